Background: an optimization exercise with open tools, aiming at small area and a short achievable clock period. Do not read the settings as production practice. Where RTL was checked, it was by simulation tests only, not by an equivalence proof against the original. The runs stand in the order in which they began. Some may have run side by side, so a run need not build on the results above it, and the first need not be the original design. The series may have gaps, and a smaller design here may also do less where the tests do not look. Function not checked in runs 2 to 15, 19, 21, 26, 29, 30, 32 and 33: the RTL went through the layout flow alone. Power is estimated from default activity; no workload was simulated.

[flow/config.mk]
export PLATFORM = sky130hd
export DESIGN_NAME = solution
export DESIGN_NICKNAME = solution
export VERILOG_FILES = /design/flow/design.v
export SDC_FILE = /design/flow/constraint.sdc
export NUM_CORES = 4
export LEC_CHECK = 0
export CAP_MARGIN = 20
export CORE_MARGIN = 2
export CORE_UTILIZATION = 40
export SLEW_MARGIN = 20
[flow/constraint.sdc]
create_clock -name core_clock -period 100.0 [get_ports {clk}]
set_input_delay 20.0000 -clock core_clock [delete_from_list [all_inputs] [get_ports {clk}]]
set_output_delay 20.0000 -clock core_clock [all_outputs]
set_load 0.01 [all_outputs]
[flow/design.v]
`timescale 1ns/1ps
module solution (
    input clk,
    input rst,
    input row_valid,
    input [281:0] row_data,
    output reg [63:0] splitters_hit,
    output reg done
);
    localparam WIDTH = 141;
    localparam HEIGHT = 142;
    localparam ROW_BITS = 282;
    reg [31:0] y;
    reg [WIDTH-1:0] active_mask;
    reg [ROW_BITS-1:0] current_row_data;
    wire [WIDTH-1:0] next_active;
    wire [15:0]      row_hit_count;  
    genvar i;
    wire [WIDTH-1:0] effective_active;
    wire [WIDTH-1:0] is_split;
    wire [WIDTH-1:0] beam_throwing_left;  
    wire [WIDTH-1:0] beam_throwing_right;  
    wire [WIDTH-1:0] beam_passing_down;    
    generate
        for (i=0; i<WIDTH; i=i+1) begin : cells
            wire [1:0] code = current_row_data[2*i+1 : 2*i];
            assign is_split[i] = (code == 2'd1);
            wire is_source = (code == 2'd2);
            assign effective_active[i] = active_mask[i] | is_source;
            assign beam_throwing_left[i]  = effective_active[i] & is_split[i];
            assign beam_throwing_right[i] = effective_active[i] & is_split[i];
            assign beam_passing_down[i]   = effective_active[i] & (~is_split[i]);
        end
    endgenerate
    generate
        for (i=0; i<WIDTH; i=i+1) begin : routing
            wire from_left;
            wire from_right;
            wire from_up;
            if (i == 0) assign from_left = 0;
            else assign from_left = beam_throwing_right[i-1];  
            if (i == WIDTH-1) assign from_right = 0;
            else assign from_right = beam_throwing_left[i+1];  
            assign from_up = beam_passing_down[i];
            assign next_active[i] = from_left | from_right | from_up;
        end
    endgenerate
    reg [15:0] pop_count;
    integer k;
    always @(*) begin
        pop_count = 0;
        for (k=0; k<WIDTH; k=k+1) begin
            if (effective_active[k] && is_split[k]) begin
                pop_count = pop_count + 1;
            end
        end
    end
    always @(posedge clk) begin
        if (rst) begin
            y <= 0;
            active_mask <= 0;
            splitters_hit <= 0;
            done <= 0;
        end else begin
            if (!done && row_valid) begin
                splitters_hit <= splitters_hit + pop_count;
                active_mask <= next_active;
                if (y == HEIGHT - 1) begin
                    done <= 1;
                end else begin
                    y <= y + 1;
                end
            end
        end
    end
    always @(*) begin
        current_row_data = row_data;
    end
endmodule
[flow/run.sh]
#!/bin/bash
# synth_recipe.tcl (not shown) runs the flow's synth.tcl, then flattens the netlist and writes it again
# the make line also repeats each setting of config.mk as NAME=value (left out here)
make -C /OpenROAD-flow-scripts/flow DESIGN_CONFIG=/design/flow/config.mk WORK_HOME=/design/flow/orfs CLKGATE_MAP_FILE= SYNTH_SCRIPT=/design/flow/synth_recipe.tcl finish
==> results of run 1 <==
-- synth_stat cells (all sizes together), types with 23 or more instances --
library cell  count
nand3           269
and3b            49
xor2            452
xnor3           164
and2             94
buf              71
clkbuf          158
a21oi           331
or2             142
mux2             33
mux2i           112
xor3             23
a21o             46
o21ai           327
nor3            229
a211oi           50
o31ai            30
inv             297
nor2            964
nand2b          171
o21bai           29
nand2           851
dfxtp           238
xnor2           973
nand3b          153
ha              160
and4             31
a311oi          138
or3              94
o22ai           143
a31oi           103
nand4b           44
a22oi            30
and3            104
nor2b           223
a21boi           31
nand4            86
nor3b            67
nor4             52
o21a             38
o211ai           43
-- timing repair --
item                                    4_1_cts  5_1_grt
gates resized for setup                      37      204
pin swaps                                     8      136
setup buffers                                 6       52
endpoints found under the setup margin       53       63
-- kinds of logic after synthesis --
logic type               synth area share
adder cells (fa/ha/maj)            0.0367
multiplexers                       0.0261
flip-flops                         0.0821
AND/OR/NAND/NOR                     0.327
buffers and inverters              0.0363
AO/OA/AOI/OAI                       0.184
XOR/XNOR                            0.307
-- path summary, 6_finish.rpt --
kind                                          end  slack, ps
worst max register to register  splitters_hit[63]      23890
worst max-delay path            splitters_hit[63]       4360
worst min-delay path            splitters_hit[13]        480
worst min register to register  splitters_hit[13]        480
-- report_power, final --
group	total [mW]	leakage [nW]	switching, mW	internal [mW]
Combinational	0.706	22.6	0.376	0.330
Sequential	0.102	1.93	0.00308	0.0985
Clock	0.133	0.579	0.0583	0.0746
Total	0.940	25.1	0.437	0.503
-- area by class of cell --
class / count / area, um^2 / area share
multi-input combinational: 7203 / 52300 / 0.763
tap: 1903 / 2380 / 0.0347
inverter: 299 / 1130 / 0.0164
sequential: 238 / 4760 / 0.0695
clock buffer: 48 / 1010 / 0.0147
clock inverter: 16 / 195 / 0.00285
timing repair buffer: 782 / 6760 / 0.0986
antenna: 11 / 27.5 / 0.000402
-- registers in the layout (all words and copies together), names as in the netlist --
name           flops
y                 32
active_mask      141
splitters_hit     64
done               1
-- worst reg2reg max path, delay by kind of cell, from the launching register on --
kind | cells | cell delay, ps
xor gates and xnor gates | 5 | 870
and+or+nand+nor | 166 | 16490
DFF | 1 | 350
muxes | 8 | 1670
AOI/OAI and AO/OA | 129 | 16190
adders and majority gates | 133 | 37700
buffers and inverters | 30 | 2700
-- through the flow --
step | area, um^2 | TNS, ps | setup slack (ps)
after floorplan | 58100 | 0 | 55.2
after global placement | 65800 | -79.8 | -53.5
after detailed placement | 65800 | -84670 | -1930
after CTS | 67100 | 0 | 9.53
after global routing | 68500 | -17370 | -573
final | 68500 | 0 | 4360
-- placed cells by master, fill, tap and decap left out, types with 138 or more instances in the layout --
master and count:
buf_4 431, a21oi_1 294, nor2b_1 220, nand2_1 823
nor3_1 211, nand3b_1 152, inv_1 286, xor2_1 419
nand3_1 265, o21ai_0 267, nor2_1 923, o22ai_1 138
xnor2_1 891, clkdlybuf4s50_1 348, dfxtp_1 238, nand2b_1 170
-- layer usage --
layer  routed length (um)  share of wire  global-route usage  vias up
met3                 5600          0.032              0.0165      168
met5                    0              0                   0        -
met1                85000           0.48               0.311    27400
met4                 4050          0.023              0.0564        0
li1                     -              -                   -    29500
met2                81600           0.46               0.383      931
==> flow_summary_export.csv, run 1 <==
group,metric,value,unit
worst_setup_path,slowest_delay,550,ps
synthesis,synth_cells,7969,
global_routing,track_usage,0.227,
synthesis,synth.distinct_cells,151,
global_routing,grt.overflow.total,0,
worst_setup_path,crit_fanout,5,
run,cap_violations,0,
cells_and_area,final_cell_count_no_fill,10500,
sta,drv_slew,0,
worst_setup_path,r2r_cells,471,
power_and_ir_drop,ir_worst_vdd,0.0166,mV
worst_setup_path,cpMostUsedCell,"ha_1",
sta,finalClockSkew,42.4,ps
synthesis,ys_ff_latch,238,
cells_and_area,postLayoutCoreUtil,0.477,
global_routing,grt_pass1_wl,283,mm
worst_setup_path,cp.depth,472,
worst_setup_path,crit_start,"row_data[0]",
synthesis,synth_flop_cell,"dfxtp_1",
global_routing,grt_pass1_vias,54700,
min_path,min_path_cells,2,
floorplan,placementRows,139,
cts,cts_buffers,36,
synthesis,syn_avg_cell_area,7.28,um^2
power_and_ir_drop,finalPower,0.940,mW
synthesis,synth_top_cell_area_share,0.135,
outcome,run_status,"complete, no violations",
global_routing,antenna_found_initial,10,
worst_setup_path,rr_startpoint,"active_mask[0]",
synthesis,synth_edf_count,0,
placed_design,dp_hpwl,142,mm
route,dr.pass1.iters,5,
sta,worst_pin_slew,1060,ps
cells_and_area,fillers,14400,
min_path,hold_class,"flip-flop to flip-flop",
floorplan,start_util,0.404,
sta,hold_viol,0,
sta,min_period_over_period,0.956,
route,wl_per_cell,16.8,um
cts,cts_tree,"yes",
floorplan,die_h,385,um
route,wl,176,mm
power_and_ir_drop,leakagePower,25.1,nW
min_path,hold_start,"splitters_hit[13]",
cts,h-tree-depth,2,
placed_design,gp_congestion,0.901,
worst_setup_path,arrival,96120,ps
sta,fmax,10.5,MHz
floorplan,io_pins,350,
synthesis,yosysWarnings,1,
cells_and_area,drive_gt1_frac,0.130,
cts,clock_latency,630,ps
synthesis,yosys.area.top_type,"xnor2_1",
worst_setup_path,cp.buffers_inverters,31,
power_and_ir_drop,power.density,13.7,nW/um^2
sta,whs,479,ps
cts,numClockSinks,238,
route,routed_via_density,5.52,
synthesis,synthArstFlopShare,0,
worst_setup_path,critPathTopFamily,"adder cells",
global_routing,grt_max_degree,107,
sta,finalWorstPathRequiredPeriod,95640,ps
cts,cts-root-buf,"clkbuf_16",
synthesis,synth.area.top_cells,"xnor2_1 13%, dfxtp_1 8.2%, xor2_1 6.4%, nor2_1 6.2%, nand2_1 5.5%",
synthesis,yosysSeqAreaShare,0.0821,
synthesis,syn-cell-area,58000,um^2
floorplan,dieArea,148000,um^2
cts,clk_pin_slew,60,ps
cells_and_area,nets,9006,
worst_setup_path,start_kind,"input pin",
floorplan,core_area,144000,um^2
worst_setup_path,end_kind,"flip-flop",
cts,cts_buffer_depth,3,
route,via_count,58000,
worst_setup_path,critical_path_class,"input pin to flip-flop",
placed_design,port_buffers,349,
cts,ctsHoldBuffers,0,
placed_design,post-place-cells,10400,
worst_setup_path,crit_required,100480,ps
sta,finalSetupViolCount,0,
route,drc,0,
cells_and_area,syn2layout_area_growth,18.1,%
route,first_iter_violations,3269,
floorplan,die-width,385,um
worst_setup_path,crit_path_top_delay_cell,"or4bb_1",
sta,max_slew_margin,0.294,
route,antenna_left,0,
==> inputs of run 2 (changes only) <==
==> flow/design.v (replaced) <==
`timescale 1ns/1ps
module solution (
    input clk,
    input rst,
    input row_valid,
    input [281:0] row_data,
    output [63:0] splitters_hit,
    output reg done
);
    localparam WIDTH = 141;
    localparam HEIGHT = 142;
    reg [7:0] y;                  
    reg [WIDTH-1:0] active;       
    wire take = row_valid & ~done & ~rst;
    wire [WIDTH-1:0] spl, src, hit;
    genvar i;
    generate
        for (i = 0; i < WIDTH; i = i + 1) begin : cells
            assign spl[i] = take & (row_data[2*i+1:2*i] == 2'd1);
            assign src[i] = take & (row_data[2*i+1:2*i] == 2'd2);
            assign hit[i] = active[i] & spl[i];
        end
    endgenerate
    wire [WIDTH-1:0] next_active = (active & ~spl) | src | (hit << 1) | (hit >> 1);
    always @(posedge clk) begin
        if (rst) begin
            active <= {WIDTH{1'b0}};
            y <= 8'd0;
            done <= 1'b0;
        end else begin
            active <= next_active;
            if (row_valid & ~done) begin
                y <= y + 8'd1;
                if (y == HEIGHT - 1) done <= 1'b1;
            end
        end
    end
    reg [7:0] pend0;
    wire s1 = hit[0] ^ hit[100] ^ hit[101];
    wire c2 = (hit[0] & hit[100]) | (hit[0] & hit[101]) | (hit[100] & hit[101]);
    wire s3 = hit[102] ^ hit[103] ^ hit[104];
    wire c4 = (hit[102] & hit[103]) | (hit[102] & hit[104]) | (hit[103] & hit[104]);
    wire s5 = hit[105] ^ hit[106] ^ hit[107];
    wire c6 = (hit[105] & hit[106]) | (hit[105] & hit[107]) | (hit[106] & hit[107]);
    wire s7 = hit[108] ^ hit[109] ^ hit[10];
    wire c8 = (hit[108] & hit[109]) | (hit[108] & hit[10]) | (hit[109] & hit[10]);
    wire s9 = hit[110] ^ hit[111] ^ hit[112];
    wire c10 = (hit[110] & hit[111]) | (hit[110] & hit[112]) | (hit[111] & hit[112]);
    wire s11 = hit[113] ^ hit[114] ^ hit[115];
    wire c12 = (hit[113] & hit[114]) | (hit[113] & hit[115]) | (hit[114] & hit[115]);
    wire s13 = hit[116] ^ hit[117] ^ hit[118];
    wire c14 = (hit[116] & hit[117]) | (hit[116] & hit[118]) | (hit[117] & hit[118]);
    wire s15 = hit[119] ^ hit[11] ^ hit[120];
    wire c16 = (hit[119] & hit[11]) | (hit[119] & hit[120]) | (hit[11] & hit[120]);
    wire s17 = hit[121] ^ hit[122] ^ hit[123];
    wire c18 = (hit[121] & hit[122]) | (hit[121] & hit[123]) | (hit[122] & hit[123]);
    wire s19 = hit[124] ^ hit[125] ^ hit[126];
    wire c20 = (hit[124] & hit[125]) | (hit[124] & hit[126]) | (hit[125] & hit[126]);
    wire s21 = hit[127] ^ hit[128] ^ hit[129];
    wire c22 = (hit[127] & hit[128]) | (hit[127] & hit[129]) | (hit[128] & hit[129]);
    wire s23 = hit[12] ^ hit[130] ^ hit[131];
    wire c24 = (hit[12] & hit[130]) | (hit[12] & hit[131]) | (hit[130] & hit[131]);
    wire s25 = hit[132] ^ hit[133] ^ hit[134];
    wire c26 = (hit[132] & hit[133]) | (hit[132] & hit[134]) | (hit[133] & hit[134]);
    wire s27 = hit[135] ^ hit[136] ^ hit[137];
    wire c28 = (hit[135] & hit[136]) | (hit[135] & hit[137]) | (hit[136] & hit[137]);
    wire s29 = hit[138] ^ hit[139] ^ hit[13];
    wire c30 = (hit[138] & hit[139]) | (hit[138] & hit[13]) | (hit[139] & hit[13]);
    wire s31 = hit[140] ^ hit[14] ^ hit[15];
    wire c32 = (hit[140] & hit[14]) | (hit[140] & hit[15]) | (hit[14] & hit[15]);
    wire s33 = hit[16] ^ hit[17] ^ hit[18];
    wire c34 = (hit[16] & hit[17]) | (hit[16] & hit[18]) | (hit[17] & hit[18]);
    wire s35 = hit[19] ^ hit[1] ^ hit[20];
    wire c36 = (hit[19] & hit[1]) | (hit[19] & hit[20]) | (hit[1] & hit[20]);
    wire s37 = hit[21] ^ hit[22] ^ hit[23];
    wire c38 = (hit[21] & hit[22]) | (hit[21] & hit[23]) | (hit[22] & hit[23]);
    wire s39 = hit[24] ^ hit[25] ^ hit[26];
    wire c40 = (hit[24] & hit[25]) | (hit[24] & hit[26]) | (hit[25] & hit[26]);
    wire s41 = hit[27] ^ hit[28] ^ hit[29];
    wire c42 = (hit[27] & hit[28]) | (hit[27] & hit[29]) | (hit[28] & hit[29]);
    wire s43 = hit[2] ^ hit[30] ^ hit[31];
    wire c44 = (hit[2] & hit[30]) | (hit[2] & hit[31]) | (hit[30] & hit[31]);
    wire s45 = hit[32] ^ hit[33] ^ hit[34];
    wire c46 = (hit[32] & hit[33]) | (hit[32] & hit[34]) | (hit[33] & hit[34]);
    wire s47 = hit[35] ^ hit[36] ^ hit[37];
    wire c48 = (hit[35] & hit[36]) | (hit[35] & hit[37]) | (hit[36] & hit[37]);
    wire s49 = hit[38] ^ hit[39] ^ hit[3];
    wire c50 = (hit[38] & hit[39]) | (hit[38] & hit[3]) | (hit[39] & hit[3]);
    wire s51 = hit[40] ^ hit[41] ^ hit[42];
    wire c52 = (hit[40] & hit[41]) | (hit[40] & hit[42]) | (hit[41] & hit[42]);
    wire s53 = hit[43] ^ hit[44] ^ hit[45];
    wire c54 = (hit[43] & hit[44]) | (hit[43] & hit[45]) | (hit[44] & hit[45]);
    wire s55 = hit[46] ^ hit[47] ^ hit[48];
    wire c56 = (hit[46] & hit[47]) | (hit[46] & hit[48]) | (hit[47] & hit[48]);
    wire s57 = hit[49] ^ hit[4] ^ hit[50];
    wire c58 = (hit[49] & hit[4]) | (hit[49] & hit[50]) | (hit[4] & hit[50]);
    wire s59 = hit[51] ^ hit[52] ^ hit[53];
    wire c60 = (hit[51] & hit[52]) | (hit[51] & hit[53]) | (hit[52] & hit[53]);
    wire s61 = hit[54] ^ hit[55] ^ hit[56];
    wire c62 = (hit[54] & hit[55]) | (hit[54] & hit[56]) | (hit[55] & hit[56]);
    wire s63 = hit[57] ^ hit[58] ^ hit[59];
    wire c64 = (hit[57] & hit[58]) | (hit[57] & hit[59]) | (hit[58] & hit[59]);
    wire s65 = hit[5] ^ hit[60] ^ hit[61];
    wire c66 = (hit[5] & hit[60]) | (hit[5] & hit[61]) | (hit[60] & hit[61]);
    wire s67 = hit[62] ^ hit[63] ^ hit[64];
    wire c68 = (hit[62] & hit[63]) | (hit[62] & hit[64]) | (hit[63] & hit[64]);
    wire s69 = hit[65] ^ hit[66] ^ hit[67];
    wire c70 = (hit[65] & hit[66]) | (hit[65] & hit[67]) | (hit[66] & hit[67]);
    wire s71 = hit[68] ^ hit[69] ^ hit[6];
    wire c72 = (hit[68] & hit[69]) | (hit[68] & hit[6]) | (hit[69] & hit[6]);
    wire s73 = hit[70] ^ hit[71] ^ hit[72];
    wire c74 = (hit[70] & hit[71]) | (hit[70] & hit[72]) | (hit[71] & hit[72]);
    wire s75 = hit[73] ^ hit[74] ^ hit[75];
    wire c76 = (hit[73] & hit[74]) | (hit[73] & hit[75]) | (hit[74] & hit[75]);
    wire s77 = hit[76] ^ hit[77] ^ hit[78];
    wire c78 = (hit[76] & hit[77]) | (hit[76] & hit[78]) | (hit[77] & hit[78]);
    wire s79 = hit[79] ^ hit[7] ^ hit[80];
    wire c80 = (hit[79] & hit[7]) | (hit[79] & hit[80]) | (hit[7] & hit[80]);
    wire s81 = hit[81] ^ hit[82] ^ hit[83];
    wire c82 = (hit[81] & hit[82]) | (hit[81] & hit[83]) | (hit[82] & hit[83]);
    wire s83 = hit[84] ^ hit[85] ^ hit[86];
    wire c84 = (hit[84] & hit[85]) | (hit[84] & hit[86]) | (hit[85] & hit[86]);
    wire s85 = hit[87] ^ hit[88] ^ hit[89];
    wire c86 = (hit[87] & hit[88]) | (hit[87] & hit[89]) | (hit[88] & hit[89]);
    wire s87 = hit[8] ^ hit[90] ^ hit[91];
    wire c88 = (hit[8] & hit[90]) | (hit[8] & hit[91]) | (hit[90] & hit[91]);
    wire s89 = hit[92] ^ hit[93] ^ hit[94];
    wire c90 = (hit[92] & hit[93]) | (hit[92] & hit[94]) | (hit[93] & hit[94]);
    wire s91 = hit[95] ^ hit[96] ^ hit[97];
    wire c92 = (hit[95] & hit[96]) | (hit[95] & hit[97]) | (hit[96] & hit[97]);
    wire s93 = hit[98] ^ hit[99] ^ hit[9];
    wire c94 = (hit[98] & hit[99]) | (hit[98] & hit[9]) | (hit[99] & hit[9]);
    wire s95 = s1 ^ s11 ^ s13;
    wire c96 = (s1 & s11) | (s1 & s13) | (s11 & s13);
    wire s97 = s15 ^ s17 ^ s19;
    wire c98 = (s15 & s17) | (s15 & s19) | (s17 & s19);
    wire s99 = s21 ^ s23 ^ s25;
    wire c100 = (s21 & s23) | (s21 & s25) | (s23 & s25);
    wire s101 = s27 ^ s29 ^ s3;
    wire c102 = (s27 & s29) | (s27 & s3) | (s29 & s3);
    wire s103 = s31 ^ s33 ^ s35;
    wire c104 = (s31 & s33) | (s31 & s35) | (s33 & s35);
    wire s105 = s37 ^ s39 ^ s41;
    wire c106 = (s37 & s39) | (s37 & s41) | (s39 & s41);
    wire s107 = s43 ^ s45 ^ s47;
    wire c108 = (s43 & s45) | (s43 & s47) | (s45 & s47);
    wire s109 = s49 ^ s5 ^ s51;
    wire c110 = (s49 & s5) | (s49 & s51) | (s5 & s51);
    wire s111 = s53 ^ s55 ^ s57;
    wire c112 = (s53 & s55) | (s53 & s57) | (s55 & s57);
    wire s113 = s59 ^ s61 ^ s63;
    wire c114 = (s59 & s61) | (s59 & s63) | (s61 & s63);
    wire s115 = s65 ^ s67 ^ s69;
    wire c116 = (s65 & s67) | (s65 & s69) | (s67 & s69);
    wire s117 = s7 ^ s71 ^ s73;
    wire c118 = (s7 & s71) | (s7 & s73) | (s71 & s73);
    wire s119 = s75 ^ s77 ^ s79;
    wire c120 = (s75 & s77) | (s75 & s79) | (s77 & s79);
    wire s121 = s81 ^ s83 ^ s85;
    wire c122 = (s81 & s83) | (s81 & s85) | (s83 & s85);
    wire s123 = s87 ^ s89 ^ s9;
    wire c124 = (s87 & s89) | (s87 & s9) | (s89 & s9);
    wire s125 = s91 ^ s93 ^ s101;
    wire c126 = (s91 & s93) | (s91 & s101) | (s93 & s101);
    wire s127 = s103 ^ s105 ^ s107;
    wire c128 = (s103 & s105) | (s103 & s107) | (s105 & s107);
    wire s129 = s109 ^ s111 ^ s113;
    wire c130 = (s109 & s111) | (s109 & s113) | (s111 & s113);
    wire s131 = s115 ^ s117 ^ s119;
    wire c132 = (s115 & s117) | (s115 & s119) | (s117 & s119);
    wire s133 = s121 ^ s123 ^ s95;
    wire c134 = (s121 & s123) | (s121 & s95) | (s123 & s95);
    wire s135 = s97 ^ s99 ^ s125;
    wire c136 = (s97 & s99) | (s97 & s125) | (s99 & s125);
    wire s137 = s127 ^ s129 ^ s131;
    wire c138 = (s127 & s129) | (s127 & s131) | (s129 & s131);
    wire s139 = s133 ^ s135 ^ s137;
    wire c140 = (s133 & s135) | (s133 & s137) | (s135 & s137);
    wire s141 = c10 ^ c12 ^ c14;
    wire c142 = (c10 & c12) | (c10 & c14) | (c12 & c14);
    wire s143 = c16 ^ c18 ^ c2;
    wire c144 = (c16 & c18) | (c16 & c2) | (c18 & c2);
    wire s145 = c20 ^ c22 ^ c24;
    wire c146 = (c20 & c22) | (c20 & c24) | (c22 & c24);
    wire s147 = c26 ^ c28 ^ c30;
    wire c148 = (c26 & c28) | (c26 & c30) | (c28 & c30);
    wire s149 = c32 ^ c34 ^ c36;
    wire c150 = (c32 & c34) | (c32 & c36) | (c34 & c36);
    wire s151 = c38 ^ c4 ^ c40;
    wire c152 = (c38 & c4) | (c38 & c40) | (c4 & c40);
    wire s153 = c42 ^ c44 ^ c46;
    wire c154 = (c42 & c44) | (c42 & c46) | (c44 & c46);
    wire s155 = c48 ^ c50 ^ c52;
    wire c156 = (c48 & c50) | (c48 & c52) | (c50 & c52);
    wire s157 = c54 ^ c56 ^ c58;
    wire c158 = (c54 & c56) | (c54 & c58) | (c56 & c58);
    wire s159 = c6 ^ c60 ^ c62;
    wire c160 = (c6 & c60) | (c6 & c62) | (c60 & c62);
    wire s161 = c64 ^ c66 ^ c68;
    wire c162 = (c64 & c66) | (c64 & c68) | (c66 & c68);
    wire s163 = c70 ^ c72 ^ c74;
    wire c164 = (c70 & c72) | (c70 & c74) | (c72 & c74);
    wire s165 = c76 ^ c78 ^ c8;
    wire c166 = (c76 & c78) | (c76 & c8) | (c78 & c8);
    wire s167 = c80 ^ c82 ^ c84;
    wire c168 = (c80 & c82) | (c80 & c84) | (c82 & c84);
    wire s169 = c86 ^ c88 ^ c90;
    wire c170 = (c86 & c88) | (c86 & c90) | (c88 & c90);
    wire s171 = c92 ^ c94 ^ c100;
    wire c172 = (c92 & c94) | (c92 & c100) | (c94 & c100);
    wire s173 = c102 ^ c104 ^ c106;
    wire c174 = (c102 & c104) | (c102 & c106) | (c104 & c106);
    wire s175 = c108 ^ c110 ^ c112;
    wire c176 = (c108 & c110) | (c108 & c112) | (c110 & c112);
    wire s177 = c114 ^ c116 ^ c118;
    wire c178 = (c114 & c116) | (c114 & c118) | (c116 & c118);
    wire s179 = c120 ^ c122 ^ c124;
    wire c180 = (c120 & c122) | (c120 & c124) | (c122 & c124);
    wire s181 = c96 ^ c98 ^ s141;
    wire c182 = (c96 & c98) | (c96 & s141) | (c98 & s141);
    wire s183 = s143 ^ s145 ^ s147;
    wire c184 = (s143 & s145) | (s143 & s147) | (s145 & s147);
    wire s185 = s149 ^ s151 ^ s153;
    wire c186 = (s149 & s151) | (s149 & s153) | (s151 & s153);
    wire s187 = s155 ^ s157 ^ s159;
    wire c188 = (s155 & s157) | (s155 & s159) | (s157 & s159);
    wire s189 = s161 ^ s163 ^ s165;
    wire c190 = (s161 & s163) | (s161 & s165) | (s163 & s165);
    wire s191 = s167 ^ s169 ^ c126;
    wire c192 = (s167 & s169) | (s167 & c126) | (s169 & c126);
    wire s193 = c128 ^ c130 ^ c132;
    wire c194 = (c128 & c130) | (c128 & c132) | (c130 & c132);
    wire s195 = c134 ^ s171 ^ s173;
    wire c196 = (c134 & s171) | (c134 & s173) | (s171 & s173);
    wire s197 = s175 ^ s177 ^ s179;
    wire c198 = (s175 & s177) | (s175 & s179) | (s177 & s179);
    wire s199 = s181 ^ s183 ^ s185;
    wire c200 = (s181 & s183) | (s181 & s185) | (s183 & s185);
    wire s201 = s187 ^ s189 ^ c136;
    wire c202 = (s187 & s189) | (s187 & c136) | (s189 & c136);
    wire s203 = c138 ^ s191 ^ s193;
    wire c204 = (c138 & s191) | (c138 & s193) | (s191 & s193);
    wire s205 = s195 ^ s197 ^ s199;
    wire c206 = (s195 & s197) | (s195 & s199) | (s197 & s199);
    wire s207 = c140 ^ s201 ^ s203;
    wire c208 = (c140 & s201) | (c140 & s203) | (s201 & s203);
    wire s209 = c142 ^ c144 ^ c146;
    wire c210 = (c142 & c144) | (c142 & c146) | (c144 & c146);
    wire s211 = c148 ^ c150 ^ c152;
    wire c212 = (c148 & c150) | (c148 & c152) | (c150 & c152);
    wire s213 = c154 ^ c156 ^ c158;
    wire c214 = (c154 & c156) | (c154 & c158) | (c156 & c158);
    wire s215 = c160 ^ c162 ^ c164;
    wire c216 = (c160 & c162) | (c160 & c164) | (c162 & c164);
    wire s217 = c166 ^ c168 ^ c170;
    wire c218 = (c166 & c168) | (c166 & c170) | (c168 & c170);
    wire s219 = c172 ^ c174 ^ c176;
    wire c220 = (c172 & c174) | (c172 & c176) | (c174 & c176);
    wire s221 = c178 ^ c180 ^ c182;
    wire c222 = (c178 & c180) | (c178 & c182) | (c180 & c182);
    wire s223 = c184 ^ c186 ^ c188;
    wire c224 = (c184 & c186) | (c184 & c188) | (c186 & c188);
    wire s225 = c190 ^ s209 ^ s211;
    wire c226 = (c190 & s209) | (c190 & s211) | (s209 & s211);
    wire s227 = s213 ^ s215 ^ s217;
    wire c228 = (s213 & s215) | (s213 & s217) | (s215 & s217);
    wire s229 = c192 ^ c194 ^ c196;
    wire c230 = (c192 & c194) | (c192 & c196) | (c194 & c196);
    wire s231 = c198 ^ c200 ^ s219;
    wire c232 = (c198 & c200) | (c198 & s219) | (c200 & s219);
    wire s233 = s221 ^ s223 ^ s225;
    wire c234 = (s221 & s223) | (s221 & s225) | (s223 & s225);
    wire s235 = s227 ^ c202 ^ c204;
    wire c236 = (s227 & c202) | (s227 & c204) | (c202 & c204);
    wire s237 = c206 ^ s229 ^ s231;
    wire c238 = (c206 & s229) | (c206 & s231) | (s229 & s231);
    wire s239 = s233 ^ c208 ^ s235;
    wire c240 = (s233 & c208) | (s233 & s235) | (c208 & s235);
    wire s241 = c210 ^ c212 ^ c214;
    wire c242 = (c210 & c212) | (c210 & c214) | (c212 & c214);
    wire s243 = c216 ^ c218 ^ c220;
    wire c244 = (c216 & c218) | (c216 & c220) | (c218 & c220);
    wire s245 = c222 ^ c224 ^ c226;
    wire c246 = (c222 & c224) | (c222 & c226) | (c224 & c226);
    wire s247 = c228 ^ s241 ^ c230;
    wire c248 = (c228 & s241) | (c228 & c230) | (s241 & c230);
    wire s249 = c232 ^ c234 ^ s243;
    wire c250 = (c232 & c234) | (c232 & s243) | (c234 & s243);
    wire s251 = s245 ^ c236 ^ c238;
    wire c252 = (s245 & c236) | (s245 & c238) | (c236 & c238);
    wire s253 = s247 ^ s249 ^ c240;
    wire c254 = (s247 & s249) | (s247 & c240) | (s249 & c240);
    wire s255 = c242 ^ c244 ^ c246;
    wire c256 = (c242 & c244) | (c242 & c246) | (c244 & c246);
    wire s257 = c248 ^ c250 ^ s255;
    wire c258 = (c248 & c250) | (c248 & s255) | (c250 & s255);
    wire s259 = c252 ^ s257 ^ c254;
    wire c260 = (c252 & s257) | (c252 & c254) | (s257 & c254);
    wire s261 = c256 ^ c258 ^ c260;
    wire c262 = (c256 & c258) | (c256 & c260) | (c258 & c260);
    wire s263 = s205 ^ s207;
    wire c264 = s205 & s207;
    wire s265 = s237 ^ s239 ^ c264;
    wire c266 = (s237 & s239) | (s237 & c264) | (s239 & c264);
    wire s267 = s251 ^ s253 ^ c266;
    wire c268 = (s251 & s253) | (s251 & c266) | (s253 & c266);
    wire s269 = s259 ^ c268;
    wire c270 = s259 & c268;
    wire s271 = s261 ^ c270;
    wire c272 = s261 & c270;
    wire s273 = c262 ^ c272;
    wire c274 = c262 & c272;
    wire [7:0] pend0_next = {c274, s273, s271, s269, s267, s265, s263, s139};
    reg [14:0] acc;
    wire s275 = acc[0] ^ pend0[0];
    wire c276 = acc[0] & pend0[0];
    wire s277 = acc[1] ^ pend0[1] ^ c276;
    wire c278 = (acc[1] & pend0[1]) | (acc[1] & c276) | (pend0[1] & c276);
    wire s279 = acc[2] ^ pend0[2] ^ c278;
    wire c280 = (acc[2] & pend0[2]) | (acc[2] & c278) | (pend0[2] & c278);
    wire s281 = acc[3] ^ pend0[3] ^ c280;
    wire c282 = (acc[3] & pend0[3]) | (acc[3] & c280) | (pend0[3] & c280);
    wire s283 = acc[4] ^ pend0[4] ^ c282;
    wire c284 = (acc[4] & pend0[4]) | (acc[4] & c282) | (pend0[4] & c282);
    wire s285 = acc[5] ^ pend0[5] ^ c284;
    wire c286 = (acc[5] & pend0[5]) | (acc[5] & c284) | (pend0[5] & c284);
    wire s287 = acc[6] ^ pend0[6] ^ c286;
    wire c288 = (acc[6] & pend0[6]) | (acc[6] & c286) | (pend0[6] & c286);
    wire s289 = acc[7] ^ pend0[7] ^ c288;
    wire c290 = (acc[7] & pend0[7]) | (acc[7] & c288) | (pend0[7] & c288);
    wire s291 = acc[8] ^ c290;
    wire c292 = acc[8] & c290;
    wire s293 = acc[9] ^ c292;
    wire c294 = acc[9] & c292;
    wire s295 = acc[10] ^ c294;
    wire c296 = acc[10] & c294;
    wire s297 = acc[11] ^ c296;
    wire c298 = acc[11] & c296;
    wire s299 = acc[12] ^ c298;
    wire c300 = acc[12] & c298;
    wire s301 = acc[13] ^ c300;
    wire c302 = acc[13] & c300;
    wire s303 = acc[14] ^ c302;
    wire c304 = acc[14] & c302;
    wire [14:0] total = {s303, s301, s299, s297, s295, s293, s291, s289, s287, s285, s283, s281, s279, s277, s275};
    always @(posedge clk) begin
        if (rst) acc <= 15'd0;
        else acc <= total;
        pend0 <= pend0_next;    
    end
    assign splitters_hit = {49'd0, total};
endmodule
==> flow_summary_export.csv, run 2 <==
group,metric,value,unit
power_and_ir_drop,ir_worst_vdd,0.0118,mV
synthesis,synthArstFlopShare,0,
global_routing,antenna_found_initial,4,
cells_and_area,final_cell_count_no_fill,2258,
sta,rsz0062_at_grt,"no",
cts,post_cts_resized,0,
worst_setup_path,timing.reg2reg.setup_slack,91570,ps
power_and_ir_drop,power.density,11.2,nW/um^2
route,drc,0,
synthesis,synth_flop_cell,"dfxtp_1",
floorplan,die-width,189,um
global_routing,grt.overflow.total,0,
synthesis,synth_cells,1551,
cts,numClockSinks,173,
sta,finalClockSkew,12.3,ps
cts,ctsHoldBuffers,0,
route,via_count,12200,
worst_setup_path,r2r-end,"pend0[6]",
placed_design,gp_congestion,0.844,
min_path,hold_path_end,"y[7]",
cts,clk_pin_slew,60,ps
worst_setup_path,arrival,28590,ps
min_path,hold_start,"y[7]",
synthesis,ys_ff_latch,173,
cts,cts_tree,"yes",
worst_setup_path,crit_required,100330,ps
cells_and_area,drive_gt1_frac,0.0221,
power_and_ir_drop,power.switching,0.0533,mW
power_and_ir_drop,clkPwrFrac,0.372,
sta,finalSetupViolCount,0,
power_and_ir_drop,p_seq_frac,0.402,
global_routing,grt_pass1_vias,12000,
cells_and_area,largest_reg_flops,141,
power_and_ir_drop,swShare,0.272,
global_routing,grt_max_degree,92,
route,antenna_left,0,
synthesis,yosysWarnings,1,
power_and_ir_drop,leakagePower,7.30,nW
placed_design,postPlaceCellArea,16800,um^2
synthesis,yosysMostFrequentCell,"inv_1",
synthesis,syn_avg_cell_area,8.86,um^2
cells_and_area,nets,2234,
cts,cts_setup_buffers,0,
run,cap_violations,0,
placed_design,dp_hpwl,32.6,mm
sta,hold_viol,0,
outcome,run_status,"complete, no violations",
sta,finalWorstPathRequiredPeriod,28260,ps
synthesis,synth.distinct_cells,37,
worst_setup_path,r2r_cells,23,
cts,cts_buffers,17,
cts,cts_buffer_depth,2,
sta,whs,491,ps
global_routing,grt_pass1_wl,66.3,mm
sta,worst_pin_slew,1080,ps
sta,fin_tns_setup,0,ps
route,routed_via_density,5.42,
global_routing,track_usage,0.236,
placed_design,post-place-cells,2225,
floorplan,placementRows,67,
cts,h-tree-depth,4,
cells_and_area,final_area,17400,um^2
cells_and_area,reg.largest.list,"active (141), acc (15)",
route,wl_per_cell,18.8,um
power_and_ir_drop,p_int,0.142,mW
route,dr.pass1.iters,5,
cells_and_area,mostFrequentLayoutCell,"inv_1",
cells_and_area,top_register,"active",
floorplan,die_h,189,um
sta,drv_slew,0,
power_and_ir_drop,finalPower,0.195,mW
worst_setup_path,critical_path_class,"input pin to flip-flop",
cells_and_area,fillers,3139,
worst_setup_path,crit_fanout,91,
min_path,min_path_cells,2,
min_path,hold_class,"flip-flop to flip-flop",
worst_setup_path,start_kind,"input pin",
sta,fmax,35.4,MHz
sta,max_slew_margin,0.280,
synthesis,synth_top_cell_area_share,0.252,
floorplan,start_util,0.408,
cts,clock_latency,450,ps
floorplan,io_pins,350,
cells_and_area,syn2layout_area_growth,26.7,%
synthesis,yosys.area.top_type,"dfxtp_1",
cts,cts-root-buf,"clkbuf_16",
sta,min_period_over_period,0.283,
worst_setup_path,end_kind,"flip-flop",
placed_design,port_buffers,300,
floorplan,dieArea,35800,um^2
route,wl,42.4,mm
synthesis,syn-cell-area,13700,um^2
cells_and_area,mostFrequentLayoutCells,"338 x inv_1, 299 x clkdlybuf4s50_1, 173 x dfxtp_1",
floorplan,core_area,33700,um^2
power_and_ir_drop,combPwrFrac,0.226,
route,first_iter_violations,823,
synthesis,yosysSeqAreaShare,0.252,
synthesis,synth_edf_count,0,
synthesis,synth.area.top_cells,"dfxtp_1 25%, fa_1 20%, inv_1 9.2%, nand4b_1 9.0%, a41oi_1 8.9%",
worst_setup_path,rr_startpoint,"done",
synthesis,synth.top_cells.by_count,"338 x inv_1, 173 x dfxtp_1, 142 x o21ai_0, 141 x nand4b_1",
-- run 2: cell types whose count changed after synthesis, sizes merged, moves of 143 or more --
cell | previous run | this run
a21oi | 331 | 7
ha | 160 | 13
nand2 | 851 | 2
nand2b | 171 | 1
nand3 | 269 | 1
nand3b | 153 | 1
nor2 | 964 | 5
nor3 | 229 | 0
o21ai | 327 | 143
o22ai | 143 | 0
xnor2 | 973 | 2
xnor3 | 164 | 0
xor2 | 452 | 1
-- run 2: logic make-up after synthesis --
kind of cell | count (synthesis) | synth area share
buf+inv | 467 | 0.148
compound gates | 433 | 0.209
simple gates | 321 | 0.172
flops | 173 | 0.252
fa+ha+maj | 153 | 0.216
xor+xnor | 3 | 0.00191
other cells | 1 | 0.000273
-- run 2: metrics by stage --
step / util / setup WS [ps]
after floorplan: - / 74210
after global placement: 0.498 / 71240
after detailed placement: 0.498 / 71270
after CTS: 0.517 / 71750
after global routing: 0.517 / 71310
final: 0.517 / 71740
-- run 2: worst max-delay path by stage --
stage,start,endpoint,cells after the start
finish,row_valid,pend0[6],24
CTS,row_valid,pend0[6],24
global route,row_valid,pend0[6],24
global placement,row_valid,pend0[6],24
floorplan,rst,pend0[6],23
detailed placement,row_valid,pend0[6],24
-- run 2: cell type report --
cell class | instances | area, um^2 | area share
Antenna cell | 2 | 5.00 | 0.000287
Clock buffer | 24 | 482 | 0.0277
Clock inverter | 7 | 135 | 0.00776
Inverter | 338 | 1270 | 0.0729
Multi-Input combinational cell | 959 | 8440 | 0.485
Sequential cell | 173 | 3460 | 0.199
Tap cell | 448 | 561 | 0.0322
Timing Repair Buffer | 307 | 3060 | 0.176
-- run 2: power groups by stage --
| stage | clock (mW) | sequential, mW | combinational (mW) |
|---|---|---|---|
| final | 0.0727 | 0.0785 | 0.0442 |
| after global routing | 0.0771 | 0.0793 | 0.0485 |
| after CTS | 0.0745 | 0.0784 | 0.0445 |
| after detailed placement | 0 | 0.0800 | 0.0442 |
| after global placement | 0 | 0.0796 | 0.0437 |
| after floorplan | 0 | 0.0791 | 0.0251 |
-- run 2: critical path, cell delays in order --
cell and delay, ps:
clkdlybuf4s50_1 720, nor3b_4 920, buf_4 470, buf_4 860, nand4b_1 360, fa_1 680, inv_1 70, fa_1 490
inv_1 50, fa_1 480, inv_1 50, fa_1 370, inv_1 70, fa_1 160, inv_1 50, fa_1 530
inv_1 50, fa_1 520, inv_1 50, fa_1 410, fa_1 450, ha_1 220, ha_1 200, ha_1 280
-- run 2: routing by layer --
| layer | up-vias | share of wire | global-route usage | routed length [um] |
|---|---|---|---|---|
| met5 | - | 0.00064 | 0 | 27 |
| met4 | 4 | 0.019 | 0.0698 | 825 |
| met3 | 44 | 0.056 | 0.0397 | 2370 |
| met2 | 374 | 0.46 | 0.368 | 19300 |
| met1 | 5982 | 0.47 | 0.337 | 19800 |
| li1 | 5840 | - | - | - |
==> inputs of run 3 (changes only) <==
--- a/flow/design.v
+++ b/flow/design.v
@@ -35,7 +35,7 @@
             end
         end
     end
-    reg [7:0] pend0;
+    reg [7:0] pend0, pend1;
     wire s1 = hit[0] ^ hit[100] ^ hit[101];
     wire c2 = (hit[0] & hit[100]) | (hit[0] & hit[101]) | (hit[100] & hit[101]);
     wire s3 = hit[102] ^ hit[103] ^ hit[104];
@@ -298,55 +298,59 @@
     wire c260 = (c252 & s257) | (c252 & c254) | (s257 & c254);
     wire s261 = c256 ^ c258 ^ c260;
     wire c262 = (c256 & c258) | (c256 & c260) | (c258 & c260);
-    wire s263 = s205 ^ s207;
-    wire c264 = s205 & s207;
-    wire s265 = s237 ^ s239 ^ c264;
-    wire c266 = (s237 & s239) | (s237 & c264) | (s239 & c264);
-    wire s267 = s251 ^ s253 ^ c266;
-    wire c268 = (s251 & s253) | (s251 & c266) | (s253 & c266);
-    wire s269 = s259 ^ c268;
-    wire c270 = s259 & c268;
-    wire s271 = s261 ^ c270;
-    wire c272 = s261 & c270;
-    wire s273 = c262 ^ c272;
-    wire c274 = c262 & c272;
-    wire [7:0] pend0_next = {c274, s273, s271, s269, s267, s265, s263, s139};
+    wire [7:0] pend0_next = {1'b0, c262, s261, s259, s251, s237, s205, s139};
+    wire [7:0] pend1_next = {1'b0, 1'b0, 1'b0, 1'b0, s253, s239, s207, 1'b0};
     reg [14:0] acc;
-    wire s275 = acc[0] ^ pend0[0];
-    wire c276 = acc[0] & pend0[0];
-    wire s277 = acc[1] ^ pend0[1] ^ c276;
-    wire c278 = (acc[1] & pend0[1]) | (acc[1] & c276) | (pend0[1] & c276);
-    wire s279 = acc[2] ^ pend0[2] ^ c278;
-    wire c280 = (acc[2] & pend0[2]) | (acc[2] & c278) | (pend0[2] & c278);
-    wire s281 = acc[3] ^ pend0[3] ^ c280;
-    wire c282 = (acc[3] & pend0[3]) | (acc[3] & c280) | (pend0[3] & c280);
-    wire s283 = acc[4] ^ pend0[4] ^ c282;
-    wire c284 = (acc[4] & pend0[4]) | (acc[4] & c282) | (pend0[4] & c282);
-    wire s285 = acc[5] ^ pend0[5] ^ c284;
-    wire c286 = (acc[5] & pend0[5]) | (acc[5] & c284) | (pend0[5] & c284);
-    wire s287 = acc[6] ^ pend0[6] ^ c286;
-    wire c288 = (acc[6] & pend0[6]) | (acc[6] & c286) | (pend0[6] & c286);
-    wire s289 = acc[7] ^ pend0[7] ^ c288;
-    wire c290 = (acc[7] & pend0[7]) | (acc[7] & c288) | (pend0[7] & c288);
-    wire s291 = acc[8] ^ c290;
-    wire c292 = acc[8] & c290;
-    wire s293 = acc[9] ^ c292;
-    wire c294 = acc[9] & c292;
-    wire s295 = acc[10] ^ c294;
-    wire c296 = acc[10] & c294;
-    wire s297 = acc[11] ^ c296;
-    wire c298 = acc[11] & c296;
-    wire s299 = acc[12] ^ c298;
-    wire c300 = acc[12] & c298;
-    wire s301 = acc[13] ^ c300;
-    wire c302 = acc[13] & c300;
-    wire s303 = acc[14] ^ c302;
-    wire c304 = acc[14] & c302;
-    wire [14:0] total = {s303, s301, s299, s297, s295, s293, s291, s289, s287, s285, s283, s281, s279, s277, s275};
+    wire s263 = acc[0] ^ pend0[0] ^ pend1[0];
+    wire c264 = (acc[0] & pend0[0]) | (acc[0] & pend1[0]) | (pend0[0] & pend1[0]);
+    wire s265 = acc[1] ^ pend0[1] ^ pend1[1];
+    wire c266 = (acc[1] & pend0[1]) | (acc[1] & pend1[1]) | (pend0[1] & pend1[1]);
+    wire s267 = acc[2] ^ pend0[2] ^ pend1[2];
+    wire c268 = (acc[2] & pend0[2]) | (acc[2] & pend1[2]) | (pend0[2] & pend1[2]);
+    wire s269 = acc[3] ^ pend0[3] ^ pend1[3];
+    wire c270 = (acc[3] & pend0[3]) | (acc[3] & pend1[3]) | (pend0[3] & pend1[3]);
+    wire s271 = acc[4] ^ pend0[4] ^ pend1[4];
+    wire c272 = (acc[4] & pend0[4]) | (acc[4] & pend1[4]) | (pend0[4] & pend1[4]);
+    wire s273 = acc[5] ^ pend0[5] ^ pend1[5];
+    wire c274 = (acc[5] & pend0[5]) | (acc[5] & pend1[5]) | (pend0[5] & pend1[5]);
+    wire s275 = acc[6] ^ pend0[6] ^ pend1[6];
+    wire c276 = (acc[6] & pend0[6]) | (acc[6] & pend1[6]) | (pend0[6] & pend1[6]);
+    wire s277 = acc[7] ^ pend0[7] ^ pend1[7];
+    wire c278 = (acc[7] & pend0[7]) | (acc[7] & pend1[7]) | (pend0[7] & pend1[7]);
+    wire s279 = c264 ^ s265;
+    wire c280 = c264 & s265;
+    wire s281 = c266 ^ s267 ^ c280;
+    wire c282 = (c266 & s267) | (c266 & c280) | (s267 & c280);
+    wire s283 = c268 ^ s269 ^ c282;
+    wire c284 = (c268 & s269) | (c268 & c282) | (s269 & c282);
+    wire s285 = c270 ^ s271 ^ c284;
+    wire c286 = (c270 & s271) | (c270 & c284) | (s271 & c284);
+    wire s287 = c272 ^ s273 ^ c286;
+    wire c288 = (c272 & s273) | (c272 & c286) | (s273 & c286);
+    wire s289 = c274 ^ s275 ^ c288;
+    wire c290 = (c274 & s275) | (c274 & c288) | (s275 & c288);
+    wire s291 = c276 ^ s277 ^ c290;
+    wire c292 = (c276 & s277) | (c276 & c290) | (s277 & c290);
+    wire s293 = acc[8] ^ c278 ^ c292;
+    wire c294 = (acc[8] & c278) | (acc[8] & c292) | (c278 & c292);
+    wire s295 = acc[9] ^ c294;
+    wire c296 = acc[9] & c294;
+    wire s297 = acc[10] ^ c296;
+    wire c298 = acc[10] & c296;
+    wire s299 = acc[11] ^ c298;
+    wire c300 = acc[11] & c298;
+    wire s301 = acc[12] ^ c300;
+    wire c302 = acc[12] & c300;
+    wire s303 = acc[13] ^ c302;
+    wire c304 = acc[13] & c302;
+    wire s305 = acc[14] ^ c304;
+    wire c306 = acc[14] & c304;
+    wire [14:0] total = {s305, s303, s301, s299, s297, s295, s293, s291, s289, s287, s285, s283, s281, s279, s263};
     always @(posedge clk) begin
         if (rst) acc <= 15'd0;
         else acc <= total;
         pend0 <= pend0_next;    
+        pend1 <= pend1_next;    
     end
     assign splitters_hit = {49'd0, total};
 endmodule
==> flow_summary_export.csv, run 3 <==
group,metric,value,unit
route,wl_per_cell,19.0,um
floorplan,start_util,0.404,
global_routing,grt.overflow.total,0,
worst_setup_path,end_kind,"flip-flop",
cells_and_area,mostFrequentLayoutCell,"inv_1",
power_and_ir_drop,ir_worst_vdd,0.0109,mV
cells_and_area,largest_reg_flops,141,
placed_design,pre_cts_slack,71690,ps
global_routing,grt_max_degree,102,
worst_setup_path,slowest_delay,840,ps
synthesis,synthSimpleGateAreaFrac,0.171,
route,wl,43.3,mm
synthesis,syn-cell-area,13800,um^2
power_and_ir_drop,leakagePower,7.33,nW
power_and_ir_drop,finalPower,0.198,mW
cts,clock_latency,440,ps
route,routed_via_density,5.42,
synthesis,synth_compound_area_frac,0.208,
route,via_count,12400,
route,antenna_left,0,
cts,numClockSinks,175,
worst_setup_path,cp.buffers_inverters,6,
cells_and_area,mostFrequentLayoutCells,"352 x inv_1, 299 x clkdlybuf4s50_1, 175 x dfxtp_1",
min_path,hold_class,"flip-flop to flip-flop",
cells_and_area,top_register,"active",
cts,post_cts_resized,0,
power_and_ir_drop,power.density,11.3,nW/um^2
route,dr.pass1.iters,4,
cts,cts_buffer_depth,2,
placed_design,gp_congestion,0.856,
synthesis,synth_fa_ha_area_frac,0.214,
sta,min_period_over_period,0.277,
synthesis,synth_edf_count,0,
synthesis,synth-xor-area-share,0.00127,
synthesis,yosysWarnings,1,
placed_design,port_buffers,300,
floorplan,core_area,34300,um^2
synthesis,synth_cells,1569,
cts,ctsHoldBuffers,0,
run,cap_violations,0,
worst_setup_path,start_kind,"input pin",
route,first_iter_violations,692,
cts,cts-root-buf,"clkbuf_16",
cts,cts_buffers,17,
cts,h-tree-depth,4,
synthesis,ys_ff_latch,175,
synthesis,synth.top_cells.by_count,"352 x inv_1, 175 x dfxtp_1, 142 x nand4b_1, 141 x o21ai_0, 140 x fa_1",
cells_and_area,final_cell_count_no_fill,2283,
synthesis,synth_top_family_by_area,"adder cells",
floorplan,die_h,190,um
placed_design,post-place-cells,2248,
placed_design,postPlaceCellArea,16900,um^2
sta,fmax,36.1,MHz
outcome,run_status,"complete, no violations",
sta,drv_slew,0,
cells_and_area,reg.largest.list,"active (141), acc (15), y (8)",
route,drc,0,
synthesis,synth.area.top_cells,"dfxtp_1 25%, fa_1 20%, inv_1 9.5%, nand4b_1 9.0%, a41oi_1 8.8%",
cells_and_area,syn2layout_area_growth,26.6,%
cts,clk_pin_slew,70,ps
synthesis,synthArstFlopShare,0,
synthesis,synth.distinct_cells,37,
cells_and_area,drive_gt1_frac,0.0236,
cts,cts_tree,"yes",
sta,worst_pin_slew,1030,ps
cells_and_area,nets,2250,
sta,finalClockSkew,16.5,ps
synthesis,yosysMostFrequentCell,"inv_1",
global_routing,grt_pass1_wl,67.4,mm
global_routing,antenna_found_initial,5,
synthesis,yosysSeqAreaShare,0.253,
synthesis,synth_top_cell_area_share,0.253,
worst_setup_path,critical_path_class,"input pin to flip-flop",
global_routing,track_usage,0.239,
worst_setup_path,arrival,28040,ps
worst_setup_path,crit_required,100310,ps
sta,hold_viol,0,
global_routing,grt_pass1_vias,12300,
sta,fin_tns_setup,0,ps
placed_design,dp_hpwl,33.5,mm
worst_setup_path,critPathTopFamily,"adder cells",
synthesis,syn_avg_cell_area,8.82,um^2
floorplan,dieArea,36100,um^2
worst_setup_path,cpMostUsedCell,"fa_1",
synthesis,yosys.area.top_type,"dfxtp_1",
synthesis,synth_flop_cell,"dfxtp_1",
floorplan,die-width,190,um
worst_setup_path,crit_fanout,83,
worst_setup_path,path_cells,"clkdlybuf4s50_1 -> nor3b_4 -> buf_4 -> buf_4 -> nand4b_1 -> fa_1 -> inv_1 -> fa_1 -> inv_1 -> fa_1 -> fa_1 -> fa_1 -> inv_1 -> fa_1 -> fa_1 -> fa_1 -> fa_1 -> fa_1",
floorplan,io_pins,350,
cells_and_area,final_area,17500,um^2
sta,rsz0062_at_grt,"no",
synthesis,synth_mux_area_frac,0.000814,
sta,finalSetupViolCount,0,
sta,max_slew_margin,0.317,
floorplan,placementRows,68,
sta,finalWorstPathRequiredPeriod,27730,ps
sta,setup_ws,72270,ps
worst_setup_path,crit_path_top_delay_cell,"buf_4",
cts,cts_setup_buffers,0,
==> run 3: cell types whose count changed after synthesis, sizes merged, moves of 2 or more <==
| cell | previous run | this run |
|---|---|---|
| nor2 | 5 | 7 |
| o21ai | 143 | 141 |
| or4 | 1 | 3 |
| o31ai | 1 | 3 |
| nand2 | 2 | 4 |
| or3 | 4 | 1 |
| dfxtp | 173 | 175 |
| inv | 338 | 352 |
| clkbuf | 37 | 39 |
==> run 3: kinds of logic (layout without fill, tap and decap cells) <==
logic type      after synthesis  in the layout
xor+xnor                      2              2
compound gates              433            433
simple gates                322            322
other cells                   1             53
buf+inv                     482            689
flops                       175            175
mux                           1              1
fa+ha+maj                   153            153
==> run 3: tightest hold or removal path: cells and delay by family (launching register included) <==
kind            cells  cell delay [ps]
flops               1              330
compound gates      2              110
==> run 3: stage by stage <==
stage               hold slack (ps)   util
floorplan                       452      -
finish                          489  0.511
CTS                             491  0.510
detailed placement              480  0.492
global placement                473  0.492
global route                    514  0.511
==> run 3: layout make-up <==
type	count	area (um^2)
Clock buffer	23	488
Sequential cell	175	3500
Tap cell	455	569
Antenna cell	4	10.0
Timing Repair Buffer	306	3050
Clock inverter	8	129
Multi-Input combinational cell	960	8440
Inverter	352	1320
Fill cell	3202	16800
==> run 3: final timing paths <==
path / startpoint / to / slack, ps / depth (start not counted)
worst max-delay path: row_valid / pend0[5] / 72270 / 18
worst min-delay path: y[7] / y[7] / 490 / 2
worst max register to register: done / pend0[5] / 92050 / 17
worst min register to register: y[7] / y[7] / 490 / 2
==> run 3: routing by layer <==
| layer | part of all wire | track usage | wire, um |
|---|---|---|---|
| met1 | 0.44 | 0.312 | 19000 |
| met5 | 0.00060 | 0 | 26 |
| met2 | 0.48 | 0.402 | 20900 |
| met4 | 0.021 | 0.0689 | 928 |
| met3 | 0.055 | 0.0489 | 2380 |
==> run 3: power breakdown <==
group | switching (mW) | internal (mW) | total (mW)
logic | 0.0214 | 0.0240 | 0.0454
clock network | 0.0310 | 0.0421 | 0.0731
registers | 0.00348 | 0.0758 | 0.0793
total | 0.0559 | 0.142 | 0.198
==> inputs of run 4 (changes only) <==
==> flow/design.v (replaced) <==
`timescale 1ns/1ps
module solution (
    input clk,
    input rst,
    input row_valid,
    input [281:0] row_data,
    output [63:0] splitters_hit,
    output reg done
);
    localparam WIDTH = 141;
    localparam HEIGHT = 142;
    reg [7:0] y;                   
    reg [WIDTH-1:0] active;        
    reg [9:0] pn;               
    reg [14:0] acc;              
    wire take = row_valid & ~done & ~rst;
    wire ntake = ~take;
    wire [WIDTH-1:0] nhit, d;
    genvar i;
    generate
        for (i = 0; i < WIDTH; i = i + 1) begin : cols
            wire nhl = (i == 0) ? 1'b1 : nhit[(i == 0) ? 0 : i - 1];
            wire nhr = (i == WIDTH - 1) ? 1'b1 : nhit[(i == WIDTH - 1) ? 0 : i + 1];
            bs_col u_col (
                .a(active[i]), .c0(row_data[2*i]), .c1(row_data[2*i+1]),
                .take(take), .ntake(ntake), .rst(rst), .nhl(nhl), .nhr(nhr),
                .nhit(nhit[i]), .d(d[i])
            );
        end
    endgenerate
    always @(posedge clk) begin
        active <= d;
        if (rst) begin
            y <= 8'd0;
            done <= 1'b0;
        end else if (take) begin
            y <= y + 8'd1;
            if (y == HEIGHT - 1) done <= 1'b1;
        end
    end
    wire s1, c2;
    bs_fa u_s1 (.a(nhit[0]), .b(nhit[100]), .c(nhit[101]), .s(s1), .co(c2));
    wire s3, c4;
    bs_fa u_s3 (.a(nhit[102]), .b(nhit[103]), .c(nhit[104]), .s(s3), .co(c4));
    wire s5, c6;
    bs_fa u_s5 (.a(nhit[105]), .b(nhit[106]), .c(nhit[107]), .s(s5), .co(c6));
    wire s7, c8;
    bs_fa u_s7 (.a(nhit[108]), .b(nhit[109]), .c(nhit[10]), .s(s7), .co(c8));
    wire s9, c10;
    bs_fa u_s9 (.a(nhit[110]), .b(nhit[111]), .c(nhit[112]), .s(s9), .co(c10));
    wire s11, c12;
    bs_fa u_s11 (.a(nhit[113]), .b(nhit[114]), .c(nhit[115]), .s(s11), .co(c12));
    wire s13, c14;
    bs_fa u_s13 (.a(nhit[116]), .b(nhit[117]), .c(nhit[118]), .s(s13), .co(c14));
    wire s15, c16;
    bs_fa u_s15 (.a(nhit[119]), .b(nhit[11]), .c(nhit[120]), .s(s15), .co(c16));
    wire s17, c18;
    bs_fa u_s17 (.a(nhit[121]), .b(nhit[122]), .c(nhit[123]), .s(s17), .co(c18));
    wire s19, c20;
    bs_fa u_s19 (.a(nhit[124]), .b(nhit[125]), .c(nhit[126]), .s(s19), .co(c20));
    wire s21, c22;
    bs_fa u_s21 (.a(nhit[127]), .b(nhit[128]), .c(nhit[129]), .s(s21), .co(c22));
    wire s23, c24;
    bs_fa u_s23 (.a(nhit[12]), .b(nhit[130]), .c(nhit[131]), .s(s23), .co(c24));
    wire s25, c26;
    bs_fa u_s25 (.a(nhit[132]), .b(nhit[133]), .c(nhit[134]), .s(s25), .co(c26));
    wire s27, c28;
    bs_fa u_s27 (.a(nhit[135]), .b(nhit[136]), .c(nhit[137]), .s(s27), .co(c28));
    wire s29, c30;
    bs_fa u_s29 (.a(nhit[138]), .b(nhit[139]), .c(nhit[13]), .s(s29), .co(c30));
    wire s31, c32;
    bs_fa u_s31 (.a(nhit[140]), .b(nhit[14]), .c(nhit[15]), .s(s31), .co(c32));
    wire s33, c34;
    bs_fa u_s33 (.a(nhit[16]), .b(nhit[17]), .c(nhit[18]), .s(s33), .co(c34));
    wire s35, c36;
    bs_fa u_s35 (.a(nhit[19]), .b(nhit[1]), .c(nhit[20]), .s(s35), .co(c36));
    wire s37, c38;
    bs_fa u_s37 (.a(nhit[21]), .b(nhit[22]), .c(nhit[23]), .s(s37), .co(c38));
    wire s39, c40;
    bs_fa u_s39 (.a(nhit[24]), .b(nhit[25]), .c(nhit[26]), .s(s39), .co(c40));
    wire s41, c42;
    bs_fa u_s41 (.a(nhit[27]), .b(nhit[28]), .c(nhit[29]), .s(s41), .co(c42));
    wire s43, c44;
    bs_fa u_s43 (.a(nhit[2]), .b(nhit[30]), .c(nhit[31]), .s(s43), .co(c44));
    wire s45, c46;
    bs_fa u_s45 (.a(nhit[32]), .b(nhit[33]), .c(nhit[34]), .s(s45), .co(c46));
    wire s47, c48;
    bs_fa u_s47 (.a(nhit[35]), .b(nhit[36]), .c(nhit[37]), .s(s47), .co(c48));
    wire s49, c50;
    bs_fa u_s49 (.a(nhit[38]), .b(nhit[39]), .c(nhit[3]), .s(s49), .co(c50));
    wire s51, c52;
    bs_fa u_s51 (.a(nhit[40]), .b(nhit[41]), .c(nhit[42]), .s(s51), .co(c52));
    wire s53, c54;
    bs_fa u_s53 (.a(nhit[43]), .b(nhit[44]), .c(nhit[45]), .s(s53), .co(c54));
    wire s55, c56;
    bs_fa u_s55 (.a(nhit[46]), .b(nhit[47]), .c(nhit[48]), .s(s55), .co(c56));
    wire s57, c58;
    bs_fa u_s57 (.a(nhit[49]), .b(nhit[4]), .c(nhit[50]), .s(s57), .co(c58));
    wire s59, c60;
    bs_fa u_s59 (.a(nhit[51]), .b(nhit[52]), .c(nhit[53]), .s(s59), .co(c60));
    wire s61, c62;
    bs_fa u_s61 (.a(nhit[54]), .b(nhit[55]), .c(nhit[56]), .s(s61), .co(c62));
    wire s63, c64;
    bs_fa u_s63 (.a(nhit[57]), .b(nhit[58]), .c(nhit[59]), .s(s63), .co(c64));
    wire s65, c66;
    bs_fa u_s65 (.a(nhit[5]), .b(nhit[60]), .c(nhit[61]), .s(s65), .co(c66));
    wire s67, c68;
    bs_fa u_s67 (.a(nhit[62]), .b(nhit[63]), .c(nhit[64]), .s(s67), .co(c68));
    wire s69, c70;
    bs_fa u_s69 (.a(nhit[65]), .b(nhit[66]), .c(nhit[67]), .s(s69), .co(c70));
    wire s71, c72;
    bs_fa u_s71 (.a(nhit[68]), .b(nhit[69]), .c(nhit[6]), .s(s71), .co(c72));
    wire s73, c74;
    bs_fa u_s73 (.a(nhit[70]), .b(nhit[71]), .c(nhit[72]), .s(s73), .co(c74));
    wire s75, c76;
    bs_fa u_s75 (.a(nhit[73]), .b(nhit[74]), .c(nhit[75]), .s(s75), .co(c76));
    wire s77, c78;
    bs_fa u_s77 (.a(nhit[76]), .b(nhit[77]), .c(nhit[78]), .s(s77), .co(c78));
    wire s79, c80;
    bs_fa u_s79 (.a(nhit[79]), .b(nhit[7]), .c(nhit[80]), .s(s79), .co(c80));
    wire s81, c82;
    bs_fa u_s81 (.a(nhit[81]), .b(nhit[82]), .c(nhit[83]), .s(s81), .co(c82));
    wire s83, c84;
    bs_fa u_s83 (.a(nhit[84]), .b(nhit[85]), .c(nhit[86]), .s(s83), .co(c84));
    wire s85, c86;
    bs_fa u_s85 (.a(nhit[87]), .b(nhit[88]), .c(nhit[89]), .s(s85), .co(c86));
    wire s87, c88;
    bs_fa u_s87 (.a(nhit[8]), .b(nhit[90]), .c(nhit[91]), .s(s87), .co(c88));
    wire s89, c90;
    bs_fa u_s89 (.a(nhit[92]), .b(nhit[93]), .c(nhit[94]), .s(s89), .co(c90));
    wire s91, c92;
    bs_fa u_s91 (.a(nhit[95]), .b(nhit[96]), .c(nhit[97]), .s(s91), .co(c92));
    wire s93, c94;
    bs_fa u_s93 (.a(nhit[98]), .b(nhit[99]), .c(nhit[9]), .s(s93), .co(c94));
    wire s95, c96;
    bs_fa u_s95 (.a(s1), .b(s11), .c(s13), .s(s95), .co(c96));
    wire s97, c98;
    bs_fa u_s97 (.a(s15), .b(s17), .c(s19), .s(s97), .co(c98));
    wire s99, c100;
    bs_fa u_s99 (.a(s21), .b(s23), .c(s25), .s(s99), .co(c100));
    wire s101, c102;
    bs_fa u_s101 (.a(s27), .b(s29), .c(s3), .s(s101), .co(c102));
    wire s103, c104;
    bs_fa u_s103 (.a(s31), .b(s33), .c(s35), .s(s103), .co(c104));
    wire s105, c106;
    bs_fa u_s105 (.a(s37), .b(s39), .c(s41), .s(s105), .co(c106));
    wire s107, c108;
    bs_fa u_s107 (.a(s43), .b(s45), .c(s47), .s(s107), .co(c108));
    wire s109, c110;
    bs_fa u_s109 (.a(s49), .b(s5), .c(s51), .s(s109), .co(c110));
    wire s111, c112;
    bs_fa u_s111 (.a(s53), .b(s55), .c(s57), .s(s111), .co(c112));
    wire s113, c114;
    bs_fa u_s113 (.a(s59), .b(s61), .c(s63), .s(s113), .co(c114));
    wire s115, c116;
    bs_fa u_s115 (.a(s65), .b(s67), .c(s69), .s(s115), .co(c116));
    wire s117, c118;
    bs_fa u_s117 (.a(s7), .b(s71), .c(s73), .s(s117), .co(c118));
    wire s119, c120;
    bs_fa u_s119 (.a(s75), .b(s77), .c(s79), .s(s119), .co(c120));
    wire s121, c122;
    bs_fa u_s121 (.a(s81), .b(s83), .c(s85), .s(s121), .co(c122));
    wire s123, c124;
    bs_fa u_s123 (.a(s87), .b(s89), .c(s9), .s(s123), .co(c124));
    wire s125, c126;
    bs_fa u_s125 (.a(s91), .b(s93), .c(s101), .s(s125), .co(c126));
    wire s127, c128;
    bs_fa u_s127 (.a(s103), .b(s105), .c(s107), .s(s127), .co(c128));
    wire s129, c130;
    bs_fa u_s129 (.a(s109), .b(s111), .c(s113), .s(s129), .co(c130));
    wire s131, c132;
    bs_fa u_s131 (.a(s115), .b(s117), .c(s119), .s(s131), .co(c132));
    wire s133, c134;
    bs_fa u_s133 (.a(s121), .b(s123), .c(s95), .s(s133), .co(c134));
    wire s135, c136;
    bs_fa u_s135 (.a(s97), .b(s99), .c(s125), .s(s135), .co(c136));
    wire s137, c138;
    bs_fa u_s137 (.a(s127), .b(s129), .c(s131), .s(s137), .co(c138));
    wire s139, c140;
    bs_fa u_s139 (.a(s133), .b(s135), .c(s137), .s(s139), .co(c140));
    wire s141, c142;
    bs_fa u_s141 (.a(c10), .b(c12), .c(c14), .s(s141), .co(c142));
    wire s143, c144;
    bs_fa u_s143 (.a(c16), .b(c18), .c(c2), .s(s143), .co(c144));
    wire s145, c146;
    bs_fa u_s145 (.a(c20), .b(c22), .c(c24), .s(s145), .co(c146));
    wire s147, c148;
    bs_fa u_s147 (.a(c26), .b(c28), .c(c30), .s(s147), .co(c148));
    wire s149, c150;
    bs_fa u_s149 (.a(c32), .b(c34), .c(c36), .s(s149), .co(c150));
    wire s151, c152;
    bs_fa u_s151 (.a(c38), .b(c4), .c(c40), .s(s151), .co(c152));
    wire s153, c154;
    bs_fa u_s153 (.a(c42), .b(c44), .c(c46), .s(s153), .co(c154));
    wire s155, c156;
    bs_fa u_s155 (.a(c48), .b(c50), .c(c52), .s(s155), .co(c156));
    wire s157, c158;
    bs_fa u_s157 (.a(c54), .b(c56), .c(c58), .s(s157), .co(c158));
    wire s159, c160;
    bs_fa u_s159 (.a(c6), .b(c60), .c(c62), .s(s159), .co(c160));
    wire s161, c162;
    bs_fa u_s161 (.a(c64), .b(c66), .c(c68), .s(s161), .co(c162));
    wire s163, c164;
    bs_fa u_s163 (.a(c70), .b(c72), .c(c74), .s(s163), .co(c164));
    wire s165, c166;
    bs_fa u_s165 (.a(c76), .b(c78), .c(c8), .s(s165), .co(c166));
    wire s167, c168;
    bs_fa u_s167 (.a(c80), .b(c82), .c(c84), .s(s167), .co(c168));
    wire s169, c170;
    bs_fa u_s169 (.a(c86), .b(c88), .c(c90), .s(s169), .co(c170));
    wire s171, c172;
    bs_fa u_s171 (.a(c92), .b(c94), .c(c100), .s(s171), .co(c172));
    wire s173, c174;
    bs_fa u_s173 (.a(c102), .b(c104), .c(c106), .s(s173), .co(c174));
    wire s175, c176;
    bs_fa u_s175 (.a(c108), .b(c110), .c(c112), .s(s175), .co(c176));
    wire s177, c178;
    bs_fa u_s177 (.a(c114), .b(c116), .c(c118), .s(s177), .co(c178));
    wire s179, c180;
    bs_fa u_s179 (.a(c120), .b(c122), .c(c124), .s(s179), .co(c180));
    wire s181, c182;
    bs_fa u_s181 (.a(c96), .b(c98), .c(s141), .s(s181), .co(c182));
    wire s183, c184;
    bs_fa u_s183 (.a(s143), .b(s145), .c(s147), .s(s183), .co(c184));
    wire s185, c186;
    bs_fa u_s185 (.a(s149), .b(s151), .c(s153), .s(s185), .co(c186));
    wire s187, c188;
    bs_fa u_s187 (.a(s155), .b(s157), .c(s159), .s(s187), .co(c188));
    wire s189, c190;
    bs_fa u_s189 (.a(s161), .b(s163), .c(s165), .s(s189), .co(c190));
    wire s191, c192;
    bs_fa u_s191 (.a(s167), .b(s169), .c(c126), .s(s191), .co(c192));
    wire s193, c194;
    bs_fa u_s193 (.a(c128), .b(c130), .c(c132), .s(s193), .co(c194));
    wire s195, c196;
    bs_fa u_s195 (.a(c134), .b(s171), .c(s173), .s(s195), .co(c196));
    wire s197, c198;
    bs_fa u_s197 (.a(s175), .b(s177), .c(s179), .s(s197), .co(c198));
    wire s199, c200;
    bs_fa u_s199 (.a(s181), .b(s183), .c(s185), .s(s199), .co(c200));
    wire s201, c202;
    bs_fa u_s201 (.a(s187), .b(s189), .c(c136), .s(s201), .co(c202));
    wire s203, c204;
    bs_fa u_s203 (.a(c138), .b(s191), .c(s193), .s(s203), .co(c204));
    wire s205, c206;
    bs_fa u_s205 (.a(s195), .b(s197), .c(s199), .s(s205), .co(c206));
    wire s207, c208;
    bs_fa u_s207 (.a(c140), .b(s201), .c(s203), .s(s207), .co(c208));
    wire s209, c210;
    bs_fa u_s209 (.a(c142), .b(c144), .c(c146), .s(s209), .co(c210));
    wire s211, c212;
    bs_fa u_s211 (.a(c148), .b(c150), .c(c152), .s(s211), .co(c212));
    wire s213, c214;
    bs_fa u_s213 (.a(c154), .b(c156), .c(c158), .s(s213), .co(c214));
    wire s215, c216;
    bs_fa u_s215 (.a(c160), .b(c162), .c(c164), .s(s215), .co(c216));
    wire s217, c218;
    bs_fa u_s217 (.a(c166), .b(c168), .c(c170), .s(s217), .co(c218));
    wire s219, c220;
    bs_fa u_s219 (.a(c172), .b(c174), .c(c176), .s(s219), .co(c220));
    wire s221, c222;
    bs_fa u_s221 (.a(c178), .b(c180), .c(c182), .s(s221), .co(c222));
    wire s223, c224;
    bs_fa u_s223 (.a(c184), .b(c186), .c(c188), .s(s223), .co(c224));
    wire s225, c226;
    bs_fa u_s225 (.a(c190), .b(s209), .c(s211), .s(s225), .co(c226));
    wire s227, c228;
    bs_fa u_s227 (.a(s213), .b(s215), .c(s217), .s(s227), .co(c228));
    wire s229, c230;
    bs_fa u_s229 (.a(c192), .b(c194), .c(c196), .s(s229), .co(c230));
    wire s231, c232;
    bs_fa u_s231 (.a(c198), .b(c200), .c(s219), .s(s231), .co(c232));
    wire s233, c234;
    bs_fa u_s233 (.a(s221), .b(s223), .c(s225), .s(s233), .co(c234));
    wire s235, c236;
    bs_fa u_s235 (.a(s227), .b(c202), .c(c204), .s(s235), .co(c236));
    wire s237, c238;
    bs_fa u_s237 (.a(c206), .b(s229), .c(s231), .s(s237), .co(c238));
    wire s239, c240;
    bs_fa u_s239 (.a(s233), .b(c208), .c(s235), .s(s239), .co(c240));
    wire s241, c242;
    bs_fa u_s241 (.a(c210), .b(c212), .c(c214), .s(s241), .co(c242));
    wire s243, c244;
    bs_fa u_s243 (.a(c216), .b(c218), .c(c220), .s(s243), .co(c244));
    wire s245, c246;
    bs_fa u_s245 (.a(c222), .b(c224), .c(c226), .s(s245), .co(c246));
    wire s247, c248;
    bs_fa u_s247 (.a(c228), .b(s241), .c(c230), .s(s247), .co(c248));
    wire s249, c250;
    bs_fa u_s249 (.a(c232), .b(c234), .c(s243), .s(s249), .co(c250));
    wire s251, c252;
    bs_fa u_s251 (.a(s245), .b(c236), .c(c238), .s(s251), .co(c252));
    wire s253, c254;
    bs_fa u_s253 (.a(s247), .b(s249), .c(c240), .s(s253), .co(c254));
    wire s255, c256;
    bs_fa u_s255 (.a(c242), .b(c244), .c(c246), .s(s255), .co(c256));
    wire s257, c258;
    bs_fa u_s257 (.a(c248), .b(c250), .c(s255), .s(s257), .co(c258));
    wire s259, c260;
    bs_fa u_s259 (.a(c252), .b(s257), .c(c254), .s(s259), .co(c260));
    wire s261, c262;
    bs_fa u_s261 (.a(c256), .b(c258), .c(c260), .s(s261), .co(c262));
    wire [9:0] pn_next = {c262, s261, s259, s253, s251, s239, s237, s207, s205, s139};
    wire [9:0] pt = ~pn;
    wire s263, c264;
    bs_fa u_s263 (.a(acc[1]), .b(pt[1]), .c(pt[2]), .s(s263), .co(c264));
    wire s265, c266;
    bs_fa u_s265 (.a(acc[2]), .b(pt[3]), .c(pt[4]), .s(s265), .co(c266));
    wire s267, c268;
    bs_fa u_s267 (.a(acc[3]), .b(pt[5]), .c(pt[6]), .s(s267), .co(c268));
    wire s269, c270;
    bs_fa u_s269 (.a(acc[4]), .b(pt[7]), .c(c268), .s(s269), .co(c270));
    wire s271, c272;
    bs_fa u_s271 (.a(acc[5]), .b(pt[8]), .c(c270), .s(s271), .co(c272));
    wire s273, c274;
    bs_fa u_s273 (.a(acc[6]), .b(pt[9]), .c(c272), .s(s273), .co(c274));
    wire s275, c276;
    bs_ha u_s275 (.a(acc[0]), .b(pt[0]), .s(s275), .co(c276));
    wire s277, c278;
    bs_ha u_s277 (.a(s263), .b(c276), .s(s277), .co(c278));
    wire s279, c280;
    bs_fa u_s279 (.a(c264), .b(s265), .c(c278), .s(s279), .co(c280));
    wire s281, c282;
    bs_fa u_s281 (.a(c266), .b(s267), .c(c280), .s(s281), .co(c282));
    wire s283, c284;
    bs_ha u_s283 (.a(s269), .b(c282), .s(s283), .co(c284));
    wire s285, c286;
    bs_ha u_s285 (.a(s271), .b(c284), .s(s285), .co(c286));
    wire s287, c288;
    bs_ha u_s287 (.a(s273), .b(c286), .s(s287), .co(c288));
    wire s289, c290;
    bs_fa u_s289 (.a(acc[7]), .b(c274), .c(c288), .s(s289), .co(c290));
    wire s291, c292;
    bs_ha u_s291 (.a(acc[8]), .b(c290), .s(s291), .co(c292));
    wire s293, c294;
    bs_ha u_s293 (.a(acc[9]), .b(c292), .s(s293), .co(c294));
    wire s295, c296;
    bs_ha u_s295 (.a(acc[10]), .b(c294), .s(s295), .co(c296));
    wire s297, c298;
    bs_ha u_s297 (.a(acc[11]), .b(c296), .s(s297), .co(c298));
    wire s299, c300;
    bs_ha u_s299 (.a(acc[12]), .b(c298), .s(s299), .co(c300));
    wire s301, c302;
    bs_ha u_s301 (.a(acc[13]), .b(c300), .s(s301), .co(c302));
    wire s303, c304;
    bs_ha u_s303 (.a(acc[14]), .b(c302), .s(s303), .co(c304));
    wire [14:0] total = {s303, s301, s299, s297, s295, s293, s291, s289, s287, s285, s283, s281, s279, s277, s275};
    always @(posedge clk) begin
        pn <= pn_next;                  
        if (rst) acc <= 15'd0;
        else acc <= total;
    end
    assign splitters_hit = {49'd0, total};
endmodule
module bs_col (
    input a, input c0, input c1, input take, input ntake, input rst,
    input nhl, input nhr,
    output nhit, output d
);
    assign nhit = ~(a & c0 & ~c1 & take);
    wire src = ~ntake & c1 & ~c0;
    wire nkeep = ~((a & nhit) | src);
    assign d = ~((nkeep & nhl & nhr) | rst);
endmodule
module bs_fa (input a, input b, input c, output s, output co);
    assign s = a ^ b ^ c;
    assign co = (a & b) | (a & c) | (b & c);
endmodule
module bs_ha (input a, input b, output s, output co);
    assign s = a ^ b;
    assign co = a & b;
endmodule
module bs_hac (input a, input b, output s, output co);
    assign s = ~(a ^ b);
    assign co = a | b;
endmodule
==> flow/flow/run.sh (new file) <==
#!/bin/bash
# Own layout flow: the standard flow, with
#  - the column cell bs_col mapped by hand (flow/bs_col_cells.v) before flattening,
#  - flow/extra.mk appended to config.mk (port buffer cell).
set -euo pipefail
cd "$(dirname "$0")/.."
W=$PWD
cat flow/extra.mk >> config.mk
# synthesis: the standard flow's script, with the hand-mapped bs_col read over the synthesized one
awk -v f="$W/flow/bs_col_cells.v" '{print} /source .*synth.tcl/ {print "read_verilog -overwrite " f}' \
  synth_recipe.tcl > my_synth.tcl
grep -q "read_verilog -overwrite" my_synth.tcl
sed "s#SYNTH_SCRIPT=[^ ]*#SYNTH_SCRIPT=$W/my_synth.tcl#" standard.sh > my_standard.sh
grep -q "my_synth.tcl" my_standard.sh
bash my_standard.sh ${FLOW_TARGET:-finish} > make_finish.log 2>&1
==> flow/flow/bs_col_cells.v (new file) <==
// bs_col (see rtl/solution.v) mapped by hand to sky130_fd_sc_hd cells.
// nhit = ~(a & c0 & ~c1 & take)
// src  = ~c0 & ~ntake & c1
// nk   = ~((a & nhit) | src)
// d    = ~((nk & nhl & nhr) | rst)
module bs_col (
    input a, input c0, input c1, input take, input ntake, input rst,
    input nhl, input nhr,
    output nhit, output d
);
    wire src, nk;
    sky130_fd_sc_hd__nand4b_1 g_hit (.A_N(c1), .B(c0), .C(a), .D(take), .Y(nhit));
    sky130_fd_sc_hd__nor3b_1 g_src (.A(c0), .B(ntake), .C_N(c1), .Y(src));
    sky130_fd_sc_hd__a21oi_1 g_keep (.A1(a), .A2(nhit), .B1(src), .Y(nk));
    sky130_fd_sc_hd__a31oi_1 g_d (.A1(nk), .A2(nhl), .A3(nhr), .B1(rst), .Y(d));
endmodule
==> flow/flow/extra.mk (new file) <==
# port buffers: the smallest buffer
export BUFFER_PORTS_ARGS = -buffer_cell sky130_fd_sc_hd__buf_1
==> flow/standard.sh (new file) <==
#!/bin/bash
# synth_recipe.tcl (not shown) runs the flow's synth.tcl, then flattens the netlist and writes it again
# the make line also repeats each setting of config.mk as NAME=value (left out here)
make -C /OpenROAD-flow-scripts/flow DESIGN_CONFIG=/design/flow/config.mk WORK_HOME=/design/flow/orfs CLKGATE_MAP_FILE= SYNTH_SCRIPT=/design/flow/synth_recipe.tcl "${@:-finish}"
--- a/flow/config.mk
+++ b/flow/config.mk
@@ -9,3 +9,7 @@
 export CORE_MARGIN = 2
 export CORE_UTILIZATION = 40
 export SLEW_MARGIN = 20
+export SYNTH_HIERARCHICAL = 1
+export SYNTH_MINIMUM_KEEP_SIZE = 0
+# port buffers: the smallest buffer
+export BUFFER_PORTS_ARGS = -buffer_cell sky130_fd_sc_hd__buf_1
removed: flow/run.sh
==> flow_summary_export.csv, run 4 <==
group,metric,value,unit
outcome,run_status,"complete, no violations",
global_routing,grt_max_degree,74,
power_and_ir_drop,swShare,0.268,
global_routing,grt_pass1_vias,9251,
route,drc,0,
route,wl_per_cell,19.2,um
cts,cts_tree,"yes",
power_and_ir_drop,leakagePower,3.56,nW
floorplan,die_h,171,um
power_and_ir_drop,combPwrFrac,0.126,
placed_design,gp_congestion,0.846,
cts,post_cts_resized,0,
power_and_ir_drop,p_seq_frac,0.437,
global_routing,grt.overflow.total,0,
min_path,hold_class,"flip-flop to flip-flop",
sta,hold_viol,0,
sta,min_period_over_period,0.268,
placed_design,port_buffers,300,
global_routing,antenna_found_initial,8,
sta,worst_pin_slew,847,ps
worst_setup_path,crit_path_top_delay_cell,"buf_4",
cells_and_area,largest_reg_flops,141,
cts,clk_pin_slew,70,ps
cts,cts-root-buf,"clkbuf_16",
power_and_ir_drop,power.switching,0.0457,mW
sta,fmax,37.3,MHz
worst_setup_path,end_kind,"flip-flop",
sta,finalWorstPathRequiredPeriod,26820,ps
floorplan,io_pins,350,
route,via_count,9534,
worst_setup_path,cpMostUsedCell,"fa_1",
synthesis,yosysWarnings,7,
route,first_iter_violations,611,
worst_setup_path,crit_required,100300,ps
worst_setup_path,arrival,27120,ps
route,wl,33.1,mm
floorplan,core_area,27700,um^2
cells_and_area,nets,1768,
global_routing,top_usage_layer,"met2",
power_and_ir_drop,clkPwrFrac,0.437,
synthesis,synth_cells,1023,
cts,ctsHoldBuffers,0,
worst_setup_path,cp.buffers_inverters,3,
global_routing,track_usage,0.223,
cells_and_area,top_register,"active",
sta,finalClockSkew,12.8,ps
worst_setup_path,slowest_delay,700,ps
cts,cts_buffer_depth,2,
cells_and_area,fillers,2706,
cts,cts_setup_buffers,0,
power_and_ir_drop,p_int,0.125,mW
cts,cts_buffers,17,
global_routing,grt_util_met2,0.361,
cells_and_area,drive_gt1_frac,0.0306,
global_routing,grt_use_met1,0.301,
placed_design,dp_hpwl,25.9,mm
cells_and_area,reg.largest.list,"active (141), acc (15), pn (10)",
cts,clock_latency,430,ps
cells_and_area,mostFrequentLayoutCell,"buf_1",
cells_and_area,mostFrequentLayoutCells,"299 x buf_1, 175 x dfxtp_1, 146 x a21oi_1",
synthesis,syn-cell-area,11200,um^2
synthesis,syn_avg_cell_area,11.0,um^2
worst_setup_path,critical_path_class,"input pin to flip-flop",
sta,rsz0062_at_grt,"no",
cells_and_area,syn2layout_area_growth,17.8,%
floorplan,placementRows,61,
worst_setup_path,critPathTopFamily,"adder cells",
worst_setup_path,path_cells,"clkbuf_4 -> nor3b_2 -> buf_4 -> buf_4 -> nand4b_1 -> fa_1 -> fa_1 -> fa_1 -> fa_1 -> fa_1 -> fa_1 -> fa_1 -> fa_1 -> fa_1 -> fa_1",
power_and_ir_drop,finalPower,0.171,mW
cts,h-tree-depth,4,
sta,drv_slew,0,
sta,max_slew_margin,0.435,
route,dr.pass1.iters,5,
power_and_ir_drop,power.density,12.9,nW/um^2
global_routing,grt_use_met3,0.0584,
floorplan,die-width,171,um
sta,fin_tns_setup,0,ps
global_routing,grt_pass1_wl,50.3,mm
route,routed_via_density,5.53,
floorplan,start_util,0.405,
cts,numClockSinks,175,
floorplan,dieArea,29400,um^2
worst_setup_path,crit_fanout,63,
route,antenna_left,0,
sta,finalSetupViolCount,0,
run,cap_violations,0,
power_and_ir_drop,ir_worst_vdd,0.0106,mV
worst_setup_path,start_kind,"input pin",
[run 4: path summary, 6_finish.rpt]
path	startpoint	end	slack, ps	depth (start not counted)
worst min register to register	y[7]	y[7]	500	2
worst max register to register	done	pn[8]	92850	14
worst min-delay path	y[7]	y[7]	500	2
worst max-delay path	rst	pn[8]	73180	15
[run 4: layout make-up]
cell class / instances / area (um^2) / share of cell area
clock buffers: 18 / 439 / 0.0332
well taps: 378 / 473 / 0.0358
clock inverters: 14 / 205 / 0.0155
repair buffers: 306 / 1170 / 0.0889
flip-flops and latches: 175 / 3500 / 0.265
multi-input cells: 817 / 7350 / 0.557
diodes: 5 / 12.5 / 0.000947
inverters: 12 / 47.5 / 0.00360
[run 4: worst register-to-register path, cell delays in order, from the launching register on]
cell and delay, ps:
dfxtp_1 360, nor3b_2 220, buf_4 560, buf_4 750
nand4b_1 480, fa_1 610, fa_1 550, fa_1 580
fa_1 440, fa_1 410, fa_1 460, fa_1 410
fa_1 380, fa_1 380, fa_1 440
[run 4: metal layers]
layer | vias up | part of all wire
met1 | 4680 | 0.44
li1 | 4488 | -
met2 | 332 | 0.47
met4 | 6 | 0.013
met3 | 28 | 0.072
met5 | - | 0.0012
[run 4: stage by stage]
step           hold slack, ps  instance area, um^2  instances  utilization  worst slack, ps
2_1_floorplan             456                11400       1072            -            65060
3_3_place_gp              475                12600       1688        0.453            72880
3_5_place_dp              488                12600       1688        0.453            72760
4_1_cts                   499                13200       1720        0.476            73200
5_1_grt                   529                13200       1722        0.477            72940
6_report                  502                13200       1725        0.477            73180
[run 4: power groups by stage]
| stage | clock network, mW | registers [mW] | logic, mW |
|---|---|---|---|
| after CTS | 0.0761 | 0.0746 | 0.0215 |
| after global routing | 0.0786 | 0.0750 | 0.0240 |
| final | 0.0746 | 0.0746 | 0.0215 |
| after floorplan | 0 | 0.0758 | 0.0137 |
| after global placement | 0 | 0.0761 | 0.0213 |
| after detailed placement | 0 | 0.0761 | 0.0214 |
==> inputs of run 5 (changes only) <==
--- a/flow/design.v
+++ b/flow/design.v
@@ -13,8 +13,16 @@
     reg [WIDTH-1:0] active;        
     reg [9:0] pn;               
     reg [14:0] acc;              
-    wire take = row_valid & ~done & ~rst;
-    wire ntake = ~take;
+    localparam NTAKE = 8;
+    wire [NTAKE-1:0] take_g, ntake_g;
+    genvar k;
+    generate
+        for (k = 0; k < NTAKE; k = k + 1) begin : tk
+            bs_take u_take (.row_valid(row_valid), .done(done), .rst(rst),
+                            .take(take_g[k]), .ntake(ntake_g[k]));
+        end
+    endgenerate
+    wire take = take_g[0];
     wire [WIDTH-1:0] nhit, d;
     genvar i;
     generate
@@ -23,7 +31,8 @@
             wire nhr = (i == WIDTH - 1) ? 1'b1 : nhit[(i == WIDTH - 1) ? 0 : i + 1];
             bs_col u_col (
                 .a(active[i]), .c0(row_data[2*i]), .c1(row_data[2*i+1]),
-                .take(take), .ntake(ntake), .rst(rst), .nhl(nhl), .nhr(nhr),
+                .take(take_g[i * NTAKE / WIDTH]), .ntake(ntake_g[i * NTAKE / WIDTH]),
+                .rst(rst), .nhl(nhl), .nhr(nhr),
                 .nhit(nhit[i]), .d(d[i])
             );
         end
@@ -362,6 +371,10 @@
     wire nkeep = ~((a & nhit) | src);
     assign d = ~((nkeep & nhl & nhr) | rst);
 endmodule
+module bs_take (input row_valid, input done, input rst, output take, output ntake);
+    assign take = row_valid & ~done & ~rst;
+    assign ntake = ~take;
+endmodule
 module bs_fa (input a, input b, input c, output s, output co);
     assign s = a ^ b ^ c;
     assign co = (a & b) | (a & c) | (b & c);
==> flow/flow/extra.mk (replaced) <==
# port buffers: the smallest buffer
export BUFFER_PORTS_ARGS = -buffer_cell sky130_fd_sc_hd__buf_1
# one tie cell per constant
export SKIP_REPAIR_TIE_FANOUT = 1
--- a/flow/config.mk
+++ b/flow/config.mk
@@ -13,3 +13,5 @@
 export SYNTH_MINIMUM_KEEP_SIZE = 0
 # port buffers: the smallest buffer
 export BUFFER_PORTS_ARGS = -buffer_cell sky130_fd_sc_hd__buf_1
+# one tie cell per constant
+export SKIP_REPAIR_TIE_FANOUT = 1
==> flow_summary_export.csv, run 5 <==
group,metric,value,unit
outcome,run_status,"complete, no violations",
worst_setup_path,arrival,26590,ps
worst_setup_path,rr_startpoint,"done",
worst_setup_path,critical_path_class,"input pin to flip-flop",
sta,fin_tns_setup,0,ps
min_path,min_path_cells,2,
cts,clock_latency,420,ps
power_and_ir_drop,p_seq_frac,0.456,
global_routing,grt_pass1_wl,50.9,mm
power_and_ir_drop,p_int,0.121,mW
route,drc,0,
floorplan,dieArea,29600,um^2
worst_setup_path,crit_path_top_delay_cell,"nor3b_2",
cells_and_area,reg.largest.list,"active (141), acc (15), pn (10)",
route,via_count,9501,
route,wl_per_cell,19.9,um
min_path,hold_path_end,"y[7]",
global_routing,track_usage,0.226,
floorplan,placementRows,61,
cts,post_cts_resized,0,
route,antenna_left,0,
cts,h-tree-depth,4,
worst_setup_path,timing.reg2reg.setup_slack,93350,ps
worst_setup_path,r2r-end,"pn[8]",
placed_design,port_buffers,300,
cells_and_area,mostFrequentLayoutCells,"299 x buf_1, 175 x dfxtp_1, 144 x a21oi_1",
power_and_ir_drop,power.density,12.5,nW/um^2
worst_setup_path,start_kind,"input pin",
worst_setup_path,slowest_delay,1010,ps
power_and_ir_drop,finalPower,0.163,mW
cts,cts_tree,"yes",
floorplan,core_area,27800,um^2
cts,cts_setup_buffers,0,
power_and_ir_drop,leakagePower,3.44,nW
worst_setup_path,crit_fanout,181,
route,wl,33.4,mm
power_and_ir_drop,swShare,0.260,
cts,cts-root-buf,"clkbuf_16",
worst_setup_path,critPathTopFamily,"adder cells",
cells_and_area,drive_gt1_frac,0.0346,
power_and_ir_drop,combPwrFrac,0.132,
global_routing,grt_max_degree,182,
cells_and_area,nets,1729,
sta,hold_viol,0,
global_routing,grt_pass1_vias,9554,
cts,numClockSinks,175,
min_path,hold_class,"flip-flop to flip-flop",
floorplan,io_pins,350,
cells_and_area,final_cell_count_no_fill,1681,
sta,worst_pin_slew,1090,ps
cts,cts_buffers,17,
synthesis,yosysWarnings,7,
placed_design,gp_congestion,0.835,
power_and_ir_drop,power.switching,0.0425,mW
global_routing,antenna_found_initial,2,
global_routing,grt.overflow.total,0,
cts,cts_buffer_depth,2,
worst_setup_path,end_kind,"flip-flop",
floorplan,start_util,0.407,
cells_and_area,syn2layout_area_growth,16.1,%
route,routed_via_density,5.65,
worst_setup_path,cpMostUsedCell,"fa_1",
placed_design,post-place-cells,1649,
placed_design,dp_hpwl,26.2,mm
cts,ctsHoldBuffers,0,
sta,drv_slew,0,
cells_and_area,postLayoutCoreUtil,0.472,
sta,finalWorstPathRequiredPeriod,26290,ps
cells_and_area,largest_reg_flops,141,
sta,fmax,38.0,MHz
synthesis,syn-cell-area,11300,um^2
sta,max_slew_margin,0.269,
placed_design,pre_cts_slack,73310,ps
sta,finalSetupViolCount,0,
sta,rsz0062_at_grt,"no",
worst_setup_path,cp.buffers_inverters,2,
floorplan,die-width,172,um
sta,min_period_over_period,0.263,
worst_setup_path,path_cells,"clkbuf_4 -> buf_12 -> nor3b_2 -> nand4b_1 -> fa_1 -> fa_1 -> fa_1 -> fa_1 -> fa_1 -> fa_1 -> fa_1 -> fa_1 -> fa_1 -> fa_1",
route,dr.pass1.iters,5,
cts,clk_pin_slew,60,ps
cells_and_area,mostFrequentLayoutCell,"buf_1",
route,first_iter_violations,580,
synthesis,synth_cells,1032,
sta,setup_ws,73710,ps
power_and_ir_drop,ir_worst_vdd,0.00978,mV
synthesis,syn_avg_cell_area,10.9,um^2
floorplan,die_h,172,um
cells_and_area,top_register,"active",
min_path,hold_start,"y[7]",
run,cap_violations,0,
worst_setup_path,r2r_cells,13,
sta,finalClockSkew,11.6,ps
power_and_ir_drop,clkPwrFrac,0.411,
worst_setup_path,crit_required,100300,ps
run 5: per-stage QoR:
stage	hold WS, ps	instance area [um^2]
2_1_floorplan	458	11300
3_3_place_gp	470	12500
3_5_place_dp	486	12500
4_1_cts	495	13100
5_1_grt	527	13100
6_report	495	13100
run 5: cell type report:
cell class	count	area (um^2)
diodes	2	5.00
clock buffers	21	470
clock inverters	9	110
fillers	2713	14700
inverters	11	41.3
multi-input cells	780	7330
flip-flops and latches	175	3500
well taps	378	473
repair buffers	305	1180
run 5: worst register-to-register path, stage by stage (launching register included):
cell	delay, ps
dfxtp_1	300
buf_4	240
nor3b_2	930
nand4b_1	390
fa_1	590
fa_1	550
fa_1	610
fa_1	440
fa_1	400
fa_1	450
fa_1	420
fa_1	390
fa_1	390
fa_1	420
run 5: power by group through the flow:
stage / clock network [mW] / logic, mW / registers [mW]
global route: 0.0717 / 0.0241 / 0.0749
global placement: 0 / 0.0213 / 0.0761
finish: 0.0672 / 0.0216 / 0.0746
detailed placement: 0 / 0.0214 / 0.0761
CTS: 0.0689 / 0.0215 / 0.0745
floorplan: 0 / 0.0138 / 0.0758
run 5: metal layers:
| metal | track usage | vias to the layer above | wire (um) |
|---|---|---|---|
| met3 | 0.0513 | 39 | 2250 |
| met2 | 0.376 | 306 | 16100 |
| met1 | 0.292 | 4667 | 14400 |
| met5 | 0 | - | 19 |
| met4 | 0.0720 | 4 | 660 |
| li1 | - | 4485 | - |
run 5: how the worst max path moves through the flow:
stage	cells past startpoint	startpoint	end	slack, ps
after floorplan	12	rst	pn[8]	73510
after global placement	14	rst	pn[8]	73190
after detailed placement	14	rst	pn[8]	73310
after CTS	14	rst	pn[8]	73760
after global routing	14	rst	pn[8]	73510
final	14	rst	pn[8]	73710
==> inputs of run 6 (changes only) <==
--- a/flow/config.mk
+++ b/flow/config.mk
@@ -7,7 +7,8 @@
 export LEC_CHECK = 0
 export CAP_MARGIN = 20
 export CORE_MARGIN = 2
-export CORE_UTILIZATION = 40
+export CORE_UTILIZATION = 65
+export CTS_BUF_LIST = sky130_fd_sc_hd__clkbuf_4 sky130_fd_sc_hd__clkbuf_8
 export SLEW_MARGIN = 20
 export SYNTH_HIERARCHICAL = 1
 export SYNTH_MINIMUM_KEEP_SIZE = 0
==> flow_summary_export.csv, run 6 <==
group,metric,value,unit
cts,clock_latency,470,ps
cts,h-tree-depth,4,
floorplan,placementRows,48,
cells_and_area,mostFrequentLayoutCell,"buf_1",
cells_and_area,largest_reg_flops,141,
route,dr.pass1.iters,5,
floorplan,die_h,136,um
cts,numClockSinks,175,
cts,clk_pin_slew,90,ps
sta,rsz0062_at_grt,"no",
sta,min_period_over_period,0.270,
worst_setup_path,crit_fanout,91,
synthesis,syn-cell-area,11300,um^2
cells_and_area,top_register,"active",
global_routing,grt.overflow.total,0,
worst_setup_path,arrival,27350,ps
worst_setup_path,cpMostUsedCell,"fa_1",
worst_setup_path,cp.buffers_inverters,4,
worst_setup_path,critical_path_class,"input pin to flip-flop",
floorplan,core_area,17100,um^2
synthesis,synth_cells,1032,
route,via_count,9670,
route,wl,30.3,mm
worst_setup_path,start_kind,"input pin",
cts,post_cts_resized,0,
synthesis,syn_avg_cell_area,10.9,um^2
route,drc,0,
sta,worst_pin_slew,1150,ps
cells_and_area,drive_gt1_frac,0.0368,
cells_and_area,nets,1729,
route,wl_per_cell,19.8,um
cells_and_area,n_antenna_cell,0,
floorplan,dieArea,18400,um^2
cells_and_area,fillers,1307,
cells_and_area,syn2layout_area_growth,12.2,%
placed_design,port_buffers,300,
sta,drv_slew,0,
outcome,run_status,"complete, no violations",
run,cap_violations,0,
min_path,hold_class,"flip-flop to flip-flop",
route,antenna_left,0,
cts,ctsHoldBuffers,0,
global_routing,grt_pass1_wl,48.3,mm
worst_setup_path,end_kind,"flip-flop",
cells_and_area,mostFrequentLayoutCells,"299 x buf_1, 175 x dfxtp_1, 144 x a21oi_1",
global_routing,grt_max_degree,92,
cts,cts_tree,"yes",
global_routing,antenna_found_initial,0,
sta,fin_tns_setup,0,ps
sta,hold_viol,0,
cts,cts_buffer_depth,2,
power_and_ir_drop,ir_worst_vdd,0.00859,mV
global_routing,grt_use_met3,0.0515,
global_routing,grt_use_met1,0.461,
global_routing,grt_util_met2,0.554,
route,first_iter_violations,685,
floorplan,io_pins,350,
sta,finalClockSkew,12.6,ps
worst_setup_path,critPathTopFamily,"adder cells",
placed_design,gp_congestion,0.913,
sta,finalSetupViolCount,0,
worst_setup_path,crit_required,100350,ps
worst_setup_path,path_cells,"clkbuf_4 -> buf_4 -> buf_4 -> nor3b_2 -> buf_4 -> nand4b_1 -> fa_1 -> fa_1 -> fa_1 -> fa_1 -> fa_1 -> fa_1 -> fa_1 -> fa_1 -> fa_1 -> fa_1",
power_and_ir_drop,power.density,11.3,nW/um^2
floorplan,start_util,0.660,
worst_setup_path,slowest_delay,870,ps
global_routing,top_usage_layer,"met2",
worst_setup_path,crit_path_top_delay_cell,"buf_4",
global_routing,track_usage,0.338,
sta,fmax,37.0,MHz
cells_and_area,reg.largest.list,"active (141), acc (15), pn (10)",
cts,cts_setup_buffers,0,
placed_design,dp_hpwl,23.7,mm
cells_and_area,postLayoutCoreUtil,0.741,
sta,max_slew_margin,0.233,
global_routing,grt_pass1_vias,9706,
cts,cts-root-buf,"clkbuf_8",
route,routed_via_density,6.33,
cts,cts_buffers,17,
power_and_ir_drop,leakagePower,3.33,nW
sta,finalWorstPathRequiredPeriod,27000,ps
synthesis,yosysWarnings,7,
floorplan,die-width,136,um
[run 6: report_power, final]
part / internal, mW / total, mW / switching, mW
sequential: 0.0730 / 0.0746 / 0.00164
clock: 0.0180 / 0.0469 / 0.0289
combinational: 0.00927 / 0.0216 / 0.0124
[run 6: final cells by class]
class | count | area [um^2] | share of cell area
Multi-Input combinational cell | 780 | 7320 | 0.578
Sequential cell | 175 | 3500 | 0.276
Timing Repair Buffer | 305 | 1170 | 0.0921
Tap cell | 225 | 282 | 0.0222
Clock buffer | 17 | 234 | 0.0185
Clock inverter | 15 | 128 | 0.0101
Inverter | 11 | 41.3 | 0.00326
[run 6: worst paths after layout]
path / slack [ps] / end / from / cells after the start
setup reg to reg: 93000 / pn[8] / done / 12
hold reg to reg: 510 / y[7] / y[7] / 2
hold / removal: 510 / y[7] / y[7] / 2
setup / recovery: 73000 / pn[8] / rst / 16
[run 6: worst min-delay path, cell delays in order, from the launching register on]
cell and delay (ps):
dfxtp_1 330, o21ai_0 70, a21oi_1 60
[run 6: layer usage]
layer | vias up | part of all wire
li1 | 4469 | -
met2 | 398 | 0.48
met5 | - | 0
met4 | 0 | 0.032
met3 | 57 | 0.070
met1 | 4746 | 0.42
[run 6: stage by stage]
step | hold slack [ps] | total power [mW] | std cells | setup WS (ps) | instance area, um^2
2_1_floorplan | 458 | 0.0895 | 1032 | 73510 | 11300
3_3_place_gp | 469 | 0.0968 | 1495 | 72730 | 12300
3_5_place_dp | 483 | 0.0973 | 1495 | 72520 | 12300
4_1_cts | 496 | 0.143 | 1527 | 73010 | 12600
5_1_grt | 536 | 0.150 | 1528 | 72750 | 12700
6_report | 505 | 0.143 | 1528 | 73000 | 12700
==> inputs of run 7 (changes only) <==
--- a/flow/design.v
+++ b/flow/design.v
@@ -14,12 +14,12 @@
     reg [9:0] pn;               
     reg [14:0] acc;              
     localparam NTAKE = 8;
-    wire [NTAKE-1:0] take_g, ntake_g;
+    wire [NTAKE-1:0] take_g, ntake_g, rst_g;
     genvar k;
     generate
         for (k = 0; k < NTAKE; k = k + 1) begin : tk
             bs_take u_take (.row_valid(row_valid), .done(done), .rst(rst),
-                            .take(take_g[k]), .ntake(ntake_g[k]));
+                            .take(take_g[k]), .ntake(ntake_g[k]), .rst_l(rst_g[k]));
         end
     endgenerate
     wire take = take_g[0];
@@ -32,7 +32,7 @@
             bs_col u_col (
                 .a(active[i]), .c0(row_data[2*i]), .c1(row_data[2*i+1]),
                 .take(take_g[i * NTAKE / WIDTH]), .ntake(ntake_g[i * NTAKE / WIDTH]),
-                .rst(rst), .nhl(nhl), .nhr(nhr),
+                .rst(rst_g[i * NTAKE / WIDTH]), .nhl(nhl), .nhr(nhr),
                 .nhit(nhit[i]), .d(d[i])
             );
         end
@@ -371,9 +371,11 @@
     wire nkeep = ~((a & nhit) | src);
     assign d = ~((nkeep & nhl & nhr) | rst);
 endmodule
-module bs_take (input row_valid, input done, input rst, output take, output ntake);
+module bs_take (input row_valid, input done, input rst, output take, output ntake,
+                output rst_l);
     assign take = row_valid & ~done & ~rst;
     assign ntake = ~take;
+    assign rst_l = rst;
 endmodule
 module bs_fa (input a, input b, input c, output s, output co);
     assign s = a ^ b ^ c;
--- a/flow/flow/bs_col_cells.v
+++ b/flow/flow/bs_col_cells.v
@@ -1,4 +1,6 @@
-// bs_col (see rtl/solution.v) mapped by hand to sky130_fd_sc_hd cells.
+// bs_col and bs_take (see rtl/solution.v) mapped by hand to sky130_fd_sc_hd cells.
+//
+// bs_col:
 // nhit = ~(a & c0 & ~c1 & take)
 // src  = ~c0 & ~ntake & c1
 // nk   = ~((a & nhit) | src)
@@ -14,3 +16,12 @@
     sky130_fd_sc_hd__a21oi_1 g_keep (.A1(a), .A2(nhit), .B1(src), .Y(nk));
     sky130_fd_sc_hd__a31oi_1 g_d (.A1(nk), .A2(nhl), .A3(nhr), .B1(rst), .Y(d));
 endmodule
+
+// bs_take:
+// ntake = done | rst | ~row_valid, take = ~ntake, rst_l = rst (buffered)
+module bs_take (input row_valid, input done, input rst, output take, output ntake,
+                output rst_l);
+    sky130_fd_sc_hd__or3b_2 g_ntake (.A(done), .B(rst), .C_N(row_valid), .X(ntake));
+    sky130_fd_sc_hd__inv_4 g_take (.A(ntake), .Y(take));
+    sky130_fd_sc_hd__buf_2 g_rst (.A(rst), .X(rst_l));
+endmodule
==> flow_summary_export.csv, run 7 <==
group,metric,value,unit
route,routed_via_density,6.23,
cts,clk_pin_slew,90,ps
route,antenna_left,0,
worst_setup_path,start_kind,"input pin",
power_and_ir_drop,finalPower,0.142,mW
global_routing,grt_pass1_wl,46.9,mm
route,drc,0,
cts,cts_setup_buffers,0,
global_routing,grt_pass1_vias,9392,
cts,h-tree-depth,4,
cts,clock_latency,470,ps
route,via_count,9500,
cells_and_area,fillers,1336,
placed_design,dp_hpwl,23.2,mm
sta,fmax,37.1,MHz
floorplan,start_util,0.659,
synthesis,yosysWarnings,7,
cts,cts_buffer_depth,2,
cts,numClockSinks,175,
power_and_ir_drop,ir_worst_vdd,0.00791,mV
synthesis,synth_cells,1040,
global_routing,antenna_found_initial,0,
worst_setup_path,critical_path_class,"input pin to flip-flop",
sta,hold_viol,0,
cells_and_area,regArea,3500,um^2
placed_design,port_buffers,300,
cells_and_area,mostFrequentLayoutCell,"buf_1",
floorplan,core_area,17200,um^2
worst_setup_path,timing.reg2reg.setup_slack,93300,ps
route,first_iter_violations,558,
sta,fin_tns_setup,0,ps
cts,ctsHoldBuffers,0,
sta,min_period_over_period,0.269,
worst_setup_path,crit_fanout,92,
worst_setup_path,end_kind,"flip-flop",
sta,drv_slew,0,
placed_design,gp_congestion,0.867,
cts,cts_tree,"yes",
worst_setup_path,cp-endpoint,"pn[8]",
synthesis,syn-cell-area,11300,um^2
floorplan,die-width,136,um
global_routing,track_usage,0.327,
worst_setup_path,crit_start,"rst",
cts,cts-root-buf,"clkbuf_8",
worst_setup_path,arrival,27290,ps
cells_and_area,final_cell_count_no_fill,1525,
run,cap_violations,0,
floorplan,io_pins,350,
cells_and_area,multi_input_area,7200,um^2
sta,finalWorstPathRequiredPeriod,26950,ps
cells_and_area,largest_reg_flops,141,
power_and_ir_drop,leakagePower,3.33,nW
floorplan,die_h,136,um
route,wl_per_cell,19.5,um
cts,cts_buffers,17,
synthesis,syn_avg_cell_area,10.9,um^2
route,dr.pass1.iters,5,
global_routing,grt.overflow.total,0,
worst_setup_path,crit_required,100350,ps
sta,rsz0062_at_grt,"no",
cells_and_area,syn2layout_area_growth,11.1,%
cells_and_area,top_register,"active",
cells_and_area,drive_gt1_frac,0.0400,
cells_and_area,reg.largest.list,"active (141), acc (15), pn (10)",
cells_and_area,nets,1725,
placed_design,post-place-cells,1492,
power_and_ir_drop,power.density,11.3,nW/um^2
worst_setup_path,r2r_cells,13,
route,wl,29.7,mm
cells_and_area,postLayoutCoreUtil,0.732,
floorplan,dieArea,18500,um^2
cts,post_cts_resized,0,
cells_and_area,mostFrequentLayoutCells,"299 x buf_1, 175 x dfxtp_1, 144 x a21oi_1",
sta,max_slew_margin,0.361,
worst_setup_path,r2r-end,"pn[8]",
floorplan,placementRows,48,
global_routing,grt_max_degree,93,
sta,finalSetupViolCount,0,
sta,worst_pin_slew,958,ps
outcome,run_status,"complete, no violations",
sta,finalClockSkew,19.2,ps
worst_setup_path,rr_startpoint,"done",
min_path,hold_class,"flip-flop to flip-flop",
run 7: changes by cell type in the layout (fill, tap and decap cells not counted), moves of 3 or more:
cell,previous run,this run
or3b_1,8,0
nor3b_2,5,0
buf_4,5,1
clkinvlp_4,4,1
or3b_2,0,8
clkinv_4,2,6
inv_4,0,8
nor3b_4,3,0
run 7: power by group:
group	total, mW	internal [mW]	switching (mW)
registers	0.0745	0.0730	0.00159
logic	0.0212	0.00907	0.0121
clock network	0.0460	0.0186	0.0274
total	0.142	0.101	0.0412
run 7: how the worst min path moves through the flow:
stage,start,end,depth (start not counted)
floorplan,y[7],y[7],2
global placement,y[7],y[7],2
detailed placement,y[7],y[7],2
CTS,y[7],y[7],2
global route,y[7],y[7],2
finish,y[7],y[7],2
run 7: per-stage QoR:
step / instance area [um^2] / hold WS (ps) / worst slack (ps)
2_1_floorplan: 11300 / 458 / 74360
3_3_place_gp: 12200 / 475 / 72660
3_5_place_dp: 12200 / 485 / 72570
4_1_cts: 12600 / 498 / 73060
5_1_grt: 12600 / 524 / 72720
6_report: 12600 / 500 / 73050
run 7: final cells by class:
class                   count  share of cell area
repair buffers            301              0.0904
clock inverters            13             0.00836
multi-input cells         772               0.573
well taps                 225              0.0224
clock buffers              19              0.0203
inverters                  19             0.00726
diodes                      1            0.000199
flip-flops and latches    175               0.279
run 7: metal layers:
layer  track usage  routed length, um
met5             0                  0
met4        0.0891                478
met3        0.0742               2150
met2         0.541              14500
met1         0.438              12500
run 7: worst max-delay path, cell delays in order:
cell and delay, ps:
clkbuf_4 710, buf_4 880, or3b_2 540, inv_4 210
nand4b_1 270, fa_1 480, fa_1 530, fa_1 570
fa_1 530, fa_1 410, fa_1 450, fa_1 420
fa_1 390, fa_1 400, fa_1 440
==> inputs of run 8 (changes only) <==
--- a/flow/design.v
+++ b/flow/design.v
@@ -11,7 +11,7 @@
     localparam HEIGHT = 142;
     reg [7:0] y;                   
     reg [WIDTH-1:0] active;        
-    reg [9:0] pn;               
+    reg [15:0] pn;               
     reg [14:0] acc;              
     localparam NTAKE = 8;
     wire [NTAKE-1:0] take_g, ntake_g, rst_g;
@@ -186,153 +186,153 @@
     wire s137, c138;
     bs_fa u_s137 (.a(s127), .b(s129), .c(s131), .s(s137), .co(c138));
     wire s139, c140;
-    bs_fa u_s139 (.a(s133), .b(s135), .c(s137), .s(s139), .co(c140));
+    bs_fa u_s139 (.a(c10), .b(c12), .c(c14), .s(s139), .co(c140));
     wire s141, c142;
-    bs_fa u_s141 (.a(c10), .b(c12), .c(c14), .s(s141), .co(c142));
+    bs_fa u_s141 (.a(c16), .b(c18), .c(c2), .s(s141), .co(c142));
     wire s143, c144;
-    bs_fa u_s143 (.a(c16), .b(c18), .c(c2), .s(s143), .co(c144));
+    bs_fa u_s143 (.a(c20), .b(c22), .c(c24), .s(s143), .co(c144));
     wire s145, c146;
-    bs_fa u_s145 (.a(c20), .b(c22), .c(c24), .s(s145), .co(c146));
+    bs_fa u_s145 (.a(c26), .b(c28), .c(c30), .s(s145), .co(c146));
     wire s147, c148;
-    bs_fa u_s147 (.a(c26), .b(c28), .c(c30), .s(s147), .co(c148));
+    bs_fa u_s147 (.a(c32), .b(c34), .c(c36), .s(s147), .co(c148));
     wire s149, c150;
-    bs_fa u_s149 (.a(c32), .b(c34), .c(c36), .s(s149), .co(c150));
+    bs_fa u_s149 (.a(c38), .b(c4), .c(c40), .s(s149), .co(c150));
     wire s151, c152;
-    bs_fa u_s151 (.a(c38), .b(c4), .c(c40), .s(s151), .co(c152));
+    bs_fa u_s151 (.a(c42), .b(c44), .c(c46), .s(s151), .co(c152));
     wire s153, c154;
-    bs_fa u_s153 (.a(c42), .b(c44), .c(c46), .s(s153), .co(c154));
+    bs_fa u_s153 (.a(c48), .b(c50), .c(c52), .s(s153), .co(c154));
     wire s155, c156;
-    bs_fa u_s155 (.a(c48), .b(c50), .c(c52), .s(s155), .co(c156));
+    bs_fa u_s155 (.a(c54), .b(c56), .c(c58), .s(s155), .co(c156));
     wire s157, c158;
-    bs_fa u_s157 (.a(c54), .b(c56), .c(c58), .s(s157), .co(c158));
+    bs_fa u_s157 (.a(c6), .b(c60), .c(c62), .s(s157), .co(c158));
     wire s159, c160;
-    bs_fa u_s159 (.a(c6), .b(c60), .c(c62), .s(s159), .co(c160));
+    bs_fa u_s159 (.a(c64), .b(c66), .c(c68), .s(s159), .co(c160));
     wire s161, c162;
-    bs_fa u_s161 (.a(c64), .b(c66), .c(c68), .s(s161), .co(c162));
+    bs_fa u_s161 (.a(c70), .b(c72), .c(c74), .s(s161), .co(c162));
     wire s163, c164;
-    bs_fa u_s163 (.a(c70), .b(c72), .c(c74), .s(s163), .co(c164));
+    bs_fa u_s163 (.a(c76), .b(c78), .c(c8), .s(s163), .co(c164));
     wire s165, c166;
-    bs_fa u_s165 (.a(c76), .b(c78), .c(c8), .s(s165), .co(c166));
+    bs_fa u_s165 (.a(c80), .b(c82), .c(c84), .s(s165), .co(c166));
     wire s167, c168;
-    bs_fa u_s167 (.a(c80), .b(c82), .c(c84), .s(s167), .co(c168));
+    bs_fa u_s167 (.a(c86), .b(c88), .c(c90), .s(s167), .co(c168));
     wire s169, c170;
-    bs_fa u_s169 (.a(c86), .b(c88), .c(c90), .s(s169), .co(c170));
+    bs_fa u_s169 (.a(c92), .b(c94), .c(c100), .s(s169), .co(c170));
     wire s171, c172;
-    bs_fa u_s171 (.a(c92), .b(c94), .c(c100), .s(s171), .co(c172));
+    bs_fa u_s171 (.a(c102), .b(c104), .c(c106), .s(s171), .co(c172));
     wire s173, c174;
-    bs_fa u_s173 (.a(c102), .b(c104), .c(c106), .s(s173), .co(c174));
+    bs_fa u_s173 (.a(c108), .b(c110), .c(c112), .s(s173), .co(c174));
     wire s175, c176;
-    bs_fa u_s175 (.a(c108), .b(c110), .c(c112), .s(s175), .co(c176));
+    bs_fa u_s175 (.a(c114), .b(c116), .c(c118), .s(s175), .co(c176));
     wire s177, c178;
-    bs_fa u_s177 (.a(c114), .b(c116), .c(c118), .s(s177), .co(c178));
+    bs_fa u_s177 (.a(c120), .b(c122), .c(c124), .s(s177), .co(c178));
     wire s179, c180;
-    bs_fa u_s179 (.a(c120), .b(c122), .c(c124), .s(s179), .co(c180));
+    bs_fa u_s179 (.a(c96), .b(c98), .c(s139), .s(s179), .co(c180));
     wire s181, c182;
-    bs_fa u_s181 (.a(c96), .b(c98), .c(s141), .s(s181), .co(c182));
+    bs_fa u_s181 (.a(s141), .b(s143), .c(s145), .s(s181), .co(c182));
     wire s183, c184;
-    bs_fa u_s183 (.a(s143), .b(s145), .c(s147), .s(s183), .co(c184));
+    bs_fa u_s183 (.a(s147), .b(s149), .c(s151), .s(s183), .co(c184));
     wire s185, c186;
-    bs_fa u_s185 (.a(s149), .b(s151), .c(s153), .s(s185), .co(c186));
+    bs_fa u_s185 (.a(s153), .b(s155), .c(s157), .s(s185), .co(c186));
     wire s187, c188;
-    bs_fa u_s187 (.a(s155), .b(s157), .c(s159), .s(s187), .co(c188));
+    bs_fa u_s187 (.a(s159), .b(s161), .c(s163), .s(s187), .co(c188));
     wire s189, c190;
-    bs_fa u_s189 (.a(s161), .b(s163), .c(s165), .s(s189), .co(c190));
+    bs_fa u_s189 (.a(s165), .b(s167), .c(c126), .s(s189), .co(c190));
     wire s191, c192;
-    bs_fa u_s191 (.a(s167), .b(s169), .c(c126), .s(s191), .co(c192));
+    bs_fa u_s191 (.a(c128), .b(c130), .c(c132), .s(s191), .co(c192));
     wire s193, c194;
-    bs_fa u_s193 (.a(c128), .b(c130), .c(c132), .s(s193), .co(c194));
+    bs_fa u_s193 (.a(c134), .b(s169), .c(s171), .s(s193), .co(c194));
     wire s195, c196;
-    bs_fa u_s195 (.a(c134), .b(s171), .c(s173), .s(s195), .co(c196));
+    bs_fa u_s195 (.a(s173), .b(s175), .c(s177), .s(s195), .co(c196));
     wire s197, c198;
-    bs_fa u_s197 (.a(s175), .b(s177), .c(s179), .s(s197), .co(c198));
+    bs_fa u_s197 (.a(s179), .b(s181), .c(s183), .s(s197), .co(c198));
     wire s199, c200;
-    bs_fa u_s199 (.a(s181), .b(s183), .c(s185), .s(s199), .co(c200));
+    bs_fa u_s199 (.a(s185), .b(s187), .c(c136), .s(s199), .co(c200));
     wire s201, c202;
-    bs_fa u_s201 (.a(s187), .b(s189), .c(c136), .s(s201), .co(c202));
+    bs_fa u_s201 (.a(c138), .b(s189), .c(s191), .s(s201), .co(c202));
     wire s203, c204;
-    bs_fa u_s203 (.a(c138), .b(s191), .c(s193), .s(s203), .co(c204));
+    bs_fa u_s203 (.a(s193), .b(s195), .c(s197), .s(s203), .co(c204));
     wire s205, c206;
-    bs_fa u_s205 (.a(s195), .b(s197), .c(s199), .s(s205), .co(c206));
+    bs_fa u_s205 (.a(c140), .b(c142), .c(c144), .s(s205), .co(c206));
     wire s207, c208;
-    bs_fa u_s207 (.a(c140), .b(s201), .c(s203), .s(s207), .co(c208));
+    bs_fa u_s207 (.a(c146), .b(c148), .c(c150), .s(s207), .co(c208));
     wire s209, c210;
-    bs_fa u_s209 (.a(c142), .b(c144), .c(c146), .s(s209), .co(c210));
+    bs_fa u_s209 (.a(c152), .b(c154), .c(c156), .s(s209), .co(c210));
     wire s211, c212;
-    bs_fa u_s211 (.a(c148), .b(c150), .c(c152), .s(s211), .co(c212));
+    bs_fa u_s211 (.a(c158), .b(c160), .c(c162), .s(s211), .co(c212));
     wire s213, c214;
-    bs_fa u_s213 (.a(c154), .b(c156), .c(c158), .s(s213), .co(c214));
+    bs_fa u_s213 (.a(c164), .b(c166), .c(c168), .s(s213), .co(c214));
     wire s215, c216;
-    bs_fa u_s215 (.a(c160), .b(c162), .c(c164), .s(s215), .co(c216));
+    bs_fa u_s215 (.a(c170), .b(c172), .c(c174), .s(s215), .co(c216));
     wire s217, c218;
-    bs_fa u_s217 (.a(c166), .b(c168), .c(c170), .s(s217), .co(c218));
+    bs_fa u_s217 (.a(c176), .b(c178), .c(c180), .s(s217), .co(c218));
     wire s219, c220;
-    bs_fa u_s219 (.a(c172), .b(c174), .c(c176), .s(s219), .co(c220));
+    bs_fa u_s219 (.a(c182), .b(c184), .c(c186), .s(s219), .co(c220));
     wire s221, c222;
-    bs_fa u_s221 (.a(c178), .b(c180), .c(c182), .s(s221), .co(c222));
+    bs_fa u_s221 (.a(c188), .b(s205), .c(s207), .s(s221), .co(c222));
     wire s223, c224;
-    bs_fa u_s223 (.a(c184), .b(c186), .c(c188), .s(s223), .co(c224));
+    bs_fa u_s223 (.a(s209), .b(s211), .c(s213), .s(s223), .co(c224));
     wire s225, c226;
-    bs_fa u_s225 (.a(c190), .b(s209), .c(s211), .s(s225), .co(c226));
+    bs_fa u_s225 (.a(c190), .b(c192), .c(c194), .s(s225), .co(c226));
     wire s227, c228;
-    bs_fa u_s227 (.a(s213), .b(s215), .c(s217), .s(s227), .co(c228));
+    bs_fa u_s227 (.a(c196), .b(c198), .c(s215), .s(s227), .co(c228));
     wire s229, c230;
-    bs_fa u_s229 (.a(c192), .b(c194), .c(c196), .s(s229), .co(c230));
+    bs_fa u_s229 (.a(s217), .b(s219), .c(s221), .s(s229), .co(c230));
     wire s231, c232;
-    bs_fa u_s231 (.a(c198), .b(c200), .c(s219), .s(s231), .co(c232));
+    bs_fa u_s231 (.a(s223), .b(c200), .c(c202), .s(s231), .co(c232));
     wire s233, c234;
-    bs_fa u_s233 (.a(s221), .b(s223), .c(s225), .s(s233), .co(c234));
+    bs_fa u_s233 (.a(c204), .b(s225), .c(s227), .s(s233), .co(c234));
     wire s235, c236;
-    bs_fa u_s235 (.a(s227), .b(c202), .c(c204), .s(s235), .co(c236));
+    bs_fa u_s235 (.a(c206), .b(c208), .c(c210), .s(s235), .co(c236));
     wire s237, c238;
-    bs_fa u_s237 (.a(c206), .b(s229), .c(s231), .s(s237), .co(c238));
+    bs_fa u_s237 (.a(c212), .b(c214), .c(c216), .s(s237), .co(c238));
     wire s239, c240;
-    bs_fa u_s239 (.a(s233), .b(c208), .c(s235), .s(s239), .co(c240));
+    bs_fa u_s239 (.a(c218), .b(c220), .c(c222), .s(s239), .co(c240));
     wire s241, c242;
-    bs_fa u_s241 (.a(c210), .b(c212), .c(c214), .s(s241), .co(c242));
+    bs_fa u_s241 (.a(c224), .b(s235), .c(c226), .s(s241), .co(c242));
     wire s243, c244;
-    bs_fa u_s243 (.a(c216), .b(c218), .c(c220), .s(s243), .co(c244));
+    bs_fa u_s243 (.a(c228), .b(c230), .c(s237), .s(s243), .co(c244));
     wire s245, c246;
-    bs_fa u_s245 (.a(c222), .b(c224), .c(c226), .s(s245), .co(c246));
+    bs_fa u_s245 (.a(s239), .b(c232), .c(c234), .s(s245), .co(c246));
     wire s247, c248;
-    bs_fa u_s247 (.a(c228), .b(s241), .c(c230), .s(s247), .co(c248));
+    bs_fa u_s247 (.a(c236), .b(c238), .c(c240), .s(s247), .co(c248));
     wire s249, c250;
-    bs_fa u_s249 (.a(c232), .b(c234), .c(s243), .s(s249), .co(c250));
+    bs_fa u_s249 (.a(c242), .b(c244), .c(s247), .s(s249), .co(c250));
+    wire [15:0] pn_next = {c250, c248, s249, c246, s245, s243, s241, s233, s231, s229, s203, s201, s199, s137, s135, s133};
+    wire [15:0] pt = ~pn;
     wire s251, c252;
-    bs_fa u_s251 (.a(s245), .b(c236), .c(c238), .s(s251), .co(c252));
+    bs_fa u_s251 (.a(acc[0]), .b(pt[0]), .c(pt[1]), .s(s251), .co(c252));
     wire s253, c254;
-    bs_fa u_s253 (.a(s247), .b(s249), .c(c240), .s(s253), .co(c254));
+    bs_fa u_s253 (.a(acc[1]), .b(pt[3]), .c(pt[4]), .s(s253), .co(c254));
     wire s255, c256;
-    bs_fa u_s255 (.a(c242), .b(c244), .c(c246), .s(s255), .co(c256));
+    bs_fa u_s255 (.a(pt[5]), .b(c252), .c(s253), .s(s255), .co(c256));
     wire s257, c258;
-    bs_fa u_s257 (.a(c248), .b(c250), .c(s255), .s(s257), .co(c258));
+    bs_fa u_s257 (.a(acc[2]), .b(pt[6]), .c(pt[7]), .s(s257), .co(c258));
     wire s259, c260;
-    bs_fa u_s259 (.a(c252), .b(s257), .c(c254), .s(s259), .co(c260));
+    bs_fa u_s259 (.a(pt[8]), .b(c254), .c(s257), .s(s259), .co(c260));
     wire s261, c262;
-    bs_fa u_s261 (.a(c256), .b(c258), .c(c260), .s(s261), .co(c262));
-    wire [9:0] pn_next = {c262, s261, s259, s253, s251, s239, s237, s207, s205, s139};
-    wire [9:0] pt = ~pn;
+    bs_fa u_s261 (.a(acc[3]), .b(pt[10]), .c(pt[11]), .s(s261), .co(c262));
     wire s263, c264;
-    bs_fa u_s263 (.a(acc[1]), .b(pt[1]), .c(pt[2]), .s(s263), .co(c264));
+    bs_fa u_s263 (.a(pt[9]), .b(c258), .c(s261), .s(s263), .co(c264));
     wire s265, c266;
-    bs_fa u_s265 (.a(acc[2]), .b(pt[3]), .c(pt[4]), .s(s265), .co(c266));
+    bs_fa u_s265 (.a(acc[4]), .b(pt[12]), .c(pt[13]), .s(s265), .co(c266));
     wire s267, c268;
-    bs_fa u_s267 (.a(acc[3]), .b(pt[5]), .c(pt[6]), .s(s267), .co(c268));
+    bs_fa u_s267 (.a(c262), .b(s265), .c(c264), .s(s267), .co(c268));
     wire s269, c270;
-    bs_fa u_s269 (.a(acc[4]), .b(pt[7]), .c(c268), .s(s269), .co(c270));
+    bs_fa u_s269 (.a(acc[5]), .b(pt[14]), .c(pt[15]), .s(s269), .co(c270));
     wire s271, c272;
-    bs_fa u_s271 (.a(acc[5]), .b(pt[8]), .c(c270), .s(s271), .co(c272));
+    bs_fa u_s271 (.a(c266), .b(s269), .c(c268), .s(s271), .co(c272));
     wire s273, c274;
-    bs_fa u_s273 (.a(acc[6]), .b(pt[9]), .c(c272), .s(s273), .co(c274));
+    bs_fa u_s273 (.a(acc[6]), .b(c270), .c(c272), .s(s273), .co(c274));
     wire s275, c276;
-    bs_ha u_s275 (.a(acc[0]), .b(pt[0]), .s(s275), .co(c276));
+    bs_ha u_s275 (.a(pt[2]), .b(s251), .s(s275), .co(c276));
     wire s277, c278;
-    bs_ha u_s277 (.a(s263), .b(c276), .s(s277), .co(c278));
+    bs_ha u_s277 (.a(s255), .b(c276), .s(s277), .co(c278));
     wire s279, c280;
-    bs_fa u_s279 (.a(c264), .b(s265), .c(c278), .s(s279), .co(c280));
+    bs_fa u_s279 (.a(c256), .b(s259), .c(c278), .s(s279), .co(c280));
     wire s281, c282;
-    bs_fa u_s281 (.a(c266), .b(s267), .c(c280), .s(s281), .co(c282));
+    bs_fa u_s281 (.a(c260), .b(s263), .c(c280), .s(s281), .co(c282));
     wire s283, c284;
-    bs_ha u_s283 (.a(s269), .b(c282), .s(s283), .co(c284));
+    bs_ha u_s283 (.a(s267), .b(c282), .s(s283), .co(c284));
     wire s285, c286;
     bs_ha u_s285 (.a(s271), .b(c284), .s(s285), .co(c286));
     wire s287, c288;
==> flow_summary_export.csv, run 8 <==
group,metric,value,unit
route,routed_via_density,6.25,
sta,finalSetupViolCount,0,
cts,ctsHoldBuffers,0,
route,via_count,9617,
route,first_iter_violations,678,
cells_and_area,drive_gt1_frac,0.0404,
cts,numClockSinks,181,
sta,fmax,39.4,MHz
sta,finalClockSkew,17.7,ps
floorplan,core_area,17300,um^2
global_routing,grt_max_degree,84,
power_and_ir_drop,leakagePower,3.51,nW
cts,h-tree-depth,4,
cts,post_cts_resized,0,
synthesis,yosysWarnings,7,
cells_and_area,fillers,1345,
route,drc,0,
placed_design,dp_hpwl,23.9,mm
worst_setup_path,critPathTopFamily,"adder cells",
floorplan,start_util,0.663,
global_routing,grt_use_met3,0.0752,
cts,cts_buffer_depth,2,
sta,worst_pin_slew,860,ps
global_routing,grt_pass1_vias,9385,
worst_setup_path,cp.buffers_inverters,1,
cells_and_area,reg.largest.list,"active (141), pn (16), acc (15)",
floorplan,die_h,137,um
worst_setup_path,end_kind,"output pin",
power_and_ir_drop,clkPwrFrac,0.339,
cts,clk_pin_slew,100,ps
worst_setup_path,crit_fanout,2,
floorplan,dieArea,18700,um^2
power_and_ir_drop,swShare,0.289,
global_routing,grt.overflow.total,0,
route,antenna_left,0,
floorplan,io_pins,350,
sta,drv_slew,0,
worst_setup_path,critical_path_class,"flip-flop to output pin",
cts,cts_buffers,17,
cts,clock_latency,470,ps
global_routing,grt_use_met1,0.432,
cts,cts-root-buf,"clkbuf_8",
floorplan,placementRows,48,
global_routing,track_usage,0.328,
sta,whs,509,ps
power_and_ir_drop,p_int,0.105,mW
synthesis,syn_avg_cell_area,10.9,um^2
min_path,hold_start,"y[7]",
worst_setup_path,crit_start,"acc[1]",
sta,hold_viol,0,
sta,min_period_over_period,0.254,
global_routing,grt_pass1_wl,46.9,mm
global_routing,top_usage_layer,"met2",
placed_design,gp_congestion,0.870,
cells_and_area,multi_input_area,7200,um^2
synthesis,synth_cells,1052,
cells_and_area,regArea,3620,um^2
power_and_ir_drop,power.switching,0.0428,mW
sta,max_slew_margin,0.427,
worst_setup_path,crit_path_top_delay_cell,"fa_1",
sta,finalWorstPathRequiredPeriod,25370,ps
power_and_ir_drop,finalPower,0.148,mW
cts,cts_setup_buffers,0,
synthesis,syn-cell-area,11500,um^2
cells_and_area,largest_reg_flops,141,
cells_and_area,nets,1738,
global_routing,antenna_found_initial,2,
min_path,hold_class,"flip-flop to flip-flop",
worst_setup_path,path_cells,"fa_1 -> fa_1 -> ha_1 -> fa_1 -> fa_1 -> ha_1 -> ha_1 -> ha_1 -> fa_1 -> ha_1 -> ha_1 -> ha_1 -> ha_1 -> ha_1 -> ha_1 -> ha_1 -> buf_1",
power_and_ir_drop,combPwrFrac,0.142,
worst_setup_path,crit_required,80000,ps
route,wl_per_cell,19.7,um
sta,rsz0062_at_grt,"no",
outcome,run_status,"complete, no violations",
worst_setup_path,cpMostUsedCell,"ha_1",
power_and_ir_drop,power.density,11.6,nW/um^2
worst_setup_path,slowest_delay,550,ps
floorplan,die-width,137,um
cells_and_area,syn2layout_area_growth,11.3,%
cells_and_area,mostFrequentLayoutCell,"buf_1",
sta,fin_tns_setup,0,ps
run,cap_violations,0,
placed_design,port_buffers,300,
power_and_ir_drop,p_seq_frac,0.519,
route,dr.pass1.iters,5,
worst_setup_path,rr_startpoint,"done",
route,wl,30.2,mm
worst_setup_path,start_kind,"flip-flop",
global_routing,grt_util_met2,0.543,
worst_setup_path,arrival,5370,ps
cells_and_area,mostFrequentLayoutCells,"299 x buf_1, 181 x dfxtp_1, 144 x a21oi_1",
cts,cts_tree,"yes",
power_and_ir_drop,ir_worst_vdd,0.0102,mV
cells_and_area,postLayoutCoreUtil,0.738,
cells_and_area,top_register,"active",
==> run 8: worst reg2reg max path, stage by stage (launching register included) <==
cell,delay [ps]
dfxtp_1,530
or3b_2,790
inv_4,340
nand4b_1,350
fa_1,630
fa_1,560
fa_1,460
fa_1,530
fa_1,470
fa_1,450
fa_1,430
==> run 8: power by group through the flow <==
stage	Sequential, mW	Clock, mW	Combinational, mW
3_3_place_gp	0.0785	0	0.0203
2_1_floorplan	0.0782	0	0.0146
6_report	0.0769	0.0503	0.0210
5_1_grt	0.0773	0.0538	0.0234
4_1_cts	0.0769	0.0509	0.0208
3_5_place_dp	0.0785	0	0.0207
==> run 8: routing by layer <==
layer | share of wire | wire (um) | vias to the layer above
met5 | 0 | 0 | -
met4 | 0.027 | 816 | 0
met3 | 0.077 | 2330 | 54
met2 | 0.49 | 14700 | 370
met1 | 0.41 | 12400 | 4708
li1 | - | - | 4485
==> run 8: worst paths after layout <==
| kind | to | slack [ps] | depth (start not counted) |
|---|---|---|---|
| hold / removal | y[7] | 510 | 2 |
| setup reg to reg | pn[11] | 94330 | 10 |
| setup / recovery | splitters_hit[14] | 74630 | 17 |
| hold reg to reg | y[7] | 510 | 2 |
==> run 8: layout make-up <==
cell class | count | area share
Antenna cell | 1 | 0.000196
Clock buffer | 18 | 0.0194
Clock inverter | 14 | 0.0112
Inverter | 25 | 0.00892
Multi-Input combinational cell | 772 | 0.564
Sequential cell | 181 | 0.284
Tap cell | 225 | 0.0221
Timing Repair Buffer | 302 | 0.0897
==> run 8: metrics by stage <==
| step | cells | area (um^2) | setup WS [ps] |
|---|---|---|---|
| after floorplan | 1052 | 11500 | 75470 |
| after global placement | 1505 | 12400 | 74360 |
| after detailed placement | 1505 | 12400 | 74310 |
| after CTS | 1537 | 12800 | 74600 |
| after global routing | 1538 | 12800 | 74440 |
| final | 1538 | 12800 | 74630 |
==> inputs of run 9 (changes only) <==
--- a/flow/design.v
+++ b/flow/design.v
@@ -5,11 +5,12 @@
     input row_valid,
     input [281:0] row_data,
     output [63:0] splitters_hit,
-    output reg done
+    output done
 );
     localparam WIDTH = 141;
     localparam HEIGHT = 142;
     reg [7:0] y;                   
+    reg running;                   
     reg [WIDTH-1:0] active;        
     reg [15:0] pn;               
     reg [14:0] acc;              
@@ -18,7 +19,7 @@
     genvar k;
     generate
         for (k = 0; k < NTAKE; k = k + 1) begin : tk
-            bs_take u_take (.row_valid(row_valid), .done(done), .rst(rst),
+            bs_take u_take (.row_valid(row_valid), .running(running), .rst(rst),
                             .take(take_g[k]), .ntake(ntake_g[k]), .rst_l(rst_g[k]));
         end
     endgenerate
@@ -37,16 +38,18 @@
             );
         end
     endgenerate
+    wire rst0 = rst_g[0];
     always @(posedge clk) begin
         active <= d;
-        if (rst) begin
+        if (rst0) begin
             y <= 8'd0;
-            done <= 1'b0;
+            running <= 1'b1;
         end else if (take) begin
             y <= y + 8'd1;
-            if (y == HEIGHT - 1) done <= 1'b1;
+            if (y == HEIGHT - 1) running <= 1'b0;
         end
     end
+    assign done = ~running;
     wire s1, c2;
     bs_fa u_s1 (.a(nhit[0]), .b(nhit[100]), .c(nhit[101]), .s(s1), .co(c2));
     wire s3, c4;
@@ -323,40 +326,13 @@
     bs_fa u_s271 (.a(c266), .b(s269), .c(c268), .s(s271), .co(c272));
     wire s273, c274;
     bs_fa u_s273 (.a(acc[6]), .b(c270), .c(c272), .s(s273), .co(c274));
-    wire s275, c276;
-    bs_ha u_s275 (.a(pt[2]), .b(s251), .s(s275), .co(c276));
-    wire s277, c278;
-    bs_ha u_s277 (.a(s255), .b(c276), .s(s277), .co(c278));
-    wire s279, c280;
-    bs_fa u_s279 (.a(c256), .b(s259), .c(c278), .s(s279), .co(c280));
-    wire s281, c282;
-    bs_fa u_s281 (.a(c260), .b(s263), .c(c280), .s(s281), .co(c282));
-    wire s283, c284;
-    bs_ha u_s283 (.a(s267), .b(c282), .s(s283), .co(c284));
-    wire s285, c286;
-    bs_ha u_s285 (.a(s271), .b(c284), .s(s285), .co(c286));
-    wire s287, c288;
-    bs_ha u_s287 (.a(s273), .b(c286), .s(s287), .co(c288));
-    wire s289, c290;
-    bs_fa u_s289 (.a(acc[7]), .b(c274), .c(c288), .s(s289), .co(c290));
-    wire s291, c292;
-    bs_ha u_s291 (.a(acc[8]), .b(c290), .s(s291), .co(c292));
-    wire s293, c294;
-    bs_ha u_s293 (.a(acc[9]), .b(c292), .s(s293), .co(c294));
-    wire s295, c296;
-    bs_ha u_s295 (.a(acc[10]), .b(c294), .s(s295), .co(c296));
-    wire s297, c298;
-    bs_ha u_s297 (.a(acc[11]), .b(c296), .s(s297), .co(c298));
-    wire s299, c300;
-    bs_ha u_s299 (.a(acc[12]), .b(c298), .s(s299), .co(c300));
-    wire s301, c302;
-    bs_ha u_s301 (.a(acc[13]), .b(c300), .s(s301), .co(c302));
-    wire s303, c304;
-    bs_ha u_s303 (.a(acc[14]), .b(c302), .s(s303), .co(c304));
-    wire [14:0] total = {s303, s301, s299, s297, s295, s293, s291, s289, s287, s285, s283, s281, s279, s277, s275};
+    wire [14:0] fr0 = {acc[14], acc[13], acc[12], acc[11], acc[10], acc[9], acc[8], acc[7], s273, s271, s267, c260, c256, s255, pt[2]};
+    wire [14:0] fr1 = {1'b0, 1'b0, 1'b0, 1'b0, 1'b0, 1'b0, 1'b0, c274, 1'b0, 1'b0, 1'b0, s263, s259, 1'b0, s251};
+    wire [14:0] fsum = fr0 + fr1;
+    wire [14:0] total = {fsum[14], fsum[13], fsum[12], fsum[11], fsum[10], fsum[9], fsum[8], fsum[7], fsum[6], fsum[5], fsum[4], fsum[3], fsum[2], fsum[1], fsum[0]};
     always @(posedge clk) begin
         pn <= pn_next;                  
-        if (rst) acc <= 15'd0;
+        if (rst0) acc <= 15'd0;
         else acc <= total;
     end
     assign splitters_hit = {49'd0, total};
@@ -371,9 +347,9 @@
     wire nkeep = ~((a & nhit) | src);
     assign d = ~((nkeep & nhl & nhr) | rst);
 endmodule
-module bs_take (input row_valid, input done, input rst, output take, output ntake,
+module bs_take (input row_valid, input running, input rst, output take, output ntake,
                 output rst_l);
-    assign take = row_valid & ~done & ~rst;
+    assign take = row_valid & running & ~rst;
     assign ntake = ~take;
     assign rst_l = rst;
 endmodule
--- a/flow/flow/bs_col_cells.v
+++ b/flow/flow/bs_col_cells.v
@@ -18,10 +18,10 @@
 endmodule
 
 // bs_take:
-// ntake = done | rst | ~row_valid, take = ~ntake, rst_l = rst (buffered)
-module bs_take (input row_valid, input done, input rst, output take, output ntake,
+// take = row_valid & running & ~rst, ntake = ~take, rst_l = rst (buffered)
+module bs_take (input row_valid, input running, input rst, output take, output ntake,
                 output rst_l);
-    sky130_fd_sc_hd__or3b_2 g_ntake (.A(done), .B(rst), .C_N(row_valid), .X(ntake));
-    sky130_fd_sc_hd__inv_4 g_take (.A(ntake), .Y(take));
+    sky130_fd_sc_hd__and3b_2 g_take (.A_N(rst), .B(running), .C(row_valid), .X(take));
+    sky130_fd_sc_hd__nand3b_1 g_ntake (.A_N(rst), .B(running), .C(row_valid), .Y(ntake));
     sky130_fd_sc_hd__buf_2 g_rst (.A(rst), .X(rst_l));
 endmodule
==> flow_summary_export.csv, run 9 <==
group,metric,value,unit
outcome,run_status,"complete, no violations",
sta,finalSetupViolCount,0,
cts,cts_tree,"yes",
route,dr.pass1.iters,6,
worst_setup_path,critPathTopFamily,"adder cells",
cts,h-tree-depth,4,
min_path,hold_start,"y[7]",
sta,max_slew_margin,0.336,
floorplan,die-width,138,um
route,wl,31.6,mm
route,first_iter_violations,788,
floorplan,start_util,0.668,
cts,clock_latency,470,ps
sta,whs,515,ps
cts,ctsHoldBuffers,0,
worst_setup_path,timing.reg2reg.setup_slack,94660,ps
cells_and_area,reg.largest.list,"active (141), pn (16), acc (15)",
worst_setup_path,crit_required,100340,ps
worst_setup_path,path_cells,"clkbuf_4 -> buf_12 -> and3b_2 -> nand4b_1 -> fa_1 -> fa_1 -> fa_1 -> fa_1 -> fa_1 -> fa_1 -> fa_1",
floorplan,dieArea,18900,um^2
min_path,min_path_cells,2,
floorplan,die_h,138,um
cells_and_area,syn2layout_area_growth,12.6,%
worst_setup_path,rr_startpoint,"running",
worst_setup_path,slowest_delay,660,ps
sta,setup_ws,75370,ps
placed_design,pre_cts_slack,75010,ps
cts,cts-root-buf,"clkbuf_8",
route,antenna_left,0,
min_path,hold_path_end,"y[7]",
worst_setup_path,r2r-end,"pn[13]",
sta,fin_tns_setup,0,ps
cts,post_cts_resized,0,
global_routing,grt_pass1_vias,9718,
cells_and_area,top_register,"active",
sta,fmax,40.6,MHz
sta,drv_slew,0,
cells_and_area,mostFrequentLayoutCells,"299 x buf_1, 181 x dfxtp_1, 148 x a21oi_1",
cells_and_area,drive_gt1_frac,0.0391,
power_and_ir_drop,power.density,11.8,nW/um^2
sta,worst_pin_slew,992,ps
placed_design,gp_congestion,0.855,
worst_setup_path,critical_path_class,"input pin to flip-flop",
sta,min_period_over_period,0.246,
route,routed_via_density,6.39,
run,cap_violations,0,
worst_setup_path,cp.buffers_inverters,2,
power_and_ir_drop,leakagePower,3.58,nW
synthesis,syn_avg_cell_area,10.7,um^2
global_routing,grt_pass1_wl,48.5,mm
worst_setup_path,arrival,24970,ps
worst_setup_path,cpMostUsedCell,"fa_1",
placed_design,port_buffers,300,
cells_and_area,largest_reg_flops,141,
worst_setup_path,crit_fanout,185,
cells_and_area,mostFrequentLayoutCell,"buf_1",
sta,finalClockSkew,26.9,ps
cells_and_area,nets,1772,
worst_setup_path,r2r_cells,10,
global_routing,track_usage,0.335,
cts,numClockSinks,181,
sta,hold_viol,0,
cts,cts_setup_buffers,0,
global_routing,antenna_found_initial,2,
synthesis,yosysWarnings,7,
power_and_ir_drop,ir_worst_vdd,0.00859,mV
cts,cts_buffer_depth,2,
cts,clk_pin_slew,90,ps
global_routing,grt.overflow.total,0,
sta,rsz0062_at_grt,"no",
floorplan,placementRows,48,
worst_setup_path,start_kind,"input pin",
power_and_ir_drop,finalPower,0.155,mW
synthesis,syn-cell-area,11600,um^2
cells_and_area,postLayoutCoreUtil,0.753,
route,drc,0,
cts,cts_buffers,17,
worst_setup_path,crit_path_top_delay_cell,"fa_1",
worst_setup_path,end_kind,"flip-flop",
floorplan,io_pins,350,
min_path,hold_class,"flip-flop to flip-flop",
synthesis,synth_cells,1082,
sta,finalWorstPathRequiredPeriod,24630,ps
route,via_count,10100,
floorplan,core_area,17400,um^2
route,wl_per_cell,20.0,um
global_routing,grt_max_degree,186,
placed_design,dp_hpwl,24.4,mm
run 9: power breakdown:
part | internal, mW | total, mW | switching (mW)
clock network | 0.0268 | 0.0549 | 0.0281
logic | 0.00946 | 0.0225 | 0.0131
registers | 0.0753 | 0.0770 | 0.00171
run 9: tightest hold or removal path, stage by stage (launching register included):
cell	delay, ps
dfxtp_1	330
o21ai_0	80
a21oi_1	60
run 9: worst max-delay path by stage:
stage | start | to | slack [ps] | cells after the start
after floorplan | rst | pn[11] | 75960 | 9
after global placement | rst | pn[11] | 75080 | 11
after detailed placement | row_valid | pn[13] | 75010 | 11
after CTS | rst | pn[13] | 75520 | 11
after global routing | rst | pn[13] | 75310 | 11
final | rst | pn[13] | 75370 | 11
run 9: stage by stage:
stage | cells | area (um^2)
4_1_cts | 1581 | 13100
3_5_place_dp | 1549 | 12600
5_1_grt | 1582 | 13100
6_report | 1583 | 13100
2_1_floorplan | 1082 | 11600
3_3_place_gp | 1549 | 12600
run 9: area by class of cell:
cell class,instances,area [um^2]
antenna,2,5.00
clock buffer,20,269
clock inverter,12,168
fill,1329,4290
inverter,18,67.6
multi-input combinational,822,7480
sequential,181,3620
tap,225,282
timing repair buffer,303,1160
run 9: routing by layer:
layer	global-route usage	vias up	wire, um
li1	-	4654	-
met1	0.447	4940	13000
met2	0.553	475	15300
met3	0.0684	52	2630
met4	0.102	0	697
met5	0	-	0
==> inputs of run 10 (changes only) <==
--- a/flow/design.v
+++ b/flow/design.v
@@ -326,10 +326,43 @@
     bs_fa u_s271 (.a(c266), .b(s269), .c(c268), .s(s271), .co(c272));
     wire s273, c274;
     bs_fa u_s273 (.a(acc[6]), .b(c270), .c(c272), .s(s273), .co(c274));
-    wire [14:0] fr0 = {acc[14], acc[13], acc[12], acc[11], acc[10], acc[9], acc[8], acc[7], s273, s271, s267, c260, c256, s255, pt[2]};
-    wire [14:0] fr1 = {1'b0, 1'b0, 1'b0, 1'b0, 1'b0, 1'b0, 1'b0, c274, 1'b0, 1'b0, 1'b0, s263, s259, 1'b0, s251};
-    wire [14:0] fsum = fr0 + fr1;
-    wire [14:0] total = {fsum[14], fsum[13], fsum[12], fsum[11], fsum[10], fsum[9], fsum[8], fsum[7], fsum[6], fsum[5], fsum[4], fsum[3], fsum[2], fsum[1], fsum[0]};
+    wire s275, c276;
+    bs_ha u_s275 (.a(pt[2]), .b(s251), .s(s275), .co(c276));
+    wire s277, c278;
+    bs_ha u_s277 (.a(s255), .b(c276), .s(s277), .co(c278));
+    wire s279, c280;
+    bs_fa u_s279 (.a(c256), .b(s259), .c(c278), .s(s279), .co(c280));
+    wire s281, c282;
+    bs_fa u_s281 (.a(c260), .b(s263), .c(c280), .s(s281), .co(c282));
+    wire s283, c284;
+    bs_ha u_s283 (.a(s267), .b(c282), .s(s283), .co(c284));
+    wire s285, c286;
+    bs_ha u_s285 (.a(s271), .b(c284), .s(s285), .co(c286));
+    wire s287, c288;
+    bs_ha u_s287 (.a(s273), .b(c286), .s(s287), .co(c288));
+    wire s289, c290;
+    bs_fa u_s289 (.a(acc[7]), .b(c274), .c(c288), .s(s289), .co(c290));
+    wire inc8 = c290;
+    wire tot8 = acc[8] ^ inc8;
+    wire pre9 = acc[8];
+    wire inc9 = c290 & pre9;
+    wire tot9 = acc[9] ^ inc9;
+    wire pre10 = pre9 & acc[9];
+    wire inc10 = c290 & pre10;
+    wire tot10 = acc[10] ^ inc10;
+    wire pre11 = pre10 & acc[10];
+    wire inc11 = c290 & pre11;
+    wire tot11 = acc[11] ^ inc11;
+    wire pre12 = pre11 & acc[11];
+    wire inc12 = c290 & pre12;
+    wire tot12 = acc[12] ^ inc12;
+    wire pre13 = pre12 & acc[12];
+    wire inc13 = c290 & pre13;
+    wire tot13 = acc[13] ^ inc13;
+    wire pre14 = pre13 & acc[13];
+    wire inc14 = c290 & pre14;
+    wire tot14 = acc[14] ^ inc14;
+    wire [14:0] total = {tot14, tot13, tot12, tot11, tot10, tot9, tot8, s289, s287, s285, s283, s281, s279, s277, s275};
     always @(posedge clk) begin
         pn <= pn_next;                  
         if (rst0) acc <= 15'd0;
==> flow_summary_export.csv, run 10 <==
group,metric,value,unit
outcome,run_status,"complete, no violations",
cells_and_area,mostFrequentLayoutCell,"buf_1",
power_and_ir_drop,power.switching,0.0426,mW
floorplan,die-width,137,um
sta,setup_ws,74370,ps
power_and_ir_drop,swShare,0.290,
synthesis,yosysWarnings,7,
worst_setup_path,crit_fanout,78,
sta,worst_pin_slew,1000,ps
synthesis,syn_avg_cell_area,10.8,um^2
worst_setup_path,critical_path_class,"input pin to flip-flop",
floorplan,start_util,0.666,
sta,max_slew_margin,0.333,
sta,finalWorstPathRequiredPeriod,25630,ps
cells_and_area,n_antenna_cell,0,
worst_setup_path,critPathTopFamily,"adder cells",
worst_setup_path,timing.reg2reg.setup_slack,94240,ps
cells_and_area,top_register,"active",
worst_setup_path,cp.depth,12,
global_routing,grt_pass1_wl,47.0,mm
route,wl,30.1,mm
global_routing,grt_max_degree,79,
worst_setup_path,end_kind,"flip-flop",
cts,post_cts_resized,0,
global_routing,antenna_found_initial,0,
route,via_count,9828,
cts,cts_buffer_depth,2,
power_and_ir_drop,clkPwrFrac,0.328,
floorplan,die_h,137,um
power_and_ir_drop,leakagePower,3.49,nW
cts,cts_tree,"yes",
power_and_ir_drop,ir_worst_vdd,0.00869,mV
synthesis,syn-cell-area,11500,um^2
cells_and_area,mostFrequentLayoutCells,"299 x buf_1, 181 x dfxtp_1, 146 x a21oi_1",
sta,fin_tns_setup,0,ps
synthesis,synth_cells,1065,
placed_design,gp_congestion,0.843,
sta,hold_viol,0,
power_and_ir_drop,combPwrFrac,0.148,
worst_setup_path,crit_start,"rst",
worst_setup_path,r2r_cells,9,
cts,ctsHoldBuffers,0,
sta,min_period_over_period,0.256,
sta,rsz0062_at_grt,"no",
floorplan,io_pins,350,
power_and_ir_drop,p_int,0.104,mW
cts,cts_buffers,17,
worst_setup_path,rr_startpoint,"running",
worst_setup_path,arrival,25980,ps
min_path,hold_class,"flip-flop to flip-flop",
worst_setup_path,crit_required,100350,ps
route,antenna_left,0,
global_routing,grt_pass1_vias,9594,
power_and_ir_drop,p_seq_frac,0.524,
route,first_iter_violations,638,
cts,cts_setup_buffers,0,
floorplan,dieArea,18800,um^2
route,wl_per_cell,19.4,um
cts,numClockSinks,181,
route,routed_via_density,6.34,
route,drc,0,
worst_setup_path,path_cells,"clkbuf_4 -> buf_4 -> buf_4 -> and3b_2 -> nand4b_1 -> fa_1 -> fa_1 -> fa_1 -> fa_1 -> fa_1 -> fa_1 -> fa_1",
cells_and_area,reg.largest.list,"active (141), pn (16), acc (15)",
worst_setup_path,crit_path_top_delay_cell,"buf_4",
worst_setup_path,start_kind,"input pin",
run,cap_violations,0,
cts,clk_pin_slew,100,ps
cells_and_area,final_area,12800,um^2
floorplan,placementRows,48,
cells_and_area,largest_reg_flops,141,
sta,whs,505,ps
sta,fmax,39.0,MHz
global_routing,grt.overflow.total,0,
sta,finalSetupViolCount,0,
worst_setup_path,slowest_delay,710,ps
cells_and_area,syn2layout_area_growth,10.9,%
global_routing,track_usage,0.326,
placed_design,port_buffers,300,
cells_and_area,drive_gt1_frac,0.0340,
route,dr.pass1.iters,6,
cts,h-tree-depth,4,
floorplan,core_area,17300,um^2
cells_and_area,postLayoutCoreUtil,0.739,
cts,cts-root-buf,"clkbuf_8",
worst_setup_path,cpMostUsedCell,"fa_1",
power_and_ir_drop,power.density,11.5,nW/um^2
placed_design,pre_cts_slack,73940,ps
placed_design,dp_hpwl,23.5,mm
sta,drv_slew,0,
worst_setup_path,cp.buffers_inverters,3,
placed_design,postPlaceCellArea,12400,um^2
worst_setup_path,r2r-end,"pn[13]",
cells_and_area,nets,1745,
worst_setup_path,cp-endpoint,"pn[13]",
cts,clock_latency,480,ps
sta,finalClockSkew,10.6,ps
-- run 10: cell types whose count changed in the layout (fill, tap and decap cells not counted), sizes merged, moves of 3 or more --
cell,before,now
or3,2,5
a21oi,149,146
mux2,5,1
xnor2,7,3
nor2,12,7
xor2,9,5
clkbuf,21,18
inv,21,24
fa,137,140
-- run 10: tightest hold or removal path: stages, from the launching register on --
cell and delay, ps:
dfxtp_1 330, o21ai_0 70, a21oi_1 60
-- run 10: cell type report --
| cell class | count | area [um^2] |
|---|---|---|
| multi-input cells | 791 | 7300 |
| fillers | 1338 | 4510 |
| flip-flops and latches | 181 | 3620 |
| repair buffers | 302 | 1140 |
| well taps | 225 | 282 |
| clock buffers | 17 | 234 |
| clock inverters | 14 | 128 |
| inverters | 19 | 71.3 |
-- run 10: how the worst min path moves through the flow --
stage          start    to  slack (ps)  cells after the start
5_1_grt         y[7]  y[7]         530                      2
6_report        y[7]  y[7]         500                      2
2_1_floorplan   y[7]  y[7]         460                      2
3_3_place_gp    y[7]  y[7]         470                      2
4_1_cts         y[7]  y[7]         500                      2
3_5_place_dp    y[7]  y[7]         480                      2
-- run 10: per-layer routing --
metal	vias to the layer above	track usage	share of wire
met3	40	0.0711	0.080
met2	420	0.543	0.49
li1	4536	-	-
met1	4832	0.432	0.41
met5	-	0	0
met4	0	0.0928	0.018
-- run 10: power by group through the flow --
| stage | registers (mW) | logic [mW] | clock network [mW] |
|---|---|---|---|
| floorplan | 0.0782 | 0.0148 | 0 |
| finish | 0.0770 | 0.0217 | 0.0482 |
| global placement | 0.0786 | 0.0212 | 0 |
| global route | 0.0775 | 0.0240 | 0.0516 |
| detailed placement | 0.0787 | 0.0214 | 0 |
| CTS | 0.0770 | 0.0215 | 0.0491 |
-- run 10: stage by stage --
| step | total power, mW | std cells |
|---|---|---|
| 2_1_floorplan | 0.0931 | 1065 |
| 3_3_place_gp | 0.0998 | 1518 |
| 3_5_place_dp | 0.100 | 1518 |
| 4_1_cts | 0.148 | 1549 |
| 5_1_grt | 0.153 | 1549 |
| 6_report | 0.147 | 1549 |
==> inputs of run 11 (changes only) <==
--- a/flow/design.v
+++ b/flow/design.v
@@ -189,180 +189,151 @@
     wire s137, c138;
     bs_fa u_s137 (.a(s127), .b(s129), .c(s131), .s(s137), .co(c138));
     wire s139, c140;
-    bs_fa u_s139 (.a(c10), .b(c12), .c(c14), .s(s139), .co(c140));
+    bs_fa u_s139 (.a(s133), .b(s135), .c(s137), .s(s139), .co(c140));
     wire s141, c142;
-    bs_fa u_s141 (.a(c16), .b(c18), .c(c2), .s(s141), .co(c142));
+    bs_fa u_s141 (.a(c10), .b(c12), .c(c14), .s(s141), .co(c142));
     wire s143, c144;
-    bs_fa u_s143 (.a(c20), .b(c22), .c(c24), .s(s143), .co(c144));
+    bs_fa u_s143 (.a(c16), .b(c18), .c(c2), .s(s143), .co(c144));
     wire s145, c146;
-    bs_fa u_s145 (.a(c26), .b(c28), .c(c30), .s(s145), .co(c146));
+    bs_fa u_s145 (.a(c20), .b(c22), .c(c24), .s(s145), .co(c146));
     wire s147, c148;
-    bs_fa u_s147 (.a(c32), .b(c34), .c(c36), .s(s147), .co(c148));
+    bs_fa u_s147 (.a(c26), .b(c28), .c(c30), .s(s147), .co(c148));
     wire s149, c150;
-    bs_fa u_s149 (.a(c38), .b(c4), .c(c40), .s(s149), .co(c150));
+    bs_fa u_s149 (.a(c32), .b(c34), .c(c36), .s(s149), .co(c150));
     wire s151, c152;
-    bs_fa u_s151 (.a(c42), .b(c44), .c(c46), .s(s151), .co(c152));
+    bs_fa u_s151 (.a(c38), .b(c4), .c(c40), .s(s151), .co(c152));
     wire s153, c154;
-    bs_fa u_s153 (.a(c48), .b(c50), .c(c52), .s(s153), .co(c154));
+    bs_fa u_s153 (.a(c42), .b(c44), .c(c46), .s(s153), .co(c154));
     wire s155, c156;
-    bs_fa u_s155 (.a(c54), .b(c56), .c(c58), .s(s155), .co(c156));
+    bs_fa u_s155 (.a(c48), .b(c50), .c(c52), .s(s155), .co(c156));
     wire s157, c158;
-    bs_fa u_s157 (.a(c6), .b(c60), .c(c62), .s(s157), .co(c158));
+    bs_fa u_s157 (.a(c54), .b(c56), .c(c58), .s(s157), .co(c158));
     wire s159, c160;
-    bs_fa u_s159 (.a(c64), .b(c66), .c(c68), .s(s159), .co(c160));
+    bs_fa u_s159 (.a(c6), .b(c60), .c(c62), .s(s159), .co(c160));
     wire s161, c162;
-    bs_fa u_s161 (.a(c70), .b(c72), .c(c74), .s(s161), .co(c162));
+    bs_fa u_s161 (.a(c64), .b(c66), .c(c68), .s(s161), .co(c162));
     wire s163, c164;
-    bs_fa u_s163 (.a(c76), .b(c78), .c(c8), .s(s163), .co(c164));
+    bs_fa u_s163 (.a(c70), .b(c72), .c(c74), .s(s163), .co(c164));
     wire s165, c166;
-    bs_fa u_s165 (.a(c80), .b(c82), .c(c84), .s(s165), .co(c166));
+    bs_fa u_s165 (.a(c76), .b(c78), .c(c8), .s(s165), .co(c166));
     wire s167, c168;
-    bs_fa u_s167 (.a(c86), .b(c88), .c(c90), .s(s167), .co(c168));
+    bs_fa u_s167 (.a(c80), .b(c82), .c(c84), .s(s167), .co(c168));
     wire s169, c170;
-    bs_fa u_s169 (.a(c92), .b(c94), .c(c100), .s(s169), .co(c170));
+    bs_fa u_s169 (.a(c86), .b(c88), .c(c90), .s(s169), .co(c170));
     wire s171, c172;
-    bs_fa u_s171 (.a(c102), .b(c104), .c(c106), .s(s171), .co(c172));
+    bs_fa u_s171 (.a(c92), .b(c94), .c(c100), .s(s171), .co(c172));
     wire s173, c174;
-    bs_fa u_s173 (.a(c108), .b(c110), .c(c112), .s(s173), .co(c174));
+    bs_fa u_s173 (.a(c102), .b(c104), .c(c106), .s(s173), .co(c174));
     wire s175, c176;
-    bs_fa u_s175 (.a(c114), .b(c116), .c(c118), .s(s175), .co(c176));
+    bs_fa u_s175 (.a(c108), .b(c110), .c(c112), .s(s175), .co(c176));
     wire s177, c178;
-    bs_fa u_s177 (.a(c120), .b(c122), .c(c124), .s(s177), .co(c178));
+    bs_fa u_s177 (.a(c114), .b(c116), .c(c118), .s(s177), .co(c178));
     wire s179, c180;
-    bs_fa u_s179 (.a(c96), .b(c98), .c(s139), .s(s179), .co(c180));
+    bs_fa u_s179 (.a(c120), .b(c122), .c(c124), .s(s179), .co(c180));
     wire s181, c182;
-    bs_fa u_s181 (.a(s141), .b(s143), .c(s145), .s(s181), .co(c182));
+    bs_fa u_s181 (.a(c96), .b(c98), .c(s141), .s(s181), .co(c182));
     wire s183, c184;
-    bs_fa u_s183 (.a(s147), .b(s149), .c(s151), .s(s183), .co(c184));
+    bs_fa u_s183 (.a(s143), .b(s145), .c(s147), .s(s183), .co(c184));
     wire s185, c186;
-    bs_fa u_s185 (.a(s153), .b(s155), .c(s157), .s(s185), .co(c186));
+    bs_fa u_s185 (.a(s149), .b(s151), .c(s153), .s(s185), .co(c186));
     wire s187, c188;
-    bs_fa u_s187 (.a(s159), .b(s161), .c(s163), .s(s187), .co(c188));
+    bs_fa u_s187 (.a(s155), .b(s157), .c(s159), .s(s187), .co(c188));
     wire s189, c190;
-    bs_fa u_s189 (.a(s165), .b(s167), .c(c126), .s(s189), .co(c190));
+    bs_fa u_s189 (.a(s161), .b(s163), .c(s165), .s(s189), .co(c190));
     wire s191, c192;
-    bs_fa u_s191 (.a(c128), .b(c130), .c(c132), .s(s191), .co(c192));
+    bs_fa u_s191 (.a(s167), .b(s169), .c(c126), .s(s191), .co(c192));
     wire s193, c194;
-    bs_fa u_s193 (.a(c134), .b(s169), .c(s171), .s(s193), .co(c194));
+    bs_fa u_s193 (.a(c128), .b(c130), .c(c132), .s(s193), .co(c194));
     wire s195, c196;
-    bs_fa u_s195 (.a(s173), .b(s175), .c(s177), .s(s195), .co(c196));
+    bs_fa u_s195 (.a(c134), .b(s171), .c(s173), .s(s195), .co(c196));
     wire s197, c198;
-    bs_fa u_s197 (.a(s179), .b(s181), .c(s183), .s(s197), .co(c198));
+    bs_fa u_s197 (.a(s175), .b(s177), .c(s179), .s(s197), .co(c198));
     wire s199, c200;
-    bs_fa u_s199 (.a(s185), .b(s187), .c(c136), .s(s199), .co(c200));
+    bs_fa u_s199 (.a(s181), .b(s183), .c(s185), .s(s199), .co(c200));
     wire s201, c202;
-    bs_fa u_s201 (.a(c138), .b(s189), .c(s191), .s(s201), .co(c202));
+    bs_fa u_s201 (.a(s187), .b(s189), .c(c136), .s(s201), .co(c202));
     wire s203, c204;
-    bs_fa u_s203 (.a(s193), .b(s195), .c(s197), .s(s203), .co(c204));
+    bs_fa u_s203 (.a(c138), .b(s191), .c(s193), .s(s203), .co(c204));
     wire s205, c206;
-    bs_fa u_s205 (.a(c140), .b(c142), .c(c144), .s(s205), .co(c206));
+    bs_fa u_s205 (.a(s195), .b(s197), .c(s199), .s(s205), .co(c206));
     wire s207, c208;
-    bs_fa u_s207 (.a(c146), .b(c148), .c(c150), .s(s207), .co(c208));
+    bs_fa u_s207 (.a(c140), .b(s201), .c(s203), .s(s207), .co(c208));
     wire s209, c210;
-    bs_fa u_s209 (.a(c152), .b(c154), .c(c156), .s(s209), .co(c210));
+    bs_fa u_s209 (.a(c142), .b(c144), .c(c146), .s(s209), .co(c210));
     wire s211, c212;
-    bs_fa u_s211 (.a(c158), .b(c160), .c(c162), .s(s211), .co(c212));
+    bs_fa u_s211 (.a(c148), .b(c150), .c(c152), .s(s211), .co(c212));
     wire s213, c214;
-    bs_fa u_s213 (.a(c164), .b(c166), .c(c168), .s(s213), .co(c214));
+    bs_fa u_s213 (.a(c154), .b(c156), .c(c158), .s(s213), .co(c214));
     wire s215, c216;
-    bs_fa u_s215 (.a(c170), .b(c172), .c(c174), .s(s215), .co(c216));
+    bs_fa u_s215 (.a(c160), .b(c162), .c(c164), .s(s215), .co(c216));
     wire s217, c218;
-    bs_fa u_s217 (.a(c176), .b(c178), .c(c180), .s(s217), .co(c218));
+    bs_fa u_s217 (.a(c166), .b(c168), .c(c170), .s(s217), .co(c218));
     wire s219, c220;
-    bs_fa u_s219 (.a(c182), .b(c184), .c(c186), .s(s219), .co(c220));
+    bs_fa u_s219 (.a(c172), .b(c174), .c(c176), .s(s219), .co(c220));
     wire s221, c222;
-    bs_fa u_s221 (.a(c188), .b(s205), .c(s207), .s(s221), .co(c222));
+    bs_fa u_s221 (.a(c178), .b(c180), .c(c182), .s(s221), .co(c222));
     wire s223, c224;
-    bs_fa u_s223 (.a(s209), .b(s211), .c(s213), .s(s223), .co(c224));
+    bs_fa u_s223 (.a(c184), .b(c186), .c(c188), .s(s223), .co(c224));
     wire s225, c226;
-    bs_fa u_s225 (.a(c190), .b(c192), .c(c194), .s(s225), .co(c226));
+    bs_fa u_s225 (.a(c190), .b(s209), .c(s211), .s(s225), .co(c226));
     wire s227, c228;
-    bs_fa u_s227 (.a(c196), .b(c198), .c(s215), .s(s227), .co(c228));
+    bs_fa u_s227 (.a(s213), .b(s215), .c(s217), .s(s227), .co(c228));
     wire s229, c230;
-    bs_fa u_s229 (.a(s217), .b(s219), .c(s221), .s(s229), .co(c230));
+    bs_fa u_s229 (.a(c192), .b(c194), .c(c196), .s(s229), .co(c230));
     wire s231, c232;
-    bs_fa u_s231 (.a(s223), .b(c200), .c(c202), .s(s231), .co(c232));
+    bs_fa u_s231 (.a(c198), .b(c200), .c(s219), .s(s231), .co(c232));
     wire s233, c234;
-    bs_fa u_s233 (.a(c204), .b(s225), .c(s227), .s(s233), .co(c234));
+    bs_fa u_s233 (.a(s221), .b(s223), .c(s225), .s(s233), .co(c234));
     wire s235, c236;
-    bs_fa u_s235 (.a(c206), .b(c208), .c(c210), .s(s235), .co(c236));
+    bs_fa u_s235 (.a(s227), .b(c202), .c(c204), .s(s235), .co(c236));
     wire s237, c238;
-    bs_fa u_s237 (.a(c212), .b(c214), .c(c216), .s(s237), .co(c238));
+    bs_fa u_s237 (.a(c206), .b(s229), .c(s231), .s(s237), .co(c238));
     wire s239, c240;
-    bs_fa u_s239 (.a(c218), .b(c220), .c(c222), .s(s239), .co(c240));
+    bs_fa u_s239 (.a(c210), .b(c212), .c(c214), .s(s239), .co(c240));
     wire s241, c242;
-    bs_fa u_s241 (.a(c224), .b(s235), .c(c226), .s(s241), .co(c242));
+    bs_fa u_s241 (.a(c216), .b(c218), .c(c220), .s(s241), .co(c242));
     wire s243, c244;
-    bs_fa u_s243 (.a(c228), .b(c230), .c(s237), .s(s243), .co(c244));
+    bs_fa u_s243 (.a(c222), .b(c224), .c(c226), .s(s243), .co(c244));
     wire s245, c246;
-    bs_fa u_s245 (.a(s239), .b(c232), .c(c234), .s(s245), .co(c246));
+    bs_fa u_s245 (.a(c228), .b(s239), .c(c230), .s(s245), .co(c246));
     wire s247, c248;
-    bs_fa u_s247 (.a(c236), .b(c238), .c(c240), .s(s247), .co(c248));
+    bs_fa u_s247 (.a(c232), .b(c234), .c(s241), .s(s247), .co(c248));
     wire s249, c250;
-    bs_fa u_s249 (.a(c242), .b(c244), .c(s247), .s(s249), .co(c250));
-    wire [15:0] pn_next = {c250, c248, s249, c246, s245, s243, s241, s233, s231, s229, s203, s201, s199, s137, s135, s133};
+    bs_fa u_s249 (.a(c240), .b(c242), .c(c244), .s(s249), .co(c250));
+    wire [15:0] pn_next = {c250, s249, c248, c246, s247, s245, c238, c236, s243, s237, s235, c208, s233, s207, s205, s139};
     wire [15:0] pt = ~pn;
     wire s251, c252;
-    bs_fa u_s251 (.a(acc[0]), .b(pt[0]), .c(pt[1]), .s(s251), .co(c252));
+    bs_ha u_s251 (.a(acc[2]), .b(pt[3]), .s(s251), .co(c252));
     wire s253, c254;
-    bs_fa u_s253 (.a(acc[1]), .b(pt[3]), .c(pt[4]), .s(s253), .co(c254));
+    bs_fa u_s253 (.a(acc[3]), .b(pt[10]), .c(pt[11]), .s(s253), .co(c254));
     wire s255, c256;
-    bs_fa u_s255 (.a(pt[5]), .b(c252), .c(s253), .s(s255), .co(c256));
+    bs_ha u_s255 (.a(pt[7]), .b(pt[8]), .s(s255), .co(c256));
     wire s257, c258;
-    bs_fa u_s257 (.a(acc[2]), .b(pt[6]), .c(pt[7]), .s(s257), .co(c258));
+    bs_fa u_s257 (.a(acc[4]), .b(pt[12]), .c(pt[13]), .s(s257), .co(c258));
     wire s259, c260;
-    bs_fa u_s259 (.a(pt[8]), .b(c254), .c(s257), .s(s259), .co(c260));
+    bs_ha u_s259 (.a(pt[4]), .b(pt[5]), .s(s259), .co(c260));
     wire s261, c262;
-    bs_fa u_s261 (.a(acc[3]), .b(pt[10]), .c(pt[11]), .s(s261), .co(c262));
+    bs_fa u_s261 (.a(pt[9]), .b(c252), .c(s255), .s(s261), .co(c262));
     wire s263, c264;
-    bs_fa u_s263 (.a(pt[9]), .b(c258), .c(s261), .s(s263), .co(c264));
+    bs_fa u_s263 (.a(pt[14]), .b(c256), .c(c254), .s(s263), .co(c264));
     wire s265, c266;
-    bs_fa u_s265 (.a(acc[4]), .b(pt[12]), .c(pt[13]), .s(s265), .co(c266));
+    bs_ha u_s265 (.a(acc[5]), .b(pt[15]), .s(s265), .co(c266));
     wire s267, c268;
-    bs_fa u_s267 (.a(c262), .b(s265), .c(c264), .s(s267), .co(c268));
+    bs_ha u_s267 (.a(acc[1]), .b(pt[1]), .s(s267), .co(c268));
     wire s269, c270;
-    bs_fa u_s269 (.a(acc[5]), .b(pt[14]), .c(pt[15]), .s(s269), .co(c270));
+    bs_fa u_s269 (.a(pt[6]), .b(s251), .c(s259), .s(s269), .co(c270));
     wire s271, c272;
-    bs_fa u_s271 (.a(c266), .b(s269), .c(c268), .s(s271), .co(c272));
+    bs_fa u_s271 (.a(c260), .b(s253), .c(s261), .s(s271), .co(c272));
     wire s273, c274;
-    bs_fa u_s273 (.a(acc[6]), .b(c270), .c(c272), .s(s273), .co(c274));
+    bs_fa u_s273 (.a(s257), .b(c262), .c(s263), .s(s273), .co(c274));
     wire s275, c276;
-    bs_ha u_s275 (.a(pt[2]), .b(s251), .s(s275), .co(c276));
+    bs_fa u_s275 (.a(s265), .b(c258), .c(c264), .s(s275), .co(c276));
     wire s277, c278;
-    bs_ha u_s277 (.a(s255), .b(c276), .s(s277), .co(c278));
-    wire s279, c280;
-    bs_fa u_s279 (.a(c256), .b(s259), .c(c278), .s(s279), .co(c280));
-    wire s281, c282;
-    bs_fa u_s281 (.a(c260), .b(s263), .c(c280), .s(s281), .co(c282));
-    wire s283, c284;
-    bs_ha u_s283 (.a(s267), .b(c282), .s(s283), .co(c284));
-    wire s285, c286;
-    bs_ha u_s285 (.a(s271), .b(c284), .s(s285), .co(c286));
-    wire s287, c288;
-    bs_ha u_s287 (.a(s273), .b(c286), .s(s287), .co(c288));
-    wire s289, c290;
-    bs_fa u_s289 (.a(acc[7]), .b(c274), .c(c288), .s(s289), .co(c290));
-    wire inc8 = c290;
-    wire tot8 = acc[8] ^ inc8;
-    wire pre9 = acc[8];
-    wire inc9 = c290 & pre9;
-    wire tot9 = acc[9] ^ inc9;
-    wire pre10 = pre9 & acc[9];
-    wire inc10 = c290 & pre10;
-    wire tot10 = acc[10] ^ inc10;
-    wire pre11 = pre10 & acc[10];
-    wire inc11 = c290 & pre11;
-    wire tot11 = acc[11] ^ inc11;
-    wire pre12 = pre11 & acc[11];
-    wire inc12 = c290 & pre12;
-    wire tot12 = acc[12] ^ inc12;
-    wire pre13 = pre12 & acc[12];
-    wire inc13 = c290 & pre13;
-    wire tot13 = acc[13] ^ inc13;
-    wire pre14 = pre13 & acc[13];
-    wire inc14 = c290 & pre14;
-    wire tot14 = acc[14] ^ inc14;
-    wire [14:0] total = {tot14, tot13, tot12, tot11, tot10, tot9, tot8, s289, s287, s285, s283, s281, s279, s277, s275};
+    bs_ha u_s277 (.a(acc[6]), .b(c266), .s(s277), .co(c278));
+    wire [14:0] fr0 = {acc[14], acc[13], acc[12], acc[11], acc[10], acc[9], acc[8], c278, c276, c274, c272, c270, c268, s267, acc[0]};
+    wire [14:0] fr1 = {1'b0, 1'b0, 1'b0, 1'b0, 1'b0, 1'b0, 1'b0, acc[7], s277, s275, s273, s271, s269, pt[2], pt[0]};
+    wire [14:0] fsum = fr0 + fr1;
+    wire [14:0] total = {fsum[14], fsum[13], fsum[12], fsum[11], fsum[10], fsum[9], fsum[8], fsum[7], fsum[6], fsum[5], fsum[4], fsum[3], fsum[2], fsum[1], fsum[0]};
     always @(posedge clk) begin
         pn <= pn_next;                  
         if (rst0) acc <= 15'd0;
==> flow_summary_export.csv, run 11 <==
group,metric,value,unit
sta,finalWorstPathRequiredPeriod,24720,ps
route,drc,0,
global_routing,grt.overflow.total,0,
worst_setup_path,path_cells,"clkbuf_4 -> buf_4 -> and3b_2 -> nand4b_1 -> fa_1 -> fa_1 -> fa_1 -> fa_1 -> fa_1 -> fa_1",
placed_design,gp_congestion,0.890,
cts,h-tree-depth,4,
worst_setup_path,r2r-end,"pn[6]",
route,dr.pass1.iters,6,
cts,cts-root-buf,"clkbuf_8",
worst_setup_path,critPathTopFamily,"adder cells",
cells_and_area,mostFrequentLayoutCells,"299 x buf_1, 181 x dfxtp_1, 146 x a21oi_1",
sta,fin_tns_setup,0,ps
floorplan,dieArea,19300,um^2
worst_setup_path,cpMostUsedCell,"fa_1",
placed_design,port_buffers,300,
min_path,min_path_cells,2,
cts,numClockSinks,181,
cells_and_area,final_area,13200,um^2
cells_and_area,reg.largest.list,"active (141), pn (16), acc (15)",
power_and_ir_drop,leakagePower,3.68,nW
placed_design,postPlaceCellArea,12800,um^2
sta,worst_pin_slew,931,ps
worst_setup_path,crit_path_top_delay_cell,"buf_4",
synthesis,yosysWarnings,7,
sta,min_period_over_period,0.247,
floorplan,die_h,139,um
cts,clk_pin_slew,90,ps
sta,fmax,40.5,MHz
sta,drv_slew,0,
cells_and_area,multi_input_area,7690,um^2
sta,hold_viol,0,
worst_setup_path,start_kind,"input pin",
run,cap_violations,0,
min_path,hold_class,"flip-flop to flip-flop",
route,first_iter_violations,612,
sta,rsz0062_at_grt,"no",
placed_design,dp_hpwl,24.8,mm
power_and_ir_drop,finalPower,0.152,mW
cells_and_area,n_antenna_cell,0,
placed_design,post-place-cells,1572,
cells_and_area,drive_gt1_frac,0.0444,
power_and_ir_drop,power.switching,0.0408,mW
route,via_count,10200,
global_routing,grt_use_met1,0.440,
route,wl,31.7,mm
worst_setup_path,slowest_delay,740,ps
floorplan,die-width,139,um
route,routed_via_density,6.34,
cts,cts_tree,"yes",
global_routing,track_usage,0.324,
cells_and_area,top_register,"active",
route,wl_per_cell,19.8,um
power_and_ir_drop,combPwrFrac,0.141,
cts,cts_buffer_depth,2,
synthesis,syn-cell-area,11800,um^2
cells_and_area,regArea,3620,um^2
global_routing,grt_max_degree,82,
cts,clock_latency,480,ps
global_routing,antenna_found_initial,0,
power_and_ir_drop,power.density,11.5,nW/um^2
cts,cts_buffers,17,
synthesis,syn_avg_cell_area,10.7,um^2
cells_and_area,nets,1797,
worst_setup_path,arrival,25070,ps
cells_and_area,largest_reg_flops,141,
worst_setup_path,critical_path_class,"input pin to flip-flop",
sta,max_slew_margin,0.379,
floorplan,core_area,17900,um^2
worst_setup_path,crit_start,"rst",
power_and_ir_drop,p_seq_frac,0.508,
sta,whs,516,ps
sta,finalSetupViolCount,0,
worst_setup_path,cp.buffers_inverters,2,
cts,cts_setup_buffers,0,
worst_setup_path,crit_required,100350,ps
synthesis,synth_cells,1102,
worst_setup_path,end_kind,"flip-flop",
power_and_ir_drop,swShare,0.269,
sta,finalClockSkew,14.6,ps
worst_setup_path,timing.reg2reg.setup_slack,94830,ps
global_routing,grt_pass1_wl,50.1,mm
global_routing,grt_pass1_vias,10100,
power_and_ir_drop,p_int,0.111,mW
power_and_ir_drop,ir_worst_vdd,0.00871,mV
outcome,run_status,"complete, no violations",
worst_setup_path,crit_fanout,81,
global_routing,grt_util_met2,0.517,
min_path,hold_start,"y[7]",
cells_and_area,fillers,1355,
cts,post_cts_resized,0,
cells_and_area,final_cell_count_no_fill,1603,
floorplan,placementRows,49,
power_and_ir_drop,clkPwrFrac,0.351,
cells_and_area,syn2layout_area_growth,12.0,%
worst_setup_path,r2r_cells,8,
min_path,hold_path_end,"y[7]",
floorplan,io_pins,350,
worst_setup_path,rr_startpoint,"running",
floorplan,start_util,0.661,
global_routing,grt_use_met3,0.0732,
route,antenna_left,0,
cts,ctsHoldBuffers,0,
cells_and_area,mostFrequentLayoutCell,"buf_1",
global_routing,top_usage_layer,"met2",
run 11: cell types whose count changed in the layout (fill, tap and decap cells not counted), sizes merged, moves of 3 or more:
| cell | delta |
|---|---|
| mux2 | +6 |
| or3 | -3 |
| a21oi | +4 |
| clkbuf | +5 |
| fa | -6 |
| xnor2 | +5 |
| xor2 | +4 |
| clkinv | -3 |
| ha | +8 |
| nor2 | +13 |
run 11: power by group through the flow:
stage                     logic (mW)  clock network (mW)  registers, mW
after floorplan               0.0140                   0         0.0782
after global placement        0.0207                   0         0.0786
after detailed placement      0.0211                   0         0.0786
after CTS                     0.0212              0.0540         0.0770
after global routing          0.0238              0.0565         0.0774
final                         0.0215              0.0532         0.0770
run 11: worst max-delay path by stage:
stage | slack (ps) | depth (start not counted) | to
after floorplan | 76320 | 8 | pn[2]
after global placement | 74900 | 10 | pn[6]
after detailed placement | 74820 | 10 | pn[2]
after CTS | 75350 | 10 | pn[2]
after global routing | 75140 | 10 | pn[2]
final | 75280 | 10 | pn[2]
run 11: worst register-to-register path, cell delays in order (launching register included):
cell and delay, ps:
dfxtp_1 890, and3b_2 690, nand4b_1 410, fa_1 610
fa_1 530, fa_1 450, fa_1 530, fa_1 460
fa_1 480
run 11: stage by stage:
stage / util / worst slack, ps
after global routing: 0.740 / 75140
after global placement: 0.717 / 74900
final: 0.740 / 75280
after floorplan: - / 76320
after CTS: 0.740 / 75350
after detailed placement: 0.717 / 74820
run 11: layout make-up:
class                   count  area share
well taps                 229      0.0216
clock inverters             9     0.00973
repair buffers            302      0.0865
flip-flops and latches    181       0.274
multi-input cells         837       0.581
clock buffers              22      0.0210
inverters                  23     0.00652
run 11: routing by layer:
layer / vias to the layer above / share of wire
met5: - / 0
met1: 4941 / 0.42
met2: 436 / 0.47
met4: 0 / 0.035
met3: 70 / 0.077
li1: 4720 / -
==> inputs of run 12 (changes only) <==
--- a/flow/design.v
+++ b/flow/design.v
@@ -330,10 +330,30 @@
     bs_fa u_s275 (.a(s265), .b(c258), .c(c264), .s(s275), .co(c276));
     wire s277, c278;
     bs_ha u_s277 (.a(acc[6]), .b(c266), .s(s277), .co(c278));
-    wire [14:0] fr0 = {acc[14], acc[13], acc[12], acc[11], acc[10], acc[9], acc[8], c278, c276, c274, c272, c270, c268, s267, acc[0]};
-    wire [14:0] fr1 = {1'b0, 1'b0, 1'b0, 1'b0, 1'b0, 1'b0, 1'b0, acc[7], s277, s275, s273, s271, s269, pt[2], pt[0]};
-    wire [14:0] fsum = fr0 + fr1;
-    wire [14:0] total = {fsum[14], fsum[13], fsum[12], fsum[11], fsum[10], fsum[9], fsum[8], fsum[7], fsum[6], fsum[5], fsum[4], fsum[3], fsum[2], fsum[1], fsum[0]};
+    wire [7:0] fr0 = {c278, c276, c274, c272, c270, c268, s267, acc[0]};
+    wire [7:0] fr1 = {acc[7], s277, s275, s273, s271, s269, pt[2], pt[0]};
+    wire [8:0] fsum = fr0 + fr1;
+    wire inc8 = fsum[8];
+    wire tot8 = acc[8] ^ inc8;
+    wire pre9 = acc[8];
+    wire inc9 = fsum[8] & pre9;
+    wire tot9 = acc[9] ^ inc9;
+    wire pre10 = pre9 & acc[9];
+    wire inc10 = fsum[8] & pre10;
+    wire tot10 = acc[10] ^ inc10;
+    wire pre11 = pre10 & acc[10];
+    wire inc11 = fsum[8] & pre11;
+    wire tot11 = acc[11] ^ inc11;
+    wire pre12 = pre11 & acc[11];
+    wire inc12 = fsum[8] & pre12;
+    wire tot12 = acc[12] ^ inc12;
+    wire pre13 = pre12 & acc[12];
+    wire inc13 = fsum[8] & pre13;
+    wire tot13 = acc[13] ^ inc13;
+    wire pre14 = pre13 & acc[13];
+    wire inc14 = fsum[8] & pre14;
+    wire tot14 = acc[14] ^ inc14;
+    wire [14:0] total = {tot14, tot13, tot12, tot11, tot10, tot9, tot8, fsum[7], fsum[6], fsum[5], fsum[4], fsum[3], fsum[2], fsum[1], fsum[0]};
     always @(posedge clk) begin
         pn <= pn_next;                  
         if (rst0) acc <= 15'd0;
==> flow_summary_export.csv, run 12 <==
group,metric,value,unit
outcome,run_status,"complete, no violations",
cells_and_area,drive_gt1_frac,0.0358,
cts,clk_pin_slew,90,ps
sta,finalSetupViolCount,0,
global_routing,grt_pass1_wl,50.9,mm
route,drc,0,
cts,cts_buffer_depth,2,
floorplan,core_area,17800,um^2
sta,min_period_over_period,0.246,
sta,max_slew_margin,0.338,
cts,numClockSinks,181,
cts,cts-root-buf,"clkbuf_8",
sta,drv_slew,0,
route,routed_via_density,6.37,
cells_and_area,syn2layout_area_growth,12.1,%
worst_setup_path,crit_fanout,68,
power_and_ir_drop,ir_worst_vdd,0.0130,mV
global_routing,track_usage,0.332,
placed_design,port_buffers,300,
placed_design,dp_hpwl,24.8,mm
sta,whs,519,ps
worst_setup_path,critical_path_class,"input pin to flip-flop",
cells_and_area,fillers,1362,
cts,h-tree-depth,4,
worst_setup_path,start_kind,"input pin",
worst_setup_path,cpMostUsedCell,"fa_1",
worst_setup_path,rr_startpoint,"running",
floorplan,die-width,138,um
sta,finalWorstPathRequiredPeriod,24590,ps
placed_design,post-place-cells,1565,
cells_and_area,multi_input_area,7530,um^2
worst_setup_path,crit_path_top_delay_cell,"buf_4",
cts,ctsHoldBuffers,0,
min_path,hold_path_end,"y[7]",
worst_setup_path,cp.buffers_inverters,2,
sta,worst_pin_slew,993,ps
worst_setup_path,slowest_delay,650,ps
sta,fmax,40.7,MHz
route,first_iter_violations,781,
cts,cts_tree,"yes",
min_path,min_path_cells,2,
floorplan,io_pins,350,
cts,clock_latency,470,ps
worst_setup_path,crit_required,100340,ps
route,wl,31.9,mm
min_path,hold_class,"flip-flop to flip-flop",
placed_design,pre_cts_slack,74960,ps
cells_and_area,reg.largest.list,"active (141), pn (16), acc (15)",
cells_and_area,largest_reg_flops,141,
floorplan,dieArea,19100,um^2
worst_setup_path,r2r-end,"pn[2]",
run,cap_violations,0,
sta,finalClockSkew,16.0,ps
sta,setup_ws,75410,ps
global_routing,grt_pass1_vias,9979,
cts,cts_buffers,17,
worst_setup_path,arrival,24930,ps
cts,cts_setup_buffers,0,
synthesis,yosysWarnings,7,
route,antenna_left,0,
sta,hold_viol,0,
worst_setup_path,timing.reg2reg.setup_slack,94880,ps
power_and_ir_drop,leakagePower,3.65,nW
cts,post_cts_resized,0,
worst_setup_path,r2r_cells,8,
worst_setup_path,cp.depth,10,
floorplan,placementRows,49,
global_routing,antenna_found_initial,1,
worst_setup_path,path_cells,"clkbuf_4 -> buf_4 -> and3b_2 -> nand4b_1 -> fa_1 -> fa_1 -> fa_1 -> fa_1 -> fa_1 -> fa_1",
synthesis,synth_cells,1101,
cells_and_area,regArea,3620,um^2
synthesis,syn-cell-area,11700,um^2
cells_and_area,mostFrequentLayoutCell,"buf_1",
sta,fin_tns_setup,0,ps
route,via_count,10200,
power_and_ir_drop,power.density,11.9,nW/um^2
synthesis,syn_avg_cell_area,10.6,um^2
floorplan,die_h,138,um
worst_setup_path,critPathTopFamily,"adder cells",
sta,rsz0062_at_grt,"no",
global_routing,grt_max_degree,71,
floorplan,start_util,0.657,
worst_setup_path,end_kind,"flip-flop",
cells_and_area,final_cell_count_no_fill,1597,
cells_and_area,mostFrequentLayoutCells,"299 x buf_1, 181 x dfxtp_1, 149 x a21oi_1",
cells_and_area,top_register,"active",
placed_design,gp_congestion,0.898,
route,wl_per_cell,20.0,um
min_path,hold_start,"y[7]",
route,dr.pass1.iters,6,
global_routing,grt.overflow.total,0,
cells_and_area,nets,1791,
-- run 12: cell type report --
type | instances | share of cell area
multi-input combinational | 828 | 0.573
sequential | 181 | 0.276
timing repair buffer | 302 | 0.0871
tap | 229 | 0.0218
clock buffer | 20 | 0.0200
clock inverter | 11 | 0.0150
inverter | 25 | 0.00714
antenna | 1 | 0.000190
-- run 12: metal layers --
metal / share of wire / routed length, um / vias to the layer above / GRT usage
li1: - / - / 4674 / -
met1: 0.43 / 13700 / 5022 / 0.470
met2: 0.48 / 15300 / 418 / 0.537
met3: 0.073 / 2330 / 51 / 0.0547
met4: 0.020 / 647 / 0 / 0.0870
met5: 0 / 0 / - / 0
-- run 12: how the worst max path moves through the flow --
stage	start	endpoint	slack, ps
6_report	rst	pn[2]	75410
5_1_grt	rst	pn[2]	75210
4_1_cts	rst	pn[2]	75440
3_5_place_dp	rst	pn[2]	74960
3_3_place_gp	rst	pn[2]	74970
2_1_floorplan	rst	pn[2]	76320
-- run 12: power by group --
group          internal (mW)  switching (mW)  leakage (nW)
clock network         0.0310          0.0273         0.219
registers             0.0753         0.00169          1.47
logic                0.00915          0.0125          1.96
-- run 12: tightest hold or removal path, delay by kind of cell, from the launching register on --
| kind | cells | cell delay (ps) |
|---|---|---|
| DFF | 1 | 340 |
| AOI/OAI and AO/OA | 2 | 140 |
-- run 12: per-stage QoR --
| stage | utilization | area (um^2) | total power, mW |
|---|---|---|---|
| final | 0.737 | 13100 | 0.157 |
| after global routing | 0.737 | 13100 | 0.163 |
| after CTS | 0.737 | 13100 | 0.157 |
| after detailed placement | 0.711 | 12700 | 0.100 |
| after global placement | 0.711 | 12700 | 0.0996 |
| after floorplan | - | 11700 | 0.0921 |
==> inputs of run 13 (changes only) <==
--- a/flow/design.v
+++ b/flow/design.v
@@ -16,10 +16,12 @@
     reg [14:0] acc;              
     localparam NTAKE = 8;
     wire [NTAKE-1:0] take_g, ntake_g, rst_g;
+    wire rst_c;
+    bs_buf u_rst (.i(rst), .o(rst_c));
     genvar k;
     generate
         for (k = 0; k < NTAKE; k = k + 1) begin : tk
-            bs_take u_take (.row_valid(row_valid), .running(running), .rst(rst),
+            bs_take u_take (.row_valid(row_valid), .running(running), .rst(rst), .rst_c(rst_c),
                             .take(take_g[k]), .ntake(ntake_g[k]), .rst_l(rst_g[k]));
         end
     endgenerate
@@ -371,11 +373,14 @@
     wire nkeep = ~((a & nhit) | src);
     assign d = ~((nkeep & nhl & nhr) | rst);
 endmodule
-module bs_take (input row_valid, input running, input rst, output take, output ntake,
-                output rst_l);
+module bs_take (input row_valid, input running, input rst, input rst_c,
+                output take, output ntake, output rst_l);
     assign take = row_valid & running & ~rst;
     assign ntake = ~take;
-    assign rst_l = rst;
+    assign rst_l = rst_c;
+endmodule
+module bs_buf (input i, output o);
+    assign o = i;
 endmodule
 module bs_fa (input a, input b, input c, output s, output co);
     assign s = a ^ b ^ c;
--- a/flow/flow/bs_col_cells.v
+++ b/flow/flow/bs_col_cells.v
@@ -18,10 +18,15 @@
 endmodule
 
 // bs_take:
-// take = row_valid & running & ~rst, ntake = ~take, rst_l = rst (buffered)
-module bs_take (input row_valid, input running, input rst, output take, output ntake,
-                output rst_l);
+// take = row_valid & running & ~rst, ntake = ~take, rst_l = rst_c (buffered)
+module bs_take (input row_valid, input running, input rst, input rst_c,
+                output take, output ntake, output rst_l);
     sky130_fd_sc_hd__and3b_2 g_take (.A_N(rst), .B(running), .C(row_valid), .X(take));
-    sky130_fd_sc_hd__nand3b_1 g_ntake (.A_N(rst), .B(running), .C(row_valid), .Y(ntake));
-    sky130_fd_sc_hd__buf_2 g_rst (.A(rst), .X(rst_l));
+    sky130_fd_sc_hd__inv_1 g_ntake (.A(take), .Y(ntake));
+    sky130_fd_sc_hd__buf_2 g_rst (.A(rst_c), .X(rst_l));
 endmodule
+
+// bs_buf: a buffer
+module bs_buf (input i, output o);
+    sky130_fd_sc_hd__buf_2 g_buf (.A(i), .X(o));
+endmodule
==> flow_summary_export.csv, run 13 <==
group,metric,value,unit
cts,cts-root-buf,"clkbuf_8",
min_path,hold_path_end,"y[7]",
sta,fin_tns_setup,0,ps
cells_and_area,nets,1790,
synthesis,syn-cell-area,11700,um^2
cells_and_area,syn2layout_area_growth,11.5,%
power_and_ir_drop,leakagePower,3.63,nW
route,antenna_left,0,
worst_setup_path,crit_path_top_delay_cell,"buf_4",
global_routing,grt_pass1_vias,9875,
cells_and_area,mostFrequentLayoutCells,"299 x buf_1, 181 x dfxtp_1, 149 x a21oi_1",
worst_setup_path,crit_fanout,97,
min_path,hold_class,"flip-flop to flip-flop",
global_routing,track_usage,0.327,
sta,worst_pin_slew,1100,ps
placed_design,port_buffers,300,
worst_setup_path,r2r-end,"pn[2]",
synthesis,yosysWarnings,7,
cells_and_area,top_register,"active",
route,routed_via_density,6.33,
worst_setup_path,rr_startpoint,"running",
sta,fmax,39.9,MHz
route,dr.pass1.iters,7,
sta,finalSetupViolCount,0,
cts,cts_buffers,17,
global_routing,grt_pass1_wl,50.0,mm
power_and_ir_drop,ir_worst_vdd,0.00940,mV
min_path,min_path_cells,2,
sta,drv_slew,0,
cells_and_area,postLayoutCoreUtil,0.734,
sta,finalClockSkew,16.8,ps
min_path,hold_start,"y[7]",
placed_design,gp_congestion,0.902,
worst_setup_path,arrival,25410,ps
power_and_ir_drop,power.switching,0.0430,mW
floorplan,dieArea,19100,um^2
placed_design,dp_hpwl,24.6,mm
placed_design,postPlaceCellArea,12600,um^2
cells_and_area,mostFrequentLayoutCell,"buf_1",
route,drc,0,
cts,cts_setup_buffers,0,
cts,h-tree-depth,4,
sta,min_period_over_period,0.251,
power_and_ir_drop,power.density,11.6,nW/um^2
synthesis,synth_cells,1102,
worst_setup_path,cpMostUsedCell,"fa_1",
worst_setup_path,timing.reg2reg.setup_slack,94940,ps
cts,cts_buffer_depth,2,
power_and_ir_drop,swShare,0.285,
floorplan,die-width,138,um
power_and_ir_drop,combPwrFrac,0.145,
floorplan,core_area,17800,um^2
cts,cts_tree,"yes",
worst_setup_path,start_kind,"input pin",
worst_setup_path,cp.buffers_inverters,2,
global_routing,antenna_found_initial,2,
route,first_iter_violations,650,
worst_setup_path,critPathTopFamily,"adder cells",
cts,post_cts_resized,0,
sta,finalWorstPathRequiredPeriod,25070,ps
worst_setup_path,slowest_delay,800,ps
cells_and_area,drive_gt1_frac,0.0351,
global_routing,grt.overflow.total,0,
worst_setup_path,end_kind,"flip-flop",
floorplan,placementRows,49,
cells_and_area,reg.largest.list,"active (141), pn (16), acc (15)",
cells_and_area,final_area,13000,um^2
power_and_ir_drop,p_seq_frac,0.510,
power_and_ir_drop,clkPwrFrac,0.345,
worst_setup_path,crit_required,100350,ps
route,wl,31.7,mm
sta,rsz0062_at_grt,"no",
sta,hold_viol,0,
cells_and_area,largest_reg_flops,141,
global_routing,grt_max_degree,98,
power_and_ir_drop,p_int,0.108,mW
worst_setup_path,r2r_cells,8,
cts,numClockSinks,181,
floorplan,die_h,138,um
route,via_count,10100,
worst_setup_path,path_cells,"clkbuf_4 -> buf_4 -> and3b_2 -> nand4b_1 -> fa_1 -> fa_1 -> fa_1 -> fa_1 -> fa_1 -> fa_1",
sta,max_slew_margin,0.268,
worst_setup_path,critical_path_class,"input pin to flip-flop",
outcome,run_status,"complete, no violations",
run,cap_violations,0,
floorplan,start_util,0.658,
cells_and_area,n_antenna_cell,0,
floorplan,io_pins,350,
cts,ctsHoldBuffers,0,
synthesis,syn_avg_cell_area,10.6,um^2
route,wl_per_cell,19.8,um
cts,clk_pin_slew,90,ps
cts,clock_latency,480,ps
-- run 13: per-layer routing --
| metal | share of wire | vias to the layer above | GRT usage |
|---|---|---|---|
| met5 | 0.0010 | - | 0 |
| met4 | 0.022 | 4 | 0.104 |
| met3 | 0.068 | 58 | 0.0578 |
| met2 | 0.48 | 395 | 0.532 |
| met1 | 0.43 | 4974 | 0.452 |
| li1 | - | 4670 | - |
-- run 13: how the worst max path moves through the flow --
stage                     start     to  depth (start not counted)  slack, ps
after floorplan             rst  pn[2]                          8      76310
after global placement      rst  pn[2]                         10      74610
after detailed placement    rst  pn[2]                         10      74550
after CTS                   rst  pn[2]                         10      75060
after global routing        rst  pn[2]                         10      74770
final                       rst  pn[2]                         10      74930
-- run 13: area by class of cell --
| cell class | instances | area [um^2] |
|---|---|---|
| Clock buffer | 19 | 255 |
| Clock inverter | 12 | 146 |
| Fill cell | 1385 | 4730 |
| Inverter | 33 | 124 |
| Multi-Input combinational cell | 820 | 7470 |
| Sequential cell | 181 | 3620 |
| Tap cell | 229 | 287 |
| Timing Repair Buffer | 301 | 1140 |
-- run 13: metrics by stage --
stage               total power, mW  std cells  hold WS [ps]  worst slack [ps]
CTS                           0.151       1595           492             75060
global route                  0.157       1595           522             74770
finish                        0.151       1595           492             74930
floorplan                    0.0921       1102           458             76310
detailed placement            0.100       1564           479             74550
global placement             0.0994       1564           469             74610
-- run 13: worst min-delay path, cell delays in order, from the launching register on --
cell     delay (ps)
dfxtp_1         330
o21ai_0          70
a21oi_1          60
-- run 13: power by group through the flow --
stage	Combinational, mW	Sequential [mW]	Clock, mW
3_5_place_dp	0.0215	0.0786	0
6_report	0.0219	0.0770	0.0521
4_1_cts	0.0216	0.0770	0.0524
5_1_grt	0.0242	0.0774	0.0551
3_3_place_gp	0.0209	0.0785	0
2_1_floorplan	0.0139	0.0782	0
==> inputs of run 14 (changes only) <==
--- a/flow/design.v
+++ b/flow/design.v
@@ -16,12 +16,10 @@
     reg [14:0] acc;              
     localparam NTAKE = 8;
     wire [NTAKE-1:0] take_g, ntake_g, rst_g;
-    wire rst_c;
-    bs_buf u_rst (.i(rst), .o(rst_c));
     genvar k;
     generate
         for (k = 0; k < NTAKE; k = k + 1) begin : tk
-            bs_take u_take (.row_valid(row_valid), .running(running), .rst(rst), .rst_c(rst_c),
+            bs_take u_take (.row_valid(row_valid), .running(running), .rst(rst),
                             .take(take_g[k]), .ntake(ntake_g[k]), .rst_l(rst_g[k]));
         end
     endgenerate
@@ -373,14 +371,11 @@
     wire nkeep = ~((a & nhit) | src);
     assign d = ~((nkeep & nhl & nhr) | rst);
 endmodule
-module bs_take (input row_valid, input running, input rst, input rst_c,
-                output take, output ntake, output rst_l);
+module bs_take (input row_valid, input running, input rst, output take, output ntake,
+                output rst_l);
     assign take = row_valid & running & ~rst;
     assign ntake = ~take;
-    assign rst_l = rst_c;
-endmodule
-module bs_buf (input i, output o);
-    assign o = i;
+    assign rst_l = rst;
 endmodule
 module bs_fa (input a, input b, input c, output s, output co);
     assign s = a ^ b ^ c;
--- a/flow/flow/bs_col_cells.v
+++ b/flow/flow/bs_col_cells.v
@@ -18,15 +18,10 @@
 endmodule
 
 // bs_take:
-// take = row_valid & running & ~rst, ntake = ~take, rst_l = rst_c (buffered)
-module bs_take (input row_valid, input running, input rst, input rst_c,
-                output take, output ntake, output rst_l);
+// take = row_valid & running & ~rst, ntake = ~take, rst_l = rst (buffered)
+module bs_take (input row_valid, input running, input rst, output take, output ntake,
+                output rst_l);
     sky130_fd_sc_hd__and3b_2 g_take (.A_N(rst), .B(running), .C(row_valid), .X(take));
-    sky130_fd_sc_hd__inv_1 g_ntake (.A(take), .Y(ntake));
-    sky130_fd_sc_hd__buf_2 g_rst (.A(rst_c), .X(rst_l));
+    sky130_fd_sc_hd__nand3b_1 g_ntake (.A_N(rst), .B(running), .C(row_valid), .Y(ntake));
+    sky130_fd_sc_hd__buf_2 g_rst (.A(rst), .X(rst_l));
 endmodule
-
-// bs_buf: a buffer
-module bs_buf (input i, output o);
-    sky130_fd_sc_hd__buf_2 g_buf (.A(i), .X(o));
-endmodule
--- a/flow/config.mk
+++ b/flow/config.mk
@@ -9,6 +9,8 @@
 export CORE_MARGIN = 2
 export CORE_UTILIZATION = 65
 export CTS_BUF_LIST = sky130_fd_sc_hd__clkbuf_4 sky130_fd_sc_hd__clkbuf_8
+export CTS_CLUSTER_DIAMETER = 150
+export CTS_CLUSTER_SIZE = 50
 export SLEW_MARGIN = 20
 export SYNTH_HIERARCHICAL = 1
 export SYNTH_MINIMUM_KEEP_SIZE = 0
==> flow_summary_export.csv, run 14 <==
group,metric,value,unit
route,wl,31.9,mm
worst_setup_path,end_kind,"flip-flop",
cts,numClockSinks,181,
sta,rsz0062_at_grt,"no",
sta,drv_slew,0,
sta,finalWorstPathRequiredPeriod,24590,ps
run,cap_violations,0,
worst_setup_path,start_kind,"input pin",
floorplan,io_pins,350,
placed_design,post-place-cells,1565,
global_routing,grt_pass1_vias,9979,
global_routing,grt.overflow.total,0,
synthesis,yosysWarnings,7,
route,routed_via_density,6.37,
min_path,hold_class,"flip-flop to flip-flop",
global_routing,antenna_found_initial,1,
cts,ctsHoldBuffers,0,
cells_and_area,mostFrequentLayoutCells,"299 x buf_1, 181 x dfxtp_1, 149 x a21oi_1",
worst_setup_path,crit_fanout,68,
placed_design,port_buffers,300,
floorplan,die-width,138,um
sta,fin_tns_setup,0,ps
cts,cts_buffers,17,
route,dr.pass1.iters,6,
worst_setup_path,rr_startpoint,"running",
worst_setup_path,critical_path_class,"input pin to flip-flop",
cells_and_area,reg.largest.list,"active (141), pn (16), acc (15)",
outcome,run_status,"complete, no violations",
cts,cts_buffer_depth,2,
sta,finalSetupViolCount,0,
synthesis,syn-cell-area,11700,um^2
cts,clock_latency,470,ps
floorplan,placementRows,49,
cells_and_area,drive_gt1_frac,0.0358,
cts,post_cts_resized,0,
sta,worst_pin_slew,993,ps
placed_design,dp_hpwl,24.8,mm
cts,cts_setup_buffers,0,
route,drc,0,
floorplan,start_util,0.657,
cells_and_area,final_cell_count_no_fill,1597,
placed_design,pre_cts_slack,74960,ps
floorplan,core_area,17800,um^2
power_and_ir_drop,ir_worst_vdd,0.0130,mV
sta,min_period_over_period,0.246,
power_and_ir_drop,power.density,11.9,nW/um^2
sta,setup_ws,75410,ps
min_path,hold_start,"y[7]",
cts,cts_tree,"yes",
cells_and_area,mostFrequentLayoutCell,"buf_1",
synthesis,synth_cells,1101,
cells_and_area,largest_reg_flops,141,
sta,finalClockSkew,16.0,ps
synthesis,syn_avg_cell_area,10.6,um^2
global_routing,track_usage,0.332,
placed_design,gp_congestion,0.898,
cells_and_area,syn2layout_area_growth,12.1,%
worst_setup_path,crit_start,"rst",
floorplan,die_h,138,um
cts,h-tree-depth,4,
floorplan,dieArea,19100,um^2
sta,hold_viol,0,
route,via_count,10200,
cells_and_area,nets,1791,
cells_and_area,postLayoutCoreUtil,0.737,
cts,cts-root-buf,"clkbuf_8",
worst_setup_path,arrival,24930,ps
worst_setup_path,crit_required,100340,ps
sta,whs,519,ps
global_routing,grt_max_degree,71,
cts,clk_pin_slew,90,ps
cells_and_area,fillers,1362,
sta,fmax,40.7,MHz
route,antenna_left,0,
route,wl_per_cell,20.0,um
cells_and_area,top_register,"active",
global_routing,grt_pass1_wl,50.9,mm
route,first_iter_violations,781,
sta,max_slew_margin,0.338,
power_and_ir_drop,leakagePower,3.65,nW
## run 14: through the flow
stage	total power, mW	instance area [um^2]
floorplan	0.0921	11700
global placement	0.0996	12700
detailed placement	0.100	12700
CTS	0.157	13100
global route	0.163	13100
finish	0.157	13100
## run 14: power breakdown
group	switching [mW]	leakage, nW	total [mW]	internal (mW)
Combinational	0.0125	1.96	0.0217	0.00915
Sequential	0.00169	1.47	0.0770	0.0753
Clock	0.0273	0.219	0.0583	0.0310
Total	0.0415	3.65	0.157	0.115
## run 14: layer usage
| layer | up-vias | global-route usage | share of wire |
|---|---|---|---|
| met5 | - | 0 | 0 |
| met4 | 0 | 0.0870 | 0.020 |
| met3 | 51 | 0.0547 | 0.073 |
| met2 | 418 | 0.537 | 0.48 |
| met1 | 5022 | 0.470 | 0.43 |
| li1 | 4674 | - | - |
## run 14: final timing paths
kind	endpoint	cells after the start	slack, ps
hold reg to reg	y[7]	2	520
hold / removal	y[7]	2	520
setup / recovery	pn[2]	10	75410
setup reg to reg	pn[2]	8	94880
## run 14: worst max-delay path, stage by stage
cell and delay, ps:
clkbuf_4 450, buf_4 650, and3b_2 480, nand4b_1 280, fa_1 490, fa_1 530
fa_1 550, fa_1 470, fa_1 560, fa_1 400
## run 14: layout make-up
class	instances	area, um^2	area share
multi-input cells	828	7530	0.573
flip-flops and latches	181	3620	0.276
repair buffers	302	1140	0.0871
well taps	229	287	0.0218
clock buffers	20	263	0.0200
clock inverters	11	198	0.0150
inverters	25	93.8	0.00714
diodes	1	2.50	0.000190
==> inputs of run 15 (changes only) <==
--- a/flow/design.v
+++ b/flow/design.v
@@ -16,10 +16,12 @@
     reg [14:0] acc;              
     localparam NTAKE = 8;
     wire [NTAKE-1:0] take_g, ntake_g, rst_g;
+    wire rst_c;
+    bs_buf u_rst (.i(rst), .o(rst_c));
     genvar k;
     generate
         for (k = 0; k < NTAKE; k = k + 1) begin : tk
-            bs_take u_take (.row_valid(row_valid), .running(running), .rst(rst),
+            bs_take u_take (.row_valid(row_valid), .running(running), .rst(rst), .rst_c(rst_c),
                             .take(take_g[k]), .ntake(ntake_g[k]), .rst_l(rst_g[k]));
         end
     endgenerate
@@ -371,11 +373,14 @@
     wire nkeep = ~((a & nhit) | src);
     assign d = ~((nkeep & nhl & nhr) | rst);
 endmodule
-module bs_take (input row_valid, input running, input rst, output take, output ntake,
-                output rst_l);
+module bs_take (input row_valid, input running, input rst, input rst_c,
+                output take, output ntake, output rst_l);
     assign take = row_valid & running & ~rst;
     assign ntake = ~take;
-    assign rst_l = rst;
+    assign rst_l = rst_c;
+endmodule
+module bs_buf (input i, output o);
+    assign o = i;
 endmodule
 module bs_fa (input a, input b, input c, output s, output co);
     assign s = a ^ b ^ c;
--- a/flow/flow/bs_col_cells.v
+++ b/flow/flow/bs_col_cells.v
@@ -18,10 +18,15 @@
 endmodule
 
 // bs_take:
-// take = row_valid & running & ~rst, ntake = ~take, rst_l = rst (buffered)
-module bs_take (input row_valid, input running, input rst, output take, output ntake,
-                output rst_l);
+// take = row_valid & running & ~rst, ntake = ~take, rst_l = rst_c (buffered)
+module bs_take (input row_valid, input running, input rst, input rst_c,
+                output take, output ntake, output rst_l);
     sky130_fd_sc_hd__and3b_2 g_take (.A_N(rst), .B(running), .C(row_valid), .X(take));
-    sky130_fd_sc_hd__nand3b_1 g_ntake (.A_N(rst), .B(running), .C(row_valid), .Y(ntake));
-    sky130_fd_sc_hd__buf_2 g_rst (.A(rst), .X(rst_l));
+    sky130_fd_sc_hd__inv_1 g_ntake (.A(take), .Y(ntake));
+    sky130_fd_sc_hd__buf_2 g_rst (.A(rst_c), .X(rst_l));
 endmodule
+
+// bs_buf: a buffer
+module bs_buf (input i, output o);
+    sky130_fd_sc_hd__buf_2 g_buf (.A(i), .X(o));
+endmodule
==> flow/flow/extra.mk (replaced) <==
# port buffers: the smallest buffer
export BUFFER_PORTS_ARGS = -buffer_cell sky130_fd_sc_hd__buf_1
# one tie cell per constant
export SKIP_REPAIR_TIE_FANOUT = 1
# clock tree: no dummy loads (they only balance the tree's levels)
export CTS_ARGS = -sink_clustering_enable -repair_clock_nets -dont_use_dummy_load -buf_list {sky130_fd_sc_hd__clkbuf_4 sky130_fd_sc_hd__clkbuf_8}
--- a/flow/config.mk
+++ b/flow/config.mk
@@ -9,8 +9,6 @@
 export CORE_MARGIN = 2
 export CORE_UTILIZATION = 65
 export CTS_BUF_LIST = sky130_fd_sc_hd__clkbuf_4 sky130_fd_sc_hd__clkbuf_8
-export CTS_CLUSTER_DIAMETER = 150
-export CTS_CLUSTER_SIZE = 50
 export SLEW_MARGIN = 20
 export SYNTH_HIERARCHICAL = 1
 export SYNTH_MINIMUM_KEEP_SIZE = 0
@@ -18,3 +16,5 @@
 export BUFFER_PORTS_ARGS = -buffer_cell sky130_fd_sc_hd__buf_1
 # one tie cell per constant
 export SKIP_REPAIR_TIE_FANOUT = 1
+# clock tree: no dummy loads (they only balance the tree's levels)
+export CTS_ARGS = -sink_clustering_enable -repair_clock_nets -dont_use_dummy_load -buf_list {sky130_fd_sc_hd__clkbuf_4 sky130_fd_sc_hd__clkbuf_8}
==> flow_summary_export.csv, run 15 <==
group,metric,value,unit
worst_setup_path,path_cells,"clkbuf_4 -> buf_4 -> and3b_2 -> nand4b_1 -> fa_1 -> fa_1 -> fa_1 -> fa_1 -> fa_1 -> fa_1",
floorplan,start_util,0.658,
worst_setup_path,r2r_cells,8,
worst_setup_path,critical_path_class,"input pin to flip-flop",
worst_setup_path,cp.buffers_inverters,2,
sta,rsz0062_at_grt,"no",
worst_setup_path,arrival,25370,ps
cells_and_area,n_antenna_cell,0,
cells_and_area,multi_input_area,7470,um^2
route,dr.pass1.iters,5,
power_and_ir_drop,combPwrFrac,0.158,
worst_setup_path,critPathTopFamily,"adder cells",
cts,cts_buffers,17,
synthesis,synth_cells,1102,
min_path,hold_start,"y[7]",
cells_and_area,fillers,1410,
worst_setup_path,crit_start,"rst",
floorplan,die-width,138,um
sta,setup_ws,74960,ps
floorplan,core_area,17800,um^2
min_path,hold_class,"flip-flop to flip-flop",
sta,min_period_over_period,0.250,
cells_and_area,syn2layout_area_growth,10.1,%
power_and_ir_drop,p_int,0.0995,mW
placed_design,pre_cts_slack,74550,ps
route,wl,31.4,mm
cts,h-tree-depth,4,
route,wl_per_cell,19.9,um
sta,whs,491,ps
sta,hold_viol,0,
worst_setup_path,crit_path_top_delay_cell,"clkbuf_4",
cells_and_area,largest_reg_flops,141,
worst_setup_path,crit_fanout,97,
cts,clk_pin_slew,80,ps
global_routing,antenna_found_initial,2,
outcome,run_status,"complete, no violations",
power_and_ir_drop,swShare,0.276,
worst_setup_path,r2r-end,"pn[2]",
worst_setup_path,start_kind,"input pin",
global_routing,grt.overflow.total,0,
cts,cts_buffer_depth,2,
route,routed_via_density,6.32,
power_and_ir_drop,clkPwrFrac,0.282,
power_and_ir_drop,power.switching,0.0380,mW
route,via_count,9989,
cells_and_area,nets,1790,
sta,drv_slew,0,
worst_setup_path,cpMostUsedCell,"fa_1",
power_and_ir_drop,power.density,10.7,nW/um^2
synthesis,syn_avg_cell_area,10.6,um^2
worst_setup_path,crit_required,100330,ps
cts,cts-root-buf,"clkbuf_8",
power_and_ir_drop,ir_worst_vdd,0.00959,mV
placed_design,gp_congestion,0.902,
route,antenna_left,0,
sta,fin_tns_setup,0,ps
worst_setup_path,rr_startpoint,"running",
cts,numClockSinks,181,
power_and_ir_drop,leakagePower,3.55,nW
sta,max_slew_margin,0.262,
global_routing,track_usage,0.325,
cells_and_area,regArea,3620,um^2
cells_and_area,reg.largest.list,"active (141), pn (16), acc (15)",
cells_and_area,top_register,"active",
worst_setup_path,slowest_delay,820,ps
sta,finalWorstPathRequiredPeriod,25040,ps
route,first_iter_violations,607,
cts,cts_tree,"yes",
cells_and_area,mostFrequentLayoutCells,"299 x buf_1, 181 x dfxtp_1, 149 x a21oi_1",
cts,cts_setup_buffers,0,
cells_and_area,drive_gt1_frac,0.0251,
min_path,hold_path_end,"y[7]",
synthesis,yosysWarnings,7,
cells_and_area,mostFrequentLayoutCell,"buf_1",
sta,finalClockSkew,32.3,ps
floorplan,die_h,138,um
sta,finalSetupViolCount,0,
placed_design,port_buffers,300,
placed_design,dp_hpwl,24.6,mm
run,cap_violations,0,
floorplan,placementRows,49,
cts,clock_latency,470,ps
global_routing,grt_pass1_wl,49.6,mm
synthesis,syn-cell-area,11700,um^2
floorplan,io_pins,350,
global_routing,grt_pass1_vias,9782,
min_path,min_path_cells,2,
power_and_ir_drop,p_seq_frac,0.560,
cts,post_cts_resized,0,
sta,worst_pin_slew,1110,ps
floorplan,dieArea,19100,um^2
worst_setup_path,timing.reg2reg.setup_slack,94990,ps
worst_setup_path,end_kind,"flip-flop",
global_routing,grt_max_degree,98,
cts,ctsHoldBuffers,0,
route,drc,0,
sta,fmax,39.9,MHz
run 15: through the flow:
stage	power (mW)	instances	utilization	area, um^2
after floorplan	0.0921	1102	-	11700
after global placement	0.0994	1564	0.711	12600
after detailed placement	0.100	1564	0.711	12600
after CTS	0.138	1581	0.724	12900
after global routing	0.143	1581	0.724	12900
final	0.138	1581	0.724	12900
run 15: how the worst max path moves through the flow:
stage	slack, ps	cells after the start	end
finish	74960	10	pn[2]
global route	74740	10	pn[2]
CTS	75040	10	pn[2]
detailed placement	74550	10	pn[2]
global placement	74610	10	pn[2]
floorplan	76310	8	pn[2]
run 15: layout make-up:
type                            count  area share
Timing Repair Buffer              301      0.0883
Inverter                           33     0.00962
Multi-Input combinational cell    820       0.580
Tap cell                          229      0.0223
Sequential cell                   181       0.281
Clock buffer                       17      0.0182
run 15: worst reg2reg max path, delay by kind of cell, from the launching register on:
kind | cells | cell delay (ps)
flops | 1 | 640
simple gates | 2 | 1170
fa+ha+maj | 6 | 3090
run 15: power groups by stage:
stage	sequential [mW]	clock (mW)	combinational (mW)
2_1_floorplan	0.0782	0	0.0139
3_3_place_gp	0.0785	0	0.0209
3_5_place_dp	0.0786	0	0.0215
4_1_cts	0.0770	0.0391	0.0215
5_1_grt	0.0773	0.0418	0.0242
6_report	0.0770	0.0387	0.0218
run 15: layer usage:
metal,part of all wire,track usage,vias to the layer above
met5,0.00086,0,-
met3,0.072,0.0613,52
met4,0.023,0.0967,4
li1,-,-,4657
met2,0.48,0.525,409
met1,0.42,0.453,4867
==> inputs of run 16 (changes only) <==
--- a/flow/design.v
+++ b/flow/design.v
@@ -16,12 +16,12 @@
     reg [14:0] acc;              
     localparam NTAKE = 8;
     wire [NTAKE-1:0] take_g, ntake_g, rst_g;
-    wire rst_c;
-    bs_buf u_rst (.i(rst), .o(rst_c));
+    wire rst_cn;
+    bs_inv u_rst (.i(rst), .o(rst_cn));
     genvar k;
     generate
         for (k = 0; k < NTAKE; k = k + 1) begin : tk
-            bs_take u_take (.row_valid(row_valid), .running(running), .rst(rst), .rst_c(rst_c),
+            bs_take u_take (.row_valid(row_valid), .running(running), .rst(rst), .rst_cn(rst_cn),
                             .take(take_g[k]), .ntake(ntake_g[k]), .rst_l(rst_g[k]));
         end
     endgenerate
@@ -373,14 +373,14 @@
     wire nkeep = ~((a & nhit) | src);
     assign d = ~((nkeep & nhl & nhr) | rst);
 endmodule
-module bs_take (input row_valid, input running, input rst, input rst_c,
+module bs_take (input row_valid, input running, input rst, input rst_cn,
                 output take, output ntake, output rst_l);
     assign take = row_valid & running & ~rst;
     assign ntake = ~take;
-    assign rst_l = rst_c;
+    assign rst_l = ~rst_cn;
 endmodule
-module bs_buf (input i, output o);
-    assign o = i;
+module bs_inv (input i, output o);
+    assign o = ~i;
 endmodule
 module bs_fa (input a, input b, input c, output s, output co);
     assign s = a ^ b ^ c;
--- a/flow/flow/bs_col_cells.v
+++ b/flow/flow/bs_col_cells.v
@@ -18,15 +18,15 @@
 endmodule
 
 // bs_take:
-// take = row_valid & running & ~rst, ntake = ~take, rst_l = rst_c (buffered)
-module bs_take (input row_valid, input running, input rst, input rst_c,
+// take = row_valid & running & ~rst, ntake = ~take, rst_l = ~rst_cn
+module bs_take (input row_valid, input running, input rst, input rst_cn,
                 output take, output ntake, output rst_l);
     sky130_fd_sc_hd__and3b_2 g_take (.A_N(rst), .B(running), .C(row_valid), .X(take));
     sky130_fd_sc_hd__inv_1 g_ntake (.A(take), .Y(ntake));
-    sky130_fd_sc_hd__buf_2 g_rst (.A(rst_c), .X(rst_l));
+    sky130_fd_sc_hd__inv_2 g_rst (.A(rst_cn), .Y(rst_l));
 endmodule
 
-// bs_buf: a buffer
-module bs_buf (input i, output o);
-    sky130_fd_sc_hd__buf_2 g_buf (.A(i), .X(o));
+// bs_inv: an inverter
+module bs_inv (input i, output o);
+    sky130_fd_sc_hd__inv_2 g_inv (.A(i), .Y(o));
 endmodule
==> flow_summary_export.csv, run 16 <==
group,metric,value,unit
cts,numClockSinks,181,
sta,fmax,41.8,MHz
route,via_count,10100,
cells_and_area,mostFrequentLayoutCell,"buf_1",
global_routing,grt_pass1_wl,49.9,mm
global_routing,grt_max_degree,50,
route,antenna_left,0,
floorplan,core_area,17800,um^2
power_and_ir_drop,ir_worst_vdd,0.00890,mV
cts,h-tree-depth,4,
cts,clock_latency,470,ps
route,drc,0,
synthesis,syn-cell-area,11700,um^2
placed_design,gp_congestion,0.879,
route,wl,31.5,mm
power_and_ir_drop,swShare,0.273,
cts,post_cts_resized,0,
worst_setup_path,end_kind,"flip-flop",
synthesis,synth_cells,1102,
worst_setup_path,arrival,24260,ps
worst_setup_path,crit_required,100330,ps
route,first_iter_violations,722,
cells_and_area,final_cell_count_no_fill,1591,
cts,cts_buffer_depth,2,
placed_design,dp_hpwl,24.9,mm
floorplan,die_h,138,um
cells_and_area,reg.largest.list,"active (141), pn (16), acc (15)",
global_routing,grt.overflow.total,0,
cells_and_area,top_register,"active",
floorplan,start_util,0.657,
global_routing,grt_pass1_vias,9932,
run,cap_violations,0,
sta,finalSetupViolCount,0,
cts,cts-root-buf,"clkbuf_8",
outcome,run_status,"complete, no violations",
power_and_ir_drop,clkPwrFrac,0.281,
cts,cts_tree,"yes",
sta,finalClockSkew,27.8,ps
placed_design,port_buffers,300,
power_and_ir_drop,combPwrFrac,0.156,
cells_and_area,largest_reg_flops,141,
cts,cts_buffers,17,
floorplan,io_pins,350,
global_routing,antenna_found_initial,3,
cells_and_area,postLayoutCoreUtil,0.726,
power_and_ir_drop,leakagePower,3.58,nW
cells_and_area,syn2layout_area_growth,10.4,%
floorplan,placementRows,49,
power_and_ir_drop,power.density,10.6,nW/um^2
power_and_ir_drop,p_int,0.0995,mW
placed_design,post-place-cells,1572,
floorplan,die-width,138,um
cts,cts_setup_buffers,0,
power_and_ir_drop,power.switching,0.0373,mW
route,wl_per_cell,19.8,um
route,routed_via_density,6.34,
cts,ctsHoldBuffers,0,
worst_setup_path,start_kind,"input pin",
sta,fin_tns_setup,0,ps
sta,max_slew_margin,0.452,
sta,worst_pin_slew,821,ps
cells_and_area,drive_gt1_frac,0.0301,
synthesis,yosysWarnings,7,
sta,drv_slew,0,
min_path,hold_class,"flip-flop to flip-flop",
sta,hold_viol,0,
floorplan,dieArea,19100,um^2
worst_setup_path,crit_fanout,27,
global_routing,track_usage,0.326,
sta,min_period_over_period,0.239,
cells_and_area,mostFrequentLayoutCells,"300 x buf_1, 181 x dfxtp_1, 149 x a21oi_1",
cts,clk_pin_slew,100,ps
cells_and_area,nets,1798,
sta,finalWorstPathRequiredPeriod,23920,ps
power_and_ir_drop,p_seq_frac,0.563,
worst_setup_path,critical_path_class,"input pin to flip-flop",
sta,rsz0062_at_grt,"no",
route,dr.pass1.iters,6,
synthesis,syn_avg_cell_area,10.6,um^2
==> run 16: power groups by stage <==
| stage | registers [mW] | logic [mW] | clock network [mW] |
|---|---|---|---|
| after floorplan | 0.0782 | 0.0139 | 0 |
| after global placement | 0.0785 | 0.0205 | 0 |
| after detailed placement | 0.0786 | 0.0210 | 0 |
| after CTS | 0.0770 | 0.0211 | 0.0394 |
| after global routing | 0.0773 | 0.0237 | 0.0418 |
| final | 0.0770 | 0.0214 | 0.0385 |
==> run 16: worst paths after layout <==
kind / endpoint / cells past startpoint / slack (ps) / start
hold / removal: y[5] / 2 / 510 / y[5]
hold reg to reg: y[5] / 2 / 510 / y[5]
setup reg to reg: pn[6] / 8 / 95390 / running
setup / recovery: pn[6] / 9 / 76080 / row_valid
==> run 16: final cells by class <==
cell class	instances	area, um^2
diodes	2	5.00
repair buffers	300	1130
fillers	1404	4870
inverters	42	158
multi-input cells	820	7470
well taps	229	287
clock buffers	17	234
flip-flops and latches	181	3620
==> run 16: metal layers <==
layer	share of wire	up-vias	GRT usage
met5	0.00086	-	0
met4	0.031	4	0.110
met3	0.086	80	0.0793
met2	0.47	446	0.520
met1	0.41	4874	0.442
li1	-	4677	-
==> run 16: critical path, stage by stage <==
cell	delay, ps
buf_1	220
and3b_2	590
nand4b_1	320
fa_1	610
fa_1	560
fa_1	460
fa_1	530
fa_1	470
fa_1	470
==> run 16: per-stage QoR <==
step	setup WS [ps]	power, mW	cell area [um^2]	hold slack [ps]
after floorplan	76310	0.0920	11700	458
after global placement	75730	0.0990	12700	471
after detailed placement	75650	0.0996	12700	478
after CTS	76120	0.137	12900	510
after global routing	75920	0.143	12900	563
final	76080	0.137	12900	508
==> inputs of run 17 (changes only) <==
--- a/flow/flow/bs_col_cells.v
+++ b/flow/flow/bs_col_cells.v
@@ -21,7 +21,7 @@
 // take = row_valid & running & ~rst, ntake = ~take, rst_l = ~rst_cn
 module bs_take (input row_valid, input running, input rst, input rst_cn,
                 output take, output ntake, output rst_l);
-    sky130_fd_sc_hd__and3b_2 g_take (.A_N(rst), .B(running), .C(row_valid), .X(take));
+    sky130_fd_sc_hd__and3b_4 g_take (.A_N(rst), .B(running), .C(row_valid), .X(take));
     sky130_fd_sc_hd__inv_1 g_ntake (.A(take), .Y(ntake));
     sky130_fd_sc_hd__inv_2 g_rst (.A(rst_cn), .Y(rst_l));
 endmodule
==> flow_summary_export.csv, run 17 <==
group,metric,value,unit
placed_design,gp_congestion,0.873,
global_routing,grt_pass1_wl,48.8,mm
global_routing,antenna_found_initial,3,
global_routing,top_usage_layer,"met2",
cells_and_area,mostFrequentLayoutCells,"300 x buf_1, 181 x dfxtp_1, 149 x a21oi_1",
sta,worst_pin_slew,819,ps
sta,finalClockSkew,27.6,ps
cells_and_area,final_cell_count_no_fill,1593,
global_routing,grt_pass1_vias,9704,
worst_setup_path,crit_path_top_delay_cell,"fa_1",
synthesis,yosysWarnings,7,
global_routing,grt_util_met2,0.505,
cells_and_area,fillers,1422,
cells_and_area,syn2layout_area_growth,10.5,%
sta,rsz0062_at_grt,"no",
min_path,hold_path_end,"y[7]",
route,via_count,10000,
cts,cts_setup_buffers,0,
cells_and_area,mostFrequentLayoutCell,"buf_1",
global_routing,track_usage,0.319,
min_path,hold_start,"y[7]",
worst_setup_path,start_kind,"input pin",
cts,cts_buffers,17,
cells_and_area,postLayoutCoreUtil,0.725,
worst_setup_path,cp.buffers_inverters,1,
route,routed_via_density,6.29,
route,first_iter_violations,468,
power_and_ir_drop,power.density,10.6,nW/um^2
sta,whs,494,ps
worst_setup_path,r2r_cells,8,
power_and_ir_drop,leakagePower,3.57,nW
floorplan,io_pins,350,
floorplan,die_h,138,um
cts,clock_latency,470,ps
min_path,hold_class,"flip-flop to flip-flop",
worst_setup_path,arrival,24210,ps
cts,clk_pin_slew,100,ps
worst_setup_path,end_kind,"flip-flop",
worst_setup_path,rr_startpoint,"running",
cells_and_area,nets,1798,
worst_setup_path,timing.reg2reg.setup_slack,95360,ps
placed_design,port_buffers,300,
worst_setup_path,crit_fanout,27,
worst_setup_path,cpMostUsedCell,"fa_1",
placed_design,dp_hpwl,24.6,mm
cts,numClockSinks,181,
outcome,run_status,"complete, no violations",
sta,fmax,41.9,MHz
floorplan,start_util,0.656,
power_and_ir_drop,ir_worst_vdd,0.00859,mV
cts,post_cts_resized,0,
sta,hold_viol,0,
floorplan,die-width,138,um
synthesis,syn-cell-area,11700,um^2
cells_and_area,reg.largest.list,"active (141), pn (16), acc (15)",
floorplan,core_area,17800,um^2
route,wl_per_cell,19.5,um
sta,finalWorstPathRequiredPeriod,23890,ps
cts,cts_buffer_depth,2,
cells_and_area,top_register,"active",
cells_and_area,drive_gt1_frac,0.0301,
sta,min_period_over_period,0.239,
worst_setup_path,critical_path_class,"input pin to flip-flop",
worst_setup_path,crit_required,100320,ps
worst_setup_path,r2r-end,"pn[2]",
route,wl,31.0,mm
synthesis,synth_cells,1102,
worst_setup_path,slowest_delay,620,ps
route,antenna_left,0,
sta,max_slew_margin,0.454,
floorplan,placementRows,49,
sta,fin_tns_setup,0,ps
cts,cts-root-buf,"clkbuf_8",
cells_and_area,largest_reg_flops,141,
worst_setup_path,critPathTopFamily,"adder cells",
route,drc,0,
global_routing,grt_use_met1,0.435,
cts,cts_tree,"yes",
global_routing,grt_use_met3,0.0669,
synthesis,syn_avg_cell_area,10.6,um^2
global_routing,grt.overflow.total,0,
sta,finalSetupViolCount,0,
worst_setup_path,path_cells,"buf_1 -> and3b_4 -> nand4b_1 -> fa_1 -> fa_1 -> fa_1 -> fa_1 -> fa_1 -> fa_1",
run,cap_violations,0,
placed_design,post-place-cells,1572,
cts,h-tree-depth,4,
sta,drv_slew,0,
global_routing,grt_max_degree,50,
cts,ctsHoldBuffers,0,
min_path,min_path_cells,2,
floorplan,dieArea,19100,um^2
route,dr.pass1.iters,5,
## run 17: how the worst max path moves through the flow
stage / startpoint / to / slack (ps) / depth (start not counted)
global route: row_valid / pn[2] / 75990 / 9
floorplan: rst / pn[2] / 76320 / 8
finish: row_valid / pn[2] / 76110 / 9
global placement: row_valid / pn[2] / 75720 / 9
detailed placement: rst / pn[2] / 75650 / 9
CTS: row_valid / pn[2] / 76130 / 9
## run 17: layer usage
| metal | wire [um] | part of all wire |
|---|---|---|
| met1 | 13300 | 0.43 |
| met2 | 14500 | 0.47 |
| met3 | 2220 | 0.072 |
| met4 | 1010 | 0.033 |
| met5 | 13 | 0.00042 |
## run 17: worst register-to-register path: cells and delay by family, from the launching register on
kind	cells	cell delay, ps
adder cells (fa/ha/maj)	6	3050
flip-flops	1	570
AND/OR/NAND/NOR	2	890
## run 17: area by class of cell
type	count	area [um^2]	share of cell area
antenna	4	10.0	0.000774
clock buffer	17	234	0.0181
inverter	42	158	0.0122
multi-input combinational	820	7490	0.579
sequential	181	3620	0.280
tap	229	287	0.0222
timing repair buffer	300	1130	0.0871
## run 17: report_power, final
group / switching [mW] / internal (mW)
registers: 0.00179 / 0.0753
clock network: 0.0232 / 0.0151
logic: 0.0123 / 0.00925
## run 17: per-stage QoR
stage          power, mW  area, um^2  setup WS, ps
6_report           0.137       12900         76110
5_1_grt            0.143       12900         75990
4_1_cts            0.137       12900         76130
3_5_place_dp      0.0999       12700         75650
3_3_place_gp      0.0993       12700         75720
2_1_floorplan     0.0922       11700         76320
==> inputs of run 18 (changes only) <==
--- a/flow/flow/bs_col_cells.v
+++ b/flow/flow/bs_col_cells.v
@@ -21,7 +21,7 @@
 // take = row_valid & running & ~rst, ntake = ~take, rst_l = ~rst_cn
 module bs_take (input row_valid, input running, input rst, input rst_cn,
                 output take, output ntake, output rst_l);
-    sky130_fd_sc_hd__and3b_4 g_take (.A_N(rst), .B(running), .C(row_valid), .X(take));
+    sky130_fd_sc_hd__and3b_2 g_take (.A_N(rst), .B(running), .C(row_valid), .X(take));
     sky130_fd_sc_hd__inv_1 g_ntake (.A(take), .Y(ntake));
     sky130_fd_sc_hd__inv_2 g_rst (.A(rst_cn), .Y(rst_l));
 endmodule
--- a/flow/flow/extra.mk
+++ b/flow/flow/extra.mk
@@ -4,3 +4,5 @@
 export SKIP_REPAIR_TIE_FANOUT = 1
 # clock tree: no dummy loads (they only balance the tree's levels)
 export CTS_ARGS = -sink_clustering_enable -repair_clock_nets -dont_use_dummy_load -buf_list {sky130_fd_sc_hd__clkbuf_4 sky130_fd_sc_hd__clkbuf_8}
+# timing repair aims for this much setup slack
+export SETUP_SLACK_MARGIN = 77
--- a/flow/config.mk
+++ b/flow/config.mk
@@ -18,3 +18,5 @@
 export SKIP_REPAIR_TIE_FANOUT = 1
 # clock tree: no dummy loads (they only balance the tree's levels)
 export CTS_ARGS = -sink_clustering_enable -repair_clock_nets -dont_use_dummy_load -buf_list {sky130_fd_sc_hd__clkbuf_4 sky130_fd_sc_hd__clkbuf_8}
+# timing repair aims for this much setup slack
+export SETUP_SLACK_MARGIN = 77
==> flow_summary_export.csv, run 18 <==
group,metric,value,unit
worst_setup_path,crit_path_top_delay_cell,"fa_1",
global_routing,track_usage,0.391,
global_routing,grt_pass1_wl,59.6,mm
cts,numClockSinks,181,
power_and_ir_drop,combPwrFrac,0.178,
min_path,min_path_cells,2,
worst_setup_path,cp.depth,12,
min_path,hold_class,"flip-flop to flip-flop",
outcome,run_status,"complete, no violations",
cells_and_area,largest_reg_flops,141,
worst_setup_path,critPathTopFamily,"adder cells",
cts,ctsHoldBuffers,0,
global_routing,grt_use_met1,0.479,
cts,cts-root-buf,"clkbuf_8",
sta,min_period_over_period,0.236,
worst_setup_path,slowest_delay,500,ps
sta,fmax,42.4,MHz
sta,hold_viol,0,
power_and_ir_drop,p_seq_frac,0.544,
synthesis,synth_cells,1102,
power_and_ir_drop,swShare,0.282,
power_and_ir_drop,power.density,9.48,nW/um^2
route,routed_via_density,6.45,
cells_and_area,mostFrequentLayoutCell,"buf_1",
cells_and_area,top_register,"active",
worst_setup_path,end_kind,"output pin",
route,wl,38.4,mm
floorplan,core_area,17800,um^2
power_and_ir_drop,finalPower,0.142,mW
power_and_ir_drop,power.switching,0.0399,mW
cts,clock_latency,480,ps
global_routing,top_usage_layer,"met2",
cts,h-tree-depth,4,
cells_and_area,mostFrequentLayoutCells,"287 x buf_1, 178 x dfxtp_1, 144 x a21oi_1",
route,antenna_left,0,
floorplan,die-width,138,um
cells_and_area,nets,1979,
floorplan,die_h,138,um
floorplan,dieArea,19100,um^2
route,wl_per_cell,21.7,um
global_routing,grt_max_degree,50,
global_routing,antenna_found_initial,4,
sta,fin_tns_setup,0,ps
power_and_ir_drop,leakagePower,4.64,nW
worst_setup_path,crit_required,80000,ps
cells_and_area,syn2layout_area_growth,27.8,%
global_routing,grt_pass1_vias,11700,
sta,finalWorstPathRequiredPeriod,23570,ps
synthesis,syn-cell-area,11700,um^2
route,via_count,11400,
floorplan,placementRows,49,
synthesis,yosysWarnings,7,
worst_setup_path,arrival,3570,ps
worst_setup_path,crit_fanout,4,
cts,clk_pin_slew,80,ps
sta,finalSetupViolCount,0,
power_and_ir_drop,ir_worst_vdd,0.00917,mV
cells_and_area,drive_gt1_frac,0.213,
sta,rsz0062_at_grt,"yes",
cts,cts_buffer_depth,2,
power_and_ir_drop,clkPwrFrac,0.278,
route,drc,0,
cts,cts_buffers,17,
worst_setup_path,cp.buffers_inverters,2,
cells_and_area,fillers,1080,
floorplan,start_util,0.657,
worst_setup_path,critical_path_class,"flip-flop to output pin",
floorplan,io_pins,350,
cts,cts_tree,"yes",
placed_design,dp_hpwl,24.8,mm
worst_setup_path,start_kind,"flip-flop",
global_routing,grt_use_met3,0.100,
placed_design,port_buffers,300,
sta,worst_pin_slew,902,ps
run,cap_violations,0,
sta,drv_slew,0,
synthesis,syn_avg_cell_area,10.6,um^2
cells_and_area,reg.largest.list,"active (141), pn (16), acc (15)",
route,first_iter_violations,869,
sta,finalClockSkew,38.9,ps
worst_setup_path,r2r_cells,8,
placed_design,gp_congestion,0.865,
power_and_ir_drop,p_int,0.102,mW
global_routing,grt_util_met2,0.659,
worst_setup_path,path_cells,"inv_1 -> ha_1 -> fa_1 -> fa_1 -> ha_4 -> nor2_2 -> a211oi_4 -> o31ai_1 -> nand2b_1 -> ha_4 -> xor2_1 -> buf_2",
global_routing,grt.overflow.total,0,
route,dr.pass1.iters,5,
sta,max_slew_margin,0.398,
[run 18: path summary, 6_finish.rpt]
kind | startpoint | to | slack (ps)
worst max-delay path | pn[7] | splitters_hit[9] | 76430
worst min register to register | y[7] | y[7] | 490
worst min-delay path | y[7] | y[7] | 490
worst max register to register | running | pn[2] | 95330
[run 18: cell type report]
| cell class | instances | area (um^2) | area share |
|---|---|---|---|
| Antenna cell | 3 | 7.51 | 0.000503 |
| Inverter | 42 | 158 | 0.0106 |
| Tap cell | 229 | 287 | 0.0192 |
| Clock buffer | 17 | 234 | 0.0157 |
| Multi-Input combinational cell | 837 | 8020 | 0.537 |
| Sequential cell | 181 | 3630 | 0.243 |
| Timing Repair Buffer | 464 | 2600 | 0.174 |
[run 18: per-stage QoR]
stage / worst slack [ps] / hold WS, ps / std cells / utilization / instance area, um^2
global route: 76280 / 509 / 1773 / 0.840 / 14900
CTS: 76520 / 504 / 1758 / 0.822 / 14600
floorplan: 76380 / 458 / 1102 / - / 11800
finish: 76430 / 494 / 1773 / 0.840 / 14900
global placement: 75710 / 474 / 1572 / 0.718 / 12800
detailed placement: 75640 / 490 / 1572 / 0.718 / 12800
[run 18: power by group through the flow]
stage	sequential, mW	combinational (mW)	clock, mW
6_report	0.0771	0.0252	0.0393
4_1_cts	0.0770	0.0241	0.0395
5_1_grt	0.0774	0.0274	0.0421
2_1_floorplan	0.0782	0.0140	0
3_3_place_gp	0.0786	0.0209	0
3_5_place_dp	0.0786	0.0214	0
[run 18: tightest hold or removal path, cell delays in order, from the launching register on]
cell     delay, ps
dfxtp_1        320
o21ai_0         70
a21oi_1         60
[run 18: repair_timing]
action	4_1_cts	5_1_grt
pin swaps	137	32
hold endpoints to repair	0	0
resized for setup	101	48
cloned	19	0
setup endpoints to repair	27	28
setup buffers	150	12
[run 18: routing by layer]
metal | up-vias | share of wire
met5 | - | 0
met4 | 0 | 0.050
met3 | 148 | 0.093
met2 | 668 | 0.49
met1 | 5526 | 0.37
li1 | 5086 | -
==> inputs of run 19 (changes only) <==
--- a/flow/design.v
+++ b/flow/design.v
@@ -12,7 +12,7 @@
     reg [7:0] y;                   
     reg running;                   
     reg [WIDTH-1:0] active;        
-    reg [15:0] pn;               
+    reg [22:0] pn;               
     reg [14:0] acc;              
     localparam NTAKE = 8;
     wire [NTAKE-1:0] take_g, ntake_g, rst_g;
@@ -191,149 +191,149 @@
     wire s137, c138;
     bs_fa u_s137 (.a(s127), .b(s129), .c(s131), .s(s137), .co(c138));
     wire s139, c140;
-    bs_fa u_s139 (.a(s133), .b(s135), .c(s137), .s(s139), .co(c140));
+    bs_fa u_s139 (.a(c10), .b(c12), .c(c14), .s(s139), .co(c140));
     wire s141, c142;
-    bs_fa u_s141 (.a(c10), .b(c12), .c(c14), .s(s141), .co(c142));
+    bs_fa u_s141 (.a(c16), .b(c18), .c(c2), .s(s141), .co(c142));
     wire s143, c144;
-    bs_fa u_s143 (.a(c16), .b(c18), .c(c2), .s(s143), .co(c144));
+    bs_fa u_s143 (.a(c20), .b(c22), .c(c24), .s(s143), .co(c144));
     wire s145, c146;
-    bs_fa u_s145 (.a(c20), .b(c22), .c(c24), .s(s145), .co(c146));
+    bs_fa u_s145 (.a(c26), .b(c28), .c(c30), .s(s145), .co(c146));
     wire s147, c148;
-    bs_fa u_s147 (.a(c26), .b(c28), .c(c30), .s(s147), .co(c148));
+    bs_fa u_s147 (.a(c32), .b(c34), .c(c36), .s(s147), .co(c148));
     wire s149, c150;
-    bs_fa u_s149 (.a(c32), .b(c34), .c(c36), .s(s149), .co(c150));
+    bs_fa u_s149 (.a(c38), .b(c4), .c(c40), .s(s149), .co(c150));
     wire s151, c152;
-    bs_fa u_s151 (.a(c38), .b(c4), .c(c40), .s(s151), .co(c152));
+    bs_fa u_s151 (.a(c42), .b(c44), .c(c46), .s(s151), .co(c152));
     wire s153, c154;
-    bs_fa u_s153 (.a(c42), .b(c44), .c(c46), .s(s153), .co(c154));
+    bs_fa u_s153 (.a(c48), .b(c50), .c(c52), .s(s153), .co(c154));
     wire s155, c156;
-    bs_fa u_s155 (.a(c48), .b(c50), .c(c52), .s(s155), .co(c156));
+    bs_fa u_s155 (.a(c54), .b(c56), .c(c58), .s(s155), .co(c156));
     wire s157, c158;
-    bs_fa u_s157 (.a(c54), .b(c56), .c(c58), .s(s157), .co(c158));
+    bs_fa u_s157 (.a(c6), .b(c60), .c(c62), .s(s157), .co(c158));
     wire s159, c160;
-    bs_fa u_s159 (.a(c6), .b(c60), .c(c62), .s(s159), .co(c160));
+    bs_fa u_s159 (.a(c64), .b(c66), .c(c68), .s(s159), .co(c160));
     wire s161, c162;
-    bs_fa u_s161 (.a(c64), .b(c66), .c(c68), .s(s161), .co(c162));
+    bs_fa u_s161 (.a(c70), .b(c72), .c(c74), .s(s161), .co(c162));
     wire s163, c164;
-    bs_fa u_s163 (.a(c70), .b(c72), .c(c74), .s(s163), .co(c164));
+    bs_fa u_s163 (.a(c76), .b(c78), .c(c8), .s(s163), .co(c164));
     wire s165, c166;
-    bs_fa u_s165 (.a(c76), .b(c78), .c(c8), .s(s165), .co(c166));
+    bs_fa u_s165 (.a(c80), .b(c82), .c(c84), .s(s165), .co(c166));
     wire s167, c168;
-    bs_fa u_s167 (.a(c80), .b(c82), .c(c84), .s(s167), .co(c168));
+    bs_fa u_s167 (.a(c86), .b(c88), .c(c90), .s(s167), .co(c168));
     wire s169, c170;
-    bs_fa u_s169 (.a(c86), .b(c88), .c(c90), .s(s169), .co(c170));
+    bs_fa u_s169 (.a(c92), .b(c94), .c(c100), .s(s169), .co(c170));
     wire s171, c172;
-    bs_fa u_s171 (.a(c92), .b(c94), .c(c100), .s(s171), .co(c172));
+    bs_fa u_s171 (.a(c102), .b(c104), .c(c106), .s(s171), .co(c172));
     wire s173, c174;
-    bs_fa u_s173 (.a(c102), .b(c104), .c(c106), .s(s173), .co(c174));
+    bs_fa u_s173 (.a(c108), .b(c110), .c(c112), .s(s173), .co(c174));
     wire s175, c176;
-    bs_fa u_s175 (.a(c108), .b(c110), .c(c112), .s(s175), .co(c176));
+    bs_fa u_s175 (.a(c114), .b(c116), .c(c118), .s(s175), .co(c176));
     wire s177, c178;
-    bs_fa u_s177 (.a(c114), .b(c116), .c(c118), .s(s177), .co(c178));
+    bs_fa u_s177 (.a(c120), .b(c122), .c(c124), .s(s177), .co(c178));
     wire s179, c180;
-    bs_fa u_s179 (.a(c120), .b(c122), .c(c124), .s(s179), .co(c180));
+    bs_fa u_s179 (.a(c96), .b(c98), .c(s139), .s(s179), .co(c180));
     wire s181, c182;
-    bs_fa u_s181 (.a(c96), .b(c98), .c(s141), .s(s181), .co(c182));
+    bs_fa u_s181 (.a(s141), .b(s143), .c(s145), .s(s181), .co(c182));
     wire s183, c184;
-    bs_fa u_s183 (.a(s143), .b(s145), .c(s147), .s(s183), .co(c184));
+    bs_fa u_s183 (.a(s147), .b(s149), .c(s151), .s(s183), .co(c184));
     wire s185, c186;
-    bs_fa u_s185 (.a(s149), .b(s151), .c(s153), .s(s185), .co(c186));
+    bs_fa u_s185 (.a(s153), .b(s155), .c(s157), .s(s185), .co(c186));
     wire s187, c188;
-    bs_fa u_s187 (.a(s155), .b(s157), .c(s159), .s(s187), .co(c188));
+    bs_fa u_s187 (.a(s159), .b(s161), .c(s163), .s(s187), .co(c188));
     wire s189, c190;
-    bs_fa u_s189 (.a(s161), .b(s163), .c(s165), .s(s189), .co(c190));
+    bs_fa u_s189 (.a(s165), .b(s167), .c(c126), .s(s189), .co(c190));
     wire s191, c192;
-    bs_fa u_s191 (.a(s167), .b(s169), .c(c126), .s(s191), .co(c192));
+    bs_fa u_s191 (.a(c128), .b(c130), .c(c132), .s(s191), .co(c192));
     wire s193, c194;
-    bs_fa u_s193 (.a(c128), .b(c130), .c(c132), .s(s193), .co(c194));
+    bs_fa u_s193 (.a(c134), .b(s169), .c(s171), .s(s193), .co(c194));
     wire s195, c196;
-    bs_fa u_s195 (.a(c134), .b(s171), .c(s173), .s(s195), .co(c196));
+    bs_fa u_s195 (.a(s173), .b(s175), .c(s177), .s(s195), .co(c196));
     wire s197, c198;
-    bs_fa u_s197 (.a(s175), .b(s177), .c(s179), .s(s197), .co(c198));
+    bs_fa u_s197 (.a(s179), .b(s181), .c(s183), .s(s197), .co(c198));
     wire s199, c200;
-    bs_fa u_s199 (.a(s181), .b(s183), .c(s185), .s(s199), .co(c200));
+    bs_fa u_s199 (.a(s185), .b(s187), .c(c136), .s(s199), .co(c200));
     wire s201, c202;
-    bs_fa u_s201 (.a(s187), .b(s189), .c(c136), .s(s201), .co(c202));
+    bs_fa u_s201 (.a(c138), .b(s189), .c(s191), .s(s201), .co(c202));
     wire s203, c204;
-    bs_fa u_s203 (.a(c138), .b(s191), .c(s193), .s(s203), .co(c204));
+    bs_fa u_s203 (.a(s193), .b(s195), .c(s197), .s(s203), .co(c204));
     wire s205, c206;
-    bs_fa u_s205 (.a(s195), .b(s197), .c(s199), .s(s205), .co(c206));
+    bs_fa u_s205 (.a(c140), .b(c142), .c(c144), .s(s205), .co(c206));
     wire s207, c208;
-    bs_fa u_s207 (.a(c140), .b(s201), .c(s203), .s(s207), .co(c208));
+    bs_fa u_s207 (.a(c146), .b(c148), .c(c150), .s(s207), .co(c208));
     wire s209, c210;
-    bs_fa u_s209 (.a(c142), .b(c144), .c(c146), .s(s209), .co(c210));
+    bs_fa u_s209 (.a(c152), .b(c154), .c(c156), .s(s209), .co(c210));
     wire s211, c212;
-    bs_fa u_s211 (.a(c148), .b(c150), .c(c152), .s(s211), .co(c212));
+    bs_fa u_s211 (.a(c158), .b(c160), .c(c162), .s(s211), .co(c212));
     wire s213, c214;
-    bs_fa u_s213 (.a(c154), .b(c156), .c(c158), .s(s213), .co(c214));
+    bs_fa u_s213 (.a(c164), .b(c166), .c(c168), .s(s213), .co(c214));
     wire s215, c216;
-    bs_fa u_s215 (.a(c160), .b(c162), .c(c164), .s(s215), .co(c216));
+    bs_fa u_s215 (.a(c170), .b(c172), .c(c174), .s(s215), .co(c216));
     wire s217, c218;
-    bs_fa u_s217 (.a(c166), .b(c168), .c(c170), .s(s217), .co(c218));
+    bs_fa u_s217 (.a(c176), .b(c178), .c(c180), .s(s217), .co(c218));
     wire s219, c220;
-    bs_fa u_s219 (.a(c172), .b(c174), .c(c176), .s(s219), .co(c220));
+    bs_fa u_s219 (.a(c182), .b(c184), .c(c186), .s(s219), .co(c220));
     wire s221, c222;
-    bs_fa u_s221 (.a(c178), .b(c180), .c(c182), .s(s221), .co(c222));
+    bs_fa u_s221 (.a(c188), .b(s205), .c(s207), .s(s221), .co(c222));
     wire s223, c224;
-    bs_fa u_s223 (.a(c184), .b(c186), .c(c188), .s(s223), .co(c224));
+    bs_fa u_s223 (.a(s209), .b(s211), .c(s213), .s(s223), .co(c224));
     wire s225, c226;
-    bs_fa u_s225 (.a(c190), .b(s209), .c(s211), .s(s225), .co(c226));
+    bs_fa u_s225 (.a(c190), .b(c192), .c(c194), .s(s225), .co(c226));
     wire s227, c228;
-    bs_fa u_s227 (.a(s213), .b(s215), .c(s217), .s(s227), .co(c228));
+    bs_fa u_s227 (.a(c196), .b(c198), .c(s215), .s(s227), .co(c228));
     wire s229, c230;
-    bs_fa u_s229 (.a(c192), .b(c194), .c(c196), .s(s229), .co(c230));
+    bs_fa u_s229 (.a(s217), .b(s219), .c(s221), .s(s229), .co(c230));
     wire s231, c232;
-    bs_fa u_s231 (.a(c198), .b(c200), .c(s219), .s(s231), .co(c232));
+    bs_fa u_s231 (.a(c206), .b(c208), .c(c210), .s(s231), .co(c232));
     wire s233, c234;
-    bs_fa u_s233 (.a(s221), .b(s223), .c(s225), .s(s233), .co(c234));
+    bs_fa u_s233 (.a(c212), .b(c214), .c(c216), .s(s233), .co(c234));
     wire s235, c236;
-    bs_fa u_s235 (.a(s227), .b(c202), .c(c204), .s(s235), .co(c236));
+    bs_fa u_s235 (.a(c218), .b(c220), .c(c222), .s(s235), .co(c236));
+    wire [22:0] pn_next = {c236, c234, c232, s235, s233, c230, c228, c226, s231, c224, s229, s227, s225, c204, c202, c200, s223, s203, s201, s199, s137, s135, s133};
+    wire [22:0] pt = ~pn;
     wire s237, c238;
-    bs_fa u_s237 (.a(c206), .b(s229), .c(s231), .s(s237), .co(c238));
+    bs_fa u_s237 (.a(acc[2]), .b(pt[10]), .c(pt[11]), .s(s237), .co(c238));
     wire s239, c240;
-    bs_fa u_s239 (.a(c210), .b(c212), .c(c214), .s(s239), .co(c240));
+    bs_fa u_s239 (.a(acc[3]), .b(pt[13]), .c(pt[14]), .s(s239), .co(c240));
     wire s241, c242;
-    bs_fa u_s241 (.a(c216), .b(c218), .c(c220), .s(s241), .co(c242));
+    bs_ha u_s241 (.a(pt[15]), .b(pt[16]), .s(s241), .co(c242));
     wire s243, c244;
-    bs_fa u_s243 (.a(c222), .b(c224), .c(c226), .s(s243), .co(c244));
+    bs_fa u_s243 (.a(pt[12]), .b(pt[6]), .c(pt[7]), .s(s243), .co(c244));
     wire s245, c246;
-    bs_fa u_s245 (.a(c228), .b(s239), .c(c230), .s(s245), .co(c246));
+    bs_fa u_s245 (.a(pt[17]), .b(pt[18]), .c(pt[19]), .s(s245), .co(c246));
     wire s247, c248;
-    bs_fa u_s247 (.a(c232), .b(c234), .c(s241), .s(s247), .co(c248));
+    bs_ha u_s247 (.a(s241), .b(c238), .s(s247), .co(c248));
     wire s249, c250;
-    bs_fa u_s249 (.a(c240), .b(c242), .c(c244), .s(s249), .co(c250));
-    wire [15:0] pn_next = {c250, s249, c248, c246, s247, s245, c238, c236, s243, s237, s235, c208, s233, s207, s205, s139};
-    wire [15:0] pt = ~pn;
+    bs_fa u_s249 (.a(acc[4]), .b(pt[20]), .c(pt[21]), .s(s249), .co(c250));
     wire s251, c252;
-    bs_ha u_s251 (.a(acc[2]), .b(pt[3]), .s(s251), .co(c252));
+    bs_fa u_s251 (.a(pt[22]), .b(c242), .c(c240), .s(s251), .co(c252));
     wire s253, c254;
-    bs_fa u_s253 (.a(acc[3]), .b(pt[10]), .c(pt[11]), .s(s253), .co(c254));
+    bs_ha u_s253 (.a(acc[0]), .b(pt[0]), .s(s253), .co(c254));
     wire s255, c256;
-    bs_ha u_s255 (.a(pt[7]), .b(pt[8]), .s(s255), .co(c256));
+    bs_fa u_s255 (.a(acc[1]), .b(pt[3]), .c(pt[4]), .s(s255), .co(c256));
     wire s257, c258;
-    bs_fa u_s257 (.a(acc[4]), .b(pt[12]), .c(pt[13]), .s(s257), .co(c258));
+    bs_fa u_s257 (.a(pt[8]), .b(pt[9]), .c(s237), .s(s257), .co(c258));
     wire s259, c260;
-    bs_ha u_s259 (.a(pt[4]), .b(pt[5]), .s(s259), .co(c260));
+    bs_fa u_s259 (.a(c244), .b(s239), .c(s245), .s(s259), .co(c260));
     wire s261, c262;
-    bs_fa u_s261 (.a(pt[9]), .b(c252), .c(s255), .s(s261), .co(c262));
+    bs_fa u_s261 (.a(c246), .b(s249), .c(c248), .s(s261), .co(c262));
     wire s263, c264;
-    bs_fa u_s263 (.a(pt[14]), .b(c256), .c(c254), .s(s263), .co(c264));
+    bs_ha u_s263 (.a(acc[5]), .b(c250), .s(s263), .co(c264));
     wire s265, c266;
-    bs_ha u_s265 (.a(acc[5]), .b(pt[15]), .s(s265), .co(c266));
+    bs_ha u_s265 (.a(pt[1]), .b(pt[2]), .s(s265), .co(c266));
     wire s267, c268;
-    bs_ha u_s267 (.a(acc[1]), .b(pt[1]), .s(s267), .co(c268));
+    bs_fa u_s267 (.a(pt[5]), .b(c254), .c(s255), .s(s267), .co(c268));
     wire s269, c270;
-    bs_fa u_s269 (.a(pt[6]), .b(s251), .c(s259), .s(s269), .co(c270));
+    bs_fa u_s269 (.a(c256), .b(s243), .c(s257), .s(s269), .co(c270));
     wire s271, c272;
-    bs_fa u_s271 (.a(c260), .b(s253), .c(s261), .s(s271), .co(c272));
+    bs_fa u_s271 (.a(s247), .b(c258), .c(s259), .s(s271), .co(c272));
     wire s273, c274;
-    bs_fa u_s273 (.a(s257), .b(c262), .c(s263), .s(s273), .co(c274));
+    bs_fa u_s273 (.a(c260), .b(s251), .c(s261), .s(s273), .co(c274));
     wire s275, c276;
-    bs_fa u_s275 (.a(s265), .b(c258), .c(c264), .s(s275), .co(c276));
+    bs_fa u_s275 (.a(s263), .b(c252), .c(c262), .s(s275), .co(c276));
     wire s277, c278;
-    bs_ha u_s277 (.a(acc[6]), .b(c266), .s(s277), .co(c278));
-    wire [7:0] fr0 = {c278, c276, c274, c272, c270, c268, s267, acc[0]};
-    wire [7:0] fr1 = {acc[7], s277, s275, s273, s271, s269, pt[2], pt[0]};
+    bs_ha u_s277 (.a(acc[6]), .b(c264), .s(s277), .co(c278));
+    wire [7:0] fr0 = {c278, c276, c274, c272, c270, c268, c266, s265};
+    wire [7:0] fr1 = {acc[7], s277, s275, s273, s271, s269, s267, s253};
     wire [8:0] fsum = fr0 + fr1;
     wire inc8 = fsum[8];
     wire tot8 = acc[8] ^ inc8;
==> flow/flow/extra.mk (replaced) <==
# port buffers: the smallest buffer
export BUFFER_PORTS_ARGS = -buffer_cell sky130_fd_sc_hd__buf_1
# one tie cell per constant
export SKIP_REPAIR_TIE_FANOUT = 1
# clock tree: no dummy loads (they only balance the tree's levels)
export CTS_ARGS = -sink_clustering_enable -repair_clock_nets -dont_use_dummy_load -buf_list {sky130_fd_sc_hd__clkbuf_4 sky130_fd_sc_hd__clkbuf_8}
--- a/flow/config.mk
+++ b/flow/config.mk
@@ -18,5 +18,3 @@
 export SKIP_REPAIR_TIE_FANOUT = 1
 # clock tree: no dummy loads (they only balance the tree's levels)
 export CTS_ARGS = -sink_clustering_enable -repair_clock_nets -dont_use_dummy_load -buf_list {sky130_fd_sc_hd__clkbuf_4 sky130_fd_sc_hd__clkbuf_8}
-# timing repair aims for this much setup slack
-export SETUP_SLACK_MARGIN = 77
==> flow_summary_export.csv, run 19 <==
group,metric,value,unit
cells_and_area,reg.largest.list,"active (141), pn (23), acc (15)",
sta,drv_slew,0,
placed_design,gp_congestion,0.840,
route,via_count,10200,
route,dr.pass1.iters,5,
sta,fin_tns_setup,0,ps
cts,cts_buffer_depth,2,
global_routing,grt_pass1_vias,9990,
global_routing,antenna_found_initial,8,
sta,fmax,41.2,MHz
sta,rsz0062_at_grt,"no",
cts,post_cts_resized,0,
floorplan,start_util,0.664,
min_path,hold_start,"y[7]",
synthesis,yosysWarnings,7,
sta,min_period_over_period,0.243,
cells_and_area,multi_input_area,7600,um^2
cts,cts_tree,"yes",
power_and_ir_drop,finalPower,0.142,mW
cts,cts-root-buf,"clkbuf_8",
floorplan,die-width,140,um
sta,hold_viol,0,
synthesis,synth_cells,1122,
sta,finalWorstPathRequiredPeriod,24260,ps
placed_design,port_buffers,300,
route,wl,32.2,mm
sta,finalClockSkew,34.0,ps
sta,finalSetupViolCount,0,
outcome,run_status,"complete, no violations",
cells_and_area,nets,1816,
cts,clock_latency,460,ps
floorplan,io_pins,350,
min_path,hold_class,"flip-flop to flip-flop",
worst_setup_path,crit_fanout,6,
sta,max_slew_margin,0.379,
cells_and_area,regArea,3760,um^2
worst_setup_path,critical_path_class,"flip-flop to output pin",
route,drc,0,
cts,cts_setup_buffers,0,
global_routing,grt_max_degree,51,
floorplan,die_h,140,um
cells_and_area,mostFrequentLayoutCell,"buf_1",
run,cap_violations,0,
worst_setup_path,timing.reg2reg.setup_slack,95900,ps
worst_setup_path,crit_start,"pn[10]",
route,routed_via_density,6.32,
global_routing,track_usage,0.328,
floorplan,placementRows,49,
cts,h-tree-depth,4,
cells_and_area,mostFrequentLayoutCells,"300 x buf_1, 188 x dfxtp_1, 149 x a21oi_1",
cts,numClockSinks,188,
global_routing,grt_pass1_wl,50.7,mm
floorplan,core_area,18000,um^2
placed_design,dp_hpwl,25.6,mm
floorplan,dieArea,19500,um^2
sta,worst_pin_slew,930,ps
global_routing,grt.overflow.total,0,
power_and_ir_drop,ir_worst_vdd,0.00914,mV
synthesis,syn_avg_cell_area,10.7,um^2
worst_setup_path,crit_required,80000,ps
worst_setup_path,arrival,4260,ps
route,first_iter_violations,636,
cells_and_area,syn2layout_area_growth,10.1,%
cells_and_area,largest_reg_flops,141,
cts,ctsHoldBuffers,0,
cells_and_area,drive_gt1_frac,0.0312,
cts,clk_pin_slew,90,ps
route,antenna_left,0,
cells_and_area,top_register,"active",
cts,cts_buffers,17,
power_and_ir_drop,leakagePower,3.86,nW
power_and_ir_drop,power.density,10.8,nW/um^2
worst_setup_path,rr_startpoint,"running",
worst_setup_path,end_kind,"output pin",
worst_setup_path,start_kind,"flip-flop",
synthesis,syn-cell-area,12000,um^2
cells_and_area,fillers,1412,
route,wl_per_cell,20.0,um
[run 19: changes by cell type in the layout (fill, tap and decap cells not counted), sizes merged, moves of 4 or more]
cell / change
dfxtp: +7
a21oi: +4
and3b: -17
buf: -164
mux2: +6
o21ai: -4
[run 19: power by group]
part / internal (mW) / leakage (nW) / total, mW / switching (mW)
logic: 0.00959 / 2.21 / 0.0225 / 0.0130
registers: 0.0782 / 1.53 / 0.0799 / 0.00169
clock network: 0.0151 / 0.122 / 0.0395 / 0.0244
total: 0.103 / 3.86 / 0.142 / 0.0390
[run 19: metrics by stage]
stage	setup slack (ps)	cells	hold WS, ps	cell area (um^2)	utilization
4_1_cts	75700	1607	510	13200	0.731
3_5_place_dp	76150	1590	498	12900	0.718
3_3_place_gp	76180	1590	477	12900	0.718
5_1_grt	75520	1607	552	13200	0.731
2_1_floorplan	76610	1122	458	12000	-
6_report	75740	1610	513	13200	0.731
[run 19: final timing paths]
path,to,cells after the start
max reg2reg,pn[5],7
min reg2reg,y[7],2
max,splitters_hit[9],12
min,y[7],2
[run 19: layout make-up]
| type | instances | share of cell area |
|---|---|---|
| Timing Repair Buffer | 300 | 0.0854 |
| Clock buffer | 17 | 0.0178 |
| Multi-Input combinational cell | 829 | 0.576 |
| Tap cell | 229 | 0.0217 |
| Inverter | 44 | 0.0125 |
| Antenna cell | 3 | 0.000570 |
| Sequential cell | 188 | 0.286 |
[run 19: per-layer routing]
metal,wire length (um),track usage,share of wire,vias up
li1,-,-,-,4743
met1,13400,0.445,0.42,4960
met2,15600,0.537,0.49,403
met3,2340,0.0709,0.073,61
met4,734,0.0911,0.023,6
met5,39,0,0.0012,-
[run 19: worst max-delay path, stage by stage, from the launching register on]
cell and delay, ps:
dfxtp_1 320, inv_1 50, fa_1 460, fa_1 530, fa_1 430, ha_1 340
a211oi_1 300, or3_1 480, o211ai_1 170, a21o_1 210, ha_1 180, xor2_1 170
buf_1 170
==> inputs of run 20 (changes only) <==
==> flow/design.v: back to that of run 16 <==
--- a/flow/config.mk
+++ b/flow/config.mk
@@ -7,7 +7,7 @@
 export LEC_CHECK = 0
 export CAP_MARGIN = 20
 export CORE_MARGIN = 2
-export CORE_UTILIZATION = 65
+export CORE_UTILIZATION = 80
 export CTS_BUF_LIST = sky130_fd_sc_hd__clkbuf_4 sky130_fd_sc_hd__clkbuf_8
 export SLEW_MARGIN = 20
 export SYNTH_HIERARCHICAL = 1
==> flow_summary_export.csv, run 20 <==
group,metric,value,unit
sta,fin_tns_setup,0,ps
cells_and_area,top_register,"active",
min_path,min_path_cells,2,
route,dr.pass1.iters,7,
min_path,hold_start,"y[7]",
cells_and_area,mostFrequentLayoutCells,"300 x buf_1, 181 x dfxtp_1, 149 x a21oi_1",
power_and_ir_drop,power.density,10.8,nW/um^2
sta,fmax,41.6,MHz
route,drc,0,
sta,drv_slew,0,
floorplan,dieArea,15600,um^2
worst_setup_path,timing.reg2reg.setup_slack,95210,ps
floorplan,die-width,125,um
sta,finalClockSkew,22.3,ps
worst_setup_path,critical_path_class,"input pin to flip-flop",
worst_setup_path,crit_fanout,27,
cells_and_area,reg.largest.list,"active (141), pn (16), acc (15)",
global_routing,grt_pass1_wl,56.7,mm
synthesis,syn-cell-area,11700,um^2
placed_design,pre_cts_slack,75590,ps
floorplan,die_h,125,um
global_routing,track_usage,0.463,
cells_and_area,syn2layout_area_growth,9.99,%
run,cap_violations,0,
sta,min_period_over_period,0.240,
floorplan,placementRows,44,
cells_and_area,multi_input_area,7470,um^2
min_path,hold_class,"flip-flop to flip-flop",
cts,h-tree-depth,4,
placed_design,dp_hpwl,27.8,mm
cts,clock_latency,480,ps
placed_design,gp_congestion,0.967,
sta,worst_pin_slew,798,ps
outcome,run_status,"complete, no violations",
cts,cts_setup_buffers,0,
synthesis,yosysWarnings,7,
placed_design,port_buffers,300,
route,antenna_left,0,
global_routing,grt.overflow.total,0,
global_routing,antenna_found_initial,2,
sta,max_slew_margin,0.467,
floorplan,core_area,14400,um^2
power_and_ir_drop,leakagePower,3.58,nW
cells_and_area,nets,1798,
cts,cts_buffer_depth,2,
sta,setup_ws,75970,ps
worst_setup_path,crit_required,100340,ps
global_routing,grt_max_degree,50,
route,wl_per_cell,23.6,um
cts,cts_tree,"yes",
worst_setup_path,arrival,24370,ps
cts,cts_buffers,17,
worst_setup_path,end_kind,"flip-flop",
floorplan,start_util,0.810,
cells_and_area,regArea,3620,um^2
min_path,hold_path_end,"y[7]",
route,via_count,11200,
cells_and_area,drive_gt1_frac,0.0301,
sta,finalSetupViolCount,0,
cts,cts-root-buf,"clkbuf_8",
synthesis,syn_avg_cell_area,10.6,um^2
cts,numClockSinks,181,
route,routed_via_density,7.26,
power_and_ir_drop,ir_worst_vdd,0.0118,mV
cells_and_area,largest_reg_flops,141,
cts,ctsHoldBuffers,0,
sta,rsz0062_at_grt,"no",
cells_and_area,mostFrequentLayoutCell,"buf_1",
route,wl,36.5,mm
worst_setup_path,rr_startpoint,"running",
sta,finalWorstPathRequiredPeriod,24030,ps
synthesis,synth_cells,1102,
worst_setup_path,r2r-end,"pn[2]",
floorplan,io_pins,350,
cts,post_cts_resized,0,
worst_setup_path,start_kind,"input pin",
global_routing,grt_pass1_vias,11200,
cts,clk_pin_slew,80,ps
sta,hold_viol,0,
cells_and_area,fillers,697,
route,first_iter_violations,1263,
worst_setup_path,r2r_cells,8,
==> run 20: cell types whose count changed in the layout (fill, tap and decap cells not counted), sizes merged, moves of 3 or more <==
cell / delta
a21oi: -4
dfxtp: -7
mux2: -6
nand2b: +3
o21ai: +4
xor2: -3
==> run 20: worst max-delay path, stage by stage <==
cell,delay [ps]
buf_1,220
and3b_2,600
nand4b_1,310
fa_1,650
fa_1,470
fa_1,590
fa_1,490
fa_1,580
fa_1,430
==> run 20: worst max-delay path by stage <==
stage	from	endpoint	slack, ps	cells past startpoint
floorplan	rst	pn[2]	76310	8
CTS	row_valid	pn[2]	76050	9
global route	row_valid	pn[2]	75870	9
global placement	rst	pn[2]	75800	9
detailed placement	row_valid	pn[2]	75590	9
finish	row_valid	pn[2]	75970	9
==> run 20: stage by stage <==
step	instance area (um^2)	util	hold slack [ps]	cells	power, mW
after floorplan	11700	-	458	1102	0.0920
after global placement	12600	0.874	471	1527	0.0989
after detailed placement	12600	0.874	489	1527	0.100
after CTS	12800	0.890	503	1544	0.137
after global routing	12800	0.891	533	1546	0.143
final	12900	0.891	513	1548	0.139
==> run 20: final cells by class <==
| class | count | area share |
|---|---|---|
| clock buffers | 17 | 0.0182 |
| inverters | 42 | 0.0123 |
| repair buffers | 300 | 0.0876 |
| diodes | 4 | 0.000779 |
| multi-input cells | 820 | 0.581 |
| flip-flops and latches | 181 | 0.282 |
| well taps | 184 | 0.0179 |
==> run 20: report_power, final <==
group          switching, mW  internal, mW
Clock                 0.0238        0.0150
Combinational         0.0137       0.00919
Sequential           0.00185        0.0753
==> run 20: layer usage <==
metal  routed length (um)  vias up  global-route usage
met1                12300     5242               0.558
met2                16700     1034               0.732
met5                    0        -                   0
li1                     -     4678                   -
met4                 2890        0               0.290
met3                 4620      284               0.138
==> inputs of run 21 (changes only) <==
--- a/flow/design.v
+++ b/flow/design.v
@@ -14,7 +14,7 @@
     reg [WIDTH-1:0] active;        
     reg [15:0] pn;               
     reg [14:0] acc;              
-    localparam NTAKE = 8;
+    localparam NTAKE = 16;
     wire [NTAKE-1:0] take_g, ntake_g, rst_g;
     wire rst_cn;
     bs_inv u_rst (.i(rst), .o(rst_cn));
--- a/flow/config.mk
+++ b/flow/config.mk
@@ -7,7 +7,7 @@
 export LEC_CHECK = 0
 export CAP_MARGIN = 20
 export CORE_MARGIN = 2
-export CORE_UTILIZATION = 80
+export CORE_UTILIZATION = 65
 export CTS_BUF_LIST = sky130_fd_sc_hd__clkbuf_4 sky130_fd_sc_hd__clkbuf_8
 export SLEW_MARGIN = 20
 export SYNTH_HIERARCHICAL = 1
==> flow_summary_export.csv, run 21 <==
group,metric,value,unit
sta,rsz0062_at_grt,"no",
global_routing,track_usage,0.337,
route,routed_via_density,6.34,
placed_design,dp_hpwl,26.2,mm
power_and_ir_drop,clkPwrFrac,0.282,
sta,hold_viol,0,
sta,fin_tns_setup,0,ps
cts,cts_tree,"yes",
cells_and_area,multi_input_area,7550,um^2
power_and_ir_drop,p_int,0.0997,mW
power_and_ir_drop,combPwrFrac,0.161,
route,wl,32.8,mm
route,drc,0,
cells_and_area,reg.largest.list,"active (141), pn (16), acc (15)",
cts,clock_latency,470,ps
worst_setup_path,crit_fanout,18,
synthesis,yosysWarnings,7,
sta,max_slew_margin,0.268,
sta,min_period_over_period,0.245,
placed_design,gp_congestion,0.863,
global_routing,grt_pass1_wl,51.4,mm
global_routing,grt_use_met1,0.432,
global_routing,top_usage_layer,"met2",
cells_and_area,mostFrequentLayoutCell,"buf_1",
worst_setup_path,crit_required,100340,ps
cts,numClockSinks,181,
cts,cts-root-buf,"clkbuf_8",
floorplan,dieArea,19300,um^2
sta,finalSetupViolCount,0,
route,dr.pass1.iters,7,
synthesis,syn-cell-area,11800,um^2
worst_setup_path,start_kind,"input pin",
sta,drv_slew,0,
power_and_ir_drop,power.density,10.6,nW/um^2
sta,setup_ws,75540,ps
floorplan,die_h,139,um
power_and_ir_drop,power.switching,0.0383,mW
cts,cts_setup_buffers,0,
placed_design,pre_cts_slack,75140,ps
sta,finalWorstPathRequiredPeriod,24460,ps
synthesis,syn_avg_cell_area,10.5,um^2
cells_and_area,top_register,"active",
sta,finalClockSkew,30.1,ps
route,wl_per_cell,20.3,um
cells_and_area,mostFrequentLayoutCells,"300 x buf_1, 181 x dfxtp_1, 149 x a21oi_1",
global_routing,antenna_found_initial,4,
cells_and_area,fillers,1420,
route,via_count,10300,
cells_and_area,syn2layout_area_growth,10.3,%
cells_and_area,drive_gt1_frac,0.0412,
sta,whs,506,ps
floorplan,start_util,0.661,
placed_design,port_buffers,300,
power_and_ir_drop,ir_worst_vdd,0.0101,mV
route,antenna_left,0,
global_routing,grt_max_degree,50,
worst_setup_path,end_kind,"flip-flop",
power_and_ir_drop,swShare,0.277,
run,cap_violations,0,
floorplan,placementRows,49,
cts,cts_buffer_depth,2,
cells_and_area,regArea,3620,um^2
outcome,run_status,"complete, no violations",
floorplan,core_area,17900,um^2
floorplan,io_pins,350,
global_routing,grt_pass1_vias,10200,
worst_setup_path,arrival,24800,ps
global_routing,grt.overflow.total,0,
sta,fmax,40.9,MHz
cts,clk_pin_slew,90,ps
global_routing,grt_util_met2,0.555,
floorplan,die-width,139,um
cells_and_area,largest_reg_flops,141,
synthesis,synth_cells,1126,
cells_and_area,nets,1822,
cts,post_cts_resized,0,
sta,worst_pin_slew,1100,ps
power_and_ir_drop,p_seq_frac,0.558,
min_path,hold_class,"flip-flop to flip-flop",
route,first_iter_violations,796,
cts,ctsHoldBuffers,0,
cts,h-tree-depth,4,
cts,cts_buffers,17,
global_routing,grt_use_met3,0.0811,
worst_setup_path,critical_path_class,"input pin to flip-flop",
power_and_ir_drop,leakagePower,3.69,nW
## run 21: metrics by stage
stage	instances	instance area [um^2]	power [mW]	util
detailed placement	1596	12800	0.100	0.715
floorplan	1126	11800	0.0923	-
global route	1616	13000	0.144	0.729
global placement	1596	12800	0.0997	0.715
CTS	1613	13000	0.138	0.728
finish	1617	13100	0.138	0.729
## run 21: final cells by class
type	instances	share of cell area
antenna	4	0.000767
clock buffer	17	0.0179
inverter	58	0.0167
multi-input combinational	828	0.579
sequential	181	0.278
tap	229	0.0220
timing repair buffer	300	0.0863
## run 21: final timing paths
check / startpoint / endpoint / slack, ps / depth (start not counted)
worst min register to register: y[7] / y[7] / 510 / 2
worst max-delay path: row_valid / pn[6] / 75540 / 9
worst min-delay path: y[7] / y[7] / 510 / 2
worst max register to register: running / pn[6] / 94900 / 8
## run 21: critical path, cell delays in order
cell and delay (ps):
buf_1 770, and3b_2 550, nand4b_1 390, fa_1 630, fa_1 530, fa_1 450, fa_1 540, fa_1 470
fa_1 480
## run 21: power groups by stage
stage,combinational (mW),sequential [mW],clock [mW]
after floorplan,0.0142,0.0782,0
after global placement,0.0212,0.0785,0
after detailed placement,0.0217,0.0786,0
after CTS,0.0218,0.0769,0.0397
after global routing,0.0244,0.0773,0.0420
final,0.0222,0.0770,0.0389
## run 21: per-layer routing
| metal | wire length [um] | part of all wire | vias to the layer above |
|---|---|---|---|
| li1 | - | - | 4746 |
| met3 | 2570 | 0.078 | 64 |
| met1 | 13100 | 0.40 | 4999 |
| met4 | 1140 | 0.035 | 2 |
| met2 | 16000 | 0.49 | 447 |
| met5 | 13 | 0.00040 | - |
==> inputs of run 22 (changes only) <==
--- a/flow/design.v
+++ b/flow/design.v
@@ -14,7 +14,7 @@
     reg [WIDTH-1:0] active;        
     reg [15:0] pn;               
     reg [14:0] acc;              
-    localparam NTAKE = 16;
+    localparam NTAKE = 8;
     wire [NTAKE-1:0] take_g, ntake_g, rst_g;
     wire rst_cn;
     bs_inv u_rst (.i(rst), .o(rst_cn));
==> flow/flow/extra.mk (replaced) <==
# port buffers: the smallest buffer
export BUFFER_PORTS_ARGS = -buffer_cell sky130_fd_sc_hd__buf_1
# one tie cell per constant
export SKIP_REPAIR_TIE_FANOUT = 1
# clock tree: no dummy loads (they only balance the tree's levels)
export CTS_ARGS = -sink_clustering_enable -repair_clock_nets -dont_use_dummy_load -buf_list {sky130_fd_sc_hd__clkbuf_16} -root_buf sky130_fd_sc_hd__clkbuf_16
--- a/flow/config.mk
+++ b/flow/config.mk
@@ -17,4 +17,4 @@
 # one tie cell per constant
 export SKIP_REPAIR_TIE_FANOUT = 1
 # clock tree: no dummy loads (they only balance the tree's levels)
-export CTS_ARGS = -sink_clustering_enable -repair_clock_nets -dont_use_dummy_load -buf_list {sky130_fd_sc_hd__clkbuf_4 sky130_fd_sc_hd__clkbuf_8}
+export CTS_ARGS = -sink_clustering_enable -repair_clock_nets -dont_use_dummy_load -buf_list {sky130_fd_sc_hd__clkbuf_16} -root_buf sky130_fd_sc_hd__clkbuf_16
==> flow_summary_export.csv, run 22 <==
group,metric,value,unit
floorplan,start_util,0.657,
cts,cts-root-buf,"clkbuf_16",
floorplan,io_pins,350,
cells_and_area,reg.largest.list,"active (141), pn (16), acc (15)",
sta,max_slew_margin,0.439,
placed_design,dp_hpwl,24.9,mm
power_and_ir_drop,power.density,11.7,nW/um^2
cts,numClockSinks,181,
cts,clock_latency,430,ps
route,routed_via_density,6.31,
floorplan,placementRows,49,
route,dr.pass1.iters,5,
cells_and_area,top_register,"active",
synthesis,synth_cells,1102,
cells_and_area,fillers,1384,
global_routing,grt.overflow.total,0,
cells_and_area,mostFrequentLayoutCell,"buf_1",
sta,min_period_over_period,0.239,
floorplan,core_area,17800,um^2
sta,hold_viol,0,
global_routing,grt_pass1_vias,9988,
power_and_ir_drop,ir_worst_vdd,0.0125,mV
cts,cts_buffers,17,
route,via_count,10100,
route,wl,31.9,mm
cells_and_area,regArea,3620,um^2
cts,cts_setup_buffers,0,
worst_setup_path,start_kind,"input pin",
sta,finalClockSkew,17.0,ps
cells_and_area,drive_gt1_frac,0.0301,
cts,h-tree-depth,4,
worst_setup_path,crit_fanout,27,
placed_design,gp_congestion,0.879,
run,cap_violations,0,
sta,whs,486,ps
global_routing,grt_max_degree,50,
sta,fin_tns_setup,0,ps
power_and_ir_drop,leakagePower,3.67,nW
sta,finalWorstPathRequiredPeriod,23930,ps
worst_setup_path,crit_required,100300,ps
sta,rsz0062_at_grt,"no",
sta,fmax,41.8,MHz
cts,clk_pin_slew,60,ps
placed_design,postPlaceCellArea,12700,um^2
floorplan,die_h,138,um
cts,post_cts_resized,0,
sta,finalSetupViolCount,0,
cells_and_area,nets,1798,
outcome,run_status,"complete, no violations",
sta,drv_slew,0,
route,wl_per_cell,20.0,um
cts,cts_buffer_depth,2,
floorplan,dieArea,19100,um^2
route,first_iter_violations,732,
cells_and_area,largest_reg_flops,141,
worst_setup_path,end_kind,"flip-flop",
synthesis,syn_avg_cell_area,10.6,um^2
cts,ctsHoldBuffers,0,
min_path,hold_class,"flip-flop to flip-flop",
sta,worst_pin_slew,840,ps
synthesis,yosysWarnings,7,
route,drc,0,
route,antenna_left,0,
floorplan,die-width,138,um
placed_design,port_buffers,300,
synthesis,syn-cell-area,11700,um^2
global_routing,antenna_found_initial,4,
cells_and_area,multi_input_area,7470,um^2
global_routing,track_usage,0.332,
worst_setup_path,arrival,24230,ps
worst_setup_path,critical_path_class,"input pin to flip-flop",
global_routing,grt_pass1_wl,50.5,mm
cts,cts_tree,"yes",
cells_and_area,syn2layout_area_growth,12.1,%
cells_and_area,final_area,13100,um^2
cells_and_area,mostFrequentLayoutCells,"300 x buf_1, 181 x dfxtp_1, 149 x a21oi_1",
-- run 22: worst max-delay path: stages --
cell      delay [ps]
buf_1            210
and3b_2          590
nand4b_1         310
fa_1             610
fa_1             560
fa_1             460
fa_1             530
fa_1             470
fa_1             470
-- run 22: worst paths after layout --
check             endpoint       from  depth (start not counted)  slack, ps
setup / recovery     pn[6]  row_valid                          9      76070
hold / removal        y[7]       y[7]                          2        490
setup reg to reg     pn[6]    running                          8      95400
hold reg to reg       y[7]       y[7]                          2        490
-- run 22: per-stage QoR --
stage | util | power, mW | worst slack (ps) | instances
after global routing | 0.736 | 0.159 | 75890 | 1589
after detailed placement | 0.712 | 0.0996 | 75650 | 1572
after global placement | 0.712 | 0.0990 | 75730 | 1572
after CTS | 0.736 | 0.154 | 76080 | 1589
final | 0.737 | 0.154 | 76070 | 1593
after floorplan | - | 0.0920 | 76310 | 1102
-- run 22: layout make-up --
type / instances / area share
multi-input combinational: 820 / 0.570
sequential: 181 / 0.277
timing repair buffer: 300 / 0.0860
clock buffer: 17 / 0.0325
tap: 229 / 0.0219
inverter: 42 / 0.0120
antenna: 4 / 0.000764
-- run 22: power breakdown --
group          total, mW  switching (mW)  internal, mW
Clock             0.0552          0.0256        0.0296
Sequential        0.0771         0.00165        0.0754
Combinational     0.0214          0.0123       0.00910
Total              0.154          0.0396         0.114
-- run 22: layer usage --
layer | vias to the layer above | GRT usage | wire, um
li1 | 4680 | - | -
met1 | 4911 | 0.440 | 13200
met2 | 402 | 0.537 | 15300
met3 | 62 | 0.0894 | 2590
met4 | 4 | 0.104 | 771
met5 | - | 0 | 31
==> inputs of run 23 (changes only) <==
==> flow/flow/extra.mk (replaced) <==
# port buffers: the smallest buffer
export BUFFER_PORTS_ARGS = -buffer_cell sky130_fd_sc_hd__buf_1
# one tie cell per constant
export SKIP_REPAIR_TIE_FANOUT = 1
# clock tree: no dummy loads (they only balance the tree's levels)
export CTS_ARGS = -sink_clustering_enable -sink_clustering_size 30 -sink_clustering_max_diameter 200 -sink_clustering_levels 1 -repair_clock_nets -dont_use_dummy_load -buf_list {sky130_fd_sc_hd__clkbuf_8}
--- a/flow/config.mk
+++ b/flow/config.mk
@@ -17,4 +17,4 @@
 # one tie cell per constant
 export SKIP_REPAIR_TIE_FANOUT = 1
 # clock tree: no dummy loads (they only balance the tree's levels)
-export CTS_ARGS = -sink_clustering_enable -repair_clock_nets -dont_use_dummy_load -buf_list {sky130_fd_sc_hd__clkbuf_16} -root_buf sky130_fd_sc_hd__clkbuf_16
+export CTS_ARGS = -sink_clustering_enable -sink_clustering_size 30 -sink_clustering_max_diameter 200 -sink_clustering_levels 1 -repair_clock_nets -dont_use_dummy_load -buf_list {sky130_fd_sc_hd__clkbuf_8}
==> flow_summary_export.csv, run 23 <==
group,metric,value,unit
worst_setup_path,end_kind,"flip-flop",
cells_and_area,drive_gt1_frac,0.0301,
cells_and_area,nets,1798,
cts,cts_tree,"yes",
power_and_ir_drop,power.density,10.6,nW/um^2
route,dr.pass1.iters,6,
worst_setup_path,crit_path_top_delay_cell,"fa_1",
cts,h-tree-depth,4,
global_routing,antenna_found_initial,3,
placed_design,gp_congestion,0.879,
cts,post_cts_resized,0,
worst_setup_path,crit_fanout,27,
min_path,min_path_cells,2,
sta,max_slew_margin,0.452,
floorplan,die-width,138,um
floorplan,placementRows,49,
sta,finalSetupViolCount,0,
cells_and_area,largest_reg_flops,141,
min_path,hold_start,"y[5]",
sta,hold_viol,0,
worst_setup_path,r2r_cells,8,
worst_setup_path,r2r-end,"pn[6]",
sta,finalWorstPathRequiredPeriod,23920,ps
cells_and_area,top_register,"active",
cells_and_area,mostFrequentLayoutCell,"buf_1",
sta,min_period_over_period,0.239,
worst_setup_path,arrival,24260,ps
cells_and_area,fillers,1404,
synthesis,syn-cell-area,11700,um^2
power_and_ir_drop,leakagePower,3.58,nW
cells_and_area,final_area,12900,um^2
cts,clock_latency,470,ps
cells_and_area,regArea,3620,um^2
floorplan,die_h,138,um
placed_design,postPlaceCellArea,12700,um^2
power_and_ir_drop,ir_worst_vdd,0.00890,mV
sta,drv_slew,0,
sta,finalClockSkew,27.8,ps
synthesis,syn_avg_cell_area,10.6,um^2
floorplan,io_pins,350,
worst_setup_path,critical_path_class,"input pin to flip-flop",
sta,fin_tns_setup,0,ps
worst_setup_path,timing.reg2reg.setup_slack,95390,ps
sta,fmax,41.8,MHz
sta,rsz0062_at_grt,"no",
power_and_ir_drop,p_int,0.0995,mW
cts,cts_setup_buffers,0,
route,antenna_left,0,
synthesis,synth_cells,1102,
outcome,run_status,"complete, no violations",
route,via_count,10100,
cts,cts_buffers,17,
global_routing,grt_pass1_vias,9932,
power_and_ir_drop,clkPwrFrac,0.281,
worst_setup_path,cpMostUsedCell,"fa_1",
cells_and_area,mostFrequentLayoutCells,"300 x buf_1, 181 x dfxtp_1, 149 x a21oi_1",
worst_setup_path,rr_startpoint,"running",
cells_and_area,reg.largest.list,"active (141), pn (16), acc (15)",
global_routing,grt_pass1_wl,49.9,mm
global_routing,grt_max_degree,50,
power_and_ir_drop,swShare,0.273,
cts,cts-root-buf,"clkbuf_8",
worst_setup_path,slowest_delay,610,ps
min_path,hold_class,"flip-flop to flip-flop",
global_routing,track_usage,0.326,
worst_setup_path,start_kind,"input pin",
floorplan,dieArea,19100,um^2
cells_and_area,multi_input_area,7470,um^2
power_and_ir_drop,combPwrFrac,0.156,
worst_setup_path,path_cells,"buf_1 -> and3b_2 -> nand4b_1 -> fa_1 -> fa_1 -> fa_1 -> fa_1 -> fa_1 -> fa_1",
floorplan,core_area,17800,um^2
placed_design,port_buffers,300,
run,cap_violations,0,
cells_and_area,syn2layout_area_growth,10.4,%
cts,numClockSinks,181,
power_and_ir_drop,power.switching,0.0373,mW
cts,clk_pin_slew,100,ps
route,wl,31.5,mm
worst_setup_path,crit_required,100330,ps
min_path,hold_path_end,"y[5]",
synthesis,yosysWarnings,7,
global_routing,grt.overflow.total,0,
floorplan,start_util,0.657,
sta,worst_pin_slew,821,ps
placed_design,dp_hpwl,24.9,mm
route,first_iter_violations,722,
route,routed_via_density,6.34,
route,wl_per_cell,19.8,um
cts,cts_buffer_depth,2,
power_and_ir_drop,p_seq_frac,0.563,
cts,ctsHoldBuffers,0,
route,drc,0,
## run 23: how the worst max path moves through the flow
stage / startpoint / endpoint / slack (ps) / depth (start not counted)
finish: row_valid / pn[6] / 76080 / 9
global route: row_valid / pn[6] / 75920 / 9
CTS: row_valid / pn[6] / 76120 / 9
detailed placement: row_valid / pn[2] / 75650 / 9
global placement: rst / pn[6] / 75730 / 9
floorplan: rst / pn[2] / 76310 / 8
## run 23: routing by layer
layer  routed length [um]  share of wire  global-route usage  vias to the layer above
li1                     -              -                   -                     4677
met1                12900           0.41               0.442                     4874
met2                14800           0.47               0.520                      446
met3                 2720          0.086              0.0793                       80
met4                  990          0.031               0.110                        4
met5                   27        0.00086                   0                        -
## run 23: worst max-delay path: cells and delay by family
kind                     cells  cell delay, ps
adder cells (fa/ha/maj)      6            3100
AND/OR/NAND/NOR              2             910
buffers and inverters        1             220
## run 23: layout make-up
class | instances | area share
multi-input cells | 820 | 0.579
repair buffers | 300 | 0.0873
diodes | 2 | 0.000388
clock buffers | 17 | 0.0181
well taps | 229 | 0.0222
flip-flops and latches | 181 | 0.281
inverters | 42 | 0.0122
## run 23: power groups by stage
stage	registers [mW]	clock network [mW]	logic, mW
6_report	0.0770	0.0385	0.0214
5_1_grt	0.0773	0.0418	0.0237
4_1_cts	0.0770	0.0394	0.0211
3_5_place_dp	0.0786	0	0.0210
3_3_place_gp	0.0785	0	0.0205
2_1_floorplan	0.0782	0	0.0139
## run 23: metrics by stage
stage / utilization / setup slack, ps / total power, mW / std cells / hold slack [ps]
after detailed placement: 0.712 / 75650 / 0.0996 / 1572 / 478
after global routing: 0.726 / 75920 / 0.143 / 1589 / 563
after global placement: 0.712 / 75730 / 0.0990 / 1572 / 471
final: 0.726 / 76080 / 0.137 / 1591 / 508
after floorplan: - / 76310 / 0.0920 / 1102 / 458
after CTS: 0.726 / 76120 / 0.137 / 1589 / 510
==> inputs of run 24 (changes only) <==
==> flow/flow/extra.mk (replaced) <==
# port buffers: the smallest buffer
export BUFFER_PORTS_ARGS = -buffer_cell sky130_fd_sc_hd__buf_1
# one tie cell per constant
export SKIP_REPAIR_TIE_FANOUT = 1
# clock tree: no dummy loads (they only balance the tree's levels)
export CTS_ARGS = -repair_clock_nets -dont_use_dummy_load -buf_list {sky130_fd_sc_hd__clkbuf_4 sky130_fd_sc_hd__clkbuf_8}
--- a/flow/config.mk
+++ b/flow/config.mk
@@ -17,4 +17,4 @@
 # one tie cell per constant
 export SKIP_REPAIR_TIE_FANOUT = 1
 # clock tree: no dummy loads (they only balance the tree's levels)
-export CTS_ARGS = -sink_clustering_enable -sink_clustering_size 30 -sink_clustering_max_diameter 200 -sink_clustering_levels 1 -repair_clock_nets -dont_use_dummy_load -buf_list {sky130_fd_sc_hd__clkbuf_8}
+export CTS_ARGS = -repair_clock_nets -dont_use_dummy_load -buf_list {sky130_fd_sc_hd__clkbuf_4 sky130_fd_sc_hd__clkbuf_8}
==> flow_summary_export.csv, run 24 <==
group,metric,value,unit
cts,cts_buffers,17,
cells_and_area,nets,1798,
floorplan,io_pins,350,
floorplan,die_h,138,um
route,antenna_left,0,
cts,clock_latency,470,ps
cells_and_area,drive_gt1_frac,0.0301,
cells_and_area,postLayoutCoreUtil,0.726,
power_and_ir_drop,leakagePower,3.58,nW
route,routed_via_density,6.34,
power_and_ir_drop,swShare,0.273,
cts,ctsHoldBuffers,0,
power_and_ir_drop,combPwrFrac,0.156,
sta,finalClockSkew,27.8,ps
route,wl_per_cell,19.8,um
sta,hold_viol,0,
sta,drv_slew,0,
worst_setup_path,cpMostUsedCell,"fa_1",
outcome,run_status,"complete, no violations",
sta,max_slew_margin,0.452,
global_routing,grt_pass1_wl,49.9,mm
global_routing,grt_pass1_vias,9932,
worst_setup_path,crit_fanout,27,
sta,rsz0062_at_grt,"no",
worst_setup_path,end_kind,"flip-flop",
floorplan,die-width,138,um
cells_and_area,final_cell_count_no_fill,1591,
synthesis,syn_avg_cell_area,10.6,um^2
sta,min_period_over_period,0.239,
worst_setup_path,critical_path_class,"input pin to flip-flop",
cts,cts_tree,"yes",
power_and_ir_drop,power.switching,0.0373,mW
placed_design,post-place-cells,1572,
global_routing,grt_max_degree,50,
min_path,hold_class,"flip-flop to flip-flop",
worst_setup_path,path_cells,"buf_1 -> and3b_2 -> nand4b_1 -> fa_1 -> fa_1 -> fa_1 -> fa_1 -> fa_1 -> fa_1",
cells_and_area,mostFrequentLayoutCell,"buf_1",
worst_setup_path,r2r_cells,8,
cts,numClockSinks,181,
sta,fmax,41.8,MHz
cells_and_area,syn2layout_area_growth,10.4,%
cells_and_area,mostFrequentLayoutCells,"300 x buf_1, 181 x dfxtp_1, 149 x a21oi_1",
power_and_ir_drop,p_int,0.0995,mW
power_and_ir_drop,power.density,10.6,nW/um^2
sta,fin_tns_setup,0,ps
floorplan,dieArea,19100,um^2
route,drc,0,
synthesis,yosysWarnings,7,
cts,clk_pin_slew,100,ps
cells_and_area,largest_reg_flops,141,
route,wl,31.5,mm
cts,h-tree-depth,4,
sta,finalWorstPathRequiredPeriod,23920,ps
sta,whs,508,ps
cells_and_area,fillers,1404,
power_and_ir_drop,p_seq_frac,0.563,
cts,cts_setup_buffers,0,
run,cap_violations,0,
global_routing,antenna_found_initial,3,
worst_setup_path,crit_path_top_delay_cell,"fa_1",
synthesis,syn-cell-area,11700,um^2
min_path,min_path_cells,2,
worst_setup_path,arrival,24260,ps
power_and_ir_drop,ir_worst_vdd,0.00890,mV
floorplan,start_util,0.657,
cts,cts-root-buf,"clkbuf_8",
cells_and_area,reg.largest.list,"active (141), pn (16), acc (15)",
floorplan,core_area,17800,um^2
worst_setup_path,start_kind,"input pin",
placed_design,gp_congestion,0.879,
route,via_count,10100,
power_and_ir_drop,clkPwrFrac,0.281,
placed_design,dp_hpwl,24.9,mm
placed_design,port_buffers,300,
global_routing,track_usage,0.326,
worst_setup_path,crit_required,100330,ps
worst_setup_path,timing.reg2reg.setup_slack,95390,ps
cts,post_cts_resized,0,
cells_and_area,top_register,"active",
route,first_iter_violations,722,
global_routing,grt.overflow.total,0,
synthesis,synth_cells,1102,
floorplan,placementRows,49,
sta,finalSetupViolCount,0,
route,dr.pass1.iters,6,
sta,worst_pin_slew,821,ps
worst_setup_path,slowest_delay,610,ps
cts,cts_buffer_depth,2,
==> run 24: path summary, 6_finish.rpt <==
| path | start | to |
|---|---|---|
| max | row_valid | pn[6] |
| min | y[5] | y[5] |
| max reg2reg | running | pn[6] |
| min reg2reg | y[5] | y[5] |
==> run 24: worst max-delay path: cells and delay by family <==
family	cells	cell delay, ps
adders and majority gates	6	3100
buffers and inverters	1	220
and+or+nand+nor	2	910
==> run 24: layer usage <==
layer | track usage | share of wire
met5 | 0 | 0.00086
met4 | 0.110 | 0.031
met3 | 0.0793 | 0.086
met2 | 0.520 | 0.47
met1 | 0.442 | 0.41
==> run 24: power by group through the flow <==
| stage | clock network, mW | logic, mW | registers (mW) |
|---|---|---|---|
| floorplan | 0 | 0.0139 | 0.0782 |
| global placement | 0 | 0.0205 | 0.0785 |
| detailed placement | 0 | 0.0210 | 0.0786 |
| CTS | 0.0394 | 0.0211 | 0.0770 |
| global route | 0.0418 | 0.0237 | 0.0773 |
| finish | 0.0385 | 0.0214 | 0.0770 |
==> run 24: cell type report <==
type | instances | area (um^2) | area share
antenna | 2 | 5.00 | 0.000388
clock buffer | 17 | 234 | 0.0181
inverter | 42 | 158 | 0.0122
multi-input combinational | 820 | 7470 | 0.579
sequential | 181 | 3620 | 0.281
tap | 229 | 287 | 0.0222
timing repair buffer | 300 | 1130 | 0.0873
==> run 24: stage by stage <==
step           total power [mW]  instance area (um^2)  setup slack (ps)
2_1_floorplan            0.0920                 11700             76310
3_3_place_gp             0.0990                 12700             75730
3_5_place_dp             0.0996                 12700             75650
4_1_cts                   0.137                 12900             76120
5_1_grt                   0.143                 12900             75920
6_report                  0.137                 12900             76080
==> inputs of run 25 (changes only) <==
--- a/flow/flow/run.sh
+++ b/flow/flow/run.sh
@@ -1,7 +1,10 @@
 #!/bin/bash
-# Own layout flow: the standard flow, with
-#  - the column cell bs_col mapped by hand (flow/bs_col_cells.v) before flattening,
-#  - flow/extra.mk appended to config.mk (port buffer cell).
+# Own layout flow: the standard flow (standard.sh, synth_recipe.tcl), with
+#  - bs_col, bs_take and bs_inv mapped to cells by hand (flow/bs_col_cells.v), read over
+#    their synthesized versions before the design is flattened,
+#  - flow/extra.mk appended to config.mk: buf_1 port buffers, one tie cell per constant,
+#    no dummy clock-tree loads.
+# The make output goes to make_finish.log; each ORFS step logs to orfs/logs/.
 set -euo pipefail
 cd "$(dirname "$0")/.."
 W=$PWD
==> flow/flow/extra.mk (replaced) <==
# port buffers: the smallest buffer
export BUFFER_PORTS_ARGS = -buffer_cell sky130_fd_sc_hd__buf_1
# one tie cell per constant
export SKIP_REPAIR_TIE_FANOUT = 1
# clock tree: no dummy loads (they only balance the tree's levels)
export CTS_ARGS = -sink_clustering_enable -repair_clock_nets -dont_use_dummy_load -buf_list {sky130_fd_sc_hd__clkbuf_4 sky130_fd_sc_hd__clkbuf_8}
--- a/flow/config.mk
+++ b/flow/config.mk
@@ -17,4 +17,4 @@
 # one tie cell per constant
 export SKIP_REPAIR_TIE_FANOUT = 1
 # clock tree: no dummy loads (they only balance the tree's levels)
-export CTS_ARGS = -repair_clock_nets -dont_use_dummy_load -buf_list {sky130_fd_sc_hd__clkbuf_4 sky130_fd_sc_hd__clkbuf_8}
+export CTS_ARGS = -sink_clustering_enable -repair_clock_nets -dont_use_dummy_load -buf_list {sky130_fd_sc_hd__clkbuf_4 sky130_fd_sc_hd__clkbuf_8}
==> flow_summary_export.csv, run 25 <==
group,metric,value,unit
worst_setup_path,crit_fanout,27,
cts,cts-root-buf,"clkbuf_8",
floorplan,core_area,17800,um^2
synthesis,syn-cell-area,11700,um^2
worst_setup_path,crit_required,100330,ps
cts,h-tree-depth,4,
worst_setup_path,r2r-end,"pn[6]",
global_routing,grt.overflow.total,0,
power_and_ir_drop,finalPower,0.137,mW
route,drc,0,
min_path,min_path_cells,2,
route,first_iter_violations,722,
cts,numClockSinks,181,
cts,ctsHoldBuffers,0,
cts,clk_pin_slew,100,ps
cts,cts_buffer_depth,2,
cells_and_area,final_area,12900,um^2
placed_design,postPlaceCellArea,12700,um^2
power_and_ir_drop,p_seq_frac,0.563,
power_and_ir_drop,clkPwrFrac,0.281,
synthesis,synth_cells,1102,
placed_design,post-place-cells,1572,
worst_setup_path,rr_startpoint,"running",
cells_and_area,syn2layout_area_growth,10.4,%
min_path,hold_path_end,"y[5]",
sta,min_period_over_period,0.239,
synthesis,yosysWarnings,7,
cells_and_area,fillers,1404,
global_routing,antenna_found_initial,3,
worst_setup_path,start_kind,"input pin",
worst_setup_path,r2r_cells,8,
floorplan,io_pins,350,
power_and_ir_drop,p_int,0.0995,mW
cts,cts_tree,"yes",
route,antenna_left,0,
worst_setup_path,critical_path_class,"input pin to flip-flop",
floorplan,placementRows,49,
worst_setup_path,end_kind,"flip-flop",
power_and_ir_drop,combPwrFrac,0.156,
route,wl_per_cell,19.8,um
route,via_count,10100,
placed_design,dp_hpwl,24.9,mm
power_and_ir_drop,swShare,0.273,
cells_and_area,mostFrequentLayoutCell,"buf_1",
route,routed_via_density,6.34,
floorplan,die-width,138,um
worst_setup_path,timing.reg2reg.setup_slack,95390,ps
global_routing,track_usage,0.326,
global_routing,grt_max_degree,50,
cts,clock_latency,470,ps
cells_and_area,largest_reg_flops,141,
power_and_ir_drop,leakagePower,3.58,nW
sta,whs,508,ps
worst_setup_path,arrival,24260,ps
cts,cts_buffers,17,
power_and_ir_drop,ir_worst_vdd,0.00890,mV
min_path,hold_class,"flip-flop to flip-flop",
cells_and_area,final_cell_count_no_fill,1591,
placed_design,gp_congestion,0.879,
placed_design,port_buffers,300,
sta,fmax,41.8,MHz
global_routing,grt_pass1_wl,49.9,mm
sta,hold_viol,0,
route,wl,31.5,mm
cts,post_cts_resized,0,
sta,finalSetupViolCount,0,
floorplan,die_h,138,um
cells_and_area,mostFrequentLayoutCells,"300 x buf_1, 181 x dfxtp_1, 149 x a21oi_1",
sta,finalClockSkew,27.8,ps
sta,drv_slew,0,
outcome,run_status,"complete, no violations",
synthesis,syn_avg_cell_area,10.6,um^2
sta,max_slew_margin,0.452,
power_and_ir_drop,power.density,10.6,nW/um^2
sta,worst_pin_slew,821,ps
cts,cts_setup_buffers,0,
cells_and_area,top_register,"active",
route,dr.pass1.iters,6,
min_path,hold_start,"y[5]",
floorplan,start_util,0.657,
global_routing,grt_pass1_vias,9932,
power_and_ir_drop,power.switching,0.0373,mW
floorplan,dieArea,19100,um^2
cells_and_area,drive_gt1_frac,0.0301,
sta,fin_tns_setup,0,ps
cells_and_area,reg.largest.list,"active (141), pn (16), acc (15)",
cells_and_area,nets,1798,
sta,finalWorstPathRequiredPeriod,23920,ps
sta,rsz0062_at_grt,"no",
run,cap_violations,0,
run 25: worst max path at each step:
stage / start / end / slack (ps) / depth (start not counted)
floorplan: rst / pn[2] / 76310 / 8
global placement: rst / pn[6] / 75730 / 9
detailed placement: row_valid / pn[2] / 75650 / 9
CTS: row_valid / pn[6] / 76120 / 9
global route: row_valid / pn[6] / 75920 / 9
finish: row_valid / pn[6] / 76080 / 9
run 25: power by group through the flow:
| stage | registers (mW) | logic [mW] | clock network, mW |
|---|---|---|---|
| floorplan | 0.0782 | 0.0139 | 0 |
| global placement | 0.0785 | 0.0205 | 0 |
| detailed placement | 0.0786 | 0.0210 | 0 |
| CTS | 0.0770 | 0.0211 | 0.0394 |
| global route | 0.0773 | 0.0237 | 0.0418 |
| finish | 0.0770 | 0.0214 | 0.0385 |
run 25: layout make-up:
cell class,instances,area [um^2],share of cell area
antenna,2,5.00,0.000388
sequential,181,3620,0.281
tap,229,287,0.0222
inverter,42,158,0.0122
multi-input combinational,820,7470,0.579
clock buffer,17,234,0.0181
timing repair buffer,300,1130,0.0873
run 25: metrics by stage:
step,setup WS [ps],utilization
final,76080,0.726
after global routing,75920,0.726
after CTS,76120,0.726
after detailed placement,75650,0.712
after global placement,75730,0.712
after floorplan,76310,-
run 25: worst max-delay path, cell delays in order:
cell and delay (ps):
buf_1 220, and3b_2 590, nand4b_1 320, fa_1 610, fa_1 560, fa_1 460
fa_1 530, fa_1 470, fa_1 470
run 25: per-layer routing:
metal  routed length (um)  global-route usage  up-vias
met1                12900               0.442     4874
li1                     -                   -     4677
met2                14800               0.520      446
met5                   27                   0        -
met4                  990               0.110        4
met3                 2720              0.0793       80
==> inputs of run 26 (changes only) <==
--- a/flow/design.v
+++ b/flow/design.v
@@ -53,187 +53,187 @@
     end
     assign done = ~running;
     wire s1, c2;
-    bs_fa u_s1 (.a(nhit[0]), .b(nhit[100]), .c(nhit[101]), .s(s1), .co(c2));
+    bs_fa u_s1 (.a(nhit[0]), .b(nhit[1]), .c(nhit[2]), .s(s1), .co(c2));
     wire s3, c4;
-    bs_fa u_s3 (.a(nhit[102]), .b(nhit[103]), .c(nhit[104]), .s(s3), .co(c4));
+    bs_fa u_s3 (.a(nhit[3]), .b(nhit[4]), .c(nhit[5]), .s(s3), .co(c4));
     wire s5, c6;
-    bs_fa u_s5 (.a(nhit[105]), .b(nhit[106]), .c(nhit[107]), .s(s5), .co(c6));
+    bs_fa u_s5 (.a(nhit[6]), .b(nhit[7]), .c(nhit[8]), .s(s5), .co(c6));
     wire s7, c8;
-    bs_fa u_s7 (.a(nhit[108]), .b(nhit[109]), .c(nhit[10]), .s(s7), .co(c8));
+    bs_fa u_s7 (.a(nhit[9]), .b(nhit[10]), .c(nhit[11]), .s(s7), .co(c8));
     wire s9, c10;
-    bs_fa u_s9 (.a(nhit[110]), .b(nhit[111]), .c(nhit[112]), .s(s9), .co(c10));
+    bs_fa u_s9 (.a(nhit[12]), .b(nhit[13]), .c(nhit[14]), .s(s9), .co(c10));
     wire s11, c12;
-    bs_fa u_s11 (.a(nhit[113]), .b(nhit[114]), .c(nhit[115]), .s(s11), .co(c12));
+    bs_fa u_s11 (.a(nhit[15]), .b(nhit[16]), .c(nhit[17]), .s(s11), .co(c12));
     wire s13, c14;
-    bs_fa u_s13 (.a(nhit[116]), .b(nhit[117]), .c(nhit[118]), .s(s13), .co(c14));
+    bs_fa u_s13 (.a(nhit[18]), .b(nhit[19]), .c(nhit[20]), .s(s13), .co(c14));
     wire s15, c16;
-    bs_fa u_s15 (.a(nhit[119]), .b(nhit[11]), .c(nhit[120]), .s(s15), .co(c16));
+    bs_fa u_s15 (.a(nhit[21]), .b(nhit[22]), .c(nhit[23]), .s(s15), .co(c16));
     wire s17, c18;
-    bs_fa u_s17 (.a(nhit[121]), .b(nhit[122]), .c(nhit[123]), .s(s17), .co(c18));
+    bs_fa u_s17 (.a(nhit[24]), .b(nhit[25]), .c(nhit[26]), .s(s17), .co(c18));
     wire s19, c20;
-    bs_fa u_s19 (.a(nhit[124]), .b(nhit[125]), .c(nhit[126]), .s(s19), .co(c20));
+    bs_fa u_s19 (.a(nhit[27]), .b(nhit[28]), .c(nhit[29]), .s(s19), .co(c20));
     wire s21, c22;
-    bs_fa u_s21 (.a(nhit[127]), .b(nhit[128]), .c(nhit[129]), .s(s21), .co(c22));
+    bs_fa u_s21 (.a(nhit[30]), .b(nhit[31]), .c(nhit[32]), .s(s21), .co(c22));
     wire s23, c24;
-    bs_fa u_s23 (.a(nhit[12]), .b(nhit[130]), .c(nhit[131]), .s(s23), .co(c24));
+    bs_fa u_s23 (.a(nhit[33]), .b(nhit[34]), .c(nhit[35]), .s(s23), .co(c24));
     wire s25, c26;
-    bs_fa u_s25 (.a(nhit[132]), .b(nhit[133]), .c(nhit[134]), .s(s25), .co(c26));
+    bs_fa u_s25 (.a(nhit[36]), .b(nhit[37]), .c(nhit[38]), .s(s25), .co(c26));
     wire s27, c28;
-    bs_fa u_s27 (.a(nhit[135]), .b(nhit[136]), .c(nhit[137]), .s(s27), .co(c28));
+    bs_fa u_s27 (.a(nhit[39]), .b(nhit[40]), .c(nhit[41]), .s(s27), .co(c28));
     wire s29, c30;
-    bs_fa u_s29 (.a(nhit[138]), .b(nhit[139]), .c(nhit[13]), .s(s29), .co(c30));
+    bs_fa u_s29 (.a(nhit[42]), .b(nhit[43]), .c(nhit[44]), .s(s29), .co(c30));
     wire s31, c32;
-    bs_fa u_s31 (.a(nhit[140]), .b(nhit[14]), .c(nhit[15]), .s(s31), .co(c32));
+    bs_fa u_s31 (.a(nhit[45]), .b(nhit[46]), .c(nhit[47]), .s(s31), .co(c32));
     wire s33, c34;
-    bs_fa u_s33 (.a(nhit[16]), .b(nhit[17]), .c(nhit[18]), .s(s33), .co(c34));
+    bs_fa u_s33 (.a(nhit[48]), .b(nhit[49]), .c(nhit[50]), .s(s33), .co(c34));
     wire s35, c36;
-    bs_fa u_s35 (.a(nhit[19]), .b(nhit[1]), .c(nhit[20]), .s(s35), .co(c36));
+    bs_fa u_s35 (.a(nhit[51]), .b(nhit[52]), .c(nhit[53]), .s(s35), .co(c36));
     wire s37, c38;
-    bs_fa u_s37 (.a(nhit[21]), .b(nhit[22]), .c(nhit[23]), .s(s37), .co(c38));
+    bs_fa u_s37 (.a(nhit[54]), .b(nhit[55]), .c(nhit[56]), .s(s37), .co(c38));
     wire s39, c40;
-    bs_fa u_s39 (.a(nhit[24]), .b(nhit[25]), .c(nhit[26]), .s(s39), .co(c40));
+    bs_fa u_s39 (.a(nhit[57]), .b(nhit[58]), .c(nhit[59]), .s(s39), .co(c40));
     wire s41, c42;
-    bs_fa u_s41 (.a(nhit[27]), .b(nhit[28]), .c(nhit[29]), .s(s41), .co(c42));
+    bs_fa u_s41 (.a(nhit[60]), .b(nhit[61]), .c(nhit[62]), .s(s41), .co(c42));
     wire s43, c44;
-    bs_fa u_s43 (.a(nhit[2]), .b(nhit[30]), .c(nhit[31]), .s(s43), .co(c44));
+    bs_fa u_s43 (.a(nhit[63]), .b(nhit[64]), .c(nhit[65]), .s(s43), .co(c44));
     wire s45, c46;
-    bs_fa u_s45 (.a(nhit[32]), .b(nhit[33]), .c(nhit[34]), .s(s45), .co(c46));
+    bs_fa u_s45 (.a(nhit[66]), .b(nhit[67]), .c(nhit[68]), .s(s45), .co(c46));
     wire s47, c48;
-    bs_fa u_s47 (.a(nhit[35]), .b(nhit[36]), .c(nhit[37]), .s(s47), .co(c48));
+    bs_fa u_s47 (.a(nhit[69]), .b(nhit[70]), .c(nhit[71]), .s(s47), .co(c48));
     wire s49, c50;
-    bs_fa u_s49 (.a(nhit[38]), .b(nhit[39]), .c(nhit[3]), .s(s49), .co(c50));
+    bs_fa u_s49 (.a(nhit[72]), .b(nhit[73]), .c(nhit[74]), .s(s49), .co(c50));
     wire s51, c52;
-    bs_fa u_s51 (.a(nhit[40]), .b(nhit[41]), .c(nhit[42]), .s(s51), .co(c52));
+    bs_fa u_s51 (.a(nhit[75]), .b(nhit[76]), .c(nhit[77]), .s(s51), .co(c52));
     wire s53, c54;
-    bs_fa u_s53 (.a(nhit[43]), .b(nhit[44]), .c(nhit[45]), .s(s53), .co(c54));
+    bs_fa u_s53 (.a(nhit[78]), .b(nhit[79]), .c(nhit[80]), .s(s53), .co(c54));
     wire s55, c56;
-    bs_fa u_s55 (.a(nhit[46]), .b(nhit[47]), .c(nhit[48]), .s(s55), .co(c56));
+    bs_fa u_s55 (.a(nhit[81]), .b(nhit[82]), .c(nhit[83]), .s(s55), .co(c56));
     wire s57, c58;
-    bs_fa u_s57 (.a(nhit[49]), .b(nhit[4]), .c(nhit[50]), .s(s57), .co(c58));
+    bs_fa u_s57 (.a(nhit[84]), .b(nhit[85]), .c(nhit[86]), .s(s57), .co(c58));
     wire s59, c60;
-    bs_fa u_s59 (.a(nhit[51]), .b(nhit[52]), .c(nhit[53]), .s(s59), .co(c60));
+    bs_fa u_s59 (.a(nhit[87]), .b(nhit[88]), .c(nhit[89]), .s(s59), .co(c60));
     wire s61, c62;
-    bs_fa u_s61 (.a(nhit[54]), .b(nhit[55]), .c(nhit[56]), .s(s61), .co(c62));
+    bs_fa u_s61 (.a(nhit[90]), .b(nhit[91]), .c(nhit[92]), .s(s61), .co(c62));
     wire s63, c64;
-    bs_fa u_s63 (.a(nhit[57]), .b(nhit[58]), .c(nhit[59]), .s(s63), .co(c64));
+    bs_fa u_s63 (.a(nhit[93]), .b(nhit[94]), .c(nhit[95]), .s(s63), .co(c64));
     wire s65, c66;
-    bs_fa u_s65 (.a(nhit[5]), .b(nhit[60]), .c(nhit[61]), .s(s65), .co(c66));
+    bs_fa u_s65 (.a(nhit[96]), .b(nhit[97]), .c(nhit[98]), .s(s65), .co(c66));
     wire s67, c68;
-    bs_fa u_s67 (.a(nhit[62]), .b(nhit[63]), .c(nhit[64]), .s(s67), .co(c68));
+    bs_fa u_s67 (.a(nhit[99]), .b(nhit[100]), .c(nhit[101]), .s(s67), .co(c68));
     wire s69, c70;
-    bs_fa u_s69 (.a(nhit[65]), .b(nhit[66]), .c(nhit[67]), .s(s69), .co(c70));
+    bs_fa u_s69 (.a(nhit[102]), .b(nhit[103]), .c(nhit[104]), .s(s69), .co(c70));
     wire s71, c72;
-    bs_fa u_s71 (.a(nhit[68]), .b(nhit[69]), .c(nhit[6]), .s(s71), .co(c72));
+    bs_fa u_s71 (.a(nhit[105]), .b(nhit[106]), .c(nhit[107]), .s(s71), .co(c72));
     wire s73, c74;
-    bs_fa u_s73 (.a(nhit[70]), .b(nhit[71]), .c(nhit[72]), .s(s73), .co(c74));
+    bs_fa u_s73 (.a(nhit[108]), .b(nhit[109]), .c(nhit[110]), .s(s73), .co(c74));
     wire s75, c76;
-    bs_fa u_s75 (.a(nhit[73]), .b(nhit[74]), .c(nhit[75]), .s(s75), .co(c76));
+    bs_fa u_s75 (.a(nhit[111]), .b(nhit[112]), .c(nhit[113]), .s(s75), .co(c76));
     wire s77, c78;
-    bs_fa u_s77 (.a(nhit[76]), .b(nhit[77]), .c(nhit[78]), .s(s77), .co(c78));
+    bs_fa u_s77 (.a(nhit[114]), .b(nhit[115]), .c(nhit[116]), .s(s77), .co(c78));
     wire s79, c80;
-    bs_fa u_s79 (.a(nhit[79]), .b(nhit[7]), .c(nhit[80]), .s(s79), .co(c80));
+    bs_fa u_s79 (.a(nhit[117]), .b(nhit[118]), .c(nhit[119]), .s(s79), .co(c80));
     wire s81, c82;
-    bs_fa u_s81 (.a(nhit[81]), .b(nhit[82]), .c(nhit[83]), .s(s81), .co(c82));
+    bs_fa u_s81 (.a(nhit[120]), .b(nhit[121]), .c(nhit[122]), .s(s81), .co(c82));
     wire s83, c84;
-    bs_fa u_s83 (.a(nhit[84]), .b(nhit[85]), .c(nhit[86]), .s(s83), .co(c84));
+    bs_fa u_s83 (.a(nhit[123]), .b(nhit[124]), .c(nhit[125]), .s(s83), .co(c84));
     wire s85, c86;
-    bs_fa u_s85 (.a(nhit[87]), .b(nhit[88]), .c(nhit[89]), .s(s85), .co(c86));
+    bs_fa u_s85 (.a(nhit[126]), .b(nhit[127]), .c(nhit[128]), .s(s85), .co(c86));
     wire s87, c88;
-    bs_fa u_s87 (.a(nhit[8]), .b(nhit[90]), .c(nhit[91]), .s(s87), .co(c88));
+    bs_fa u_s87 (.a(nhit[129]), .b(nhit[130]), .c(nhit[131]), .s(s87), .co(c88));
     wire s89, c90;
-    bs_fa u_s89 (.a(nhit[92]), .b(nhit[93]), .c(nhit[94]), .s(s89), .co(c90));
+    bs_fa u_s89 (.a(nhit[132]), .b(nhit[133]), .c(nhit[134]), .s(s89), .co(c90));
     wire s91, c92;
-    bs_fa u_s91 (.a(nhit[95]), .b(nhit[96]), .c(nhit[97]), .s(s91), .co(c92));
+    bs_fa u_s91 (.a(nhit[135]), .b(nhit[136]), .c(nhit[137]), .s(s91), .co(c92));
     wire s93, c94;
-    bs_fa u_s93 (.a(nhit[98]), .b(nhit[99]), .c(nhit[9]), .s(s93), .co(c94));
+    bs_fa u_s93 (.a(nhit[138]), .b(nhit[139]), .c(nhit[140]), .s(s93), .co(c94));
     wire s95, c96;
-    bs_fa u_s95 (.a(s1), .b(s11), .c(s13), .s(s95), .co(c96));
+    bs_fa u_s95 (.a(s1), .b(s3), .c(s5), .s(s95), .co(c96));
     wire s97, c98;
-    bs_fa u_s97 (.a(s15), .b(s17), .c(s19), .s(s97), .co(c98));
+    bs_fa u_s97 (.a(s7), .b(s9), .c(s11), .s(s97), .co(c98));
     wire s99, c100;
-    bs_fa u_s99 (.a(s21), .b(s23), .c(s25), .s(s99), .co(c100));
+    bs_fa u_s99 (.a(s13), .b(s15), .c(s17), .s(s99), .co(c100));
     wire s101, c102;
-    bs_fa u_s101 (.a(s27), .b(s29), .c(s3), .s(s101), .co(c102));
+    bs_fa u_s101 (.a(s19), .b(s21), .c(s23), .s(s101), .co(c102));
     wire s103, c104;
-    bs_fa u_s103 (.a(s31), .b(s33), .c(s35), .s(s103), .co(c104));
+    bs_fa u_s103 (.a(s25), .b(s27), .c(s29), .s(s103), .co(c104));
     wire s105, c106;
-    bs_fa u_s105 (.a(s37), .b(s39), .c(s41), .s(s105), .co(c106));
+    bs_fa u_s105 (.a(s31), .b(s33), .c(s35), .s(s105), .co(c106));
     wire s107, c108;
-    bs_fa u_s107 (.a(s43), .b(s45), .c(s47), .s(s107), .co(c108));
+    bs_fa u_s107 (.a(s37), .b(s39), .c(s41), .s(s107), .co(c108));
     wire s109, c110;
-    bs_fa u_s109 (.a(s49), .b(s5), .c(s51), .s(s109), .co(c110));
+    bs_fa u_s109 (.a(s43), .b(s45), .c(s47), .s(s109), .co(c110));
     wire s111, c112;
-    bs_fa u_s111 (.a(s53), .b(s55), .c(s57), .s(s111), .co(c112));
+    bs_fa u_s111 (.a(s49), .b(s51), .c(s53), .s(s111), .co(c112));
     wire s113, c114;
-    bs_fa u_s113 (.a(s59), .b(s61), .c(s63), .s(s113), .co(c114));
+    bs_fa u_s113 (.a(s55), .b(s57), .c(s59), .s(s113), .co(c114));
     wire s115, c116;
-    bs_fa u_s115 (.a(s65), .b(s67), .c(s69), .s(s115), .co(c116));
+    bs_fa u_s115 (.a(s61), .b(s63), .c(s65), .s(s115), .co(c116));
     wire s117, c118;
-    bs_fa u_s117 (.a(s7), .b(s71), .c(s73), .s(s117), .co(c118));
+    bs_fa u_s117 (.a(s67), .b(s69), .c(s71), .s(s117), .co(c118));
     wire s119, c120;
-    bs_fa u_s119 (.a(s75), .b(s77), .c(s79), .s(s119), .co(c120));
+    bs_fa u_s119 (.a(s73), .b(s75), .c(s77), .s(s119), .co(c120));
     wire s121, c122;
-    bs_fa u_s121 (.a(s81), .b(s83), .c(s85), .s(s121), .co(c122));
+    bs_fa u_s121 (.a(s79), .b(s81), .c(s83), .s(s121), .co(c122));
     wire s123, c124;
-    bs_fa u_s123 (.a(s87), .b(s89), .c(s9), .s(s123), .co(c124));
+    bs_fa u_s123 (.a(s85), .b(s87), .c(s89), .s(s123), .co(c124));
     wire s125, c126;
-    bs_fa u_s125 (.a(s91), .b(s93), .c(s101), .s(s125), .co(c126));
+    bs_fa u_s125 (.a(s91), .b(s93), .c(s95), .s(s125), .co(c126));
     wire s127, c128;
-    bs_fa u_s127 (.a(s103), .b(s105), .c(s107), .s(s127), .co(c128));
+    bs_fa u_s127 (.a(s97), .b(s99), .c(s101), .s(s127), .co(c128));
     wire s129, c130;
-    bs_fa u_s129 (.a(s109), .b(s111), .c(s113), .s(s129), .co(c130));
+    bs_fa u_s129 (.a(s103), .b(s105), .c(s107), .s(s129), .co(c130));
     wire s131, c132;
-    bs_fa u_s131 (.a(s115), .b(s117), .c(s119), .s(s131), .co(c132));
+    bs_fa u_s131 (.a(s109), .b(s111), .c(s113), .s(s131), .co(c132));
     wire s133, c134;
-    bs_fa u_s133 (.a(s121), .b(s123), .c(s95), .s(s133), .co(c134));
+    bs_fa u_s133 (.a(s115), .b(s117), .c(s119), .s(s133), .co(c134));
     wire s135, c136;
-    bs_fa u_s135 (.a(s97), .b(s99), .c(s125), .s(s135), .co(c136));
+    bs_fa u_s135 (.a(s121), .b(s123), .c(s125), .s(s135), .co(c136));
     wire s137, c138;
     bs_fa u_s137 (.a(s127), .b(s129), .c(s131), .s(s137), .co(c138));
     wire s139, c140;
     bs_fa u_s139 (.a(s133), .b(s135), .c(s137), .s(s139), .co(c140));
     wire s141, c142;
-    bs_fa u_s141 (.a(c10), .b(c12), .c(c14), .s(s141), .co(c142));
+    bs_fa u_s141 (.a(c2), .b(c4), .c(c6), .s(s141), .co(c142));
     wire s143, c144;
-    bs_fa u_s143 (.a(c16), .b(c18), .c(c2), .s(s143), .co(c144));
+    bs_fa u_s143 (.a(c8), .b(c10), .c(c12), .s(s143), .co(c144));
     wire s145, c146;
-    bs_fa u_s145 (.a(c20), .b(c22), .c(c24), .s(s145), .co(c146));
+    bs_fa u_s145 (.a(c14), .b(c16), .c(c18), .s(s145), .co(c146));
     wire s147, c148;
-    bs_fa u_s147 (.a(c26), .b(c28), .c(c30), .s(s147), .co(c148));
+    bs_fa u_s147 (.a(c20), .b(c22), .c(c24), .s(s147), .co(c148));
     wire s149, c150;
-    bs_fa u_s149 (.a(c32), .b(c34), .c(c36), .s(s149), .co(c150));
+    bs_fa u_s149 (.a(c26), .b(c28), .c(c30), .s(s149), .co(c150));
     wire s151, c152;
-    bs_fa u_s151 (.a(c38), .b(c4), .c(c40), .s(s151), .co(c152));
+    bs_fa u_s151 (.a(c32), .b(c34), .c(c36), .s(s151), .co(c152));
     wire s153, c154;
-    bs_fa u_s153 (.a(c42), .b(c44), .c(c46), .s(s153), .co(c154));
+    bs_fa u_s153 (.a(c38), .b(c40), .c(c42), .s(s153), .co(c154));
     wire s155, c156;
-    bs_fa u_s155 (.a(c48), .b(c50), .c(c52), .s(s155), .co(c156));
+    bs_fa u_s155 (.a(c44), .b(c46), .c(c48), .s(s155), .co(c156));
     wire s157, c158;
-    bs_fa u_s157 (.a(c54), .b(c56), .c(c58), .s(s157), .co(c158));
+    bs_fa u_s157 (.a(c50), .b(c52), .c(c54), .s(s157), .co(c158));
     wire s159, c160;
-    bs_fa u_s159 (.a(c6), .b(c60), .c(c62), .s(s159), .co(c160));
+    bs_fa u_s159 (.a(c56), .b(c58), .c(c60), .s(s159), .co(c160));
     wire s161, c162;
-    bs_fa u_s161 (.a(c64), .b(c66), .c(c68), .s(s161), .co(c162));
+    bs_fa u_s161 (.a(c62), .b(c64), .c(c66), .s(s161), .co(c162));
     wire s163, c164;
-    bs_fa u_s163 (.a(c70), .b(c72), .c(c74), .s(s163), .co(c164));
+    bs_fa u_s163 (.a(c68), .b(c70), .c(c72), .s(s163), .co(c164));
     wire s165, c166;
-    bs_fa u_s165 (.a(c76), .b(c78), .c(c8), .s(s165), .co(c166));
+    bs_fa u_s165 (.a(c74), .b(c76), .c(c78), .s(s165), .co(c166));
     wire s167, c168;
     bs_fa u_s167 (.a(c80), .b(c82), .c(c84), .s(s167), .co(c168));
     wire s169, c170;
     bs_fa u_s169 (.a(c86), .b(c88), .c(c90), .s(s169), .co(c170));
     wire s171, c172;
-    bs_fa u_s171 (.a(c92), .b(c94), .c(c100), .s(s171), .co(c172));
+    bs_fa u_s171 (.a(c92), .b(c94), .c(c96), .s(s171), .co(c172));
     wire s173, c174;
-    bs_fa u_s173 (.a(c102), .b(c104), .c(c106), .s(s173), .co(c174));
+    bs_fa u_s173 (.a(c98), .b(c100), .c(c102), .s(s173), .co(c174));
     wire s175, c176;
-    bs_fa u_s175 (.a(c108), .b(c110), .c(c112), .s(s175), .co(c176));
+    bs_fa u_s175 (.a(c104), .b(c106), .c(c108), .s(s175), .co(c176));
     wire s177, c178;
-    bs_fa u_s177 (.a(c114), .b(c116), .c(c118), .s(s177), .co(c178));
+    bs_fa u_s177 (.a(c110), .b(c112), .c(c114), .s(s177), .co(c178));
     wire s179, c180;
-    bs_fa u_s179 (.a(c120), .b(c122), .c(c124), .s(s179), .co(c180));
+    bs_fa u_s179 (.a(c116), .b(c118), .c(c120), .s(s179), .co(c180));
     wire s181, c182;
-    bs_fa u_s181 (.a(c96), .b(c98), .c(s141), .s(s181), .co(c182));
+    bs_fa u_s181 (.a(c122), .b(c124), .c(s141), .s(s181), .co(c182));
     wire s183, c184;
     bs_fa u_s183 (.a(s143), .b(s145), .c(s147), .s(s183), .co(c184));
     wire s185, c186;
@@ -307,15 +307,15 @@
     wire s251, c252;
     bs_ha u_s251 (.a(acc[2]), .b(pt[3]), .s(s251), .co(c252));
     wire s253, c254;
-    bs_fa u_s253 (.a(acc[3]), .b(pt[10]), .c(pt[11]), .s(s253), .co(c254));
+    bs_fa u_s253 (.a(acc[3]), .b(pt[7]), .c(pt[8]), .s(s253), .co(c254));
     wire s255, c256;
-    bs_ha u_s255 (.a(pt[7]), .b(pt[8]), .s(s255), .co(c256));
+    bs_ha u_s255 (.a(pt[9]), .b(pt[10]), .s(s255), .co(c256));
     wire s257, c258;
     bs_fa u_s257 (.a(acc[4]), .b(pt[12]), .c(pt[13]), .s(s257), .co(c258));
     wire s259, c260;
     bs_ha u_s259 (.a(pt[4]), .b(pt[5]), .s(s259), .co(c260));
     wire s261, c262;
-    bs_fa u_s261 (.a(pt[9]), .b(c252), .c(s255), .s(s261), .co(c262));
+    bs_fa u_s261 (.a(pt[11]), .b(c252), .c(s255), .s(s261), .co(c262));
     wire s263, c264;
     bs_fa u_s263 (.a(pt[14]), .b(c256), .c(c254), .s(s263), .co(c264));
     wire s265, c266;
@@ -323,7 +323,7 @@
     wire s267, c268;
     bs_ha u_s267 (.a(acc[1]), .b(pt[1]), .s(s267), .co(c268));
     wire s269, c270;
-    bs_fa u_s269 (.a(pt[6]), .b(s251), .c(s259), .s(s269), .co(c270));
+    bs_fa u_s269 (.a(pt[6]), .b(s259), .c(s251), .s(s269), .co(c270));
     wire s271, c272;
     bs_fa u_s271 (.a(c260), .b(s253), .c(s261), .s(s271), .co(c272));
     wire s273, c274;
==> flow_summary_export.csv, run 26 <==
group,metric,value,unit
placed_design,gp_congestion,0.843,
min_path,hold_class,"flip-flop to flip-flop",
placed_design,dp_hpwl,23.3,mm
power_and_ir_drop,finalPower,0.137,mW
cells_and_area,regArea,3620,um^2
worst_setup_path,crit_fanout,27,
sta,whs,515,ps
sta,fin_tns_setup,0,ps
cts,h-tree-depth,4,
worst_setup_path,timing.reg2reg.setup_slack,95310,ps
route,drc,0,
cells_and_area,final_cell_count_no_fill,1590,
worst_setup_path,crit_required,100330,ps
cells_and_area,syn2layout_area_growth,10.4,%
floorplan,start_util,0.657,
route,wl,29.6,mm
global_routing,grt_max_degree,50,
floorplan,io_pins,350,
power_and_ir_drop,power.density,10.6,nW/um^2
route,wl_per_cell,18.6,um
synthesis,yosysWarnings,7,
route,dr.pass1.iters,5,
synthesis,syn_avg_cell_area,10.6,um^2
cts,cts_tree,"yes",
placed_design,port_buffers,300,
worst_setup_path,rr_startpoint,"running",
cells_and_area,top_register,"active",
worst_setup_path,r2r-end,"pn[2]",
route,routed_via_density,6.26,
cells_and_area,postLayoutCoreUtil,0.726,
worst_setup_path,arrival,24220,ps
cts,ctsHoldBuffers,0,
sta,min_period_over_period,0.239,
cts,clk_pin_slew,80,ps
worst_setup_path,start_kind,"input pin",
floorplan,placementRows,49,
global_routing,antenna_found_initial,1,
cts,clock_latency,470,ps
sta,rsz0062_at_grt,"no",
sta,setup_ws,76110,ps
min_path,hold_start,"y[5]",
cells_and_area,nets,1798,
worst_setup_path,r2r_cells,8,
route,via_count,9948,
power_and_ir_drop,ir_worst_vdd,0.00804,mV
global_routing,grt.overflow.total,0,
global_routing,grt_pass1_vias,9859,
floorplan,core_area,17800,um^2
sta,finalClockSkew,22.2,ps
cells_and_area,mostFrequentLayoutCell,"buf_1",
run,cap_violations,0,
cells_and_area,multi_input_area,7470,um^2
sta,hold_viol,0,
sta,drv_slew,0,
sta,max_slew_margin,0.474,
route,first_iter_violations,500,
power_and_ir_drop,leakagePower,3.58,nW
cells_and_area,reg.largest.list,"active (141), pn (16), acc (15)",
cells_and_area,drive_gt1_frac,0.0301,
route,antenna_left,0,
placed_design,post-place-cells,1572,
cts,cts_buffer_depth,2,
floorplan,die-width,138,um
cells_and_area,final_area,12900,um^2
placed_design,pre_cts_slack,75650,ps
sta,finalWorstPathRequiredPeriod,23890,ps
cts,cts-root-buf,"clkbuf_8",
placed_design,postPlaceCellArea,12700,um^2
cts,cts_setup_buffers,0,
worst_setup_path,critical_path_class,"input pin to flip-flop",
cells_and_area,fillers,1430,
outcome,run_status,"complete, no violations",
cells_and_area,largest_reg_flops,141,
sta,worst_pin_slew,788,ps
global_routing,track_usage,0.307,
min_path,min_path_cells,2,
min_path,hold_path_end,"y[5]",
worst_setup_path,end_kind,"flip-flop",
global_routing,grt_pass1_wl,47.5,mm
cts,cts_buffers,17,
sta,finalSetupViolCount,0,
synthesis,synth_cells,1102,
cts,post_cts_resized,0,
cts,numClockSinks,181,
cells_and_area,mostFrequentLayoutCells,"300 x buf_1, 181 x dfxtp_1, 149 x a21oi_1",
sta,fmax,41.9,MHz
floorplan,die_h,138,um
floorplan,dieArea,19100,um^2
synthesis,syn-cell-area,11700,um^2
-- run 26: worst max-delay path, cell delays in order --
cell and delay, ps:
buf_1 270, and3b_2 580, nand4b_1 310, fa_1 570
fa_1 510, fa_1 520, fa_1 470, fa_1 560
fa_1 400
-- run 26: area by class of cell --
cell class | instances | area share
Antenna cell | 1 | 0.000194
Sequential cell | 181 | 0.281
Multi-Input combinational cell | 820 | 0.579
Clock buffer | 17 | 0.0181
Timing Repair Buffer | 300 | 0.0873
Tap cell | 229 | 0.0222
Inverter | 42 | 0.0122
-- run 26: worst max-delay path by stage --
| stage | startpoint | cells past startpoint | slack [ps] | end |
|---|---|---|---|---|
| CTS | row_valid | 9 | 76130 | pn[2] |
| global placement | row_valid | 9 | 75690 | pn[2] |
| detailed placement | row_valid | 9 | 75650 | pn[2] |
| floorplan | rst | 8 | 76300 | pn[2] |
| global route | row_valid | 9 | 75950 | pn[2] |
| finish | row_valid | 9 | 76110 | pn[2] |
-- run 26: metal layers --
metal  wire [um]  global-route usage  up-vias  share of wire
met1       12600               0.415     4861           0.43
met2       14400               0.506      359           0.49
met3        1740              0.0540       52          0.059
met4         757               0.107        0          0.026
li1            -                   -     4676              -
met5           0                   0        -              0
-- run 26: power by group --
group	total (mW)	internal, mW	switching, mW
clock network	0.0382	0.0151	0.0231
logic	0.0217	0.00907	0.0127
registers	0.0770	0.0753	0.00164
==> inputs of run 27 (changes only) <==
==> flow/design.v: back to that of run 16 <==
--- a/flow/flow/bs_col_cells.v
+++ b/flow/flow/bs_col_cells.v
@@ -1,8 +1,9 @@
 // bs_col and bs_take (see rtl/solution.v) mapped by hand to sky130_fd_sc_hd cells.
 //
 // bs_col:
-// nhit = ~(a & c0 & ~c1 & take)
-// src  = ~c0 & ~ntake & c1
+// nc1  = ~c1
+// nhit = ~(a & c0 & nc1 & take)
+// src  = ~(c0 | ntake | nc1)
 // nk   = ~((a & nhit) | src)
 // d    = ~((nk & nhl & nhr) | rst)
 module bs_col (
@@ -10,9 +11,10 @@
     input nhl, input nhr,
     output nhit, output d
 );
-    wire src, nk;
-    sky130_fd_sc_hd__nand4b_1 g_hit (.A_N(c1), .B(c0), .C(a), .D(take), .Y(nhit));
-    sky130_fd_sc_hd__nor3b_1 g_src (.A(c0), .B(ntake), .C_N(c1), .Y(src));
+    wire nc1, src, nk;
+    sky130_fd_sc_hd__inv_1 g_nc1 (.A(c1), .Y(nc1));
+    sky130_fd_sc_hd__nand4_1 g_hit (.A(a), .B(c0), .C(nc1), .D(take), .Y(nhit));
+    sky130_fd_sc_hd__nor3_1 g_src (.A(c0), .B(ntake), .C(nc1), .Y(src));
     sky130_fd_sc_hd__a21oi_1 g_keep (.A1(a), .A2(nhit), .B1(src), .Y(nk));
     sky130_fd_sc_hd__a31oi_1 g_d (.A1(nk), .A2(nhl), .A3(nhr), .B1(rst), .Y(d));
 endmodule
==> flow_summary_export.csv, run 27 <==
group,metric,value,unit
sta,drv_slew,0,
worst_setup_path,crit_fanout,27,
sta,rsz0062_at_grt,"no",
floorplan,io_pins,350,
sta,worst_pin_slew,826,ps
global_routing,grt_use_met3,0.0678,
cts,ctsHoldBuffers,0,
route,antenna_left,0,
cells_and_area,top_register,"active",
floorplan,placementRows,48,
run,cap_violations,0,
sta,finalSetupViolCount,0,
worst_setup_path,slowest_delay,640,ps
route,dr.pass1.iters,5,
global_routing,grt_max_degree,50,
global_routing,grt_pass1_vias,10200,
cts,clock_latency,470,ps
power_and_ir_drop,power.switching,0.0391,mW
cts,cts_buffer_depth,2,
global_routing,grt_util_met2,0.568,
sta,hold_viol,0,
route,wl,31.7,mm
route,routed_via_density,6.21,
worst_setup_path,crit_required,100330,ps
worst_setup_path,crit_path_top_delay_cell,"fa_1",
sta,fmax,41.6,MHz
global_routing,antenna_found_initial,1,
route,drc,0,
cells_and_area,nets,1939,
worst_setup_path,end_kind,"flip-flop",
worst_setup_path,path_cells,"buf_1 -> and3b_2 -> nand4_1 -> fa_1 -> fa_1 -> fa_1 -> fa_1 -> fa_1 -> fa_1",
worst_setup_path,start_kind,"input pin",
worst_setup_path,cpMostUsedCell,"fa_1",
cts,cts_tree,"yes",
power_and_ir_drop,leakagePower,4.19,nW
worst_setup_path,critical_path_class,"input pin to flip-flop",
sta,max_slew_margin,0.449,
floorplan,die_h,137,um
power_and_ir_drop,p_int,0.0984,mW
cts,cts_buffers,17,
synthesis,syn_avg_cell_area,9.26,um^2
floorplan,die-width,137,um
cells_and_area,syn2layout_area_growth,10.5,%
global_routing,track_usage,0.339,
cells_and_area,n_antenna_cell,0,
sta,finalClockSkew,26.8,ps
global_routing,grt.overflow.total,0,
cts,cts_setup_buffers,0,
power_and_ir_drop,clkPwrFrac,0.283,
power_and_ir_drop,swShare,0.284,
power_and_ir_drop,combPwrFrac,0.157,
route,via_count,10700,
power_and_ir_drop,finalPower,0.137,mW
cells_and_area,reg.largest.list,"active (141), pn (16), acc (15)",
sta,min_period_over_period,0.240,
sta,finalWorstPathRequiredPeriod,24030,ps
min_path,hold_class,"flip-flop to flip-flop",
power_and_ir_drop,p_seq_frac,0.560,
global_routing,grt_use_met1,0.448,
cts,h-tree-depth,4,
power_and_ir_drop,ir_worst_vdd,0.00767,mV
placed_design,dp_hpwl,25.7,mm
cts,post_cts_resized,0,
cells_and_area,largest_reg_flops,141,
global_routing,grt_pass1_wl,49.2,mm
outcome,run_status,"complete, no violations",
cts,clk_pin_slew,80,ps
worst_setup_path,cp.buffers_inverters,1,
cts,cts-root-buf,"clkbuf_8",
global_routing,top_usage_layer,"met2",
route,wl_per_cell,18.4,um
sta,fin_tns_setup,0,ps
worst_setup_path,arrival,24350,ps
power_and_ir_drop,power.density,10.8,nW/um^2
floorplan,core_area,17300,um^2
floorplan,dieArea,18800,um^2
synthesis,synth_cells,1243,
worst_setup_path,critPathTopFamily,"adder cells",
placed_design,port_buffers,300,
cells_and_area,mostFrequentLayoutCells,"300 x buf_1, 181 x dfxtp_1, 174 x inv_1",
cells_and_area,mostFrequentLayoutCell,"buf_1",
synthesis,syn-cell-area,11500,um^2
cts,numClockSinks,181,
cells_and_area,drive_gt1_frac,0.0273,
synthesis,yosysWarnings,7,
route,first_iter_violations,808,
placed_design,gp_congestion,0.914,
floorplan,start_util,0.665,
==> run 27: tightest hold or removal path, delay by kind of cell, from the launching register on <==
family / cells / cell delay, ps
AO/OA/AOI/OAI: 2 / 130
flip-flops: 1 / 340
==> run 27: worst paths after layout <==
check | startpoint | end | slack (ps) | cells after the start
min | y[5] | y[5] | 510 | 2
min reg2reg | y[5] | y[5] | 510 | 2
max reg2reg | running | pn[2] | 95200 | 8
max | row_valid | pn[2] | 75970 | 9
==> run 27: per-stage QoR <==
stage               hold WS [ps]  setup slack (ps)  cells  utilization  instance area (um^2)
finish                       511             75970   1726        0.735                 12700
floorplan                    458             76320   1243            -                 11500
global placement             485             75640   1709        0.722                 12500
global route                 544             75810   1726        0.735                 12700
detailed placement           494             75570   1709        0.722                 12500
CTS                          505             76040   1726        0.735                 12700
==> run 27: routing by layer <==
metal  routed length, um  up-vias  share of wire
met3                2370       66          0.075
met1               13100     5167           0.41
li1                    -     4993              -
met4                 723        2          0.023
met2               15500      494           0.49
met5                  12        -        0.00038
==> run 27: area by class of cell <==
class | instances | area [um^2]
well taps | 225 | 282
clock buffers | 17 | 234
flip-flops and latches | 181 | 3620
repair buffers | 300 | 1130
multi-input cells | 820 | 6770
inverters | 183 | 687
fillers | 1420 | 4580
==> run 27: power groups by stage <==
stage	clock, mW	combinational [mW]	sequential, mW
2_1_floorplan	0	0.0139	0.0782
3_3_place_gp	0	0.0208	0.0785
3_5_place_dp	0	0.0213	0.0786
4_1_cts	0.0389	0.0213	0.0770
5_1_grt	0.0416	0.0243	0.0773
6_report	0.0389	0.0216	0.0770
==> inputs of run 28 (changes only) <==
--- a/flow/flow/run.sh
+++ b/flow/flow/run.sh
@@ -3,12 +3,12 @@
 #  - bs_col, bs_take and bs_inv mapped to cells by hand (flow/bs_col_cells.v), read over
 #    their synthesized versions before the design is flattened,
 #  - flow/extra.mk appended to config.mk: buf_1 port buffers, one tie cell per constant,
-#    no dummy clock-tree loads.
+#    no dummy clock-tree loads, stronger buffers on the row_valid and rst ports (port_bufs.tcl).
 # The make output goes to make_finish.log; each ORFS step logs to orfs/logs/.
 set -euo pipefail
 cd "$(dirname "$0")/.."
 W=$PWD
-cat flow/extra.mk >> config.mk
+sed "s#@W@#$W#g" flow/extra.mk >> config.mk
 # synthesis: the standard flow's script, with the hand-mapped bs_col read over the synthesized one
 awk -v f="$W/flow/bs_col_cells.v" '{print} /source .*synth.tcl/ {print "read_verilog -overwrite " f}' \
   synth_recipe.tcl > my_synth.tcl
--- a/flow/flow/extra.mk
+++ b/flow/flow/extra.mk
@@ -4,3 +4,5 @@
 export SKIP_REPAIR_TIE_FANOUT = 1
 # clock tree: no dummy loads (they only balance the tree's levels)
 export CTS_ARGS = -sink_clustering_enable -repair_clock_nets -dont_use_dummy_load -buf_list {sky130_fd_sc_hd__clkbuf_4 sky130_fd_sc_hd__clkbuf_8}
+# stronger port buffers on row_valid and rst
+export POST_RESIZE_TCL = @W@/flow/port_bufs.tcl
==> flow/flow/port_bufs.tcl (new file) <==
# POST_RESIZE hook: the buffers on the row_valid and rst ports drive the take logic of
# every column group; give them a stronger buffer than the other ports' buf_1.
foreach p {row_valid rst} {
  set net [get_nets -of_objects [get_ports $p]]
  foreach pin [get_pins -of_objects $net] {
    set inst [get_cells -of_objects $pin]
    set ref [get_property $inst ref_name]
    if {[string match "sky130_fd_sc_hd__buf_*" $ref] || [string match "sky130_fd_sc_hd__clkbuf_*" $ref]} {
      puts "port $p: [get_full_name $inst] $ref -> sky130_fd_sc_hd__buf_4"
      replace_cell $inst sky130_fd_sc_hd__buf_4
    }
  }
}
--- a/flow/config.mk
+++ b/flow/config.mk
@@ -18,3 +18,5 @@
 export SKIP_REPAIR_TIE_FANOUT = 1
 # clock tree: no dummy loads (they only balance the tree's levels)
 export CTS_ARGS = -sink_clustering_enable -repair_clock_nets -dont_use_dummy_load -buf_list {sky130_fd_sc_hd__clkbuf_4 sky130_fd_sc_hd__clkbuf_8}
+# stronger port buffers on row_valid and rst
+export POST_RESIZE_TCL = /design/flow/flow/port_bufs.tcl
==> flow_summary_export.csv, run 28 <==
group,metric,value,unit
placed_design,gp_congestion,0.914,
synthesis,synth_cells,1243,
placed_design,port_buffers,300,
outcome,error_message,"[ERROR STA-0100] unsupported object type Port.",
floorplan,placementRows,48,
synthesis,syn-cell-area,11500,um^2
synthesis,yosysWarnings,7,
floorplan,io_pins,350,
synthesis,syn_avg_cell_area,9.26,um^2
outcome,run_status,"aborted with a tool error",
outcome,failed_stage,"placement repair",
floorplan,die_h,137,um
floorplan,die-width,137,um
floorplan,start_util,0.665,
-- run 28: worst max path at each step --
stage                     end  slack (ps)  depth (start not counted)
after floorplan         pn[2]       76320                          8
after global placement  pn[2]       75640                          9
-- run 28: metrics by stage --
step | worst slack, ps | hold WS, ps | power, mW | area [um^2] | instances
2_1_floorplan | 76320 | 458 | 0.0921 | 11500 | 1243
3_3_place_gp | 75640 | 485 | 0.0993 | 12500 | 1709
-- run 28: power groups by stage --
| stage | registers [mW] | logic (mW) | clock network [mW] |
|---|---|---|---|
| 3_3_place_gp | 0.0785 | 0.0208 | 0 |
| 2_1_floorplan | 0.0782 | 0.0139 | 0 |
==> inputs of run 29 (changes only) <==
==> flow/design.v (replaced) <==
`timescale 1ns/1ps
module solution (
    input clk,
    input rst,
    input row_valid,
    input [281:0] row_data,
    output [63:0] splitters_hit,
    output done
);
    localparam WIDTH = 141;
    localparam HEIGHT = 142;
    reg [7:0] y;                   
    reg running;                   
    reg [WIDTH-1:0] active;        
    reg [15:0] pn;               
    reg [14:0] acc;              
    localparam NTAKE = 16;
    wire [NTAKE-1:0] take_g, ntake_g, rst_g;
    wire rst_cn;
    bs_inv u_rst (.i(rst), .o(rst_cn));
    genvar k;
    generate
        for (k = 0; k < NTAKE; k = k + 1) begin : tk
            bs_take u_take (.row_valid(row_valid), .running(running), .rst(rst), .rst_cn(rst_cn),
                            .take(take_g[k]), .ntake(ntake_g[k]), .rst_l(rst_g[k]));
        end
    endgenerate
    wire take = take_g[0];
    wire [WIDTH-1:0] nhit, d;
    genvar i;
    generate
        for (i = 0; i < WIDTH; i = i + 1) begin : cols
            wire nhl = (i == 0) ? 1'b1 : nhit[(i == 0) ? 0 : i - 1];
            wire nhr = (i == WIDTH - 1) ? 1'b1 : nhit[(i == WIDTH - 1) ? 0 : i + 1];
            bs_col u_col (
                .a(active[i]), .c0(row_data[2*i]), .c1(row_data[2*i+1]),
                .take(take_g[i * NTAKE / WIDTH]), .ntake(ntake_g[i * NTAKE / WIDTH]),
                .rst(rst_g[i * NTAKE / WIDTH]), .nhl(nhl), .nhr(nhr),
                .nhit(nhit[i]), .d(d[i])
            );
        end
    endgenerate
    wire rst0 = rst_g[0];
    always @(posedge clk) begin
        active <= d;
        if (rst0) begin
            y <= 8'd0;
            running <= 1'b1;
        end else if (take) begin
            y <= y + 8'd1;
            if (y == HEIGHT - 1) running <= 1'b0;
        end
    end
    assign done = ~running;
    wire s1, c2;
    bs_fa u_s1 (.a(nhit[0]), .b(nhit[1]), .c(nhit[2]), .s(s1), .co(c2));
    wire s3, c4;
    bs_fa u_s3 (.a(nhit[3]), .b(nhit[4]), .c(nhit[5]), .s(s3), .co(c4));
    wire s5, c6;
    bs_fa u_s5 (.a(nhit[6]), .b(nhit[7]), .c(nhit[8]), .s(s5), .co(c6));
    wire s7, c8;
    bs_fa u_s7 (.a(nhit[9]), .b(nhit[10]), .c(nhit[11]), .s(s7), .co(c8));
    wire s9, c10;
    bs_fa u_s9 (.a(nhit[12]), .b(nhit[13]), .c(nhit[14]), .s(s9), .co(c10));
    wire s11, c12;
    bs_fa u_s11 (.a(nhit[15]), .b(nhit[16]), .c(nhit[17]), .s(s11), .co(c12));
    wire s13, c14;
    bs_fa u_s13 (.a(nhit[18]), .b(nhit[19]), .c(nhit[20]), .s(s13), .co(c14));
    wire s15, c16;
    bs_fa u_s15 (.a(nhit[21]), .b(nhit[22]), .c(nhit[23]), .s(s15), .co(c16));
    wire s17, c18;
    bs_fa u_s17 (.a(nhit[24]), .b(nhit[25]), .c(nhit[26]), .s(s17), .co(c18));
    wire s19, c20;
    bs_fa u_s19 (.a(nhit[27]), .b(nhit[28]), .c(nhit[29]), .s(s19), .co(c20));
    wire s21, c22;
    bs_fa u_s21 (.a(nhit[30]), .b(nhit[31]), .c(nhit[32]), .s(s21), .co(c22));
    wire s23, c24;
    bs_fa u_s23 (.a(nhit[33]), .b(nhit[34]), .c(nhit[35]), .s(s23), .co(c24));
    wire s25, c26;
    bs_fa u_s25 (.a(nhit[36]), .b(nhit[37]), .c(nhit[38]), .s(s25), .co(c26));
    wire s27, c28;
    bs_fa u_s27 (.a(nhit[39]), .b(nhit[40]), .c(nhit[41]), .s(s27), .co(c28));
    wire s29, c30;
    bs_fa u_s29 (.a(nhit[42]), .b(nhit[43]), .c(nhit[44]), .s(s29), .co(c30));
    wire s31, c32;
    bs_fa u_s31 (.a(nhit[45]), .b(nhit[46]), .c(nhit[47]), .s(s31), .co(c32));
    wire s33, c34;
    bs_fa u_s33 (.a(nhit[48]), .b(nhit[49]), .c(nhit[50]), .s(s33), .co(c34));
    wire s35, c36;
    bs_fa u_s35 (.a(nhit[51]), .b(nhit[52]), .c(nhit[53]), .s(s35), .co(c36));
    wire s37, c38;
    bs_fa u_s37 (.a(nhit[54]), .b(nhit[55]), .c(nhit[56]), .s(s37), .co(c38));
    wire s39, c40;
    bs_fa u_s39 (.a(nhit[57]), .b(nhit[58]), .c(nhit[59]), .s(s39), .co(c40));
    wire s41, c42;
    bs_fa u_s41 (.a(nhit[60]), .b(nhit[61]), .c(nhit[62]), .s(s41), .co(c42));
    wire s43, c44;
    bs_fa u_s43 (.a(nhit[63]), .b(nhit[64]), .c(nhit[65]), .s(s43), .co(c44));
    wire s45, c46;
    bs_fa u_s45 (.a(nhit[66]), .b(nhit[67]), .c(nhit[68]), .s(s45), .co(c46));
    wire s47, c48;
    bs_fa u_s47 (.a(nhit[69]), .b(nhit[70]), .c(nhit[71]), .s(s47), .co(c48));
    wire s49, c50;
    bs_fa u_s49 (.a(nhit[72]), .b(nhit[73]), .c(nhit[74]), .s(s49), .co(c50));
    wire s51, c52;
    bs_fa u_s51 (.a(nhit[75]), .b(nhit[76]), .c(nhit[77]), .s(s51), .co(c52));
    wire s53, c54;
    bs_fa u_s53 (.a(nhit[78]), .b(nhit[79]), .c(nhit[80]), .s(s53), .co(c54));
    wire s55, c56;
    bs_fa u_s55 (.a(nhit[81]), .b(nhit[82]), .c(nhit[83]), .s(s55), .co(c56));
    wire s57, c58;
    bs_fa u_s57 (.a(nhit[84]), .b(nhit[85]), .c(nhit[86]), .s(s57), .co(c58));
    wire s59, c60;
    bs_fa u_s59 (.a(nhit[87]), .b(nhit[88]), .c(nhit[89]), .s(s59), .co(c60));
    wire s61, c62;
    bs_fa u_s61 (.a(nhit[90]), .b(nhit[91]), .c(nhit[92]), .s(s61), .co(c62));
    wire s63, c64;
    bs_fa u_s63 (.a(nhit[93]), .b(nhit[94]), .c(nhit[95]), .s(s63), .co(c64));
    wire s65, c66;
    bs_fa u_s65 (.a(nhit[96]), .b(nhit[97]), .c(nhit[98]), .s(s65), .co(c66));
    wire s67, c68;
    bs_fa u_s67 (.a(nhit[99]), .b(nhit[100]), .c(nhit[101]), .s(s67), .co(c68));
    wire s69, c70;
    bs_fa u_s69 (.a(nhit[102]), .b(nhit[103]), .c(nhit[104]), .s(s69), .co(c70));
    wire s71, c72;
    bs_fa u_s71 (.a(nhit[105]), .b(nhit[106]), .c(nhit[107]), .s(s71), .co(c72));
    wire s73, c74;
    bs_fa u_s73 (.a(nhit[108]), .b(nhit[109]), .c(nhit[110]), .s(s73), .co(c74));
    wire s75, c76;
    bs_fa u_s75 (.a(nhit[111]), .b(nhit[112]), .c(nhit[113]), .s(s75), .co(c76));
    wire s77, c78;
    bs_fa u_s77 (.a(nhit[114]), .b(nhit[115]), .c(nhit[116]), .s(s77), .co(c78));
    wire s79, c80;
    bs_fa u_s79 (.a(nhit[117]), .b(nhit[118]), .c(nhit[119]), .s(s79), .co(c80));
    wire s81, c82;
    bs_fa u_s81 (.a(nhit[120]), .b(nhit[121]), .c(nhit[122]), .s(s81), .co(c82));
    wire s83, c84;
    bs_fa u_s83 (.a(nhit[123]), .b(nhit[124]), .c(nhit[125]), .s(s83), .co(c84));
    wire s85, c86;
    bs_fa u_s85 (.a(nhit[126]), .b(nhit[127]), .c(nhit[128]), .s(s85), .co(c86));
    wire s87, c88;
    bs_fa u_s87 (.a(nhit[129]), .b(nhit[130]), .c(nhit[131]), .s(s87), .co(c88));
    wire s89, c90;
    bs_fa u_s89 (.a(nhit[132]), .b(nhit[133]), .c(nhit[134]), .s(s89), .co(c90));
    wire s91, c92;
    bs_fa u_s91 (.a(nhit[135]), .b(nhit[136]), .c(nhit[137]), .s(s91), .co(c92));
    wire s93, c94;
    bs_fa u_s93 (.a(nhit[138]), .b(nhit[139]), .c(nhit[140]), .s(s93), .co(c94));
    wire s95, c96;
    bs_fa u_s95 (.a(s1), .b(s3), .c(s5), .s(s95), .co(c96));
    wire s97, c98;
    bs_fa u_s97 (.a(s7), .b(s9), .c(s11), .s(s97), .co(c98));
    wire s99, c100;
    bs_fa u_s99 (.a(s13), .b(s15), .c(s17), .s(s99), .co(c100));
    wire s101, c102;
    bs_fa u_s101 (.a(s19), .b(s21), .c(s23), .s(s101), .co(c102));
    wire s103, c104;
    bs_fa u_s103 (.a(s25), .b(s27), .c(s29), .s(s103), .co(c104));
    wire s105, c106;
    bs_fa u_s105 (.a(s31), .b(s33), .c(s35), .s(s105), .co(c106));
    wire s107, c108;
    bs_fa u_s107 (.a(s37), .b(s39), .c(s41), .s(s107), .co(c108));
    wire s109, c110;
    bs_fa u_s109 (.a(s43), .b(s45), .c(s47), .s(s109), .co(c110));
    wire s111, c112;
    bs_fa u_s111 (.a(s49), .b(s51), .c(s53), .s(s111), .co(c112));
    wire s113, c114;
    bs_fa u_s113 (.a(s55), .b(s57), .c(s59), .s(s113), .co(c114));
    wire s115, c116;
    bs_fa u_s115 (.a(s61), .b(s63), .c(s65), .s(s115), .co(c116));
    wire s117, c118;
    bs_fa u_s117 (.a(s67), .b(s69), .c(s71), .s(s117), .co(c118));
    wire s119, c120;
    bs_fa u_s119 (.a(s73), .b(s75), .c(s77), .s(s119), .co(c120));
    wire s121, c122;
    bs_fa u_s121 (.a(s79), .b(s81), .c(s83), .s(s121), .co(c122));
    wire s123, c124;
    bs_fa u_s123 (.a(s85), .b(s87), .c(s89), .s(s123), .co(c124));
    wire s125, c126;
    bs_fa u_s125 (.a(s91), .b(s93), .c(s95), .s(s125), .co(c126));
    wire s127, c128;
    bs_fa u_s127 (.a(s97), .b(s99), .c(s101), .s(s127), .co(c128));
    wire s129, c130;
    bs_fa u_s129 (.a(s103), .b(s105), .c(s107), .s(s129), .co(c130));
    wire s131, c132;
    bs_fa u_s131 (.a(s109), .b(s111), .c(s113), .s(s131), .co(c132));
    wire s133, c134;
    bs_fa u_s133 (.a(s115), .b(s117), .c(s119), .s(s133), .co(c134));
    wire s135, c136;
    bs_fa u_s135 (.a(s121), .b(s123), .c(s125), .s(s135), .co(c136));
    wire s137, c138;
    bs_fa u_s137 (.a(s127), .b(s129), .c(s131), .s(s137), .co(c138));
    wire s139, c140;
    bs_fa u_s139 (.a(s133), .b(s135), .c(s137), .s(s139), .co(c140));
    wire s141, c142;
    bs_fa u_s141 (.a(c2), .b(c4), .c(c6), .s(s141), .co(c142));
    wire s143, c144;
    bs_fa u_s143 (.a(c8), .b(c10), .c(c12), .s(s143), .co(c144));
    wire s145, c146;
    bs_fa u_s145 (.a(c14), .b(c16), .c(c18), .s(s145), .co(c146));
    wire s147, c148;
    bs_fa u_s147 (.a(c20), .b(c22), .c(c24), .s(s147), .co(c148));
    wire s149, c150;
    bs_fa u_s149 (.a(c26), .b(c28), .c(c30), .s(s149), .co(c150));
    wire s151, c152;
    bs_fa u_s151 (.a(c32), .b(c34), .c(c36), .s(s151), .co(c152));
    wire s153, c154;
    bs_fa u_s153 (.a(c38), .b(c40), .c(c42), .s(s153), .co(c154));
    wire s155, c156;
    bs_fa u_s155 (.a(c44), .b(c46), .c(c48), .s(s155), .co(c156));
    wire s157, c158;
    bs_fa u_s157 (.a(c50), .b(c52), .c(c54), .s(s157), .co(c158));
    wire s159, c160;
    bs_fa u_s159 (.a(c56), .b(c58), .c(c60), .s(s159), .co(c160));
    wire s161, c162;
    bs_fa u_s161 (.a(c62), .b(c64), .c(c66), .s(s161), .co(c162));
    wire s163, c164;
    bs_fa u_s163 (.a(c68), .b(c70), .c(c72), .s(s163), .co(c164));
    wire s165, c166;
    bs_fa u_s165 (.a(c74), .b(c76), .c(c78), .s(s165), .co(c166));
    wire s167, c168;
    bs_fa u_s167 (.a(c80), .b(c82), .c(c84), .s(s167), .co(c168));
    wire s169, c170;
    bs_fa u_s169 (.a(c86), .b(c88), .c(c90), .s(s169), .co(c170));
    wire s171, c172;
    bs_fa u_s171 (.a(c92), .b(c94), .c(c96), .s(s171), .co(c172));
    wire s173, c174;
    bs_fa u_s173 (.a(c98), .b(c100), .c(c102), .s(s173), .co(c174));
    wire s175, c176;
    bs_fa u_s175 (.a(c104), .b(c106), .c(c108), .s(s175), .co(c176));
    wire s177, c178;
    bs_fa u_s177 (.a(c110), .b(c112), .c(c114), .s(s177), .co(c178));
    wire s179, c180;
    bs_fa u_s179 (.a(c116), .b(c118), .c(c120), .s(s179), .co(c180));
    wire s181, c182;
    bs_fa u_s181 (.a(c122), .b(c124), .c(s141), .s(s181), .co(c182));
    wire s183, c184;
    bs_fa u_s183 (.a(s143), .b(s145), .c(s147), .s(s183), .co(c184));
    wire s185, c186;
    bs_fa u_s185 (.a(s149), .b(s151), .c(s153), .s(s185), .co(c186));
    wire s187, c188;
    bs_fa u_s187 (.a(s155), .b(s157), .c(s159), .s(s187), .co(c188));
    wire s189, c190;
    bs_fa u_s189 (.a(s161), .b(s163), .c(s165), .s(s189), .co(c190));
    wire s191, c192;
    bs_fa u_s191 (.a(s167), .b(s169), .c(c126), .s(s191), .co(c192));
    wire s193, c194;
    bs_fa u_s193 (.a(c128), .b(c130), .c(c132), .s(s193), .co(c194));
    wire s195, c196;
    bs_fa u_s195 (.a(c134), .b(s171), .c(s173), .s(s195), .co(c196));
    wire s197, c198;
    bs_fa u_s197 (.a(s175), .b(s177), .c(s179), .s(s197), .co(c198));
    wire s199, c200;
    bs_fa u_s199 (.a(s181), .b(s183), .c(s185), .s(s199), .co(c200));
    wire s201, c202;
    bs_fa u_s201 (.a(s187), .b(s189), .c(c136), .s(s201), .co(c202));
    wire s203, c204;
    bs_fa u_s203 (.a(c138), .b(s191), .c(s193), .s(s203), .co(c204));
    wire s205, c206;
    bs_fa u_s205 (.a(s195), .b(s197), .c(s199), .s(s205), .co(c206));
    wire s207, c208;
    bs_fa u_s207 (.a(c140), .b(s201), .c(s203), .s(s207), .co(c208));
    wire s209, c210;
    bs_fa u_s209 (.a(c142), .b(c144), .c(c146), .s(s209), .co(c210));
    wire s211, c212;
    bs_fa u_s211 (.a(c148), .b(c150), .c(c152), .s(s211), .co(c212));
    wire s213, c214;
    bs_fa u_s213 (.a(c154), .b(c156), .c(c158), .s(s213), .co(c214));
    wire s215, c216;
    bs_fa u_s215 (.a(c160), .b(c162), .c(c164), .s(s215), .co(c216));
    wire s217, c218;
    bs_fa u_s217 (.a(c166), .b(c168), .c(c170), .s(s217), .co(c218));
    wire s219, c220;
    bs_fa u_s219 (.a(c172), .b(c174), .c(c176), .s(s219), .co(c220));
    wire s221, c222;
    bs_fa u_s221 (.a(c178), .b(c180), .c(c182), .s(s221), .co(c222));
    wire s223, c224;
    bs_fa u_s223 (.a(c184), .b(c186), .c(c188), .s(s223), .co(c224));
    wire s225, c226;
    bs_fa u_s225 (.a(c190), .b(s209), .c(s211), .s(s225), .co(c226));
    wire s227, c228;
    bs_fa u_s227 (.a(s213), .b(s215), .c(s217), .s(s227), .co(c228));
    wire s229, c230;
    bs_fa u_s229 (.a(c192), .b(c194), .c(c196), .s(s229), .co(c230));
    wire s231, c232;
    bs_fa u_s231 (.a(c198), .b(c200), .c(s219), .s(s231), .co(c232));
    wire s233, c234;
    bs_fa u_s233 (.a(s221), .b(s223), .c(s225), .s(s233), .co(c234));
    wire s235, c236;
    bs_fa u_s235 (.a(s227), .b(c202), .c(c204), .s(s235), .co(c236));
    wire s237, c238;
    bs_fa u_s237 (.a(c206), .b(s229), .c(s231), .s(s237), .co(c238));
    wire s239, c240;
    bs_fa u_s239 (.a(c210), .b(c212), .c(c214), .s(s239), .co(c240));
    wire s241, c242;
    bs_fa u_s241 (.a(c216), .b(c218), .c(c220), .s(s241), .co(c242));
    wire s243, c244;
    bs_fa u_s243 (.a(c222), .b(c224), .c(c226), .s(s243), .co(c244));
    wire s245, c246;
    bs_fa u_s245 (.a(c228), .b(s239), .c(c230), .s(s245), .co(c246));
    wire s247, c248;
    bs_fa u_s247 (.a(c232), .b(c234), .c(s241), .s(s247), .co(c248));
    wire s249, c250;
    bs_fa u_s249 (.a(c240), .b(c242), .c(c244), .s(s249), .co(c250));
    wire [15:0] pn_next = {c250, s249, c248, c246, s247, s245, c238, c236, s243, s237, s235, c208, s233, s207, s205, s139};
    wire [15:0] pt = ~pn;
    wire s251, c252;
    bs_ha u_s251 (.a(acc[2]), .b(pt[3]), .s(s251), .co(c252));
    wire s253, c254;
    bs_fa u_s253 (.a(acc[3]), .b(pt[7]), .c(pt[8]), .s(s253), .co(c254));
    wire s255, c256;
    bs_ha u_s255 (.a(pt[9]), .b(pt[10]), .s(s255), .co(c256));
    wire s257, c258;
    bs_fa u_s257 (.a(acc[4]), .b(pt[12]), .c(pt[13]), .s(s257), .co(c258));
    wire s259, c260;
    bs_ha u_s259 (.a(pt[4]), .b(pt[5]), .s(s259), .co(c260));
    wire s261, c262;
    bs_fa u_s261 (.a(pt[11]), .b(c252), .c(s255), .s(s261), .co(c262));
    wire s263, c264;
    bs_fa u_s263 (.a(pt[14]), .b(c256), .c(c254), .s(s263), .co(c264));
    wire s265, c266;
    bs_ha u_s265 (.a(acc[5]), .b(pt[15]), .s(s265), .co(c266));
    wire s267, c268;
    bs_ha u_s267 (.a(acc[1]), .b(pt[1]), .s(s267), .co(c268));
    wire s269, c270;
    bs_fa u_s269 (.a(pt[6]), .b(s259), .c(s251), .s(s269), .co(c270));
    wire s271, c272;
    bs_fa u_s271 (.a(c260), .b(s253), .c(s261), .s(s271), .co(c272));
    wire s273, c274;
    bs_fa u_s273 (.a(s257), .b(c262), .c(s263), .s(s273), .co(c274));
    wire s275, c276;
    bs_fa u_s275 (.a(s265), .b(c258), .c(c264), .s(s275), .co(c276));
    wire s277, c278;
    bs_ha u_s277 (.a(acc[6]), .b(c266), .s(s277), .co(c278));
    wire [7:0] fr0 = {c278, c276, c274, c272, c270, c268, s267, acc[0]};
    wire [7:0] fr1 = {acc[7], s277, s275, s273, s271, s269, pt[2], pt[0]};
    wire [8:0] fsum = fr0 + fr1;
    wire inc8 = fsum[8];
    wire tot8 = acc[8] ^ inc8;
    wire pre9 = acc[8];
    wire inc9 = fsum[8] & pre9;
    wire tot9 = acc[9] ^ inc9;
    wire pre10 = pre9 & acc[9];
    wire inc10 = fsum[8] & pre10;
    wire tot10 = acc[10] ^ inc10;
    wire pre11 = pre10 & acc[10];
    wire inc11 = fsum[8] & pre11;
    wire tot11 = acc[11] ^ inc11;
    wire pre12 = pre11 & acc[11];
    wire inc12 = fsum[8] & pre12;
    wire tot12 = acc[12] ^ inc12;
    wire pre13 = pre12 & acc[12];
    wire inc13 = fsum[8] & pre13;
    wire tot13 = acc[13] ^ inc13;
    wire pre14 = pre13 & acc[13];
    wire inc14 = fsum[8] & pre14;
    wire tot14 = acc[14] ^ inc14;
    wire [14:0] total = {tot14, tot13, tot12, tot11, tot10, tot9, tot8, fsum[7], fsum[6], fsum[5], fsum[4], fsum[3], fsum[2], fsum[1], fsum[0]};
    always @(posedge clk) begin
        pn <= pn_next;                  
        if (rst0) acc <= 15'd0;
        else acc <= total;
    end
    assign splitters_hit = {49'd0, total};
endmodule
module bs_col (
    input a, input c0, input c1, input take, input ntake, input rst,
    input nhl, input nhr,
    output nhit, output d
);
    assign nhit = ~(a & c0 & ~c1 & take);
    wire src = ~ntake & c1 & ~c0;
    wire nkeep = ~((a & nhit) | src);
    assign d = ~((nkeep & nhl & nhr) | rst);
endmodule
module bs_take (input row_valid, input running, input rst, input rst_cn,
                output take, output ntake, output rst_l);
    assign take = row_valid & running & ~rst;
    assign ntake = ~take;
    assign rst_l = ~rst_cn;
endmodule
module bs_inv (input i, output o);
    assign o = ~i;
endmodule
module bs_fa (input a, input b, input c, output s, output co);
    assign s = a ^ b ^ c;
    assign co = (a & b) | (a & c) | (b & c);
endmodule
module bs_ha (input a, input b, output s, output co);
    assign s = a ^ b;
    assign co = a & b;
endmodule
module bs_hac (input a, input b, output s, output co);
    assign s = ~(a ^ b);
    assign co = a | b;
endmodule
==> flow/flow/port_bufs.tcl (replaced) <==
# POST_RESIZE hook: the buffers on the row_valid and rst ports drive the take logic of
# every column group; give them a stronger buffer than the other ports' buf_1.
set block [ord::get_db_block]
foreach p {row_valid rst} {
  set net [[$block findBTerm $p] getNet]
  foreach it [$net getITerms] {
    set inst [$it getInst]
    set m [[$inst getMaster] getName]
    if {[string match "sky130_fd_sc_hd__buf_*" $m] || [string match "sky130_fd_sc_hd__clkbuf_*" $m]} {
      puts "port $p: [$inst getName] $m -> sky130_fd_sc_hd__buf_4"
      replace_cell [$inst getName] sky130_fd_sc_hd__buf_4
    }
  }
}
==> flow_summary_export.csv, run 29 <==
group,metric,value,unit
route,antenna_left,0,
route,first_iter_violations,730,
power_and_ir_drop,p_seq_frac,0.563,
floorplan,core_area,17400,um^2
cells_and_area,fillers,1438,
sta,setup_ws,76330,ps
worst_setup_path,crit_start,"row_valid",
synthesis,synth_cells,1267,
route,wl,29.0,mm
floorplan,die-width,138,um
min_path,hold_start,"y[7]",
cts,cts-root-buf,"clkbuf_8",
outcome,run_status,"complete, no violations",
global_routing,grt.overflow.total,0,
placed_design,pre_cts_slack,75910,ps
cts,cts_setup_buffers,0,
cells_and_area,top_register,"active",
cells_and_area,mostFrequentLayoutCells,"298 x buf_1, 182 x inv_1, 181 x dfxtp_1",
min_path,min_path_cells,2,
placed_design,port_buffers,300,
cts,cts_tree,"yes",
cts,ctsHoldBuffers,0,
power_and_ir_drop,combPwrFrac,0.160,
power_and_ir_drop,finalPower,0.137,mW
sta,finalSetupViolCount,0,
floorplan,die_h,138,um
route,wl_per_cell,16.5,um
run,cap_violations,0,
sta,hold_viol,0,
cells_and_area,syn2layout_area_growth,10.5,%
sta,finalWorstPathRequiredPeriod,23670,ps
worst_setup_path,end_kind,"flip-flop",
cts,cts_buffers,17,
power_and_ir_drop,swShare,0.278,
global_routing,grt_pass1_vias,9761,
worst_setup_path,arrival,23980,ps
route,via_count,10400,
worst_setup_path,critical_path_class,"input pin to flip-flop",
worst_setup_path,crit_fanout,16,
cells_and_area,mostFrequentLayoutCell,"buf_1",
route,drc,0,
global_routing,grt_max_degree,50,
synthesis,syn-cell-area,11600,um^2
power_and_ir_drop,clkPwrFrac,0.278,
cells_and_area,multi_input_area,6850,um^2
sta,rsz0062_at_grt,"no",
route,dr.pass1.iters,5,
global_routing,antenna_found_initial,0,
route,wl_met3,2.31,mm
cts,clk_pin_slew,100,ps
placed_design,post-place-cells,1733,
route,routed_via_density,5.95,
sta,worst_pin_slew,1020,ps
cells_and_area,drive_gt1_frac,0.0387,
global_routing,track_usage,0.305,
power_and_ir_drop,power.density,10.6,nW/um^2
route,topRoutingLayerUsed,"met4",
global_routing,grt_pass1_wl,45.1,mm
sta,fin_tns_setup,0,ps
cells_and_area,final_cell_count_no_fill,1751,
placed_design,dp_hpwl,23.4,mm
cts,numClockSinks,181,
worst_setup_path,crit_required,100310,ps
power_and_ir_drop,power.switching,0.0381,mW
cts,cts_buffer_depth,2,
floorplan,io_pins,350,
floorplan,dieArea,19000,um^2
cells_and_area,nets,1963,
route,met1_length,11.9,mm
cells_and_area,regArea,3620,um^2
route,wl_met2,14.1,mm
placed_design,gp_congestion,0.918,
synthesis,yosysWarnings,7,
min_path,hold_class,"flip-flop to flip-flop",
power_and_ir_drop,p_int,0.0987,mW
cts,h-tree-depth,4,
cts,post_cts_resized,0,
floorplan,start_util,0.669,
cells_and_area,reg.largest.list,"active (141), pn (16), acc (15)",
synthesis,syn_avg_cell_area,9.19,um^2
sta,max_slew_margin,0.319,
power_and_ir_drop,ir_worst_vdd,0.00841,mV
sta,fmax,42.3,MHz
power_and_ir_drop,leakagePower,4.30,nW
floorplan,placementRows,48,
cts,clock_latency,460,ps
worst_setup_path,rr_startpoint,"running",
worst_setup_path,start_kind,"input pin",
cells_and_area,largest_reg_flops,141,
worst_setup_path,r2r_cells,8,
sta,finalClockSkew,33.3,ps
sta,min_period_over_period,0.237,
sta,drv_slew,0,
## run 29: metal layers
layer / vias to the layer above / global-route usage
li1: 5054 / -
met1: 4898 / 0.403
met2: 417 / 0.516
met3: 45 / 0.0588
met4: 0 / 0.0845
met5: - / 0
## run 29: metrics by stage
step / cell area [um^2] / util / hold WS, ps
after floorplan: 11600 / - / 458
final: 12900 / 0.739 / 501
after global routing: 12900 / 0.739 / 528
after global placement: 12600 / 0.725 / 479
after detailed placement: 12600 / 0.725 / 490
after CTS: 12900 / 0.739 / 504
## run 29: layout make-up
| cell class | count | area share |
|---|---|---|
| antenna | 1 | 0.000194 |
| sequential | 181 | 0.282 |
| timing repair buffer | 300 | 0.0881 |
| clock buffer | 17 | 0.0182 |
| multi-input combinational | 828 | 0.532 |
| inverter | 199 | 0.0580 |
| tap | 225 | 0.0219 |
## run 29: worst paths after layout
kind | end | slack, ps
worst max register to register | pn[2] | 94990
worst max-delay path | pn[2] | 76330
worst min-delay path | y[7] | 500
worst min register to register | y[7] | 500
## run 29: power by group through the flow
stage	Sequential, mW	Clock, mW	Combinational [mW]
after floorplan	0.0782	0	0.0142
after global placement	0.0785	0	0.0210
after detailed placement	0.0786	0	0.0216
after CTS	0.0770	0.0387	0.0216
after global routing	0.0773	0.0413	0.0247
final	0.0770	0.0380	0.0218
## run 29: critical path, stage by stage
cell and delay (ps):
buf_4 250, and3b_2 340, nand4_1 240, fa_1 570
fa_1 540, fa_1 570, fa_1 500, fa_1 570
fa_1 400
==> inputs of run 30 (changes only) <==
--- a/flow/flow/bs_col_cells.v
+++ b/flow/flow/bs_col_cells.v
@@ -13,7 +13,7 @@
 );
     wire nc1, src, nk;
     sky130_fd_sc_hd__inv_1 g_nc1 (.A(c1), .Y(nc1));
-    sky130_fd_sc_hd__nand4_1 g_hit (.A(a), .B(c0), .C(nc1), .D(take), .Y(nhit));
+    sky130_fd_sc_hd__nand4_1 g_hit (.A(take), .B(c0), .C(nc1), .D(a), .Y(nhit));
     sky130_fd_sc_hd__nor3_1 g_src (.A(c0), .B(ntake), .C(nc1), .Y(src));
     sky130_fd_sc_hd__a21oi_1 g_keep (.A1(a), .A2(nhit), .B1(src), .Y(nk));
     sky130_fd_sc_hd__a31oi_1 g_d (.A1(nk), .A2(nhl), .A3(nhr), .B1(rst), .Y(d));
==> flow_summary_export.csv, run 30 <==
group,metric,value,unit
cts,cts_setup_buffers,0,
global_routing,grt_pass1_vias,9802,
cts,h-tree-depth,4,
power_and_ir_drop,p_int,0.0986,mW
floorplan,die-width,138,um
placed_design,dp_hpwl,23.8,mm
power_and_ir_drop,power.switching,0.0384,mW
power_and_ir_drop,leakagePower,4.31,nW
power_and_ir_drop,ir_worst_vdd,0.00835,mV
sta,finalClockSkew,26.2,ps
cells_and_area,top_register,"active",
power_and_ir_drop,combPwrFrac,0.159,
synthesis,synth_cells,1267,
cells_and_area,reg.largest.list,"active (141), pn (16), acc (15)",
worst_setup_path,critical_path_class,"flip-flop to output pin",
cells_and_area,drive_gt1_frac,0.0393,
floorplan,start_util,0.669,
worst_setup_path,timing.reg2reg.setup_slack,95530,ps
route,wl_per_cell,17.0,um
cells_and_area,nets,1964,
sta,drv_slew,0,
route,first_iter_violations,629,
worst_setup_path,crit_required,80000,ps
cts,post_cts_resized,0,
sta,finalSetupViolCount,0,
cts,cts_tree,"yes",
worst_setup_path,end_kind,"output pin",
cts,clk_pin_slew,90,ps
worst_setup_path,crit_path_top_delay_cell,"fa_1",
placed_design,gp_congestion,0.910,
cts,cts-root-buf,"clkbuf_8",
route,dr.pass1.iters,5,
worst_setup_path,arrival,3670,ps
global_routing,antenna_found_initial,0,
synthesis,yosysWarnings,7,
cells_and_area,n_antenna_cell,0,
sta,fin_tns_setup,0,ps
cts,cts_buffers,17,
cells_and_area,postLayoutCoreUtil,0.739,
sta,fmax,42.2,MHz
cells_and_area,largest_reg_flops,141,
sta,hold_viol,0,
cts,numClockSinks,181,
route,routed_via_density,5.98,
global_routing,track_usage,0.316,
worst_setup_path,slowest_delay,520,ps
route,via_count,10500,
worst_setup_path,path_cells,"inv_1 -> fa_1 -> fa_1 -> fa_1 -> ha_1 -> o21ai_2 -> a211oi_4 -> o31ai_1 -> nand2b_1 -> ha_1 -> xor2_1 -> buf_1",
floorplan,dieArea,19000,um^2
cts,clock_latency,470,ps
sta,min_period_over_period,0.237,
floorplan,core_area,17400,um^2
floorplan,io_pins,350,
run,cap_violations,0,
sta,rsz0062_at_grt,"no",
synthesis,syn_avg_cell_area,9.19,um^2
synthesis,syn-cell-area,11600,um^2
outcome,run_status,"complete, no violations",
route,drc,0,
worst_setup_path,crit_fanout,4,
power_and_ir_drop,power.density,10.6,nW/um^2
sta,max_slew_margin,0.600,
power_and_ir_drop,clkPwrFrac,0.278,
power_and_ir_drop,swShare,0.280,
sta,finalWorstPathRequiredPeriod,23670,ps
global_routing,grt_pass1_wl,46.4,mm
route,antenna_left,0,
cts,cts_buffer_depth,2,
min_path,hold_class,"flip-flop to flip-flop",
sta,worst_pin_slew,600,ps
worst_setup_path,cpMostUsedCell,"fa_1",
route,wl,29.8,mm
floorplan,placementRows,48,
cells_and_area,syn2layout_area_growth,10.5,%
cells_and_area,mostFrequentLayoutCell,"buf_1",
worst_setup_path,start_kind,"flip-flop",
cells_and_area,mostFrequentLayoutCells,"298 x buf_1, 182 x inv_1, 181 x dfxtp_1",
placed_design,port_buffers,300,
global_routing,grt.overflow.total,0,
cts,ctsHoldBuffers,0,
sta,whs,503,ps
floorplan,die_h,138,um
global_routing,grt_max_degree,50,
power_and_ir_drop,p_seq_frac,0.562,
==> run 30: cell type report <==
| type | count | area, um^2 |
|---|---|---|
| Multi-Input combinational cell | 828 | 6850 |
| Fill cell | 1402 | 4540 |
| Sequential cell | 181 | 3620 |
| Timing Repair Buffer | 301 | 1140 |
| Inverter | 199 | 747 |
| Tap cell | 225 | 282 |
| Clock buffer | 17 | 234 |
==> run 30: worst max-delay path: cells and delay by family (launching register included) <==
kind                     cells  cell delay (ps)
adder cells (fa/ha/maj)      5             1840
AO/OA/AOI/OAI                3              540
flip-flops                   1              350
buffers and inverters        2              230
XOR/XNOR                     1              180
AND/OR/NAND/NOR              1               80
==> run 30: power by group through the flow <==
stage,clock [mW],combinational (mW),sequential (mW)
2_1_floorplan,0,0.0142,0.0782
6_report,0.0381,0.0218,0.0770
4_1_cts,0.0388,0.0216,0.0770
5_1_grt,0.0413,0.0247,0.0774
3_5_place_dp,0,0.0215,0.0786
3_3_place_gp,0,0.0212,0.0785
==> run 30: metrics by stage <==
step | instance area (um^2) | total power, mW | setup slack (ps) | cells
global placement | 12600 | 0.0997 | 75360 | 1734
global route | 12900 | 0.143 | 76070 | 1751
finish | 12900 | 0.137 | 76330 | 1751
detailed placement | 12600 | 0.100 | 75920 | 1734
floorplan | 11600 | 0.0924 | 76430 | 1267
CTS | 12900 | 0.137 | 76310 | 1751
==> run 30: metal layers <==
metal  vias to the layer above  global-route usage  share of wire
met5                         -                   0              0
met4                         0               0.115          0.030
met3                        71              0.0647          0.073
met2                       452               0.535           0.49
met1                      4905               0.404           0.41
li1                       5045                   -              -
==> run 30: worst paths after layout <==
path | endpoint | depth (start not counted) | from
hold / removal | y[7] | 2 | y[7]
hold reg to reg | y[7] | 2 | y[7]
setup / recovery | splitters_hit[9] | 12 | pn[7]
setup reg to reg | pn[2] | 9 | running
==> inputs of run 31 (changes only) <==
==> flow/design.v: back to that of run 16 <==
--- a/flow/flow/bs_col_cells.v
+++ b/flow/flow/bs_col_cells.v
@@ -13,7 +13,7 @@
 );
     wire nc1, src, nk;
     sky130_fd_sc_hd__inv_1 g_nc1 (.A(c1), .Y(nc1));
-    sky130_fd_sc_hd__nand4_1 g_hit (.A(take), .B(c0), .C(nc1), .D(a), .Y(nhit));
+    sky130_fd_sc_hd__nand4_1 g_hit (.A(a), .B(c0), .C(nc1), .D(take), .Y(nhit));
     sky130_fd_sc_hd__nor3_1 g_src (.A(c0), .B(ntake), .C(nc1), .Y(src));
     sky130_fd_sc_hd__a21oi_1 g_keep (.A1(a), .A2(nhit), .B1(src), .Y(nk));
     sky130_fd_sc_hd__a31oi_1 g_d (.A1(nk), .A2(nhl), .A3(nhr), .B1(rst), .Y(d));
==> flow_summary_export.csv, run 31 <==
group,metric,value,unit
floorplan,io_pins,350,
power_and_ir_drop,leakagePower,4.20,nW
global_routing,grt_pass1_wl,49.2,mm
worst_setup_path,end_kind,"flip-flop",
worst_setup_path,crit_fanout,27,
cells_and_area,fillers,1388,
cells_and_area,nets,1939,
floorplan,placementRows,48,
cts,cts-root-buf,"clkbuf_8",
placed_design,dp_hpwl,25.5,mm
route,via_count,10600,
global_routing,antenna_found_initial,2,
cts,post_cts_resized,0,
sta,finalClockSkew,33.4,ps
worst_setup_path,critical_path_class,"input pin to flip-flop",
cts,cts_tree,"yes",
sta,max_slew_margin,0.456,
worst_setup_path,crit_start,"rst",
sta,worst_pin_slew,814,ps
sta,finalWorstPathRequiredPeriod,23910,ps
outcome,run_status,"complete, no violations",
worst_setup_path,r2r_cells,8,
worst_setup_path,r2r-end,"pn[6]",
global_routing,track_usage,0.340,
sta,min_period_over_period,0.239,
sta,fin_tns_setup,0,ps
worst_setup_path,timing.reg2reg.setup_slack,95220,ps
floorplan,dieArea,18800,um^2
route,routed_via_density,6.13,
cts,numClockSinks,181,
floorplan,die_h,137,um
worst_setup_path,start_kind,"input pin",
route,first_iter_violations,702,
route,drc,0,
sta,fmax,41.8,MHz
global_routing,grt_max_degree,50,
global_routing,grt_pass1_vias,10200,
cells_and_area,n_antenna_cell,0,
floorplan,start_util,0.665,
power_and_ir_drop,power.density,10.8,nW/um^2
cts,clock_latency,460,ps
placed_design,post-place-cells,1709,
worst_setup_path,arrival,24220,ps
cells_and_area,largest_reg_flops,141,
cts,cts_buffers,17,
run,cap_violations,0,
placed_design,port_buffers,300,
floorplan,core_area,17300,um^2
sta,finalSetupViolCount,0,
cts,cts_setup_buffers,0,
cts,h-tree-depth,4,
worst_setup_path,cp-endpoint,"pn[6]",
min_path,hold_class,"flip-flop to flip-flop",
cells_and_area,postLayoutCoreUtil,0.736,
synthesis,synth_cells,1243,
cells_and_area,final_cell_count_no_fill,1726,
cells_and_area,drive_gt1_frac,0.0286,
cts,cts_buffer_depth,2,
cells_and_area,mostFrequentLayoutCells,"298 x buf_1, 181 x dfxtp_1, 174 x inv_1",
cts,ctsHoldBuffers,0,
route,dr.pass1.iters,5,
placed_design,gp_congestion,0.914,
floorplan,die-width,137,um
power_and_ir_drop,ir_worst_vdd,0.00856,mV
worst_setup_path,crit_required,100310,ps
route,antenna_left,0,
cells_and_area,syn2layout_area_growth,10.6,%
cells_and_area,mostFrequentLayoutCell,"buf_1",
route,wl_per_cell,18.3,um
global_routing,grt.overflow.total,0,
cells_and_area,reg.largest.list,"active (141), pn (16), acc (15)",
cells_and_area,top_register,"active",
synthesis,yosysWarnings,7,
sta,hold_viol,0,
synthesis,syn-cell-area,11500,um^2
worst_setup_path,rr_startpoint,"running",
sta,drv_slew,0,
route,wl,31.6,mm
cts,clk_pin_slew,80,ps
synthesis,syn_avg_cell_area,9.26,um^2
sta,rsz0062_at_grt,"no",
-- run 31: worst max-delay path: stages --
cell and delay, ps:
buf_4 140, and3b_2 580, nand4_1 420, fa_1 610
fa_1 520, fa_1 460, fa_1 520, fa_1 460
fa_1 490
-- run 31: cell type report --
type | instances | area [um^2] | share of cell area
multi-input combinational | 820 | 6770 | 0.532
sequential | 181 | 3620 | 0.285
timing repair buffer | 300 | 1130 | 0.0891
inverter | 183 | 687 | 0.0540
tap | 225 | 282 | 0.0221
clock buffer | 17 | 234 | 0.0184
-- run 31: where the power goes --
group	switching, mW	leakage, nW	internal (mW)
Combinational	0.0136	2.60	0.00805
Sequential	0.00163	1.47	0.0753
Clock	0.0234	0.122	0.0151
Total	0.0386	4.20	0.0985
-- run 31: layer usage --
metal | part of all wire | up-vias | global-route usage
met3 | 0.079 | 63 | 0.0756
li1 | - | 5000 | -
met1 | 0.41 | 5007 | 0.442
met4 | 0.020 | 4 | 0.0922
met2 | 0.49 | 503 | 0.575
met5 | 0.00079 | - | 0
-- run 31: how the worst min path moves through the flow --
stage	from	endpoint	cells past startpoint
6_report	y[5]	y[5]	2
5_1_grt	y[7]	y[7]	2
4_1_cts	y[5]	y[5]	2
3_5_place_dp	y[5]	y[5]	2
3_3_place_gp	y[7]	y[7]	2
2_1_floorplan	y[7]	y[7]	2
-- run 31: stage by stage --
step / hold slack (ps) / setup slack, ps / area (um^2) / power [mW]
floorplan: 458 / 76320 / 11500 / 0.0921
global placement: 485 / 75640 / 12500 / 0.0993
detailed placement: 494 / 75670 / 12500 / 0.0999
CTS: 506 / 76140 / 12700 / 0.137
global route: 543 / 75980 / 12700 / 0.143
finish: 510 / 76090 / 12700 / 0.137
==> inputs of run 32 (changes only) <==
--- a/flow/design.v
+++ b/flow/design.v
@@ -12,7 +12,7 @@
     reg [7:0] y;                   
     reg running;                   
     reg [WIDTH-1:0] active;        
-    reg [15:0] pn;               
+    reg [18:0] pn;               
     reg [14:0] acc;              
     localparam NTAKE = 8;
     wire [NTAKE-1:0] take_g, ntake_g, rst_g;
@@ -259,81 +259,83 @@
     wire s205, c206;
     bs_fa u_s205 (.a(s195), .b(s197), .c(s199), .s(s205), .co(c206));
     wire s207, c208;
-    bs_fa u_s207 (.a(c140), .b(s201), .c(s203), .s(s207), .co(c208));
+    bs_fa u_s207 (.a(c142), .b(c144), .c(c146), .s(s207), .co(c208));
     wire s209, c210;
-    bs_fa u_s209 (.a(c142), .b(c144), .c(c146), .s(s209), .co(c210));
+    bs_fa u_s209 (.a(c148), .b(c150), .c(c152), .s(s209), .co(c210));
     wire s211, c212;
-    bs_fa u_s211 (.a(c148), .b(c150), .c(c152), .s(s211), .co(c212));
+    bs_fa u_s211 (.a(c154), .b(c156), .c(c158), .s(s211), .co(c212));
     wire s213, c214;
-    bs_fa u_s213 (.a(c154), .b(c156), .c(c158), .s(s213), .co(c214));
+    bs_fa u_s213 (.a(c160), .b(c162), .c(c164), .s(s213), .co(c214));
     wire s215, c216;
-    bs_fa u_s215 (.a(c160), .b(c162), .c(c164), .s(s215), .co(c216));
+    bs_fa u_s215 (.a(c166), .b(c168), .c(c170), .s(s215), .co(c216));
     wire s217, c218;
-    bs_fa u_s217 (.a(c166), .b(c168), .c(c170), .s(s217), .co(c218));
+    bs_fa u_s217 (.a(c172), .b(c174), .c(c176), .s(s217), .co(c218));
     wire s219, c220;
-    bs_fa u_s219 (.a(c172), .b(c174), .c(c176), .s(s219), .co(c220));
+    bs_fa u_s219 (.a(c178), .b(c180), .c(c182), .s(s219), .co(c220));
     wire s221, c222;
-    bs_fa u_s221 (.a(c178), .b(c180), .c(c182), .s(s221), .co(c222));
+    bs_fa u_s221 (.a(c184), .b(c186), .c(c188), .s(s221), .co(c222));
     wire s223, c224;
-    bs_fa u_s223 (.a(c184), .b(c186), .c(c188), .s(s223), .co(c224));
+    bs_fa u_s223 (.a(c190), .b(s207), .c(s209), .s(s223), .co(c224));
     wire s225, c226;
-    bs_fa u_s225 (.a(c190), .b(s209), .c(s211), .s(s225), .co(c226));
+    bs_fa u_s225 (.a(s211), .b(s213), .c(s215), .s(s225), .co(c226));
     wire s227, c228;
-    bs_fa u_s227 (.a(s213), .b(s215), .c(s217), .s(s227), .co(c228));
+    bs_fa u_s227 (.a(c192), .b(c194), .c(c196), .s(s227), .co(c228));
     wire s229, c230;
-    bs_fa u_s229 (.a(c192), .b(c194), .c(c196), .s(s229), .co(c230));
+    bs_fa u_s229 (.a(c198), .b(c200), .c(s217), .s(s229), .co(c230));
     wire s231, c232;
-    bs_fa u_s231 (.a(c198), .b(c200), .c(s219), .s(s231), .co(c232));
+    bs_fa u_s231 (.a(s219), .b(s221), .c(s223), .s(s231), .co(c232));
     wire s233, c234;
-    bs_fa u_s233 (.a(s221), .b(s223), .c(s225), .s(s233), .co(c234));
+    bs_fa u_s233 (.a(c208), .b(c210), .c(c212), .s(s233), .co(c234));
     wire s235, c236;
-    bs_fa u_s235 (.a(s227), .b(c202), .c(c204), .s(s235), .co(c236));
+    bs_fa u_s235 (.a(c214), .b(c216), .c(c218), .s(s235), .co(c236));
     wire s237, c238;
-    bs_fa u_s237 (.a(c206), .b(s229), .c(s231), .s(s237), .co(c238));
+    bs_fa u_s237 (.a(c220), .b(c222), .c(c224), .s(s237), .co(c238));
     wire s239, c240;
-    bs_fa u_s239 (.a(c210), .b(c212), .c(c214), .s(s239), .co(c240));
+    bs_fa u_s239 (.a(c226), .b(s233), .c(c228), .s(s239), .co(c240));
     wire s241, c242;
-    bs_fa u_s241 (.a(c216), .b(c218), .c(c220), .s(s241), .co(c242));
+    bs_fa u_s241 (.a(c230), .b(c232), .c(s235), .s(s241), .co(c242));
     wire s243, c244;
-    bs_fa u_s243 (.a(c222), .b(c224), .c(c226), .s(s243), .co(c244));
+    bs_fa u_s243 (.a(c234), .b(c236), .c(c238), .s(s243), .co(c244));
+    wire [18:0] pn_next = {c244, s243, c242, c240, s241, s239, s237, s231, s229, s227, c206, c204, c202, s225, s205, s203, s201, c140, s139};
+    wire [18:0] pt = ~pn;
     wire s245, c246;
-    bs_fa u_s245 (.a(c228), .b(s239), .c(c230), .s(s245), .co(c246));
+    bs_fa u_s245 (.a(acc[2]), .b(pt[10]), .c(pt[11]), .s(s245), .co(c246));
     wire s247, c248;
-    bs_fa u_s247 (.a(c232), .b(c234), .c(s241), .s(s247), .co(c248));
+    bs_ha u_s247 (.a(acc[1]), .b(pt[1]), .s(s247), .co(c248));
     wire s249, c250;
-    bs_fa u_s249 (.a(c240), .b(c242), .c(c244), .s(s249), .co(c250));
-    wire [15:0] pn_next = {c250, s249, c248, c246, s247, s245, c238, c236, s243, s237, s235, c208, s233, s207, s205, s139};
-    wire [15:0] pt = ~pn;
+    bs_fa u_s249 (.a(pt[5]), .b(pt[6]), .c(pt[7]), .s(s249), .co(c250));
     wire s251, c252;
-    bs_ha u_s251 (.a(acc[2]), .b(pt[3]), .s(s251), .co(c252));
+    bs_ha u_s251 (.a(pt[8]), .b(pt[9]), .s(s251), .co(c252));
     wire s253, c254;
-    bs_fa u_s253 (.a(acc[3]), .b(pt[10]), .c(pt[11]), .s(s253), .co(c254));
+    bs_fa u_s253 (.a(acc[3]), .b(pt[12]), .c(pt[13]), .s(s253), .co(c254));
     wire s255, c256;
-    bs_ha u_s255 (.a(pt[7]), .b(pt[8]), .s(s255), .co(c256));
+    bs_ha u_s255 (.a(pt[14]), .b(c246), .s(s255), .co(c256));
     wire s257, c258;
-    bs_fa u_s257 (.a(acc[4]), .b(pt[12]), .c(pt[13]), .s(s257), .co(c258));
+    bs_fa u_s257 (.a(acc[4]), .b(pt[15]), .c(pt[16]), .s(s257), .co(c258));
     wire s259, c260;
-    bs_ha u_s259 (.a(pt[4]), .b(pt[5]), .s(s259), .co(c260));
+    bs_ha u_s259 (.a(pt[2]), .b(pt[3]), .s(s259), .co(c260));
     wire s261, c262;
-    bs_fa u_s261 (.a(pt[9]), .b(c252), .c(s255), .s(s261), .co(c262));
+    bs_fa u_s261 (.a(c248), .b(s251), .c(s245), .s(s261), .co(c262));
     wire s263, c264;
-    bs_fa u_s263 (.a(pt[14]), .b(c256), .c(c254), .s(s263), .co(c264));
+    bs_fa u_s263 (.a(c252), .b(c250), .c(s253), .s(s263), .co(c264));
     wire s265, c266;
-    bs_ha u_s265 (.a(acc[5]), .b(pt[15]), .s(s265), .co(c266));
+    bs_fa u_s265 (.a(pt[17]), .b(c254), .c(s257), .s(s265), .co(c266));
     wire s267, c268;
-    bs_ha u_s267 (.a(acc[1]), .b(pt[1]), .s(s267), .co(c268));
+    bs_ha u_s267 (.a(acc[5]), .b(pt[18]), .s(s267), .co(c268));
     wire s269, c270;
-    bs_fa u_s269 (.a(pt[6]), .b(s251), .c(s259), .s(s269), .co(c270));
+    bs_ha u_s269 (.a(pt[4]), .b(s247), .s(s269), .co(c270));
     wire s271, c272;
-    bs_fa u_s271 (.a(c260), .b(s253), .c(s261), .s(s271), .co(c272));
+    bs_fa u_s271 (.a(c260), .b(s249), .c(s261), .s(s271), .co(c272));
     wire s273, c274;
-    bs_fa u_s273 (.a(s257), .b(c262), .c(s263), .s(s273), .co(c274));
+    bs_fa u_s273 (.a(s255), .b(c262), .c(s263), .s(s273), .co(c274));
     wire s275, c276;
-    bs_fa u_s275 (.a(s265), .b(c258), .c(c264), .s(s275), .co(c276));
+    bs_fa u_s275 (.a(c256), .b(c264), .c(s265), .s(s275), .co(c276));
     wire s277, c278;
-    bs_ha u_s277 (.a(acc[6]), .b(c266), .s(s277), .co(c278));
-    wire [7:0] fr0 = {c278, c276, c274, c272, c270, c268, s267, acc[0]};
-    wire [7:0] fr1 = {acc[7], s277, s275, s273, s271, s269, pt[2], pt[0]};
+    bs_fa u_s277 (.a(s267), .b(c258), .c(c266), .s(s277), .co(c278));
+    wire s279, c280;
+    bs_ha u_s279 (.a(acc[6]), .b(c268), .s(s279), .co(c280));
+    wire [7:0] fr0 = {c280, c278, c276, c274, c272, c270, s269, acc[0]};
+    wire [7:0] fr1 = {acc[7], s279, s277, s275, s273, s271, s259, pt[0]};
     wire [8:0] fsum = fr0 + fr1;
     wire inc8 = fsum[8];
     wire tot8 = acc[8] ^ inc8;
==> flow_summary_export.csv, run 32 <==
group,metric,value,unit
sta,rsz0062_at_grt,"no",
cts,clock_latency,470,ps
sta,min_period_over_period,0.243,
cts,clk_pin_slew,90,ps
route,drc,0,
sta,finalSetupViolCount,0,
worst_setup_path,arrival,4340,ps
cells_and_area,largest_reg_flops,141,
worst_setup_path,critical_path_class,"flip-flop to output pin",
floorplan,dieArea,19100,um^2
global_routing,grt_pass1_wl,50.9,mm
floorplan,die-width,138,um
cts,h-tree-depth,4,
synthesis,yosysWarnings,7,
sta,worst_pin_slew,892,ps
cells_and_area,mostFrequentLayoutCells,"298 x buf_1, 184 x dfxtp_1, 172 x inv_1",
worst_setup_path,crit_fanout,6,
worst_setup_path,r2r-end,"pn[14]",
sta,fin_tns_setup,0,ps
route,first_iter_violations,766,
global_routing,antenna_found_initial,0,
cells_and_area,final_cell_count_no_fill,1741,
cts,cts-root-buf,"clkbuf_8",
cts,cts_buffer_depth,2,
synthesis,synth_cells,1256,
min_path,hold_start,"y[7]",
cts,cts_tree,"yes",
floorplan,die_h,138,um
min_path,min_path_cells,2,
route,dr.pass1.iters,5,
floorplan,core_area,17800,um^2
route,antenna_left,0,
cells_and_area,mostFrequentLayoutCell,"buf_1",
min_path,hold_class,"flip-flop to flip-flop",
cells_and_area,nets,1951,
worst_setup_path,crit_required,80000,ps
cells_and_area,n_antenna_cell,0,
power_and_ir_drop,power.density,10.7,nW/um^2
cells_and_area,top_register,"active",
worst_setup_path,rr_startpoint,"running",
cts,post_cts_resized,0,
run,cap_violations,0,
synthesis,syn_avg_cell_area,9.33,um^2
sta,finalClockSkew,39.0,ps
placed_design,port_buffers,300,
cells_and_area,syn2layout_area_growth,10.3,%
cells_and_area,drive_gt1_frac,0.0298,
floorplan,io_pins,350,
power_and_ir_drop,ir_worst_vdd,0.00870,mV
power_and_ir_drop,finalPower,0.139,mW
worst_setup_path,start_kind,"flip-flop",
placed_design,dp_hpwl,25.5,mm
sta,fmax,41.1,MHz
cts,cts_buffers,17,
global_routing,track_usage,0.329,
floorplan,placementRows,49,
global_routing,grt_max_degree,51,
cts,ctsHoldBuffers,0,
worst_setup_path,r2r_cells,8,
global_routing,grt_pass1_vias,10300,
power_and_ir_drop,leakagePower,4.37,nW
outcome,run_status,"complete, no violations",
worst_setup_path,end_kind,"output pin",
floorplan,start_util,0.657,
global_routing,grt.overflow.total,0,
synthesis,syn-cell-area,11700,um^2
route,wl_per_cell,18.1,um
cells_and_area,reg.largest.list,"active (141), pn (19), acc (15)",
placed_design,post-place-cells,1724,
route,wl,31.4,mm
worst_setup_path,timing.reg2reg.setup_slack,95410,ps
route,routed_via_density,6.11,
sta,finalWorstPathRequiredPeriod,24340,ps
min_path,hold_path_end,"y[7]",
placed_design,gp_congestion,0.881,
sta,max_slew_margin,0.404,
sta,drv_slew,0,
cts,numClockSinks,184,
sta,hold_viol,0,
cells_and_area,fillers,1461,
cts,cts_setup_buffers,0,
route,via_count,10600,
[run 32: cell type report]
| type | instances | area (um^2) | area share |
|---|---|---|---|
| Multi-Input combinational cell | 830 | 6900 | 0.534 |
| Timing Repair Buffer | 300 | 1130 | 0.0877 |
| Sequential cell | 184 | 3680 | 0.285 |
| Inverter | 181 | 679 | 0.0526 |
| Clock buffer | 17 | 234 | 0.0181 |
| Tap cell | 229 | 287 | 0.0222 |
[run 32: worst max-delay path by stage]
stage | start | to | slack (ps) | cells past startpoint
3_3_place_gp | rst | pn[14] | 75830 | 9
3_5_place_dp | rst | pn[14] | 75770 | 9
2_1_floorplan | rst | pn[14] | 76400 | 8
6_report | acc[2] | splitters_hit[9] | 75660 | 11
4_1_cts | acc[2] | splitters_hit[9] | 75620 | 11
5_1_grt | acc[2] | splitters_hit[9] | 75380 | 11
[run 32: metal layers]
| metal | GRT usage | up-vias | wire [um] |
|---|---|---|---|
| li1 | - | 5035 | - |
| met1 | 0.439 | 5119 | 13300 |
| met2 | 0.551 | 434 | 15200 |
| met3 | 0.0693 | 57 | 2110 |
| met4 | 0.0934 | 0 | 814 |
| met5 | 0 | - | 0 |
[run 32: through the flow]
step / cell area (um^2) / worst slack [ps] / hold WS, ps / utilization
final: 12900 / 75660 / 507 / 0.724
after global routing: 12900 / 75380 / 562 / 0.724
after CTS: 12900 / 75620 / 500 / 0.724
after detailed placement: 12700 / 75770 / 485 / 0.711
after global placement: 12700 / 75830 / 476 / 0.711
after floorplan: 11700 / 76400 / 458 / -
[run 32: worst max-delay path, cell delays in order (launching register included)]
cell and delay (ps):
dfxtp_1 340, fa_1 550, fa_1 420, fa_1 440, ha_1 340, a211oi_1 330
or3_1 490, o211ai_1 210, a21o_1 220, ha_1 180, xor2_1 190, buf_1 170
[run 32: power by group]
part | internal [mW] | switching, mW | total (mW) | leakage (nW)
Sequential | 0.0765 | 0.00159 | 0.0781 | 1.50
Combinational | 0.00819 | 0.0137 | 0.0219 | 2.76
Clock | 0.0151 | 0.0236 | 0.0386 | 0.122
Total | 0.0998 | 0.0388 | 0.139 | 4.37
==> inputs of run 33 (changes only) <==
--- a/flow/design.v
+++ b/flow/design.v
@@ -12,7 +12,7 @@
     reg [7:0] y;                   
     reg running;                   
     reg [WIDTH-1:0] active;        
-    reg [18:0] pn;               
+    reg [14:0] pn;               
     reg [14:0] acc;              
     localparam NTAKE = 8;
     wire [NTAKE-1:0] take_g, ntake_g, rst_g;
@@ -259,83 +259,81 @@
     wire s205, c206;
     bs_fa u_s205 (.a(s195), .b(s197), .c(s199), .s(s205), .co(c206));
     wire s207, c208;
-    bs_fa u_s207 (.a(c142), .b(c144), .c(c146), .s(s207), .co(c208));
+    bs_fa u_s207 (.a(c140), .b(s201), .c(s203), .s(s207), .co(c208));
     wire s209, c210;
-    bs_fa u_s209 (.a(c148), .b(c150), .c(c152), .s(s209), .co(c210));
+    bs_fa u_s209 (.a(c142), .b(c144), .c(c146), .s(s209), .co(c210));
     wire s211, c212;
-    bs_fa u_s211 (.a(c154), .b(c156), .c(c158), .s(s211), .co(c212));
+    bs_fa u_s211 (.a(c148), .b(c150), .c(c152), .s(s211), .co(c212));
     wire s213, c214;
-    bs_fa u_s213 (.a(c160), .b(c162), .c(c164), .s(s213), .co(c214));
+    bs_fa u_s213 (.a(c154), .b(c156), .c(c158), .s(s213), .co(c214));
     wire s215, c216;
-    bs_fa u_s215 (.a(c166), .b(c168), .c(c170), .s(s215), .co(c216));
+    bs_fa u_s215 (.a(c160), .b(c162), .c(c164), .s(s215), .co(c216));
     wire s217, c218;
-    bs_fa u_s217 (.a(c172), .b(c174), .c(c176), .s(s217), .co(c218));
+    bs_fa u_s217 (.a(c166), .b(c168), .c(c170), .s(s217), .co(c218));
     wire s219, c220;
-    bs_fa u_s219 (.a(c178), .b(c180), .c(c182), .s(s219), .co(c220));
+    bs_fa u_s219 (.a(c172), .b(c174), .c(c176), .s(s219), .co(c220));
     wire s221, c222;
-    bs_fa u_s221 (.a(c184), .b(c186), .c(c188), .s(s221), .co(c222));
+    bs_fa u_s221 (.a(c178), .b(c180), .c(c182), .s(s221), .co(c222));
     wire s223, c224;
-    bs_fa u_s223 (.a(c190), .b(s207), .c(s209), .s(s223), .co(c224));
+    bs_fa u_s223 (.a(c184), .b(c186), .c(c188), .s(s223), .co(c224));
     wire s225, c226;
-    bs_fa u_s225 (.a(s211), .b(s213), .c(s215), .s(s225), .co(c226));
+    bs_fa u_s225 (.a(c190), .b(s209), .c(s211), .s(s225), .co(c226));
     wire s227, c228;
-    bs_fa u_s227 (.a(c192), .b(c194), .c(c196), .s(s227), .co(c228));
+    bs_fa u_s227 (.a(s213), .b(s215), .c(s217), .s(s227), .co(c228));
     wire s229, c230;
-    bs_fa u_s229 (.a(c198), .b(c200), .c(s217), .s(s229), .co(c230));
+    bs_fa u_s229 (.a(c192), .b(c194), .c(c196), .s(s229), .co(c230));
     wire s231, c232;
-    bs_fa u_s231 (.a(s219), .b(s221), .c(s223), .s(s231), .co(c232));
+    bs_fa u_s231 (.a(c198), .b(c200), .c(s219), .s(s231), .co(c232));
     wire s233, c234;
-    bs_fa u_s233 (.a(c208), .b(c210), .c(c212), .s(s233), .co(c234));
+    bs_fa u_s233 (.a(s221), .b(s223), .c(s225), .s(s233), .co(c234));
     wire s235, c236;
-    bs_fa u_s235 (.a(c214), .b(c216), .c(c218), .s(s235), .co(c236));
+    bs_fa u_s235 (.a(s227), .b(c202), .c(c204), .s(s235), .co(c236));
     wire s237, c238;
-    bs_fa u_s237 (.a(c220), .b(c222), .c(c224), .s(s237), .co(c238));
+    bs_fa u_s237 (.a(c206), .b(s229), .c(s231), .s(s237), .co(c238));
     wire s239, c240;
-    bs_fa u_s239 (.a(c226), .b(s233), .c(c228), .s(s239), .co(c240));
+    bs_fa u_s239 (.a(c210), .b(c212), .c(c214), .s(s239), .co(c240));
     wire s241, c242;
-    bs_fa u_s241 (.a(c230), .b(c232), .c(s235), .s(s241), .co(c242));
+    bs_fa u_s241 (.a(c216), .b(c218), .c(c220), .s(s241), .co(c242));
     wire s243, c244;
-    bs_fa u_s243 (.a(c234), .b(c236), .c(c238), .s(s243), .co(c244));
-    wire [18:0] pn_next = {c244, s243, c242, c240, s241, s239, s237, s231, s229, s227, c206, c204, c202, s225, s205, s203, s201, c140, s139};
-    wire [18:0] pt = ~pn;
+    bs_fa u_s243 (.a(c222), .b(c224), .c(c226), .s(s243), .co(c244));
     wire s245, c246;
-    bs_fa u_s245 (.a(acc[2]), .b(pt[10]), .c(pt[11]), .s(s245), .co(c246));
+    bs_fa u_s245 (.a(c228), .b(s239), .c(c230), .s(s245), .co(c246));
     wire s247, c248;
-    bs_ha u_s247 (.a(acc[1]), .b(pt[1]), .s(s247), .co(c248));
+    bs_fa u_s247 (.a(c232), .b(c234), .c(s241), .s(s247), .co(c248));
     wire s249, c250;
-    bs_fa u_s249 (.a(pt[5]), .b(pt[6]), .c(pt[7]), .s(s249), .co(c250));
+    bs_fa u_s249 (.a(c240), .b(c242), .c(c244), .s(s249), .co(c250));
     wire s251, c252;
-    bs_ha u_s251 (.a(pt[8]), .b(pt[9]), .s(s251), .co(c252));
+    bs_fa u_s251 (.a(c246), .b(c248), .c(s249), .s(s251), .co(c252));
+    wire [14:0] pn_next = {c252, c250, s251, s247, s245, c238, c236, s243, s237, s235, c208, s233, s207, s205, s139};
+    wire [14:0] pt = ~pn;
     wire s253, c254;
-    bs_fa u_s253 (.a(acc[3]), .b(pt[12]), .c(pt[13]), .s(s253), .co(c254));
+    bs_ha u_s253 (.a(acc[2]), .b(pt[3]), .s(s253), .co(c254));
     wire s255, c256;
-    bs_ha u_s255 (.a(pt[14]), .b(c246), .s(s255), .co(c256));
+    bs_fa u_s255 (.a(acc[3]), .b(pt[10]), .c(pt[11]), .s(s255), .co(c256));
     wire s257, c258;
-    bs_fa u_s257 (.a(acc[4]), .b(pt[15]), .c(pt[16]), .s(s257), .co(c258));
+    bs_ha u_s257 (.a(pt[7]), .b(pt[8]), .s(s257), .co(c258));
     wire s259, c260;
-    bs_ha u_s259 (.a(pt[2]), .b(pt[3]), .s(s259), .co(c260));
+    bs_ha u_s259 (.a(pt[4]), .b(pt[5]), .s(s259), .co(c260));
     wire s261, c262;
-    bs_fa u_s261 (.a(c248), .b(s251), .c(s245), .s(s261), .co(c262));
+    bs_fa u_s261 (.a(pt[9]), .b(c254), .c(s257), .s(s261), .co(c262));
     wire s263, c264;
-    bs_fa u_s263 (.a(c252), .b(c250), .c(s253), .s(s263), .co(c264));
+    bs_fa u_s263 (.a(acc[4]), .b(pt[12]), .c(c258), .s(s263), .co(c264));
     wire s265, c266;
-    bs_fa u_s265 (.a(pt[17]), .b(c254), .c(s257), .s(s265), .co(c266));
+    bs_ha u_s265 (.a(acc[5]), .b(pt[13]), .s(s265), .co(c266));
     wire s267, c268;
-    bs_ha u_s267 (.a(acc[5]), .b(pt[18]), .s(s267), .co(c268));
+    bs_ha u_s267 (.a(acc[1]), .b(pt[1]), .s(s267), .co(c268));
     wire s269, c270;
-    bs_ha u_s269 (.a(pt[4]), .b(s247), .s(s269), .co(c270));
+    bs_fa u_s269 (.a(pt[6]), .b(s253), .c(s259), .s(s269), .co(c270));
     wire s271, c272;
-    bs_fa u_s271 (.a(c260), .b(s249), .c(s261), .s(s271), .co(c272));
+    bs_fa u_s271 (.a(c260), .b(s255), .c(s261), .s(s271), .co(c272));
     wire s273, c274;
-    bs_fa u_s273 (.a(s255), .b(c262), .c(s263), .s(s273), .co(c274));
+    bs_fa u_s273 (.a(c256), .b(c262), .c(s263), .s(s273), .co(c274));
     wire s275, c276;
-    bs_fa u_s275 (.a(c256), .b(c264), .c(s265), .s(s275), .co(c276));
+    bs_fa u_s275 (.a(pt[14]), .b(s265), .c(c264), .s(s275), .co(c276));
     wire s277, c278;
-    bs_fa u_s277 (.a(s267), .b(c258), .c(c266), .s(s277), .co(c278));
-    wire s279, c280;
-    bs_ha u_s279 (.a(acc[6]), .b(c268), .s(s279), .co(c280));
-    wire [7:0] fr0 = {c280, c278, c276, c274, c272, c270, s269, acc[0]};
-    wire [7:0] fr1 = {acc[7], s279, s277, s275, s273, s271, s259, pt[0]};
+    bs_ha u_s277 (.a(acc[6]), .b(c266), .s(s277), .co(c278));
+    wire [7:0] fr0 = {c278, c276, c274, c272, c270, c268, s267, acc[0]};
+    wire [7:0] fr1 = {acc[7], s277, s275, s273, s271, s269, pt[2], pt[0]};
     wire [8:0] fsum = fr0 + fr1;
     wire inc8 = fsum[8];
     wire tot8 = acc[8] ^ inc8;
==> flow_summary_export.csv, run 33 <==
group,metric,value,unit
worst_setup_path,arrival,24600,ps
worst_setup_path,crit_fanout,27,
sta,fmax,41.2,MHz
power_and_ir_drop,power.density,10.8,nW/um^2
placed_design,dp_hpwl,25.0,mm
cts,post_cts_resized,0,
route,wl,31.2,mm
placed_design,gp_congestion,0.871,
cts,cts_buffer_depth,2,
sta,drv_slew,0,
power_and_ir_drop,power.switching,0.0388,mW
sta,finalWorstPathRequiredPeriod,24270,ps
placed_design,postPlaceCellArea,12500,um^2
route,first_iter_violations,736,
sta,hold_viol,0,
cts,clk_pin_slew,80,ps
cts,h-tree-depth,4,
floorplan,io_pins,350,
cells_and_area,final_area,12700,um^2
cts,cts_setup_buffers,0,
synthesis,syn_avg_cell_area,9.26,um^2
cells_and_area,n_antenna_cell,0,
power_and_ir_drop,leakagePower,4.17,nW
synthesis,syn-cell-area,11500,um^2
cts,cts_tree,"yes",
floorplan,core_area,17300,um^2
power_and_ir_drop,clkPwrFrac,0.282,
floorplan,die-width,137,um
run,cap_violations,0,
sta,min_period_over_period,0.243,
synthesis,yosysWarnings,7,
sta,finalClockSkew,37.5,ps
worst_setup_path,crit_required,100320,ps
worst_setup_path,critical_path_class,"input pin to flip-flop",
power_and_ir_drop,p_int,0.0981,mW
global_routing,antenna_found_initial,0,
worst_setup_path,start_kind,"input pin",
cells_and_area,fillers,1422,
global_routing,grt.overflow.total,0,
cells_and_area,top_register,"active",
floorplan,start_util,0.664,
global_routing,grt_pass1_vias,10100,
global_routing,grt_max_degree,50,
floorplan,die_h,137,um
cells_and_area,mostFrequentLayoutCell,"buf_1",
synthesis,synth_cells,1241,
global_routing,track_usage,0.335,
sta,fin_tns_setup,0,ps
global_routing,grt_pass1_wl,48.7,mm
cts,cts-root-buf,"clkbuf_8",
sta,worst_pin_slew,832,ps
power_and_ir_drop,combPwrFrac,0.158,
outcome,run_status,"complete, no violations",
floorplan,placementRows,48,
min_path,hold_class,"flip-flop to flip-flop",
route,wl_per_cell,18.1,um
sta,rsz0062_at_grt,"no",
route,antenna_left,0,
cts,numClockSinks,180,
cells_and_area,syn2layout_area_growth,10.6,%
cells_and_area,mostFrequentLayoutCells,"298 x buf_1, 180 x dfxtp_1, 173 x inv_1",
route,via_count,10600,
power_and_ir_drop,ir_worst_vdd,0.00985,mV
sta,max_slew_margin,0.444,
route,routed_via_density,6.13,
worst_setup_path,end_kind,"flip-flop",
placed_design,port_buffers,300,
cells_and_area,largest_reg_flops,141,
sta,finalSetupViolCount,0,
cts,clock_latency,470,ps
route,dr.pass1.iters,5,
cells_and_area,nets,1937,
cts,cts_buffers,17,
route,drc,0,
cells_and_area,reg.largest.list,"active (141), acc (15), pn (15)",
power_and_ir_drop,p_seq_frac,0.560,
power_and_ir_drop,swShare,0.283,
cts,ctsHoldBuffers,0,
floorplan,dieArea,18700,um^2
cells_and_area,drive_gt1_frac,0.0287,
## run 33: power by group through the flow
stage	logic, mW	registers, mW	clock network (mW)
after detailed placement	0.0213	0.0782	0
final	0.0216	0.0766	0.0387
after CTS	0.0213	0.0766	0.0391
after floorplan	0.0139	0.0777	0
after global placement	0.0206	0.0781	0
after global routing	0.0243	0.0769	0.0416
## run 33: worst paths after layout
check,start,to,slack (ps),cells after the start
max,rst,pn[12],75730,10
min,y[7],y[7],500,2
max reg2reg,running,pn[12],94810,9
min reg2reg,y[7],y[7],500,2
## run 33: per-layer routing
metal / share of wire / vias to the layer above / track usage
met1: 0.41 / 5047 / 0.430
li1: - / 4989 / -
met2: 0.48 / 452 / 0.562
met4: 0.033 / 0 / 0.129
met3: 0.075 / 75 / 0.0663
met5: 0 / - / 0
## run 33: cell type report
| cell class | count | area [um^2] | share of cell area |
|---|---|---|---|
| multi-input combinational | 820 | 6770 | 0.533 |
| sequential | 180 | 3600 | 0.284 |
| timing repair buffer | 300 | 1130 | 0.0892 |
| inverter | 182 | 683 | 0.0538 |
| tap | 225 | 282 | 0.0222 |
| clock buffer | 17 | 234 | 0.0184 |
## run 33: critical path: stages
cell	delay, ps
buf_4	140
and3b_2	620
nand4_1	440
fa_1	620
fa_1	470
fa_1	500
fa_1	430
fa_1	460
fa_1	450
fa_1	460
## run 33: metrics by stage
step                      std cells  hold WS, ps  power (mW)   util  setup slack (ps)
final                          1724          496       0.137  0.734             75730
after global routing           1724          532       0.143  0.734             75600
after CTS                      1724          496       0.137  0.734             75780
after detailed placement       1707          485      0.0994  0.721             75320
after global placement         1707          476      0.0987  0.720             75300
after floorplan                1241          458      0.0917      -             75970

[re-timing with driven ports]
Ports are ideal in the flow. The routed layouts listed here were re-timed in OpenROAD. Step 1, drivers: a clkbuf_16 drives clk and a buf_2 each remaining input, both assumed. Step 2, shift: input delay + t, output delay - t, t = (earliest + latest rising clock arrival at the registers) / 2. This alone moves slack from input paths to output paths. a / b / c = no drivers / after step 1 / after step 2; a / b = the first two.
run | t, ns | slack for setup (ns) | worst hold slack (ns) | worst setup path after step 2
run 1 | 0.684 | 4.364 / 4.415 / 3.731 | 0.479 / 0.479 / 0.479 | input to register
run 2 | 0.492 | 71.735 / 71.747 / 71.255 | 0.491 / 0.491 / 0.491 | input to register
run 3 | 0.489 | 72.267 / 72.292 / 71.803 | 0.489 / 0.489 / 0.489 | input to register
run 4 | 0.477 | 73.177 / 73.204 / 72.727 | 0.502 / 0.502 / 0.502 | input to register
run 5 | 0.466 | 73.706 / 73.733 / 73.267 | 0.495 / 0.495 / 0.495 | input to register
run 6 | 0.507 | 72.999 / 73.018 / 72.511 | 0.505 / 0.505 / 0.505 | input to register
run 7 | 0.508 | 73.053 / 73.073 / 72.565 | 0.500 / 0.500 / 0.500 | input to register
run 8 | 0.507 | 74.630 / 74.588 / 74.255 | 0.509 / 0.509 / 0.509 | input to register
run 9 | 0.501 | 75.373 / 75.395 / 74.894 | 0.515 / 0.515 / 0.515 | input to register
run 10 | 0.516 | 74.371 / 74.391 / 73.875 | 0.505 / 0.505 / 0.505 | input to register
run 11 | 0.510 | 75.281 / 75.295 / 74.785 | 0.516 / 0.516 / 0.516 | input to register
run 12 | 0.504 | 75.412 / 75.385 / 74.881 | 0.519 / 0.519 / 0.519 | input to register
run 13 | 0.510 | 74.932 / 74.951 / 74.442 | 0.492 / 0.492 / 0.492 | input to register
run 14 | 0.504 | 75.412 / 75.385 / 74.881 | 0.519 / 0.519 / 0.519 | input to register
run 15 | 0.495 | 74.962 / 74.982 / 74.487 | 0.491 / 0.491 / 0.491 | input to register
run 16 | 0.493 | 76.076 / 76.072 / 75.579 | 0.508 / 0.508 / 0.508 | input to register
run 17 | 0.495 | 76.111 / 76.113 / 75.618 | 0.494 / 0.494 / 0.494 | input to register
run 18 | 0.500 | 76.427 / 76.384 / 75.884 | 0.494 / 0.494 / 0.494 | input to register
run 19 | 0.496 | 75.738 / 75.690 / 76.113 | 0.513 / 0.513 / 0.513 | input to register
run 20 | 0.512 | 75.969 / 75.974 / 75.462 | 0.513 / 0.513 / 0.513 | input to register
run 21 | 0.494 | 75.540 / 75.552 / 75.058 | 0.506 / 0.506 / 0.506 | input to register
run 22 | 0.473 | 76.073 / 76.083 / 75.610 | 0.486 / 0.486 / 0.486 | input to register
run 23 | 0.493 | 76.076 / 76.072 / 75.579 | 0.508 / 0.508 / 0.508 | input to register
run 24 | 0.493 | 76.076 / 76.072 / 75.579 | 0.508 / 0.508 / 0.508 | input to register
run 25 | 0.493 | 76.076 / 76.072 / 75.579 | 0.508 / 0.508 / 0.508 | input to register
run 26 | 0.491 | 76.111 / 76.126 / 75.635 | 0.515 / 0.515 / 0.515 | input to register
run 27 | 0.495 | 75.971 / 75.969 / 75.473 | 0.511 / 0.511 / 0.511 | input to register
run 29 | 0.486 | 76.332 / 76.343 / 75.857 | 0.501 / 0.501 / 0.501 | input to register
run 30 | 0.500 | 76.328 / 76.286 / 75.893 | 0.503 / 0.503 / 0.503 | input to register
run 31 | 0.494 | 76.090 / 76.107 / 75.613 | 0.510 / 0.510 / 0.510 | input to register
run 32 | 0.489 | 75.665 / 75.624 / 75.694 | 0.507 / 0.507 / 0.507 | input to register
run 33 | 0.496 | 75.726 / 75.727 / 75.231 | 0.496 / 0.496 / 0.496 | input to register
After both steps setup and hold are still met in every run listed. The setup slack of run 1, which loses most, moves by +0.051 ns with the drivers and by -0.633 ns with both steps.
